This design comes from an exercise in tuning for a short achievable clock period and few clock cycles on the open sky130 flow, not from production work.
Where RTL was checked, it was by simulation tests only, not by an equivalence proof against the original.
The runs stand in the order in which they began. Some may have run side by side, so a run need not build on the results above it, and the first need not be the original design.
Not every run is shown, and edits may drop behaviour that the tests do not exercise.
No functional check of the RTL was part of run 4.
No activity file was given, so power comes from the tool's default toggle rates.

## design/flow/config.mk

```make
export PLATFORM = sky130hd
export DESIGN_NAME = SCPU
export DESIGN_NICKNAME = SCPU
export VERILOG_FILES = /design/flow/design.v
export SDC_FILE = /design/flow/constraint.sdc
export NUM_CORES = 4
export LEC_CHECK = 0
export CAP_MARGIN = 20
export CORE_MARGIN = 2
export CORE_UTILIZATION = 40
export SLEW_MARGIN = 20
```

## design/flow/constraint.sdc

```tcl
create_clock -name core_clock -period 7.0 [get_ports {clk}]
set_input_delay 1.4000 -clock core_clock [delete_from_list [all_inputs] [get_ports {clk}]]
set_output_delay 1.4000 -clock core_clock [all_outputs]
set_load 0.01 [all_outputs]
```

## design/flow/design.v

```verilog
`timescale 1ns / 1ps
`timescale 1ns / 1ps
module add_32 (
	input [31:0] a,
	input [31:0] b,
	output [31:0] c );
	assign c = a + b;
endmodule
`timescale 1ns / 1ps
module ADC32 (
	input [31:0] A,
	input [31:0] B,
	input C0,
	output [32:0] S );
	assign S = {1'b0, A} + {C0, B} + C0;
endmodule
`timescale 1ns / 1ps
module and32 (
	input [31:0] A,
	input [31:0] B,
	output [31:0] res );
	assign res = A & B;
endmodule
`timescale 1ns / 1ps
module or32 (
	input [31:0] A,
	input [31:0] B,
	output [31:0] res );
	assign res = A | B;
endmodule
`timescale 1ns / 1ps
module xor32 (
	input [31:0] A,
	input [31:0] B,
	output [31:0] res );
	assign res = A ^ B;
endmodule
`timescale 1ns / 1ps
module nor32 (
	input [31:0] A,
	input [31:0] B,
	output [31:0] res );
	assign res = ~ (A | B);
endmodule
`timescale 1ns / 1ps
module srl32 (
	input [31:0] A,
	input [4:0] B,
	output  [31:0] res );
	reg [31:0] temp;
	always @ (A or B) begin
				temp = B[0] ? {1'b0, A[31:1]} : A;
             temp = B[1] ? {2'b0, temp[31:2]} : temp;
             temp = B[2] ? {4'b0, temp[31:4]} : temp;
             temp = B[3] ? {8'b0, temp[31:8]} : temp;
             temp = B[4] ? {16'b0, temp[31:16]} : temp;
	end
	assign res[31:0]=temp[31:0];
endmodule
`timescale 1ns / 1ps
module or_bit_32 (
	input [31:0] A,
	output o );
	assign o = | A;
endmodule
`timescale 1ns / 1ps
module SignalExt_32 (
	input S,
	output [31:0] So );
	assign So = {32{S}};
endmodule
`timescale 1ns / 1ps
module Ext_32 (
	input [15:0] imm_16,
	output [31:0] Imm_32 );
	assign Imm_32 = {{16{imm_16[15]}}, imm_16};
endmodule
`timescale 1ns / 1ps
module mux2to1_32 (
	input [31:0] a,
	input [31:0] b,
	input sel,
	output [31:0] o );
	assign o = sel ? a : b;
endmodule
`timescale 1ns / 1ps
module mux2to1_5 (
	input [4:0] a,
	input [4:0] b,
	input sel,
	output [4:0] o );
	assign o = sel ? a : b;
endmodule
`timescale 1ns / 1ps
module mux4to1_2(
input [1:0] sel,
	input [1:0] a,
	input [1:0] b,
	input [1:0] c,
	input [1:0] d,
	output reg[1:0] o );
	always @* begin
		case(sel)
			'b00: o = a;
			'b01: o = b;
			'b10: o = c;
			'b11: o = d;
		endcase
	end
endmodule
`timescale 1ns / 1ps
module mux4to1_32 (
	input [1:0] sel,
	input [31:0] a,
	input [31:0] b,
	input [31:0] c,
	input [31:0] d,
	output reg[31:0] o );
	always @* begin
		case(sel)
			'b00: o = a;
			'b01: o = b;
			'b10: o = c;
			'b11: o = d;
		endcase
	end
endmodule
`timescale 1ns / 1ps
module mux8to1_32(
	input [31:0] x0,
	input [31:0] x1,
	input [31:0] x2,
	input [31:0] x3,
	input [31:0] x4,
	input [31:0] x5,
	input [31:0] x6,
	input [31:0] x7,
	input [2:0] sel,
	output reg[31:0] o );
	always @* begin
		case(sel)
			'b000: o = x0;
			'b001: o = x1;
			'b010: o = x2;
			'b011: o = x3;
			'b100: o = x4;
			'b101: o = x5;
			'b110: o = x6;
			'b111: o = x7;
		endcase
	end
endmodule
`timescale 1ns / 1ps
module ALU(A, 
           ALU_operation, 
           B, 
           overflow, 
           res, 
           zero);
    input wire [31:0] A;
    input [2:0] ALU_operation;
    input wire [31:0] B;
   output overflow;
   output  [31:0] res;
   output zero;
   wire N0;
   wire [32:0] S;
   wire [31:0] XLXN_1;
   wire [31:0] XLXN_7;
   wire [31:0] XLXN_8;
   wire [31:0] XLXN_9;
   wire [31:0] XLXN_36;
   wire [31:0] XLXN_48;
   wire [31:0] XLXN_88;
   wire [31:0] res_DUMMY;
   assign res[31:0] = res_DUMMY[31:0];
   and32  XLXI_6 (.A(A[31:0]), 
                 .B(B[31:0]), 
                 .res(XLXN_1[31:0]));
   or32  XLXI_7 (.A(A[31:0]), 
                .B(B[31:0]), 
                .res(XLXN_88[31:0]));
   ADC32  XLXI_8 (.A(A[31:0]), 
                 .B(XLXN_36[31:0]), 
                 .C0(ALU_operation[2]), 
                 .S(S[32:0]));
   xor32  XLXI_10 (.A(A[31:0]), 
                  .B(B[31:0]), 
                  .res(XLXN_7[31:0]));
   nor32  XLXI_11 (.A(A[31:0]), 
                  .B(B[31:0]), 
                  .res(XLXN_8[31:0]));
   srl32  XLXI_12 (.A(B[31:0]), 
                  .B(A[4:0]), 
                  .res(XLXN_9[31:0]));
   xor32  XLXI_13 (.A(XLXN_48[31:0]), 
                  .B(B[31:0]), 
                  .res(XLXN_36[31:0]));
   mux8to1_32  XLXI_14 (.sel(ALU_operation[2:0]), 
                       .x0(XLXN_1[31:0]), 
                       .x1(XLXN_88[31:0]), 
                       .x2(S[31:0]), 
                       .x3(XLXN_7[31:0]), 
                       .x4(XLXN_8[31:0]), 
                       .x5(XLXN_9[31:0]), 
                       .x6(S[31:0]), 
                       .x7({N0, N0, N0, N0, N0, N0, N0, N0, N0, N0, N0, N0, N0, 
         N0, N0, N0, N0, N0, N0, N0, N0, N0, N0, N0, N0, N0, N0, N0, N0, N0, 
         N0, S[32]}), 
                       .o(res_DUMMY[31:0]));
   or_bit_32  XLXI_15 (.A(res_DUMMY[31:0]), 
                      .o(zero));
   assign N0 = 1'b0;
   SignalExt_32  XLXI_23 (.S(ALU_operation[2]), 
                         .So(XLXN_48[31:0]));
endmodule
`timescale 1ns / 1ps
 `timescale 1ns / 1ps
module Regs(
	input clk, rst, L_S,
	input [4:0] R_addr_A, R_addr_B, Wt_addr,
	input [31:0] Wt_data,
	output [31:0] rdata_A, rdata_B );
	reg [31:0] register [1:31];
	integer i;
	assign rdata_A = (R_addr_A == 0)? 0: (L_S && Wt_addr == R_addr_A)? Wt_data: register[R_addr_A];
	assign rdata_B = (R_addr_B == 0)? 0: (L_S && Wt_addr == R_addr_B)? Wt_data: register[R_addr_B];
	always @(posedge clk, posedge rst) begin
		if(rst == 1) for(i = 1; i < 32; i = i + 1) register[i] <= 0;
		else if(Wt_addr != 0 && L_S == 1) register[Wt_addr] <= Wt_data;
	end
endmodule
`timescale 1ns / 1ps
 `timescale 1ns / 1ps
module SCPU_control(
	input wire clk,   
	input wire rst,   
	input [31:0] inst,
	input [31:0] if_inst,
	input [31:0] exe_inst,
	input [31:0] mem_inst,
	input [31:0] wb_inst,
	input [1:0] Branch_mem,
	output reg ALUSrc_B,
	output reg ALUSrc_A,
	output reg Jal,
	output reg RegDst,
	output reg RegWrite,
	output reg[1:0] DatatoReg,
	output reg Memread,
	output reg Memwrite,
	output reg[1:0] Branch,
	output reg[1:0] Branch2,
	output reg[2:0] ALU_Control,
	output reg rs_lock,
	output reg rt_lock,
	output reg if_rst,   
	output reg if_en,   
	output reg if_valid,
	output reg id_rst,
	output reg id_en,
	output reg exe_rst,
	output reg exe_en,
	output reg mem_rst,
	output reg mem_en,
	output reg wb_rst,
	output reg wb_en,
	output wire stall,
	output wire branch_stall,
	output wire [1:0] ForwardA,
	output wire [2:0] ForwardB,
	output wire ForwardM
    );
	wire i_type_exe,i_type_mem;
	wire [4:0] exe_rs;
	wire [4:0] exe_rt;
	wire [4:0] exe_rd;
	wire [4:0] mem_rt;
	wire [4:0] mem_rd;
	wire [4:0] wb_rd;
	wire [4:0] wb_rt;
	wire [5:0] OPcode;
	wire [5:0] if_OPcode;
	wire [5:0] exe_OPcode;
	wire [5:0] mem_OPcode;
	wire [5:0] wb_OPcode;
	wire [5:0] Fun;
	wire [4:0] rs;
	wire [4:0] rt;
	wire [4:0] rd;
	wire [4:0] if_rs;
	wire [4:0] if_rt;
	wire [4:0] if_rd;
	wire [1:0] Forwardb;
	assign OPcode = inst[31:26];
	assign Fun = inst[5:0];
	assign rs[4:0] = inst[25:21];
	assign rt[4:0] = inst[20:16];
	assign rd[4:0] = inst[15:11];
	assign if_OPcode[5:0] =if_inst[31:26];
	assign if_rs[4:0] = if_inst[25:21];
	assign if_rt[4:0] = if_inst[20:16];
	assign if_rd[4:0] = if_inst[15:11];
	assign i_type_if = (if_OPcode > 6'h07 && if_OPcode <6'h10)?1:0;	
	assign exe_OPcode[5:0] = exe_inst[31:26];
	assign exe_rs[4:0] = exe_inst[25:21];
	assign exe_rt[4:0] = exe_inst[20:16];
	assign exe_rd[4:0] = exe_inst[15:11];
	assign i_type_exe = (exe_OPcode > 6'h07 && exe_OPcode <6'h10)?1:0;
	assign mem_OPcode[5:0] = mem_inst[31:26];
	assign mem_rt[4:0] = mem_inst[20:16];
	assign mem_rd[4:0] = mem_inst[15:11];
	assign i_type_mem = (mem_OPcode > 6'h07 && mem_OPcode <6'h10)?1:0;
	assign wb_rd[4:0] = wb_inst[15:11];
	assign wb_rt[4:0] = wb_inst[20:16];
	assign wb_OPcode[5:0] = wb_inst[31:26];
	assign id_branch = ((OPcode > 6'h00) &  (OPcode < 6'h08)) || ((OPcode == 6'h0) & (Fun == 6'h08)) || ((OPcode == 6'h0) & (Fun == 6'h09));
	assign exe_branch = ((exe_OPcode > 6'h00) &  (exe_OPcode < 6'h08)) || ((exe_OPcode == 6'h0) & (exe_inst[5:0] == 6'h08)) || ((exe_OPcode == 6'h0) & (exe_inst[5:0] == 6'h09));
	always @ (OPcode or Fun) begin
		case(OPcode)
			6'b100011: begin {RegDst, ALUSrc_B, DatatoReg, RegWrite, Memread, Memwrite, Branch, Jal, ALU_Control,ALUSrc_A,Branch2} <= 16'b0_1_01_1_1_0_00_0_010_0_00; end  
			6'b101011: begin {RegDst, ALUSrc_B, DatatoReg, RegWrite, Memread, Memwrite, Branch, Jal, ALU_Control,ALUSrc_A,Branch2} <= 16'b0_1_00_0_0_1_00_0_010_0_00; end  
			6'b000100: begin {RegDst, ALUSrc_B, DatatoReg, RegWrite, Memread, Memwrite, Branch, Jal, ALU_Control,ALUSrc_A,Branch2} <= 16'b0_0_00_0_0_0_00_0_110_0_10; end  
			6'b000010: begin {RegDst, ALUSrc_B, DatatoReg, RegWrite, Memread, Memwrite, Branch, Jal, ALU_Control,ALUSrc_A,Branch2} <= 16'b0_0_00_0_0_0_10_0_000_0_00; end  
			6'h0A: begin {RegDst, ALUSrc_B, DatatoReg, RegWrite, Memread, Memwrite, Branch, Jal, ALU_Control,ALUSrc_A,Branch2} <= 16'b0_1_00_1_0_0_00_0_111_0_00; end  
			6'h08: begin {RegDst, ALUSrc_B, DatatoReg, RegWrite, Memread, Memwrite, Branch, Jal, ALU_Control,ALUSrc_A,Branch2} <= 16'b0_1_00_1_0_0_00_0_010_0_00; end  
			6'h09: begin {RegDst, ALUSrc_B, DatatoReg, RegWrite, Memread, Memwrite, Branch, Jal, ALU_Control,ALUSrc_A,Branch2} <= 16'b0_1_00_1_0_0_00_0_010_0_00; end  
			6'h0C: begin {RegDst, ALUSrc_B, DatatoReg, RegWrite, Memread, Memwrite, Branch, Jal, ALU_Control,ALUSrc_A,Branch2} <= 16'b0_1_00_1_0_0_00_0_000_0_00; end  
			6'h0D: begin {RegDst, ALUSrc_B, DatatoReg, RegWrite, Memread, Memwrite, Branch, Jal, ALU_Control,ALUSrc_A,Branch2} <= 16'b0_1_00_1_0_0_00_0_001_0_00; end  
			6'h0E: begin {RegDst, ALUSrc_B, DatatoReg, RegWrite, Memread, Memwrite, Branch, Jal, ALU_Control,ALUSrc_A,Branch2} <= 16'b0_1_00_1_0_0_00_0_011_0_00; end  
			6'h0F: begin {RegDst, ALUSrc_B, DatatoReg, RegWrite, Memread, Memwrite, Branch, Jal, ALU_Control,ALUSrc_A,Branch2} <= 16'b0_0_10_1_0_0_00_0_000_0_00; end  
			6'h03: begin {RegDst, ALUSrc_B, DatatoReg, RegWrite, Memread, Memwrite, Branch, Jal, ALU_Control,ALUSrc_A,Branch2} <= 16'b0_0_11_1_0_0_10_1_000_0_00; end  
			6'h05: begin {RegDst, ALUSrc_B, DatatoReg, RegWrite, Memread, Memwrite, Branch, Jal, ALU_Control,ALUSrc_A,Branch2} <= 16'b0_0_00_0_0_0_0_0_0_110_0_11; end  
			6'b000000: begin case(Fun)
				6'b100000: begin {RegDst, ALUSrc_B, DatatoReg, RegWrite, Memread, Memwrite, Branch, Jal, ALU_Control,ALUSrc_A,Branch2} <= 16'b1_0_00_1_0_0_00_0_010_0_00; end  
				6'b100010: begin {RegDst, ALUSrc_B, DatatoReg, RegWrite, Memread, Memwrite, Branch, Jal, ALU_Control,ALUSrc_A,Branch2} <= 16'b1_0_00_1_0_0_00_0_110_0_00; end  
				6'b100100: begin {RegDst, ALUSrc_B, DatatoReg, RegWrite, Memread, Memwrite, Branch, Jal, ALU_Control,ALUSrc_A,Branch2} <= 16'b1_0_00_1_0_0_00_0_000_0_00; end  
				6'b100101: begin {RegDst, ALUSrc_B, DatatoReg, RegWrite, Memread, Memwrite, Branch, Jal, ALU_Control,ALUSrc_A,Branch2} <= 16'b1_0_00_1_0_0_00_0_001_0_00; end  
				6'b101010: begin {RegDst, ALUSrc_B, DatatoReg, RegWrite, Memread, Memwrite, Branch, Jal, ALU_Control,ALUSrc_A,Branch2} <= 16'b1_0_00_1_0_0_00_0_111_0_00; end  
				6'b100111: begin {RegDst, ALUSrc_B, DatatoReg, RegWrite, Memread, Memwrite, Branch, Jal, ALU_Control,ALUSrc_A,Branch2} <= 16'b1_0_00_1_0_0_00_0_100_0_00; end  
				6'b000010: begin {RegDst, ALUSrc_B, DatatoReg, RegWrite, Memread, Memwrite, Branch, Jal, ALU_Control,ALUSrc_A,Branch2} <= 16'b1_0_00_1_0_0_00_0_101_1_00; end  
				6'b010110: begin {RegDst, ALUSrc_B, DatatoReg, RegWrite, Memread, Memwrite, Branch, Jal, ALU_Control,ALUSrc_A,Branch2} <= 16'b1_0_00_1_0_0_00_0_011_0_00; end  
				6'h08: begin {RegDst, ALUSrc_B, DatatoReg, RegWrite, Memread, Memwrite, Branch, Jal, ALU_Control,ALUSrc_A,Branch2} <= 16'b0_0_00_0_0_0_11_0_000_0_00; end  
				6'h9: begin {RegDst, ALUSrc_B, DatatoReg, RegWrite, Memread, Memwrite, Branch, Jal, ALU_Control,ALUSrc_A,Branch2} <= 16'b0_1_11_1_0_0_11_1_000_0_00; end  
				default: begin {RegDst, ALUSrc_B, DatatoReg, RegWrite, Memread, Memwrite, Branch, Jal, ALU_Control,ALUSrc_A,Branch2} <= 16'b0; end
			endcase end
			default: begin {RegDst, ALUSrc_B, DatatoReg, RegWrite, Memread, Memwrite, Branch, Jal, ALU_Control,ALUSrc_A,Branch2} <= 16'b0; end
		endcase
	end
	assign AfromEx = ((rs==exe_rd) & (rs != 0) & (exe_OPcode == 6'b000000)) || ((rs==exe_rt) & (rs != 0) & (i_type_exe==1));
	assign BfromEx = ((rt==exe_rd) & (rt != 0) & (exe_OPcode == 6'b000000)) || ((rt==exe_rt) & (rt != 0) & (i_type_exe==1));
	assign AfromMem = ((rs==mem_rd) & (rs!= 0) & (mem_OPcode == 6'b000000)) ||  ((rs==mem_rt) & (rs != 0) & (i_type_mem==1));
	assign BfromMem = ((rt==mem_rd) & (rt!= 0) & (mem_OPcode == 6'b000000)) ||  ((rt==mem_rt) & (rt != 0) & (i_type_mem==1));
	assign AfromDM = ((rs==mem_rt) & (rs!=0) & (mem_OPcode == 6'b100011));
	assign BfromDM = ((rt==mem_rt) & (rt!=0) & (mem_OPcode == 6'b100011));
	assign AfromExLW = (if_rs==rt) & (if_rs!=0) & (OPcode == 6'b100011);
	assign BfromExLW = (if_rt==rt) & (if_rt!=0) & (OPcode == 6'b100011) & (if_OPcode != 6'b101011 & if_OPcode != 6'b100011) & (i_type_if!=1);
	assign MfromLW = (exe_OPcode == 6'b100011) &(rt == exe_rt) & (rt!=0) & (OPcode == 6'b101011);
	assign ForwardA[1:0] = (AfromEx == 1) ? 2'b01:((AfromMem == 1) ? 2'b10:((AfromDM == 1) ? 2'b11:2'b00));
	assign Forwardb[1:0] = (BfromEx == 1) ? 2'b01:((BfromMem == 1) ? 2'b10:((BfromDM == 1) ? 2'b11:2'b00));
	assign ForwardM = (MfromLW == 1)?1:0;
	assign stall = AfromExLW || BfromExLW;
	assign ForwardB={1'b0,Forwardb};
	always @(*) begin
		if_rst=0;
		if_en=1;
		if_valid=1;
		id_rst=0;
		id_en=1;
		exe_rst=0;
		exe_en=1;
		mem_rst=0;
		mem_en=1;
		wb_rst=0;
		wb_en=1;
		if (rst) begin
			if_rst=1;
			id_rst=1;
			exe_rst=1;
			mem_rst=1;
			wb_rst=1;
		end
		else if(Branch_mem != 2'b00) begin
	   		if_valid = 0;
	   		id_rst=1;
	   		exe_rst=1;
	   		mem_rst=1;
		end
		else if (stall) begin
		     if_en=0;
			 id_rst=1;
	   	end
	end
endmodule
`timescale 1ns / 1ps
 `timescale 1ns / 1ps
module Data_path(
		input wire clk,
		input rst,
		input [31:0] inst_data,
		input [31:0] Data_in,
		output[31:0] ALU_out,
		output[31:0] Data_out,
		output reg [31:0] inst_addr,    
		output reg[31:0]  inst_data_id,   
		output reg[31:0]  inst_data_mem,
		output reg[31:0]  inst_data_exe,
		output reg[31:0]  inst_data_wb,
		output zero,
		output reg [1:0] Branch_mem,
		input  [2:0] ALU_Control,
		input  ALUSrc_B,
		input  ALUSrc_A,
		input  [1:0] Branch,
		input [1:0] Branch2,
		input  Jal,
		input  RegDst,
		input  RegWrite,
		input  [1:0] DatatoReg,
		input mem_r_control,
		input mem_w_control,
		output  mem_r,
		output  mem_w,
		output inst_r,
		input if_rst,
		input if_en,
		input if_valid,
		input id_rst,
		input id_en,
		input exe_rst,
		input exe_en,
		input mem_rst,
		input mem_en,
		input wb_rst,
		input wb_en,
		input wire data_stall,
		input wire branch_stall,	
		output overflow,    
		input wire[1:0] ForwardA,
		input wire[2:0] ForwardB,
		input wire ForwardM
    );
	reg[31:0] pc_4_if,pc_4_id,pc_4_exe,pc_4_mem,pc_4_wb;
	wire [31:0] pc_4_if_wire,pc_next,pc_next_final;
	wire[31:0] addr_rs_id,addr_rt_id,addr_rd_id;
	wire[15:0] imm_16;
	reg[31:0] inst_addr_id,inst_addr_exe,inst_addr_mem,inst_addr_wb;
	reg[31:0] Imm_32,Imm_32_exe;
	wire[31:0] Imm_32_id;
	wire[31:0] branch_pc;      
	reg[31:0] branch_pc_mem;
	reg[4:0]   Reg_addr_mem,Reg_addr_wb;    
	wire[4:0] wt_addr_1, wt_addr_2;
	reg[4:0]  addr_rd_exe,addr_rt_exe;
	reg[31:0] data_rs_exe,data_rt_exe,data_rs_mem,data_rt_mem;
	wire[31:0] data_rs_id,data_rt_id; 
	wire[31:0] Reg_data_wb;    
	wire[31:0] ALU_A;
	wire[31:0] ALU_B;
	reg[31:0] ALU_out_mem,ALU_out_wb;
	wire[31:0] ALU_out_DUMMY;
	wire[31:0] exe_result;    
	wire[31:0] PC_out;
	reg[31:0] Mem_data;
	reg[2:0] ALU_Control_exe;
	reg ALUSrc_A_exe,ALUSrc_B_exe;
	reg[1:0] Branch_exe,Branch2_exe;
	wire[1:0] finalBranch;
	reg Jal_exe,Jal_mem;
	reg RegDst_exe,RegDst_mem;
	reg RegWrite_exe,RegWrite_mem,RegWrite_wb;
	reg[1:0] DatatoReg_exe,DatatoReg_mem,DatatoReg_wb; 
	reg mem_r_exe,mem_r_mem;
	reg mem_w_exe,mem_w_mem;
	reg inst_ren;
	wire [31:0] data_rs_final,data_rt_final;
	wire [31:0] display_inst_data;
	wire [31:0] memout;
	reg [31:0] memout_mem;
	reg ForwardM_exe;
	assign inst_r = inst_ren;
	add_32  ALU_PC_4 (.a(inst_addr[31:0]), 
						  .b(32'b00000000_00000000_00000000_00000100), 
						  .c(pc_4_if_wire[31:0]));
	always @(posedge clk) begin
		if (if_rst) begin
			inst_ren <= 0;
			inst_addr <= 0;
		end
		else if(if_valid==0) begin
			inst_ren <= 1;
			inst_addr <=PC_out;
		end
		else if (if_en) begin
			inst_ren <= 1;
			inst_addr <= PC_out;
		end
	end
	mux4to1_32  ChoosePC (	.a(pc_4_if_wire[31:0]), 
						.b(branch_pc_mem[31:0]), 
						.c({pc_4_mem[31:28], inst_data_mem[25:0], 2'b00}), 
						.d(data_rs_mem[31:0]), 
						.sel(Branch_mem[1:0]), 
						.o(PC_out[31:0]));	
	always @(posedge clk) begin
		if (id_rst) begin
				inst_addr_id <= 0;
				inst_data_id <= 0;
				pc_4_id<=0;
		end
		else if (id_en) begin
				inst_addr_id <= inst_addr;
				inst_data_id <= inst_data;
				pc_4_id <= pc_4_if_wire;
		end
	end
	assign
		addr_rs_id = inst_data_id[25:21],
		addr_rt_id = inst_data_id[20:16],
		addr_rd_id = inst_data_id[15:11],
		imm_16 = inst_data_id[15:0];
	Ext_32  Ext32 (.imm_16(inst_data_id[15:0]), 
					  .Imm_32(Imm_32_id[31:0]));
	Regs  U2 (.clk(clk), 
				.L_S(RegWrite_wb),      
				.rst(rst), 
				.R_addr_A(addr_rs_id), 
				.R_addr_B(addr_rt_id), 
				.Wt_addr(Reg_addr_wb), 
				.Wt_data(Reg_data_wb), 
				.rdata_A(data_rs_id), 
				.rdata_B(data_rt_id));
    mux4to1_32  FOWRA (.a(data_rs_id),
						.b(exe_result),
						.c(ALU_out_mem),
						.d(Data_in),
						.sel(ForwardA),
						.o(data_rs_final)
						);
    mux8to1_32  FOWRB (.x0(data_rt_id),
						.x1(exe_result),
						.x2(ALU_out_mem),
						.x3(Data_in),
						.x4(32'b0),
						.x5(0),
						.x6(0),
						.x7(0),
						.sel(ForwardB),
						.o(data_rt_final)
						);
    always @(posedge clk) begin
		if (exe_rst) begin
				inst_addr_exe <= 0;
				inst_data_exe <= 0;
				pc_4_exe <= 0;
				Imm_32_exe <= 0;
				ALU_Control_exe <= 0;
				ALUSrc_A_exe <= 0;
				ALUSrc_B_exe <= 0;
				Branch_exe<= 0;
				Branch2_exe<= 0;
				ForwardM_exe<= 0;
				Jal_exe<=0;
				RegDst_exe<=0;
				RegWrite_exe<=0;
				DatatoReg_exe<=0;
				addr_rd_exe <= 0;
				data_rt_exe <= 0;
				data_rs_exe<=0;
				mem_r_exe <= 0;
				mem_w_exe <= 0;
		end
		else if (exe_en) begin
				inst_addr_exe <= inst_addr_id;
				inst_data_exe <= inst_data_id;
				pc_4_exe <= pc_4_id;  
				Imm_32_exe <= Imm_32_id;
				ALU_Control_exe <= ALU_Control;
				ALUSrc_A_exe <= ALUSrc_A;
				ALUSrc_B_exe <= ALUSrc_B;
				Branch_exe <= Branch;
				Branch2_exe <= Branch2;
				Jal_exe <= Jal;
				RegDst_exe <= RegDst;
				RegWrite_exe <= RegWrite;
				DatatoReg_exe <= DatatoReg;
				addr_rd_exe <= addr_rd_id;
				addr_rt_exe <= addr_rt_id;
				data_rt_exe <= data_rt_final;
				data_rs_exe <= data_rs_final;
				mem_r_exe <= mem_r_control;
				mem_w_exe <= mem_w_control;
				ForwardM_exe <=ForwardM;
		end
	end
	mux2to1_32  ALU_A_Choose (.b(data_rs_exe[31:0]),
							.a({27'b0,Imm_32_exe[10:6]}),  
						  .sel(ALUSrc_A_exe), 
						  .o(ALU_A[31:0]));
    mux2to1_32  ALU_B_Choose (.a(Imm_32_exe[31:0]), 
						  .b(data_rt_exe[31:0]), 
						  .sel(ALUSrc_B_exe), 
						  .o(ALU_B[31:0]));
    ALU  U1 (.A(ALU_A[31:0]), 
				.ALU_operation(ALU_Control_exe[2:0]), 
				.B(ALU_B[31:0]), 
				.overflow(overflow), 
				.res(ALU_out_DUMMY[31:0]), 
				.zero(zero));
	assign exe_result = (DatatoReg_exe == 2'b10) ? {Imm_32_exe[15:0], 16'b0} : ALU_out_DUMMY;
	mux2to1_5  RegWriteChoose_1 (.a(5'b11111), 
						 .b(addr_rt_exe),
						 .sel(Jal_exe), 
						 .o(wt_addr_1[4:0]));
	mux2to1_5  RegWriteChoose_2 ( 
						.a(addr_rd_exe),
						 .b(wt_addr_1[4:0]), 
						 .sel(RegDst_exe), 
						 .o(wt_addr_2[4:0]));
	add_32  ALU_Branch (.a(pc_4_exe[31:0]), 
							 .b({Imm_32_exe[29:0], 2'b00}), 
							 .c(branch_pc[31:0]));
	mux4to1_2 ChooseBranch(.a(Branch_exe),
							.b(2'b00),
							.c({Branch_exe[1],~zero}),
							.d({Branch_exe[1],zero}),
							.sel(Branch2_exe),
							.o(finalBranch));
	mux2to1_32  Data_Out_Choose (.a(Data_in[31:0]), 
						  .b(data_rt_exe[31:0]), 
						  .sel(ForwardM_exe), 
						  .o(memout[31:0]));
	always @(posedge clk) begin
		if (mem_rst) begin
			inst_addr_mem <= 0;
			inst_data_mem <= 0;
			pc_4_mem <=0;
			data_rt_mem <= 0;
			data_rs_mem <=0;
			ALU_out_mem <= 0;
			mem_r_mem <= 0;
			mem_w_mem <= 0;
			Branch_mem<= 0;
			RegWrite_mem<=0;
			DatatoReg_mem <= 0;
			Reg_addr_mem <= 0;
			branch_pc_mem <= 0;
			memout_mem <= 0;
		end
		else if (mem_en) begin
			inst_addr_mem <= inst_addr_exe;
			inst_data_mem <= inst_data_exe;  
			pc_4_mem <=pc_4_exe;
			data_rt_mem <= data_rt_exe;  
			data_rs_mem <= data_rs_exe;
			ALU_out_mem <= exe_result;  
			mem_r_mem <= mem_r_exe;  
			mem_w_mem <= mem_w_exe;  
			Branch_mem <= finalBranch;
			RegWrite_mem <= RegWrite_exe;
			DatatoReg_mem <=DatatoReg_exe;
			Reg_addr_mem <= wt_addr_2;
			branch_pc_mem <= branch_pc;
			memout_mem <= memout;
		end
	end
	assign 
		ALU_out = ALU_out_mem,
		Data_out = memout_mem,
		mem_r = mem_r_mem,
		mem_w = mem_w_mem & mem_en;
	 always @(posedge clk) begin
		if(wb_rst) begin 
			RegWrite_wb <=0;
			Reg_addr_wb <=0;
			Mem_data <=0;
			ALU_out_wb <=0;
			pc_4_wb <= 0;
			inst_data_wb <=0;
			DatatoReg_wb <=0;
			inst_addr_wb <= 0;
		end
		else if(wb_en) begin
			Reg_addr_wb <= Reg_addr_mem; 
			Mem_data <= Data_in;
			ALU_out_wb <=ALU_out_mem;
			pc_4_wb <= pc_4_mem;
			inst_data_wb <= inst_data_mem;
			DatatoReg_wb <= DatatoReg_mem;
			inst_addr_wb <= inst_addr_mem;
		end	
		RegWrite_wb <= RegWrite_mem & wb_en;
	end
	mux4to1_32  RegWriteDataChoose (.a(ALU_out_wb[31:0]), 
						  .b(Mem_data[31:0]), 
						  .c({inst_data_wb[15:0], 16'b00000000_00000000}), 
						  .d(pc_4_wb[31:0]), 
						  .sel(DatatoReg_wb[1:0]), 
						  .o(Reg_data_wb[31:0]));
endmodule
`timescale 1ns / 1ps
 `timescale 1ns / 1ps
module SCPU( 
	input wire clk,
	input wire rst,
	output wire inst_ren,   
	output wire [31:0] inst_addr,   
	input wire [31:0] inst_data,   
	output wire mem_ren,   
	output wire mem_wen,   
	output wire [31:0] mem_addr,   
	output wire [31:0] mem_dout,   
	input wire [31:0] mem_din   
    );
	 wire mem_w_controller,mem_r_controller;
	 wire RegDst;
	 wire ALUSrc_B,ALUSrc_A;
	 wire Jal;
	 wire RegWrite;
	 wire [1:0] DatatoReg;
	 wire [1:0] Branch,Branch2;
	 wire [2:0] ALU_Control;
	 wire zero;
	 wire rs_lock,rt_lock;
	 wire stall,branch_stall;
	 wire if_rst, if_en,if_valid;
	 wire id_rst, id_en;
	 wire exe_rst, exe_en;
	 wire mem_rst, mem_en;
	 wire wb_rst, wb_en;
	 wire [31:0] inst_data_control;
	 wire [31:0] inst_data_exe,inst_data_mem,inst_data_wb;
	 wire [1:0] Branch_mem, ForwardA;
	 wire [2:0] ForwardB;
	 wire ForwardM;
	 SCPU_control SCPU_control(
		.clk(clk),
		.rst(rst),
	    .inst(inst_data_control),    
	    .if_inst(inst_data),   
		.exe_inst(inst_data_exe),
		.mem_inst(inst_data_mem),
		.wb_inst(inst_data_wb),
		.RegDst(RegDst),
		.DatatoReg(DatatoReg),
		.ALUSrc_B(ALUSrc_B),
		.ALUSrc_A(ALUSrc_A),
		.Jal(Jal),
		.RegWrite(RegWrite),
		.Memread(mem_r_controller),
		.Memwrite(mem_w_controller),
		.Branch(Branch),
		.Branch2(Branch2),
		.Branch_mem(Branch_mem),
		.ALU_Control(ALU_Control),
		.rs_lock(rs_lock),
		.rt_lock(rt_lock),
		.if_rst(if_rst),
		.if_en(if_en),
		.if_valid(if_valid),
		.id_rst(id_rst),
		.id_en(id_en),
		.exe_rst(exe_rst),
		.exe_en(exe_en),
		.mem_rst(mem_rst),
		.mem_en(mem_en),
		.wb_rst(wb_rst),
		.wb_en(wb_en),
		.stall(stall),
		.branch_stall(branch_stall),
		.ForwardA(ForwardA),
		.ForwardB(ForwardB),
		.ForwardM(ForwardM)
	 );
	 Data_path Data_path(
		.clk(clk),
		.rst(rst),
		.inst_data(inst_data[31:0]), 
		.inst_data_id(inst_data_control[31:0]),   
		.inst_data_mem(inst_data_mem),  
	    .inst_data_exe(inst_data_exe),
	    .inst_data_wb(inst_data_wb),
		.RegDst(RegDst),
		.RegWrite(RegWrite),
		.DatatoReg(DatatoReg),
		.ALUSrc_B(ALUSrc_B),
		.ALUSrc_A(ALUSrc_A),
		.ALU_Control(ALU_Control),
		.Jal(Jal),
		.Branch(Branch),
		.Branch2(Branch2),
		.data_stall(stall),
		.branch_stall(branch_stall),
		.if_rst(if_rst),
		.if_en(if_en),
		.if_valid(if_valid),
		.id_rst(id_rst),
		.id_en(id_en),
		.exe_rst(exe_rst),
		.exe_en(exe_en),
		.mem_rst(mem_rst),
		.mem_en(mem_en),
		.wb_rst(wb_rst),
		.wb_en(wb_en),
		.mem_r_control(mem_r_controller),
		.mem_w_control(mem_w_controller),
		.mem_r(mem_ren),
		.mem_w(mem_wen),
		.Branch_mem(Branch_mem),
		.Data_in(mem_din),
		.ALU_out(mem_addr),
		.Data_out(mem_dout),
		.inst_addr(inst_addr),
		.inst_r(inst_ren),
		.zero(zero),
		.ForwardA(ForwardA),
		.ForwardB(ForwardB),
		.ForwardM(ForwardM)
	 );
endmodule
```

## design/flow/run.sh

```bash
#!/bin/bash
# synth_recipe.tcl (not shown) runs the flow's synth.tcl, then flattens the netlist and writes it again
# the make line also repeats each setting of config.mk as NAME=value (left out here)
make -C /OpenROAD-flow-scripts/flow DESIGN_CONFIG=/design/flow/config.mk WORK_HOME=/design/flow/orfs CLKGATE_MAP_FILE= SYNTH_SCRIPT=/design/flow/synth_recipe.tcl finish
```

==> qor.yml, run 1 <==
syn-instance-count: 8156
antenna_found_initial: 27
p_leak_nw: 35.5
synthArstFlopShare: 0.635
vias: 72800
yosys.area.top_type: "dfrtp_1"
synth_edf_count: 5
crit_fanout: 5
final_max_slew_viol_count: 0
cp-end-kind: "register"
vias_per_cell: 6.80
fin_skew_ns: 0.0690
postCtsSetupRepairBufs: 0
die_height_um: 438
area_growth_syn_to_layout_pct: 15.0
clock_latency_ns: 0.89
fmax_mhz: 147
drt-total-wl_mm: 394
drc: 0
ant_nets: 0
seqCellArea_um2: 36300
routedWlPerCell_um: 36.9
avgSynthCellArea_um2: 9.22
fin_nets: 8234
hold_viol: 0
htree_levels: 4
status: "timing/DRC/antenna clean"
tightest_slew_ns: 1.35
clk_pin_slew_ns: 0.07
slew_headroom: 0.0959
initial_core_util: 0.401
peakVddDrop_uv: 208
path_cells: "mux2i_2 > inv_2 > mux2_4 > fa_1 > a211oi_1 > o21ai_0 > o211ai_1 > nand4b_1 > a21boi_0 > nor2_1 > a211oi_1 > buf_4 > nor4bb_1 > nand4b_1 > or4_1 > or4_1 > nor4_2 > xnor2_1 > o21ai_1"
ctsResizeCount: 0
port_buffers: 164
first_global_vias: 67600
grtUsageTotal: 0.400
gp_congestion: 0.996
crit_cells: 19
synth_seq_cells: 1561
pin_count: 165
cp_slowest_stage_delay_ns: 0.68
period_share: 0.971
hold_buffers: 0
grt_overflow: 0
setup_viol: 0
startpoint_type: "register"
critPathKind: "reg2reg"
multi_input_area_um2: 36700
syn_area_um2: 75200
fin_setup_tns_ns: 0
synth_ff_type: "dfrtp_1"
max_cap_violations: 0
rows: 159
core_um2: 187000
finalCriticalPeriod_ns: 6.80
final_util: 0.462
min_delay_path_depth: 0
drt-initial-drc-count: 12900
crit_slowest_cell: "dfxtp_1"
synth.distinct_cells: 88
yosys-top-cells-area: "dfrtp_1, dfxtp_1, o21ai_0"
power_density_nw_per_um2: 239
drt_pre_antenna_iters: 14
drive_above_1_share: 0.102
clockBufferDepth: 3
synth_top_area_frac: 0.330
hpwl_mm: 248
yosysSeqAreaShare: 0.482
clock-root-buffer: "clkbuf_16"
grt_max_degree: 186
r2r_cells: 19
ys_warn_count: 22
die_w_um: 438
hold_class: "reg2reg"
die_area_um2: 192000
grt_first_pass_wirelength_mm: 542
grt_setup_unrepaired: "false"
clock-sinks: 1561
required_ns: 7.73
power_mw: 20.6
critical_path_buf_inv_count: 2
crit_arrival_ns: 7.52
fillers: 17900
cts_buffers: 171
crit_family: "simple AND/OR/NAND/NOR gates"
cts_tree: "built"
holdWs_ns: 0.359
[metrics by stage]
| stage | std cells | area [µm²] | setup slack (ns) |
|---|---|---|---|
| 2_1_floorplan | 8156 | 75200 | 1.28 |
| 3_3_place_gp | 10400 | 80400 | 0.620 |
| 3_5_place_dp | 10400 | 80500 | 0.520 |
| 4_1_cts | 10700 | 86300 | 0.469 |
| 5_1_grt | 10700 | 86400 | 0.227 |
| 6_report | 10700 | 86500 | 0.202 |
[cell type report]
type / instances / area share
inverter: 104 / 0.00460
sequential: 1561 / 0.419
tap: 2495 / 0.0361
timing repair buffer: 445 / 0.0478
antenna: 22 / 0.000636
clock buffer: 245 / 0.0562
clock inverter: 70 / 0.0110
multi-input combinational: 5758 / 0.424
[where the power goes]
group | switching [mW] | internal, mW | leakage, nW | total, mW
clock network | 4.20 | 5.24 | 2.82 | 9.44
logic | 1.40 | 0.546 | 14.2 | 1.94
registers | 0.154 | 9.10 | 18.5 | 9.25
total | 5.75 | 14.9 | 35.5 | 20.6
[cell usage after synthesis (148+ instances only)]
library cell and n:
nand2_1 1245, o21ai_0 1078, dfrtp_1 992, clkbuf_1 663, dfxtp_1 564, nor2_1 417
a221oi_1 362, a22o_1 309, a21oi_1 236, mux2i_1 216, a22oi_1 191, and3_1 181
nor2b_1 178, nand4_1 148
[worst paths after layout]
check / from / to / slack [ns]
worst max-delay path: Data_path.Imm_32_exe[0] / Data_path.Branch_mem[0] / 0.20
worst min-delay path: Data_path.RegWrite_mem / Data_path.RegWrite_wb / 0.36
worst max register to register: Data_path.Imm_32_exe[0] / Data_path.Branch_mem[0] / 0.20
worst min register to register: Data_path.RegWrite_mem / Data_path.RegWrite_wb / 0.36
max in group asynchronous: rst / Data_path.U2.register[10][17] / 3.49
min in group asynchronous: rst / Data_path.U2.register[17][1] / 1.04
[cell usage in the layout, fill, tap and decap left out, types with 97 or more instances in the layout]
| cell type | instances |
|---|---|
| ha_1 | 125 |
| nand2_1 | 1220 |
| clkdlybuf4s50_1 | 163 |
| clkbuf_16 | 171 |
| mux2i_1 | 215 |
| nor2b_1 | 177 |
| xnor2_1 | 100 |
| nor2_1 | 353 |
| nand4_1 | 148 |
| a221oi_1 | 362 |
| a21oi_1 | 219 |
| o21ai_0 | 1060 |
| a222oi_1 | 125 |
| dfxtp_1 | 556 |
| a22o_1 | 309 |
| a22oi_1 | 191 |
| buf_4 | 253 |
| and3_1 | 179 |
| dfrtp_1 | 992 |
| nand3_1 | 97 |
[worst register-to-register path: cells and delay by family (launching register included)]
| kind | cells | cell delay (ns) |
|---|---|---|
| buffers and inverters | 2 | 0.37 |
| AO/OA/AOI/OAI | 6 | 1.91 |
| multiplexers | 2 | 0.59 |
| flip-flops | 1 | 0.68 |
| XOR/XNOR | 1 | 0.17 |
| AND/OR/NAND/NOR | 7 | 2.45 |
| adder cells (fa/ha/maj) | 1 | 0.49 |
[cells by family after synthesis]
logic type      count (synthesis)  share of synthesized area
compound gates               2611                      0.232
simple gates                 2562                      0.156
flops                        1561                      0.482
buf+inv                       837                     0.0428
mux                           307                     0.0480
xor+xnor                      151                     0.0176
fa+ha+maj                     127                     0.0213
[flip-flops by register name, summed over array words and instances, names as in the netlist, 11 cells and up]
name,cells
Data_path.ALU_out_mem,32
Data_path.ALU_out_wb,32
Data_path.Imm_32_exe,11
Data_path.Mem_data,32
Data_path.U2.register,992
Data_path.branch_pc_mem,32
Data_path.data_rs_exe,32
Data_path.data_rs_mem,32
Data_path.data_rt_exe,32
Data_path.inst_addr,32
Data_path.inst_data_exe,17
Data_path.inst_data_id,32
Data_path.inst_data_mem,32
Data_path.inst_data_wb,16
Data_path.memout_mem,32
Data_path.pc_4_exe,32
Data_path.pc_4_id,32
Data_path.pc_4_mem,30
Data_path.pc_4_wb,32
[routing by layer]
layer | global-route usage | routed length, µm | vias up
li1 | - | - | 29600
met4 | 0.250 | 31600 | 26
met1 | 0.525 | 151000 | 35400
met2 | 0.535 | 153000 | 5976
met3 | 0.172 | 58700 | 1815
met5 | 0.00176 | 221 | -
Testbench counts, summed over its fixed seeds: cycles 68,843.
==> inputs of run 2 (changes only) <==
==> design/flow/design.v (replaced) <==
`timescale 1ns / 1ps
`timescale 1ns / 1ps
module SCPU(
	input wire clk,
	input wire rst,
	output wire inst_ren,
	output wire [31:0] inst_addr,
	input wire [31:0] inst_data,
	output wire mem_ren,
	output wire mem_wen,
	output wire [31:0] mem_addr,
	output wire [31:0] mem_dout,
	input wire [31:0] mem_din
	);
	reg [31:0] pc;
	reg        ren_r;
	reg [31:0] ras;
	reg        x_valid;
	reg        x_wen;
	reg [4:0]  x_rd;
	reg        x_load, x_store;
	reg        x_br, x_beq, x_bpred, x_jreg;
	reg [31:0] x_alt;       
	reg [31:0] x_pnpc;      
	reg [31:0] x_a, x_bv, x_bi;
	reg [4:0]  x_sh;
	reg [8:0]  x_op;        
	reg [2:0]  x_fa;        
	reg [2:0]  x_fb;        
	reg [3:0]  x_fi;        
	reg        m_load;
	reg [30:0] m_we;        
	reg [4:0]  m_rd;
	reg        m_wen;
	reg [31:0] m_res;
	reg [31:0] maddr_r, mdout_r;
	reg        mwen_r, mren_r;
	reg [31:0] rf [1:31];
	assign inst_addr = pc;
	assign inst_ren  = ren_r;
	assign mem_addr  = maddr_r;
	assign mem_dout  = mdout_r;
	assign mem_wen   = mwen_r;
	assign mem_ren   = mren_r;
	wire [31:0] m_val = m_load ? mem_din : m_res;
	wire [31:0] a_f  = ({32{x_fa[0]}} & x_a)  | ({32{x_fa[1]}} & m_res) | ({32{x_fa[2]}} & mem_din);
	wire [31:0] bv_f = ({32{x_fb[0]}} & x_bv) | ({32{x_fb[1]}} & m_res) | ({32{x_fb[2]}} & mem_din);
	wire [31:0] b_f  = ({32{x_fi[0]}} & x_bv) | ({32{x_fi[1]}} & m_res) | ({32{x_fi[2]}} & mem_din) |
	                   ({32{x_fi[3]}} & x_bi);
	wire [31:0] sum  = a_f + b_f;
	wire [32:0] diff = {1'b0, a_f} - {1'b0, b_f};
	wire [31:0] shr  = b_f >> x_sh;
	wire [31:0] alu =
		({32{x_op[0]}} & sum) |
		({32{x_op[1]}} & diff[31:0]) |
		({32{x_op[2]}} & (a_f & b_f)) |
		({32{x_op[3]}} & (a_f | b_f)) |
		({32{x_op[4]}} & (a_f ^ b_f)) |
		({32{x_op[5]}} & ~(a_f | b_f)) |
		({32{x_op[6]}} & {31'b0, diff[32]}) |
		({32{x_op[7]}} & shr) |
		({32{x_op[8]}} & b_f);
	wire eq = (a_f == bv_f);
	wire taken = x_beq ? eq : ~eq;
	wire mispredict = x_valid & ((x_br & (taken ^ x_bpred)) | (x_jreg & (a_f != x_pnpc)));
	wire [31:0] fix_pc = x_jreg ? a_f : x_alt;
	wire [31:0] ins = inst_data;
	wire [5:0] op = ins[31:26];
	wire [5:0] fn = ins[5:0];
	wire [4:0] rs = ins[25:21];
	wire [4:0] rt = ins[20:16];
	wire [4:0] rd = ins[15:11];
	wire [31:0] imm = {{16{ins[15]}}, ins[15:0]};
	wire rtype  = (op == 6'h00);
	wire f_j    = (op == 6'h02);
	wire f_jal  = (op == 6'h03);
	wire f_beq  = (op == 6'h04);
	wire f_bne  = (op == 6'h05);
	wire f_jr   = rtype & (fn == 6'h08);
	wire f_jalr = rtype & (fn == 6'h09);
	wire f_add  = rtype & (fn == 6'h20);
	wire f_sub  = rtype & (fn == 6'h22);
	wire f_and  = rtype & (fn == 6'h24);
	wire f_or   = rtype & (fn == 6'h25);
	wire f_nor  = rtype & (fn == 6'h27);
	wire f_xor  = rtype & (fn == 6'h16);
	wire f_slt  = rtype & (fn == 6'h2A);
	wire f_srl  = rtype & (fn == 6'h02);
	wire f_addi = (op == 6'h08) | (op == 6'h09);
	wire f_slti = (op == 6'h0A);
	wire f_andi = (op == 6'h0C);
	wire f_ori  = (op == 6'h0D);
	wire f_xori = (op == 6'h0E);
	wire f_lui  = (op == 6'h0F);
	wire f_lw   = (op == 6'h23);
	wire f_sw   = (op == 6'h2B);
	wire f_ralu = f_add | f_sub | f_and | f_or | f_nor | f_xor | f_slt | f_srl;
	wire f_ialu = f_addi | f_slti | f_andi | f_ori | f_xori | f_lui;
	wire f_link = f_jal | f_jalr;
	wire [4:0] f_dst = f_link ? 5'd31 : f_ralu ? rd : rt;
	wire f_writes = (f_ralu | f_ialu | f_lw | f_link) & (f_dst != 5'd0);
	wire [31:0] pc4 = pc + 32'd4;
	wire [31:0] btarget = pc4 + {imm[29:0], 2'b00};
	wire [31:0] jtarget = {pc4[31:28], ins[25:0], 2'b00};
	wire f_br = (f_beq | f_bne) & (ins[15:0] != 16'd0);
	wire f_bpred = f_br & ((rs == rt) ? f_beq : (f_bne | ins[15]));
	wire [31:0] npc = mispredict ? fix_pc :
	                  (f_j | f_jal) ? jtarget :
	                  f_jr ? ras :
	                  f_bpred ? btarget : pc4;
	wire [31:0] rf_a = (rs == 5'd0) ? 32'd0 : (m_wen && m_rd == rs) ? m_val : rf[rs];
	wire [31:0] rf_b = (rt == 5'd0) ? 32'd0 : (m_wen && m_rd == rt) ? m_val : rf[rt];
	wire fa = x_wen & (x_rd == rs);
	wire fb = x_wen & (x_rd == rt);
	wire f_useimm = f_ialu | f_lw | f_sw | f_link;
	always @(posedge clk) begin
		if (rst) begin
			pc <= 32'd0;
			ren_r <= 1'b0;
			ras <= 32'd0;
			x_valid <= 1'b0;
			x_wen <= 1'b0;
			x_rd <= 5'd0;
			x_load <= 1'b0;
			x_store <= 1'b0;
			x_br <= 1'b0;
			x_beq <= 1'b0;
			x_bpred <= 1'b0;
			x_jreg <= 1'b0;
			x_alt <= 32'd0;
			x_pnpc <= 32'd0;
			x_a <= 32'd0;
			x_bv <= 32'd0;
			x_bi <= 32'd0;
			x_sh <= 5'd0;
			x_op <= 9'd0;
			x_fa <= 3'd0;
			x_fb <= 3'd0;
			x_fi <= 4'd0;
		end else begin
			pc <= npc;
			ren_r <= 1'b1;
			if (~mispredict & f_link) ras <= pc4;
			x_valid <= ~mispredict;
			x_wen <= ~mispredict & f_writes;
			x_rd <= f_dst;
			x_load <= ~mispredict & f_lw;
			x_store <= ~mispredict & f_sw;
			x_br <= ~mispredict & f_br;
			x_beq <= f_beq;
			x_bpred <= f_bpred;
			x_jreg <= ~mispredict & (f_jr | f_jalr);
			x_alt <= f_bpred ? pc4 : btarget;
			x_pnpc <= f_jr ? ras : pc4;
			x_a <= rf_a;
			x_bv <= rf_b;
			x_bi <= f_lui ? {ins[15:0], 16'd0} : f_link ? pc4 : imm;
			x_sh <= ins[10:6];
			x_op <= {f_lui | f_link, f_srl, f_slt | f_slti, f_nor, f_xor | f_xori,
			         f_or | f_ori, f_and | f_andi, f_sub, f_add | f_addi | f_lw | f_sw};
			x_fa <= {fa & x_load, fa & ~x_load, ~fa};
			x_fb <= {fb & x_load, fb & ~x_load, ~fb};
			x_fi <= {f_useimm, ~f_useimm & fb & x_load, ~f_useimm & fb & ~x_load, ~f_useimm & ~fb};
		end
	end
	integer i;
	always @(posedge clk) begin
		if (rst) begin
			m_load <= 1'b0;
			m_we <= 31'd0;
			m_rd <= 5'd0;
			m_wen <= 1'b0;
			m_res <= 32'd0;
			mwen_r <= 1'b0;
			mren_r <= 1'b0;
			maddr_r <= 32'd0;
			mdout_r <= 32'd0;
		end else begin
			m_load <= x_load;
			m_wen <= x_wen;
			m_rd <= x_rd;
			for (i = 1; i < 32; i = i + 1)
				m_we[i-1] <= x_wen & (x_rd == i);
			m_res <= alu;
			mwen_r <= x_store;
			mren_r <= x_load;
			if (x_load | x_store) maddr_r <= sum;
			if (x_store) mdout_r <= bv_f;
		end
	end
	always @(posedge clk) begin
		for (i = 1; i < 32; i = i + 1)
			if (rst) rf[i] <= 32'd0;
			else if (m_we[i-1]) rf[i] <= m_val;
	end
endmodule
==> run 2 against run 1 <==
Compared with the run above:
- die area is 8.3% lower
- register-to-register slack better by 1.2 ns
- cell count is 3.6% lower
- cell area is 8.3% lower
- global-route usage is 1.6 points higher
- power is 13% lower
- critical path type is now in2reg
- fmax is 16% higher
- wire length is 3.2% lower
- worst setup slack better by 0.92 ns
- still clean on timing, DRC and antenna
==> qor.yml, run 2 <==
rows: 152
crit_arrival_ns: 6.62
setup_viol: 0
critPathKind: "in2reg"
peakVddDrop_uv: 181
tightest_slew_ns: 1.32
ys_warn_count: 34
fin_nets: 8059
largest_register_ffs: 992
drc: 0
yosysSeqAreaShare: 0.403
drt-initial-drc-count: 16700
synth_ff_type: "dfxtp_1"
max_cap_violations: 0
power_density_nw_per_um2: 226
design_area_um2: 79300
grtUsageTotal: 0.416
dpl-instance-area_um2: 74000
final_util: 0.463
layout_commonest_cell: "nor2_1"
grt_setup_unrepaired: "false"
hpwl_mm: 237
port_buffers: 164
pin_count: 165
avgSynthCellArea_um2: 8.49
grt_first_pass_wirelength_mm: 525
seqCellArea_um2: 27900
hold_class: "reg2reg"
yosys-top-cells-area: "dfxtp_1, a211oi_1, nor2_1"
postCtsSetupRepairBufs: 0
layout_common_cells: "nor2_1, dfxtp_1, a211oi_1"
required_ns: 7.74
area_growth_syn_to_layout_pct: 15.1
cp-end-kind: "register"
rr_startpoint: "pc[2]"
status: "timing/DRC/antenna clean"
drt-total-wl_mm: 382
hold_buffers: 0
die_height_um: 419
hold_viol: 0
synthArstFlopShare: 0
ctsResizeCount: 0
gp_congestion: 1.05
clock-sinks: 1389
critPathLaunch: "mem_din[0]"
clk_pin_slew_ns: 0.07
place_inst: 10000
final_max_slew_viol_count: 0
clockBufferDepth: 3
p_leak_nw: 26.1
fin_skew_ns: 0.0507
clock_latency_ns: 0.84
syn-instance-count: 8113
ant_nets: 0
syn_area_um2: 68900
die_w_um: 419
antenna_found_initial: 19
regMostFlops: "rf"
cts_buffers: 155
hp-start: "m_we[17]"
synth.most_common_cell: "nor2_1"
synth_top_area_frac: 0.403
fillers: 16500
drt_pre_antenna_iters: 14
vias_per_cell: 7.18
fin_setup_tns_ns: 0
htree_levels: 4
die_area_um2: 176000
startpoint_type: "input port"
yosys.area.top_type: "dfxtp_1"
synth_seq_cells: 1389
first_global_vias: 66800
clock-root-buffer: "clkbuf_16"
final_cells: 10300
multi_input_area_um2: 38200
fmax_mhz: 170
vias: 74100
grt_overflow: 0
synth_edf_count: 0
period_share: 0.840
crit_fanout: 5
synth.distinct_cells: 77
holdWs_ns: 0.436
routedWlPerCell_um: 37.0
core_um2: 171000
slew_headroom: 0.121
drive_above_1_share: 0.104
grt_max_degree: 230
cts_tree: "built"
synthTopCellsByCount: "nor2_1, dfxtp_1, a211oi_1"
initial_core_util: 0.402
finalCriticalPeriod_ns: 5.88
## run 2: worst max-delay path, stage by stage
cell and delay, ns:
clkdlybuf4s50_1 0.62, a222oi_1 0.48, buf_4 0.26, inv_1 0.06, ha_1 0.29, fa_1 0.52, a211oi_1 0.36, o21ai_0 0.22
a41oi_1 0.65, o21ai_1 0.36, a211oi_1 0.31, buf_4 0.19, nor2_1 0.06, a311oi_1 0.33, and2_1 0.20, o21ai_0 0.11
a31oi_1 0.18
## run 2: power breakdown
part / internal [mW] / switching (mW)
combinational: 0.384 / 0.957
clock: 4.86 / 3.67
sequential: 7.96 / 0.0935
total: 13.2 / 4.72
## run 2: path summary, 6_finish.rpt
path                     end  slack, ns  cells after the start
hold / removal    rf[18][31]       0.44                      1
setup reg to reg      pc[31]       1.45                     17
setup / recovery   m_res[30]       1.12                     17
hold reg to reg   rf[18][31]       0.44                      1
## run 2: final cells by class
class / instances / area share
Multi-Input combinational cell: 5725 / 0.482
Inverter: 127 / 0.00601
Antenna cell: 21 / 0.000663
Timing Repair Buffer: 466 / 0.0574
Clock buffer: 212 / 0.0559
Clock inverter: 63 / 0.00954
Tap cell: 2310 / 0.0364
Sequential cell: 1389 / 0.352
## run 2: routing by layer
| layer | global-route usage | up-vias | wire length (µm) |
|---|---|---|---|
| li1 | - | 30300 | - |
| met1 | 0.546 | 35300 | 146000 |
| met2 | 0.560 | 6651 | 148000 |
| met3 | 0.158 | 1805 | 56700 |
| met4 | 0.278 | 16 | 31400 |
| met5 | 0.00556 | - | 263 |
## run 2: logic make-up after synthesis
| logic type | synth area share |
|---|---|
| fa+ha+maj | 0.0237 |
| mux | 0.0308 |
| buf+inv | 0.0552 |
| xor+xnor | 0.0241 |
| simple gates | 0.142 |
| compound gates | 0.321 |
| flops | 0.403 |
## run 2: metrics by stage
step / power [mW] / worst slack [ns]
after floorplan: 8.89 / 1.94
after global placement: 9.48 / 0.452
after detailed placement: 9.49 / 0.492
after CTS: 17.8 / 1.30
after global routing: 18.3 / 1.03
final: 17.9 / 1.12
Testbench counts for the RTL of run 2, summed over its fixed seeds: cycles 46,702.
==> inputs of run 3 (changes only) <==
--- a/design/flow/config.mk
+++ b/design/flow/config.mk
@@ -5,7 +5,9 @@
 export SDC_FILE = /design/flow/constraint.sdc
 export NUM_CORES = 4
 export LEC_CHECK = 0
+export ABC_CLOCK_PERIOD_IN_PS = 2500
 export CAP_MARGIN = 20
 export CORE_MARGIN = 2
-export CORE_UTILIZATION = 40
+export CORE_UTILIZATION = 65
+export SETUP_SLACK_MARGIN = 4.3
 export SLEW_MARGIN = 20
==> run 3 against run 2 <==
Compared with the run above:
- the flow now stops in 5_1_grt
- synthesized cell count unchanged
- area after synthesis unchanged
==> qor.yml, run 3 <==
synth_seq_cells: 1389
synth.distinct_cells: 77
cts_buffers: 140
htree_levels: 4
rows: 119
syn_area_um2: 68900
clockBufferDepth: 3
yosysSeqAreaShare: 0.403
pin_count: 165
synth.most_common_cell: "nor2_1"
grt_overflow: 1093
hold_buffers: 0
status: "aborted with a tool error"
grt_first_pass_wirelength_mm: 737
syn-instance-count: 8113
grtUsageTotal: 0.918
die_height_um: 330
yosys-top-cells-area: "dfxtp_1, a211oi_1, nor2_1"
synthTopCellsByCount: "nor2_1, dfxtp_1, a211oi_1"
yosys.area.top_type: "dfxtp_1"
lastStage: "5_1_grt"
initial_core_util: 0.655
hpwl_mm: 213
port_buffers: 164
die_w_um: 330
first_global_vias: 96100
synth_top_area_frac: 0.403
grt_max_degree: 222
synthArstFlopShare: 0
avgSynthCellArea_um2: 8.49
clock-root-buffer: "clkbuf_16"
stop_error: "[ERROR GRT-0116] Global routing finished with congestion. Check the congestion regions in the DRC Viewer."
ys_warn_count: 34
synth_edf_count: 0
synth_ff_type: "dfxtp_1"
gp_congestion: 1.10
clock-sinks: 1389
run 3: cell counts after synthesis:
No cell type changed its count.
run 3: what timing repair did:
action | in CTS
gates cloned | 61
pin swaps | 531
endpoints found under the hold margin | 0
setup endpoints to repair | 1080
resized for setup | 1836
setup buffers | 690
run 3: metrics by stage:
step	instances	worst slack (ns)	hold slack, ns	cell area (µm²)	power (mW)
after CTS	10000	3.05	0.453	90900	17.6
after global placement	9036	0.931	0.443	73700	9.47
after detailed placement	9038	0.872	0.448	73800	9.48
after floorplan	8113	2.36	0.458	72200	9.01
run 3: metal layers:
layer	track usage	overflow
met4	0.879	335
met1	0.927	161
met2	0.977	404
met3	0.872	176
met5	0.740	17
run 3: power by group through the flow:
stage	registers, mW	clock network [mW]	logic [mW]
after floorplan	8.18	0	0.829
after global placement	8.22	0	1.25
after detailed placement	8.22	0	1.26
after CTS	8.03	7.80	1.73
run 3: how the worst max path moves through the flow:
stage | startpoint | endpoint | cells past startpoint
3_5_place_dp | mem_din[8] | m_res[30] | 14
2_1_floorplan | mem_din[12] | m_res[30] | 14
4_1_cts | mem_din[0] | m_res[30] | 17
3_3_place_gp | mem_din[8] | m_res[30] | 14
run 3: logic make-up after synthesis:
group | synth area share
AO/OA/AOI/OAI | 0.321
buffers and inverters | 0.0552
flip-flops | 0.403
adder cells (fa/ha/maj) | 0.0237
XOR/XNOR | 0.0241
multiplexers | 0.0308
AND/OR/NAND/NOR | 0.142
==> inputs of run 4 (changes only) <==
==> design/flow/design.v (replaced) <==
`timescale 1ns / 1ps
`timescale 1ns / 1ps
module SCPU(
	input wire clk,
	input wire rst,
	output wire inst_ren,
	output wire [31:0] inst_addr,
	input wire [31:0] inst_data,
	output wire mem_ren,
	output wire mem_wen,
	output wire [31:0] mem_addr,
	output wire [31:0] mem_dout,
	input wire [31:0] mem_din
	);
	reg [31:0] pc_o;        
	reg [31:0] pc_i;        
	reg        ren_r;
	reg [31:0] ras;
	reg        x_wen;
	reg [4:0]  x_rd;
	reg        x_load, x_store, x_sdl;
	reg        x_br, x_beq, x_bpred, x_jreg;
	reg [31:0] x_alt;       
	reg [31:0] x_pnpc;      
	reg [31:0] x_a, x_b, x_bv;
	reg [4:0]  x_sh;
	reg [8:0]  x_op;        
	reg        m_load;
	reg [30:0] m_we;        
	reg [4:0]  m_rd;
	reg        m_wen;
	reg [31:0] m_res;
	reg [31:0] maddr_r, mdout_r;
	reg        mwen_r, mren_r;
	reg [31:0] rf [1:31];
	assign inst_addr = pc_o;
	assign inst_ren  = ren_r;
	assign mem_addr  = maddr_r;
	assign mem_dout  = mdout_r;
	assign mem_wen   = mwen_r;
	assign mem_ren   = mren_r;
	wire [31:0] m_val = m_load ? mem_din : m_res;
	wire [31:0] alu, sum;
	wire        mispredict;
	wire [31:0] fix_pc;
	wire [32:0] diff;
	scpu_add32 u_add(.a(x_a), .b(x_b), .s(sum));
	scpu_sub33 u_sub(.a(x_a), .b(x_b), .d(diff));
	scpu_resolve u_res(.a(x_a), .bv(x_bv), .pnpc(x_pnpc), .alt(x_alt),
		.br(x_br), .beq(x_beq), .bpred(x_bpred), .jreg(x_jreg),
		.mispredict(mispredict), .fix_pc(fix_pc));
	wire [31:0] npc, npc_i, pc4, alt, pnpc, immv;
	wire        lu_stall, f_go, f_link, f_writes, f_lw, f_sw, f_br, f_beq, f_bpred, f_jreg;
	wire        f_useimm, fa, fb, sdl;
	wire [4:0]  f_dst;
	wire [8:0]  f_op;
	scpu_fetch u_fetch(.ins(inst_data), .pc(pc_i), .ras(ras),
		.mispredict(mispredict), .fix_pc(fix_pc),
		.x_wen(x_wen), .x_load(x_load), .x_rd(x_rd),
		.npc(npc), .npc_i(npc_i), .pc4(pc4), .alt(alt), .pnpc(pnpc), .immv(immv),
		.lu_stall(lu_stall), .go(f_go), .link(f_link), .writes(f_writes), .dst(f_dst),
		.lw(f_lw), .sw(f_sw), .br(f_br), .beq(f_beq), .bpred(f_bpred), .jreg(f_jreg),
		.useimm(f_useimm), .op(f_op), .fa(fa), .fb(fb), .sdl(sdl));
	wire [32*31-1:0] rf_flat;
	genvar g;
	generate
		for (g = 1; g < 32; g = g + 1) begin : rf_out
			assign rf_flat[32*(g-1) +: 32] = rf[g];
		end
	endgenerate
	wire [31:0] op_a, op_b, op_bv, rf_a, rf_b;
	scpu_rfread u_rd(.rs(inst_data[25:21]), .rt(inst_data[20:16]), .rf(rf_flat),
		.m_wen(m_wen), .m_rd(m_rd), .m_val(m_val), .rf_a(rf_a), .rf_b(rf_b));
	scpu_xsel u_xsel(.a(x_a), .b(x_b), .sum(sum), .diff(diff), .op(x_op), .sh(x_sh),
		.fa(fa), .fb(fb), .rf_a(rf_a), .rf_b(rf_b), .useimm(f_useimm), .immv(immv),
		.res(alu), .op_a(op_a), .op_b(op_b), .op_bv(op_bv));
	always @(posedge clk) begin
		if (rst) begin
			pc_o <= 32'd0;
			pc_i <= 32'd0;
			ren_r <= 1'b0;
			x_wen <= 1'b0;
			x_load <= 1'b0;
			x_store <= 1'b0;
			x_br <= 1'b0;
			x_jreg <= 1'b0;
		end else begin
			pc_o <= npc;
			if (mispredict | ~lu_stall) pc_i <= npc_i;
			ren_r <= 1'b1;
			x_wen <= f_go & f_writes;
			x_load <= f_go & f_lw;
			x_store <= f_go & f_sw;
			x_br <= f_go & f_br;
			x_jreg <= f_go & f_jreg;
		end
	end
	always @(posedge clk) begin
		if (f_go & f_link) ras <= pc4;
		x_rd <= f_dst;
		x_sdl <= sdl;
		x_beq <= f_beq;
		x_bpred <= f_bpred;
		x_alt <= alt;
		x_pnpc <= pnpc;
		x_a <= op_a;
		x_b <= op_b;
		x_bv <= op_bv;
		x_sh <= inst_data[10:6];
		x_op <= f_op;
	end
	integer i;
	always @(posedge clk) begin
		if (rst) begin
			m_load <= 1'b0;
			m_we <= 31'd0;
			m_wen <= 1'b0;
			mwen_r <= 1'b0;
			mren_r <= 1'b0;
		end else begin
			m_load <= x_load;
			m_wen <= x_wen;
			for (i = 1; i < 32; i = i + 1)
				m_we[i-1] <= x_wen & (x_rd == i);
			mwen_r <= x_store;
			mren_r <= x_load;
		end
	end
	always @(posedge clk) begin
		m_rd <= x_rd;
		m_res <= alu;
		if (x_load | x_store) maddr_r <= sum;
		if (x_store) mdout_r <= x_sdl ? mem_din : x_bv;
	end
	always @(posedge clk) begin
		for (i = 1; i < 32; i = i + 1)
			if (rst) rf[i] <= 32'd0;
			else if (m_we[i-1]) rf[i] <= m_val;
	end
endmodule
module scpu_add32(
	input wire [31:0] a,
	input wire [31:0] b,
	output wire [31:0] s
	);
	assign s = a + b;
endmodule
module scpu_sub33(
	input wire [31:0] a,
	input wire [31:0] b,
	output wire [32:0] d
	);
	assign d = {1'b0, a} - {1'b0, b};
endmodule
module scpu_xsel(
	input wire [31:0] a,
	input wire [31:0] b,
	input wire [31:0] sum,
	input wire [32:0] diff,
	input wire [8:0] op,
	input wire [4:0] sh,
	input wire fa, fb,
	input wire [31:0] rf_a,
	input wire [31:0] rf_b,
	input wire useimm,
	input wire [31:0] immv,
	output wire [31:0] res,
	output wire [31:0] op_a,
	output wire [31:0] op_b,
	output wire [31:0] op_bv
	);
	wire [31:0] shr = b >> sh;
	assign res =
		({32{op[0]}} & sum) |
		({32{op[1]}} & diff[31:0]) |
		({32{op[2]}} & (a & b)) |
		({32{op[3]}} & (a | b)) |
		({32{op[4]}} & (a ^ b)) |
		({32{op[5]}} & ~(a | b)) |
		({32{op[6]}} & {31'b0, diff[32]}) |
		({32{op[7]}} & shr) |
		({32{op[8]}} & b);
	assign op_a  = fa ? res : rf_a;
	assign op_bv = fb ? res : rf_b;
	assign op_b  = useimm ? immv : op_bv;
endmodule
module scpu_resolve(
	input wire [31:0] a,
	input wire [31:0] bv,
	input wire [31:0] pnpc,
	input wire [31:0] alt,
	input wire br, beq, bpred, jreg,
	output wire mispredict,
	output wire [31:0] fix_pc
	);
	wire eq = (a == bv);
	wire taken = beq ? eq : ~eq;
	assign mispredict = (br & (taken ^ bpred)) | (jreg & (a != pnpc));
	assign fix_pc = jreg ? a : alt;
endmodule
module scpu_fetch(
	input wire [31:0] ins,
	input wire [31:0] pc,
	input wire [31:0] ras,
	input wire mispredict,
	input wire [31:0] fix_pc,
	input wire x_wen, x_load,
	input wire [4:0] x_rd,
	output wire [31:0] npc,      
	output wire [31:0] npc_i,    
	output wire [31:0] pc4,
	output wire [31:0] alt,
	output wire [31:0] pnpc,
	output wire [31:0] immv,
	output wire lu_stall, go, link, writes,
	output wire [4:0] dst,
	output wire lw, sw, br, beq, bpred, jreg, useimm,
	output wire [8:0] op,
	output wire fa, fb, sdl
	);
	wire [5:0] opc = ins[31:26];
	wire [5:0] fn = ins[5:0];
	wire [4:0] rs = ins[25:21];
	wire [4:0] rt = ins[20:16];
	wire [4:0] rd = ins[15:11];
	wire rtype  = (opc == 6'h00);
	wire f_j    = (opc == 6'h02);
	wire f_jal  = (opc == 6'h03);
	wire f_beq  = (opc == 6'h04);
	wire f_bne  = (opc == 6'h05);
	wire f_jr   = rtype & (fn == 6'h08);
	wire f_jalr = rtype & (fn == 6'h09);
	wire f_add  = rtype & (fn == 6'h20);
	wire f_sub  = rtype & (fn == 6'h22);
	wire f_and  = rtype & (fn == 6'h24);
	wire f_or   = rtype & (fn == 6'h25);
	wire f_nor  = rtype & (fn == 6'h27);
	wire f_xor  = rtype & (fn == 6'h16);
	wire f_slt  = rtype & (fn == 6'h2A);
	wire f_srl  = rtype & (fn == 6'h02);
	wire f_addi = (opc == 6'h08) | (opc == 6'h09);
	wire f_slti = (opc == 6'h0A);
	wire f_andi = (opc == 6'h0C);
	wire f_ori  = (opc == 6'h0D);
	wire f_xori = (opc == 6'h0E);
	wire f_lui  = (opc == 6'h0F);
	wire f_lw   = (opc == 6'h23);
	wire f_sw   = (opc == 6'h2B);
	wire f_ralu = f_add | f_sub | f_and | f_or | f_nor | f_xor | f_slt | f_srl;
	wire f_ialu = f_addi | f_slti | f_andi | f_ori | f_xori | f_lui;
	assign link = f_jal | f_jalr;
	assign dst = link ? 5'd31 : f_ralu ? rd : rt;
	assign writes = (f_ralu | f_ialu | f_lw | link) & (dst != 5'd0);
	assign useimm = f_ialu | f_lw | f_sw | link;
	assign br = (f_beq | f_bne) & (ins[15:0] != 16'd0);
	assign bpred = br & ((rs == rt) ? f_beq : (f_bne | ins[15]));
	assign beq = f_beq;
	assign lw = f_lw;
	assign sw = f_sw;
	assign jreg = f_jr | f_jalr;
	assign op = {f_lui | link, f_srl, f_slt | f_slti, f_nor, f_xor | f_xori,
	             f_or | f_ori, f_and | f_andi, f_sub, f_add | f_addi | f_lw | f_sw};
	wire use_rs = (f_ralu & ~f_srl) | f_jr | f_jalr | (f_ialu & ~f_lui) | f_lw | f_sw | f_beq | f_bne;
	wire use_rt = f_ralu | f_beq | f_bne;    
	assign lu_stall = x_load & x_wen & (((x_rd == rs) & use_rs) | ((x_rd == rt) & use_rt));
	assign go = ~mispredict & ~lu_stall;
	assign fa = x_wen & ~x_load & (x_rd == rs);
	assign fb = x_wen & ~x_load & (x_rd == rt);
	assign sdl = x_load & x_wen & (x_rd == rt);
	wire [13:0] h   = pc[31:18];
	wire [13:0] hm1 = h - 14'd1;
	wire [13:0] hp1 = h + 14'd1;
	assign pc4 = pc + 32'd4;
	wire [16:0] blo = {1'b0, pc[17:2]} + {1'b0, ins[15:0]} + 17'd1;
	wire cb = blo[16];
	wire s = ins[15];
	wire [13:0] bhi = (cb & ~s) ? hp1 : (~cb & s) ? hm1 : h;
	wire [31:0] btarget = {bhi, blo[15:0], pc[1:0]};
	wire [31:0] jtarget = {pc4[31:28], ins[25:0], 2'b00};
	wire [31:0] pred = (f_j | f_jal) ? jtarget :
	                   f_jr ? ras :
	                   bpred ? btarget : pc4;
	wire take_pred = ~mispredict & ~lu_stall;
	wire [31:0] other = mispredict ? fix_pc : pc;
	assign npc = take_pred ? pred : other;
	assign npc_i = mispredict ? fix_pc : pred;
	assign alt = bpred ? pc4 : btarget;
	assign pnpc = f_jr ? ras : pc4;
	assign immv = f_lui ? {ins[15:0], 16'd0} : link ? pc4 : {{16{ins[15]}}, ins[15:0]};
endmodule
module scpu_rfread(
	input wire [4:0] rs,
	input wire [4:0] rt,
	input wire [32*31-1:0] rf,
	input wire m_wen,
	input wire [4:0] m_rd,
	input wire [31:0] m_val,
	output wire [31:0] rf_a,
	output wire [31:0] rf_b
	);
	wire [32*32-1:0] regs = {rf, 32'd0};
	wire [31:0] ra = regs[32*rs +: 32];
	wire [31:0] rb = regs[32*rt +: 32];
	assign rf_a = (rs != 5'd0 && m_wen && m_rd == rs) ? m_val : ra;
	assign rf_b = (rt != 5'd0 && m_wen && m_rd == rt) ? m_val : rb;
endmodule
==> design/flow/config.mk (replaced) <==
export PLATFORM = sky130hd
export DESIGN_NAME = SCPU
export DESIGN_NICKNAME = SCPU
export VERILOG_FILES = /design/flow/design.v
export SDC_FILE = /design/flow/constraint.sdc
export NUM_CORES = 4
export LEC_CHECK = 0
export CAP_MARGIN = 20
export CORE_MARGIN = 2
export CORE_UTILIZATION = 50
export SETUP_SLACK_MARGIN = 4.3
export SLEW_MARGIN = 20
export SYNTH_HIERARCHICAL = 1
export SYNTH_MINIMUM_KEEP_SIZE = 0
==> run 4 against run 3 <==
Compared with the run above:
- the run now finishes clean
- synthesized cell count grew 0.60%
- area after synthesis up 14%
==> qor.yml, run 4 <==
peakVddDrop_uv: 265
drive_above_1_share: 0.293
core_um2: 156000
area_growth_syn_to_layout_pct: 21.5
clock_latency_ns: 0.83
pin_count: 165
rows: 145
synth_top_family_by_area: "compound AO/OA/AOI/OAI gates"
status: "timing/DRC/antenna clean"
grt_overflow: 0
layout_common_cells: "nor2_1, dfxtp_1, a211oi_1"
synthAdderAreaFrac: 0.0243
fillers: 13100
fin_nets: 8488
clock-root-buffer: "clkbuf_16"
synth.most_common_cell: "nor2_1"
synth-simple-area-share: 0.115
grt_setup_unrepaired: "true"
slew_headroom: 0.231
synth.area.mux_share: 0.193
syn_area_um2: 78300
yosysSeqAreaShare: 0.373
vias: 70500
cp-end-kind: "register"
cts_buffers: 158
seqCellArea_um2: 29500
htree_levels: 4
clockBufferDepth: 3
die_area_um2: 160000
yosys-top-cells-area: "dfxtp_1, mux4_2, a211oi_1"
hold_class: "reg2reg"
hold_viol: 0
power_density_nw_per_um2: 215
p_leak_nw: 34.7
grt_max_degree: 158
ys_warn_count: 8
dpl-instance-area_um2: 81000
cp_common_cell: "a21oi_1"
cp_slowest_stage_delay_ns: 0.40
fin_setup_tns_ns: 0
holdWs_ns: 0.475
synth_compound_area_frac: 0.205
grt_first_pass_wirelength_mm: 462
finalCriticalPeriod_ns: 3.70
critPathKind: "reg2reg"
critical_path_buf_inv_count: 1
power_mw: 20.4
synthArstFlopShare: 0
ant_nets: 0
period_share: 0.529
cts_tree: "built"
crit_arrival_ns: 4.41
synth_top_area_frac: 0.336
largest_register_ffs: 992
first_global_vias: 65500
vias_per_cell: 6.75
synth_seq_cells: 1411
syn-instance-count: 8162
synth_edf_count: 96
fmax_mhz: 270
yosys.area_share.xor_xnor: 0.0217
hpwl_mm: 193
drc: 0
design_area_um2: 95200
gp_congestion: 1.01
clk_pin_slew_ns: 0.06
yosys.area.top_type: "dfxtp_1"
initial_core_util: 0.503
synth_ff_type: "dfxtp_1"
avgSynthCellArea_um2: 9.60
fin_skew_ns: 0.0401
max_cap_violations: 0
startpoint_type: "register"
grtUsageTotal: 0.391
clock-sinks: 1411
routedWlPerCell_um: 31.2
antenna_found_initial: 10
crit_slowest_cell: "or3_4"
drt-total-wl_mm: 326
final_max_slew_viol_count: 0
multi_input_area_um2: 48200
drt-initial-drc-count: 8997
crit_fanout: 13
layout_commonest_cell: "nor2_1"
synth.distinct_cells: 124
required_ns: 7.71
die_w_um: 400
crit_family: "compound AO/OA/AOI/OAI gates"
die_height_um: 400
tightest_slew_ns: 1.15
port_buffers: 164
path_cells: "buf_6 > ha_2 > a21oi_1 > o21bai_1 > a21oi_1 > nor2_1 > a2111oi_2 > o21ai_0 > or3_4 > a222oi_1 > nand3_1 > a21oi_4 > a21oi_2 > mux2_4"
setup_viol: 0
hold_buffers: 0
final_util: 0.611
regMostFlops: "rf"
drt_pre_antenna_iters: 8
synthTopCellsByCount: "nor2_1, dfxtp_1, a211oi_1"
run 4: cell types whose count changed after synthesis, moves of 181 or more:
cell,delta
mux2i_1,+185
mux4_2,+371
mux2_2,+181
clkbuf_1,-304
a221oi_1,-464
a22o_1,-367
run 4: where the power goes:
group,switching [mW],internal (mW)
Sequential,0.265,8.28
Clock,3.56,4.78
Combinational,2.11,1.45
Total,5.93,14.5
run 4: per-layer routing:
layer,part of all wire,global-route usage
met2,0.44,0.598
met3,0.10,0.0739
met1,0.38,0.512
met4,0.070,0.237
met5,0.00018,0
run 4: worst register-to-register path, cell delays in order, from the launching register on:
cell and delay (ns):
dfxtp_1 0.39, buf_6 0.21, ha_2 0.37, a21oi_1 0.17, o21bai_1 0.08, a21oi_1 0.21, nor2_1 0.08, a2111oi_2 0.39
o21ai_0 0.14, or3_4 0.40, a222oi_1 0.38, nand3_1 0.20, a21oi_4 0.21, a21oi_2 0.09, mux2_4 0.27
run 4: timing repair:
action	CTS	global route
gates cloned	46	13
gates resized for setup	1300	331
pin swaps	237	211
setup endpoints to repair	470	357
setup buffers	274	132
run 4: final timing paths:
path / startpoint / to / slack, ns / depth (start not counted)
max reg2reg: x_b[24] / x_b[31] / 3.30 / 14
min: m_we[8] / rf[9][30] / 0.48 / 1
max: x_b[24] / x_b[31] / 3.30 / 14
min reg2reg: m_we[8] / rf[9][30] / 0.48 / 1
run 4: cell type report:
| class | instances | area share |
|---|---|---|
| multi-input combinational | 5658 | 0.506 |
| sequential | 1411 | 0.310 |
| timing repair buffer | 786 | 0.0920 |
| clock buffer | 235 | 0.0485 |
| tap | 2058 | 0.0271 |
| inverter | 253 | 0.0107 |
| clock inverter | 38 | 0.00480 |
| timing repair inverter | 5 | 0.000776 |
| antenna | 3 | 0.0000789 |
run 4: cells by family (layout without fill, tap and decap cells):
| family | after synthesis | in the layout |
|---|---|---|
| other | 0 | 3 |
| DFF | 1411 | 1411 |
| xor gates and xnor gates | 194 | 194 |
| and+or+nand+nor | 2119 | 2127 |
| buffers and inverters | 1102 | 1317 |
| AOI/OAI and AO/OA | 2191 | 2191 |
| adders and majority gates | 151 | 151 |
| muxes | 994 | 995 |
run 4: Yosys stat by module (local to each module, per instance), excerpt:
| module | cell area (µm²) | flip-flops and latches | times used |
|---|---|---|---|
| SCPU | 44800 | 1411 | 1 |
| scpu_rfread | 17300 | 0 | 1 |
| scpu_xsel | 5790 | 0 | 1 |
| scpu_fetch | 5600 | 0 | 1 |
| scpu_add32 | 1740 | 0 | 1 |
| scpu_resolve | 1120 | 0 | 1 |
run 4: per-stage QoR:
| stage | std cells | worst slack (ns) |
|---|---|---|
| after CTS | 10300 | 3.32 |
| after floorplan | 8162 | 3.03 |
| after global placement | 9701 | 1.77 |
| after detailed placement | 9703 | 1.70 |
| final | 10400 | 3.30 |
| after global routing | 10400 | 3.23 |
==> inputs of run 5 (changes only) <==
==> design/flow/design.v (replaced) <==
`timescale 1ns / 1ps
`timescale 1ns / 1ps
module SCPU(
	input wire clk,
	input wire rst,
	output wire inst_ren,
	output wire [31:0] inst_addr,
	input wire [31:0] inst_data,
	output wire mem_ren,
	output wire mem_wen,
	output wire [31:0] mem_addr,
	output wire [31:0] mem_dout,
	input wire [31:0] mem_din
	);
	reg [31:0] pc_o;        
	reg [31:0] pc_i;        
	reg        ren_r;
	reg [31:0] ras;
	reg        x_wen;
	reg [4:0]  x_rd;
	reg        x_load, x_store, x_sdl;
	reg        x_br, x_beq, x_bpred, x_jreg, x_link;
	reg [31:0] x_alt;       
	reg [31:0] x_pnpc;      
	reg [31:0] x_a, x_b, x_bv;
	reg [4:0]  x_sh;
	reg [8:0]  x_op;        
	reg        m_load;
	reg [30:0] m_we;        
	reg [4:0]  m_rd;
	reg        m_wen;
	reg [31:0] m_res;
	reg [31:0] maddr_r, mdout_r;
	reg        mwen_r, mren_r;
	reg [31:0] rf [1:31];
	assign inst_addr = pc_o;
	assign inst_ren  = ren_r;
	assign mem_addr  = maddr_r;
	assign mem_dout  = mdout_r;
	assign mem_wen   = mwen_r;
	assign mem_ren   = mren_r;
	wire [31:0] m_val = m_load ? mem_din : m_res;
	wire [31:0] sum;
	wire [32:0] diff;
	wire        mispredict;
	wire [31:0] fix_pc;
	scpu_add32 u_add(.a(x_a), .b(x_b), .s(sum));
	scpu_sub33 u_sub(.a(x_a), .b(x_b), .d(diff));
	scpu_resolve u_res(.a(x_a), .bv(x_bv), .pnpc(x_pnpc), .alt(x_alt),
		.br(x_br), .beq(x_beq), .bpred(x_bpred), .jreg(x_jreg),
		.mispredict(mispredict), .fix_pc(fix_pc));
	wire        lu_stall, f_link, f_writes, f_lw, f_sw, f_br, f_beq, f_bpred, f_jreg;
	wire        f_useimm, fa, fb, sdl, f_j, f_jr, f_lui;
	wire [4:0]  f_dst;
	wire [8:0]  f_op;
	scpu_dec u_dec(.ins(inst_data), .x_wen(x_wen), .x_load(x_load), .x_rd(x_rd),
		.lu_stall(lu_stall), .link(f_link), .writes(f_writes), .dst(f_dst),
		.lw(f_lw), .sw(f_sw), .br(f_br), .beq(f_beq), .bpred(f_bpred), .jreg(f_jreg),
		.useimm(f_useimm), .op(f_op), .fa(fa), .fb(fb), .sdl(sdl),
		.j(f_j), .jr(f_jr), .lui(f_lui));
	wire f_go = ~mispredict & ~lu_stall;    
	wire [15:0] blo;
	wire        bco;
	scpu_add16 u_badd(.a(pc_i[17:2]), .b(inst_data[15:0]), .s(blo), .co(bco));
	wire [31:0] pc4, pnpc, immv, e_o, e_i, e_alt;
	wire [13:0] bx1, bx0;
	wire        t_o, t_i, t_alt;
	scpu_npc u_npc(.ins(inst_data), .pc(pc_i), .pc_hold(pc_o), .ras(ras), .rst(rst),
		.mispredict(mispredict), .fix_pc(fix_pc), .lu_stall(lu_stall),
		.j(f_j), .jr(f_jr), .bpred(f_bpred), .link(f_link), .lui(f_lui),
		.pc4(pc4), .pnpc(pnpc), .immv(immv), .x1(bx1), .x0(bx0),
		.e_o(e_o), .t_o(t_o), .e_i(e_i), .t_i(t_i), .e_alt(e_alt), .t_alt(t_alt));
	wire [31:0] npc_o, npc_i, alt;
	scpu_pclate u_lo(.e(e_o), .t(t_o), .c(bco), .x1(bx1), .x0(bx0), .lo(blo), .pc10(pc_i[1:0]), .o(npc_o));
	scpu_pclate u_li(.e(e_i), .t(t_i), .c(bco), .x1(bx1), .x0(bx0), .lo(blo), .pc10(pc_i[1:0]), .o(npc_i));
	scpu_pclate u_la(.e(e_alt), .t(t_alt), .c(bco), .x1(bx1), .x0(bx0), .lo(blo), .pc10(pc_i[1:0]), .o(alt));
	wire [32*31-1:0] rf_flat;
	genvar g;
	generate
		for (g = 1; g < 32; g = g + 1) begin : rf_out
			assign rf_flat[32*(g-1) +: 32] = rf[g];
		end
	endgenerate
	wire [31:0] rf_a, rf_b;
	scpu_rfread u_rd(.rs(inst_data[25:21]), .rt(inst_data[20:16]), .rf(rf_flat),
		.m_wen(m_wen), .m_rd(m_rd), .m_val(m_val), .rf_a(rf_a), .rf_b(rf_b));
	wire [31:0] e_res, e_a, e_b, e_bv;
	wire [3:0]  ss, sd, sl;
	scpu_xearly u_xe(.a(x_a), .b(x_b), .op(x_op), .sh(x_sh),
		.fa(fa), .fb(fb), .rf_a(rf_a), .rf_b(rf_b), .useimm(f_useimm), .immv(immv),
		.e_res(e_res), .e_a(e_a), .e_b(e_b), .e_bv(e_bv), .ss(ss), .sd(sd), .sl(sl));
	wire [31:0] alu, op_a, op_b, op_bv;
	scpu_xlate u_xr(.e(e_res), .ss(ss[0]), .sd(sd[0]), .sl(sl[0]), .sum(sum), .diff(diff), .o(alu));
	scpu_xlate u_xa(.e(e_a),   .ss(ss[1]), .sd(sd[1]), .sl(sl[1]), .sum(sum), .diff(diff), .o(op_a));
	scpu_xlate u_xb(.e(e_b),   .ss(ss[2]), .sd(sd[2]), .sl(sl[2]), .sum(sum), .diff(diff), .o(op_b));
	scpu_xlate u_xv(.e(e_bv),  .ss(ss[3]), .sd(sd[3]), .sl(sl[3]), .sum(sum), .diff(diff), .o(op_bv));
	always @(posedge clk) begin
		pc_o <= npc_o;
		pc_i <= npc_i;
	end
	always @(posedge clk) begin
		if (rst) begin
			ren_r <= 1'b0;
			x_wen <= 1'b0;
			x_load <= 1'b0;
			x_store <= 1'b0;
			x_br <= 1'b0;
			x_jreg <= 1'b0;
			x_link <= 1'b0;
		end else begin
			ren_r <= 1'b1;
			x_wen <= f_go & f_writes;
			x_load <= f_go & f_lw;
			x_store <= f_go & f_sw;
			x_br <= f_go & f_br;
			x_jreg <= f_go & f_jreg;
			x_link <= f_go & f_link;
		end
	end
	always @(posedge clk) begin
		if (x_link) ras <= x_b;    
		x_rd <= f_dst;
		x_sdl <= sdl;
		x_beq <= f_beq;
		x_bpred <= f_bpred;
		x_alt <= alt;
		x_pnpc <= pnpc;
		x_a <= op_a;
		x_b <= op_b;
		x_bv <= op_bv;
		x_sh <= inst_data[10:6];
		x_op <= f_op;
	end
	integer i;
	always @(posedge clk) begin
		if (rst) begin
			m_load <= 1'b0;
			m_we <= 31'd0;
			m_wen <= 1'b0;
			mwen_r <= 1'b0;
			mren_r <= 1'b0;
		end else begin
			m_load <= x_load & x_wen;    
			m_wen <= x_wen;
			for (i = 1; i < 32; i = i + 1)
				m_we[i-1] <= x_wen & (x_rd == i);
			mwen_r <= x_store;
			mren_r <= x_load;
		end
	end
	always @(posedge clk) begin
		m_rd <= x_rd;
		m_res <= alu;
		maddr_r <= sum;
		mdout_r <= x_sdl ? mem_din : x_bv;
	end
	always @(posedge clk) begin
		for (i = 1; i < 32; i = i + 1)
			if (rst) rf[i] <= 32'd0;
			else if (m_we[i-1]) rf[i] <= m_val;
	end
endmodule
module scpu_pg32(
	input wire [31:0] a,
	input wire [31:0] b,
	output wire [31:0] g,
	output wire [31:0] p
	);
	assign g = a & b;
	assign p = a ^ b;
endmodule
module scpu_pg32n(
	input wire [31:0] a,
	input wire [31:0] b,
	output wire [31:0] g,
	output wire [31:0] p
	);
	assign g = a & ~b;
	assign p = ~(a ^ b);
endmodule
module scpu_add32(
	input wire [31:0] a,
	input wire [31:0] b,
	output wire [31:0] s
	);
	wire [31:0] g, p, G;
	scpu_pg32 u_pg(.a(a), .b(b), .g(g), .p(p));
	ks32_prefix u_px(.g(g), .p(p), .G(G));
	scpu_xor32 u_x(.a(p), .b({G[30:0], 1'b0}), .o(s));
endmodule
module scpu_sub33(
	input wire [31:0] a,
	input wire [31:0] b,
	output wire [32:0] d
	);
	wire [31:0] g, p, G;
	scpu_pg32n u_pg(.a(a), .b(b), .g(g), .p(p));
	ks32_prefix u_px(.g({g[31:1], g[0] | p[0]}), .p(p), .G(G));
	scpu_xor32 u_x(.a(p), .b({G[30:0], 1'b1}), .o(d[31:0]));
	assign d[32] = ~G[31];
endmodule
module scpu_xor32(
	input wire [31:0] a,
	input wire [31:0] b,
	output wire [31:0] o
	);
	assign o = a ^ b;
endmodule
module scpu_xearly(
	input wire [31:0] a,
	input wire [31:0] b,
	input wire [8:0] op,
	input wire [4:0] sh,
	input wire fa, fb,
	input wire [31:0] rf_a,
	input wire [31:0] rf_b,
	input wire useimm,
	input wire [31:0] immv,
	output wire [31:0] e_res,
	output wire [31:0] e_a,
	output wire [31:0] e_b,
	output wire [31:0] e_bv,
	output wire [3:0] ss,
	output wire [3:0] sd,
	output wire [3:0] sl
	);
	wire [31:0] shr = b >> sh;
	assign e_res =
		({32{op[2]}} & (a & b)) |
		({32{op[3]}} & (a | b)) |
		({32{op[4]}} & (a ^ b)) |
		({32{op[5]}} & ~(a | b)) |
		({32{op[7]}} & shr) |
		({32{op[8]}} & b);
	assign e_a  = fa ? e_res : rf_a;
	assign e_bv = fb ? e_res : rf_b;
	assign e_b  = useimm ? immv : e_bv;
	wire [3:0] to = {fb, ~useimm & fb, fa, 1'b1};
	assign ss = to & {4{op[0]}};
	assign sd = to & {4{op[1]}};
	assign sl = to & {4{op[6]}};
endmodule
module scpu_xlate(
	input wire [31:0] e,
	input wire ss, sd, sl,
	input wire [31:0] sum,
	input wire [32:0] diff,
	output wire [31:0] o
	);
	assign o = e | ({32{ss}} & sum) | ({32{sd}} & diff[31:0]) | {31'b0, sl & diff[32]};
endmodule
module scpu_resolve(
	input wire [31:0] a,
	input wire [31:0] bv,
	input wire [31:0] pnpc,
	input wire [31:0] alt,
	input wire br, beq, bpred, jreg,
	output wire mispredict,
	output wire [31:0] fix_pc
	);
	wire eq = (a == bv);
	wire taken = beq ? eq : ~eq;
	assign mispredict = (br & (taken ^ bpred)) | (jreg & (a != pnpc));
	assign fix_pc = jreg ? a : alt;
endmodule
module scpu_dec(
	input wire [31:0] ins,
	input wire x_wen, x_load,
	input wire [4:0] x_rd,
	output wire lu_stall, link, writes,
	output wire [4:0] dst,
	output wire lw, sw, br, beq, bpred, jreg, useimm,
	output wire [8:0] op,
	output wire fa, fb, sdl,
	output wire j, jr, lui
	);
	wire [5:0] opc = ins[31:26];
	wire [5:0] fn = ins[5:0];
	wire [4:0] rs = ins[25:21];
	wire [4:0] rt = ins[20:16];
	wire [4:0] rd = ins[15:11];
	wire rtype  = (opc == 6'h00);
	wire f_j    = (opc == 6'h02);
	wire f_jal  = (opc == 6'h03);
	wire f_beq  = (opc == 6'h04);
	wire f_bne  = (opc == 6'h05);
	wire f_jr   = rtype & (fn == 6'h08);
	wire f_jalr = rtype & (fn == 6'h09);
	wire f_add  = rtype & (fn == 6'h20);
	wire f_sub  = rtype & (fn == 6'h22);
	wire f_and  = rtype & (fn == 6'h24);
	wire f_or   = rtype & (fn == 6'h25);
	wire f_nor  = rtype & (fn == 6'h27);
	wire f_xor  = rtype & (fn == 6'h16);
	wire f_slt  = rtype & (fn == 6'h2A);
	wire f_srl  = rtype & (fn == 6'h02);
	wire f_addi = (opc == 6'h08) | (opc == 6'h09);
	wire f_slti = (opc == 6'h0A);
	wire f_andi = (opc == 6'h0C);
	wire f_ori  = (opc == 6'h0D);
	wire f_xori = (opc == 6'h0E);
	wire f_lui  = (opc == 6'h0F);
	wire f_lw   = (opc == 6'h23);
	wire f_sw   = (opc == 6'h2B);
	wire f_ralu = f_add | f_sub | f_and | f_or | f_nor | f_xor | f_slt | f_srl;
	wire f_ialu = f_addi | f_slti | f_andi | f_ori | f_xori | f_lui;
	assign link = f_jal | f_jalr;
	assign dst = link ? 5'd31 : f_ralu ? rd : rt;
	assign writes = (f_ralu | f_ialu | f_lw | link) & (dst != 5'd0);
	assign useimm = f_ialu | f_lw | f_sw | link;
	assign br = (f_beq | f_bne) & (ins[15:0] != 16'd0);
	assign bpred = br & ((rs == rt) ? f_beq : (f_bne | ins[15]));
	assign beq = f_beq;
	assign lw = f_lw;
	assign sw = f_sw;
	assign jreg = f_jr | f_jalr;
	assign j = f_j | f_jal;
	assign jr = f_jr;
	assign lui = f_lui;
	assign op = {f_lui | link, f_srl, f_slt | f_slti, f_nor, f_xor | f_xori,
	             f_or | f_ori, f_and | f_andi, f_sub, f_add | f_addi | f_lw | f_sw};
	wire use_rs = (f_ralu & ~f_srl) | f_jr | f_jalr | (f_ialu & ~f_lui) | f_lw | f_sw | f_beq | f_bne;
	wire use_rt = f_ralu | f_beq | f_bne;    
	assign lu_stall = x_load & x_wen & (((x_rd == rs) & use_rs) | ((x_rd == rt) & use_rt));
	assign fa = x_wen & ~x_load & (x_rd == rs);
	assign fb = x_wen & ~x_load & (x_rd == rt);
	assign sdl = x_load & x_wen & (x_rd == rt);
endmodule
module scpu_add16(
	input wire [15:0] a,
	input wire [15:0] b,
	output wire [15:0] s,
	output wire co
	);
	wire [15:0] g = a & b;
	wire [15:0] p = a ^ b;
	wire [15:0] G;
	ks16_prefix u_px(.g({g[15:1], g[0] | p[0]}), .p(p), .G(G));
	assign s = p ^ {G[14:0], 1'b1};
	assign co = G[15];
endmodule
module scpu_npc(
	input wire [31:0] ins,
	input wire [31:0] pc,
	input wire [31:0] pc_hold,    
	input wire [31:0] ras,
	input wire rst,
	input wire mispredict,
	input wire [31:0] fix_pc,
	input wire lu_stall,
	input wire j, jr, bpred, link, lui,
	output wire [31:0] pc4,
	output wire [31:0] pnpc,
	output wire [31:0] immv,
	output wire [13:0] x1,
	output wire [13:0] x0,
	output wire [31:0] e_o,
	output wire t_o,
	output wire [31:0] e_i,
	output wire t_i,
	output wire [31:0] e_alt,
	output wire t_alt
	);
	wire [13:0] h = pc[31:18];
	wire s = ins[15];
	assign x1 = s ? h : h + 14'd1;
	assign x0 = s ? h - 14'd1 : h;
	assign pc4 = pc + 32'd4;
	wire [31:0] jtarget = {pc4[31:28], ins[25:0], 2'b00};
	wire [31:0] pred_nb = j ? jtarget : jr ? ras : bpred ? 32'd0 : pc4;
	wire take_b = ~j & ~jr & bpred;
	wire [31:0] other = rst ? 32'd0 : fix_pc;
	wire redirect = rst | mispredict;
	assign e_i = redirect ? other : lu_stall ? pc_hold : pred_nb;
	assign t_i = ~redirect & ~lu_stall & take_b;
	assign e_o = redirect ? other : lu_stall ? pc : pred_nb;
	assign t_o = ~redirect & ~lu_stall & take_b;
	assign e_alt = bpred ? pc4 : 32'd0;
	assign t_alt = ~bpred;
	assign pnpc = jr ? ras : pc4;
	assign immv = lui ? {ins[15:0], 16'd0} : link ? pc4 : {{16{ins[15]}}, ins[15:0]};
endmodule
module scpu_pclate(
	input wire [31:0] e,
	input wire t, c,
	input wire [13:0] x1,
	input wire [13:0] x0,
	input wire [15:0] lo,
	input wire [1:0] pc10,
	output wire [31:0] o
	);
	assign o = e | ({32{t}} & {c ? x1 : x0, lo, pc10});
endmodule
module scpu_rfread(
	input wire [4:0] rs,
	input wire [4:0] rt,
	input wire [32*31-1:0] rf,
	input wire m_wen,
	input wire [4:0] m_rd,
	input wire [31:0] m_val,
	output wire [31:0] rf_a,
	output wire [31:0] rf_b
	);
	wire [32*32-1:0] regs = {rf, 32'd0};
	wire [31:0] ra = regs[32*rs +: 32];
	wire [31:0] rb = regs[32*rt +: 32];
	assign rf_a = (rs != 5'd0 && m_wen && m_rd == rs) ? m_val : ra;
	assign rf_b = (rt != 5'd0 && m_wen && m_rd == rt) ? m_val : rb;
endmodule
module ks32_l1(
	input wire [31:0] g,
	input wire [31:0] p,
	output wire [31:1] go,
	output wire [31:1] po
	);
	assign go = g[31:1] | (p[31:1] & g[30:0]);
	assign po = p[31:1] & p[30:0];
endmodule
module ks32_l2(
	input wire [31:0] g,
	input wire [31:0] p,
	output wire [31:2] go,
	output wire [31:2] po
	);
	assign go = g[31:2] | (p[31:2] & g[29:0]);
	assign po = p[31:2] & p[29:0];
endmodule
module ks32_l4(
	input wire [31:0] g,
	input wire [31:0] p,
	output wire [31:4] go,
	output wire [31:4] po
	);
	assign go = g[31:4] | (p[31:4] & g[27:0]);
	assign po = p[31:4] & p[27:0];
endmodule
module ks32_l8(
	input wire [31:0] g,
	input wire [31:0] p,
	output wire [31:8] go,
	output wire [31:8] po
	);
	assign go = g[31:8] | (p[31:8] & g[23:0]);
	assign po = p[31:8] & p[23:0];
endmodule
module ks32_l16(
	input wire [31:0] g,
	input wire [31:0] p,
	output wire [31:16] go,
	output wire [31:16] po
	);
	assign go = g[31:16] | (p[31:16] & g[15:0]);
	assign po = p[31:16] & p[15:0];
endmodule
module ks32_prefix(
	input wire [31:0] g,
	input wire [31:0] p,
	output wire [31:0] G
	);
	wire [31:0] g1, p1;
	ks32_l1 u1(.g(g), .p(p), .go(g1[31:1]), .po(p1[31:1]));
	assign g1[0:0] = g[0:0];
	assign p1[0:0] = p[0:0];
	wire [31:0] g2, p2;
	ks32_l2 u2(.g(g1), .p(p1), .go(g2[31:2]), .po(p2[31:2]));
	assign g2[1:0] = g1[1:0];
	assign p2[1:0] = p1[1:0];
	wire [31:0] g3, p3;
	ks32_l4 u3(.g(g2), .p(p2), .go(g3[31:4]), .po(p3[31:4]));
	assign g3[3:0] = g2[3:0];
	assign p3[3:0] = p2[3:0];
	wire [31:0] g4, p4;
	ks32_l8 u4(.g(g3), .p(p3), .go(g4[31:8]), .po(p4[31:8]));
	assign g4[7:0] = g3[7:0];
	assign p4[7:0] = p3[7:0];
	wire [31:0] g5, p5;
	ks32_l16 u5(.g(g4), .p(p4), .go(g5[31:16]), .po(p5[31:16]));
	assign g5[15:0] = g4[15:0];
	assign p5[15:0] = p4[15:0];
	assign G = g5;
endmodule
module ks16_l1(
	input wire [15:0] g,
	input wire [15:0] p,
	output wire [15:1] go,
	output wire [15:1] po
	);
	assign go = g[15:1] | (p[15:1] & g[14:0]);
	assign po = p[15:1] & p[14:0];
endmodule
module ks16_l2(
	input wire [15:0] g,
	input wire [15:0] p,
	output wire [15:2] go,
	output wire [15:2] po
	);
	assign go = g[15:2] | (p[15:2] & g[13:0]);
	assign po = p[15:2] & p[13:0];
endmodule
module ks16_l4(
	input wire [15:0] g,
	input wire [15:0] p,
	output wire [15:4] go,
	output wire [15:4] po
	);
	assign go = g[15:4] | (p[15:4] & g[11:0]);
	assign po = p[15:4] & p[11:0];
endmodule
module ks16_l8(
	input wire [15:0] g,
	input wire [15:0] p,
	output wire [15:8] go,
	output wire [15:8] po
	);
	assign go = g[15:8] | (p[15:8] & g[7:0]);
	assign po = p[15:8] & p[7:0];
endmodule
module ks16_prefix(
	input wire [15:0] g,
	input wire [15:0] p,
	output wire [15:0] G
	);
	wire [15:0] g1, p1;
	ks16_l1 u1(.g(g), .p(p), .go(g1[15:1]), .po(p1[15:1]));
	assign g1[0:0] = g[0:0];
	assign p1[0:0] = p[0:0];
	wire [15:0] g2, p2;
	ks16_l2 u2(.g(g1), .p(p1), .go(g2[15:2]), .po(p2[15:2]));
	assign g2[1:0] = g1[1:0];
	assign p2[1:0] = p1[1:0];
	wire [15:0] g3, p3;
	ks16_l4 u3(.g(g2), .p(p2), .go(g3[15:4]), .po(p3[15:4]));
	assign g3[3:0] = g2[3:0];
	assign p3[3:0] = p2[3:0];
	wire [15:0] g4, p4;
	ks16_l8 u4(.g(g3), .p(p3), .go(g4[15:8]), .po(p4[15:8]));
	assign g4[7:0] = g3[7:0];
	assign p4[7:0] = p3[7:0];
	assign G = g4;
endmodule
==> run 5 against run 4 <==
Compared with the run above:
- largest cell class unchanged
- global-route usage grew 3.5 points
- first-iteration DRC count grew 21%
- largest power group is now clock
- synthesized cell count grew 2.8%
- critical endpoint is now pc_i[26]
==> qor.yml, run 5 <==
fmax_mhz: 300
avgSynthCellArea_um2: 10.0
required_ns: 7.76
grt_max_degree: 141
grt_overflow: 0
finalCriticalPeriod_ns: 3.34
clock_latency_ns: 0.83
hold_viol: 0
gp_congestion: 1.04
multi_input_area_um2: 54600
die_height_um: 414
pin_count: 165
vias_per_cell: 7.00
tightest_slew_ns: 1.20
fin_setup_tns_ns: 0
crit_fanout: 9
status: "timing/DRC/antenna clean"
clock-sinks: 1413
hpwl_mm: 215
die_w_um: 414
clk_pin_slew_ns: 0.07
grtUsageTotal: 0.425
startpoint_type: "register"
final_max_slew_viol_count: 0
syn-instance-count: 8392
period_share: 0.477
peakVddDrop_uv: 244
ant_nets: 0
drt-total-wl_mm: 382
cts_buffers: 162
max_cap_violations: 0
core_um2: 167000
drive_above_1_share: 0.365
final_util: 0.627
ys_warn_count: 8
cts_tree: "built"
drc: 0
layout_commonest_cell: "dfxtp_1"
syn_area_um2: 83900
antenna_found_initial: 27
critPathKind: "reg2reg"
port_buffers: 164
hold_class: "reg2reg"
largest_register_ffs: 992
regMostFlops: "rf"
drt_pre_antenna_iters: 9
fin_skew_ns: 0.0820
slew_headroom: 0.200
seqCellArea_um2: 28900
setup_viol: 0
grt_first_pass_wirelength_mm: 526
first_global_vias: 71600
fin_nets: 8821
crit_arrival_ns: 4.09
die_area_um2: 171000
rows: 150
htree_levels: 4
power_density_nw_per_um2: 210
drt-initial-drc-count: 10900
clock-root-buffer: "clkbuf_16"
grt_setup_unrepaired: "true"
area_growth_syn_to_layout_pct: 24.6
vias: 76600
clockBufferDepth: 3
routedWlPerCell_um: 34.9
layout_common_cells: "dfxtp_1, nor2_1, a211oi_2"
initial_core_util: 0.503
fillers: 13300
p_leak_nw: 40.8
cp-end-kind: "register"
run 5: changes by cell type in the layout (fill, tap and decap cells not counted), sizes merged, moves of 82 or more:
cell,delta
a221o,+136
o21ai,-88
a21oi,-82
and2,+262
nor2,-94
nand2,-127
a21o,+392
run 5: area by class of cell:
type / instances / area share
Clock inverter: 52 / 0.00600
Clock buffer: 239 / 0.0449
Tap cell: 2204 / 0.0264
Timing Repair Buffer: 880 / 0.114
Inverter: 254 / 0.00945
Antenna cell: 10 / 0.000239
Multi-Input combinational cell: 5897 / 0.523
Sequential cell: 1413 / 0.277
run 5: final timing paths:
check	endpoint	from	depth (start not counted)	slack, ns
worst max register to register	pc_i[26]	x_a[18]	13	3.66
worst min register to register	mwen_r	x_store	1	0.45
worst max-delay path	pc_i[26]	x_a[18]	13	3.66
worst min-delay path	mwen_r	x_store	1	0.45
run 5: timing repair:
action / in CTS / in global routing
cloned: 104 / 28
hold buffers: 0 / 0
pin swaps: 168 / 200
setup buffers: 258 / 127
setup endpoints to repair: 1013 / 647
gates resized for setup: 1556 / 472
run 5: critical path: stages, from the launching register on:
cell and delay (ns):
dfxtp_1 0.37, buf_12 0.22, xor2_1 0.11, nor4_1 0.28, nand4_1 0.25, o21ai_4 0.29, o311ai_4 0.16, buf_12 0.18
or4_4 0.55, nor3_4 0.24, buf_12 0.17, buf_12 0.12, clkbuf_16 0.16, a21o_1 0.15
run 5: metal layers:
metal  track usage  wire (µm)  up-vias
met1         0.518     137000    37700
met3         0.115      44200     1637
li1              -          -    31800
met5             0        132        -
met4         0.326      35500       18
met2         0.639     165000     5474
run 5: metrics by stage:
step / power [mW] / setup WS (ns) / cells / hold slack (ns) / cell area (µm²)
2_1_floorplan: 10.7 / 2.99 / 8392 / 0.383 / 85000
3_3_place_gp: 12.2 / 1.56 / 10100 / 0.446 / 86200
3_5_place_dp: 12.2 / 1.54 / 10100 / 0.451 / 86200
4_1_cts: 21.4 / 3.75 / 10800 / 0.458 / 100000
5_1_grt: 22.3 / 3.67 / 10900 / 0.469 / 105000
6_report: 21.9 / 3.66 / 10900 / 0.445 / 105000
run 5: power by group:
part	leakage (nW)	switching [mW]	internal, mW
Clock	2.61	3.72	4.93
Combinational	26.6	2.93	1.80
Sequential	11.6	0.260	8.28
Testbench counts for the RTL of run 5, summed over its fixed seeds: cycles 47,301.
==> inputs of run 6 (changes only) <==
--- a/design/flow/design.v
+++ b/design/flow/design.v
@@ -62,14 +62,23 @@
 	wire [15:0] blo;
 	wire        bco;
 	scpu_add16 u_badd(.a(pc_i[17:2]), .b(inst_data[15:0]), .s(blo), .co(bco));
-	wire [31:0] pc4, pnpc, immv, e_o, e_i, e_alt;
+	wire [31:0] pc4, jtarget, pnpc, immv, e_o, e_i, e_alt;
 	wire [13:0] bx1, bx0;
-	wire        t_o, t_i, t_alt;
-	scpu_npc u_npc(.ins(inst_data), .pc(pc_i), .pc_hold(pc_o), .ras(ras), .rst(rst),
-		.mispredict(mispredict), .fix_pc(fix_pc), .lu_stall(lu_stall),
-		.j(f_j), .jr(f_jr), .bpred(f_bpred), .link(f_link), .lui(f_lui),
-		.pc4(pc4), .pnpc(pnpc), .immv(immv), .x1(bx1), .x0(bx0),
-		.e_o(e_o), .t_o(t_o), .e_i(e_i), .t_i(t_i), .e_alt(e_alt), .t_alt(t_alt));
+	scpu_npc u_npc(.ins(inst_data), .pc(pc_i), .ras(ras),
+		.jr(f_jr), .bpred(f_bpred), .link(f_link), .lui(f_lui),
+		.pc4(pc4), .jtarget(jtarget), .pnpc(pnpc), .immv(immv), .x1(bx1), .x0(bx0),
+		.e_alt(e_alt));
+	wire t_alt = ~f_bpred;
+	wire so_fix, so_hold, so_j, so_ras, so_pc4, t_o;
+	wire si_fix, si_hold, si_j, si_ras, si_pc4, t_i;
+	scpu_pcctl u_pco(.rst(rst), .mispredict(mispredict), .lu_stall(lu_stall), .j(f_j), .jr(f_jr), .bpred(f_bpred),
+		.s_fix(so_fix), .s_hold(so_hold), .s_j(so_j), .s_ras(so_ras), .s_pc4(so_pc4), .t(t_o));
+	scpu_pcctl u_pci(.rst(rst), .mispredict(mispredict), .lu_stall(lu_stall), .j(f_j), .jr(f_jr), .bpred(f_bpred),
+		.s_fix(si_fix), .s_hold(si_hold), .s_j(si_j), .s_ras(si_ras), .s_pc4(si_pc4), .t(t_i));
+	scpu_npcsel u_eo(.s_fix(so_fix), .s_hold(so_hold), .s_j(so_j), .s_ras(so_ras), .s_pc4(so_pc4),
+		.fix(fix_pc), .hold(pc_i), .jt(jtarget), .ras(ras), .pc4(pc4), .e(e_o));
+	scpu_npcsel u_ei(.s_fix(si_fix), .s_hold(si_hold), .s_j(si_j), .s_ras(si_ras), .s_pc4(si_pc4),
+		.fix(fix_pc), .hold(pc_o), .jt(jtarget), .ras(ras), .pc4(pc4), .e(e_i));
 	wire [31:0] npc_o, npc_i, alt;
 	scpu_pclate u_lo(.e(e_o), .t(t_o), .c(bco), .x1(bx1), .x0(bx0), .lo(blo), .pc10(pc_i[1:0]), .o(npc_o));
 	scpu_pclate u_li(.e(e_i), .t(t_i), .c(bco), .x1(bx1), .x0(bx0), .lo(blo), .pc10(pc_i[1:0]), .o(npc_i));
@@ -81,14 +90,19 @@
 			assign rf_flat[32*(g-1) +: 32] = rf[g];
 		end
 	endgenerate
-	wire [31:0] rf_a, rf_b;
-	scpu_rfread u_rd(.rs(inst_data[25:21]), .rt(inst_data[20:16]), .rf(rf_flat),
-		.m_wen(m_wen), .m_rd(m_rd), .m_val(m_val), .rf_a(rf_a), .rf_b(rf_b));
-	wire [31:0] e_res, e_a, e_b, e_bv;
+	wire [31:0] ra, rb;
+	scpu_rfread u_rd(.rs(inst_data[25:21]), .rt(inst_data[20:16]), .rf(rf_flat), .ra(ra), .rb(rb));
+	wire [31:0] e_res;
 	wire [3:0]  ss, sd, sl;
-	scpu_xearly u_xe(.a(x_a), .b(x_b), .op(x_op), .sh(x_sh),
-		.fa(fa), .fb(fb), .rf_a(rf_a), .rf_b(rf_b), .useimm(f_useimm), .immv(immv),
-		.e_res(e_res), .e_a(e_a), .e_b(e_b), .e_bv(e_bv), .ss(ss), .sd(sd), .sl(sl));
+	scpu_xearly u_xe(.a(x_a), .b(x_b), .op(x_op), .sh(x_sh), .fa(fa), .fb(fb), .useimm(f_useimm),
+		.e_res(e_res), .ss(ss), .sd(sd), .sl(sl));
+	wire [3:0] sa, sv;
+	wire [4:0] sb;
+	scpu_opctl u_oc(.rs(inst_data[25:21]), .rt(inst_data[20:16]), .m_wen(m_wen), .m_rd(m_rd),
+		.m_load(m_load), .fa(fa), .fb(fb), .useimm(f_useimm), .sa(sa), .sb(sb), .sv(sv));
+	wire [31:0] e_a, e_b, e_bv;
+	scpu_opsel u_os(.sa(sa), .sb(sb), .sv(sv), .e_res(e_res), .mem_din(mem_din), .m_res(m_res),
+		.ra(ra), .rb(rb), .immv(immv), .e_a(e_a), .e_b(e_b), .e_bv(e_bv));
 	wire [31:0] alu, op_a, op_b, op_bv;
 	scpu_xlate u_xr(.e(e_res), .ss(ss[0]), .sd(sd[0]), .sl(sl[0]), .sum(sum), .diff(diff), .o(alu));
 	scpu_xlate u_xa(.e(e_a),   .ss(ss[1]), .sd(sd[1]), .sl(sl[1]), .sum(sum), .diff(diff), .o(op_a));
@@ -211,15 +225,8 @@
 	input wire [31:0] b,
 	input wire [8:0] op,
 	input wire [4:0] sh,
-	input wire fa, fb,
-	input wire [31:0] rf_a,
-	input wire [31:0] rf_b,
-	input wire useimm,
-	input wire [31:0] immv,
+	input wire fa, fb, useimm,
 	output wire [31:0] e_res,
-	output wire [31:0] e_a,
-	output wire [31:0] e_b,
-	output wire [31:0] e_bv,
 	output wire [3:0] ss,
 	output wire [3:0] sd,
 	output wire [3:0] sl
@@ -232,14 +239,47 @@
 		({32{op[5]}} & ~(a | b)) |
 		({32{op[7]}} & shr) |
 		({32{op[8]}} & b);
-	assign e_a  = fa ? e_res : rf_a;
-	assign e_bv = fb ? e_res : rf_b;
-	assign e_b  = useimm ? immv : e_bv;
 	wire [3:0] to = {fb, ~useimm & fb, fa, 1'b1};
 	assign ss = to & {4{op[0]}};
 	assign sd = to & {4{op[1]}};
 	assign sl = to & {4{op[6]}};
 endmodule
+module scpu_opctl(
+	input wire [4:0] rs,
+	input wire [4:0] rt,
+	input wire m_wen,
+	input wire [4:0] m_rd,
+	input wire m_load,
+	input wire fa, fb, useimm,
+	output wire [3:0] sa,
+	output wire [4:0] sb,
+	output wire [3:0] sv
+	);
+	wire bpa = m_wen & (m_rd == rs);
+	wire bpb = m_wen & (m_rd == rt);
+	assign sa = {fa, ~fa & bpa & m_load, ~fa & bpa & ~m_load, ~fa & ~bpa};
+	assign sv = {fb, ~fb & bpb & m_load, ~fb & bpb & ~m_load, ~fb & ~bpb};
+	assign sb = {useimm, sv & {4{~useimm}}};
+endmodule
+module scpu_opsel(
+	input wire [3:0] sa,
+	input wire [4:0] sb,
+	input wire [3:0] sv,
+	input wire [31:0] e_res,
+	input wire [31:0] mem_din,
+	input wire [31:0] m_res,
+	input wire [31:0] ra,
+	input wire [31:0] rb,
+	input wire [31:0] immv,
+	output wire [31:0] e_a,
+	output wire [31:0] e_b,
+	output wire [31:0] e_bv
+	);
+	assign e_a  = ({32{sa[3]}} & e_res) | ({32{sa[2]}} & mem_din) | ({32{sa[1]}} & m_res) | ({32{sa[0]}} & ra);
+	assign e_bv = ({32{sv[3]}} & e_res) | ({32{sv[2]}} & mem_din) | ({32{sv[1]}} & m_res) | ({32{sv[0]}} & rb);
+	assign e_b  = ({32{sb[3]}} & e_res) | ({32{sb[2]}} & mem_din) | ({32{sb[1]}} & m_res) | ({32{sb[0]}} & rb) |
+	              ({32{sb[4]}} & immv);
+endmodule
 module scpu_xlate(
 	input wire [31:0] e,
 	input wire ss, sd, sl,
@@ -342,44 +382,50 @@
 module scpu_npc(
 	input wire [31:0] ins,
 	input wire [31:0] pc,
-	input wire [31:0] pc_hold,    
 	input wire [31:0] ras,
-	input wire rst,
-	input wire mispredict,
-	input wire [31:0] fix_pc,
-	input wire lu_stall,
-	input wire j, jr, bpred, link, lui,
+	input wire jr, bpred, link, lui,
 	output wire [31:0] pc4,
+	output wire [31:0] jtarget,
 	output wire [31:0] pnpc,
 	output wire [31:0] immv,
 	output wire [13:0] x1,
 	output wire [13:0] x0,
-	output wire [31:0] e_o,
-	output wire t_o,
-	output wire [31:0] e_i,
-	output wire t_i,
-	output wire [31:0] e_alt,
-	output wire t_alt
+	output wire [31:0] e_alt
 	);
 	wire [13:0] h = pc[31:18];
 	wire s = ins[15];
 	assign x1 = s ? h : h + 14'd1;
 	assign x0 = s ? h - 14'd1 : h;
 	assign pc4 = pc + 32'd4;
-	wire [31:0] jtarget = {pc4[31:28], ins[25:0], 2'b00};
-	wire [31:0] pred_nb = j ? jtarget : jr ? ras : bpred ? 32'd0 : pc4;
-	wire take_b = ~j & ~jr & bpred;
-	wire [31:0] other = rst ? 32'd0 : fix_pc;
-	wire redirect = rst | mispredict;
-	assign e_i = redirect ? other : lu_stall ? pc_hold : pred_nb;
-	assign t_i = ~redirect & ~lu_stall & take_b;
-	assign e_o = redirect ? other : lu_stall ? pc : pred_nb;
-	assign t_o = ~redirect & ~lu_stall & take_b;
+	assign jtarget = {pc4[31:28], ins[25:0], 2'b00};
 	assign e_alt = bpred ? pc4 : 32'd0;
-	assign t_alt = ~bpred;
 	assign pnpc = jr ? ras : pc4;
 	assign immv = lui ? {ins[15:0], 16'd0} : link ? pc4 : {{16{ins[15]}}, ins[15:0]};
 endmodule
+module scpu_pcctl(
+	input wire rst, mispredict, lu_stall, j, jr, bpred,
+	output wire s_fix, s_hold, s_j, s_ras, s_pc4, t
+	);
+	wire go = ~rst & ~mispredict & ~lu_stall;
+	assign s_fix  = ~rst & mispredict;
+	assign s_hold = ~rst & ~mispredict & lu_stall;
+	assign s_j    = go & j;
+	assign s_ras  = go & ~j & jr;
+	assign t      = go & ~j & ~jr & bpred;
+	assign s_pc4  = go & ~j & ~jr & ~bpred;
+endmodule
+module scpu_npcsel(
+	input wire s_fix, s_hold, s_j, s_ras, s_pc4,
+	input wire [31:0] fix,
+	input wire [31:0] hold,
+	input wire [31:0] jt,
+	input wire [31:0] ras,
+	input wire [31:0] pc4,
+	output wire [31:0] e
+	);
+	assign e = ({32{s_fix}} & fix) | ({32{s_hold}} & hold) | ({32{s_j}} & jt) |
+	           ({32{s_ras}} & ras) | ({32{s_pc4}} & pc4);
+endmodule
 module scpu_pclate(
 	input wire [31:0] e,
 	input wire t, c,
@@ -395,17 +441,12 @@
 	input wire [4:0] rs,
 	input wire [4:0] rt,
 	input wire [32*31-1:0] rf,
-	input wire m_wen,
-	input wire [4:0] m_rd,
-	input wire [31:0] m_val,
-	output wire [31:0] rf_a,
-	output wire [31:0] rf_b
+	output wire [31:0] ra,
+	output wire [31:0] rb
 	);
 	wire [32*32-1:0] regs = {rf, 32'd0};
-	wire [31:0] ra = regs[32*rs +: 32];
-	wire [31:0] rb = regs[32*rt +: 32];
-	assign rf_a = (rs != 5'd0 && m_wen && m_rd == rs) ? m_val : ra;
-	assign rf_b = (rt != 5'd0 && m_wen && m_rd == rt) ? m_val : rb;
+	assign ra = regs[32*rs +: 32];
+	assign rb = regs[32*rt +: 32];
 endmodule
 module ks32_l1(
 	input wire [31:0] g,
==> run 6 against run 5 <==
Compared with the run above:
- first-iteration DRC count increased by 5.3%
- core utilization is 0.21 points higher
- clock-buffer cell count shrank 9
- combinational power fell by 42%
- cell area fell by 4.7%
- cell count down 5.5%
- clock skew is 0.019 ns lower
- sequential share of layout area increased by 1.4 points
- hold slack better by 0.030 ns
==> qor.yml, run 6 <==
status: "timing/DRC/antenna clean"
syn_area_um2: 79900
crit_family: "compound AO/OA/AOI/OAI gates"
fin_skew_ns: 0.0631
vias: 74200
peakVddDrop_uv: 256
required_ns: 7.69
largest_register_ffs: 992
hp-start: "m_we[26]"
crit_fanout: 8
die_w_um: 404
grt_first_pass_wirelength_mm: 530
gp_congestion: 1.01
ant_nets: 0
p_seq_frac: 0.417
grtUsageTotal: 0.452
clock-root-buffer: "clkbuf_16"
period_share: 0.474
cp_slowest_stage_delay_ns: 0.42
design_area_um2: 99700
regMostFlops: "rf"
drt_pre_antenna_iters: 14
initial_core_util: 0.504
drc: 0
dpl-instance-area_um2: 82600
grt_max_degree: 186
hold_buffers: 0
max_cap_violations: 0
pin_count: 165
place_inst: 9559
port_buffers: 164
critical_path_buf_inv_count: 4
path_cells: "buf_6 > buf_12 > and3b_2 > o221ai_2 > a221o_2 > a21o_1 > a21oi_4 > or4_4 > buf_6 > nor2_4 > buf_12 > a222oi_1 > nand2_1 > a21o_1"
crit_arrival_ns: 4.01
fmax_mhz: 301
area_growth_syn_to_layout_pct: 24.8
die_height_um: 404
fillers: 12900
power_density_nw_per_um2: 201
clk_pin_slew_ns: 0.06
final_max_slew_viol_count: 0
crit_slowest_cell: "a221o_2"
p_clk_frac: 0.446
critPathKind: "in2reg"
avgSynthCellArea_um2: 9.99
startpoint_type: "input port"
slew_headroom: 0.141
p_leak_nw: 39.0
rows: 146
clockBufferDepth: 3
hold_viol: 0
die_area_um2: 163000
p_int_mw: 14.4
drive_above_1_share: 0.298
antenna_found_initial: 14
fin_nets: 8349
cts_buffers: 159
swShare: 0.278
hpwl_mm: 215
layout_commonest_cell: "dfxtp_1"
ys_warn_count: 8
core_um2: 159000
setup_viol: 0
htree_levels: 4
clock_latency_ns: 0.84
cp-end-kind: "register"
hold_class: "reg2reg"
clock-sinks: 1413
rr_startpoint: "x_a[7]"
syn-instance-count: 8000
final_cells: 10300
layout_common_cells: "dfxtp_1, nor2_1, a211oi_1"
tightest_slew_ns: 1.29
power.switching_mw: 5.57
cts_tree: "built"
routedWlPerCell_um: 37.1
first_global_vias: 70300
grt_setup_unrepaired: "true"
vias_per_cell: 7.17
fin_setup_tns_ns: 0
drt-initial-drc-count: 11400
finalCriticalPeriod_ns: 3.32
drt-total-wl_mm: 384
comb_power_share: 0.137
critPathLaunch: "inst_data[5]"
grt_overflow: 0
[run 6: changes by cell type in the layout (fill, tap and decap cells not counted), sizes merged, moves of 53 or more]
cell / before / now
a221o: 180 / 127
nor2: 1238 / 1078
inv: 255 / 138
mux2i: 308 / 174
mux2: 376 / 237
a22oi: 47 / 236
mux4: 359 / 505
nand2: 235 / 334
a222oi: 27 / 124
a22o: 24 / 130
o221ai: 94 / 5
a21oi: 236 / 40
[run 6: area by class of cell]
cell class / instances / area (µm²) / area share
clock buffers: 230 / 4650 / 0.0467
flip-flops and latches: 1413 / 29000 / 0.291
diodes: 8 / 20.0 / 0.000201
inverters: 132 / 567 / 0.00569
repair inverters: 5 / 56.3 / 0.000565
clock inverters: 60 / 878 / 0.00881
repair buffers: 816 / 11300 / 0.114
multi-input cells: 5609 / 50600 / 0.508
well taps: 2072 / 2590 / 0.0260
[run 6: final timing paths]
| kind | slack (ns) | cells after the start | end |
|---|---|---|---|
| setup / recovery | 3.68 | 14 | pc_o[31] |
| hold / removal | 0.48 | 1 | rf[27][24] |
| setup reg to reg | 3.69 | 13 | pc_o[21] |
| hold reg to reg | 0.48 | 1 | rf[27][24] |
[run 6: worst register-to-register path, stage by stage, from the launching register on]
cell and delay (ns):
dfxtp_4 0.47, xor2_1 0.56, nor4_1 0.09, nand4_1 0.11
buf_6 0.17, buf_4 0.14, o311ai_4 0.13, or4_4 0.64
nor3_4 0.30, buf_6 0.15, buf_12 0.14, a222oi_1 0.10
nand2_1 0.13, a21o_1 0.09
[run 6: timing repair]
item | 4_1_cts | 5_1_grt
setup buffers | 244 | 96
gates resized for setup | 1422 | 268
endpoints found under the hold margin | 0 | 0
cloned | 120 | 18
pin swaps | 252 | 177
endpoints found under the setup margin | 1024 | 566
[run 6: per-stage QoR]
step	hold WS, ns	utilization	power, mW	worst slack [ns]
after floorplan	0.383	-	9.69	3.22
after global placement	0.455	0.520	10.4	1.57
after detailed placement	0.457	0.521	10.4	1.52
after CTS	0.466	0.611	19.7	3.81
after global routing	0.479	0.629	20.4	3.62
final	0.475	0.629	20.0	3.68
[run 6: metal layers]
layer / vias to the layer above / global-route usage / routed length (µm)
li1: 30800 / - / -
met1: 36300 / 0.547 / 135000
met2: 5420 / 0.674 / 166000
met3: 1694 / 0.122 / 46300
met4: 6 / 0.369 / 37300
met5: - / 0 / 35
[run 6: power groups by stage]
stage          registers, mW  clock network (mW)  logic, mW
4_1_cts                 8.34                8.93       2.47
5_1_grt                 8.34                9.26       2.77
3_5_place_dp            8.52                   0       1.93
2_1_floorplan           8.45                   0       1.24
6_report                8.35                8.92       2.73
3_3_place_gp            8.52                   0       1.93
Testbench counts for the RTL of run 6, summed over its fixed seeds: cycles 47,301.
==> inputs of run 7 (changes only) <==
--- a/design/flow/design.v
+++ b/design/flow/design.v
@@ -16,15 +16,18 @@
 	reg [31:0] pc_i;        
 	reg        ren_r;
 	reg [31:0] ras;
-	reg        x_wen;
+	reg        x_wen;       
+	reg        x_fwd;       
+	reg        x_ldw;       
 	reg [4:0]  x_rd;
 	reg        x_load, x_store, x_sdl;
 	reg        x_br, x_beq, x_bpred, x_jreg, x_link;
 	reg [31:0] x_alt;       
 	reg [31:0] x_pnpc;      
+	reg [31:0] x_lnk;       
 	reg [31:0] x_a, x_b, x_bv;
 	reg [4:0]  x_sh;
-	reg [8:0]  x_op;        
+	reg [9:0]  x_op;        
 	reg        m_load;
 	reg [30:0] m_we;        
 	reg [4:0]  m_rd;
@@ -40,20 +43,21 @@
 	assign mem_wen   = mwen_r;
 	assign mem_ren   = mren_r;
 	wire [31:0] m_val = m_load ? mem_din : m_res;
-	wire [31:0] sum;
+	wire [31:0] sum, shr;
 	wire [32:0] diff;
 	wire        mispredict;
 	wire [31:0] fix_pc;
 	scpu_add32 u_add(.a(x_a), .b(x_b), .s(sum));
 	scpu_sub33 u_sub(.a(x_a), .b(x_b), .d(diff));
+	scpu_srl32 u_srl(.a(x_b), .sh(x_sh), .o(shr));
 	scpu_resolve u_res(.a(x_a), .bv(x_bv), .pnpc(x_pnpc), .alt(x_alt),
 		.br(x_br), .beq(x_beq), .bpred(x_bpred), .jreg(x_jreg),
 		.mispredict(mispredict), .fix_pc(fix_pc));
 	wire        lu_stall, f_link, f_writes, f_lw, f_sw, f_br, f_beq, f_bpred, f_jreg;
 	wire        f_useimm, fa, fb, sdl, f_j, f_jr, f_lui;
 	wire [4:0]  f_dst;
-	wire [8:0]  f_op;
-	scpu_dec u_dec(.ins(inst_data), .x_wen(x_wen), .x_load(x_load), .x_rd(x_rd),
+	wire [9:0]  f_op;
+	scpu_dec u_dec(.ins(inst_data), .x_fwd(x_fwd), .x_ldw(x_ldw), .x_rd(x_rd),
 		.lu_stall(lu_stall), .link(f_link), .writes(f_writes), .dst(f_dst),
 		.lw(f_lw), .sw(f_sw), .br(f_br), .beq(f_beq), .bpred(f_bpred), .jreg(f_jreg),
 		.useimm(f_useimm), .op(f_op), .fa(fa), .fb(fb), .sdl(sdl),
@@ -62,27 +66,30 @@
 	wire [15:0] blo;
 	wire        bco;
 	scpu_add16 u_badd(.a(pc_i[17:2]), .b(inst_data[15:0]), .s(blo), .co(bco));
-	wire [31:0] pc4, jtarget, pnpc, immv, e_o, e_i, e_alt;
+	wire [31:0] pc4, jtarget, pnpc, immv, e_alt;
 	wire [13:0] bx1, bx0;
-	scpu_npc u_npc(.ins(inst_data), .pc(pc_i), .ras(ras),
-		.jr(f_jr), .bpred(f_bpred), .link(f_link), .lui(f_lui),
+	scpu_npc u_npc(.ins(inst_data), .pc(pc_i), .ras(ras), .jr(f_jr), .bpred(f_bpred), .lui(f_lui),
 		.pc4(pc4), .jtarget(jtarget), .pnpc(pnpc), .immv(immv), .x1(bx1), .x0(bx0),
 		.e_alt(e_alt));
 	wire t_alt = ~f_bpred;
-	wire so_fix, so_hold, so_j, so_ras, so_pc4, t_o;
-	wire si_fix, si_hold, si_j, si_ras, si_pc4, t_i;
-	scpu_pcctl u_pco(.rst(rst), .mispredict(mispredict), .lu_stall(lu_stall), .j(f_j), .jr(f_jr), .bpred(f_bpred),
-		.s_fix(so_fix), .s_hold(so_hold), .s_j(so_j), .s_ras(so_ras), .s_pc4(so_pc4), .t(t_o));
-	scpu_pcctl u_pci(.rst(rst), .mispredict(mispredict), .lu_stall(lu_stall), .j(f_j), .jr(f_jr), .bpred(f_bpred),
-		.s_fix(si_fix), .s_hold(si_hold), .s_j(si_j), .s_ras(si_ras), .s_pc4(si_pc4), .t(t_i));
-	scpu_npcsel u_eo(.s_fix(so_fix), .s_hold(so_hold), .s_j(so_j), .s_ras(so_ras), .s_pc4(so_pc4),
-		.fix(fix_pc), .hold(pc_i), .jt(jtarget), .ras(ras), .pc4(pc4), .e(e_o));
-	scpu_npcsel u_ei(.s_fix(si_fix), .s_hold(si_hold), .s_j(si_j), .s_ras(si_ras), .s_pc4(si_pc4),
-		.fix(fix_pc), .hold(pc_o), .jt(jtarget), .ras(ras), .pc4(pc4), .e(e_i));
-	wire [31:0] npc_o, npc_i, alt;
-	scpu_pclate u_lo(.e(e_o), .t(t_o), .c(bco), .x1(bx1), .x0(bx0), .lo(blo), .pc10(pc_i[1:0]), .o(npc_o));
-	scpu_pclate u_li(.e(e_i), .t(t_i), .c(bco), .x1(bx1), .x0(bx0), .lo(blo), .pc10(pc_i[1:0]), .o(npc_i));
+	wire so_hold, so_j, so_ras, so_pc4, t_o;
+	wire si_hold, si_j, si_ras, si_pc4, t_i;
+	scpu_pcctl u_pco(.lu_stall(lu_stall), .j(f_j), .jr(f_jr), .bpred(f_bpred),
+		.s_hold(so_hold), .s_j(so_j), .s_ras(so_ras), .s_pc4(so_pc4), .t(t_o));
+	scpu_pcctl u_pci(.lu_stall(lu_stall), .j(f_j), .jr(f_jr), .bpred(f_bpred),
+		.s_hold(si_hold), .s_j(si_j), .s_ras(si_ras), .s_pc4(si_pc4), .t(t_i));
+	wire [31:0] e_o, e_i;
+	scpu_npcsel u_eo(.s_hold(so_hold), .s_j(so_j), .s_ras(so_ras), .s_pc4(so_pc4),
+		.hold(pc_i), .jt(jtarget), .ras(ras), .pc4(pc4), .e(e_o));
+	scpu_npcsel u_ei(.s_hold(si_hold), .s_j(si_j), .s_ras(si_ras), .s_pc4(si_pc4),
+		.hold(pc_o), .jt(jtarget), .ras(ras), .pc4(pc4), .e(e_i));
+	wire [31:0] pred_o, pred_i, alt;
+	scpu_pclate u_lo(.e(e_o), .t(t_o), .c(bco), .x1(bx1), .x0(bx0), .lo(blo), .pc10(pc_i[1:0]), .o(pred_o));
+	scpu_pclate u_li(.e(e_i), .t(t_i), .c(bco), .x1(bx1), .x0(bx0), .lo(blo), .pc10(pc_i[1:0]), .o(pred_i));
 	scpu_pclate u_la(.e(e_alt), .t(t_alt), .c(bco), .x1(bx1), .x0(bx0), .lo(blo), .pc10(pc_i[1:0]), .o(alt));
+	wire [31:0] npc_o, npc_i;
+	scpu_pcfin u_fo(.rst(rst), .mispredict(mispredict), .fix(fix_pc), .pred(pred_o), .o(npc_o));
+	scpu_pcfin u_fi(.rst(rst), .mispredict(mispredict), .fix(fix_pc), .pred(pred_i), .o(npc_i));
 	wire [32*31-1:0] rf_flat;
 	genvar g;
 	generate
@@ -93,9 +100,9 @@
 	wire [31:0] ra, rb;
 	scpu_rfread u_rd(.rs(inst_data[25:21]), .rt(inst_data[20:16]), .rf(rf_flat), .ra(ra), .rb(rb));
 	wire [31:0] e_res;
-	wire [3:0]  ss, sd, sl;
-	scpu_xearly u_xe(.a(x_a), .b(x_b), .op(x_op), .sh(x_sh), .fa(fa), .fb(fb), .useimm(f_useimm),
-		.e_res(e_res), .ss(ss), .sd(sd), .sl(sl));
+	wire [3:0]  ss, sd, sl, sh;
+	scpu_xearly u_xe(.a(x_a), .b(x_b), .lnk(x_lnk), .op(x_op), .fa(fa), .fb(fb), .useimm(f_useimm),
+		.e_res(e_res), .ss(ss), .sd(sd), .sl(sl), .sh(sh));
 	wire [3:0] sa, sv;
 	wire [4:0] sb;
 	scpu_opctl u_oc(.rs(inst_data[25:21]), .rt(inst_data[20:16]), .m_wen(m_wen), .m_rd(m_rd),
@@ -104,10 +111,10 @@
 	scpu_opsel u_os(.sa(sa), .sb(sb), .sv(sv), .e_res(e_res), .mem_din(mem_din), .m_res(m_res),
 		.ra(ra), .rb(rb), .immv(immv), .e_a(e_a), .e_b(e_b), .e_bv(e_bv));
 	wire [31:0] alu, op_a, op_b, op_bv;
-	scpu_xlate u_xr(.e(e_res), .ss(ss[0]), .sd(sd[0]), .sl(sl[0]), .sum(sum), .diff(diff), .o(alu));
-	scpu_xlate u_xa(.e(e_a),   .ss(ss[1]), .sd(sd[1]), .sl(sl[1]), .sum(sum), .diff(diff), .o(op_a));
-	scpu_xlate u_xb(.e(e_b),   .ss(ss[2]), .sd(sd[2]), .sl(sl[2]), .sum(sum), .diff(diff), .o(op_b));
-	scpu_xlate u_xv(.e(e_bv),  .ss(ss[3]), .sd(sd[3]), .sl(sl[3]), .sum(sum), .diff(diff), .o(op_bv));
+	scpu_xlate u_xr(.e(e_res), .ss(ss[0]), .sd(sd[0]), .sl(sl[0]), .sh(sh[0]), .sum(sum), .diff(diff), .shr(shr), .o(alu));
+	scpu_xlate u_xa(.e(e_a),   .ss(ss[1]), .sd(sd[1]), .sl(sl[1]), .sh(sh[1]), .sum(sum), .diff(diff), .shr(shr), .o(op_a));
+	scpu_xlate u_xb(.e(e_b),   .ss(ss[2]), .sd(sd[2]), .sl(sl[2]), .sh(sh[2]), .sum(sum), .diff(diff), .shr(shr), .o(op_b));
+	scpu_xlate u_xv(.e(e_bv),  .ss(ss[3]), .sd(sd[3]), .sl(sl[3]), .sh(sh[3]), .sum(sum), .diff(diff), .shr(shr), .o(op_bv));
 	always @(posedge clk) begin
 		pc_o <= npc_o;
 		pc_i <= npc_i;
@@ -116,6 +123,8 @@
 		if (rst) begin
 			ren_r <= 1'b0;
 			x_wen <= 1'b0;
+			x_fwd <= 1'b0;
+			x_ldw <= 1'b0;
 			x_load <= 1'b0;
 			x_store <= 1'b0;
 			x_br <= 1'b0;
@@ -124,6 +133,8 @@
 		end else begin
 			ren_r <= 1'b1;
 			x_wen <= f_go & f_writes;
+			x_fwd <= f_go & f_writes & ~f_lw;
+			x_ldw <= f_go & f_writes & f_lw;
 			x_load <= f_go & f_lw;
 			x_store <= f_go & f_sw;
 			x_br <= f_go & f_br;
@@ -132,13 +143,14 @@
 		end
 	end
 	always @(posedge clk) begin
-		if (x_link) ras <= x_b;    
+		if (x_link) ras <= x_lnk;
 		x_rd <= f_dst;
 		x_sdl <= sdl;
 		x_beq <= f_beq;
 		x_bpred <= f_bpred;
 		x_alt <= alt;
 		x_pnpc <= pnpc;
+		x_lnk <= pc4;
 		x_a <= op_a;
 		x_b <= op_b;
 		x_bv <= op_bv;
@@ -154,7 +166,7 @@
 			mwen_r <= 1'b0;
 			mren_r <= 1'b0;
 		end else begin
-			m_load <= x_load & x_wen;    
+			m_load <= x_ldw;    
 			m_wen <= x_wen;
 			for (i = 1; i < 32; i = i + 1)
 				m_we[i-1] <= x_wen & (x_rd == i);
@@ -220,29 +232,37 @@
 	);
 	assign o = a ^ b;
 endmodule
+module scpu_srl32(
+	input wire [31:0] a,
+	input wire [4:0] sh,
+	output wire [31:0] o
+	);
+	assign o = a >> sh;
+endmodule
 module scpu_xearly(
 	input wire [31:0] a,
 	input wire [31:0] b,
-	input wire [8:0] op,
-	input wire [4:0] sh,
+	input wire [31:0] lnk,
+	input wire [9:0] op,
 	input wire fa, fb, useimm,
 	output wire [31:0] e_res,
 	output wire [3:0] ss,
 	output wire [3:0] sd,
-	output wire [3:0] sl
+	output wire [3:0] sl,
+	output wire [3:0] sh
 	);
-	wire [31:0] shr = b >> sh;
 	assign e_res =
 		({32{op[2]}} & (a & b)) |
 		({32{op[3]}} & (a | b)) |
 		({32{op[4]}} & (a ^ b)) |
 		({32{op[5]}} & ~(a | b)) |
-		({32{op[7]}} & shr) |
-		({32{op[8]}} & b);
+		({32{op[8]}} & b) |
+		({32{op[9]}} & lnk);
 	wire [3:0] to = {fb, ~useimm & fb, fa, 1'b1};
 	assign ss = to & {4{op[0]}};
 	assign sd = to & {4{op[1]}};
 	assign sl = to & {4{op[6]}};
+	assign sh = to & {4{op[7]}};
 endmodule
 module scpu_opctl(
 	input wire [4:0] rs,
@@ -282,12 +302,14 @@
 endmodule
 module scpu_xlate(
 	input wire [31:0] e,
-	input wire ss, sd, sl,
+	input wire ss, sd, sl, sh,
 	input wire [31:0] sum,
 	input wire [32:0] diff,
+	input wire [31:0] shr,
 	output wire [31:0] o
 	);
-	assign o = e | ({32{ss}} & sum) | ({32{sd}} & diff[31:0]) | {31'b0, sl & diff[32]};
+	assign o = e | ({32{ss}} & sum) | ({32{sd}} & diff[31:0]) | ({32{sh}} & shr) |
+	           {31'b0, sl & diff[32]};
 endmodule
 module scpu_resolve(
 	input wire [31:0] a,
@@ -305,12 +327,12 @@
 endmodule
 module scpu_dec(
 	input wire [31:0] ins,
-	input wire x_wen, x_load,
+	input wire x_fwd, x_ldw,
 	input wire [4:0] x_rd,
 	output wire lu_stall, link, writes,
 	output wire [4:0] dst,
 	output wire lw, sw, br, beq, bpred, jreg, useimm,
-	output wire [8:0] op,
+	output wire [9:0] op,
 	output wire fa, fb, sdl,
 	output wire j, jr, lui
 	);
@@ -347,9 +369,9 @@
 	assign link = f_jal | f_jalr;
 	assign dst = link ? 5'd31 : f_ralu ? rd : rt;
 	assign writes = (f_ralu | f_ialu | f_lw | link) & (dst != 5'd0);
-	assign useimm = f_ialu | f_lw | f_sw | link;
+	assign useimm = ~rtype;
 	assign br = (f_beq | f_bne) & (ins[15:0] != 16'd0);
-	assign bpred = br & ((rs == rt) ? f_beq : (f_bne | ins[15]));
+	assign bpred = (f_beq | f_bne) & ((rs == rt) ? f_beq : (f_bne | ins[15]));
 	assign beq = f_beq;
 	assign lw = f_lw;
 	assign sw = f_sw;
@@ -357,14 +379,12 @@
 	assign j = f_j | f_jal;
 	assign jr = f_jr;
 	assign lui = f_lui;
-	assign op = {f_lui | link, f_srl, f_slt | f_slti, f_nor, f_xor | f_xori,
+	assign op = {link, f_lui, f_srl, f_slt | f_slti, f_nor, f_xor | f_xori,
 	             f_or | f_ori, f_and | f_andi, f_sub, f_add | f_addi | f_lw | f_sw};
-	wire use_rs = (f_ralu & ~f_srl) | f_jr | f_jalr | (f_ialu & ~f_lui) | f_lw | f_sw | f_beq | f_bne;
-	wire use_rt = f_ralu | f_beq | f_bne;    
-	assign lu_stall = x_load & x_wen & (((x_rd == rs) & use_rs) | ((x_rd == rt) & use_rt));
-	assign fa = x_wen & ~x_load & (x_rd == rs);
-	assign fb = x_wen & ~x_load & (x_rd == rt);
-	assign sdl = x_load & x_wen & (x_rd == rt);
+	assign lu_stall = x_ldw & ((x_rd == rs) | ((x_rd == rt) & ~f_sw));
+	assign fa = x_fwd & (x_rd == rs);
+	assign fb = x_fwd & (x_rd == rt);
+	assign sdl = x_ldw & (x_rd == rt);
 endmodule
 module scpu_add16(
 	input wire [15:0] a,
@@ -383,7 +403,7 @@
 	input wire [31:0] ins,
 	input wire [31:0] pc,
 	input wire [31:0] ras,
-	input wire jr, bpred, link, lui,
+	input wire jr, bpred, lui,
 	output wire [31:0] pc4,
 	output wire [31:0] jtarget,
 	output wire [31:0] pnpc,
@@ -400,31 +420,27 @@
 	assign jtarget = {pc4[31:28], ins[25:0], 2'b00};
 	assign e_alt = bpred ? pc4 : 32'd0;
 	assign pnpc = jr ? ras : pc4;
-	assign immv = lui ? {ins[15:0], 16'd0} : link ? pc4 : {{16{ins[15]}}, ins[15:0]};
+	assign immv = lui ? {ins[15:0], 16'd0} : {{16{ins[15]}}, ins[15:0]};
 endmodule
 module scpu_pcctl(
-	input wire rst, mispredict, lu_stall, j, jr, bpred,
-	output wire s_fix, s_hold, s_j, s_ras, s_pc4, t
+	input wire lu_stall, j, jr, bpred,
+	output wire s_hold, s_j, s_ras, s_pc4, t
 	);
-	wire go = ~rst & ~mispredict & ~lu_stall;
-	assign s_fix  = ~rst & mispredict;
-	assign s_hold = ~rst & ~mispredict & lu_stall;
-	assign s_j    = go & j;
-	assign s_ras  = go & ~j & jr;
-	assign t      = go & ~j & ~jr & bpred;
-	assign s_pc4  = go & ~j & ~jr & ~bpred;
+	assign s_hold = lu_stall;
+	assign s_j    = ~lu_stall & j;
+	assign s_ras  = ~lu_stall & ~j & jr;
+	assign t      = ~lu_stall & ~j & ~jr & bpred;
+	assign s_pc4  = ~lu_stall & ~j & ~jr & ~bpred;
 endmodule
 module scpu_npcsel(
-	input wire s_fix, s_hold, s_j, s_ras, s_pc4,
-	input wire [31:0] fix,
+	input wire s_hold, s_j, s_ras, s_pc4,
 	input wire [31:0] hold,
 	input wire [31:0] jt,
 	input wire [31:0] ras,
 	input wire [31:0] pc4,
 	output wire [31:0] e
 	);
-	assign e = ({32{s_fix}} & fix) | ({32{s_hold}} & hold) | ({32{s_j}} & jt) |
-	           ({32{s_ras}} & ras) | ({32{s_pc4}} & pc4);
+	assign e = ({32{s_hold}} & hold) | ({32{s_j}} & jt) | ({32{s_ras}} & ras) | ({32{s_pc4}} & pc4);
 endmodule
 module scpu_pclate(
 	input wire [31:0] e,
@@ -437,6 +453,16 @@
 	);
 	assign o = e | ({32{t}} & {c ? x1 : x0, lo, pc10});
 endmodule
+module scpu_pcfin(
+	input wire rst, mispredict,
+	input wire [31:0] fix,
+	input wire [31:0] pred,
+	output wire [31:0] o
+	);
+	wire s_fix = ~rst & mispredict;
+	wire s_pred = ~rst & ~mispredict;
+	assign o = ({32{s_fix}} & fix) | ({32{s_pred}} & pred);
+endmodule
 module scpu_rfread(
 	input wire [4:0] rs,
 	input wire [4:0] rt,
==> run 7 against run 6 <==
Compared with the run above:
- still clean
- core utilization shrank 0.87 points
- cell count grew 4.3%
- combinational power shrank 6%
- cell area grew 1.0%
- via count grew 2.3%
- sequential share of layout area grew 0.40 points
- clock-buffer cell count shrank 1
- register-to-register slack gained 0.23 ns
==> qor.yml, run 7 <==
status: "timing/DRC/antenna clean"
finalCriticalPeriod_ns: 3.13
busiest_layer: "met2"
die_area_um2: 167000
holdWs_ns: 0.428
cp-end-kind: "register"
pin_count: 165
syn_area_um2: 81600
fillers: 13300
power_density_nw_per_um2: 199
ff2ff_setup_slack_ns: 3.92
routedWlPerCell_um: 35.7
hpwl_mm: 214
critPathKind: "in2reg"
required_ns: 7.73
p_leak_nw: 39.4
layout_common_cells: "dfxtp_1, nor2_1, a211oi_1"
layout_commonest_cell: "dfxtp_1"
clockBufferDepth: 3
die_height_um: 408
max_cap_violations: 0
hold_viol: 0
swShare: 0.278
drt-total-wl_mm: 385
fin_nets: 8695
grt_overflow: 0
fin_setup_tns_ns: 0
ant_nets: 0
core_um2: 162000
vias_per_cell: 7.03
crit_fanout: 6
vias: 75900
clock-root-buffer: "clkbuf_16"
drive_above_1_share: 0.282
dpl-instance-area_um2: 84200
grtUsageTotal: 0.442
drt-initial-drc-count: 12100
crit_arrival_ns: 3.86
final_util: 0.620
comb_power_share: 0.127
fmax_mhz: 319
first_global_vias: 71000
design_area_um2: 101000
drt_pre_antenna_iters: 10
ys_warn_count: 8
grt_use_met1: 0.556
largest_register_ffs: 992
avgSynthCellArea_um2: 9.70
clk_pin_slew_ns: 0.07
grt_setup_unrepaired: "true"
clock-sinks: 1448
cts_tree: "built"
area_growth_syn_to_layout_pct: 23.4
drc: 0
grt_first_pass_wirelength_mm: 535
p_clk_frac: 0.447
grt_max_degree: 214
startpoint_type: "input port"
regMostFlops: "rf"
clock_latency_ns: 0.86
htree_levels: 4
peakVddDrop_uv: 273
rows: 148
cts_buffers: 164
fin_skew_ns: 0.0554
syn-instance-count: 8418
antenna_found_initial: 20
grtUsageMet2: 0.645
setup_viol: 0
hold_class: "reg2reg"
port_buffers: 164
power_mw: 20.1
slew_headroom: 0.0353
p_int_mw: 14.5
grt_use_met3: 0.126
period_share: 0.447
initial_core_util: 0.503
die_w_um: 408
final_max_slew_viol_count: 0
power.switching_mw: 5.59
gp_congestion: 1.02
tightest_slew_ns: 1.44
p_seq_frac: 0.426
==> run 7: stage by stage <==
step,worst slack [ns],instances
detailed placement,1.78,10000
finish,3.87,10800
CTS,3.98,10700
floorplan,3.51,8419
global route,3.85,10800
global placement,1.89,10000
==> run 7: worst max-delay path, stage by stage <==
cell and delay (ns):
buf_16 0.15, buf_12 0.13, buf_16 0.13, mux4_2 0.53
a22o_1 0.24, o21ai_2 0.18, o31ai_4 0.11, buf_6 0.16
a222oi_1 0.41, nand2_1 0.17, a21oi_2 0.13, nand2_1 0.06
==> run 7: final cells by class <==
class                      count  area, µm²  area share
timing repair buffer         755      10800       0.107
antenna                        6       15.0    0.000149
tap                         2175       2720      0.0270
clock inverter                69        803     0.00798
clock buffer                 229       4700      0.0467
multi-input combinational   5979      51400       0.510
timing repair inverter         3       56.3    0.000559
inverter                     131        558     0.00554
sequential                  1448      29700       0.295
==> run 7: path summary, 6_finish.rpt <==
path                   to          start  cells past startpoint
setup / recovery  x_b[27]  inst_data[16]                     12
hold / removal    ras[22]      x_lnk[22]                      0
setup reg to reg  pc_o[7]        x_bv[5]                      9
hold reg to reg   ras[22]      x_lnk[22]                      0
==> run 7: per-layer routing <==
layer,wire length (µm),up-vias,share of wire
li1,-,31700,-
met1,140000,37100,0.36
met2,163000,5599,0.42
met3,47400,1531,0.12
met4,34600,18,0.090
met5,111,-,0.00029
==> run 7: power by group through the flow <==
stage	Sequential (mW)	Clock, mW	Combinational [mW]
global route	8.54	9.33	2.61
detailed placement	8.71	0	1.86
floorplan	8.65	0	1.20
finish	8.55	8.98	2.56
CTS	8.53	8.97	2.33
global placement	8.71	0	1.84
==> run 7: what timing repair did <==
| action | 4_1_cts | 5_1_grt |
|---|---|---|
| setup buffers | 192 | 105 |
| resized for setup | 1294 | 351 |
| cloned | 127 | 13 |
| hold buffers | 0 | 0 |
| pin swaps | 200 | 156 |
| endpoints found under the setup margin | 396 | 292 |
Testbench counts for the RTL of run 7, summed over its fixed seeds: cycles 47,365.
==> inputs of run 8 (changes only) <==
--- a/design/flow/config.mk
+++ b/design/flow/config.mk
@@ -7,7 +7,8 @@
 export LEC_CHECK = 0
 export CAP_MARGIN = 20
 export CORE_MARGIN = 2
-export CORE_UTILIZATION = 50
+export CORE_UTILIZATION = 60
+export PLACE_DENSITY = 0.68
 export SETUP_SLACK_MARGIN = 4.3
 export SLEW_MARGIN = 20
 export SYNTH_HIERARCHICAL = 1
==> run 8 against run 7 <==
Compared with the run above:
- fmax is 1.5% lower
- power is 0.74% lower
- via count is 3.7% higher
- die area is 17% lower
- core utilization is 11 points higher
- clock-buffer cell count is 2 lower
- sequential share of layout area is 0.47 points higher
- area after synthesis stayed put
- critical path type unchanged
==> qor.yml, run 8 <==
fmax_mhz: 315
grt_setup_unrepaired: "true"
peakVddDrop_uv: 289
critPathKind: "in2reg"
drc: 0
slew_headroom: 0.0946
status: "timing/DRC/antenna clean"
ys_warn_count: 8
fin_skew_ns: 0.0356
drt_pre_antenna_iters: 9
rr_startpoint: "pc_i[2]"
fin_nets: 8622
design_area_um2: 99300
grtUsageTotal: 0.518
ff2ff_setup_slack_ns: 4.16
fillers: 9346
die_area_um2: 139000
final_max_slew_viol_count: 0
largest_register_ffs: 992
pin_count: 165
gp_congestion: 1.08
grt_max_degree: 228
area_growth_syn_to_layout_pct: 21.6
rows: 135
startpoint_type: "input port"
grt_overflow: 0
clockBufferDepth: 3
finalCriticalPeriod_ns: 3.18
grt_first_pass_wirelength_mm: 527
die_w_um: 373
max_cap_violations: 0
power_mw: 19.9
fin_setup_tns_ns: 0
vias_per_cell: 7.63
syn-instance-count: 8418
reg2reg_to: "pc_i[24]"
drt-total-wl_mm: 379
crit_arrival_ns: 3.91
drive_above_1_share: 0.282
port_buffers: 164
hp-start: "x_lnk[21]"
initial_core_util: 0.603
antenna_found_initial: 13
maxUsedRoutingLayer: "met5"
core_um2: 135000
clock-sinks: 1448
vias: 78800
hpwl_mm: 204
syn_area_um2: 81600
first_global_vias: 73700
met1Wirelength_mm: 128
min_delay_path_depth: 0
cts_buffers: 156
die_height_um: 373
tightest_slew_ns: 1.35
clock-root-buffer: "clkbuf_16"
clock_latency_ns: 0.87
setup_viol: 0
cp-end-kind: "register"
p_leak_nw: 38.8
power_density_nw_per_um2: 201
r2r_cells: 10
htree_levels: 4
wl_met3_mm: 57.9
regMostFlops: "rf"
wl_met2_mm: 153
clk_pin_slew_ns: 0.06
hold_viol: 0
period_share: 0.454
holdPathEnd: "ras[21]"
hold_class: "reg2reg"
layout_commonest_cell: "dfxtp_1"
layout_common_cells: "dfxtp_1, nor2_1, a211oi_1"
dpl-instance-area_um2: 83400
crit_fanout: 5
drt-initial-drc-count: 14200
cts_tree: "built"
ant_nets: 0
required_ns: 7.74
avgSynthCellArea_um2: 9.70
routedWlPerCell_um: 36.7
## run 8: worst max-delay path by stage
stage                   from  endpoint  slack, ns  cells after the start
5_1_grt        inst_data[16]    x_b[1]       3.85                     14
4_1_cts        inst_data[21]    x_a[4]       3.98                     11
2_1_floorplan  inst_data[21]    x_a[0]       3.51                     10
6_report       inst_data[16]   x_b[20]       3.82                     13
3_5_place_dp    inst_data[3]  pc_i[31]       1.94                     10
3_3_place_gp    inst_data[3]  pc_o[31]       1.93                     10
## run 8: repair_timing
item                       4_1_cts  5_1_grt
hold buffers                     0        0
gates cloned                   116       20
setup endpoints to repair      401      280
setup buffers                  168       91
pin swaps                      193      180
gates resized for setup       1304      371
## run 8: layer usage
metal	up-vias	track usage
li1	31500	-
met3	2230	0.194
met1	37700	0.630
met4	10	0.425
met5	-	0
met2	7250	0.730
## run 8: report_power, final
group | switching [mW] | internal (mW)
clock | 3.77 | 5.10
combinational | 1.54 | 0.978
sequential | 0.177 | 8.37
## run 8: through the flow
step	std cells	setup slack, ns	hold slack, ns	util
6_report	10300	3.82	0.434	0.734
5_1_grt	10300	3.85	0.439	0.734
4_1_cts	10200	3.98	0.434	0.711
3_5_place_dp	9629	1.94	0.420	0.616
3_3_place_gp	9627	1.93	0.420	0.616
2_1_floorplan	8419	3.51	0.392	-
## run 8: cell type report
class	instances	area (µm²)	share of cell area
diodes	11	27.5	0.000277
clock buffers	227	4500	0.0453
clock inverters	58	920	0.00926
inverters	131	541	0.00544
multi-input cells	5980	51600	0.520
flip-flops and latches	1448	29700	0.299
well taps	1781	2230	0.0224
repair buffers	692	9770	0.0984
## run 8: worst max-delay path: stages
cell	delay, ns
buf_16	0.16
buf_12	0.15
buf_12	0.12
buf_16	0.13
buf_12	0.11
mux4_2	0.50
nand2_2	0.09
and3_4	0.20
o31ai_4	0.15
a222oi_1	0.49
nand2_1	0.16
a21oi_1	0.15
nand2_1	0.07
==> inputs of run 9 (changes only) <==
--- a/design/flow/design.v
+++ b/design/flow/design.v
@@ -50,9 +50,11 @@
 	scpu_add32 u_add(.a(x_a), .b(x_b), .s(sum));
 	scpu_sub33 u_sub(.a(x_a), .b(x_b), .d(diff));
 	scpu_srl32 u_srl(.a(x_b), .sh(x_sh), .o(shr));
-	scpu_resolve u_res(.a(x_a), .bv(x_bv), .pnpc(x_pnpc), .alt(x_alt),
-		.br(x_br), .beq(x_beq), .bpred(x_bpred), .jreg(x_jreg),
-		.mispredict(mispredict), .fix_pc(fix_pc));
+	wire eq, jeq;
+	scpu_resolve u_res(.a(x_a), .bv(x_bv), .pnpc(x_pnpc), .alt(x_alt), .jreg(x_jreg),
+		.eq(eq), .jeq(jeq), .fix_pc(fix_pc));
+	scpu_mis u_mis(.eq(eq), .jeq(jeq), .br(x_br), .beq(x_beq), .bpred(x_bpred), .jreg(x_jreg),
+		.mispredict(mispredict));
 	wire        lu_stall, f_link, f_writes, f_lw, f_sw, f_br, f_beq, f_bpred, f_jreg;
 	wire        f_useimm, fa, fb, sdl, f_j, f_jr, f_lui;
 	wire [4:0]  f_dst;
@@ -72,24 +74,20 @@
 		.pc4(pc4), .jtarget(jtarget), .pnpc(pnpc), .immv(immv), .x1(bx1), .x0(bx0),
 		.e_alt(e_alt));
 	wire t_alt = ~f_bpred;
-	wire so_hold, so_j, so_ras, so_pc4, t_o;
-	wire si_hold, si_j, si_ras, si_pc4, t_i;
-	scpu_pcctl u_pco(.lu_stall(lu_stall), .j(f_j), .jr(f_jr), .bpred(f_bpred),
-		.s_hold(so_hold), .s_j(so_j), .s_ras(so_ras), .s_pc4(so_pc4), .t(t_o));
-	scpu_pcctl u_pci(.lu_stall(lu_stall), .j(f_j), .jr(f_jr), .bpred(f_bpred),
-		.s_hold(si_hold), .s_j(si_j), .s_ras(si_ras), .s_pc4(si_pc4), .t(t_i));
+	wire s_j, s_ras, s_pc4, t_p;
+	scpu_pcctl u_pcc(.j(f_j), .jr(f_jr), .bpred(f_bpred), .s_j(s_j), .s_ras(s_ras), .s_pc4(s_pc4), .t(t_p));
 	wire [31:0] e_o, e_i;
-	scpu_npcsel u_eo(.s_hold(so_hold), .s_j(so_j), .s_ras(so_ras), .s_pc4(so_pc4),
-		.hold(pc_i), .jt(jtarget), .ras(ras), .pc4(pc4), .e(e_o));
-	scpu_npcsel u_ei(.s_hold(si_hold), .s_j(si_j), .s_ras(si_ras), .s_pc4(si_pc4),
-		.hold(pc_o), .jt(jtarget), .ras(ras), .pc4(pc4), .e(e_i));
+	scpu_npcsel u_eo(.s_j(s_j), .s_ras(s_ras), .s_pc4(s_pc4), .jt(jtarget), .ras(ras), .pc4(pc4), .e(e_o));
+	scpu_npcsel u_ei(.s_j(s_j), .s_ras(s_ras), .s_pc4(s_pc4), .jt(jtarget), .ras(ras), .pc4(pc4), .e(e_i));
 	wire [31:0] pred_o, pred_i, alt;
-	scpu_pclate u_lo(.e(e_o), .t(t_o), .c(bco), .x1(bx1), .x0(bx0), .lo(blo), .pc10(pc_i[1:0]), .o(pred_o));
-	scpu_pclate u_li(.e(e_i), .t(t_i), .c(bco), .x1(bx1), .x0(bx0), .lo(blo), .pc10(pc_i[1:0]), .o(pred_i));
+	scpu_pclate u_lo(.e(e_o), .t(t_p), .c(bco), .x1(bx1), .x0(bx0), .lo(blo), .pc10(pc_i[1:0]), .o(pred_o));
+	scpu_pclate u_li(.e(e_i), .t(t_p), .c(bco), .x1(bx1), .x0(bx0), .lo(blo), .pc10(pc_i[1:0]), .o(pred_i));
 	scpu_pclate u_la(.e(e_alt), .t(t_alt), .c(bco), .x1(bx1), .x0(bx0), .lo(blo), .pc10(pc_i[1:0]), .o(alt));
 	wire [31:0] npc_o, npc_i;
-	scpu_pcfin u_fo(.rst(rst), .mispredict(mispredict), .fix(fix_pc), .pred(pred_o), .o(npc_o));
-	scpu_pcfin u_fi(.rst(rst), .mispredict(mispredict), .fix(fix_pc), .pred(pred_i), .o(npc_i));
+	scpu_pcfin u_fo(.rst(rst), .eq(eq), .jeq(jeq), .br(x_br), .beq(x_beq), .bpred(x_bpred), .jreg(x_jreg),
+		.lu_stall(lu_stall), .fix(fix_pc), .hold(pc_i), .pred(pred_o), .o(npc_o));
+	scpu_pcfin u_fi(.rst(rst), .eq(eq), .jeq(jeq), .br(x_br), .beq(x_beq), .bpred(x_bpred), .jreg(x_jreg),
+		.lu_stall(lu_stall), .fix(fix_pc), .hold(pc_o), .pred(pred_i), .o(npc_i));
 	wire [32*31-1:0] rf_flat;
 	genvar g;
 	generate
@@ -98,7 +96,11 @@
 		end
 	endgenerate
 	wire [31:0] ra, rb;
-	scpu_rfread u_rd(.rs(inst_data[25:21]), .rt(inst_data[20:16]), .rf(rf_flat), .ra(ra), .rb(rb));
+	wire [31:1] rsel_a, rsel_b;
+	scpu_rfdec u_da(.r(inst_data[25:21]), .sel(rsel_a));
+	scpu_rfdec u_db(.r(inst_data[20:16]), .sel(rsel_b));
+	scpu_rfsel u_ra(.sel(rsel_a), .rf(rf_flat), .o(ra));
+	scpu_rfsel u_rb(.sel(rsel_b), .rf(rf_flat), .o(rb));
 	wire [31:0] e_res;
 	wire [3:0]  ss, sd, sl, sh;
 	scpu_xearly u_xe(.a(x_a), .b(x_b), .lnk(x_lnk), .op(x_op), .fa(fa), .fb(fb), .useimm(f_useimm),
@@ -316,15 +318,22 @@
 	input wire [31:0] bv,
 	input wire [31:0] pnpc,
 	input wire [31:0] alt,
-	input wire br, beq, bpred, jreg,
-	output wire mispredict,
+	input wire jreg,
+	output wire eq,
+	output wire jeq,
 	output wire [31:0] fix_pc
 	);
-	wire eq = (a == bv);
-	wire taken = beq ? eq : ~eq;
-	assign mispredict = (br & (taken ^ bpred)) | (jreg & (a != pnpc));
+	assign eq = (a == bv);
+	assign jeq = (a == pnpc);
 	assign fix_pc = jreg ? a : alt;
 endmodule
+module scpu_mis(
+	input wire eq, jeq, br, beq, bpred, jreg,
+	output wire mispredict
+	);
+	wire taken = beq ? eq : ~eq;
+	assign mispredict = (br & (taken ^ bpred)) | (jreg & ~jeq);
+endmodule
 module scpu_dec(
 	input wire [31:0] ins,
 	input wire x_fwd, x_ldw,
@@ -423,24 +432,22 @@
 	assign immv = lui ? {ins[15:0], 16'd0} : {{16{ins[15]}}, ins[15:0]};
 endmodule
 module scpu_pcctl(
-	input wire lu_stall, j, jr, bpred,
-	output wire s_hold, s_j, s_ras, s_pc4, t
+	input wire j, jr, bpred,
+	output wire s_j, s_ras, s_pc4, t
 	);
-	assign s_hold = lu_stall;
-	assign s_j    = ~lu_stall & j;
-	assign s_ras  = ~lu_stall & ~j & jr;
-	assign t      = ~lu_stall & ~j & ~jr & bpred;
-	assign s_pc4  = ~lu_stall & ~j & ~jr & ~bpred;
+	assign s_j   = j;
+	assign s_ras = ~j & jr;
+	assign t     = ~j & ~jr & bpred;
+	assign s_pc4 = ~j & ~jr & ~bpred;
 endmodule
 module scpu_npcsel(
-	input wire s_hold, s_j, s_ras, s_pc4,
-	input wire [31:0] hold,
+	input wire s_j, s_ras, s_pc4,
 	input wire [31:0] jt,
 	input wire [31:0] ras,
 	input wire [31:0] pc4,
 	output wire [31:0] e
 	);
-	assign e = ({32{s_hold}} & hold) | ({32{s_j}} & jt) | ({32{s_ras}} & ras) | ({32{s_pc4}} & pc4);
+	assign e = ({32{s_j}} & jt) | ({32{s_ras}} & ras) | ({32{s_pc4}} & pc4);
 endmodule
 module scpu_pclate(
 	input wire [31:0] e,
@@ -454,25 +461,46 @@
 	assign o = e | ({32{t}} & {c ? x1 : x0, lo, pc10});
 endmodule
 module scpu_pcfin(
-	input wire rst, mispredict,
+	input wire rst,
+	input wire eq, jeq, br, beq, bpred, jreg,
+	input wire lu_stall,
 	input wire [31:0] fix,
+	input wire [31:0] hold,
 	input wire [31:0] pred,
 	output wire [31:0] o
 	);
-	wire s_fix = ~rst & mispredict;
-	wire s_pred = ~rst & ~mispredict;
-	assign o = ({32{s_fix}} & fix) | ({32{s_pred}} & pred);
+	wire mispredict;
+	scpu_mis u_mis(.eq(eq), .jeq(jeq), .br(br), .beq(beq), .bpred(bpred), .jreg(jreg),
+		.mispredict(mispredict));
+	wire s_fix  = ~rst & mispredict;
+	wire s_hold = ~rst & ~mispredict & lu_stall;
+	wire s_pred = ~rst & ~mispredict & ~lu_stall;
+	assign o = ({32{s_fix}} & fix) | ({32{s_hold}} & hold) | ({32{s_pred}} & pred);
+endmodule
+module scpu_rfdec(
+	input wire [4:0] r,
+	output wire [31:1] sel
+	);
+	genvar k;
+	generate
+		for (k = 1; k < 32; k = k + 1) begin : d
+			assign sel[k] = (r == k);
+		end
+	endgenerate
 endmodule
-module scpu_rfread(
-	input wire [4:0] rs,
-	input wire [4:0] rt,
+module scpu_rfsel(
+	input wire [31:1] sel,
 	input wire [32*31-1:0] rf,
-	output wire [31:0] ra,
-	output wire [31:0] rb
+	output wire [31:0] o
 	);
-	wire [32*32-1:0] regs = {rf, 32'd0};
-	assign ra = regs[32*rs +: 32];
-	assign rb = regs[32*rt +: 32];
+	integer k;
+	reg [31:0] acc;
+	always @(*) begin
+		acc = 32'd0;
+		for (k = 1; k < 32; k = k + 1)
+			acc = acc | ({32{sel[k]}} & rf[32*(k-1) +: 32]);
+	end
+	assign o = acc;
 endmodule
 module ks32_l1(
 	input wire [31:0] g,
--- a/design/flow/config.mk
+++ b/design/flow/config.mk
@@ -7,8 +7,7 @@
 export LEC_CHECK = 0
 export CAP_MARGIN = 20
 export CORE_MARGIN = 2
-export CORE_UTILIZATION = 60
-export PLACE_DENSITY = 0.68
+export CORE_UTILIZATION = 50
 export SETUP_SLACK_MARGIN = 4.3
 export SLEW_MARGIN = 20
 export SYNTH_HIERARCHICAL = 1
==> run 9 against run 8 <==
Compared with the run above:
- fmax decreased by 8.1%
- hold slack better by 0.0031 ns
- area after synthesis decreased by 5.5%
- still clean
- global-route usage decreased by 3.9 points
- cell area shrank 3.6%
==> qor.yml, run 9 <==
fin_skew_ns: 0.0576
largest_register_ffs: 992
drc: 0
layout_commonest_cell: "dfxtp_1"
routedWlPerCell_um: 36.1
initial_core_util: 0.502
layout_common_cells: "dfxtp_1, a211oi_1, nor2_1"
die_height_um: 397
slew_headroom: 0.193
power_density_nw_per_um2: 202
tightest_slew_ns: 1.21
clock_latency_ns: 0.85
holdWs_ns: 0.438
peakVddDrop_uv: 281
grtUsageTotal: 0.479
hold_buffers: 0
clk_pin_slew_ns: 0.06
final_max_slew_viol_count: 0
max_cap_violations: 0
dpl-instance-area_um2: 79800
fmax_mhz: 289
design_area_um2: 95700
hold_class: "reg2reg"
fillers: 12900
ant_nets: 0
gp_congestion: 1.03
hpwl_mm: 234
period_share: 0.494
fin_setup_tns_ns: 0
antenna_found_initial: 13
clockBufferDepth: 3
die_w_um: 397
p_leak_nw: 37.6
die_area_um2: 157000
clock-sinks: 1448
grt_overflow: 0
critPathKind: "in2reg"
cts_buffers: 159
drt-initial-drc-count: 14300
hold_viol: 0
fin_nets: 9104
cts_tree: "built"
syn_area_um2: 77100
grt_first_pass_wirelength_mm: 550
required_ns: 7.67
crit_fanout: 8
pin_count: 165
rows: 144
crit_arrival_ns: 4.13
avgSynthCellArea_um2: 8.85
finalCriticalPeriod_ns: 3.46
syn-instance-count: 8716
grt_max_degree: 169
port_buffers: 164
drive_above_1_share: 0.234
drt-total-wl_mm: 400
min_delay_path_depth: 1
regMostFlops: "rf"
setup_viol: 0
drt_pre_antenna_iters: 13
startpoint_type: "input port"
grt_setup_unrepaired: "true"
cp-end-kind: "register"
htree_levels: 4
core_um2: 154000
first_global_vias: 73100
vias: 80400
r2r_cells: 11
ys_warn_count: 9
status: "timing/DRC/antenna clean"
vias_per_cell: 7.26
area_growth_syn_to_layout_pct: 24.1
clock-root-buffer: "clkbuf_16"
## run 9: changes by cell type in the layout (fill, tap and decap cells not counted), moves of 67 or more
| cell | previous run | this run |
|---|---|---|
| inv_1 | 118 | 186 |
| nor2_1 | 1140 | 1048 |
| mux4_2 | 486 | 22 |
| mux2_2 | 173 | 106 |
| nand4_1 | 45 | 173 |
| buf_4 | 241 | 367 |
| a222oi_1 | 36 | 164 |
| nand2_1 | 452 | 330 |
| nand3_1 | 22 | 95 |
| a22oi_1 | 342 | 980 |
| mux2i_1 | 152 | 81 |
| nor2_4 | 3 | 81 |
## run 9: routing by layer
layer  GRT usage  part of all wire
met5           0           0.00026
met4       0.398              0.11
met3       0.145              0.13
met2       0.690              0.41
met1       0.585              0.35
## run 9: worst paths after layout
kind | end | startpoint | slack [ns]
worst min-delay path | mren_r | x_load | 0.44
worst max register to register | pc_o[30] | pc_i[2] | 3.87
worst max-delay path | x_b[15] | inst_data[17] | 3.54
worst min register to register | mren_r | x_load | 0.44
## run 9: power breakdown
part / switching (mW) / internal, mW
Clock: 3.80 / 5.00
Combinational: 1.24 / 0.721
Sequential: 0.162 / 8.37
## run 9: through the flow
step | instances | worst slack, ns | util | power (mW)
floorplan | 8717 | 3.41 | - | 9.49
detailed placement | 10300 | 1.60 | 0.519 | 10.1
global placement | 10300 | 1.63 | 0.518 | 10.1
CTS | 10900 | 3.77 | 0.604 | 19.1
finish | 11100 | 3.54 | 0.623 | 19.3
global route | 11100 | 3.60 | 0.623 | 19.7
## run 9: worst max-delay path, stage by stage
cell      delay, ns
buf_16         0.11
nand3b_1       0.20
buf_12         0.15
nor2_4         0.09
buf_4          0.16
a22oi_2        0.41
nand4_1        0.29
or4_4          0.61
a222oi_1       0.36
nand2_1        0.11
a21oi_1        0.14
nand2_1        0.08
## run 9: cell type report
class	instances	area, µm²	area share
timing repair buffer	837	9730	0.102
clock inverter	53	741	0.00774
multi-input combinational	6248	47600	0.497
tap	2044	2560	0.0267
inverter	197	768	0.00803
clock buffer	235	4670	0.0488
antenna	6	15.0	0.000157
sequential	1448	29600	0.310
## run 9: repair_timing
action                     in CTS  in global routing
gates resized for setup      1494                271
setup endpoints to repair     888                596
pin swaps                     392                286
setup buffers                 272                129
cloned                         94                 17
Testbench counts for the RTL of run 9, summed over its fixed seeds: cycles 47,365.
==> inputs of run 10 (changes only) <==
--- a/design/flow/design.v
+++ b/design/flow/design.v
@@ -84,10 +84,17 @@
 	scpu_pclate u_li(.e(e_i), .t(t_p), .c(bco), .x1(bx1), .x0(bx0), .lo(blo), .pc10(pc_i[1:0]), .o(pred_i));
 	scpu_pclate u_la(.e(e_alt), .t(t_alt), .c(bco), .x1(bx1), .x0(bx0), .lo(blo), .pc10(pc_i[1:0]), .o(alt));
 	wire [31:0] npc_o, npc_i;
-	scpu_pcfin u_fo(.rst(rst), .eq(eq), .jeq(jeq), .br(x_br), .beq(x_beq), .bpred(x_bpred), .jreg(x_jreg),
-		.lu_stall(lu_stall), .fix(fix_pc), .hold(pc_i), .pred(pred_o), .o(npc_o));
-	scpu_pcfin u_fi(.rst(rst), .eq(eq), .jeq(jeq), .br(x_br), .beq(x_beq), .bpred(x_bpred), .jreg(x_jreg),
-		.lu_stall(lu_stall), .fix(fix_pc), .hold(pc_o), .pred(pred_i), .o(npc_i));
+	genvar q;
+	generate
+		for (q = 0; q < 4; q = q + 1) begin : fin
+			scpu_pcfin u_fo(.rst(rst), .eq(eq), .jeq(jeq), .br(x_br), .beq(x_beq), .bpred(x_bpred), .jreg(x_jreg),
+				.lu_stall(lu_stall), .fix(fix_pc[8*q +: 8]), .hold(pc_i[8*q +: 8]), .pred(pred_o[8*q +: 8]),
+				.o(npc_o[8*q +: 8]));
+			scpu_pcfin u_fi(.rst(rst), .eq(eq), .jeq(jeq), .br(x_br), .beq(x_beq), .bpred(x_bpred), .jreg(x_jreg),
+				.lu_stall(lu_stall), .fix(fix_pc[8*q +: 8]), .hold(pc_o[8*q +: 8]), .pred(pred_i[8*q +: 8]),
+				.o(npc_i[8*q +: 8]));
+		end
+	endgenerate
 	wire [32*31-1:0] rf_flat;
 	genvar g;
 	generate
@@ -96,11 +103,7 @@
 		end
 	endgenerate
 	wire [31:0] ra, rb;
-	wire [31:1] rsel_a, rsel_b;
-	scpu_rfdec u_da(.r(inst_data[25:21]), .sel(rsel_a));
-	scpu_rfdec u_db(.r(inst_data[20:16]), .sel(rsel_b));
-	scpu_rfsel u_ra(.sel(rsel_a), .rf(rf_flat), .o(ra));
-	scpu_rfsel u_rb(.sel(rsel_b), .rf(rf_flat), .o(rb));
+	scpu_rfread u_rd(.rs(inst_data[25:21]), .rt(inst_data[20:16]), .rf(rf_flat), .ra(ra), .rb(rb));
 	wire [31:0] e_res;
 	wire [3:0]  ss, sd, sl, sh;
 	scpu_xearly u_xe(.a(x_a), .b(x_b), .lnk(x_lnk), .op(x_op), .fa(fa), .fb(fb), .useimm(f_useimm),
@@ -425,12 +428,19 @@
 	wire s = ins[15];
 	assign x1 = s ? h : h + 14'd1;
 	assign x0 = s ? h - 14'd1 : h;
-	assign pc4 = pc + 32'd4;
+	scpu_inc30 u_inc(.a(pc[31:2]), .o(pc4[31:2]));
+	assign pc4[1:0] = pc[1:0];
 	assign jtarget = {pc4[31:28], ins[25:0], 2'b00};
 	assign e_alt = bpred ? pc4 : 32'd0;
 	assign pnpc = jr ? ras : pc4;
 	assign immv = lui ? {ins[15:0], 16'd0} : {{16{ins[15]}}, ins[15:0]};
 endmodule
+module scpu_inc30(
+	input wire [29:0] a,
+	output wire [29:0] o
+	);
+	assign o = a + 30'd1;
+endmodule
 module scpu_pcctl(
 	input wire j, jr, bpred,
 	output wire s_j, s_ras, s_pc4, t
@@ -464,10 +474,10 @@
 	input wire rst,
 	input wire eq, jeq, br, beq, bpred, jreg,
 	input wire lu_stall,
-	input wire [31:0] fix,
-	input wire [31:0] hold,
-	input wire [31:0] pred,
-	output wire [31:0] o
+	input wire [7:0] fix,
+	input wire [7:0] hold,
+	input wire [7:0] pred,
+	output wire [7:0] o
 	);
 	wire mispredict;
 	scpu_mis u_mis(.eq(eq), .jeq(jeq), .br(br), .beq(beq), .bpred(bpred), .jreg(jreg),
@@ -475,32 +485,18 @@
 	wire s_fix  = ~rst & mispredict;
 	wire s_hold = ~rst & ~mispredict & lu_stall;
 	wire s_pred = ~rst & ~mispredict & ~lu_stall;
-	assign o = ({32{s_fix}} & fix) | ({32{s_hold}} & hold) | ({32{s_pred}} & pred);
+	assign o = ({8{s_fix}} & fix) | ({8{s_hold}} & hold) | ({8{s_pred}} & pred);
 endmodule
-module scpu_rfdec(
-	input wire [4:0] r,
-	output wire [31:1] sel
-	);
-	genvar k;
-	generate
-		for (k = 1; k < 32; k = k + 1) begin : d
-			assign sel[k] = (r == k);
-		end
-	endgenerate
-endmodule
-module scpu_rfsel(
-	input wire [31:1] sel,
+module scpu_rfread(
+	input wire [4:0] rs,
+	input wire [4:0] rt,
 	input wire [32*31-1:0] rf,
-	output wire [31:0] o
+	output wire [31:0] ra,
+	output wire [31:0] rb
 	);
-	integer k;
-	reg [31:0] acc;
-	always @(*) begin
-		acc = 32'd0;
-		for (k = 1; k < 32; k = k + 1)
-			acc = acc | ({32{sel[k]}} & rf[32*(k-1) +: 32]);
-	end
-	assign o = acc;
+	wire [32*32-1:0] regs = {rf, 32'd0};
+	assign ra = regs[32*rs +: 32];
+	assign rb = regs[32*rt +: 32];
 endmodule
 module ks32_l1(
 	input wire [31:0] g,
==> run 10 against run 9 <==
Compared with the run above:
- worst setup slack improved by 0.24 ns
- non-clock buffer count shrank 64
- sequential power is 0.5% higher
- still clean
- cell area up 6.2%
- sequential share of layout area shrank 1.8 points
==> qor.yml, run 10 <==
grt_first_pass_wirelength_mm: 530
design_area_um2: 102000
crit_cells: 15
tightest_slew_ns: 1.34
hold_viol: 0
cp_common_cell: "buf_4"
fin_skew_ns: 0.0498
die_area_um2: 167000
ant_nets: 0
cts_tree: "built"
clock_latency_ns: 0.87
layout_common_cells: "dfxtp_1, a211oi_1, nor2_1"
fin_setup_tns_ns: 0
p_leak_nw: 39.9
max_cap_violations: 0
grt_setup_unrepaired: "true"
die_height_um: 409
syn-instance-count: 8309
p_clk_frac: 0.447
fmax_mhz: 311
dpl-instance-area_um2: 84300
p_seq_frac: 0.424
clock-sinks: 1448
grtUsageTotal: 0.438
power.switching_mw: 5.46
crit_arrival_ns: 3.88
avgSynthCellArea_um2: 9.87
hold_class: "reg2reg"
crit_fanout: 5
port_buffers: 164
rr_startpoint: "pc_i[2]"
slew_headroom: 0.105
core_um2: 163000
reg2reg_to: "pc_i[22]"
area_growth_syn_to_layout_pct: 24.0
grt_overflow: 0
peakVddDrop_uv: 285
pin_count: 165
required_ns: 7.67
routedWlPerCell_um: 35.7
path_cells: "buf_8 > or4_4 > buf_4 > nor2_4 > buf_4 > nor3_4 > buf_6 > buf_6 > buf_16 > buf_4 > a222oi_1 > inv_1 > a21o_1 > mux2i_1 > a211oi_1"
syn_area_um2: 82000
crit_family: "buffers and inverters"
die_w_um: 409
holdWs_ns: 0.442
gp_congestion: 1.01
first_global_vias: 70000
ys_warn_count: 8
fin_nets: 8628
cts_buffers: 163
drive_above_1_share: 0.289
layout_commonest_cell: "dfxtp_1"
worst_slack_ns: 3.79
grt_max_degree: 216
cp_slowest_stage_delay_ns: 0.57
seqCellArea_um2: 29700
htree_levels: 4
drt-initial-drc-count: 11500
fillers: 13200
clock-root-buffer: "clkbuf_16"
ff2ff_setup_slack_ns: 3.96
p_int_mw: 14.7
status: "timing/DRC/antenna clean"
regMostFlops: "rf"
clk_pin_slew_ns: 0.06
startpoint_type: "input port"
finalCriticalPeriod_ns: 3.21
power_density_nw_per_um2: 199
vias: 75400
crit_slowest_cell: "or4_4"
min_delay_path_depth: 1
critical_path_buf_inv_count: 8
multi_input_area_um2: 51500
initial_core_util: 0.504
rows: 148
antenna_found_initial: 17
drt-total-wl_mm: 383
holdPathEnd: "mwen_r"
final_max_slew_viol_count: 0
period_share: 0.459
setup_viol: 0
critPathKind: "in2reg"
clockBufferDepth: 3
largest_register_ffs: 992
drc: 0
drt_pre_antenna_iters: 17
hp-start: "x_store"
r2r_cells: 12
comb_power_share: 0.129
vias_per_cell: 7.02
hpwl_mm: 209
swShare: 0.270
cp-end-kind: "register"
place_worst_setup_slack_ns: 1.94
run 10: cell count changes in the layout (fill, tap and decap cells not counted), sizes merged, moves of 75 or more:
cell,change
a22oi,-768
buf,-79
or4,-75
nand3,-137
nand4,-127
nor2,-102
mux2,+112
mux4,+480
run 10: worst max-delay path by stage:
| stage | startpoint | to | slack (ns) |
|---|---|---|---|
| finish | inst_data[28] | pc_i[16] | 3.79 |
| global route | inst_data[20] | pc_o[31] | 3.73 |
| CTS | inst_data[30] | pc_o[20] | 3.92 |
| detailed placement | inst_data[31] | pc_o[7] | 1.94 |
| global placement | inst_data[31] | pc_i[7] | 2.02 |
| floorplan | inst_data[31] | pc_o[22] | 3.50 |
run 10: per-stage QoR:
stage,total power [mW],std cells,util
2_1_floorplan,9.90,8310,-
3_3_place_gp,10.6,9940,0.518
3_5_place_dp,10.6,9944,0.518
4_1_cts,19.9,10600,0.605
5_1_grt,20.6,10700,0.624
6_report,20.2,10700,0.625
run 10: power by group through the flow:
stage                     clock network (mW)  registers, mW  logic, mW
final                                   9.02           8.57       2.61
after global routing                    9.37           8.56       2.66
after CTS                               9.02           8.55       2.37
after detailed placement                   0           8.73       1.87
after global placement                     0           8.73       1.87
after floorplan                            0           8.67       1.23
run 10: final cells by class:
cell class	count	area share
timing repair buffer	773	0.112
clock inverter	56	0.00702
clock buffer	239	0.0473
sequential	1448	0.292
inverter	209	0.00801
tap	2175	0.0268
multi-input combinational	5820	0.507
antenna	11	0.000271
run 10: metal layers:
metal,vias to the layer above,routed length (µm),track usage
li1,31500,-,-
met1,36800,137000,0.535
met2,5408,163000,0.647
met3,1654,45000,0.130
met4,8,37400,0.339
met5,-,57,0.00575
run 10: repair_timing:
action                                   CTS  global route
resized for setup                       1310           358
buffers inserted                         216           102
pin swaps                                219           228
hold buffers                               0             0
gates cloned                             134            23
endpoints found under the setup margin   523           389
Testbench counts for the RTL of run 10, summed over its fixed seeds: cycles 47,365.
==> inputs of run 11 (changes only) <==
==> design/flow/design.v: back to that of run 7 <==
--- a/design/flow/config.mk
+++ b/design/flow/config.mk
@@ -8,7 +8,8 @@
 export CAP_MARGIN = 20
 export CORE_MARGIN = 2
 export CORE_UTILIZATION = 50
-export SETUP_SLACK_MARGIN = 4.3
+export SETUP_SLACK_MARGIN = 4.0
 export SLEW_MARGIN = 20
 export SYNTH_HIERARCHICAL = 1
 export SYNTH_MINIMUM_KEEP_SIZE = 0
+export TNS_END_PERCENT = 10
==> run 11 against run 10 <==
Compared with the run above:
- highest routed layer unchanged
- core utilization down 3.9 points
- die area down 0.41%
- clock-buffer cell count down 3
- register-to-register slack worse by 0.21 ns
- clock skew up 0.00068 ns
- critical path depth down 3
==> qor.yml, run 11 <==
grt_use_met3: 0.0940
layout_commonest_cell: "dfxtp_1"
htree_levels: 4
setup_viol: 0
avgSynthCellArea_um2: 9.70
gp_congestion: 1.05
hold_viol: 0
fillers: 14000
clock-sinks: 1448
first_global_vias: 68200
startpoint_type: "input port"
grt_max_degree: 213
critPathKind: "in2reg"
required_ns: 7.75
vias: 74100
final_max_slew_viol_count: 0
power_density_nw_per_um2: 207
peakVddDrop_uv: 281
drt_pre_antenna_iters: 13
crit_arrival_ns: 4.01
fin_nets: 8522
initial_core_util: 0.503
dpl-instance-area_um2: 84000
clock_latency_ns: 0.87
tightest_slew_ns: 1.28
final_util: 0.586
hpwl_mm: 217
grtUsageMet2: 0.620
area_growth_syn_to_layout_pct: 16.6
drt-total-wl_mm: 374
routedWlPerCell_um: 35.2
grt_overflow: 0
hold_class: "reg2reg"
clock-root-buffer: "clkbuf_16"
max_cap_violations: 0
busiest_layer: "met2"
hold_buffers: 0
drt-initial-drc-count: 11200
status: "timing/DRC/antenna clean"
pin_count: 165
design_area_um2: 95200
finalCriticalPeriod_ns: 3.26
largest_register_ffs: 992
antenna_found_initial: 24
cts_buffers: 162
power_mw: 19.7
clk_pin_slew_ns: 0.06
ant_nets: 0
holdWs_ns: 0.456
port_buffers: 164
p_leak_nw: 37.4
rows: 148
drive_above_1_share: 0.212
grt_first_pass_wirelength_mm: 506
clockBufferDepth: 3
grt_use_met1: 0.539
fin_skew_ns: 0.0505
die_w_um: 408
layout_common_cells: "dfxtp_1, nor2_1, a211oi_1"
drc: 0
period_share: 0.465
ys_warn_count: 8
cts_tree: "built"
regMostFlops: "rf"
fmax_mhz: 307
die_area_um2: 167000
core_um2: 162000
syn-instance-count: 8418
grt_setup_unrepaired: "true"
die_height_um: 408
slew_headroom: 0.144
cp-end-kind: "register"
grtUsageTotal: 0.415
fin_setup_tns_ns: 0
crit_fanout: 32
vias_per_cell: 6.98
syn_area_um2: 81600
==> run 11: path summary, 6_finish.rpt <==
kind,from,to,slack [ns],depth (start not counted)
worst max-delay path,inst_data[18],x_b[31],3.74,12
worst min-delay path,x_load,mren_r,0.46,1
worst max register to register,x_a[9],x_b[10],3.75,8
worst min register to register,x_load,mren_r,0.46,1
==> run 11: power by group <==
part | leakage [nW] | internal [mW] | switching (mW)
Clock | 2.67 | 5.04 | 3.81
Sequential | 11.8 | 8.38 | 0.174
Combinational | 22.9 | 0.860 | 1.46
Total | 37.4 | 14.3 | 5.44
==> run 11: metal layers <==
| layer | wire (µm) | part of all wire | vias to the layer above |
|---|---|---|---|
| met5 | 190 | 0.00051 | - |
| met4 | 29200 | 0.078 | 2 |
| met3 | 43200 | 0.12 | 1265 |
| met2 | 160000 | 0.43 | 5063 |
| met1 | 141000 | 0.38 | 36500 |
| li1 | - | - | 31300 |
==> run 11: critical path, stage by stage <==
cell and delay, ns:
buf_16 0.16, buf_12 0.26, nor2_4 0.06, buf_6 0.21, a22o_1 0.31, o21ai_2 0.18, o31ai_4 0.18, a222oi_1 0.53
buf_4 0.26, nand2_1 0.07, a21oi_1 0.14, nand2_1 0.07
==> run 11: what timing repair did <==
item	4_1_cts	5_1_grt
gates resized for setup	297	217
hold endpoints to repair	0	0
pin swaps	46	49
buffers inserted	91	69
setup endpoints to repair	383	334
gates cloned	35	54
==> run 11: final cells by class <==
type	instances	area, µm²	area share
multi-input combinational	5971	49300	0.518
sequential	1448	29500	0.310
timing repair buffer	595	7750	0.0815
clock buffer	236	4720	0.0496
tap	2175	2720	0.0286
clock inverter	59	697	0.00732
inverter	131	508	0.00534
antenna	10	25.0	0.000263
==> run 11: through the flow <==
step,setup slack [ns],instances
3_3_place_gp,1.81,10100
5_1_grt,3.75,10600
6_report,3.74,10600
4_1_cts,3.73,10500
3_5_place_dp,1.75,10100
2_1_floorplan,3.51,8419
Testbench counts for the RTL of run 11, summed over its fixed seeds: cycles 47,365.
==> inputs of run 12 (changes only) <==
--- a/design/flow/design.v
+++ b/design/flow/design.v
@@ -50,9 +50,11 @@
 	scpu_add32 u_add(.a(x_a), .b(x_b), .s(sum));
 	scpu_sub33 u_sub(.a(x_a), .b(x_b), .d(diff));
 	scpu_srl32 u_srl(.a(x_b), .sh(x_sh), .o(shr));
-	scpu_resolve u_res(.a(x_a), .bv(x_bv), .pnpc(x_pnpc), .alt(x_alt),
-		.br(x_br), .beq(x_beq), .bpred(x_bpred), .jreg(x_jreg),
-		.mispredict(mispredict), .fix_pc(fix_pc));
+	wire eq, jeq;
+	scpu_resolve u_res(.a(x_a), .bv(x_bv), .pnpc(x_pnpc), .alt(x_alt), .jreg(x_jreg),
+		.eq(eq), .jeq(jeq), .fix_pc(fix_pc));
+	scpu_mis u_mis(.eq(eq), .jeq(jeq), .br(x_br), .beq(x_beq), .bpred(x_bpred), .jreg(x_jreg),
+		.mispredict(mispredict));
 	wire        lu_stall, f_link, f_writes, f_lw, f_sw, f_br, f_beq, f_bpred, f_jreg;
 	wire        f_useimm, fa, fb, sdl, f_j, f_jr, f_lui;
 	wire [4:0]  f_dst;
@@ -72,24 +74,24 @@
 		.pc4(pc4), .jtarget(jtarget), .pnpc(pnpc), .immv(immv), .x1(bx1), .x0(bx0),
 		.e_alt(e_alt));
 	wire t_alt = ~f_bpred;
-	wire so_hold, so_j, so_ras, so_pc4, t_o;
-	wire si_hold, si_j, si_ras, si_pc4, t_i;
-	scpu_pcctl u_pco(.lu_stall(lu_stall), .j(f_j), .jr(f_jr), .bpred(f_bpred),
-		.s_hold(so_hold), .s_j(so_j), .s_ras(so_ras), .s_pc4(so_pc4), .t(t_o));
-	scpu_pcctl u_pci(.lu_stall(lu_stall), .j(f_j), .jr(f_jr), .bpred(f_bpred),
-		.s_hold(si_hold), .s_j(si_j), .s_ras(si_ras), .s_pc4(si_pc4), .t(t_i));
-	wire [31:0] e_o, e_i;
-	scpu_npcsel u_eo(.s_hold(so_hold), .s_j(so_j), .s_ras(so_ras), .s_pc4(so_pc4),
-		.hold(pc_i), .jt(jtarget), .ras(ras), .pc4(pc4), .e(e_o));
-	scpu_npcsel u_ei(.s_hold(si_hold), .s_j(si_j), .s_ras(si_ras), .s_pc4(si_pc4),
-		.hold(pc_o), .jt(jtarget), .ras(ras), .pc4(pc4), .e(e_i));
-	wire [31:0] pred_o, pred_i, alt;
-	scpu_pclate u_lo(.e(e_o), .t(t_o), .c(bco), .x1(bx1), .x0(bx0), .lo(blo), .pc10(pc_i[1:0]), .o(pred_o));
-	scpu_pclate u_li(.e(e_i), .t(t_i), .c(bco), .x1(bx1), .x0(bx0), .lo(blo), .pc10(pc_i[1:0]), .o(pred_i));
-	scpu_pclate u_la(.e(e_alt), .t(t_alt), .c(bco), .x1(bx1), .x0(bx0), .lo(blo), .pc10(pc_i[1:0]), .o(alt));
-	wire [31:0] npc_o, npc_i;
-	scpu_pcfin u_fo(.rst(rst), .mispredict(mispredict), .fix(fix_pc), .pred(pred_o), .o(npc_o));
-	scpu_pcfin u_fi(.rst(rst), .mispredict(mispredict), .fix(fix_pc), .pred(pred_i), .o(npc_i));
+	wire [31:0] bt1 = {bx1, blo, pc_i[1:0]};
+	wire [31:0] bt0 = {bx0, blo, pc_i[1:0]};
+	wire [31:0] npc_o, npc_i, alt;
+	genvar q;
+	generate
+		for (q = 0; q < 4; q = q + 1) begin : pcs
+			scpu_pcslice u_so(.rst(rst), .eq(eq), .jeq(jeq), .br(x_br), .beq(x_beq), .xbpred(x_bpred),
+				.jreg(x_jreg), .lu_stall(lu_stall), .j(f_j), .jr(f_jr), .bpred(f_bpred), .c(bco),
+				.fix(fix_pc[8*q +: 8]), .hold(pc_i[8*q +: 8]), .jt(jtarget[8*q +: 8]), .ras(ras[8*q +: 8]),
+				.pc4(pc4[8*q +: 8]), .bt1(bt1[8*q +: 8]), .bt0(bt0[8*q +: 8]), .o(npc_o[8*q +: 8]));
+			scpu_pcslice u_si(.rst(rst), .eq(eq), .jeq(jeq), .br(x_br), .beq(x_beq), .xbpred(x_bpred),
+				.jreg(x_jreg), .lu_stall(lu_stall), .j(f_j), .jr(f_jr), .bpred(f_bpred), .c(bco),
+				.fix(fix_pc[8*q +: 8]), .hold(pc_o[8*q +: 8]), .jt(jtarget[8*q +: 8]), .ras(ras[8*q +: 8]),
+				.pc4(pc4[8*q +: 8]), .bt1(bt1[8*q +: 8]), .bt0(bt0[8*q +: 8]), .o(npc_i[8*q +: 8]));
+			scpu_pclate u_la(.e(e_alt[8*q +: 8]), .t(t_alt), .c(bco), .bt1(bt1[8*q +: 8]), .bt0(bt0[8*q +: 8]),
+				.o(alt[8*q +: 8]));
+		end
+	endgenerate
 	wire [32*31-1:0] rf_flat;
 	genvar g;
 	generate
@@ -316,15 +318,22 @@
 	input wire [31:0] bv,
 	input wire [31:0] pnpc,
 	input wire [31:0] alt,
-	input wire br, beq, bpred, jreg,
-	output wire mispredict,
+	input wire jreg,
+	output wire eq,
+	output wire jeq,
 	output wire [31:0] fix_pc
 	);
-	wire eq = (a == bv);
-	wire taken = beq ? eq : ~eq;
-	assign mispredict = (br & (taken ^ bpred)) | (jreg & (a != pnpc));
+	assign eq = (a == bv);
+	assign jeq = (a == pnpc);
 	assign fix_pc = jreg ? a : alt;
 endmodule
+module scpu_mis(
+	input wire eq, jeq, br, beq, bpred, jreg,
+	output wire mispredict
+	);
+	wire taken = beq ? eq : ~eq;
+	assign mispredict = (br & (taken ^ bpred)) | (jreg & ~jeq);
+endmodule
 module scpu_dec(
 	input wire [31:0] ins,
 	input wire x_fwd, x_ldw,
@@ -416,52 +425,84 @@
 	wire s = ins[15];
 	assign x1 = s ? h : h + 14'd1;
 	assign x0 = s ? h - 14'd1 : h;
-	assign pc4 = pc + 32'd4;
+	scpu_inc30 u_inc(.a(pc[31:2]), .o(pc4[31:2]));
+	assign pc4[1:0] = pc[1:0];
 	assign jtarget = {pc4[31:28], ins[25:0], 2'b00};
 	assign e_alt = bpred ? pc4 : 32'd0;
 	assign pnpc = jr ? ras : pc4;
 	assign immv = lui ? {ins[15:0], 16'd0} : {{16{ins[15]}}, ins[15:0]};
 endmodule
+module scpu_inc30(
+	input wire [29:0] a,
+	output wire [29:0] o
+	);
+	assign o = a + 30'd1;
+endmodule
 module scpu_pcctl(
-	input wire lu_stall, j, jr, bpred,
-	output wire s_hold, s_j, s_ras, s_pc4, t
+	input wire j, jr, bpred,
+	output wire s_j, s_ras, s_pc4, t
 	);
-	assign s_hold = lu_stall;
-	assign s_j    = ~lu_stall & j;
-	assign s_ras  = ~lu_stall & ~j & jr;
-	assign t      = ~lu_stall & ~j & ~jr & bpred;
-	assign s_pc4  = ~lu_stall & ~j & ~jr & ~bpred;
+	assign s_j   = j;
+	assign s_ras = ~j & jr;
+	assign t     = ~j & ~jr & bpred;
+	assign s_pc4 = ~j & ~jr & ~bpred;
 endmodule
 module scpu_npcsel(
-	input wire s_hold, s_j, s_ras, s_pc4,
-	input wire [31:0] hold,
-	input wire [31:0] jt,
-	input wire [31:0] ras,
-	input wire [31:0] pc4,
-	output wire [31:0] e
+	input wire s_j, s_ras, s_pc4,
+	input wire [7:0] jt,
+	input wire [7:0] ras,
+	input wire [7:0] pc4,
+	output wire [7:0] e
 	);
-	assign e = ({32{s_hold}} & hold) | ({32{s_j}} & jt) | ({32{s_ras}} & ras) | ({32{s_pc4}} & pc4);
+	assign e = ({8{s_j}} & jt) | ({8{s_ras}} & ras) | ({8{s_pc4}} & pc4);
 endmodule
 module scpu_pclate(
-	input wire [31:0] e,
+	input wire [7:0] e,
 	input wire t, c,
-	input wire [13:0] x1,
-	input wire [13:0] x0,
-	input wire [15:0] lo,
-	input wire [1:0] pc10,
-	output wire [31:0] o
-	);
-	assign o = e | ({32{t}} & {c ? x1 : x0, lo, pc10});
+	input wire [7:0] bt1,
+	input wire [7:0] bt0,
+	output wire [7:0] o
+	);
+	assign o = e | ({8{t}} & (c ? bt1 : bt0));
+endmodule
+module scpu_pcslice(
+	input wire rst,
+	input wire eq, jeq, br, beq, xbpred, jreg,
+	input wire lu_stall,
+	input wire j, jr, bpred, c,
+	input wire [7:0] fix,
+	input wire [7:0] hold,
+	input wire [7:0] jt,
+	input wire [7:0] ras,
+	input wire [7:0] pc4,
+	input wire [7:0] bt1,
+	input wire [7:0] bt0,
+	output wire [7:0] o
+	);
+	wire s_j, s_ras, s_pc4, t;
+	scpu_pcctl u_c(.j(j), .jr(jr), .bpred(bpred), .s_j(s_j), .s_ras(s_ras), .s_pc4(s_pc4), .t(t));
+	wire [7:0] e, pred;
+	scpu_npcsel u_e(.s_j(s_j), .s_ras(s_ras), .s_pc4(s_pc4), .jt(jt), .ras(ras), .pc4(pc4), .e(e));
+	scpu_pclate u_l(.e(e), .t(t), .c(c), .bt1(bt1), .bt0(bt0), .o(pred));
+	scpu_pcfin u_f(.rst(rst), .eq(eq), .jeq(jeq), .br(br), .beq(beq), .bpred(xbpred), .jreg(jreg),
+		.lu_stall(lu_stall), .fix(fix), .hold(hold), .pred(pred), .o(o));
 endmodule
 module scpu_pcfin(
-	input wire rst, mispredict,
-	input wire [31:0] fix,
-	input wire [31:0] pred,
-	output wire [31:0] o
-	);
-	wire s_fix = ~rst & mispredict;
-	wire s_pred = ~rst & ~mispredict;
-	assign o = ({32{s_fix}} & fix) | ({32{s_pred}} & pred);
+	input wire rst,
+	input wire eq, jeq, br, beq, bpred, jreg,
+	input wire lu_stall,
+	input wire [7:0] fix,
+	input wire [7:0] hold,
+	input wire [7:0] pred,
+	output wire [7:0] o
+	);
+	wire mispredict;
+	scpu_mis u_mis(.eq(eq), .jeq(jeq), .br(br), .beq(beq), .bpred(bpred), .jreg(jreg),
+		.mispredict(mispredict));
+	wire s_fix  = ~rst & mispredict;
+	wire s_hold = ~rst & ~mispredict & lu_stall;
+	wire s_pred = ~rst & ~mispredict & ~lu_stall;
+	assign o = ({8{s_fix}} & fix) | ({8{s_hold}} & hold) | ({8{s_pred}} & pred);
 endmodule
 module scpu_rfread(
 	input wire [4:0] rs,
--- a/design/flow/config.mk
+++ b/design/flow/config.mk
@@ -8,8 +8,7 @@
 export CAP_MARGIN = 20
 export CORE_MARGIN = 2
 export CORE_UTILIZATION = 50
-export SETUP_SLACK_MARGIN = 4.0
+export SETUP_SLACK_MARGIN = 4.3
 export SLEW_MARGIN = 20
 export SYNTH_HIERARCHICAL = 1
 export SYNTH_MINIMUM_KEEP_SIZE = 0
-export TNS_END_PERCENT = 10
==> run 12 against run 11 <==
Compared with the run above:
- cell count grew 1.5%
- hold slack lost 0.019 ns
- clock power shrank 0.7%
- register-to-register slack gained 0.15 ns
- worst setup slack gained 0.13 ns
- sequential cell count is the same
- area after synthesis grew 1.9%
- first-iteration DRC count grew 1.6%
==> qor.yml, run 12 <==
cts_buffers: 161
min_delay_path_depth: 1
first_global_vias: 70200
vias: 74900
port_buffers: 164
startpoint_type: "input port"
worst_slack_ns: 3.88
drc: 0
layout_common_cells: "dfxtp_1, a211oi_1, nor2_1"
cts_tree: "built"
fin_skew_ns: 0.0460
drt-total-wl_mm: 377
cp_slowest_stage_delay_ns: 0.29
p_clk_frac: 0.437
rr_startpoint: "pc_i[17]"
avgSynthCellArea_um2: 9.90
clock-root-buffer: "clkbuf_16"
p_int_mw: 14.5
fin_setup_tns_ns: 0
swShare: 0.278
status: "timing/DRC/antenna clean"
clockBufferDepth: 3
pin_count: 165
critical_path_buf_inv_count: 4
htree_levels: 4
crit_slowest_cell: "mux2_4"
routedWlPerCell_um: 34.9
clock_latency_ns: 0.86
comb_power_share: 0.136
grt_overflow: 0
ys_warn_count: 8
power.switching_mw: 5.59
hold_buffers: 0
layout_commonest_cell: "dfxtp_1"
clock-sinks: 1448
fin_nets: 8672
hold_viol: 0
reg2reg_to: "pc_o[5]"
holdWs_ns: 0.437
hold_class: "reg2reg"
initial_core_util: 0.504
syn_area_um2: 83200
fmax_mhz: 320
tightest_slew_ns: 1.23
ant_nets: 0
core_um2: 165000
area_growth_syn_to_layout_pct: 22.7
die_w_um: 412
grt_setup_unrepaired: "true"
clk_pin_slew_ns: 0.06
cp-end-kind: "register"
peakVddDrop_uv: 273
grt_first_pass_wirelength_mm: 522
required_ns: 7.66
finalCriticalPeriod_ns: 3.12
drt_pre_antenna_iters: 10
die_height_um: 412
p_seq_frac: 0.427
grtUsageTotal: 0.426
final_max_slew_viol_count: 0
largest_register_ffs: 992
setup_viol: 0
die_area_um2: 170000
hp-start: "x_store"
drt-initial-drc-count: 11400
r2r_cells: 12
path_cells: "buf_6 > ha_4 > and2_1 > a21o_1 > a21o_4 > a21o_4 > buf_12 > buf_12 > buf_16 > mux2_4 > a21o_1 > mux2i_1 > a211oi_1"
crit_arrival_ns: 3.79
final_util: 0.618
period_share: 0.446
p_leak_nw: 40.1
grt_max_degree: 203
place_worst_setup_slack_ns: 1.79
critPathKind: "in2reg"
gp_congestion: 1.01
crit_family: "compound AO/OA/AOI/OAI gates"
ff2ff_setup_slack_ns: 3.90
rows: 149
final_cells: 10800
antenna_found_initial: 6
regMostFlops: "rf"
holdPathEnd: "mwen_r"
max_cap_violations: 0
drive_above_1_share: 0.285
crit_fanout: 7
syn-instance-count: 8401
slew_headroom: 0.181
place_inst: 10000
hpwl_mm: 211
power_density_nw_per_um2: 197
vias_per_cell: 6.94
run 12: worst max path at each step:
stage,cells past startpoint,slack (ns),endpoint,startpoint
after floorplan,11,3.08,pc_o[19],inst_data[29]
after global placement,11,1.84,pc_i[19],inst_data[1]
after detailed placement,11,1.79,pc_o[17],inst_data[1]
after CTS,14,3.88,pc_o[5],inst_data[3]
after global routing,15,3.82,pc_i[20],inst_data[22]
final,13,3.88,pc_o[5],inst_data[10]
run 12: cell type report:
type,count,area [µm²]
clock buffers,241,4780
well taps,2189,2740
multi-input cells,5882,52300
inverters,209,812
fillers,13400,63000
diodes,4,10.0
flip-flops and latches,1448,29700
repair buffers,757,11100
clock inverters,56,651
run 12: through the flow:
stage               cell area [µm²]  power [mW]
finish                       102000        20.1
global route                 102000        20.5
CTS                           99100        19.9
detailed placement            85500        10.7
global placement              85500        10.7
floorplan                     84100        10.0
run 12: repair_timing:
action / CTS / global route
pin swaps: 199 / 201
setup buffers: 203 / 90
gates resized for setup: 1310 / 332
gates cloned: 119 / 16
endpoints found under the setup margin: 402 / 373
run 12: power by group through the flow:
stage               clock network (mW)  logic [mW]  registers, mW
floorplan                            0        1.36           8.67
global placement                     0        1.99           8.74
detailed placement                   0        1.99           8.74
CTS                               8.83        2.52           8.56
global route                      9.16        2.80           8.57
finish                            8.79        2.73           8.57
run 12: metal layers:
metal  part of all wire  vias up  track usage  routed length [µm]
met2               0.44     4981        0.643              165000
met3               0.11     1307        0.102               40600
met4              0.086        6        0.303               32300
met5            0.00040        -            0                 152
li1                   -    31700            -                   -
met1               0.37    36900        0.535              139000
Testbench counts for the RTL of run 12, summed over its fixed seeds: cycles 47,365.
==> inputs of run 13 (changes only) <==
--- a/design/flow/design.v
+++ b/design/flow/design.v
@@ -440,21 +440,20 @@
 endmodule
 module scpu_pcctl(
 	input wire j, jr, bpred,
-	output wire s_j, s_ras, s_pc4, t
+	output wire s_j, s_ras, seq, t
 	);
-	assign s_j   = j;
-	assign s_ras = ~j & jr;
-	assign t     = ~j & ~jr & bpred;
-	assign s_pc4 = ~j & ~jr & ~bpred;
+	assign s_j = j;
+	assign s_ras = jr;
+	assign t = bpred;
+	assign seq = ~(j | jr | bpred);
 endmodule
 module scpu_npcsel(
-	input wire s_j, s_ras, s_pc4,
+	input wire s_j, s_ras,
 	input wire [7:0] jt,
 	input wire [7:0] ras,
-	input wire [7:0] pc4,
 	output wire [7:0] e
 	);
-	assign e = ({8{s_j}} & jt) | ({8{s_ras}} & ras) | ({8{s_pc4}} & pc4);
+	assign e = ({8{s_j}} & jt) | ({8{s_ras}} & ras);
 endmodule
 module scpu_pclate(
 	input wire [7:0] e,
@@ -479,30 +478,32 @@
 	input wire [7:0] bt0,
 	output wire [7:0] o
 	);
-	wire s_j, s_ras, s_pc4, t;
-	scpu_pcctl u_c(.j(j), .jr(jr), .bpred(bpred), .s_j(s_j), .s_ras(s_ras), .s_pc4(s_pc4), .t(t));
+	wire s_j, s_ras, seq, t;
+	scpu_pcctl u_c(.j(j), .jr(jr), .bpred(bpred), .s_j(s_j), .s_ras(s_ras), .seq(seq), .t(t));
 	wire [7:0] e, pred;
-	scpu_npcsel u_e(.s_j(s_j), .s_ras(s_ras), .s_pc4(s_pc4), .jt(jt), .ras(ras), .pc4(pc4), .e(e));
+	scpu_npcsel u_e(.s_j(s_j), .s_ras(s_ras), .jt(jt), .ras(ras), .e(e));
 	scpu_pclate u_l(.e(e), .t(t), .c(c), .bt1(bt1), .bt0(bt0), .o(pred));
 	scpu_pcfin u_f(.rst(rst), .eq(eq), .jeq(jeq), .br(br), .beq(beq), .bpred(xbpred), .jreg(jreg),
-		.lu_stall(lu_stall), .fix(fix), .hold(hold), .pred(pred), .o(o));
+		.lu_stall(lu_stall), .seq(seq), .fix(fix), .hold(hold), .pc4(pc4), .pred(pred), .o(o));
 endmodule
 module scpu_pcfin(
 	input wire rst,
 	input wire eq, jeq, br, beq, bpred, jreg,
-	input wire lu_stall,
+	input wire lu_stall, seq,
 	input wire [7:0] fix,
 	input wire [7:0] hold,
-	input wire [7:0] pred,
+	input wire [7:0] pc4,
+	input wire [7:0] pred,    
 	output wire [7:0] o
 	);
 	wire mispredict;
 	scpu_mis u_mis(.eq(eq), .jeq(jeq), .br(br), .beq(beq), .bpred(bpred), .jreg(jreg),
 		.mispredict(mispredict));
+	wire go     = ~rst & ~mispredict & ~lu_stall;
 	wire s_fix  = ~rst & mispredict;
 	wire s_hold = ~rst & ~mispredict & lu_stall;
-	wire s_pred = ~rst & ~mispredict & ~lu_stall;
-	assign o = ({8{s_fix}} & fix) | ({8{s_hold}} & hold) | ({8{s_pred}} & pred);
+	wire s_seq  = go & seq;
+	assign o = ({8{s_fix}} & fix) | ({8{s_hold}} & hold) | ({8{s_seq}} & pc4) | ({8{go}} & pred);
 endmodule
 module scpu_rfread(
 	input wire [4:0] rs,
==> run 13 against run 12 <==
Compared with the run above:
- still clean
- combinational power fell by 3%
- clock skew decreased by 0.012 ns
- cell count rose by 0.23%
- non-clock buffer count increased by 14
==> qor.yml, run 13 <==
fin_setup_tns_ns: 0
drive_above_1_share: 0.290
cts_tree: "built"
grtUsageTotal: 0.425
fin_skew_ns: 0.0337
grt_setup_unrepaired: "true"
period_share: 0.460
port_buffers: 164
hold_viol: 0
p_leak_nw: 39.8
fmax_mhz: 310
slew_headroom: 0.178
layout_commonest_cell: "dfxtp_1"
htree_levels: 4
syn-instance-count: 8418
avgSynthCellArea_um2: 9.94
routedWlPerCell_um: 35.0
layout_common_cells: "dfxtp_1, nor2_1, a211oi_1"
cp-end-kind: "register"
clockBufferDepth: 3
peakVddDrop_uv: 288
vias: 75000
maxUsedRoutingLayer: "met5"
status: "timing/DRC/antenna clean"
drt-initial-drc-count: 11100
cts_buffers: 164
pin_count: 165
final_max_slew_viol_count: 0
crit_arrival_ns: 3.99
die_area_um2: 171000
drc: 0
largest_register_ffs: 992
clock-root-buffer: "clkbuf_16"
drt-total-wl_mm: 378
initial_core_util: 0.502
grt_overflow: 0
wl_met2_mm: 163
rows: 150
vias_per_cell: 6.94
first_global_vias: 69700
fillers: 13700
regMostFlops: "rf"
syn_area_um2: 83600
final_util: 0.610
final_cells: 10800
power_density_nw_per_um2: 197
max_cap_violations: 0
antenna_found_initial: 18
gp_congestion: 1.05
required_ns: 7.77
drt_pre_antenna_iters: 10
crit_fanout: 7
die_w_um: 413
grt_max_degree: 212
place_inst: 10100
fin_nets: 8682
tightest_slew_ns: 1.23
hpwl_mm: 214
met1Wirelength_mm: 143
area_growth_syn_to_layout_pct: 21.5
wl_met3_mm: 39.8
startpoint_type: "register"
clock-sinks: 1448
grt_first_pass_wirelength_mm: 523
hold_class: "reg2reg"
critPathKind: "reg2reg"
ant_nets: 0
hold_buffers: 0
setup_viol: 0
core_um2: 167000
die_height_um: 413
ys_warn_count: 8
finalCriticalPeriod_ns: 3.22
power_mw: 20.1
clk_pin_slew_ns: 0.06
clock_latency_ns: 0.86
## run 13: worst paths after layout
path	from	endpoint	slack, ns	cells after the start
hold / removal	x_load	mren_r	0.43	1
setup reg to reg	x_a[7]	pc_i[8]	3.78	13
hold reg to reg	x_load	mren_r	0.43	1
setup / recovery	x_a[7]	pc_i[8]	3.78	13
## run 13: report_power, final
group / leakage (nW) / internal [mW] / switching [mW]
Combinational: 25.4 / 1.12 / 1.54
Sequential: 11.8 / 8.38 / 0.184
Clock: 2.64 / 5.04 / 3.80
Total: 39.8 / 14.5 / 5.52
## run 13: timing repair
item	CTS	global route
gates cloned	108	14
setup endpoints to repair	447	351
setup buffers	199	117
endpoints found under the hold margin	0	0
resized for setup	1272	293
pin swaps	249	167
## run 13: layout make-up
cell class | count | area, µm² | area share
Multi-Input combinational cell | 5947 | 52700 | 0.518
Sequential cell | 1448 | 29700 | 0.292
Timing Repair Buffer | 771 | 10500 | 0.104
Clock buffer | 242 | 4780 | 0.0470
Tap cell | 2204 | 2760 | 0.0271
Clock inverter | 49 | 612 | 0.00602
Inverter | 136 | 549 | 0.00540
Antenna cell | 13 | 32.5 | 0.000320
Timing Repair inverter | 1 | 8.76 | 0.0000862
## run 13: critical path, cell delays in order, from the launching register on
cell       delay [ns]
dfxtp_1          0.37
buf_12           0.17
xor2_1           0.67
nor4_2           0.11
nand4_1          0.18
nor2_4           0.07
buf_12           0.15
clkbuf_16        0.15
xnor3_1          0.35
a22o_4           0.25
nor4b_4          0.29
buf_4            0.20
nand2_1          0.06
o21ai_1          0.11
## run 13: routing by layer
metal,up-vias,track usage
li1,31600,-
met1,37000,0.545
met2,5017,0.631
met3,1343,0.0965
met4,6,0.307
met5,-,0
## run 13: metrics by stage
stage	worst slack, ns	hold WS, ns	instance area [µm²]
2_1_floorplan	3.38	0.392	84800
3_3_place_gp	1.58	0.423	85800
3_5_place_dp	1.52	0.420	85900
4_1_cts	3.78	0.434	98900
5_1_grt	3.75	0.462	102000
6_report	3.78	0.433	102000
Testbench counts for the RTL of run 13, summed over its fixed seeds: cycles 47,365.
==> inputs of run 14 (changes only) <==
--- a/design/flow/design.v
+++ b/design/flow/design.v
@@ -440,20 +440,21 @@
 endmodule
 module scpu_pcctl(
 	input wire j, jr, bpred,
-	output wire s_j, s_ras, seq, t
+	output wire s_j, s_ras, s_pc4, t
 	);
-	assign s_j = j;
-	assign s_ras = jr;
-	assign t = bpred;
-	assign seq = ~(j | jr | bpred);
+	assign s_j   = j;
+	assign s_ras = ~j & jr;
+	assign t     = ~j & ~jr & bpred;
+	assign s_pc4 = ~j & ~jr & ~bpred;
 endmodule
 module scpu_npcsel(
-	input wire s_j, s_ras,
+	input wire s_j, s_ras, s_pc4,
 	input wire [7:0] jt,
 	input wire [7:0] ras,
+	input wire [7:0] pc4,
 	output wire [7:0] e
 	);
-	assign e = ({8{s_j}} & jt) | ({8{s_ras}} & ras);
+	assign e = ({8{s_j}} & jt) | ({8{s_ras}} & ras) | ({8{s_pc4}} & pc4);
 endmodule
 module scpu_pclate(
 	input wire [7:0] e,
@@ -478,32 +479,30 @@
 	input wire [7:0] bt0,
 	output wire [7:0] o
 	);
-	wire s_j, s_ras, seq, t;
-	scpu_pcctl u_c(.j(j), .jr(jr), .bpred(bpred), .s_j(s_j), .s_ras(s_ras), .seq(seq), .t(t));
+	wire s_j, s_ras, s_pc4, t;
+	scpu_pcctl u_c(.j(j), .jr(jr), .bpred(bpred), .s_j(s_j), .s_ras(s_ras), .s_pc4(s_pc4), .t(t));
 	wire [7:0] e, pred;
-	scpu_npcsel u_e(.s_j(s_j), .s_ras(s_ras), .jt(jt), .ras(ras), .e(e));
+	scpu_npcsel u_e(.s_j(s_j), .s_ras(s_ras), .s_pc4(s_pc4), .jt(jt), .ras(ras), .pc4(pc4), .e(e));
 	scpu_pclate u_l(.e(e), .t(t), .c(c), .bt1(bt1), .bt0(bt0), .o(pred));
 	scpu_pcfin u_f(.rst(rst), .eq(eq), .jeq(jeq), .br(br), .beq(beq), .bpred(xbpred), .jreg(jreg),
-		.lu_stall(lu_stall), .seq(seq), .fix(fix), .hold(hold), .pc4(pc4), .pred(pred), .o(o));
+		.lu_stall(lu_stall), .fix(fix), .hold(hold), .pred(pred), .o(o));
 endmodule
 module scpu_pcfin(
 	input wire rst,
 	input wire eq, jeq, br, beq, bpred, jreg,
-	input wire lu_stall, seq,
+	input wire lu_stall,
 	input wire [7:0] fix,
 	input wire [7:0] hold,
-	input wire [7:0] pc4,
-	input wire [7:0] pred,    
+	input wire [7:0] pred,
 	output wire [7:0] o
 	);
 	wire mispredict;
 	scpu_mis u_mis(.eq(eq), .jeq(jeq), .br(br), .beq(beq), .bpred(bpred), .jreg(jreg),
 		.mispredict(mispredict));
-	wire go     = ~rst & ~mispredict & ~lu_stall;
 	wire s_fix  = ~rst & mispredict;
 	wire s_hold = ~rst & ~mispredict & lu_stall;
-	wire s_seq  = go & seq;
-	assign o = ({8{s_fix}} & fix) | ({8{s_hold}} & hold) | ({8{s_seq}} & pc4) | ({8{go}} & pred);
+	wire s_pred = ~rst & ~mispredict & ~lu_stall;
+	assign o = ({8{s_fix}} & fix) | ({8{s_hold}} & hold) | ({8{s_pred}} & pred);
 endmodule
 module scpu_rfread(
 	input wire [4:0] rs,
==> design/flow/flow/run.sh (new file) <==
#!/bin/bash
# The standard layout (standard.sh: the standard flow's own ORFS flow, synthesis included),
# with one more cell on the platform's don't-use list: a222oi_1, which the
# library has only in size 1, so that neither synthesis nor timing repair
# leaves a weak 6-input and-or gate on a path it cannot upsize.
set -euo pipefail
DONT_USE="sky130_fd_sc_hd__probe_p_8 sky130_fd_sc_hd__probec_p_8 sky130_fd_sc_hd__lpflow_bleeder_1 sky130_fd_sc_hd__lpflow_clkbufkapwr_1 sky130_fd_sc_hd__lpflow_clkbufkapwr_16 sky130_fd_sc_hd__lpflow_clkbufkapwr_2 sky130_fd_sc_hd__lpflow_clkbufkapwr_4 sky130_fd_sc_hd__lpflow_clkbufkapwr_8 sky130_fd_sc_hd__lpflow_clkinvkapwr_1 sky130_fd_sc_hd__lpflow_clkinvkapwr_16 sky130_fd_sc_hd__lpflow_clkinvkapwr_2 sky130_fd_sc_hd__lpflow_clkinvkapwr_4 sky130_fd_sc_hd__lpflow_clkinvkapwr_8 sky130_fd_sc_hd__lpflow_decapkapwr_12 sky130_fd_sc_hd__lpflow_decapkapwr_3 sky130_fd_sc_hd__lpflow_decapkapwr_4 sky130_fd_sc_hd__lpflow_decapkapwr_6 sky130_fd_sc_hd__lpflow_decapkapwr_8 sky130_fd_sc_hd__lpflow_inputiso0n_1 sky130_fd_sc_hd__lpflow_inputiso0p_1 sky130_fd_sc_hd__lpflow_inputiso1n_1 sky130_fd_sc_hd__lpflow_inputiso1p_1 sky130_fd_sc_hd__lpflow_inputisolatch_1 sky130_fd_sc_hd__lpflow_isobufsrc_1 sky130_fd_sc_hd__lpflow_isobufsrc_16 sky130_fd_sc_hd__lpflow_isobufsrc_2 sky130_fd_sc_hd__lpflow_isobufsrc_4 sky130_fd_sc_hd__lpflow_isobufsrc_8 sky130_fd_sc_hd__lpflow_isobufsrckapwr_16 sky130_fd_sc_hd__lpflow_lsbuf_lh_hl_isowell_tap_1 sky130_fd_sc_hd__lpflow_lsbuf_lh_hl_isowell_tap_2 sky130_fd_sc_hd__lpflow_lsbuf_lh_hl_isowell_tap_4 sky130_fd_sc_hd__lpflow_lsbuf_lh_isowell_4 sky130_fd_sc_hd__lpflow_lsbuf_lh_isowell_tap_1 sky130_fd_sc_hd__lpflow_lsbuf_lh_isowell_tap_2 sky130_fd_sc_hd__lpflow_lsbuf_lh_isowell_tap_4 sky130_fd_sc_hd__a222oi_1"
bash standard.sh "DONT_USE_CELLS=$DONT_USE" finish > standard_make.log 2>&1
==> design/flow/standard.sh (new file) <==
#!/bin/bash
# synth_recipe.tcl (not shown) runs the flow's synth.tcl, then flattens the netlist and writes it again
# the make line also repeats each setting of config.mk as NAME=value (left out here)
make -C /OpenROAD-flow-scripts/flow DESIGN_CONFIG=/design/flow/config.mk WORK_HOME=/design/flow/orfs CLKGATE_MAP_FILE= SYNTH_SCRIPT=/design/flow/synth_recipe.tcl "${@:-finish}"
removed: design/flow/run.sh
==> run 14 against run 13 <==
Compared with the run above:
- fmax rose by 6.6%
- still clean on timing, DRC and antenna
- core utilization rose by 1.7 points
- highest routed layer unchanged
- register-to-register slack improved by 0.28 ns
- non-clock buffer count rose by 78
- via count rose by 1.4%
==> qor.yml, run 14 <==
largest_register_ffs: 992
slew_headroom: 0.181
core_um2: 167000
htree_levels: 4
drt-total-wl_mm: 389
fillers: 13500
cp_slowest_stage_delay_ns: 0.62
max_cap_violations: 0
hp-start: "m_we[30]"
regMostFlops: "rf"
crit_arrival_ns: 3.73
clk_pin_slew_ns: 0.06
routedWlPerCell_um: 35.4
port_buffers: 164
pin_count: 165
vias: 76000
area_growth_syn_to_layout_pct: 24.8
fin_setup_tns_ns: 0
crit_fanout: 6
design_area_um2: 105000
die_height_um: 413
first_global_vias: 71400
final_max_slew_viol_count: 0
ant_nets: 0
initial_core_util: 0.502
power_density_nw_per_um2: 195
seqCellArea_um2: 29700
finalCriticalPeriod_ns: 3.02
die_area_um2: 171000
rows: 150
dpl-instance-area_um2: 86000
cp-end-kind: "register"
hpwl_mm: 216
path_cells: "buf_8 > or4_4 > nor2_8 > nand2_4 > nor3_4 > buf_6 > buf_16 > buf_6 > nor3_4 > buf_12 > a22oi_2 > nand2_1 > a21o_1 > mux2i_1 > a211oi_1"
drive_above_1_share: 0.312
tightest_slew_ns: 1.22
avgSynthCellArea_um2: 9.85
startpoint_type: "input port"
syn_area_um2: 83800
grt_overflow: 0
drt_pre_antenna_iters: 6
required_ns: 7.71
critPathKind: "in2reg"
r2r_cells: 11
peakVddDrop_uv: 263
grt_first_pass_wirelength_mm: 534
crit_slowest_cell: "or4_4"
cts_buffers: 163
clock-sinks: 1448
hold_viol: 0
grt_max_degree: 212
clock_latency_ns: 0.88
status: "timing/DRC/antenna clean"
die_w_um: 413
fin_skew_ns: 0.0409
drt-initial-drc-count: 10700
clock-root-buffer: "clkbuf_16"
period_share: 0.432
final_util: 0.627
min_delay_path_depth: 1
p_leak_nw: 40.7
antenna_found_initial: 4
grtUsageTotal: 0.436
fin_nets: 8865
setup_viol: 0
rr_startpoint: "x_a[6]"
layout_commonest_cell: "dfxtp_1"
vias_per_cell: 6.92
drc: 0
hold_class: "reg2reg"
grt_setup_unrepaired: "true"
ys_warn_count: 8
gp_congestion: 1.02
cts_tree: "built"
clockBufferDepth: 3
multi_input_area_um2: 53700
syn-instance-count: 8509
final_cells: 11000
fmax_mhz: 331
worst_slack_ns: 3.98
place_inst: 10200
hold_buffers: 0
layout_common_cells: "dfxtp_1, a211oi_1, nor2_1"
place_worst_setup_slack_ns: 1.90
critPathLaunch: "inst_data[28]"
-- run 14: final timing paths --
| check | endpoint | slack, ns |
|---|---|---|
| worst max-delay path | pc_o[12] | 3.98 |
| worst min-delay path | rf[31][3] | 0.47 |
| worst max register to register | pc_o[20] | 4.06 |
| worst min register to register | rf[31][3] | 0.47 |
-- run 14: critical path: cells and delay by family --
family / cells / cell delay, ns
AO/OA/AOI/OAI: 3 / 0.42
buffers and inverters: 5 / 0.66
AND/OR/NAND/NOR: 6 / 1.10
multiplexers: 1 / 0.12
-- run 14: timing repair --
item / in CTS / in global routing
setup endpoints to repair: 418 / 321
gates cloned: 117 / 21
pin swaps: 173 / 282
resized for setup: 1403 / 388
setup buffers: 277 / 112
-- run 14: stage by stage --
step	total power [mW]	hold WS, ns
global route	20.8	0.477
CTS	20.1	0.461
floorplan	10.0	0.392
global placement	10.7	0.432
finish	20.4	0.474
detailed placement	10.7	0.443
-- run 14: layer usage --
layer  part of all wire  vias up  GRT usage
met4              0.093        2      0.324
met1               0.36    37200      0.534
met5            0.00011        -          0
li1                   -    32000          -
met3               0.12     1483      0.121
met2               0.43     5357      0.654
-- run 14: layout make-up --
class,count,share of cell area
multi-input cells,6045,0.514
flip-flops and latches,1448,0.284
repair buffers,849,0.117
clock buffers,232,0.0444
well taps,2204,0.0264
clock inverters,62,0.00854
inverters,145,0.00553
diodes,2,0.0000479
-- run 14: report_power, final --
part / internal [mW] / total (mW) / switching [mW]
Clock: 5.14 / 9.02 / 3.87
Combinational: 1.20 / 2.82 / 1.62
Sequential: 8.39 / 8.56 / 0.174
Total: 14.7 / 20.4 / 5.67
Testbench counts for the RTL of run 14, summed over its fixed seeds: cycles 47,365.
==> inputs of run 15 (changes only) <==
==> design/flow/flow/run.sh (replaced) <==
#!/bin/bash
# The standard layout (standard.sh: the standard flow's own ORFS flow, synthesis included),
# with more cells on the platform's don't-use list: a222oi_1, which the
# library has only in size 1, so that neither synthesis nor timing repair
# leaves a weak 6-input and-or gate on a path it cannot upsize; and the
# 4-input or / nor gates, whose four series p-transistors make them slow.
set -euo pipefail
DONT_USE="sky130_fd_sc_hd__probe_p_8 sky130_fd_sc_hd__probec_p_8 sky130_fd_sc_hd__lpflow_bleeder_1 sky130_fd_sc_hd__lpflow_clkbufkapwr_1 sky130_fd_sc_hd__lpflow_clkbufkapwr_16 sky130_fd_sc_hd__lpflow_clkbufkapwr_2 sky130_fd_sc_hd__lpflow_clkbufkapwr_4 sky130_fd_sc_hd__lpflow_clkbufkapwr_8 sky130_fd_sc_hd__lpflow_clkinvkapwr_1 sky130_fd_sc_hd__lpflow_clkinvkapwr_16 sky130_fd_sc_hd__lpflow_clkinvkapwr_2 sky130_fd_sc_hd__lpflow_clkinvkapwr_4 sky130_fd_sc_hd__lpflow_clkinvkapwr_8 sky130_fd_sc_hd__lpflow_decapkapwr_12 sky130_fd_sc_hd__lpflow_decapkapwr_3 sky130_fd_sc_hd__lpflow_decapkapwr_4 sky130_fd_sc_hd__lpflow_decapkapwr_6 sky130_fd_sc_hd__lpflow_decapkapwr_8 sky130_fd_sc_hd__lpflow_inputiso0n_1 sky130_fd_sc_hd__lpflow_inputiso0p_1 sky130_fd_sc_hd__lpflow_inputiso1n_1 sky130_fd_sc_hd__lpflow_inputiso1p_1 sky130_fd_sc_hd__lpflow_inputisolatch_1 sky130_fd_sc_hd__lpflow_isobufsrc_1 sky130_fd_sc_hd__lpflow_isobufsrc_16 sky130_fd_sc_hd__lpflow_isobufsrc_2 sky130_fd_sc_hd__lpflow_isobufsrc_4 sky130_fd_sc_hd__lpflow_isobufsrc_8 sky130_fd_sc_hd__lpflow_isobufsrckapwr_16 sky130_fd_sc_hd__lpflow_lsbuf_lh_hl_isowell_tap_1 sky130_fd_sc_hd__lpflow_lsbuf_lh_hl_isowell_tap_2 sky130_fd_sc_hd__lpflow_lsbuf_lh_hl_isowell_tap_4 sky130_fd_sc_hd__lpflow_lsbuf_lh_isowell_4 sky130_fd_sc_hd__lpflow_lsbuf_lh_isowell_tap_1 sky130_fd_sc_hd__lpflow_lsbuf_lh_isowell_tap_2 sky130_fd_sc_hd__lpflow_lsbuf_lh_isowell_tap_4 sky130_fd_sc_hd__a222oi_1 sky130_fd_sc_hd__or4_1 sky130_fd_sc_hd__or4_2 sky130_fd_sc_hd__or4_4 sky130_fd_sc_hd__or4b_1 sky130_fd_sc_hd__or4b_2 sky130_fd_sc_hd__or4b_4 sky130_fd_sc_hd__or4bb_1 sky130_fd_sc_hd__or4bb_2 sky130_fd_sc_hd__or4bb_4 sky130_fd_sc_hd__nor4_1 sky130_fd_sc_hd__nor4_2 sky130_fd_sc_hd__nor4_4 sky130_fd_sc_hd__nor4b_1 sky130_fd_sc_hd__nor4b_2 sky130_fd_sc_hd__nor4b_4 sky130_fd_sc_hd__nor4bb_1 sky130_fd_sc_hd__nor4bb_2 sky130_fd_sc_hd__nor4bb_4"
bash standard.sh "DONT_USE_CELLS=$DONT_USE" finish > standard_make.log 2>&1
==> run 15 against run 14 <==
Compared with the run above:
- power increased by 0.18%
- sequential share of layout area increased by 0.63 points
- die area is 0.30% higher
==> qor.yml, run 15 <==
avgSynthCellArea_um2: 9.86
final_max_slew_viol_count: 0
antenna_found_initial: 24
ys_warn_count: 8
hold_viol: 0
fin_nets: 8762
hold_buffers: 0
largest_register_ffs: 992
tightest_slew_ns: 1.26
grt_setup_unrepaired: "true"
cts_tree: "built"
drt-initial-drc-count: 10500
core_um2: 167000
routedWlPerCell_um: 34.6
crit_fanout: 7
power_density_nw_per_um2: 200
critPathKind: "in2reg"
clock-root-buffer: "clkbuf_16"
grt_overflow: 0
clock-sinks: 1448
htree_levels: 4
fin_setup_tns_ns: 0
hold_class: "reg2reg"
cts_buffers: 162
area_growth_syn_to_layout_pct: 21.9
fillers: 13700
syn-instance-count: 8524
fin_skew_ns: 0.0695
startpoint_type: "input port"
vias: 75600
grtUsageTotal: 0.428
status: "timing/DRC/antenna clean"
first_global_vias: 71200
cp-end-kind: "register"
drc: 0
hpwl_mm: 213
setup_viol: 0
die_area_um2: 171000
rows: 150
vias_per_cell: 6.93
drt-total-wl_mm: 377
drt_pre_antenna_iters: 9
grt_max_degree: 190
multi_input_area_um2: 53200
die_height_um: 414
required_ns: 7.72
clock_latency_ns: 0.86
drive_above_1_share: 0.289
gp_congestion: 1.05
layout_commonest_cell: "dfxtp_1"
die_w_um: 414
max_cap_violations: 0
port_buffers: 164
crit_arrival_ns: 3.82
clk_pin_slew_ns: 0.06
grt_first_pass_wirelength_mm: 529
peakVddDrop_uv: 288
finalCriticalPeriod_ns: 3.10
period_share: 0.443
pin_count: 165
seqCellArea_um2: 29700
initial_core_util: 0.503
final_util: 0.613
slew_headroom: 0.156
regMostFlops: "rf"
fmax_mhz: 322
syn_area_um2: 84000
clockBufferDepth: 3
ant_nets: 0
p_leak_nw: 39.6
layout_common_cells: "dfxtp_1, a211oi_1, nor2_1"
==> run 15: layout make-up <==
class	instances	share of cell area
clock buffers	244	0.0480
clock inverters	57	0.00723
well taps	2204	0.0269
inverters	140	0.00557
multi-input cells	6065	0.520
repair buffers	732	0.102
flip-flops and latches	1448	0.290
diodes	16	0.000391
==> run 15: repair_timing <==
action | in CTS | in global routing
gates cloned | 126 | 3
endpoints found under the hold margin | 0 | 0
endpoints found under the setup margin | 394 | 283
setup buffers | 228 | 68
pin swaps | 211 | 168
resized for setup | 1316 | 296
==> run 15: per-stage QoR <==
| stage | worst slack, ns | power [mW] | hold slack [ns] | std cells | area [µm²] |
|---|---|---|---|---|---|
| global placement | 2.00 | 10.8 | 0.461 | 10200 | 85900 |
| global route | 3.85 | 20.9 | 0.498 | 10900 | 102000 |
| detailed placement | 1.95 | 10.8 | 0.460 | 10200 | 86000 |
| floorplan | 3.50 | 10.1 | 0.392 | 8525 | 85100 |
| finish | 3.90 | 20.4 | 0.494 | 10900 | 102000 |
| CTS | 3.91 | 20.3 | 0.477 | 10800 | 100000 |
==> run 15: path summary, 6_finish.rpt <==
check                           slack (ns)         start    endpoint  cells after the start
worst max register to register        4.05      pc_i[16]    pc_o[27]                     12
worst max-delay path                  3.90  inst_data[3]    pc_o[27]                     14
worst min register to register        0.49    rf[30][18]  rf[30][18]                      2
worst min-delay path                  0.49    rf[30][18]  rf[30][18]                      2
==> run 15: critical path, stage by stage <==
cell,delay (ns)
buf_6,0.09
buf_8,0.11
ha_4,0.24
a21o_1,0.18
a21o_1,0.20
a21o_4,0.22
a21o_4,0.23
buf_12,0.16
buf_12,0.14
buf_12,0.14
mux2_4,0.29
a21o_1,0.15
mux2i_1,0.15
a211oi_2,0.09
==> run 15: report_power, final <==
group	internal, mW	switching, mW	leakage, nW
registers	8.38	0.182	11.8
logic	1.18	1.56	25.0
clock network	5.30	3.83	2.80
==> run 15: layer usage <==
layer	GRT usage	part of all wire	routed length, µm	vias to the layer above
met3	0.116	0.11	42000	1391
met4	0.312	0.085	32000	16
li1	-	-	-	31900
met2	0.638	0.43	164000	5106
met5	0	0.00029	109	-
met1	0.534	0.37	139000	37200
==> inputs of run 16 (changes only) <==
--- a/design/flow/design.v
+++ b/design/flow/design.v
@@ -100,7 +100,11 @@
 		end
 	endgenerate
 	wire [31:0] ra, rb;
-	scpu_rfread u_rd(.rs(inst_data[25:21]), .rt(inst_data[20:16]), .rf(rf_flat), .ra(ra), .rb(rb));
+	wire [31:1] rsel_a, rsel_b;
+	scpu_rfdec u_da(.r(inst_data[25:21]), .sel(rsel_a));
+	scpu_rfdec u_db(.r(inst_data[20:16]), .sel(rsel_b));
+	scpu_rfsel u_ra(.sel(rsel_a), .rf(rf_flat), .o(ra));
+	scpu_rfsel u_rb(.sel(rsel_b), .rf(rf_flat), .o(rb));
 	wire [31:0] e_res;
 	wire [3:0]  ss, sd, sl, sh;
 	scpu_xearly u_xe(.a(x_a), .b(x_b), .lnk(x_lnk), .op(x_op), .fa(fa), .fb(fb), .useimm(f_useimm),
@@ -504,16 +508,30 @@
 	wire s_pred = ~rst & ~mispredict & ~lu_stall;
 	assign o = ({8{s_fix}} & fix) | ({8{s_hold}} & hold) | ({8{s_pred}} & pred);
 endmodule
-module scpu_rfread(
-	input wire [4:0] rs,
-	input wire [4:0] rt,
+module scpu_rfdec(
+	input wire [4:0] r,
+	output wire [31:1] sel
+	);
+	genvar k;
+	generate
+		for (k = 1; k < 32; k = k + 1) begin : d
+			assign sel[k] = (r == k);
+		end
+	endgenerate
+endmodule
+module scpu_rfsel(
+	input wire [31:1] sel,
 	input wire [32*31-1:0] rf,
-	output wire [31:0] ra,
-	output wire [31:0] rb
+	output wire [31:0] o
 	);
-	wire [32*32-1:0] regs = {rf, 32'd0};
-	assign ra = regs[32*rs +: 32];
-	assign rb = regs[32*rt +: 32];
+	integer k;
+	reg [31:0] acc;
+	always @(*) begin
+		acc = 32'd0;
+		for (k = 1; k < 32; k = k + 1)
+			acc = acc | ({32{sel[k]}} & rf[32*(k-1) +: 32]);
+	end
+	assign o = acc;
 endmodule
 module ks32_l1(
 	input wire [31:0] g,
==> run 16 against run 15 <==
Compared with the run above:
- largest cell class unchanged
- combinational power decreased by 22%
- sequential share of layout area increased by 0.86 points
- still clean on timing, DRC and antenna
- sequential power down 0.5%
- die area is 5.4% lower
- power fell by 4.1%
- global-route usage up 4.0 points
- non-clock buffer count grew 102
- sequential cell count is the same
- via count rose by 6.2%
==> qor.yml, run 16 <==
required_ns: 7.71
hold_class: "reg2reg"
syn_area_um2: 79400
clockBufferDepth: 3
area_growth_syn_to_layout_pct: 24.5
power_density_nw_per_um2: 198
core_um2: 158000
slew_headroom: 0.156
layout_common_cells: "dfxtp_1, a211oi_1, nor2_1"
ant_nets: 0
largest_register_ffs: 992
tightest_slew_ns: 1.26
drt_pre_antenna_iters: 9
fin_nets: 9266
avgSynthCellArea_um2: 8.93
drt-total-wl_mm: 400
fin_setup_tns_ns: 0
gp_congestion: 1.05
layout_commonest_cell: "dfxtp_1"
antenna_found_initial: 28
design_area_um2: 98800
hpwl_mm: 236
drive_above_1_share: 0.257
critPathKind: "in2reg"
port_buffers: 164
grt_max_degree: 187
cp-end-kind: "register"
clock-sinks: 1448
grtUsageTotal: 0.468
pin_count: 165
die_height_um: 403
power_mw: 19.6
peakVddDrop_uv: 273
ys_warn_count: 9
regMostFlops: "rf"
first_global_vias: 74100
initial_core_util: 0.503
grt_first_pass_wirelength_mm: 554
hold_buffers: 0
clock_latency_ns: 0.84
fmax_mhz: 292
grt_setup_unrepaired: "true"
grt_overflow: 0
cts_buffers: 162
dpl-instance-area_um2: 83600
setup_viol: 0
period_share: 0.488
fin_skew_ns: 0.0325
rows: 146
vias_per_cell: 7.13
drc: 0
die_w_um: 403
hold_viol: 0
crit_fanout: 6
routedWlPerCell_um: 35.5
drt-initial-drc-count: 12100
clk_pin_slew_ns: 0.06
htree_levels: 4
startpoint_type: "input port"
clock-root-buffer: "clkbuf_16"
crit_arrival_ns: 4.13
vias: 80300
syn-instance-count: 8895
cts_tree: "built"
p_leak_nw: 38.0
max_cap_violations: 0
final_max_slew_viol_count: 0
status: "timing/DRC/antenna clean"
die_area_um2: 162000
finalCriticalPeriod_ns: 3.42
==> run 16: cell count changes in the layout (fill, tap and decap cells not counted), moves of 57 or more <==
cell,change
buf_16,-84
dfxtp_4,-57
nand4_1,+192
a22o_1,+128
a221oi_2,+234
nor2_4,+80
mux2_2,-63
buf_4,+111
or3_4,+66
a22oi_1,+427
mux4_2,-480
mux2i_1,-65
==> run 16: final cells by class <==
type	count	area [µm²]
timing repair buffer	834	9530
multi-input combinational	6468	51100
fill	13200	59200
inverter	139	534
tap	2072	2590
sequential	1448	29500
clock buffer	225	4670
antenna	14	35.0
clock inverter	70	850
==> run 16: layer usage <==
layer	global-route usage	vias to the layer above	wire length (µm)
met5	0	-	196
met4	0.392	24	42200
met3	0.145	1889	49200
met2	0.683	6040	166000
met1	0.561	38500	143000
li1	-	33800	-
==> run 16: worst paths after layout <==
check	from	to	slack, ns	cells past startpoint
worst max-delay path	inst_data[19]	x_b[31]	3.58	13
worst min-delay path	x_load	mren_r	0.45	1
worst max register to register	x_bv[0]	pc_i[21]	4.00	9
worst min register to register	x_load	mren_r	0.45	1
==> run 16: metrics by stage <==
stage | worst slack, ns | util | hold slack [ns] | std cells
5_1_grt | 3.61 | 0.625 | 0.461 | 11300
4_1_cts | 3.84 | 0.607 | 0.455 | 11100
6_report | 3.58 | 0.626 | 0.447 | 11300
3_5_place_dp | 1.39 | 0.529 | 0.445 | 10500
2_1_floorplan | 3.62 | - | 0.392 | 8896
3_3_place_gp | 1.43 | 0.529 | 0.424 | 10500
==> run 16: repair_timing <==
item                                    in CTS  in global routing
cloned                                      74                 15
buffers inserted                           290                108
endpoints found under the setup margin     829                368
pin swaps                                  231                292
resized for setup                         1279                329
==> run 16: critical path: stages <==
cell	delay, ns
buf_16	0.14
nand2b_4	0.20
buf_12	0.14
buf_6	0.19
nor2_4	0.15
a22o_1	0.23
a221oi_2	0.17
nand4_1	0.41
or3_4	0.59
a22oi_2	0.16
nand3_2	0.10
a21oi_2	0.14
nand2_1	0.05
==> run 16: report_power, final <==
group	total (mW)	internal (mW)	switching (mW)
logic	2.15	0.829	1.32
clock network	8.95	5.12	3.83
registers	8.52	8.37	0.144
Testbench counts for the RTL of run 16, summed over its fixed seeds: cycles 47,365.
==> inputs of run 17 (changes only) <==
--- a/design/flow/design.v
+++ b/design/flow/design.v
@@ -100,11 +100,7 @@
 		end
 	endgenerate
 	wire [31:0] ra, rb;
-	wire [31:1] rsel_a, rsel_b;
-	scpu_rfdec u_da(.r(inst_data[25:21]), .sel(rsel_a));
-	scpu_rfdec u_db(.r(inst_data[20:16]), .sel(rsel_b));
-	scpu_rfsel u_ra(.sel(rsel_a), .rf(rf_flat), .o(ra));
-	scpu_rfsel u_rb(.sel(rsel_b), .rf(rf_flat), .o(rb));
+	scpu_rfread u_rd(.rs(inst_data[25:21]), .rt(inst_data[20:16]), .rf(rf_flat), .ra(ra), .rb(rb));
 	wire [31:0] e_res;
 	wire [3:0]  ss, sd, sl, sh;
 	scpu_xearly u_xe(.a(x_a), .b(x_b), .lnk(x_lnk), .op(x_op), .fa(fa), .fb(fb), .useimm(f_useimm),
@@ -427,8 +423,11 @@
 	);
 	wire [13:0] h = pc[31:18];
 	wire s = ins[15];
-	assign x1 = s ? h : h + 14'd1;
-	assign x0 = s ? h - 14'd1 : h;
+	wire [13:0] hp1, hm1;
+	scpu_inc14 u_hp(.a(h), .o(hp1));
+	scpu_dec14 u_hm(.a(h), .o(hm1));
+	assign x1 = s ? h : hp1;
+	assign x0 = s ? hm1 : h;
 	scpu_inc30 u_inc(.a(pc[31:2]), .o(pc4[31:2]));
 	assign pc4[1:0] = pc[1:0];
 	assign jtarget = {pc4[31:28], ins[25:0], 2'b00};
@@ -436,6 +435,18 @@
 	assign pnpc = jr ? ras : pc4;
 	assign immv = lui ? {ins[15:0], 16'd0} : {{16{ins[15]}}, ins[15:0]};
 endmodule
+module scpu_inc14(
+	input wire [13:0] a,
+	output wire [13:0] o
+	);
+	assign o = a + 14'd1;
+endmodule
+module scpu_dec14(
+	input wire [13:0] a,
+	output wire [13:0] o
+	);
+	assign o = a - 14'd1;
+endmodule
 module scpu_inc30(
 	input wire [29:0] a,
 	output wire [29:0] o
@@ -508,30 +519,16 @@
 	wire s_pred = ~rst & ~mispredict & ~lu_stall;
 	assign o = ({8{s_fix}} & fix) | ({8{s_hold}} & hold) | ({8{s_pred}} & pred);
 endmodule
-module scpu_rfdec(
-	input wire [4:0] r,
-	output wire [31:1] sel
-	);
-	genvar k;
-	generate
-		for (k = 1; k < 32; k = k + 1) begin : d
-			assign sel[k] = (r == k);
-		end
-	endgenerate
-endmodule
-module scpu_rfsel(
-	input wire [31:1] sel,
+module scpu_rfread(
+	input wire [4:0] rs,
+	input wire [4:0] rt,
 	input wire [32*31-1:0] rf,
-	output wire [31:0] o
+	output wire [31:0] ra,
+	output wire [31:0] rb
 	);
-	integer k;
-	reg [31:0] acc;
-	always @(*) begin
-		acc = 32'd0;
-		for (k = 1; k < 32; k = k + 1)
-			acc = acc | ({32{sel[k]}} & rf[32*(k-1) +: 32]);
-	end
-	assign o = acc;
+	wire [32*32-1:0] regs = {rf, 32'd0};
+	assign ra = regs[32*rs +: 32];
+	assign rb = regs[32*rt +: 32];
 endmodule
 module ks32_l1(
 	input wire [31:0] g,
==> design/flow/flow/run.sh (replaced) <==
#!/bin/bash
# The standard layout (standard.sh: the standard flow's own ORFS flow, synthesis included),
# with one more cell on the platform's don't-use list: a222oi_1, which the
# library has only in size 1, so that neither synthesis nor timing repair
# leaves a weak 6-input and-or gate on a path it cannot upsize.
set -euo pipefail
DONT_USE="sky130_fd_sc_hd__probe_p_8 sky130_fd_sc_hd__probec_p_8 sky130_fd_sc_hd__lpflow_bleeder_1 sky130_fd_sc_hd__lpflow_clkbufkapwr_1 sky130_fd_sc_hd__lpflow_clkbufkapwr_16 sky130_fd_sc_hd__lpflow_clkbufkapwr_2 sky130_fd_sc_hd__lpflow_clkbufkapwr_4 sky130_fd_sc_hd__lpflow_clkbufkapwr_8 sky130_fd_sc_hd__lpflow_clkinvkapwr_1 sky130_fd_sc_hd__lpflow_clkinvkapwr_16 sky130_fd_sc_hd__lpflow_clkinvkapwr_2 sky130_fd_sc_hd__lpflow_clkinvkapwr_4 sky130_fd_sc_hd__lpflow_clkinvkapwr_8 sky130_fd_sc_hd__lpflow_decapkapwr_12 sky130_fd_sc_hd__lpflow_decapkapwr_3 sky130_fd_sc_hd__lpflow_decapkapwr_4 sky130_fd_sc_hd__lpflow_decapkapwr_6 sky130_fd_sc_hd__lpflow_decapkapwr_8 sky130_fd_sc_hd__lpflow_inputiso0n_1 sky130_fd_sc_hd__lpflow_inputiso0p_1 sky130_fd_sc_hd__lpflow_inputiso1n_1 sky130_fd_sc_hd__lpflow_inputiso1p_1 sky130_fd_sc_hd__lpflow_inputisolatch_1 sky130_fd_sc_hd__lpflow_isobufsrc_1 sky130_fd_sc_hd__lpflow_isobufsrc_16 sky130_fd_sc_hd__lpflow_isobufsrc_2 sky130_fd_sc_hd__lpflow_isobufsrc_4 sky130_fd_sc_hd__lpflow_isobufsrc_8 sky130_fd_sc_hd__lpflow_isobufsrckapwr_16 sky130_fd_sc_hd__lpflow_lsbuf_lh_hl_isowell_tap_1 sky130_fd_sc_hd__lpflow_lsbuf_lh_hl_isowell_tap_2 sky130_fd_sc_hd__lpflow_lsbuf_lh_hl_isowell_tap_4 sky130_fd_sc_hd__lpflow_lsbuf_lh_isowell_4 sky130_fd_sc_hd__lpflow_lsbuf_lh_isowell_tap_1 sky130_fd_sc_hd__lpflow_lsbuf_lh_isowell_tap_2 sky130_fd_sc_hd__lpflow_lsbuf_lh_isowell_tap_4 sky130_fd_sc_hd__a222oi_1"
bash standard.sh "DONT_USE_CELLS=$DONT_USE" finish > standard_make.log 2>&1
==> run 17 against run 16 <==
Compared with the run above:
- non-clock buffer count increased by 14
- global-route usage decreased by 4.6 points
- combinational power increased by 31%
- sequential share of layout area decreased by 1.3 points
- register-to-register slack improved by 0.05 ns
- largest cell class unchanged
- highest routed layer unchanged
- critical path type unchanged
- sequential cell count unchanged
==> qor.yml, run 17 <==
clk_pin_slew_ns: 0.06
layout_common_cells: "dfxtp_1, a211oi_1, nor2_1"
htree_levels: 4
port_buffers: 164
syn-instance-count: 8509
crit_slowest_cell: "mux4_2"
status: "timing/DRC/antenna clean"
reg2reg_to: "pc_o[26]"
ff2ff_setup_slack_ns: 4.05
power_mw: 20.3
core_um2: 167000
drt-initial-drc-count: 11200
antenna_found_initial: 14
grtUsageTotal: 0.422
vias_per_cell: 6.95
rows: 150
grt_overflow: 0
layout_commonest_cell: "dfxtp_1"
crit_arrival_ns: 3.87
r2r_cells: 11
clock-sinks: 1448
fin_nets: 8873
drt_pre_antenna_iters: 8
finalCriticalPeriod_ns: 3.15
min_delay_path_depth: 1
hp-start: "x_store"
fin_setup_tns_ns: 0
max_cap_violations: 0
grt_first_pass_wirelength_mm: 530
slew_headroom: 0.182
period_share: 0.450
holdWs_ns: 0.436
first_global_vias: 70800
drc: 0
grt_setup_unrepaired: "true"
design_area_um2: 104000
cp-end-kind: "register"
peakVddDrop_uv: 265
gp_congestion: 1.03
setup_viol: 0
pin_count: 165
critPathKind: "in2reg"
power_density_nw_per_um2: 196
avgSynthCellArea_um2: 9.91
ant_nets: 0
fmax_mhz: 318
drive_above_1_share: 0.302
cts_tree: "built"
hold_class: "reg2reg"
area_growth_syn_to_layout_pct: 23.2
syn_area_um2: 84300
fillers: 13600
clockBufferDepth: 3
clock-root-buffer: "clkbuf_16"
fin_skew_ns: 0.0441
rr_startpoint: "pc_i[3]"
vias: 76500
grt_max_degree: 236
largest_register_ffs: 992
regMostFlops: "rf"
critical_path_buf_inv_count: 4
drt-total-wl_mm: 384
hold_viol: 0
cts_buffers: 163
holdPathEnd: "mwen_r"
final_util: 0.621
hpwl_mm: 213
dpl-instance-area_um2: 86500
die_area_um2: 172000
final_max_slew_viol_count: 0
die_height_um: 415
crit_fanout: 6
path_cells: "buf_16 > buf_12 > buf_12 > buf_16 > mux4_2 > mux4_2 > mux2_4 > a22oi_2 > nand2_1 > a21oi_2 > nand2_1"
die_w_um: 415
initial_core_util: 0.504
clock_latency_ns: 0.86
required_ns: 7.72
tightest_slew_ns: 1.23
startpoint_type: "input port"
p_leak_nw: 40.7
routedWlPerCell_um: 34.9
crit_family: "multiplexers"
ys_warn_count: 8
cp_slowest_stage_delay_ns: 0.50
==> run 17: cell types whose count changed in the layout (fill, tap and decap cells not counted), sizes merged, moves of 127 or more <==
cell    previous run  this run
a22o             268       141
nand4            250        46
a22oi            905       458
mux4              23       504
a221oi           256         0
mux2             204       348
==> run 17: stage by stage <==
| stage | setup slack, ns | instances |
|---|---|---|
| finish | 3.85 | 11000 |
| global placement | 1.87 | 10200 |
| CTS | 3.96 | 10800 |
| floorplan | 3.10 | 8510 |
| global route | 3.84 | 11000 |
| detailed placement | 1.92 | 10200 |
==> run 17: cell type report <==
| cell class | instances | area [µm²] | share of cell area |
|---|---|---|---|
| Inverter | 146 | 611 | 0.00588 |
| Timing Repair Buffer | 848 | 11700 | 0.113 |
| Multi-Input combinational cell | 6051 | 53600 | 0.516 |
| Timing Repair inverter | 2 | 27.5 | 0.000265 |
| Antenna cell | 7 | 17.5 | 0.000169 |
| Sequential cell | 1448 | 29700 | 0.286 |
| Tap cell | 2204 | 2760 | 0.0265 |
| Clock inverter | 52 | 704 | 0.00678 |
| Clock buffer | 243 | 4830 | 0.0465 |
==> run 17: report_power, final <==
part           internal, mW  switching [mW]
Sequential             8.38           0.165
Clock                  5.15            3.83
Combinational          1.20            1.62
Total                  14.7            5.61
==> run 17: per-layer routing <==
layer | wire length [µm] | up-vias | track usage | share of wire
met5 | 58 | - | 0 | 0.00015
met4 | 33200 | 10 | 0.297 | 0.086
met3 | 42600 | 1436 | 0.100 | 0.11
met2 | 167000 | 5336 | 0.638 | 0.43
met1 | 141000 | 37500 | 0.532 | 0.37
li1 | - | 32100 | - | -
==> run 17: worst max-delay path by stage <==
| stage | start | to | slack [ns] | cells after the start |
|---|---|---|---|---|
| finish | inst_data[21] | x_a[23] | 3.85 | 11 |
| CTS | inst_data[21] | x_a[4] | 3.96 | 10 |
| global placement | inst_data[18] | x_b[26] | 1.87 | 10 |
| floorplan | inst_data[29] | pc_o[5] | 3.10 | 11 |
| global route | inst_data[10] | pc_i[27] | 3.84 | 13 |
| detailed placement | inst_data[2] | pc_o[16] | 1.92 | 11 |
==> run 17: timing repair <==
action / in CTS / in global routing
gates resized for setup: 1268 / 349
hold endpoints to repair: 0 / 0
pin swaps: 173 / 214
hold buffers: 0 / 0
gates cloned: 99 / 27
buffers inserted: 257 / 138
endpoints found under the setup margin: 510 / 490
Testbench counts for the RTL of run 17, summed over its fixed seeds: cycles 47,365.
==> inputs of run 18 (changes only) <==
--- a/design/flow/design.v
+++ b/design/flow/design.v
@@ -111,12 +111,12 @@
 		.m_load(m_load), .fa(fa), .fb(fb), .useimm(f_useimm), .sa(sa), .sb(sb), .sv(sv));
 	wire [31:0] e_a, e_b, e_bv;
 	scpu_opsel u_os(.sa(sa), .sb(sb), .sv(sv), .e_res(e_res), .mem_din(mem_din), .m_res(m_res),
-		.ra(ra), .rb(rb), .immv(immv), .e_a(e_a), .e_b(e_b), .e_bv(e_bv));
+		.immv(immv), .e_a(e_a), .e_b(e_b), .e_bv(e_bv));
 	wire [31:0] alu, op_a, op_b, op_bv;
 	scpu_xlate u_xr(.e(e_res), .ss(ss[0]), .sd(sd[0]), .sl(sl[0]), .sh(sh[0]), .sum(sum), .diff(diff), .shr(shr), .o(alu));
-	scpu_xlate u_xa(.e(e_a),   .ss(ss[1]), .sd(sd[1]), .sl(sl[1]), .sh(sh[1]), .sum(sum), .diff(diff), .shr(shr), .o(op_a));
-	scpu_xlate u_xb(.e(e_b),   .ss(ss[2]), .sd(sd[2]), .sl(sl[2]), .sh(sh[2]), .sum(sum), .diff(diff), .shr(shr), .o(op_b));
-	scpu_xlate u_xv(.e(e_bv),  .ss(ss[3]), .sd(sd[3]), .sl(sl[3]), .sh(sh[3]), .sum(sum), .diff(diff), .shr(shr), .o(op_bv));
+	scpu_xlater u_xa(.e(e_a),  .sr(sa[0]), .r(ra), .ss(ss[1]), .sd(sd[1]), .sl(sl[1]), .sh(sh[1]), .sum(sum), .diff(diff), .shr(shr), .o(op_a));
+	scpu_xlater u_xb(.e(e_b),  .sr(sb[0]), .r(rb), .ss(ss[2]), .sd(sd[2]), .sl(sl[2]), .sh(sh[2]), .sum(sum), .diff(diff), .shr(shr), .o(op_b));
+	scpu_xlater u_xv(.e(e_bv), .sr(sv[0]), .r(rb), .ss(ss[3]), .sd(sd[3]), .sl(sl[3]), .sh(sh[3]), .sum(sum), .diff(diff), .shr(shr), .o(op_bv));
 	always @(posedge clk) begin
 		pc_o <= npc_o;
 		pc_i <= npc_i;
@@ -290,17 +290,14 @@
 	input wire [31:0] e_res,
 	input wire [31:0] mem_din,
 	input wire [31:0] m_res,
-	input wire [31:0] ra,
-	input wire [31:0] rb,
 	input wire [31:0] immv,
 	output wire [31:0] e_a,
 	output wire [31:0] e_b,
 	output wire [31:0] e_bv
 	);
-	assign e_a  = ({32{sa[3]}} & e_res) | ({32{sa[2]}} & mem_din) | ({32{sa[1]}} & m_res) | ({32{sa[0]}} & ra);
-	assign e_bv = ({32{sv[3]}} & e_res) | ({32{sv[2]}} & mem_din) | ({32{sv[1]}} & m_res) | ({32{sv[0]}} & rb);
-	assign e_b  = ({32{sb[3]}} & e_res) | ({32{sb[2]}} & mem_din) | ({32{sb[1]}} & m_res) | ({32{sb[0]}} & rb) |
-	              ({32{sb[4]}} & immv);
+	assign e_a  = ({32{sa[3]}} & e_res) | ({32{sa[2]}} & mem_din) | ({32{sa[1]}} & m_res);
+	assign e_bv = ({32{sv[3]}} & e_res) | ({32{sv[2]}} & mem_din) | ({32{sv[1]}} & m_res);
+	assign e_b  = ({32{sb[3]}} & e_res) | ({32{sb[2]}} & mem_din) | ({32{sb[1]}} & m_res) | ({32{sb[4]}} & immv);
 endmodule
 module scpu_xlate(
 	input wire [31:0] e,
@@ -313,6 +310,19 @@
 	assign o = e | ({32{ss}} & sum) | ({32{sd}} & diff[31:0]) | ({32{sh}} & shr) |
 	           {31'b0, sl & diff[32]};
 endmodule
+module scpu_xlater(
+	input wire [31:0] e,
+	input wire sr,
+	input wire [31:0] r,
+	input wire ss, sd, sl, sh,
+	input wire [31:0] sum,
+	input wire [32:0] diff,
+	input wire [31:0] shr,
+	output wire [31:0] o
+	);
+	assign o = e | ({32{sr}} & r) | ({32{ss}} & sum) | ({32{sd}} & diff[31:0]) | ({32{sh}} & shr) |
+	           {31'b0, sl & diff[32]};
+endmodule
 module scpu_resolve(
 	input wire [31:0] a,
 	input wire [31:0] bv,
==> run 18 against run 17 <==
Compared with the run above:
- still clean on timing, DRC and antenna
- worst setup slack improved by 0.11 ns
- core utilization fell by 0.14 points
- sequential cell count did not move
- critical path type is now reg2reg
- critical endpoint is now pc_o[15]
==> qor.yml, run 18 <==
grt_first_pass_wirelength_mm: 543
rows: 150
required_ns: 7.75
max_cap_violations: 0
critPathLaunch: "x_bv[14]"
cp-end-kind: "register"
r2r_cells: 9
antenna_found_initial: 16
cts_buffers: 163
initial_core_util: 0.504
holdPathEnd: "mren_r"
hp-start: "x_load"
largest_register_ffs: 992
crit_fanout: 9
cts_tree: "built"
hold_class: "reg2reg"
startpoint_type: "register"
cp_slowest_stage_delay_ns: 0.49
syn-instance-count: 8581
avgSynthCellArea_um2: 9.83
fmax_mhz: 330
grt_setup_unrepaired: "true"
p_leak_nw: 40.4
final_max_slew_viol_count: 0
pin_count: 165
fin_setup_tns_ns: 0
grt_overflow: 0
drt-initial-drc-count: 10500
peakVddDrop_uv: 267
layout_common_cells: "dfxtp_1, a211oi_1, nor2_1"
die_height_um: 415
drt-total-wl_mm: 390
port_buffers: 164
first_global_vias: 71700
final_cells: 11000
syn_area_um2: 84300
rr_startpoint: "x_bv[14]"
finalCriticalPeriod_ns: 3.03
grtUsageTotal: 0.436
slew_headroom: 0.0960
final_util: 0.619
die_area_um2: 172000
hold_buffers: 0
drt_pre_antenna_iters: 9
clockBufferDepth: 3
place_inst: 10300
setup_viol: 0
fin_skew_ns: 0.0438
hold_viol: 0
critPathKind: "reg2reg"
multi_input_area_um2: 54000
fillers: 13600
clock-root-buffer: "clkbuf_16"
clock_latency_ns: 0.86
ff2ff_setup_slack_ns: 3.97
crit_slowest_cell: "dfxtp_2"
regMostFlops: "rf"
seqCellArea_um2: 29700
area_growth_syn_to_layout_pct: 22.9
crit_arrival_ns: 3.78
ys_warn_count: 8
die_w_um: 415
ant_nets: 0
vias: 75900
routedWlPerCell_um: 35.4
core_um2: 167000
drive_above_1_share: 0.299
reg2reg_to: "pc_o[15]"
drc: 0
power_density_nw_per_um2: 196
period_share: 0.433
grt_max_degree: 235
htree_levels: 4
min_delay_path_depth: 1
status: "timing/DRC/antenna clean"
clk_pin_slew_ns: 0.07
fin_nets: 8892
gp_congestion: 1.03
clock-sinks: 1448
vias_per_cell: 6.89
path_cells: "xor2_1 > nor4_2 > nand4_1 > nor2_4 > buf_6 > xnor3_1 > a22o_1 > inv_2 > a211oi_1"
hpwl_mm: 225
layout_commonest_cell: "dfxtp_1"
tightest_slew_ns: 1.35
==> run 18: how the worst max path moves through the flow <==
stage,to,slack (ns),cells after the start
5_1_grt,pc_o[26],3.90,15
4_1_cts,pc_o[10],3.95,15
3_3_place_gp,pc_o[3],1.72,13
2_1_floorplan,pc_o[5],3.10,11
3_5_place_dp,pc_i[5],1.72,11
6_report,pc_o[15],3.97,9
==> run 18: area by class of cell <==
| class | instances | share of cell area |
|---|---|---|
| Timing Repair Buffer | 795 | 0.106 |
| Clock buffer | 241 | 0.0460 |
| Timing Repair inverter | 2 | 0.000169 |
| Multi-Input combinational cell | 6123 | 0.521 |
| Antenna cell | 5 | 0.000121 |
| Tap cell | 2204 | 0.0266 |
| Sequential cell | 1448 | 0.286 |
| Inverter | 146 | 0.00573 |
| Clock inverter | 56 | 0.00745 |
==> run 18: metal layers <==
metal | track usage | routed length [µm] | share of wire
met2 | 0.651 | 168000 | 0.43
met5 | 0 | 137 | 0.00035
met3 | 0.119 | 43500 | 0.11
met1 | 0.539 | 143000 | 0.37
met4 | 0.324 | 35300 | 0.091
==> run 18: worst max-delay path, delay by kind of cell, from the launching register on <==
family / cells / cell delay [ns]
xor gates and xnor gates: 2 / 0.36
DFF: 1 / 0.49
buffers and inverters: 2 / 0.47
and+or+nand+nor: 3 / 0.85
AOI/OAI and AO/OA: 2 / 0.73
==> run 18: through the flow <==
stage               instance area (µm²)  total power, mW  hold slack, ns  worst slack (ns)
floorplan                         85700             10.1           0.392              3.10
global placement                  86800             10.8           0.424              1.72
detailed placement                87100             10.8           0.422              1.72
CTS                              101000             20.1           0.438              3.95
global route                     104000             20.8           0.449              3.90
finish                           104000             20.3           0.433              3.97
==> run 18: power breakdown <==
group | total [mW] | switching [mW] | internal, mW | leakage [nW]
registers | 8.56 | 0.171 | 8.38 | 11.8
logic | 2.82 | 1.63 | 1.19 | 25.9
clock network | 8.95 | 3.87 | 5.09 | 2.69
==> run 18: timing repair <==
item                       4_1_cts  5_1_grt
setup buffers                  242       87
setup endpoints to repair      534      318
pin swaps                      190      181
gates resized for setup       1372      264
gates cloned                   103       15
Testbench counts for the RTL of run 18, summed over its fixed seeds: cycles 47,365.
==> inputs of run 19 (changes only) <==
--- a/design/flow/design.v
+++ b/design/flow/design.v
@@ -65,30 +65,36 @@
 		.useimm(f_useimm), .op(f_op), .fa(fa), .fb(fb), .sdl(sdl),
 		.j(f_j), .jr(f_jr), .lui(f_lui));
 	wire f_go = ~mispredict & ~lu_stall;    
-	wire [15:0] blo;
-	wire        bco;
-	scpu_add16 u_badd(.a(pc_i[17:2]), .b(inst_data[15:0]), .s(blo), .co(bco));
+	wire [15:0] blo_o, blo_i, blo_a;
+	wire        bco_o, bco_i, bco_a;
+	scpu_add16 u_bao(.a(pc_i[17:2]), .b(inst_data[15:0]), .s(blo_o), .co(bco_o));
+	scpu_add16 u_bai(.a(pc_i[17:2]), .b(inst_data[15:0]), .s(blo_i), .co(bco_i));
+	scpu_add16 u_baa(.a(pc_i[17:2]), .b(inst_data[15:0]), .s(blo_a), .co(bco_a));
 	wire [31:0] pc4, jtarget, pnpc, immv, e_alt;
 	wire [13:0] bx1, bx0;
 	scpu_npc u_npc(.ins(inst_data), .pc(pc_i), .ras(ras), .jr(f_jr), .bpred(f_bpred), .lui(f_lui),
 		.pc4(pc4), .jtarget(jtarget), .pnpc(pnpc), .immv(immv), .x1(bx1), .x0(bx0),
 		.e_alt(e_alt));
 	wire t_alt = ~f_bpred;
-	wire [31:0] bt1 = {bx1, blo, pc_i[1:0]};
-	wire [31:0] bt0 = {bx0, blo, pc_i[1:0]};
+	wire [31:0] bt1_o = {bx1, blo_o, pc_i[1:0]};
+	wire [31:0] bt0_o = {bx0, blo_o, pc_i[1:0]};
+	wire [31:0] bt1_i = {bx1, blo_i, pc_i[1:0]};
+	wire [31:0] bt0_i = {bx0, blo_i, pc_i[1:0]};
+	wire [31:0] bt1_a = {bx1, blo_a, pc_i[1:0]};
+	wire [31:0] bt0_a = {bx0, blo_a, pc_i[1:0]};
 	wire [31:0] npc_o, npc_i, alt;
 	genvar q;
 	generate
 		for (q = 0; q < 4; q = q + 1) begin : pcs
 			scpu_pcslice u_so(.rst(rst), .eq(eq), .jeq(jeq), .br(x_br), .beq(x_beq), .xbpred(x_bpred),
-				.jreg(x_jreg), .lu_stall(lu_stall), .j(f_j), .jr(f_jr), .bpred(f_bpred), .c(bco),
+				.jreg(x_jreg), .lu_stall(lu_stall), .j(f_j), .jr(f_jr), .bpred(f_bpred), .c(bco_o),
 				.fix(fix_pc[8*q +: 8]), .hold(pc_i[8*q +: 8]), .jt(jtarget[8*q +: 8]), .ras(ras[8*q +: 8]),
-				.pc4(pc4[8*q +: 8]), .bt1(bt1[8*q +: 8]), .bt0(bt0[8*q +: 8]), .o(npc_o[8*q +: 8]));
+				.pc4(pc4[8*q +: 8]), .bt1(bt1_o[8*q +: 8]), .bt0(bt0_o[8*q +: 8]), .o(npc_o[8*q +: 8]));
 			scpu_pcslice u_si(.rst(rst), .eq(eq), .jeq(jeq), .br(x_br), .beq(x_beq), .xbpred(x_bpred),
-				.jreg(x_jreg), .lu_stall(lu_stall), .j(f_j), .jr(f_jr), .bpred(f_bpred), .c(bco),
+				.jreg(x_jreg), .lu_stall(lu_stall), .j(f_j), .jr(f_jr), .bpred(f_bpred), .c(bco_i),
 				.fix(fix_pc[8*q +: 8]), .hold(pc_o[8*q +: 8]), .jt(jtarget[8*q +: 8]), .ras(ras[8*q +: 8]),
-				.pc4(pc4[8*q +: 8]), .bt1(bt1[8*q +: 8]), .bt0(bt0[8*q +: 8]), .o(npc_i[8*q +: 8]));
-			scpu_pclate u_la(.e(e_alt[8*q +: 8]), .t(t_alt), .c(bco), .bt1(bt1[8*q +: 8]), .bt0(bt0[8*q +: 8]),
+				.pc4(pc4[8*q +: 8]), .bt1(bt1_i[8*q +: 8]), .bt0(bt0_i[8*q +: 8]), .o(npc_i[8*q +: 8]));
+			scpu_pclate u_la(.e(e_alt[8*q +: 8]), .t(t_alt), .c(bco_a), .bt1(bt1_a[8*q +: 8]), .bt0(bt0_a[8*q +: 8]),
 				.o(alt[8*q +: 8]));
 		end
 	endgenerate
@@ -111,12 +117,12 @@
 		.m_load(m_load), .fa(fa), .fb(fb), .useimm(f_useimm), .sa(sa), .sb(sb), .sv(sv));
 	wire [31:0] e_a, e_b, e_bv;
 	scpu_opsel u_os(.sa(sa), .sb(sb), .sv(sv), .e_res(e_res), .mem_din(mem_din), .m_res(m_res),
-		.immv(immv), .e_a(e_a), .e_b(e_b), .e_bv(e_bv));
+		.ra(ra), .rb(rb), .immv(immv), .e_a(e_a), .e_b(e_b), .e_bv(e_bv));
 	wire [31:0] alu, op_a, op_b, op_bv;
 	scpu_xlate u_xr(.e(e_res), .ss(ss[0]), .sd(sd[0]), .sl(sl[0]), .sh(sh[0]), .sum(sum), .diff(diff), .shr(shr), .o(alu));
-	scpu_xlater u_xa(.e(e_a),  .sr(sa[0]), .r(ra), .ss(ss[1]), .sd(sd[1]), .sl(sl[1]), .sh(sh[1]), .sum(sum), .diff(diff), .shr(shr), .o(op_a));
-	scpu_xlater u_xb(.e(e_b),  .sr(sb[0]), .r(rb), .ss(ss[2]), .sd(sd[2]), .sl(sl[2]), .sh(sh[2]), .sum(sum), .diff(diff), .shr(shr), .o(op_b));
-	scpu_xlater u_xv(.e(e_bv), .sr(sv[0]), .r(rb), .ss(ss[3]), .sd(sd[3]), .sl(sl[3]), .sh(sh[3]), .sum(sum), .diff(diff), .shr(shr), .o(op_bv));
+	scpu_xlate u_xa(.e(e_a),   .ss(ss[1]), .sd(sd[1]), .sl(sl[1]), .sh(sh[1]), .sum(sum), .diff(diff), .shr(shr), .o(op_a));
+	scpu_xlate u_xb(.e(e_b),   .ss(ss[2]), .sd(sd[2]), .sl(sl[2]), .sh(sh[2]), .sum(sum), .diff(diff), .shr(shr), .o(op_b));
+	scpu_xlate u_xv(.e(e_bv),  .ss(ss[3]), .sd(sd[3]), .sl(sl[3]), .sh(sh[3]), .sum(sum), .diff(diff), .shr(shr), .o(op_bv));
 	always @(posedge clk) begin
 		pc_o <= npc_o;
 		pc_i <= npc_i;
@@ -290,14 +296,17 @@
 	input wire [31:0] e_res,
 	input wire [31:0] mem_din,
 	input wire [31:0] m_res,
+	input wire [31:0] ra,
+	input wire [31:0] rb,
 	input wire [31:0] immv,
 	output wire [31:0] e_a,
 	output wire [31:0] e_b,
 	output wire [31:0] e_bv
 	);
-	assign e_a  = ({32{sa[3]}} & e_res) | ({32{sa[2]}} & mem_din) | ({32{sa[1]}} & m_res);
-	assign e_bv = ({32{sv[3]}} & e_res) | ({32{sv[2]}} & mem_din) | ({32{sv[1]}} & m_res);
-	assign e_b  = ({32{sb[3]}} & e_res) | ({32{sb[2]}} & mem_din) | ({32{sb[1]}} & m_res) | ({32{sb[4]}} & immv);
+	assign e_a  = ({32{sa[3]}} & e_res) | ({32{sa[2]}} & mem_din) | ({32{sa[1]}} & m_res) | ({32{sa[0]}} & ra);
+	assign e_bv = ({32{sv[3]}} & e_res) | ({32{sv[2]}} & mem_din) | ({32{sv[1]}} & m_res) | ({32{sv[0]}} & rb);
+	assign e_b  = ({32{sb[3]}} & e_res) | ({32{sb[2]}} & mem_din) | ({32{sb[1]}} & m_res) | ({32{sb[0]}} & rb) |
+	              ({32{sb[4]}} & immv);
 endmodule
 module scpu_xlate(
 	input wire [31:0] e,
@@ -310,19 +319,6 @@
 	assign o = e | ({32{ss}} & sum) | ({32{sd}} & diff[31:0]) | ({32{sh}} & shr) |
 	           {31'b0, sl & diff[32]};
 endmodule
-module scpu_xlater(
-	input wire [31:0] e,
-	input wire sr,
-	input wire [31:0] r,
-	input wire ss, sd, sl, sh,
-	input wire [31:0] sum,
-	input wire [32:0] diff,
-	input wire [31:0] shr,
-	output wire [31:0] o
-	);
-	assign o = e | ({32{sr}} & r) | ({32{ss}} & sum) | ({32{sd}} & diff[31:0]) | ({32{sh}} & shr) |
-	           {31'b0, sl & diff[32]};
-endmodule
 module scpu_resolve(
 	input wire [31:0] a,
 	input wire [31:0] bv,
@@ -433,11 +429,8 @@
 	);
 	wire [13:0] h = pc[31:18];
 	wire s = ins[15];
-	wire [13:0] hp1, hm1;
-	scpu_inc14 u_hp(.a(h), .o(hp1));
-	scpu_dec14 u_hm(.a(h), .o(hm1));
-	assign x1 = s ? h : hp1;
-	assign x0 = s ? hm1 : h;
+	assign x1 = s ? h : h + 14'd1;
+	assign x0 = s ? h - 14'd1 : h;
 	scpu_inc30 u_inc(.a(pc[31:2]), .o(pc4[31:2]));
 	assign pc4[1:0] = pc[1:0];
 	assign jtarget = {pc4[31:28], ins[25:0], 2'b00};
@@ -445,18 +438,6 @@
 	assign pnpc = jr ? ras : pc4;
 	assign immv = lui ? {ins[15:0], 16'd0} : {{16{ins[15]}}, ins[15:0]};
 endmodule
-module scpu_inc14(
-	input wire [13:0] a,
-	output wire [13:0] o
-	);
-	assign o = a + 14'd1;
-endmodule
-module scpu_dec14(
-	input wire [13:0] a,
-	output wire [13:0] o
-	);
-	assign o = a - 14'd1;
-endmodule
 module scpu_inc30(
 	input wire [29:0] a,
 	output wire [29:0] o
==> run 19 against run 18 <==
Compared with the run above:
- combinational power increased by 2%
- critical endpoint is now x_a[2]
- power increased by 0.21%
- largest power group unchanged
- fmax decreased by 4.4%
- sequential cell count unchanged
- sequential power about the same
- die area increased by 1.5%
==> qor.yml, run 19 <==
rr_startpoint: "pc_i[9]"
fin_nets: 9015
rows: 151
final_max_slew_viol_count: 0
power_mw: 20.4
p_seq_frac: 0.421
dpl-instance-area_um2: 88000
grt_max_degree: 217
grt_first_pass_wirelength_mm: 536
hold_class: "reg2reg"
ff2ff_setup_slack_ns: 4.12
required_ns: 7.70
grtUsageTotal: 0.424
final_cells: 11100
die_height_um: 418
startpoint_type: "input port"
comb_power_share: 0.141
antenna_found_initial: 18
p_int_mw: 14.7
cts_tree: "built"
area_growth_syn_to_layout_pct: 21.4
ant_nets: 0
crit_fanout: 8
cp-end-kind: "register"
fin_skew_ns: 0.0595
hpwl_mm: 229
clock_latency_ns: 0.84
finalCriticalPeriod_ns: 3.17
clk_pin_slew_ns: 0.07
core_um2: 170000
die_area_um2: 175000
power_density_nw_per_um2: 196
clockBufferDepth: 3
r2r_cells: 11
fmax_mhz: 315
critPathKind: "in2reg"
die_w_um: 418
regMostFlops: "rf"
drt-initial-drc-count: 11000
min_delay_path_depth: 0
initial_core_util: 0.504
p_leak_nw: 41.4
drt_pre_antenna_iters: 7
crit_arrival_ns: 3.88
largest_register_ffs: 992
reg2reg_to: "pc_i[11]"
gp_congestion: 1.01
pin_count: 165
avgSynthCellArea_um2: 9.79
routedWlPerCell_um: 34.7
cts_buffers: 162
critPathLaunch: "inst_data[21]"
grt_overflow: 0
design_area_um2: 104000
drt-total-wl_mm: 386
tightest_slew_ns: 1.29
syn_area_um2: 85600
hp-start: "x_lnk[1]"
slew_headroom: 0.137
status: "timing/DRC/antenna clean"
clock-root-buffer: "clkbuf_16"
peakVddDrop_uv: 263
vias: 76800
holdWs_ns: 0.463
max_cap_violations: 0
layout_commonest_cell: "dfxtp_1"
htree_levels: 4
fin_setup_tns_ns: 0
period_share: 0.453
drc: 0
layout_common_cells: "dfxtp_1, a211oi_1, nor2_1"
ys_warn_count: 8
holdPathEnd: "ras[1]"
power.switching_mw: 5.68
setup_viol: 0
hold_viol: 0
grt_setup_unrepaired: "true"
drive_above_1_share: 0.290
syn-instance-count: 8747
place_inst: 10400
vias_per_cell: 6.90
swShare: 0.279
first_global_vias: 71600
clock-sinks: 1448
port_buffers: 164
p_clk_frac: 0.438
[run 19: final cells by class]
type,count,area (µm²)
fill,14100,65900
multi-input combinational,6265,55300
sequential,1448,29700
timing repair buffer,740,10000
clock buffer,225,4660
tap,2218,2780
clock inverter,64,806
inverter,153,601
antenna,16,40.0
[run 19: power by group through the flow]
| stage | registers [mW] | logic, mW | clock network, mW |
|---|---|---|---|
| after floorplan | 8.67 | 1.46 | 0 |
| after global placement | 8.74 | 2.19 | 0 |
| after detailed placement | 8.74 | 2.20 | 0 |
| after CTS | 8.57 | 2.61 | 8.97 |
| after global routing | 8.57 | 2.94 | 9.29 |
| final | 8.57 | 2.87 | 8.93 |
[run 19: worst max path at each step]
stage / cells past startpoint / to
2_1_floorplan: 11 / pc_o[21]
3_3_place_gp: 11 / pc_i[17]
3_5_place_dp: 11 / pc_i[19]
4_1_cts: 10 / x_a[19]
5_1_grt: 11 / x_a[5]
6_report: 11 / x_a[2]
[run 19: critical path: stages]
cell and delay [ns]:
buf_16 0.15, buf_12 0.16, buf_16 0.13, buf_12 0.15
mux4_2 0.51, mux4_2 0.49, mux2_4 0.36, a22oi_1 0.18
nand2_1 0.10, a21oi_2 0.11, nand2_1 0.06
[run 19: repair_timing]
action / CTS / global route
setup endpoints to repair: 464 / 285
gates cloned: 75 / 20
gates resized for setup: 1279 / 374
pin swaps: 170 / 228
buffers inserted: 172 / 122
hold buffers: 0 / 0
[run 19: per-layer routing]
metal	share of wire	global-route usage
met1	0.38	0.549
met2	0.43	0.632
met3	0.11	0.0998
met4	0.078	0.281
met5	0.00015	0
[run 19: through the flow]
| stage | util | worst slack [ns] |
|---|---|---|
| 6_report | 0.612 | 3.83 |
| 5_1_grt | 0.612 | 3.82 |
| 4_1_cts | 0.592 | 3.91 |
| 3_5_place_dp | 0.518 | 1.53 |
| 3_3_place_gp | 0.518 | 1.55 |
| 2_1_floorplan | - | 3.11 |
Testbench counts for the RTL of run 19, summed over its fixed seeds: cycles 47,365.
==> inputs of run 20 (changes only) <==
--- a/design/flow/design.v
+++ b/design/flow/design.v
@@ -117,12 +117,12 @@
 		.m_load(m_load), .fa(fa), .fb(fb), .useimm(f_useimm), .sa(sa), .sb(sb), .sv(sv));
 	wire [31:0] e_a, e_b, e_bv;
 	scpu_opsel u_os(.sa(sa), .sb(sb), .sv(sv), .e_res(e_res), .mem_din(mem_din), .m_res(m_res),
-		.ra(ra), .rb(rb), .immv(immv), .e_a(e_a), .e_b(e_b), .e_bv(e_bv));
+		.immv(immv), .e_a(e_a), .e_b(e_b), .e_bv(e_bv));
 	wire [31:0] alu, op_a, op_b, op_bv;
 	scpu_xlate u_xr(.e(e_res), .ss(ss[0]), .sd(sd[0]), .sl(sl[0]), .sh(sh[0]), .sum(sum), .diff(diff), .shr(shr), .o(alu));
-	scpu_xlate u_xa(.e(e_a),   .ss(ss[1]), .sd(sd[1]), .sl(sl[1]), .sh(sh[1]), .sum(sum), .diff(diff), .shr(shr), .o(op_a));
-	scpu_xlate u_xb(.e(e_b),   .ss(ss[2]), .sd(sd[2]), .sl(sl[2]), .sh(sh[2]), .sum(sum), .diff(diff), .shr(shr), .o(op_b));
-	scpu_xlate u_xv(.e(e_bv),  .ss(ss[3]), .sd(sd[3]), .sl(sl[3]), .sh(sh[3]), .sum(sum), .diff(diff), .shr(shr), .o(op_bv));
+	scpu_xlater u_xa(.e(e_a),  .sr(sa[0]), .r(ra), .ss(ss[1]), .sd(sd[1]), .sl(sl[1]), .sh(sh[1]), .sum(sum), .diff(diff), .shr(shr), .o(op_a));
+	scpu_xlater u_xb(.e(e_b),  .sr(sb[0]), .r(rb), .ss(ss[2]), .sd(sd[2]), .sl(sl[2]), .sh(sh[2]), .sum(sum), .diff(diff), .shr(shr), .o(op_b));
+	scpu_xlater u_xv(.e(e_bv), .sr(sv[0]), .r(rb), .ss(ss[3]), .sd(sd[3]), .sl(sl[3]), .sh(sh[3]), .sum(sum), .diff(diff), .shr(shr), .o(op_bv));
 	always @(posedge clk) begin
 		pc_o <= npc_o;
 		pc_i <= npc_i;
@@ -296,17 +296,14 @@
 	input wire [31:0] e_res,
 	input wire [31:0] mem_din,
 	input wire [31:0] m_res,
-	input wire [31:0] ra,
-	input wire [31:0] rb,
 	input wire [31:0] immv,
 	output wire [31:0] e_a,
 	output wire [31:0] e_b,
 	output wire [31:0] e_bv
 	);
-	assign e_a  = ({32{sa[3]}} & e_res) | ({32{sa[2]}} & mem_din) | ({32{sa[1]}} & m_res) | ({32{sa[0]}} & ra);
-	assign e_bv = ({32{sv[3]}} & e_res) | ({32{sv[2]}} & mem_din) | ({32{sv[1]}} & m_res) | ({32{sv[0]}} & rb);
-	assign e_b  = ({32{sb[3]}} & e_res) | ({32{sb[2]}} & mem_din) | ({32{sb[1]}} & m_res) | ({32{sb[0]}} & rb) |
-	              ({32{sb[4]}} & immv);
+	assign e_a  = ({32{sa[3]}} & e_res) | ({32{sa[2]}} & mem_din) | ({32{sa[1]}} & m_res);
+	assign e_bv = ({32{sv[3]}} & e_res) | ({32{sv[2]}} & mem_din) | ({32{sv[1]}} & m_res);
+	assign e_b  = ({32{sb[3]}} & e_res) | ({32{sb[2]}} & mem_din) | ({32{sb[1]}} & m_res) | ({32{sb[4]}} & immv);
 endmodule
 module scpu_xlate(
 	input wire [31:0] e,
@@ -319,6 +316,19 @@
 	assign o = e | ({32{ss}} & sum) | ({32{sd}} & diff[31:0]) | ({32{sh}} & shr) |
 	           {31'b0, sl & diff[32]};
 endmodule
+module scpu_xlater(
+	input wire [31:0] e,
+	input wire sr,
+	input wire [31:0] r,
+	input wire ss, sd, sl, sh,
+	input wire [31:0] sum,
+	input wire [32:0] diff,
+	input wire [31:0] shr,
+	output wire [31:0] o
+	);
+	assign o = e | ({32{sr}} & r) | ({32{ss}} & sum) | ({32{sd}} & diff[31:0]) | ({32{sh}} & shr) |
+	           {31'b0, sl & diff[32]};
+endmodule
 module scpu_resolve(
 	input wire [31:0] a,
 	input wire [31:0] bv,
@@ -429,8 +439,11 @@
 	);
 	wire [13:0] h = pc[31:18];
 	wire s = ins[15];
-	assign x1 = s ? h : h + 14'd1;
-	assign x0 = s ? h - 14'd1 : h;
+	wire [13:0] hp1, hm1;
+	scpu_inc14 u_hp(.a(h), .o(hp1));
+	scpu_dec14 u_hm(.a(h), .o(hm1));
+	assign x1 = s ? h : hp1;
+	assign x0 = s ? hm1 : h;
 	scpu_inc30 u_inc(.a(pc[31:2]), .o(pc4[31:2]));
 	assign pc4[1:0] = pc[1:0];
 	assign jtarget = {pc4[31:28], ins[25:0], 2'b00};
@@ -438,6 +451,18 @@
 	assign pnpc = jr ? ras : pc4;
 	assign immv = lui ? {ins[15:0], 16'd0} : {{16{ins[15]}}, ins[15:0]};
 endmodule
+module scpu_inc14(
+	input wire [13:0] a,
+	output wire [13:0] o
+	);
+	assign o = a + 14'd1;
+endmodule
+module scpu_dec14(
+	input wire [13:0] a,
+	output wire [13:0] o
+	);
+	assign o = a - 14'd1;
+endmodule
 module scpu_inc30(
 	input wire [29:0] a,
 	output wire [29:0] o
==> run 20 against run 19 <==
Compared with the run above:
- combinational power barely moved
- area after synthesis rose by 0.66%
- register-to-register slack got worse by 0.19 ns
- highest routed layer unchanged
- worst setup slack improved by 0.10 ns
- cell count rose by 1.2%
- critical path depth fell by 1
- fmax rose by 3.3%
- still clean
- clock-buffer cell count rose by 12
- wire length fell by 0.35%
==> qor.yml, run 20 <==
drt-initial-drc-count: 10700
clock_latency_ns: 0.85
initial_core_util: 0.503
drt_pre_antenna_iters: 6
ys_warn_count: 8
hpwl_mm: 226
hold_class: "reg2reg"
die_area_um2: 176000
syn_area_um2: 86200
fillers: 14400
clock-sinks: 1448
area_growth_syn_to_layout_pct: 20.7
ant_nets: 0
clock-root-buffer: "clkbuf_16"
peakVddDrop_uv: 210
grt_overflow: 0
fin_setup_tns_ns: 0
holdWs_ns: 0.438
cts_buffers: 162
tightest_slew_ns: 1.24
multi_input_area_um2: 55800
first_global_vias: 72000
port_buffers: 164
die_height_um: 419
htree_levels: 4
regMostFlops: "rf"
hold_viol: 0
syn-instance-count: 8819
finalCriticalPeriod_ns: 3.07
power_density_nw_per_um2: 195
clk_pin_slew_ns: 0.06
pin_count: 165
fin_nets: 9050
clockBufferDepth: 3
cts_tree: "built"
required_ns: 7.74
grt_first_pass_wirelength_mm: 535
p_leak_nw: 41.2
grt_max_degree: 158
layout_common_cells: "dfxtp_1, a211oi_1, nor2_1"
die_w_um: 419
period_share: 0.439
routedWlPerCell_um: 34.2
seqCellArea_um2: 29700
power_mw: 20.2
layout_commonest_cell: "dfxtp_1"
antenna_found_initial: 22
final_cells: 11300
fmax_mhz: 326
place_inst: 10600
status: "timing/DRC/antenna clean"
max_cap_violations: 0
vias_per_cell: 6.84
rows: 152
gp_congestion: 1.02
crit_arrival_ns: 3.81
slew_headroom: 0.176
drive_above_1_share: 0.287
fin_skew_ns: 0.0377
drt-total-wl_mm: 385
grtUsageTotal: 0.421
final_max_slew_viol_count: 0
worst_slack_ns: 3.93
place_worst_setup_slack_ns: 1.50
vias: 77000
crit_fanout: 9
grt_setup_unrepaired: "true"
startpoint_type: "register"
drc: 0
largest_register_ffs: 992
core_um2: 172000
avgSynthCellArea_um2: 9.78
critPathKind: "reg2reg"
setup_viol: 0
cp-end-kind: "register"
==> run 20: report_power, final <==
group / switching (mW) / internal [mW]
clock network: 3.82 / 4.99
registers: 0.180 / 8.38
logic: 1.68 / 1.19
==> run 20: layout make-up <==
class,count,share of cell area
Tap cell,2310,0.0278
Inverter,154,0.00589
Timing Repair Buffer,693,0.0920
Clock inverter,57,0.00682
Antenna cell,13,0.000313
Sequential cell,1448,0.286
Clock buffer,237,0.0449
Multi-Input combinational cell,6346,0.537
==> run 20: repair_timing <==
action / 4_1_cts / 5_1_grt
cloned: 77 / 22
hold buffers: 0 / 0
endpoints found under the hold margin: 0 / 0
endpoints found under the setup margin: 446 / 342
resized for setup: 1285 / 309
pin swaps: 197 / 154
buffers inserted: 151 / 99
==> run 20: through the flow <==
stage	area, µm²	utilization
6_report	104000	0.606
5_1_grt	104000	0.606
4_1_cts	101000	0.588
3_5_place_dp	88900	0.518
3_3_place_gp	88800	0.518
2_1_floorplan	87500	-
==> run 20: worst paths after layout <==
kind	slack, ns	cells past startpoint	end	from
max	3.93	10	pc_o[23]	x_a[5]
min	0.44	0	ras[29]	x_lnk[29]
max reg2reg	3.93	10	pc_o[23]	x_a[5]
min reg2reg	0.44	0	ras[29]	x_lnk[29]
==> run 20: routing by layer <==
metal / vias up / GRT usage / wire length (µm)
li1: 32800 / - / -
met1: 38100 / 0.531 / 146000
met2: 4922 / 0.634 / 168000
met3: 1204 / 0.116 / 42400
met4: 6 / 0.272 / 28100
met5: - / 0.00917 / 239
==> run 20: critical path, stage by stage (launching register included) <==
cell and delay (ns):
dfxtp_4 0.47, xor2_1 0.67, nor4_2 0.08, nand4_1 0.21, nor2_4 0.06, buf_12 0.14, bufbuf_16 0.27, xnor3_1 0.36
a22o_4 0.30, nor2b_1 0.15, a211oi_1 0.25
Testbench counts for the RTL of run 20, summed over its fixed seeds: cycles 47,365.
==> inputs of run 21 (changes only) <==
--- a/design/flow/design.v
+++ b/design/flow/design.v
@@ -59,42 +59,40 @@
 	wire        f_useimm, fa, fb, sdl, f_j, f_jr, f_lui;
 	wire [4:0]  f_dst;
 	wire [9:0]  f_op;
+	wire d_useimm, d_bpred, d_j, d_jr, d_fa, d_fb, d_sdl, d_lu;
 	scpu_dec u_dec(.ins(inst_data), .x_fwd(x_fwd), .x_ldw(x_ldw), .x_rd(x_rd),
-		.lu_stall(lu_stall), .link(f_link), .writes(f_writes), .dst(f_dst),
-		.lw(f_lw), .sw(f_sw), .br(f_br), .beq(f_beq), .bpred(f_bpred), .jreg(f_jreg),
-		.useimm(f_useimm), .op(f_op), .fa(fa), .fb(fb), .sdl(sdl),
-		.j(f_j), .jr(f_jr), .lui(f_lui));
+		.lu_stall(d_lu), .link(f_link), .writes(f_writes), .dst(f_dst),
+		.lw(f_lw), .sw(f_sw), .br(f_br), .beq(f_beq), .bpred(d_bpred), .jreg(f_jreg),
+		.useimm(d_useimm), .op(f_op), .fa(d_fa), .fb(d_fb), .sdl(d_sdl),
+		.j(d_j), .jr(d_jr), .lui(f_lui));
+	scpu_pcdec u_pcd(.ins(inst_data), .j(f_j), .jr(f_jr), .bpred(f_bpred), .useimm(f_useimm));
+	scpu_hazard u_hz(.ins(inst_data), .x_fwd(x_fwd), .x_ldw(x_ldw), .x_rd(x_rd),
+		.lu_stall(lu_stall), .fa(fa), .fb(fb), .sdl(sdl));
 	wire f_go = ~mispredict & ~lu_stall;    
-	wire [15:0] blo_o, blo_i, blo_a;
-	wire        bco_o, bco_i, bco_a;
-	scpu_add16 u_bao(.a(pc_i[17:2]), .b(inst_data[15:0]), .s(blo_o), .co(bco_o));
-	scpu_add16 u_bai(.a(pc_i[17:2]), .b(inst_data[15:0]), .s(blo_i), .co(bco_i));
-	scpu_add16 u_baa(.a(pc_i[17:2]), .b(inst_data[15:0]), .s(blo_a), .co(bco_a));
+	wire [15:0] blo;
+	wire        bco;
+	scpu_add16 u_badd(.a(pc_i[17:2]), .b(inst_data[15:0]), .s(blo), .co(bco));
 	wire [31:0] pc4, jtarget, pnpc, immv, e_alt;
 	wire [13:0] bx1, bx0;
 	scpu_npc u_npc(.ins(inst_data), .pc(pc_i), .ras(ras), .jr(f_jr), .bpred(f_bpred), .lui(f_lui),
 		.pc4(pc4), .jtarget(jtarget), .pnpc(pnpc), .immv(immv), .x1(bx1), .x0(bx0),
 		.e_alt(e_alt));
 	wire t_alt = ~f_bpred;
-	wire [31:0] bt1_o = {bx1, blo_o, pc_i[1:0]};
-	wire [31:0] bt0_o = {bx0, blo_o, pc_i[1:0]};
-	wire [31:0] bt1_i = {bx1, blo_i, pc_i[1:0]};
-	wire [31:0] bt0_i = {bx0, blo_i, pc_i[1:0]};
-	wire [31:0] bt1_a = {bx1, blo_a, pc_i[1:0]};
-	wire [31:0] bt0_a = {bx0, blo_a, pc_i[1:0]};
+	wire [31:0] bt1 = {bx1, blo, pc_i[1:0]};
+	wire [31:0] bt0 = {bx0, blo, pc_i[1:0]};
 	wire [31:0] npc_o, npc_i, alt;
 	genvar q;
 	generate
 		for (q = 0; q < 4; q = q + 1) begin : pcs
 			scpu_pcslice u_so(.rst(rst), .eq(eq), .jeq(jeq), .br(x_br), .beq(x_beq), .xbpred(x_bpred),
-				.jreg(x_jreg), .lu_stall(lu_stall), .j(f_j), .jr(f_jr), .bpred(f_bpred), .c(bco_o),
+				.jreg(x_jreg), .lu_stall(lu_stall), .j(f_j), .jr(f_jr), .bpred(f_bpred), .c(bco),
 				.fix(fix_pc[8*q +: 8]), .hold(pc_i[8*q +: 8]), .jt(jtarget[8*q +: 8]), .ras(ras[8*q +: 8]),
-				.pc4(pc4[8*q +: 8]), .bt1(bt1_o[8*q +: 8]), .bt0(bt0_o[8*q +: 8]), .o(npc_o[8*q +: 8]));
+				.pc4(pc4[8*q +: 8]), .bt1(bt1[8*q +: 8]), .bt0(bt0[8*q +: 8]), .o(npc_o[8*q +: 8]));
 			scpu_pcslice u_si(.rst(rst), .eq(eq), .jeq(jeq), .br(x_br), .beq(x_beq), .xbpred(x_bpred),
-				.jreg(x_jreg), .lu_stall(lu_stall), .j(f_j), .jr(f_jr), .bpred(f_bpred), .c(bco_i),
+				.jreg(x_jreg), .lu_stall(lu_stall), .j(f_j), .jr(f_jr), .bpred(f_bpred), .c(bco),
 				.fix(fix_pc[8*q +: 8]), .hold(pc_o[8*q +: 8]), .jt(jtarget[8*q +: 8]), .ras(ras[8*q +: 8]),
-				.pc4(pc4[8*q +: 8]), .bt1(bt1_i[8*q +: 8]), .bt0(bt0_i[8*q +: 8]), .o(npc_i[8*q +: 8]));
-			scpu_pclate u_la(.e(e_alt[8*q +: 8]), .t(t_alt), .c(bco_a), .bt1(bt1_a[8*q +: 8]), .bt0(bt0_a[8*q +: 8]),
+				.pc4(pc4[8*q +: 8]), .bt1(bt1[8*q +: 8]), .bt0(bt0[8*q +: 8]), .o(npc_i[8*q +: 8]));
+			scpu_pclate u_la(.e(e_alt[8*q +: 8]), .t(t_alt), .c(bco), .bt1(bt1[8*q +: 8]), .bt0(bt0[8*q +: 8]),
 				.o(alt[8*q +: 8]));
 		end
 	endgenerate
@@ -411,6 +409,35 @@
 	assign fb = x_fwd & (x_rd == rt);
 	assign sdl = x_ldw & (x_rd == rt);
 endmodule
+module scpu_pcdec(
+	input wire [31:0] ins,
+	output wire j, jr, bpred, useimm
+	);
+	wire [5:0] opc = ins[31:26];
+	wire rtype = (opc == 6'h00);
+	wire f_beq = (opc == 6'h04);
+	wire f_bne = (opc == 6'h05);
+	assign j = (opc[5:1] == 5'b00001);
+	assign jr = rtype & (ins[5:0] == 6'h08);
+	assign bpred = (f_beq | f_bne) & ((ins[25:21] == ins[20:16]) ? f_beq : (f_bne | ins[15]));
+	assign useimm = ~rtype;
+endmodule
+module scpu_hazard(
+	input wire [31:0] ins,
+	input wire x_fwd, x_ldw,
+	input wire [4:0] x_rd,
+	output wire lu_stall, fa, fb, sdl
+	);
+	wire [4:0] rs = ins[25:21];
+	wire [4:0] rt = ins[20:16];
+	wire f_sw = (ins[31:26] == 6'h2B);
+	wire ea = (x_rd == rs);
+	wire eb = (x_rd == rt);
+	assign lu_stall = x_ldw & (ea | (eb & ~f_sw));
+	assign fa = x_fwd & ea;
+	assign fb = x_fwd & eb;
+	assign sdl = x_ldw & eb;
+endmodule
 module scpu_add16(
 	input wire [15:0] a,
 	input wire [15:0] b,
==> run 21 against run 20 <==
Compared with the run above:
- still clean
- sequential share of layout area increased by 0.30 points
- clock-buffer cell count increased by 4
- clock power increased by 2%
- critical path depth increased by 7
- register-to-register slack improved by 0.06 ns
- critical path type is now in2reg
==> qor.yml, run 21 <==
die_height_um: 415
vias_per_cell: 6.90
drt_pre_antenna_iters: 7
finalCriticalPeriod_ns: 3.13
hold_class: "reg2reg"
power_density_nw_per_um2: 197
cts_buffers: 164
fin_nets: 8870
largest_register_ffs: 992
p_int_mw: 14.7
grtUsageTotal: 0.427
path_cells: "buf_12 > nor3_4 > nand2b_4 > or3_4 > nor4_4 > buf_6 > buf_12 > buf_16 > buf_8 > nor3_4 > buf_12 > buf_6 > a22oi_2 > nand2_1 > a21o_1 > mux2i_1 > a211oi_1"
p_clk_frac: 0.444
clock_latency_ns: 0.87
syn_area_um2: 84400
p_seq_frac: 0.422
grt_first_pass_wirelength_mm: 535
max_cap_violations: 0
hold_buffers: 0
ys_warn_count: 8
cp_common_cell: "buf_12"
cts_tree: "built"
fmax_mhz: 319
final_max_slew_viol_count: 0
antenna_found_initial: 18
power_mw: 20.3
first_global_vias: 71300
tightest_slew_ns: 1.34
die_w_um: 415
drt-initial-drc-count: 10700
syn-instance-count: 8589
hpwl_mm: 221
crit_slowest_cell: "or3_4"
fin_skew_ns: 0.0363
routedWlPerCell_um: 34.9
hold_viol: 0
design_area_um2: 103000
clk_pin_slew_ns: 0.06
htree_levels: 4
grt_max_degree: 197
startpoint_type: "input port"
grt_overflow: 0
required_ns: 7.70
core_um2: 167000
drt-total-wl_mm: 384
setup_viol: 0
avgSynthCellArea_um2: 9.83
gp_congestion: 1.06
ant_nets: 0
dpl-instance-area_um2: 87000
slew_headroom: 0.105
port_buffers: 164
fin_setup_tns_ns: 0
regMostFlops: "rf"
crit_fanout: 8
cp_slowest_stage_delay_ns: 0.37
clock-sinks: 1448
pin_count: 165
holdWs_ns: 0.429
cp-end-kind: "register"
rows: 150
critPathKind: "in2reg"
crit_family: "simple AND/OR/NAND/NOR gates"
final_util: 0.614
layout_commonest_cell: "dfxtp_1"
status: "timing/DRC/antenna clean"
clock-root-buffer: "clkbuf_16"
critical_path_buf_inv_count: 7
swShare: 0.277
power.switching_mw: 5.61
peakVddDrop_uv: 284
crit_arrival_ns: 3.83
layout_common_cells: "dfxtp_1, a211oi_1, nor2_1"
area_growth_syn_to_layout_pct: 21.7
die_area_um2: 172000
grt_setup_unrepaired: "true"
comb_power_share: 0.134
period_share: 0.447
vias: 76000
drc: 0
clockBufferDepth: 3
p_leak_nw: 40.1
initial_core_util: 0.504
drive_above_1_share: 0.294
## run 21: power groups by stage
| stage | registers, mW | logic (mW) | clock network (mW) |
|---|---|---|---|
| final | 8.56 | 2.72 | 8.99 |
| after global routing | 8.55 | 2.79 | 9.36 |
| after CTS | 8.55 | 2.52 | 9.04 |
| after detailed placement | 8.73 | 2.09 | 0 |
| after global placement | 8.73 | 2.09 | 0 |
| after floorplan | 8.67 | 1.41 | 0 |
## run 21: timing repair
| action | CTS | global route |
|---|---|---|
| setup endpoints to repair | 403 | 338 |
| resized for setup | 1276 | 287 |
| cloned | 103 | 17 |
| buffers inserted | 220 | 99 |
| endpoints found under the hold margin | 0 | 0 |
| pin swaps | 195 | 196 |
## run 21: worst reg2reg max path, stage by stage, from the launching register on
cell	delay (ns)
dfxtp_1	0.52
or4_4	0.62
or3_4	0.37
nor3_2	0.19
xor2_1	0.13
mux2_4	0.32
mux2_4	0.27
a21o_1	0.17
mux2i_1	0.16
a211oi_1	0.11
## run 21: area by class of cell
class	instances	area, µm²
tap	2204	2760
multi-input combinational	6137	53900
inverter	146	564
fill	13800	64700
timing repair buffer	760	10300
sequential	1448	29700
antenna	10	25.0
clock inverter	61	694
clock buffer	241	4860
## run 21: path summary, 6_finish.rpt
check                   to  cells past startpoint           from  slack [ns]
setup / recovery   pc_o[1]                     17  inst_data[30]        3.87
hold / removal      mren_r                      1         x_load        0.43
setup reg to reg  pc_o[30]                      9       pc_i[26]        3.99
hold reg to reg     mren_r                      1         x_load        0.43
## run 21: layer usage
layer,up-vias,share of wire,GRT usage
li1,32200,-,-
met5,-,0.00015,0
met1,37400,0.37,0.538
met2,5040,0.43,0.639
met3,1406,0.11,0.112
met4,10,0.084,0.297
## run 21: metrics by stage
step / worst slack, ns / instances
floorplan: 2.99 / 8590
global placement: 1.80 / 10200
detailed placement: 1.77 / 10300
CTS: 3.97 / 10900
global route: 3.83 / 11000
finish: 3.87 / 11000
Testbench counts for the RTL of run 21, summed over its fixed seeds: cycles 47,365.

==> separate check: timing with driven ports <==
The flow's constraints put no driver on any port. The routed layouts listed below were extracted and timed again, unchanged, in two steps.
Step 1 sets driving cells, clkbuf_16 on the clock port and buf_2 on the other inputs (assumed; they add their load-dependent delay and slew).
Step 2 adds t to the input delays and takes it off the output delays; t is the mean of the earliest and latest rising clock arrival at the registers after step 1. Input paths then give back, and output paths get back, about the clock's delay inside the block.
Three values: no drivers, after step 1, after step 2; two values: the first two.
run | shift t [ns] | setup WS [ns] | clock arrival spread, ns
run 1 | 0.951 | 0.202 / 0.202 / 0.202 | 0.072 / 0.071
run 2 | 0.905 | 1.119 / 1.187 / 0.282 | 0.053 / 0.053
run 4 | 0.899 | 3.297 / 3.297 / 2.685 | 0.046 / 0.046
run 5 | 0.877 | 3.665 / 3.304 / 2.427 | 0.083 / 0.083
run 6 | 0.889 | 3.682 / 3.282 / 2.393 | 0.071 / 0.070
run 7 | 0.920 | 3.870 / 3.363 / 2.443 | 0.059 / 0.059
run 8 | 0.928 | 3.822 / 3.382 / 2.454 | 0.038 / 0.038
run 9 | 0.903 | 3.542 / 3.535 / 2.633 | 0.061 / 0.061
run 10 | 0.923 | 3.785 / 3.435 / 2.512 | 0.054 / 0.055
run 11 | 0.939 | 3.743 / 3.362 / 2.423 | 0.051 / 0.050
run 12 | 0.927 | 3.876 / 3.415 / 2.488 | 0.049 / 0.049
run 13 | 0.934 | 3.778 / 3.570 / 2.636 | 0.042 / 0.042
run 14 | 0.944 | 3.978 / 3.389 / 2.446 | 0.055 / 0.055
run 15 | 0.916 | 3.897 / 3.396 / 2.479 | 0.071 / 0.071
run 16 | 0.913 | 3.581 / 3.359 / 2.445 | 0.035 / 0.035
run 17 | 0.920 | 3.851 / 3.438 / 2.518 | 0.044 / 0.044
run 18 | 0.927 | 3.966 / 3.696 / 2.769 | 0.045 / 0.044
run 19 | 0.899 | 3.827 / 3.348 / 2.449 | 0.062 / 0.062
run 20 | 0.924 | 3.928 / 3.465 / 2.541 | 0.040 / 0.040
run 21 | 0.944 | 3.868 / 3.613 / 2.669 | 0.039 / 0.040
After both steps setup and hold are still met in every run listed. The setup slack of run 14, which loses most, moves by -0.589 ns with the drivers and by -1.532 ns with both steps.
